Source: an optimization exercise on an open RTL-to-GDS flow (aim: small area and a short achievable clock period). Production flows keep margins and buffers that such runs may drop.
RTL that was checked went through simulation tests only; none was proved equivalent to the original.
The runs stand in the order in which they began. Some may have run side by side, so a run need not build on the results above it, and the first need not be the original design.
Not every run is shown, and edits may drop behaviour that the tests do not exercise.
The RTL of runs 10, 17, 21, 23, 24, 26, 30, 33 and 34 was laid out without a check of its function.
No activity file was given, so power comes from the tool's default toggle rates.

<file path="design/flow/run.sh">
#!/bin/bash
# synth_recipe.tcl (not shown) runs the flow's synth.tcl, then flattens the netlist and writes it again
# the make line also repeats each setting of config.mk as NAME=value (left out here)
make -C /OpenROAD-flow-scripts/flow DESIGN_CONFIG=/design/flow/config.mk WORK_HOME=/design/flow/orfs CLKGATE_MAP_FILE= SYNTH_SCRIPT=/design/flow/synth_recipe.tcl finish
</file>
<file path="design/flow/config.mk">
export PLATFORM = sky130hd
export DESIGN_NAME = DALU
export DESIGN_NICKNAME = DALU
export VERILOG_FILES = /design/flow/design.v
export SDC_FILE = /design/flow/constraint.sdc
export NUM_CORES = 4
export LEC_CHECK = 0
export CAP_MARGIN = 20
export CORE_MARGIN = 2
export CORE_UTILIZATION = 40
export SLEW_MARGIN = 20
</file>
<file path="design/flow/constraint.sdc">
create_clock -name core_clock -period 9.0 [get_ports {clk}]
set_input_delay 1.8000 -clock core_clock [delete_from_list [all_inputs] [get_ports {clk}]]
set_output_delay 1.8000 -clock core_clock [all_outputs]
set_load 0.01 [all_outputs]
</file>
<file path="design/flow/design.v">
`timescale 1ns / 1ps
module DALU(
	clk,
	rst,
	in_valid,
	instruction,
  out_valid,
  out
    );
input signed [18:0] instruction;
input clk,rst,in_valid;
output reg signed [15:0] out;
output reg out_valid;
reg signed [2:0] op;
reg signed [5:0] s,t;
reg signed [3:0] fun;
reg signed [9:0] i;
reg count;
always@(posedge clk) begin
	if(rst==1) out<=0;
	else if(count==1) begin
		if(op==3'b000) begin
			case(fun)
				4'b0000:out<=s&t;
				4'b0001:out<=s|t;
				4'b0010:out<=s^t;
				4'b0011:out<=s+t;
				4'b0100:out<=s-t;
				default:out<=0;
			endcase
		end
		else if(op==3'b001) out<=s*t*fun;
		else if(op==3'b010) out<=(s+t+fun)*(s+t+fun);
		else if(op==3'b011) out<=s+i;
		else if(op==3'b100) out<=s-i;
		else out<=0;
	end
	else out<=0;
end
always@(posedge clk) begin
	if(rst==1) out_valid<=0;
	else if(count==1) out_valid<=1;
	else out_valid<=0;
end
always@(posedge clk) begin
	if(rst==1) count<=0;
	else if(in_valid==1) count<=1;
	else count<=0;
end
always@(posedge clk) begin
	if(rst==1) op<=0;
	else if(in_valid==1) op<=instruction[18:16];
	else op<=op;
end
always@(posedge clk) begin
	if(rst==1) s<=0;
	else if(in_valid==1) s<=instruction[15:10];
	else s<=s;
end
always@(posedge clk) begin
	if(rst==1) t<=0;
	else if(in_valid==1&&instruction[18:16]==3'b000||instruction[18:16]==3'b001||instruction[18:16]==3'b010) t<=instruction[9:4];
	else t<=t;
end
always@(posedge clk) begin
	if(rst==1) i<=0;
	else if(in_valid==1&&instruction[18:16]==3'b011||instruction[18:16]==3'b100) i<=instruction[9:0];
	else i<=i;
end
always@(posedge clk) begin
	if(rst==1) fun<=0;
	else if(in_valid==1&&instruction[18:16]==3'b000||instruction[18:16]==3'b001||instruction[18:16]==3'b010) fun<=instruction[3:0];
	else fun<=fun;
end
endmodule
</file>
==> summary.txt, run 1 <==
DRC 0; Worst-Margin Slew about 1.1 ns; cts hold-fix bufs 0; htree depth 2; largest net degree at the start of global routing 33; critical path class register to register; hold path start i[2]; number of enable flip-flop cells after synthesis 0; asr flop ratio synth 0; slew margin rel. 0.294; Initial Utilization 0.405; cell family with the largest share of critical-path delay adder cells; IO buf count 38; vias in the first global route 7243; synthesized net count ~1.3k; placed cells around 1.4k; Hold Fails Final Rpt 0; Routed Antenna Nets 0; Max Slew Vio Count 0; Synth Cell Area 8810 um^2; DRT iter0 DRCs 436; die height around 150 um; area delta synth->final 9.92%; initial antenna violation count 0; gr ovfl total 0; Finished Cell Area 9690 um^2; final core utilization 0.445; ANT cells 0; syn avg cell area around 8.1 um^2; post-synthesis register bit count 47; CTS buffer count 5; Fmax between 100 and 150 MHz; # nets final roughly 1.4k; Setup violations, final 0; WHS between 0.5 and 0.6 ns; Worst Hold Path Cells 2; Cell Rows 54; FF-to-FF setup slack ~1.6 ns; RR Startpoint t[0]; Crit path top cell by count fa_1; # IOs 39; main flop type after synthesis dfxtp_1; worst min-delay path category register to register; Die ar. between 20000 and 25000 um^2; unrepaired setup endpoints after global routing false; status no timing/DRC/antenna violations; post-cts resize count 0; main area contributors after synthesis fa_1, ha_1, dfxtp_1; CTS root buffer clkbuf_16; WP data required between 9 and 10 ns; endpoint arrival time on the critical path around 7.6 ns; Core ar. 21800 um^2; post-synth top area share 0.213; total track usage 0.190; slowest stage cell, crit path fa_1; register area share after synthesis 0.107; Mapped Cells about 1.1k; vias per cell roughly 5.2; Min-Delay Endpoint i[2]; Worst Setup End Kind register; slowest stage delay, CP 0.56 ns; drt total wl between 20000 and 25000 um; shortest period the worst path allows 7.39 ns; Synth warnings 1; area post-placement about 9500 um^2; clk_skew around 0.011 ns; leakage about 4.7 nW; maximum vdd ir drop between 0.15 and 0.2 mV; post-synth top area cell fa_1; Fillers 2215; crit share post-route 0.821; die width roughly 150 um; placed wire-length estimate roughly 18000 um; Post-synth top cells inv_1, ha_1, nor2_1; Layout Cells excl Fill between 1k and 1.5k; share of cells above drive strength 1 0.0386; Worst setup SP type register; max_cap viols 0; maximum fanout along the worst path 5; clk sinks 47; WP buf/inv 3; gpl congestion 0.881; Bufs on Longest Clock Path 2; CTS tree built; first-pass GRT wire length 36400 um; Setup TNS 0 ns; Reg clk slew, reported paths about 0.07 ns; DR WL/cell between 15 and 20 um; synth unique cells 60; drt pass-1 iters 5; most common cell in the netlist inv_1; PwrDens 183 nW/um^2; r2r worst-path depth 25; # Post-CTS Setup Buffers 0; via count 7270; Clk Latency, worst-skew pair between 0.3 and 0.4 ns; RR Endpoint out[15]
cells by family (layout without fill, tap and decap cells):
logic type      Yosys count  after routing  share of synthesized area
simple gates            299            299                      0.153
fa+ha+maj               226            226                      0.401
buf+inv                 221            248                     0.0954
compound gates          191            191                      0.138
xor+xnor                 69             69                     0.0686
flops                    47             47                      0.107
mux                      33             33                     0.0376
power by group:
group	internal, mW	switching [mW]	total (mW)
clock	0.106	0.0955	0.202
sequential	0.220	0.0159	0.235
combinational	0.578	0.762	1.34
flip-flops by register name, summed over array words and instances (netlist names):
name and cells:
count 1, fun 4, i 10, op 3, out 16, out_valid 1, s 6, t 6
worst reg2reg max path, stage by stage, from the launching register on:
cell and delay (ns):
dfxtp_1 0.43, inv_1 0.14, nor2_1 0.34, fa_1 0.49
inv_1 0.09, fa_1 0.38, inv_1 0.08, fa_1 0.42
fa_1 0.48, fa_1 0.42, a21o_1 0.18, a21oi_1 0.22
o21bai_1 0.09, a21oi_1 0.17, xnor2_1 0.13, and2_1 0.20
fa_1 0.56, fa_1 0.42, ha_1 0.30, ha_1 0.35
a2111oi_0 0.54, nand2b_1 0.14, a311oi_1 0.32, xnor2_1 0.17
xnor2_1 0.14, o21ai_1 0.08
how the worst max path moves through the flow:
| stage | start | end | cells after the start |
|---|---|---|---|
| 2_1_floorplan | s[5] | out[15] | 25 |
| 3_3_place_gp | t[1] | out[15] | 25 |
| 3_5_place_dp | s[3] | out[15] | 25 |
| 4_1_cts | s[3] | out[15] | 25 |
| 5_1_grt | t[0] | out[15] | 25 |
| 6_report | t[0] | out[15] | 25 |
metrics by stage:
| step | total power, mW | worst slack (ns) |
|---|---|---|
| 2_1_floorplan | 1.27 | 1.76 |
| 3_3_place_gp | 1.56 | 1.68 |
| 3_5_place_dp | 1.57 | 1.58 |
| 4_1_cts | 1.79 | 1.55 |
| 5_1_grt | 2.02 | 1.01 |
| 6_report | 1.78 | 1.61 |
cells in the final DEF (no fill, tap or decap), types with 6 or more instances in the layout:
master           Yosys  routed
inv_1              182     182
ha_1               132     132
nor2_1             123     123
fa_1                94      94
nand2_1             77      77
a21oi_1             62      62
xnor2_1             50      50
dfxtp_1             47      47
clkdlybuf4s50_1      0      38
mux2i_1             32      32
o21ai_0             31      31
and2_1              20      20
xor2_1              19      19
nand3_1             17      17
buf_4                0      16
nor3_1              14      14
nand2b_1            14      14
nor2b_1             11      11
a21o_1              10      10
a31oi_1             10      10
o21bai_1            10      10
o21ai_1              8       8
o21a_1               6       6
o211ai_1             6       6
or2_2                6       6
per-layer routing:
metal,track usage,vias up,part of all wire
met3,0.0245,32,0.045
met5,0,-,0
li1,-,3577,-
met4,0.0485,0,0.020
met1,0.266,3449,0.47
met2,0.312,212,0.47
area by class of cell:
| type | instances | area (um^2) | area share |
|---|---|---|---|
| Tap cell | 280 | 350 | 0.0362 |
| Clock buffer | 5 | 125 | 0.0129 |
| Sequential cell | 47 | 941 | 0.0971 |
| Multi-Input combinational cell | 818 | 7050 | 0.727 |
| Clock inverter | 3 | 27.5 | 0.00284 |
| Timing Repair Buffer | 54 | 500 | 0.0517 |
| Inverter | 186 | 698 | 0.0721 |
==> inputs of run 2 (changes only) <==
==> design/flow/design.v (replaced) <==
module DALU(clk, rst, in_valid, instruction, out_valid, out);
input clk, rst, in_valid;
input [18:0] instruction;
output [15:0] out;
output reg out_valid;
wire [18:0] ins = instruction;
wire [2:0] op = ins[18:16];
wire [5:0] s = ins[15:10];
wire [3:0] f = ins[3:0];
wire op0 = op == 3'd0, mo1 = op == 3'd1, mo2 = op == 3'd2, mo3 = op == 3'd3, mo4 = op == 3'd4;
wire mlog = op0 & (f == 4'd0 | f == 4'd1 | f == 4'd2);
wire madd = op0 & (f == 4'd3);
wire msub = op0 & (f == 4'd4);
wire selAs = madd | msub | mo2 | mo3 | mo4;
wire selBt = madd | mo2;
wire selBnt = msub;
wire [5:0] tt = ins[9:4];
wire [5:0] lg = f[1] ? (s ^ tt) : f[0] ? (s | tt) : (s & tt);
wire pass = (op0 & (f <= 4'd4)) | mo3 | mo4;
wire [10:0] sum;
wire a0 = ins[0] ^ 1'b0;
wire a1 = (ins[1] & ~ins[0] & ~1'b0) | (~ins[1] & ins[0] & 1'b0);
wire a2 = ((a0 & ins[4]) | (a1 & 1'b0)) ^ ins[1];
wire a3 = ((a0 & ins[5]) | (a1 & ins[4])) ^ ins[1];
wire a4 = ((a0 & ins[6]) | (a1 & ins[5])) ^ ins[1];
wire a5 = ((a0 & ins[7]) | (a1 & ins[6])) ^ ins[1];
wire a6 = ((a0 & ins[8]) | (a1 & ins[7])) ^ ins[1];
wire a7 = ((a0 & ins[9]) | (a1 & ins[8])) ^ ins[1];
wire a8 = ((a0 & ins[9]) | (a1 & ins[9])) ^ ins[1];
wire a9 = ins[2] ^ ins[1];
wire a10 = (ins[3] & ~ins[2] & ~ins[1]) | (~ins[3] & ins[2] & ins[1]);
wire a11 = ((a9 & ins[4]) | (a10 & 1'b0)) ^ ins[3];
wire a12 = ((a9 & ins[5]) | (a10 & ins[4])) ^ ins[3];
wire a13 = ((a9 & ins[6]) | (a10 & ins[5])) ^ ins[3];
wire a14 = ((a9 & ins[7]) | (a10 & ins[6])) ^ ins[3];
wire a15 = ((a9 & ins[8]) | (a10 & ins[7])) ^ ins[3];
wire a16 = ((a9 & ins[9]) | (a10 & ins[8])) ^ ins[3];
wire a17 = ((a9 & ins[9]) | (a10 & ins[9])) ^ ins[3];
wire a18 = (selAs & s[0]) | (mo1 & a2) | (mlog & lg[0]);
wire a19 = (selBt & ins[4]) | (selBnt & ~ins[4]) | (mo3 & ins[0]) | (mo4 & ~ins[0]);
wire a20 = (mo2 & ins[0]);
wire a21 = (selAs & s[1]) | (mo1 & a3) | (mlog & lg[1]);
wire a22 = (selBt & ins[5]) | (selBnt & ~ins[5]) | (mo3 & ins[1]) | (mo4 & ~ins[1]);
wire a23 = (mo2 & ins[1]);
wire a24 = (selAs & s[2]) | (mo1 & a4) | (mlog & lg[2]);
wire a25 = (selBt & ins[6]) | (selBnt & ~ins[6]) | (mo3 & ins[2]) | (mo4 & ~ins[2]) | (mo1 & a11);
wire a26 = (mo2 & ins[2]) | (mo1 & ins[3]);
wire a27 = (selAs & s[3]) | (mo1 & a5) | (mlog & lg[3]);
wire a28 = (selBt & ins[7]) | (selBnt & ~ins[7]) | (mo3 & ins[3]) | (mo4 & ~ins[3]) | (mo1 & a12);
wire a29 = (mo2 & ins[3]);
wire a30 = (selAs & s[4]) | (mo1 & a6) | (mlog & lg[4]);
wire a31 = (selBt & ins[8]) | (selBnt & ~ins[8]) | (mo3 & ins[4]) | (mo4 & ~ins[4]) | (mo1 & a13);
wire a32 = (mo2 & ins[3]);
wire a33 = (selAs & s[5]) | (mo1 & a7) | (mlog & lg[5]);
wire a34 = (selBt & ins[9]) | (selBnt & ~ins[9]) | (mo3 & ins[5]) | (mo4 & ~ins[5]) | (mo1 & a14);
wire a35 = (mo2 & ins[3]);
wire a36 = (selAs & s[5]) | (mo1 & a8) | (mlog & lg[5]);
wire a37 = (selBt & ins[9]) | (selBnt & ~ins[9]) | (mo3 & ins[6]) | (mo4 & ~ins[6]) | (mo1 & a15);
wire a38 = (mo2 & ins[3]);
wire a39 = (selAs & s[5]) | (mo1 & a8) | (mlog & lg[5]);
wire a40 = (selBt & ins[9]) | (selBnt & ~ins[9]) | (mo3 & ins[7]) | (mo4 & ~ins[7]) | (mo1 & a16);
wire a41 = (mo2 & ins[3]);
wire a42 = (selAs & s[5]) | (mo1 & a8) | (mlog & lg[5]);
wire a43 = (selBt & ins[9]) | (selBnt & ~ins[9]) | (mo3 & ins[8]) | (mo4 & ~ins[8]) | (mo1 & a17);
wire a44 = (mo2 & ins[3]);
wire a45 = (selAs & s[5]) | (mo1 & a8) | (mlog & lg[5]);
wire a46 = (selBt & ins[9]) | (selBnt & ~ins[9]) | (mo3 & ins[9]) | (mo4 & ~ins[9]) | (mo1 & a17);
wire a47 = (mo2 & ins[3]);
wire a48 = (selAs & s[5]) | (mo1 & a8) | (mlog & lg[5]);
wire a49 = (selBt & ins[9]) | (selBnt & ~ins[9]) | (mo3 & ins[9]) | (mo4 & ~ins[9]) | (mo1 & a17);
wire a50 = (mo2 & ins[3]);
wire a51 = selBnt | mo4 | (mo1 & ins[1]);
wire a52 = a20 ^ a51 ^ a18;
wire a53 = (a20 & a51) | (a20 & a18) | (a51 & a18);
wire a54 = a23 ^ a21 ^ a22;
wire a55 = (a23 & a21) | (a23 & a22) | (a21 & a22);
wire a56 = a26 ^ a24 ^ a25;
wire a57 = (a26 & a24) | (a26 & a25) | (a24 & a25);
wire a58 = a29 ^ a27 ^ a28;
wire a59 = (a29 & a27) | (a29 & a28) | (a27 & a28);
wire a60 = a32 ^ a30 ^ a31;
wire a61 = (a32 & a30) | (a32 & a31) | (a30 & a31);
wire a62 = a35 ^ a33 ^ a34;
wire a63 = (a35 & a33) | (a35 & a34) | (a33 & a34);
wire a64 = a38 ^ a36 ^ a37;
wire a65 = (a38 & a36) | (a38 & a37) | (a36 & a37);
wire a66 = a41 ^ a39 ^ a40;
wire a67 = (a41 & a39) | (a41 & a40) | (a39 & a40);
wire a68 = a44 ^ a42 ^ a43;
wire a69 = (a44 & a42) | (a44 & a43) | (a42 & a43);
wire a70 = a47 ^ a45 ^ a46;
wire a71 = (a47 & a45) | (a47 & a46) | (a45 & a46);
wire a72 = a50 ^ a48 ^ a49;
wire a73 = (a50 & a48) | (a50 & a49) | (a48 & a49);
assign sum = {a71, a69, a67, a65, a63, a61, a59, a57, a55, a53, a19} + {a72, a70, a68, a66, a64, a62, a60, a58, a56, a54, a52};
wire [5:0] ua = sum[7:2];
wire [5:0] ar = ua + {5'd0, sum[1]};
wire [5:0] xn = mo1 ? s : mo2 ? ar : {5'd0, pass};
wire [10:0] yn = mo2 ? {sum[7], ua, sum[0], 3'b000} : sum;
wire [1:0] en = {mo2 & sum[1] & ~sum[0], mo2 & sum[0]};
reg v1;
reg [5:0] x;
reg [10:0] y;
reg [1:0] e;
reg [13:0] r;
wire [13:0] p;
always @(posedge clk) begin
  v1 <= in_valid & ~rst;
  out_valid <= v1 & ~rst;
  x <= xn;
  y <= yn;
  e <= en;
  r <= p;
end
wire m0 = x[0] & y[0];
wire m1 = x[0] & y[1];
wire m2 = x[0] & y[2];
wire m3 = x[0] & y[3];
wire m4 = x[0] & y[4];
wire m5 = x[0] & y[5];
wire m6 = x[0] & y[6];
wire m7 = x[0] & y[7];
wire m8 = x[0] & y[8];
wire m9 = x[0] & y[9];
wire m10 = ~(x[0] & y[10]);
wire m11 = x[1] & y[0];
wire m12 = x[1] & y[1];
wire m13 = x[1] & y[2];
wire m14 = x[1] & y[3];
wire m15 = x[1] & y[4];
wire m16 = x[1] & y[5];
wire m17 = x[1] & y[6];
wire m18 = x[1] & y[7];
wire m19 = x[1] & y[8];
wire m20 = x[1] & y[9];
wire m21 = ~(x[1] & y[10]);
wire m22 = x[2] & y[0];
wire m23 = x[2] & y[1];
wire m24 = x[2] & y[2];
wire m25 = x[2] & y[3];
wire m26 = x[2] & y[4];
wire m27 = x[2] & y[5];
wire m28 = x[2] & y[6];
wire m29 = x[2] & y[7];
wire m30 = x[2] & y[8];
wire m31 = x[2] & y[9];
wire m32 = ~(x[2] & y[10]);
wire m33 = x[3] & y[0];
wire m34 = x[3] & y[1];
wire m35 = x[3] & y[2];
wire m36 = x[3] & y[3];
wire m37 = x[3] & y[4];
wire m38 = x[3] & y[5];
wire m39 = x[3] & y[6];
wire m40 = x[3] & y[7];
wire m41 = x[3] & y[8];
wire m42 = x[3] & y[9];
wire m43 = ~(x[3] & y[10]);
wire m44 = x[4] & y[0];
wire m45 = x[4] & y[1];
wire m46 = x[4] & y[2];
wire m47 = x[4] & y[3];
wire m48 = x[4] & y[4];
wire m49 = x[4] & y[5];
wire m50 = x[4] & y[6];
wire m51 = x[4] & y[7];
wire m52 = x[4] & y[8];
wire m53 = x[4] & y[9];
wire m54 = ~(x[5] & y[0]);
wire m55 = ~(x[5] & y[1]);
wire m56 = ~(x[5] & y[2]);
wire m57 = ~(x[5] & y[3]);
wire m58 = ~(x[5] & y[4]);
wire m59 = ~(x[5] & y[5]);
wire m60 = ~(x[5] & y[6]);
wire m61 = ~(x[5] & y[7]);
wire m62 = ~(x[5] & y[8]);
wire m63 = e[1] ^ m2 ^ m12;
wire m64 = (e[1] & m2) | (e[1] & m12) | (m2 & m12);
wire m65 = m3 ^ m13 ^ m23;
wire m66 = (m3 & m13) | (m3 & m23) | (m13 & m23);
wire m67 = m33 ^ m64;
wire m68 = m33 & m64;
wire m69 = m4 ^ m14 ^ m24;
wire m70 = (m4 & m14) | (m4 & m24) | (m14 & m24);
wire m71 = m34 ^ m44 ^ m66;
wire m72 = (m34 & m44) | (m34 & m66) | (m44 & m66);
wire m73 = m69 ^ m68;
wire m74 = m69 & m68;
wire m75 = 1'b1 ^ m5 ^ m15;
wire m76 = (1'b1 & m5) | (1'b1 & m15) | (m5 & m15);
wire m77 = m25 ^ m35 ^ m45;
wire m78 = (m25 & m35) | (m25 & m45) | (m35 & m45);
wire m79 = m54 ^ m70 ^ m75;
wire m80 = (m54 & m70) | (m54 & m75) | (m70 & m75);
wire m81 = m77 ^ m72 ^ m74;
wire m82 = (m77 & m72) | (m77 & m74) | (m72 & m74);
wire m83 = m6 ^ m16 ^ m26;
wire m84 = (m6 & m16) | (m6 & m26) | (m16 & m26);
wire m85 = m36 ^ m46 ^ m55;
wire m86 = (m36 & m46) | (m36 & m55) | (m46 & m55);
wire m87 = m76 ^ m78 ^ m83;
wire m88 = (m76 & m78) | (m76 & m83) | (m78 & m83);
wire m89 = m85 ^ m80 ^ m87;
wire m90 = (m85 & m80) | (m85 & m87) | (m80 & m87);
wire m91 = m7 ^ m17 ^ m27;
wire m92 = (m7 & m17) | (m7 & m27) | (m17 & m27);
wire m93 = m37 ^ m47 ^ m56;
wire m94 = (m37 & m47) | (m37 & m56) | (m47 & m56);
wire m95 = m84 ^ m86 ^ m91;
wire m96 = (m84 & m86) | (m84 & m91) | (m86 & m91);
wire m97 = m93 ^ m88 ^ m95;
wire m98 = (m93 & m88) | (m93 & m95) | (m88 & m95);
wire m99 = m8 ^ m18 ^ m28;
wire m100 = (m8 & m18) | (m8 & m28) | (m18 & m28);
wire m101 = m38 ^ m48 ^ m57;
wire m102 = (m38 & m48) | (m38 & m57) | (m48 & m57);
wire m103 = m92 ^ m94 ^ m99;
wire m104 = (m92 & m94) | (m92 & m99) | (m94 & m99);
wire m105 = m101 ^ m96 ^ m103;
wire m106 = (m101 & m96) | (m101 & m103) | (m96 & m103);
wire m107 = m9 ^ m19 ^ m29;
wire m108 = (m9 & m19) | (m9 & m29) | (m19 & m29);
wire m109 = m39 ^ m49 ^ m58;
wire m110 = (m39 & m49) | (m39 & m58) | (m49 & m58);
wire m111 = m100 ^ m102 ^ m107;
wire m112 = (m100 & m102) | (m100 & m107) | (m102 & m107);
wire m113 = m109 ^ m104 ^ m111;
wire m114 = (m109 & m104) | (m109 & m111) | (m104 & m111);
wire m115 = 1'b1 ^ m10 ^ m20;
wire m116 = (1'b1 & m10) | (1'b1 & m20) | (m10 & m20);
wire m117 = m30 ^ m40 ^ m50;
wire m118 = (m30 & m40) | (m30 & m50) | (m40 & m50);
wire m119 = m59 ^ m108 ^ m110;
wire m120 = (m59 & m108) | (m59 & m110) | (m108 & m110);
wire m121 = m115 ^ m117 ^ m112;
wire m122 = (m115 & m117) | (m115 & m112) | (m117 & m112);
wire m123 = m119 ^ m114;
wire m124 = m119 & m114;
wire m125 = m21 ^ m31 ^ m41;
wire m126 = (m21 & m31) | (m21 & m41) | (m31 & m41);
wire m127 = m51 ^ m60 ^ m116;
wire m128 = (m51 & m60) | (m51 & m116) | (m60 & m116);
wire m129 = m118 ^ m125 ^ m120;
wire m130 = (m118 & m125) | (m118 & m120) | (m125 & m120);
wire m131 = m127 ^ m122 ^ m129;
wire m132 = (m127 & m122) | (m127 & m129) | (m122 & m129);
wire m133 = m32 ^ m42 ^ m52;
wire m134 = (m32 & m42) | (m32 & m52) | (m42 & m52);
wire m135 = m61 ^ m126 ^ m133;
wire m136 = (m61 & m126) | (m61 & m133) | (m126 & m133);
wire m137 = m128 ^ m135 ^ m130;
wire m138 = (m128 & m135) | (m128 & m130) | (m135 & m130);
wire m139 = m43 ^ m53 ^ m62;
wire m140 = (m43 & m53) | (m43 & m62) | (m53 & m62);
wire m141 = m134 ^ m139 ^ m136;
wire m142 = (m134 & m139) | (m134 & m136) | (m139 & m136);
wire m143 = e[0] & m0;
wire m144 = m1 & m11;
wire m145 = m22 & m63;
wire m146 = m65 & m67;
wire m147 = m71 & m73;
wire m148 = m79 & m81;
wire m149 = m82 & m89;
wire m150 = m90 & m97;
wire m151 = m98 & m105;
wire m152 = m106 & m113;
wire m153 = m121 & m123;
wire m154 = m124 & m131;
wire m155 = m132 & m137;
wire m156 = m138 & m141;
wire m157 = e[0] ^ m0;
wire m158 = m1 ^ m11;
wire m159 = m22 ^ m63;
wire m160 = m65 ^ m67;
wire m161 = m71 ^ m73;
wire m162 = m79 ^ m81;
wire m163 = m82 ^ m89;
wire m164 = m90 ^ m97;
wire m165 = m98 ^ m105;
wire m166 = m106 ^ m113;
wire m167 = m121 ^ m123;
wire m168 = m124 ^ m131;
wire m169 = m132 ^ m137;
wire m170 = m138 ^ m141;
wire m171 = m144 | (m158 & m143);
wire m172 = m158 & m157;
wire m173 = m146 | (m160 & m145);
wire m174 = m160 & m159;
wire m175 = m148 | (m162 & m147);
wire m176 = m162 & m161;
wire m177 = m150 | (m164 & m149);
wire m178 = m164 & m163;
wire m179 = m152 | (m166 & m151);
wire m180 = m166 & m165;
wire m181 = m154 | (m168 & m153);
wire m182 = m168 & m167;
wire m183 = m156 | (m170 & m155);
wire m184 = m170 & m169;
wire m185 = m145 | (m159 & m171);
wire m186 = m159 & m172;
wire m187 = m173 | (m174 & m171);
wire m188 = m174 & m172;
wire m189 = m149 | (m163 & m175);
wire m190 = m163 & m176;
wire m191 = m177 | (m178 & m175);
wire m192 = m178 & m176;
wire m193 = m153 | (m167 & m179);
wire m194 = m167 & m180;
wire m195 = m181 | (m182 & m179);
wire m196 = m182 & m180;
wire m197 = m147 | (m161 & m187);
wire m198 = m161 & m188;
wire m199 = m175 | (m176 & m187);
wire m200 = m176 & m188;
wire m201 = m189 | (m190 & m187);
wire m202 = m190 & m188;
wire m203 = m191 | (m192 & m187);
wire m204 = m192 & m188;
wire m205 = m155 | (m169 & m195);
wire m206 = m169 & m196;
wire m207 = m183 | (m184 & m195);
wire m208 = m184 & m196;
wire m209 = m151 | (m165 & m203);
wire m210 = m165 & m204;
wire m211 = m179 | (m180 & m203);
wire m212 = m180 & m204;
wire m213 = m193 | (m194 & m203);
wire m214 = m194 & m204;
wire m215 = m195 | (m196 & m203);
wire m216 = m196 & m204;
wire m217 = m205 | (m206 & m203);
wire m218 = m206 & m204;
wire m219 = m207 | (m208 & m203);
wire m220 = m208 & m204;
assign p[0] = m157;
assign p[1] = m158 ^ m143;
assign p[2] = m159 ^ m171;
assign p[3] = m160 ^ m185;
assign p[4] = m161 ^ m187;
assign p[5] = m162 ^ m197;
assign p[6] = m163 ^ m199;
assign p[7] = m164 ^ m201;
assign p[8] = m165 ^ m203;
assign p[9] = m166 ^ m209;
assign p[10] = m167 ^ m211;
assign p[11] = m168 ^ m213;
assign p[12] = m169 ^ m215;
assign p[13] = m170 ^ m217;
assign out = {{2{r[13]}}, r};
endmodule
==> summary.txt, run 2 <==
status no timing/DRC/antenna violations; area of the multi-input gates ~3500 um^2; DR WL/cell roughly 14 um; # Post-CTS Setup Buffers 0; Crit. Startpoint instruction[1]; Hold Fails Final Rpt 0; placed wire-length estimate roughly 8400 um; die height around 110 um; most common cell in the netlist inv_1; Worst-Margin Slew slightly above 0.7 ns; Clk Latency, worst-skew pair between 0.2 and 0.3 ns; Biggest register r; maximum vdd ir drop approximately 0.24 mV; Mapped Cells 566; post-cts resize count 0; Bufs on Longest Clock Path 2; IO buf count 38; gpl congestion 0.887; worst min-delay path category register to register; post-synthesis register bit count 35; die width around 110 um; max reg flops 14; DRC 0; GR Util met1 0.233; worst path cell trace clkdlybuf4s50_1, buf_4, nand2b_1, nor2_1, a21oi_1, o221ai_1, a222oi_1, inv_1, fa_1, ha_1, inv_1, fa_1, nor2b_1, o31a_1, nor4b_2, a211oi_1, nor3_1, a221o_1; max_cap viols 0; CTS tree built; shortest period the worst path allows ~6.7 ns; Synth Cell Area between 4000 and 5000 um^2; share of cells above drive strength 1 0.0325; RR Startpoint x[0]; initial antenna violation count 0; vias in the first global route 3816; Setup TNS 0 ns; Setup violations, final 0; gr ovfl total 0; number of enable flip-flop cells after synthesis 0; Die ar. between 10000 and 15000 um^2; most frequent cells in the layout inv_1, nand2_1, fa_1, o21ai_0, ha_1; total track usage 0.175; cts hold-fix bufs 0; unrepaired setup endpoints after global routing false; placed cells between 700 and 800; Power, Total 1.10 mW; Core ar. approximately 11000 um^2; most common cell after layout, fill and taps aside inv_1; htree depth 2; hold path start v1; Worst setup SP type input port; main flop type after synthesis dfxtp_1; via count around 3.9k; # IOs 39; slowest stage cell, crit path clkdlybuf4s50_1; critical path class input port to register; # nets final just under 700; Top Registers r (14), y (11), x (6); clk_skew around 0.0065 ns; ANT cells 0; register area share after synthesis 0.152; leakage between 2 and 2.5 nW; WP buf/inv 4; Fmax roughly 150 MHz; clk sinks 35; Fillers roughly 1.1k; cell family with the largest share of critical-path delay compound AO/OA/AOI/OAI gates; WP data required roughly 9.2 ns; crit share post-route 0.743; global routing's busiest layer met2; post-synth top area share 0.208; asr flop ratio synth 0; first-pass GRT wire length ~18000 um; DRT iter0 DRCs between 200 and 300; Max Slew Vio Count 0; Synth warnings 1; Post-synth top cells inv_1, nand2_1, fa_1; Cell Rows 39; post-synth top area cell fa_1; area delta synth->final 12.8%; synth unique cells a little under 60; CTS buffer count 5; vias per cell about 5.3; Routed Antenna Nets 0; slew margin rel. 0.503; Storage cell area about 700 um^2; Worst Setup End Kind register; met2 usage 0.304; Initial Utilization 0.407; slowest stage delay, CP 0.78 ns; drt total wl between 10000 and 15000 um; maximum fanout along the worst path 22; Layout Cells excl Fill about 730; main area contributors after synthesis fa_1, dfxtp_1, ha_1; synthesized net count ~680; drt pass-1 iters 5; Reg clk slew, reported paths 0.05 ns; syn avg cell area about 8.2 um^2; endpoint arrival time on the critical path between 6 and 7 ns; largest net degree at the start of global routing 27; PwrDens 210 nW/um^2; CTS root buffer clkbuf_16; M3 GR Usage 0.0169
run 2: metal layers:
layer  up-vias  wire length [um]
met2       112              5120
met5         -                 0
met3        12               411
met4         0               151
met1      1837              4770
li1       1915                 -
run 2: area by class of cell:
| class | instances | area share |
|---|---|---|
| flip-flops and latches | 35 | 0.134 |
| repair buffers | 41 | 0.0773 |
| well taps | 143 | 0.0343 |
| clock buffers | 6 | 0.0266 |
| multi-input cells | 420 | 0.667 |
| clock inverters | 1 | 0.000960 |
| inverters | 82 | 0.0590 |
run 2: logic make-up (layout without fill, tap and decap cells):
kind of cell,count (synthesis),after routing,synth area share
buffers and inverters,111,130,0.0958
adder cells (fa/ha/maj),89,89,0.319
flip-flops,35,35,0.152
multiplexers,9,9,0.0198
AO/OA/AOI/OAI,129,129,0.187
XOR/XNOR,23,23,0.0436
AND/OR/NAND/NOR,170,170,0.184
run 2: power by group:
part	internal [mW]	total, mW	switching (mW)
clock network	0.108	0.171	0.0627
logic	0.323	0.671	0.348
registers	0.215	0.255	0.0400
run 2: worst paths after layout:
kind / endpoint / slack [ns] / depth (start not counted)
hold / removal: out_valid / 0.44 / 1
setup reg to reg: r[9] / 4.98 / 12
setup / recovery: x[5] / 2.31 / 18
hold reg to reg: out_valid / 0.44 / 1
run 2: stage by stage:
step	hold slack [ns]	worst slack [ns]	area (um^2)	util
after global placement	0.426	2.27	5070	0.446
after CTS	0.446	2.37	5220	0.459
after floorplan	0.414	3.31	4620	-
after detailed placement	0.440	2.06	5070	0.446
final	0.440	2.31	5220	0.459
after global routing	0.481	2.00	5220	0.459
==> inputs of run 3 (changes only) <==
==> design/flow/design.v (replaced) <==
module DALU(clk, rst, in_valid, instruction, out_valid, out);
input clk, rst, in_valid;
input [18:0] instruction;
output [15:0] out;
output reg out_valid;
wire [18:0] ins = instruction;
wire [2:0] op = ins[18:16];
wire [5:0] s = ins[15:10];
wire [3:0] f = ins[3:0];
wire op0 = op == 3'd0, mo1 = op == 3'd1, mo2 = op == 3'd2, mo3 = op == 3'd3, mo4 = op == 3'd4;
wire mlog = op0 & (f == 4'd0 | f == 4'd1 | f == 4'd2);
wire madd = op0 & (f == 4'd3);
wire msub = op0 & (f == 4'd4);
wire selAs = madd | msub | mo3 | mo4;
wire [5:0] tt = ins[9:4];
wire [5:0] lg = f[1] ? (s ^ tt) : f[0] ? (s | tt) : (s & tt);
wire pass = (op0 & (f <= 4'd4)) | mo3 | mo4;
wire [10:0] sum;
wire a0 = ins[0] ^ 1'b0;
wire a1 = (ins[1] & ~ins[0] & ~1'b0) | (~ins[1] & ins[0] & 1'b0);
wire a2 = ((a0 & ins[4]) | (a1 & 1'b0)) ^ ins[1];
wire a3 = ((a0 & ins[5]) | (a1 & ins[4])) ^ ins[1];
wire a4 = ((a0 & ins[6]) | (a1 & ins[5])) ^ ins[1];
wire a5 = ((a0 & ins[7]) | (a1 & ins[6])) ^ ins[1];
wire a6 = ((a0 & ins[8]) | (a1 & ins[7])) ^ ins[1];
wire a7 = ((a0 & ins[9]) | (a1 & ins[8])) ^ ins[1];
wire a8 = ((a0 & ins[9]) | (a1 & ins[9])) ^ ins[1];
wire a9 = ins[2] ^ ins[1];
wire a10 = (ins[3] & ~ins[2] & ~ins[1]) | (~ins[3] & ins[2] & ins[1]);
wire a11 = ((a9 & ins[4]) | (a10 & 1'b0)) ^ ins[3];
wire a12 = ((a9 & ins[5]) | (a10 & ins[4])) ^ ins[3];
wire a13 = ((a9 & ins[6]) | (a10 & ins[5])) ^ ins[3];
wire a14 = ((a9 & ins[7]) | (a10 & ins[6])) ^ ins[3];
wire a15 = ((a9 & ins[8]) | (a10 & ins[7])) ^ ins[3];
wire a16 = ((a9 & ins[9]) | (a10 & ins[8])) ^ ins[3];
wire a17 = ((a9 & ins[9]) | (a10 & ins[9])) ^ ins[3];
wire a18 = (selAs & s[0]) | (mo1 & a2) | (mlog & lg[0]);
wire a19 = (madd & ins[4]) | (msub & ~ins[4]) | (mo3 & ins[0]) | (mo4 & ~ins[0]);
wire a20 = (selAs & s[1]) | (mo1 & a3) | (mlog & lg[1]);
wire a21 = (madd & ins[5]) | (msub & ~ins[5]) | (mo3 & ins[1]) | (mo4 & ~ins[1]);
wire a22 = (selAs & s[2]) | (mo1 & a4) | (mlog & lg[2]) | (mo2 & s[0]);
wire a23 = (madd & ins[6]) | (msub & ~ins[6]) | (mo3 & ins[2]) | (mo4 & ~ins[2]) | (mo1 & a11) | (mo2 & ins[4]);
wire a24 = (mo2 & ins[0]) | (mo1 & ins[3]);
wire a25 = (selAs & s[3]) | (mo1 & a5) | (mlog & lg[3]) | (mo2 & s[1]);
wire a26 = (madd & ins[7]) | (msub & ~ins[7]) | (mo3 & ins[3]) | (mo4 & ~ins[3]) | (mo1 & a12) | (mo2 & ins[5]);
wire a27 = (mo2 & ins[1]);
wire a28 = (selAs & s[4]) | (mo1 & a6) | (mlog & lg[4]) | (mo2 & s[2]);
wire a29 = (madd & ins[8]) | (msub & ~ins[8]) | (mo3 & ins[4]) | (mo4 & ~ins[4]) | (mo1 & a13) | (mo2 & ins[6]);
wire a30 = (mo2 & ins[2]);
wire a31 = (selAs & s[5]) | (mo1 & a7) | (mlog & lg[5]) | (mo2 & s[3]);
wire a32 = (madd & ins[9]) | (msub & ~ins[9]) | (mo3 & ins[5]) | (mo4 & ~ins[5]) | (mo1 & a14) | (mo2 & ins[7]);
wire a33 = (mo2 & ins[3]);
wire a34 = (selAs & s[5]) | (mo1 & a8) | (mlog & lg[5]) | (mo2 & s[4]);
wire a35 = (madd & ins[9]) | (msub & ~ins[9]) | (mo3 & ins[6]) | (mo4 & ~ins[6]) | (mo1 & a15) | (mo2 & ins[8]);
wire a36 = (mo2 & ins[3]);
wire a37 = (selAs & s[5]) | (mo1 & a8) | (mlog & lg[5]) | (mo2 & s[5]);
wire a38 = (madd & ins[9]) | (msub & ~ins[9]) | (mo3 & ins[7]) | (mo4 & ~ins[7]) | (mo1 & a16) | (mo2 & ins[9]);
wire a39 = (mo2 & ins[3]);
wire a40 = (selAs & s[5]) | (mo1 & a8) | (mlog & lg[5]) | (mo2 & s[5]);
wire a41 = (madd & ins[9]) | (msub & ~ins[9]) | (mo3 & ins[8]) | (mo4 & ~ins[8]) | (mo1 & a17) | (mo2 & ins[9]);
wire a42 = (mo2 & ins[3]);
wire a43 = (selAs & s[5]) | (mo1 & a8) | (mlog & lg[5]) | (mo2 & s[5]);
wire a44 = (madd & ins[9]) | (msub & ~ins[9]) | (mo3 & ins[9]) | (mo4 & ~ins[9]) | (mo1 & a17) | (mo2 & ins[9]);
wire a45 = (mo2 & ins[3]);
wire a46 = (selAs & s[5]) | (mo1 & a8) | (mlog & lg[5]) | (mo2 & s[5]);
wire a47 = (madd & ins[9]) | (msub & ~ins[9]) | (mo3 & ins[9]) | (mo4 & ~ins[9]) | (mo1 & a17) | (mo2 & ins[9]);
wire a48 = (mo2 & ins[3]);
wire a49 = msub | mo4 | (mo1 & ins[1]);
wire a50, a51;
DALU_fa u_a50 (.a(a49), .b(a18), .c(a19), .s(a50), .co(a51));
wire a52, a53;
DALU_fa u_a52 (.a(a20), .b(a21), .c(a51), .s(a52), .co(a53));
wire a54, a55;
DALU_fa u_a54 (.a(a24), .b(a22), .c(a23), .s(a54), .co(a55));
wire a56, a57;
DALU_fa u_a56 (.a(a27), .b(a25), .c(a26), .s(a56), .co(a57));
wire a58, a59;
DALU_fa u_a58 (.a(a30), .b(a28), .c(a29), .s(a58), .co(a59));
wire a60, a61;
DALU_fa u_a60 (.a(a33), .b(a31), .c(a32), .s(a60), .co(a61));
wire a62, a63;
DALU_fa u_a62 (.a(a36), .b(a34), .c(a35), .s(a62), .co(a63));
wire a64, a65;
DALU_fa u_a64 (.a(a39), .b(a37), .c(a38), .s(a64), .co(a65));
wire a66, a67;
DALU_fa u_a66 (.a(a42), .b(a40), .c(a41), .s(a66), .co(a67));
wire a68, a69;
DALU_fa u_a68 (.a(a45), .b(a43), .c(a44), .s(a68), .co(a69));
wire a70, a71;
DALU_fa u_a70 (.a(a48), .b(a46), .c(a47), .s(a70), .co(a71));
wire a72, a73;
DALU_ha u_a72 (.a(a54), .b(a53), .s(a72), .co(a73));
wire a74, a75;
DALU_ha u_a74 (.a(a55), .b(a56), .s(a74), .co(a75));
wire a76, a77;
DALU_ha u_a76 (.a(a57), .b(a58), .s(a76), .co(a77));
wire a78, a79;
DALU_ha u_a78 (.a(a59), .b(a60), .s(a78), .co(a79));
wire a80, a81;
DALU_ha u_a80 (.a(a61), .b(a62), .s(a80), .co(a81));
wire a82, a83;
DALU_ha u_a82 (.a(a63), .b(a64), .s(a82), .co(a83));
wire a84, a85;
DALU_ha u_a84 (.a(a65), .b(a66), .s(a84), .co(a85));
wire a86, a87;
DALU_ha u_a86 (.a(a67), .b(a68), .s(a86), .co(a87));
wire a88, a89;
DALU_ha u_a88 (.a(a69), .b(a70), .s(a88), .co(a89));
wire a90 = a52 & a50;
wire a91 = a75 | (a74 & a73);
wire a92 = a74 & a72;
wire a93 = a79 | (a78 & a77);
wire a94 = a78 & a76;
wire a95 = a83 | (a82 & a81);
wire a96 = a82 & a80;
wire a97 = a87 | (a86 & a85);
wire a98 = a86 & a84;
wire a99 = a72 & a90;
wire a100 = a92 & a90;
wire a101 = a81 | (a80 & a93);
wire a102 = a80 & a94;
wire a103 = a95 | (a96 & a93);
wire a104 = a96 & a94;
wire a105 = a89 | (a88 & a97);
wire a106 = a88 & a98;
wire a107 = a77 | (a76 & a91);
wire a108 = a76 & a100;
wire a109 = a93 | (a94 & a91);
wire a110 = a94 & a100;
wire a111 = a101 | (a102 & a91);
wire a112 = a102 & a100;
wire a113 = a103 | (a104 & a91);
wire a114 = a104 & a100;
wire a115 = a85 | (a84 & a113);
wire a116 = a84 & a114;
wire a117 = a97 | (a98 & a113);
wire a118 = a98 & a114;
wire a119 = a105 | (a106 & a113);
wire a120 = a106 & a114;
wire a121 = a74 ^ a73;
wire a122 = a76 ^ a91;
wire a123 = a78 ^ a107;
wire a124 = a80 ^ a109;
wire a125 = a82 ^ a111;
wire a126 = a84 ^ a113;
wire a127 = a86 ^ a115;
wire a128 = a88 ^ a117;
assign sum[0] = a50;
assign sum[1] = a52;
assign sum[2] = a72;
assign sum[3] = a121;
assign sum[4] = a122;
assign sum[5] = a123;
assign sum[6] = a124;
assign sum[7] = a125;
assign sum[8] = a126;
assign sum[9] = a127;
assign sum[10] = a128;
wire [5:0] xn = mo1 ? s : mo2 ? sum[9:4] : {5'd0, pass};
wire [10:0] yn = {sum[10:4], mo2 ? sum[2] : sum[3], ~mo2 & sum[2], sum[1:0]};
reg v1;
reg [5:0] x;
reg [10:0] y;
reg g, e0;
reg [13:0] r;
wire [13:0] p;
always @(posedge clk) begin
  v1 <= in_valid & ~rst;
  out_valid <= v1 & ~rst;
  x <= xn;
  y <= yn;
  g <= mo2 & sum[3];
  e0 <= mo2 & sum[2];
  r <= p;
end
wire m0 = x[0] & y[0];
wire m1 = x[0] & y[1];
wire m2 = x[0] & y[2];
wire m3 = x[0] & y[3];
wire m4 = x[0] & y[4];
wire m5 = x[0] & y[5];
wire m6 = x[0] & y[6];
wire m7 = x[0] & y[7];
wire m8 = x[0] & y[8];
wire m9 = x[0] & y[9];
wire m10 = ~(x[0] & y[10]);
wire m11 = x[1] & y[0];
wire m12 = x[1] & y[1];
wire m13 = x[1] & y[2];
wire m14 = x[1] & y[3];
wire m15 = x[1] & y[4];
wire m16 = x[1] & y[5];
wire m17 = x[1] & y[6];
wire m18 = x[1] & y[7];
wire m19 = x[1] & y[8];
wire m20 = x[1] & y[9];
wire m21 = ~(x[1] & y[10]);
wire m22 = x[2] & y[0];
wire m23 = x[2] & y[1];
wire m24 = x[2] & y[2];
wire m25 = x[2] & y[3];
wire m26 = x[2] & y[4];
wire m27 = x[2] & y[5];
wire m28 = x[2] & y[6];
wire m29 = x[2] & y[7];
wire m30 = x[2] & y[8];
wire m31 = x[2] & y[9];
wire m32 = ~(x[2] & y[10]);
wire m33 = x[3] & y[0];
wire m34 = x[3] & y[1];
wire m35 = x[3] & y[2];
wire m36 = x[3] & y[3];
wire m37 = x[3] & y[4];
wire m38 = x[3] & y[5];
wire m39 = x[3] & y[6];
wire m40 = x[3] & y[7];
wire m41 = x[3] & y[8];
wire m42 = x[3] & y[9];
wire m43 = ~(x[3] & y[10]);
wire m44 = x[4] & y[0];
wire m45 = x[4] & y[1];
wire m46 = x[4] & y[2];
wire m47 = x[4] & y[3];
wire m48 = x[4] & y[4];
wire m49 = x[4] & y[5];
wire m50 = x[4] & y[6];
wire m51 = x[4] & y[7];
wire m52 = x[4] & y[8];
wire m53 = x[4] & y[9];
wire m54 = ~(x[5] & y[0]);
wire m55 = ~(x[5] & y[1]);
wire m56 = ~(x[5] & y[2]);
wire m57 = ~(x[5] & y[3]);
wire m58 = ~(x[5] & y[4]);
wire m59 = ~(x[5] & y[5]);
wire m60 = ~(x[5] & y[6]);
wire m61 = ~(x[5] & y[7]);
wire m62 = ~(x[5] & y[8]);
wire m63 = g & x[0];
wire m64 = g & x[1];
wire m65 = g & x[2];
wire m66 = g & x[3];
wire m67 = g & x[4];
wire m68 = ~(g & x[5]);
wire m69 = g & ~e0;
wire m70 = g & e0;
wire m71, m72;
DALU_fa u_m71 (.a(m69), .b(m2), .c(m12), .s(m71), .co(m72));
wire m73, m74;
DALU_fa u_m73 (.a(m70), .b(m3), .c(m13), .s(m73), .co(m74));
wire m75, m76;
DALU_fa u_m75 (.a(m23), .b(m33), .c(m72), .s(m75), .co(m76));
wire m77, m78;
DALU_fa u_m77 (.a(m4), .b(m14), .c(m24), .s(m77), .co(m78));
wire m79, m80;
DALU_fa u_m79 (.a(m34), .b(m44), .c(m63), .s(m79), .co(m80));
wire m81, m82;
DALU_fa u_m81 (.a(m74), .b(m77), .c(m79), .s(m81), .co(m82));
wire m83 = ~(m5 ^ m15);
wire m84 = m5 | m15;
wire m85, m86;
DALU_fa u_m85 (.a(m25), .b(m35), .c(m45), .s(m85), .co(m86));
wire m87, m88;
DALU_fa u_m87 (.a(m54), .b(m64), .c(m78), .s(m87), .co(m88));
wire m89, m90;
DALU_fa u_m89 (.a(m80), .b(m83), .c(m85), .s(m89), .co(m90));
wire m91, m92;
DALU_fa u_m91 (.a(m82), .b(m87), .c(m89), .s(m91), .co(m92));
wire m93, m94;
DALU_fa u_m93 (.a(m6), .b(m16), .c(m26), .s(m93), .co(m94));
wire m95, m96;
DALU_fa u_m95 (.a(m36), .b(m46), .c(m55), .s(m95), .co(m96));
wire m97, m98;
DALU_fa u_m97 (.a(m65), .b(m84), .c(m86), .s(m97), .co(m98));
wire m99, m100;
DALU_fa u_m99 (.a(m93), .b(m95), .c(m88), .s(m99), .co(m100));
wire m101, m102;
DALU_fa u_m101 (.a(m90), .b(m97), .c(m99), .s(m101), .co(m102));
wire m103, m104;
DALU_fa u_m103 (.a(m7), .b(m17), .c(m27), .s(m103), .co(m104));
wire m105, m106;
DALU_fa u_m105 (.a(m37), .b(m47), .c(m56), .s(m105), .co(m106));
wire m107, m108;
DALU_fa u_m107 (.a(m66), .b(m94), .c(m96), .s(m107), .co(m108));
wire m109, m110;
DALU_fa u_m109 (.a(m103), .b(m105), .c(m98), .s(m109), .co(m110));
wire m111, m112;
DALU_fa u_m111 (.a(m107), .b(m100), .c(m109), .s(m111), .co(m112));
wire m113, m114;
DALU_fa u_m113 (.a(m8), .b(m18), .c(m28), .s(m113), .co(m114));
wire m115, m116;
DALU_fa u_m115 (.a(m38), .b(m48), .c(m57), .s(m115), .co(m116));
wire m117, m118;
DALU_fa u_m117 (.a(m67), .b(m104), .c(m106), .s(m117), .co(m118));
wire m119, m120;
DALU_fa u_m119 (.a(m113), .b(m115), .c(m108), .s(m119), .co(m120));
wire m121, m122;
DALU_fa u_m121 (.a(m117), .b(m110), .c(m119), .s(m121), .co(m122));
wire m123 = ~(m9 ^ m19);
wire m124 = m9 | m19;
wire m125, m126;
DALU_fa u_m125 (.a(m29), .b(m39), .c(m49), .s(m125), .co(m126));
wire m127, m128;
DALU_fa u_m127 (.a(m58), .b(m68), .c(m114), .s(m127), .co(m128));
wire m129, m130;
DALU_fa u_m129 (.a(m116), .b(m123), .c(m125), .s(m129), .co(m130));
wire m131, m132;
DALU_fa u_m131 (.a(m118), .b(m127), .c(m129), .s(m131), .co(m132));
wire m133, m134;
DALU_fa u_m133 (.a(m120), .b(m131), .c(m122), .s(m133), .co(m134));
wire m135, m136;
DALU_fa u_m135 (.a(m10), .b(m20), .c(m30), .s(m135), .co(m136));
wire m137, m138;
DALU_fa u_m137 (.a(m40), .b(m50), .c(m59), .s(m137), .co(m138));
wire m139, m140;
DALU_fa u_m139 (.a(m124), .b(m126), .c(m135), .s(m139), .co(m140));
wire m141, m142;
DALU_fa u_m141 (.a(m137), .b(m128), .c(m130), .s(m141), .co(m142));
wire m143, m144;
DALU_fa u_m143 (.a(m139), .b(m132), .c(m141), .s(m143), .co(m144));
wire m145, m146;
DALU_fa u_m145 (.a(m21), .b(m31), .c(m41), .s(m145), .co(m146));
wire m147, m148;
DALU_fa u_m147 (.a(m51), .b(m60), .c(m136), .s(m147), .co(m148));
wire m149, m150;
DALU_fa u_m149 (.a(m138), .b(m145), .c(m140), .s(m149), .co(m150));
wire m151, m152;
DALU_fa u_m151 (.a(m147), .b(m142), .c(m149), .s(m151), .co(m152));
wire m153, m154;
DALU_fa u_m153 (.a(m32), .b(m42), .c(m52), .s(m153), .co(m154));
wire m155, m156;
DALU_fa u_m155 (.a(m61), .b(m146), .c(m153), .s(m155), .co(m156));
wire m157, m158;
DALU_fa u_m157 (.a(m148), .b(m155), .c(m150), .s(m157), .co(m158));
wire m159, m160;
DALU_fa u_m159 (.a(m43), .b(m53), .c(m62), .s(m159), .co(m160));
wire m161, m162;
DALU_fa u_m161 (.a(m154), .b(m159), .c(m156), .s(m161), .co(m162));
wire m163, m164;
DALU_ha u_m163 (.a(e0), .b(m0), .s(m163), .co(m164));
wire m165, m166;
DALU_ha u_m165 (.a(m1), .b(m11), .s(m165), .co(m166));
wire m167, m168;
DALU_ha u_m167 (.a(m22), .b(m71), .s(m167), .co(m168));
wire m169, m170;
DALU_ha u_m169 (.a(m73), .b(m75), .s(m169), .co(m170));
wire m171, m172;
DALU_ha u_m171 (.a(m76), .b(m81), .s(m171), .co(m172));
wire m173, m174;
DALU_ha u_m173 (.a(m92), .b(m101), .s(m173), .co(m174));
wire m175, m176;
DALU_ha u_m175 (.a(m102), .b(m111), .s(m175), .co(m176));
wire m177, m178;
DALU_ha u_m177 (.a(m112), .b(m121), .s(m177), .co(m178));
wire m179, m180;
DALU_ha u_m179 (.a(m143), .b(m134), .s(m179), .co(m180));
wire m181, m182;
DALU_ha u_m181 (.a(m144), .b(m151), .s(m181), .co(m182));
wire m183, m184;
DALU_ha u_m183 (.a(m152), .b(m157), .s(m183), .co(m184));
wire m185, m186;
DALU_ha u_m185 (.a(m161), .b(m158), .s(m185), .co(m186));
wire m187 = m166 | (m165 & m164);
wire m188 = m165 & m163;
wire m189 = m170 | (m169 & m168);
wire m190 = m169 & m167;
wire m191 = m91 & m172;
wire m192 = m91 & m171;
wire m193 = m176 | (m175 & m174);
wire m194 = m175 & m173;
wire m195 = m133 & m178;
wire m196 = m133 & m177;
wire m197 = m182 | (m181 & m180);
wire m198 = m181 & m179;
wire m199 = m186 | (m185 & m184);
wire m200 = m185 & m183;
wire m201 = m168 | (m167 & m187);
wire m202 = m167 & m188;
wire m203 = m189 | (m190 & m187);
wire m204 = m190 & m188;
wire m205 = m174 | (m173 & m191);
wire m206 = m173 & m192;
wire m207 = m193 | (m194 & m191);
wire m208 = m194 & m192;
wire m209 = m180 | (m179 & m195);
wire m210 = m179 & m196;
wire m211 = m197 | (m198 & m195);
wire m212 = m198 & m196;
wire m213 = m172 | (m171 & m203);
wire m214 = m171 & m204;
wire m215 = m191 | (m192 & m203);
wire m216 = m192 & m204;
wire m217 = m205 | (m206 & m203);
wire m218 = m206 & m204;
wire m219 = m207 | (m208 & m203);
wire m220 = m208 & m204;
wire m221 = m184 | (m183 & m211);
wire m222 = m183 & m212;
wire m223 = m199 | (m200 & m211);
wire m224 = m200 & m212;
wire m225 = m178 | (m177 & m219);
wire m226 = m177 & m220;
wire m227 = m195 | (m196 & m219);
wire m228 = m196 & m220;
wire m229 = m209 | (m210 & m219);
wire m230 = m210 & m220;
wire m231 = m211 | (m212 & m219);
wire m232 = m212 & m220;
wire m233 = m221 | (m222 & m219);
wire m234 = m222 & m220;
wire m235 = m223 | (m224 & m219);
wire m236 = m224 & m220;
wire m237 = m165 ^ m164;
wire m238 = m167 ^ m187;
wire m239 = m169 ^ m201;
wire m240 = m171 ^ m203;
wire m241 = m91 ^ m213;
wire m242 = m173 ^ m215;
wire m243 = m175 ^ m217;
wire m244 = m177 ^ m219;
wire m245 = m133 ^ m225;
wire m246 = m179 ^ m227;
wire m247 = m181 ^ m229;
wire m248 = m183 ^ m231;
wire m249 = m185 ^ m233;
assign p[0] = m163;
assign p[1] = m237;
assign p[2] = m238;
assign p[3] = m239;
assign p[4] = m240;
assign p[5] = m241;
assign p[6] = m242;
assign p[7] = m243;
assign p[8] = m244;
assign p[9] = m245;
assign p[10] = m246;
assign p[11] = m247;
assign p[12] = m248;
assign p[13] = m249;
assign out = {{2{r[13]}}, r};
endmodule
module DALU_fa(input a, input b, input c, output s, output co);
assign s = a ^ b ^ c;
assign co = (a & b) | (a & c) | (b & c);
endmodule
module DALU_ha(input a, input b, output s, output co);
assign s = a ^ b;
assign co = a & b;
endmodule
--- a/design/flow/config.mk
+++ b/design/flow/config.mk
@@ -10,2 +10,4 @@
 export CORE_UTILIZATION = 40
 export SLEW_MARGIN = 20
+export SYNTH_HIERARCHICAL = 1
+export SYNTH_MINIMUM_KEEP_SIZE = 0
==> summary.txt, run 3 <==
most common cell after layout, fill and taps aside and2_1; first-pass GRT wire length 17300 um; ANT cells 0; gpl congestion ~0.87; Min-Delay Endpoint out_valid; Power, Total between 1 and 1.5 mW; Initial Utilization 0.413; most frequent cells in the layout and2_1, fa_1, nand2_1, ha_1, clkdlybuf4s50_1; sequential power share 0.252; hold path start v1; switching share of power 0.416; Top Registers r (14), y (11), x (6); Hold Fails Final Rpt 0; cts hold-fix bufs 0; largest net degree at the start of global routing 26; DRC 0; critical path class input port to register; Cell Rows 38; drt total wl about 10000 um; slew margin rel. 0.277; die height 110 um; unrepaired setup endpoints after global routing false; placed cells about 650; slowest stage delay, CP roughly 1.0 ns; endpoint arrival time on the critical path around 6.7 ns; Met1 Routed Length ~4600 um; Layout Cells excl Fill approximately 660; leakage around 2.2 nW; via count ~3.6k; clk sinks 35; PwrDens between 200 and 250 nW/um^2; Max Slew Vio Count 0; htree depth 2; DRT iter0 DRCs 357; Worst setup SP type input port; Synth Cell Area 4500 um^2; CTS tree built; total track usage 0.182; CTS buffer count 5; clk_skew 0.0111 ns; post-synth top area cell fa_1; internal power around 0.59 mW; final core utilization 0.458; IO buf count 38; number of enable flip-flop cells after synthesis 0; slowest stage cell, crit path clkdlybuf4s50_1; Setup violations, final 0; WP data required between 9 and 10 ns; drt pass-1 iters 5; Bufs on Longest Clock Path 2; Die ar. about 12000 um^2; post-cts resize count 0; Setup TNS 0 ns; Mapped Cells approximately 500; DR top layer met4; worst path cell trace clkdlybuf4s50_1, inv_1, nand2b_1, nand3_1, a222oi_1, inv_1, fa_1, fa_1, ha_1, ha_1, o21a_1, o21ai_1, nand2b_1, a31o_2, ha_1, nor2_1, xnor2_1, nand2_1, o21ai_0; register area share after synthesis 0.156; die width around 110 um; synthesized net count 621; maximum vdd ir drop between 0.1 and 0.15 mV; Setup WS post-layout between 2 and 2.5 ns; Reg clk slew, reported paths about 0.080 ns; crit share post-route 0.724; WP buf/inv 3; Biggest register r; Clk Latency, worst-skew pair 0.30 ns; DR WL met2 4830 um; shortest period the worst path allows between 6 and 7 ns; CTS root buffer clkbuf_8; syn avg cell area 8.96 um^2; vias in the first global route 3582; max reg flops 14; Net Sw Power 0.418 mW; pre-CTS WS between 2 and 2.5 ns; clock network power share 0.124; synth unique cells 52; Core ar. between 10000 and 15000 um^2; Worst Setup End Kind register; FF-to-FF setup slack 4.99 ns; share of cells above drive strength 1 0.0466; DR WL/cell between 15 and 20 um; area delta synth->final 10.8%; Post-synth top cells and2_1, fa_1, nand2_1; # nets final between 600 and 700; RR Startpoint x[0]; post-synth top area share 0.245; max_cap viols 0; initial antenna violation count 0; Worst-Margin Slew 1.08 ns; RR Endpoint r[13]; r2r worst-path depth 12; cell family with the largest share of critical-path delay adder cells; # IOs 39; routed length on met3 between 400 and 500 um; Fmax 153 MHz; main flop type after synthesis dfxtp_1; Crit path top cell by count ha_1; post-synthesis register bit count 35; most common cell in the netlist and2_1; gr ovfl total 0; main area contributors after synthesis fa_1, dfxtp_1, ha_1; vias per cell approximately 5.5; Gate power share 0.624; status no timing/DRC/antenna violations; placed wire-length estimate a little under 8000 um; maximum fanout along the worst path 21; worst min-delay path category register to register; Worst Hold Path Cells 1; # Post-CTS Setup Buffers 0; Synth warnings 7; WP depth 19; Routed Antenna Nets 0; asr flop ratio synth 0
## run 3: final cells by class
type | count | area (um^2)
fillers | 1056 | 5910
multi-input cells | 410 | 3540
flip-flops and latches | 35 | 701
repair buffers | 40 | 395
well taps | 140 | 175
inverters | 22 | 82.6
clock buffers | 5 | 68.8
clock inverters | 3 | 23.8
## run 3: through the flow
stage	instance area (um^2)	hold WS (ns)
2_1_floorplan	4500	0.414
3_3_place_gp	4890	0.434
3_5_place_dp	4890	0.436
4_1_cts	4980	0.458
5_1_grt	4980	0.475
6_report	4980	0.451
## run 3: routing by layer
metal	vias up	GRT usage
met1	1752	0.245
met4	0	0.0470
met3	13	0.0241
met2	102	0.308
met5	-	0
li1	1748	-
## run 3: power groups by stage
stage          logic [mW]  registers [mW]  clock network (mW)
2_1_floorplan       0.465           0.256                   0
3_3_place_gp        0.623           0.257                   0
3_5_place_dp        0.638           0.258                   0
4_1_cts             0.642           0.255               0.128
5_1_grt             0.728           0.262               0.134
6_report            0.628           0.254               0.125
## run 3: Yosys stat by module, one instance, submodules excluded
module   copies in the design  area [um^2]
DALU                        1         3130
DALU_fa                    55         20.0
DALU_ha                    21         12.5
## run 3: worst max-delay path by stage
stage / slack (ns) / from / to
2_1_floorplan: 3.68 / instruction[4] / x[5]
4_1_cts: 2.50 / instruction[16] / x[5]
6_report: 2.48 / instruction[16] / x[5]
3_3_place_gp: 2.39 / instruction[16] / x[5]
3_5_place_dp: 2.21 / instruction[16] / x[5]
5_1_grt: 2.10 / instruction[16] / x[5]
## run 3: logic make-up (layout without fill, tap and decap cells)
group,after synthesis,count (layout),share of synthesized area
AND/OR/NAND/NOR,162,162,0.191
AO/OA/AOI/OAI,119,119,0.168
adder cells (fa/ha/maj),98,98,0.364
buffers and inverters,57,70,0.0579
flip-flops,35,35,0.156
XOR/XNOR,19,19,0.0370
multiplexers,12,12,0.0270
==> inputs of run 4 (changes only) <==
--- a/design/flow/config.mk
+++ b/design/flow/config.mk
@@ -9,4 +9,5 @@
 export CORE_MARGIN = 2
 export CORE_UTILIZATION = 40
+export SETUP_SLACK_MARGIN = 5
 export SLEW_MARGIN = 20
 export SYNTH_HIERARCHICAL = 1
==> summary.txt, run 4 <==
Top Registers r (14), y (11), x (6); Fmax 206 MHz; RR Startpoint x[5]; crit share post-route 0.539; cts hold-fix bufs 0; gpl congestion about 0.87; CTS root buffer clkbuf_8; Core ar. roughly 11000 um^2; RR Endpoint r[13]; die width between 100 and 150 um; first-pass GRT wire length ~19000 um; Setup TNS 0 ns; Worst setup SP type input port; total track usage 0.198; Max Slew Vio Count 0; Setup violations, final 0; most common cell in the netlist and2_1; WP buf/inv 2; Worst Hold Path Cells 1; Worst-Margin Slew roughly 0.60 ns; slowest stage cell, crit path fa_1; # IOs 39; DR WL/cell around 16 um; unrepaired setup endpoints after global routing true; WHS between 0.4 and 0.5 ns; Post-synth top cells and2_1, fa_1, nand2_1; maximum vdd ir drop approximately 0.14 mV; status no timing/DRC/antenna violations; DRT iter0 DRCs 224; leakage 2.44 nW; slowest stage delay, CP approximately 0.57 ns; worst path cell trace clkdlybuf4s50_1, inv_1, ha_1, mux2i_1, o22ai_1, a22oi_2, nand2_2, fa_1, ha_4, a21o_1, a31o_4, ha_4, nor2_4, xnor2_2, nand2_1, o21ai_1; synth unique cells 52; Synth Cell Area 4500 um^2; Initial Utilization 0.413; via count 3816; endpoint arrival time on the critical path approximately 5.1 ns; shortest period the worst path allows roughly 4.9 ns; Mapped Cells approximately 500; largest net degree at the start of global routing 26; clk_skew 0.00977 ns; vias in the first global route between 3k and 4k; Synth warnings 7; htree depth 2; initial antenna violation count 0; drt pass-1 iters 5; main flop type after synthesis dfxtp_1; main area contributors after synthesis fa_1, dfxtp_1, ha_1; Finished Cell Area between 5000 and 6000 um^2; die height ~110 um; Biggest register r; clk sinks 35; WP data required between 9 and 10 ns; syn avg cell area around 9 um^2; vias per cell about 5.6; Cell Rows 38; drt total wl between 10000 and 15000 um; final core utilization 0.514; area delta synth->final 24.4%; hold path start v1; Layout Cells excl Fill between 600 and 700; Die ar. ~12000 um^2; Clk Latency, worst-skew pair slightly below 0.3 ns; post-synthesis register bit count 35; Worst Setup End Kind register; CTS tree built; ANT cells 0; most common cell after layout, fill and taps aside and2_1; r2r worst-path depth 12; post-synth top area share 0.245; share of cells above drive strength 1 0.208; Crit path top cell by count ha_4; asr flop ratio synth 0; PwrDens about 200 nW/um^2; maximum fanout along the worst path 4; cell family with the largest share of critical-path delay adder cells; DRC 0; Min-Delay Endpoint out_valid; post-synth top area cell fa_1; FF-to-FF setup slack between 5 and 6 ns; critical path class input port to register; max_cap viols 0; Hold Fails Final Rpt 0; CTS buffer count 5; slew margin rel. 0.595; synthesized net count slightly above 600; gr ovfl total 0; # nets final 660; placed cells between 600 and 700; IO buf count 38; placed wire-length estimate around 8100 um; number of enable flip-flop cells after synthesis 0; Reg clk slew, reported paths 0.08 ns; max reg flops 14; worst min-delay path category register to register; most frequent cells in the layout and2_1, fa_1, nand2_1, ha_1, dfxtp_1; area post-placement about 5000 um^2; Bufs on Longest Clock Path 2; register area share after synthesis 0.156; Routed Antenna Nets 0
==> run 4: changes by cell type in the layout (fill, tap and decap cells not counted), sizes merged <==
cell and delta:
bufinv +2, buf +41, clkinvlp -1, dlygate4sd2 +1, bufbuf +1, clkdlybuf4s50 -18, clkdlybuf4s15 +1, inv -2
clkbuf +2
==> run 4: repair_timing <==
item / 4_1_cts / 5_1_grt
setup buffers: 24 / 3
gates cloned: 1 / 0
pin swaps: 20 / 9
gates resized for setup: 144 / 19
setup endpoints to repair: 21 / 18
==> run 4: cell type report <==
class	instances	area, um^2
fillers	1024	5300
inverters	22	101
repair buffers	67	683
flip-flops and latches	35	707
clock buffers	6	72.6
multi-input cells	410	3790
well taps	140	175
clock inverters	2	60.1
==> run 4: logic make-up (layout without fill, tap and decap cells) <==
logic type | after synthesis | after routing | synth area share
DFF | 35 | 35 | 0.156
adders and majority gates | 98 | 98 | 0.364
AOI/OAI and AO/OA | 119 | 119 | 0.168
muxes | 12 | 12 | 0.0270
buffers and inverters | 57 | 97 | 0.0579
xor gates and xnor gates | 19 | 19 | 0.0370
and+or+nand+nor | 162 | 162 | 0.191
==> run 4: worst max path at each step <==
stage / start / endpoint / slack [ns] / depth (start not counted)
after floorplan: instruction[4] / x[5] / 4.04 / 20
after global placement: instruction[16] / x[5] / 2.63 / 19
after detailed placement: instruction[16] / x[5] / 2.56 / 19
after CTS: instruction[10] / x[5] / 4.14 / 20
after global routing: instruction[10] / x[5] / 3.99 / 20
final: instruction[15] / x[5] / 4.14 / 16
==> run 4: where the power goes <==
part / total [mW] / internal, mW / switching (mW) / leakage [nW]
Sequential: 0.255 / 0.215 / 0.0396 / 0.294
Clock: 0.172 / 0.111 / 0.0607 / 0.0654
Combinational: 0.713 / 0.373 / 0.340 / 2.08
==> run 4: metrics by stage <==
stage               power [mW]  setup slack (ns)
finish                    1.14              4.14
CTS                       1.14              4.14
global route              1.26              3.99
detailed placement       0.912              2.56
global placement         0.893              2.63
floorplan                0.734              4.04
==> run 4: modules after synthesis, one instance, submodules excluded <==
module / cell area, um^2 / copies in the design / cells
DALU: 3130 / 1 / 426
DALU_ha: 12.5 / 21 / 1
DALU_fa: 20.0 / 55 / 1
==> run 4: layer usage <==
| layer | share of wire | track usage | vias to the layer above |
|---|---|---|---|
| met5 | 0 | 0 | - |
| met2 | 0.49 | 0.331 | 123 |
| met3 | 0.047 | 0.0300 | 14 |
| met1 | 0.45 | 0.265 | 1876 |
| met4 | 0.018 | 0.0606 | 0 |
| li1 | - | - | 1803 |
==> run 4: worst register-to-register path: cells and delay by family (launching register included) <==
kind / cells / cell delay [ns]
and+or+nand+nor: 2 / 0.24
buffers and inverters: 1 / 0.15
xor gates and xnor gates: 1 / 0.14
DFF: 1 / 0.59
AOI/OAI and AO/OA: 2 / 0.30
adders and majority gates: 6 / 2.33
==> inputs of run 5 (changes only) <==
==> design/flow/flow/run.sh (new file) <==
#!/bin/bash
# The standard layout, with the port buffers made of buf_2 cells instead of
# the resizer's default choice (a slow delay cell).
set -euo pipefail
echo 'export BUFFER_PORTS_ARGS = -buffer_cell sky130_fd_sc_hd__buf_2' >> config.mk
bash standard.sh finish > flow.log 2>&1
==> design/flow/standard.sh (new file) <==
#!/bin/bash
# synth_recipe.tcl (not shown) runs the flow's synth.tcl, then flattens the netlist and writes it again
# the make line also repeats each setting of config.mk as NAME=value (left out here)
make -C /OpenROAD-flow-scripts/flow DESIGN_CONFIG=/design/flow/config.mk WORK_HOME=/design/flow/orfs CLKGATE_MAP_FILE= SYNTH_SCRIPT=/design/flow/synth_recipe.tcl "${@:-finish}"
--- a/design/flow/config.mk
+++ b/design/flow/config.mk
@@ -13,2 +13,3 @@
 export SYNTH_HIERARCHICAL = 1
 export SYNTH_MINIMUM_KEEP_SIZE = 0
+export BUFFER_PORTS_ARGS = -buffer_cell sky130_fd_sc_hd__buf_2
removed: design/flow/run.sh
==> summary.txt, run 5 <==
slew margin rel. 0.677; leakage between 2 and 2.5 nW; main flop type after synthesis dfxtp_1; Synth Cell Area between 4000 and 5000 um^2; worst min-delay path category register to register; vias per cell 5.54; main area contributors after synthesis fa_1, dfxtp_1, ha_1; hold path start v1; # nets final about 660; post-synthesis register bit count 35; post-synth top area cell fa_1; first-pass GRT wire length 18500 um; gpl congestion 0.925; CTS tree built; Core ar. between 10000 and 15000 um^2; largest net degree at the start of global routing 26; critical path class input port to register; Max Slew Vio Count 0; gr ovfl total 0; Clk Latency, worst-skew pair 0.28 ns; final core utilization 0.507; slowest stage delay, CP around 0.5 ns; unrepaired setup endpoints after global routing true; slowest stage cell, crit path or4_1; IO buf count 38; synth unique cells 52; Synth warnings 7; area post-placement ~4800 um^2; post-synth top area share 0.245; shortest period the worst path allows around 4.9 ns; WP data required ~9.2 ns; Initial Utilization 0.413; drt total wl 11100 um; die height 110 um; Finished Cell Area approximately 5500 um^2; Post-synth top cells and2_1, fa_1, nand2_1; htree depth 2; vias in the first global route approximately 3.8k; WHS 0.451 ns; max_cap viols 0; Top Registers r (14), y (11), x (6); endpoint arrival time on the critical path 5.09 ns; worst path cell trace buf_16, clkinvlp_4, and2_4, buf_4, a222oi_1, inv_1, fa_2, fa_2, ha_4, ha_4, o21a_1, o21ai_1, nand2b_1, a31o_4, or4_1, nand4_1; Worst Hold Path Cells 1; pre-CTS WS between 3 and 4 ns; CTS root buffer clkbuf_8; FF-to-FF setup slack slightly above 5 ns; Biggest register r; Worst setup SP type input port; ANT cells 0; clk sinks 35; Min-Delay Endpoint out_valid; Bufs on Longest Clock Path 2; drt pass-1 iters 5; # IOs 39; area delta synth->final 22.7%; Power, Total around 1.1 mW; Worst-Margin Slew just under 0.5 ns; via count around 3.8k; most frequent cells in the layout and2_1, fa_1, nand2_1, ha_1, dfxtp_1; Reg clk slew, reported paths 0.08 ns; status no timing/DRC/antenna violations; Routed Antenna Nets 0; PwrDens roughly 190 nW/um^2; Hold Fails Final Rpt 0; Mapped Cells between 500 and 600; DRT iter0 DRCs around 280; Die ar. 12100 um^2; crit share post-route 0.541; Fillers ~1k; DR WL/cell between 15 and 20 um; Cell Rows 38; asr flop ratio synth 0; Setup WS post-layout 4.14 ns; number of enable flip-flop cells after synthesis 0; RR Endpoint r[13]; cts hold-fix bufs 0; total track usage 0.194; RR Startpoint x[5]; die width ~110 um; placed cells 645; maximum vdd ir drop roughly 0.13 mV; clk_skew around 0.0042 ns; Setup TNS 0 ns; Worst Setup End Kind register; synthesized net count between 600 and 700; Fmax slightly above 200 MHz; Setup violations, final 0; placed wire-length estimate about 8200 um; Layout Cells excl Fill roughly 690; DRC 0; CTS buffer count 5; syn avg cell area about 9.0 um^2; register area share after synthesis 0.156; maximum fanout along the worst path 22; most common cell in the netlist and2_1; initial antenna violation count 0; max reg flops 14; r2r worst-path depth 12; most common cell after layout, fill and taps aside and2_1; share of cells above drive strength 1 0.244
-- run 5: cell type report --
cell class                      count  area (um^2)  share of cell area
Sequential cell                    35          707               0.128
Inverter                           22          103              0.0186
Tap cell                          140          175              0.0317
Clock buffer                        6         82.6              0.0150
Clock inverter                      2         16.3             0.00295
Multi-Input combinational cell    410         3770               0.683
Timing Repair Buffer               70          663               0.120
-- run 5: logic make-up (layout without fill, tap and decap cells) --
family / after synthesis / after routing / synth area share
AND/OR/NAND/NOR: 162 / 162 / 0.191
AO/OA/AOI/OAI: 119 / 119 / 0.168
XOR/XNOR: 19 / 19 / 0.0370
adder cells (fa/ha/maj): 98 / 98 / 0.364
multiplexers: 12 / 12 / 0.0270
flip-flops: 35 / 35 / 0.156
buffers and inverters: 57 / 100 / 0.0579
-- run 5: critical path, delay by kind of cell --
| kind | cells | cell delay, ns |
|---|---|---|
| AND/OR/NAND/NOR | 4 | 0.88 |
| adder cells (fa/ha/maj) | 4 | 1.04 |
| buffers and inverters | 4 | 0.52 |
| AO/OA/AOI/OAI | 4 | 0.87 |
-- run 5: how the worst max path moves through the flow --
stage / slack (ns) / start / end / cells after the start
2_1_floorplan: 4.04 / instruction[4] / x[5] / 20
3_3_place_gp: 3.28 / instruction[1] / x[5] / 20
3_5_place_dp: 3.20 / instruction[1] / x[5] / 20
4_1_cts: 4.18 / instruction[10] / x[5] / 20
5_1_grt: 3.97 / instruction[9] / x[5] / 16
6_report: 4.14 / instruction[2] / y[10] / 16
-- run 5: report_power, final --
group	leakage, nW	switching, mW	internal (mW)
Combinational	2.11	0.344	0.347
Sequential	0.294	0.0375	0.215
Clock	0.0474	0.0612	0.0625
Total	2.46	0.442	0.624
-- run 5: modules after synthesis (local to each module, per instance) --
module / times used / area [um^2] / cells inside / flops+latches
DALU: 1 / 3130 / 426 / 35
DALU_fa: 55 / 20.0 / 1 / 0
DALU_ha: 21 / 12.5 / 1 / 0
-- run 5: repair_timing --
action                     in CTS  in global routing
gates resized for setup        71                 23
cloned                          1                  1
pin swaps                      26                 12
hold endpoints to repair        0                  0
setup endpoints to repair      20                 17
buffers inserted               23                  7
-- run 5: per-layer routing --
metal,vias to the layer above,share of wire,track usage
met5,-,0,0
met4,0,0.011,0.0479
met3,11,0.055,0.0176
met2,114,0.48,0.326
met1,1875,0.45,0.268
li1,1798,-,-
==> inputs of run 6 (changes only) <==
==> design/flow/design.v (replaced) <==
module DALU(clk, rst, in_valid, instruction, out_valid, out);
input clk, rst, in_valid;
input [18:0] instruction;
output [15:0] out;
output reg out_valid;
wire [18:0] ins = instruction;
wire [2:0] op = ins[18:16];
wire [5:0] s = ins[15:10];
wire [5:0] tt = ins[9:4];
wire [3:0] f = ins[3:0];
wire op0 = op == 3'd0, mo1 = op == 3'd1, mo2 = op == 3'd2, mo3 = op == 3'd3, mo4 = op == 3'd4;
wire mlog = op0 & (f == 4'd0 | f == 4'd1 | f == 4'd2);
wire madd = op0 & (f == 4'd3);
wire msub = op0 & (f == 4'd4);
wire selAs = madd | msub | mo3 | mo4;
wire pass = (op0 & (f <= 4'd4)) | mo3 | mo4;
wire [5:0] lg = f[1] ? (s ^ tt) : f[0] ? (s | tt) : (s & tt);
wire [6:0] nt = 7'd0 - {tt[5], tt};
reg [7:0] r0, r1;
always @* begin
  case (f[1:0])
    2'b01: r0 = {{2{tt[5]}}, tt};
    2'b10: r0 = {nt, 1'b0};
    2'b11: r0 = {nt[6], nt};
    default: r0 = 8'd0;
  endcase
  case (f[3:1])
    3'b001, 3'b010: r1 = {{2{tt[5]}}, tt};
    3'b011: r1 = {tt[5], tt, 1'b0};
    3'b100: r1 = {nt, 1'b0};
    3'b101, 3'b110: r1 = {nt[6], nt};
    default: r1 = 8'd0;
  endcase
end
wire [7:0] u;
wire a0, a1;
DALU_fa u_a0 (.a(s[0]), .b(tt[0]), .c(f[0]), .s(a0), .co(a1));
wire a2, a3;
DALU_fa u_a2 (.a(s[1]), .b(tt[1]), .c(f[1]), .s(a2), .co(a3));
wire a4, a5;
DALU_fa u_a4 (.a(s[2]), .b(tt[2]), .c(f[2]), .s(a4), .co(a5));
wire a6, a7;
DALU_fa u_a6 (.a(s[3]), .b(tt[3]), .c(f[3]), .s(a6), .co(a7));
wire a8, a9;
DALU_fa u_a8 (.a(s[4]), .b(tt[4]), .c(f[3]), .s(a8), .co(a9));
wire a10, a11;
DALU_fa u_a10 (.a(s[5]), .b(tt[5]), .c(f[3]), .s(a10), .co(a11));
wire a12, a13;
DALU_fa u_a12 (.a(s[5]), .b(tt[5]), .c(f[3]), .s(a12), .co(a13));
wire a14, a15;
DALU_fa u_a14 (.a(s[5]), .b(tt[5]), .c(f[3]), .s(a14), .co(a15));
wire a16, a17;
DALU_ha u_a16 (.a(a1), .b(a2), .s(a16), .co(a17));
wire a18, a19;
DALU_ha u_a18 (.a(a3), .b(a4), .s(a18), .co(a19));
wire a20, a21;
DALU_ha u_a20 (.a(a5), .b(a6), .s(a20), .co(a21));
wire a22, a23;
DALU_ha u_a22 (.a(a7), .b(a8), .s(a22), .co(a23));
wire a24, a25;
DALU_ha u_a24 (.a(a9), .b(a10), .s(a24), .co(a25));
wire a26, a27;
DALU_ha u_a26 (.a(a11), .b(a12), .s(a26), .co(a27));
wire a28, a29;
DALU_ha u_a28 (.a(a13), .b(a14), .s(a28), .co(a29));
wire a30 = a16 & a0;
wire a31 = a21 | (a20 & a19);
wire a32 = a20 & a18;
wire a33 = a25 | (a24 & a23);
wire a34 = a24 & a22;
wire a35 = a29 | (a28 & a27);
wire a36 = a28 & a26;
wire a37 = a19 | (a18 & a17);
wire a38 = a18 & a30;
wire a39 = a31 | (a32 & a17);
wire a40 = a32 & a30;
wire a41 = a27 | (a26 & a33);
wire a42 = a26 & a34;
wire a43 = a35 | (a36 & a33);
wire a44 = a36 & a34;
wire a45 = a23 | (a22 & a39);
wire a46 = a22 & a40;
wire a47 = a33 | (a34 & a39);
wire a48 = a34 & a40;
wire a49 = a41 | (a42 & a39);
wire a50 = a42 & a40;
wire a51 = a43 | (a44 & a39);
wire a52 = a44 & a40;
wire a53 = a18 ^ a17;
wire a54 = a20 ^ a37;
wire a55 = a22 ^ a39;
wire a56 = a24 ^ a45;
wire a57 = a26 ^ a47;
wire a58 = a28 ^ a49;
assign u[0] = a0;
assign u[1] = a16;
assign u[2] = a53;
assign u[3] = a54;
assign u[4] = a55;
assign u[5] = a56;
assign u[6] = a57;
assign u[7] = a58;
reg v1;
reg ya0;
reg ya1;
reg ya2;
reg ya3;
reg ya4;
reg ya5;
reg ya6;
reg ya7;
reg ya8;
reg ya9;
reg yb0;
reg yb1;
reg yb2;
reg yb3;
reg yb4;
reg yb5;
reg yb6;
reg yb7;
reg yb8;
reg yb9;
reg yc0;
reg x0;
reg x1;
reg x2;
reg x3;
reg x4;
reg x5;
reg g0;
reg e0;
reg plo0;
reg plo1;
reg plo2;
reg plo3;
reg plo4;
reg plo5;
reg pc0;
reg pa0;
reg pa1;
reg pa2;
reg pa3;
reg pa4;
reg pa5;
reg pa6;
reg pa7;
reg pb0;
reg pb1;
reg pb2;
reg pb4;
reg pb5;
reg pb6;
reg pb7;
always @(posedge clk) begin
  v1 <= in_valid & ~rst;
  out_valid <= v1 & ~rst;
  ya0 <= (selAs & s[0]) | (mo1 & r0[0]) | (mlog & lg[0]) | (mo2 & 1'b0);
  ya1 <= (selAs & s[1]) | (mo1 & r0[1]) | (mlog & lg[1]) | (mo2 & 1'b0);
  ya2 <= (selAs & s[2]) | (mo1 & r0[2]) | (mlog & lg[2]) | (mo2 & 1'b0);
  ya3 <= (selAs & s[3]) | (mo1 & r0[3]) | (mlog & lg[3]) | (mo2 & u[0]);
  ya4 <= (selAs & s[4]) | (mo1 & r0[4]) | (mlog & lg[4]) | (mo2 & u[2]);
  ya5 <= (selAs & s[5]) | (mo1 & r0[5]) | (mlog & lg[5]) | (mo2 & u[3]);
  ya6 <= (selAs & s[5]) | (mo1 & r0[6]) | (mlog & lg[5]) | (mo2 & u[4]);
  ya7 <= (selAs & s[5]) | (mo1 & r0[7]) | (mlog & lg[5]) | (mo2 & u[5]);
  ya8 <= (selAs & s[5]) | (mo1 & r0[7]) | (mlog & lg[5]) | (mo2 & u[6]);
  ya9 <= (selAs & s[5]) | (mo1 & r0[7]) | (mlog & lg[5]) | (mo2 & u[7]);
  yb0 <= (madd & tt[0]) | (msub & nt[0]) | (mo3 & ins[0]) | (mo4 & ~ins[0]) | (mo1 & 1'b0);
  yb1 <= (madd & tt[1]) | (msub & nt[1]) | (mo3 & ins[1]) | (mo4 & ~ins[1]) | (mo1 & 1'b0);
  yb2 <= (madd & tt[2]) | (msub & nt[2]) | (mo3 & ins[2]) | (mo4 & ~ins[2]) | (mo1 & r1[0]);
  yb3 <= (madd & tt[3]) | (msub & nt[3]) | (mo3 & ins[3]) | (mo4 & ~ins[3]) | (mo1 & r1[1]);
  yb4 <= (madd & tt[4]) | (msub & nt[4]) | (mo3 & ins[4]) | (mo4 & ~ins[4]) | (mo1 & r1[2]);
  yb5 <= (madd & tt[5]) | (msub & nt[5]) | (mo3 & ins[5]) | (mo4 & ~ins[5]) | (mo1 & r1[3]);
  yb6 <= (madd & tt[5]) | (msub & nt[6]) | (mo3 & ins[6]) | (mo4 & ~ins[6]) | (mo1 & r1[4]);
  yb7 <= (madd & tt[5]) | (msub & nt[6]) | (mo3 & ins[7]) | (mo4 & ~ins[7]) | (mo1 & r1[5]);
  yb8 <= (madd & tt[5]) | (msub & nt[6]) | (mo3 & ins[8]) | (mo4 & ~ins[8]) | (mo1 & r1[6]);
  yb9 <= (madd & tt[5]) | (msub & nt[6]) | (mo3 & ins[9]) | (mo4 & ~ins[9]) | (mo1 & r1[7]);
  yc0 <= mo4;
  x0 <= mo1 ? s[0] : mo2 ? u[2] : pass;
  x1 <= mo1 ? s[1] : mo2 ? u[3] : 1'b0;
  x2 <= mo1 ? s[2] : mo2 ? u[4] : 1'b0;
  x3 <= mo1 ? s[3] : mo2 ? u[5] : 1'b0;
  x4 <= mo1 ? s[4] : mo2 ? u[6] : 1'b0;
  x5 <= mo1 ? s[5] : mo2 ? u[7] : 1'b0;
  g0 <= mo2 & u[1];
  e0 <= mo2 & u[0];
  plo0 <= m241;
  plo1 <= m243;
  plo2 <= m245;
  plo3 <= m247;
  plo4 <= m249;
  plo5 <= m251;
  pc0 <= m252;
  pa0 <= m170;
  pa1 <= m180;
  pa2 <= m190;
  pa3 <= m211;
  pa4 <= m212;
  pa5 <= m222;
  pa6 <= m230;
  pa7 <= m239;
  pb0 <= m179;
  pb1 <= m189;
  pb2 <= m199;
  pb4 <= m221;
  pb5 <= m229;
  pb6 <= m235;
  pb7 <= m236;
end
wire [10:0] y;
wire m0, m1;
DALU_ha u_m0 (.a(ya0), .b(yb0), .s(m0), .co(m1));
wire m2, m3;
DALU_ha u_m2 (.a(ya1), .b(yb1), .s(m2), .co(m3));
wire m4, m5;
DALU_ha u_m4 (.a(ya2), .b(yb2), .s(m4), .co(m5));
wire m6, m7;
DALU_ha u_m6 (.a(ya3), .b(yb3), .s(m6), .co(m7));
wire m8, m9;
DALU_ha u_m8 (.a(ya4), .b(yb4), .s(m8), .co(m9));
wire m10, m11;
DALU_ha u_m10 (.a(ya5), .b(yb5), .s(m10), .co(m11));
wire m12, m13;
DALU_ha u_m12 (.a(ya6), .b(yb6), .s(m12), .co(m13));
wire m14, m15;
DALU_ha u_m14 (.a(ya7), .b(yb7), .s(m14), .co(m15));
wire m16, m17;
DALU_ha u_m16 (.a(ya8), .b(yb8), .s(m16), .co(m17));
wire m18, m19;
DALU_ha u_m18 (.a(ya9), .b(yb9), .s(m18), .co(m19));
wire m20, m21;
DALU_ha u_m20 (.a(ya9), .b(yb9), .s(m20), .co(m21));
wire m22 = m3 | (m2 & m1);
wire m23 = m2 & m0;
wire m24 = m7 | (m6 & m5);
wire m25 = m6 & m4;
wire m26 = m11 | (m10 & m9);
wire m27 = m10 & m8;
wire m28 = m15 | (m14 & m13);
wire m29 = m14 & m12;
wire m30 = m19 | (m18 & m17);
wire m31 = m18 & m16;
wire m32 = m5 | (m4 & m22);
wire m33 = m4 & m23;
wire m34 = m24 | (m25 & m22);
wire m35 = m25 & m23;
wire m36 = m13 | (m12 & m26);
wire m37 = m12 & m27;
wire m38 = m28 | (m29 & m26);
wire m39 = m29 & m27;
wire m40 = m21 | (m20 & m30);
wire m41 = m20 & m31;
wire m42 = m9 | (m8 & m34);
wire m43 = m8 & m35;
wire m44 = m26 | (m27 & m34);
wire m45 = m27 & m35;
wire m46 = m36 | (m37 & m34);
wire m47 = m37 & m35;
wire m48 = m38 | (m39 & m34);
wire m49 = m39 & m35;
wire m50 = m17 | (m16 & m48);
wire m51 = m16 & m49;
wire m52 = m30 | (m31 & m48);
wire m53 = m31 & m49;
wire m54 = m40 | (m41 & m48);
wire m55 = m41 & m49;
wire m56 = m1 | (m0 & yc0);
wire m57 = m22 | (m23 & yc0);
wire m58 = m32 | (m33 & yc0);
wire m59 = m34 | (m35 & yc0);
wire m60 = m42 | (m43 & yc0);
wire m61 = m44 | (m45 & yc0);
wire m62 = m46 | (m47 & yc0);
wire m63 = m48 | (m49 & yc0);
wire m64 = m50 | (m51 & yc0);
wire m65 = m52 | (m53 & yc0);
wire m66 = m54 | (m55 & yc0);
wire m67 = m0 ^ yc0;
wire m68 = m2 ^ m56;
wire m69 = m4 ^ m57;
wire m70 = m6 ^ m58;
wire m71 = m8 ^ m59;
wire m72 = m10 ^ m60;
wire m73 = m12 ^ m61;
wire m74 = m14 ^ m62;
wire m75 = m16 ^ m63;
wire m76 = m18 ^ m64;
wire m77 = m20 ^ m65;
assign y[0] = m67;
assign y[1] = m68;
assign y[2] = m69;
assign y[3] = m70;
assign y[4] = m71;
assign y[5] = m72;
assign y[6] = m73;
assign y[7] = m74;
assign y[8] = m75;
assign y[9] = m76;
assign y[10] = m77;
wire m78 = x0 & y[0];
wire m79 = x0 & y[1];
wire m80 = x0 & y[2];
wire m81 = x0 & y[3];
wire m82 = x0 & y[4];
wire m83 = x0 & y[5];
wire m84 = x0 & y[6];
wire m85 = x0 & y[7];
wire m86 = x0 & y[8];
wire m87 = x0 & y[9];
wire m88 = ~(x0 & y[10]);
wire m89 = x1 & y[0];
wire m90 = x1 & y[1];
wire m91 = x1 & y[2];
wire m92 = x1 & y[3];
wire m93 = x1 & y[4];
wire m94 = x1 & y[5];
wire m95 = x1 & y[6];
wire m96 = x1 & y[7];
wire m97 = x1 & y[8];
wire m98 = x1 & y[9];
wire m99 = ~(x1 & y[10]);
wire m100 = x2 & y[0];
wire m101 = x2 & y[1];
wire m102 = x2 & y[2];
wire m103 = x2 & y[3];
wire m104 = x2 & y[4];
wire m105 = x2 & y[5];
wire m106 = x2 & y[6];
wire m107 = x2 & y[7];
wire m108 = x2 & y[8];
wire m109 = x2 & y[9];
wire m110 = ~(x2 & y[10]);
wire m111 = x3 & y[0];
wire m112 = x3 & y[1];
wire m113 = x3 & y[2];
wire m114 = x3 & y[3];
wire m115 = x3 & y[4];
wire m116 = x3 & y[5];
wire m117 = x3 & y[6];
wire m118 = x3 & y[7];
wire m119 = x3 & y[8];
wire m120 = x3 & y[9];
wire m121 = ~(x3 & y[10]);
wire m122 = x4 & y[0];
wire m123 = x4 & y[1];
wire m124 = x4 & y[2];
wire m125 = x4 & y[3];
wire m126 = x4 & y[4];
wire m127 = x4 & y[5];
wire m128 = x4 & y[6];
wire m129 = x4 & y[7];
wire m130 = x4 & y[8];
wire m131 = x4 & y[9];
wire m132 = ~(x5 & y[0]);
wire m133 = ~(x5 & y[1]);
wire m134 = ~(x5 & y[2]);
wire m135 = ~(x5 & y[3]);
wire m136 = ~(x5 & y[4]);
wire m137 = ~(x5 & y[5]);
wire m138 = ~(x5 & y[6]);
wire m139 = ~(x5 & y[7]);
wire m140 = ~(x5 & y[8]);
wire m141 = g0 & x0;
wire m142 = g0 & x1;
wire m143 = g0 & x2;
wire m144 = g0 & x3;
wire m145 = g0 & x4;
wire m146 = ~(g0 & x5);
wire m147 = g0 & ~e0;
wire m148 = g0 & e0;
wire m149, m150;
DALU_fa u_m149 (.a(m147), .b(m100), .c(m90), .s(m149), .co(m150));
wire m151, m152;
DALU_fa u_m151 (.a(m148), .b(m111), .c(m101), .s(m151), .co(m152));
wire m153, m154;
DALU_fa u_m153 (.a(m91), .b(m81), .c(m150), .s(m153), .co(m154));
wire m155, m156;
DALU_fa u_m155 (.a(m141), .b(m122), .c(m112), .s(m155), .co(m156));
wire m157, m158;
DALU_fa u_m157 (.a(m102), .b(m92), .c(m82), .s(m157), .co(m158));
wire m159, m160;
DALU_fa u_m159 (.a(m152), .b(m155), .c(m154), .s(m159), .co(m160));
wire m161 = ~(m142 ^ m132);
wire m162 = m142 | m132;
wire m163, m164;
DALU_fa u_m163 (.a(m123), .b(m113), .c(m103), .s(m163), .co(m164));
wire m165, m166;
DALU_fa u_m165 (.a(m161), .b(m93), .c(m156), .s(m165), .co(m166));
wire m167, m168;
DALU_fa u_m167 (.a(m83), .b(m163), .c(m158), .s(m167), .co(m168));
wire m169, m170;
DALU_fa u_m169 (.a(m165), .b(m160), .c(m167), .s(m169), .co(m170));
wire m171, m172;
DALU_fa u_m171 (.a(m143), .b(m133), .c(m124), .s(m171), .co(m172));
wire m173, m174;
DALU_fa u_m173 (.a(m114), .b(m162), .c(m104), .s(m173), .co(m174));
wire m175, m176;
DALU_fa u_m175 (.a(m94), .b(m171), .c(m84), .s(m175), .co(m176));
wire m177, m178;
DALU_fa u_m177 (.a(m164), .b(m166), .c(m173), .s(m177), .co(m178));
wire m179, m180;
DALU_fa u_m179 (.a(m175), .b(m168), .c(m177), .s(m179), .co(m180));
wire m181, m182;
DALU_fa u_m181 (.a(m144), .b(m134), .c(m125), .s(m181), .co(m182));
wire m183, m184;
DALU_fa u_m183 (.a(m115), .b(m105), .c(m172), .s(m183), .co(m184));
wire m185, m186;
DALU_fa u_m185 (.a(m95), .b(m181), .c(m85), .s(m185), .co(m186));
wire m187, m188;
DALU_fa u_m187 (.a(m174), .b(m183), .c(m176), .s(m187), .co(m188));
wire m189, m190;
DALU_fa u_m189 (.a(m185), .b(m178), .c(m187), .s(m189), .co(m190));
wire m191, m192;
DALU_fa u_m191 (.a(m145), .b(m135), .c(m126), .s(m191), .co(m192));
wire m193, m194;
DALU_fa u_m193 (.a(m116), .b(m106), .c(m182), .s(m193), .co(m194));
wire m195, m196;
DALU_fa u_m195 (.a(m96), .b(m191), .c(m86), .s(m195), .co(m196));
wire m197, m198;
DALU_fa u_m197 (.a(m184), .b(m193), .c(m186), .s(m197), .co(m198));
wire m199, m200;
DALU_fa u_m199 (.a(m195), .b(m188), .c(m197), .s(m199), .co(m200));
wire m201 = ~(m146 ^ m136);
wire m202 = m146 | m136;
wire m203, m204;
DALU_fa u_m203 (.a(m127), .b(m117), .c(m107), .s(m203), .co(m204));
wire m205, m206;
DALU_fa u_m205 (.a(m192), .b(m201), .c(m87), .s(m205), .co(m206));
wire m207, m208;
DALU_fa u_m207 (.a(m97), .b(m194), .c(m203), .s(m207), .co(m208));
wire m209, m210;
DALU_fa u_m209 (.a(m196), .b(m205), .c(m198), .s(m209), .co(m210));
wire m211, m212;
DALU_fa u_m211 (.a(m207), .b(m200), .c(m209), .s(m211), .co(m212));
wire m213, m214;
DALU_fa u_m213 (.a(m137), .b(m128), .c(m118), .s(m213), .co(m214));
wire m215, m216;
DALU_fa u_m215 (.a(m202), .b(m88), .c(m98), .s(m215), .co(m216));
wire m217, m218;
DALU_fa u_m217 (.a(m108), .b(m204), .c(m213), .s(m217), .co(m218));
wire m219, m220;
DALU_fa u_m219 (.a(m206), .b(m215), .c(m208), .s(m219), .co(m220));
wire m221, m222;
DALU_fa u_m221 (.a(m217), .b(m210), .c(m219), .s(m221), .co(m222));
wire m223, m224;
DALU_fa u_m223 (.a(m138), .b(m129), .c(m99), .s(m223), .co(m224));
wire m225, m226;
DALU_fa u_m225 (.a(m109), .b(m119), .c(m214), .s(m225), .co(m226));
wire m227, m228;
DALU_fa u_m227 (.a(m216), .b(m223), .c(m218), .s(m227), .co(m228));
wire m229, m230;
DALU_fa u_m229 (.a(m225), .b(m220), .c(m227), .s(m229), .co(m230));
wire m231, m232;
DALU_fa u_m231 (.a(m139), .b(m110), .c(m120), .s(m231), .co(m232));
wire m233, m234;
DALU_fa u_m233 (.a(m130), .b(m224), .c(m231), .s(m233), .co(m234));
wire m235, m236;
DALU_fa u_m235 (.a(m226), .b(m233), .c(m228), .s(m235), .co(m236));
wire m237, m238;
DALU_fa u_m237 (.a(m121), .b(m131), .c(m140), .s(m237), .co(m238));
wire m239, m240;
DALU_fa u_m239 (.a(m232), .b(m237), .c(m234), .s(m239), .co(m240));
wire m241, m242;
DALU_ha u_m241 (.a(e0), .b(m78), .s(m241), .co(m242));
wire m243, m244;
DALU_fa u_m243 (.a(m89), .b(m79), .c(m242), .s(m243), .co(m244));
wire m245, m246;
DALU_fa u_m245 (.a(m80), .b(m149), .c(m244), .s(m245), .co(m246));
wire m247, m248;
DALU_fa u_m247 (.a(m151), .b(m153), .c(m246), .s(m247), .co(m248));
wire m249, m250;
DALU_fa u_m249 (.a(m157), .b(m159), .c(m248), .s(m249), .co(m250));
wire m251, m252;
DALU_ha u_m251 (.a(m169), .b(m250), .s(m251), .co(m252));
wire [7:0] phi;
wire o0, o1;
DALU_ha u_o0 (.a(pa0), .b(pb0), .s(o0), .co(o1));
wire o2, o3;
DALU_ha u_o2 (.a(pa1), .b(pb1), .s(o2), .co(o3));
wire o4, o5;
DALU_ha u_o4 (.a(pa2), .b(pb2), .s(o4), .co(o5));
wire o6, o7;
DALU_ha u_o6 (.a(pa4), .b(pb4), .s(o6), .co(o7));
wire o8, o9;
DALU_ha u_o8 (.a(pa5), .b(pb5), .s(o8), .co(o9));
wire o10, o11;
DALU_ha u_o10 (.a(pa6), .b(pb6), .s(o10), .co(o11));
wire o12, o13;
DALU_ha u_o12 (.a(pa7), .b(pb7), .s(o12), .co(o13));
wire o14 = o3 | (o2 & o1);
wire o15 = o2 & o0;
wire o16 = pa3 & o5;
wire o17 = pa3 & o4;
wire o18 = o9 | (o8 & o7);
wire o19 = o8 & o6;
wire o20 = o13 | (o12 & o11);
wire o21 = o12 & o10;
wire o22 = o5 | (o4 & o14);
wire o23 = o4 & o15;
wire o24 = o16 | (o17 & o14);
wire o25 = o17 & o15;
wire o26 = o11 | (o10 & o18);
wire o27 = o10 & o19;
wire o28 = o20 | (o21 & o18);
wire o29 = o21 & o19;
wire o30 = o7 | (o6 & o24);
wire o31 = o6 & o25;
wire o32 = o18 | (o19 & o24);
wire o33 = o19 & o25;
wire o34 = o26 | (o27 & o24);
wire o35 = o27 & o25;
wire o36 = o28 | (o29 & o24);
wire o37 = o29 & o25;
wire o38 = o1 | (o0 & pc0);
wire o39 = o14 | (o15 & pc0);
wire o40 = o22 | (o23 & pc0);
wire o41 = o24 | (o25 & pc0);
wire o42 = o30 | (o31 & pc0);
wire o43 = o32 | (o33 & pc0);
wire o44 = o34 | (o35 & pc0);
wire o45 = o36 | (o37 & pc0);
wire o46 = o0 ^ pc0;
wire o47 = o2 ^ o38;
wire o48 = o4 ^ o39;
wire o49 = pa3 ^ o40;
wire o50 = o6 ^ o41;
wire o51 = o8 ^ o42;
wire o52 = o10 ^ o43;
wire o53 = o12 ^ o44;
assign phi[0] = o46;
assign phi[1] = o47;
assign phi[2] = o48;
assign phi[3] = o49;
assign phi[4] = o50;
assign phi[5] = o51;
assign phi[6] = o52;
assign phi[7] = o53;
wire [13:0] p = {phi, plo5, plo4, plo3, plo2, plo1, plo0};
assign out = {{2{p[13]}}, p};
endmodule
module DALU_fa(input a, input b, input c, output s, output co);
assign s = a ^ b ^ c;
assign co = (a & b) | (a & c) | (b & c);
endmodule
module DALU_ha(input a, input b, output s, output co);
assign s = a ^ b;
assign co = a & b;
endmodule
==> design/flow/run.sh (new file) <==
#!/bin/bash
# synth_recipe.tcl (not shown) runs the flow's synth.tcl, then flattens the netlist and writes it again
# the make line also repeats each setting of config.mk as NAME=value (left out here)
make -C /OpenROAD-flow-scripts/flow DESIGN_CONFIG=/design/flow/config.mk WORK_HOME=/design/flow/orfs CLKGATE_MAP_FILE= SYNTH_SCRIPT=/design/flow/synth_recipe.tcl finish
--- a/design/flow/config.mk
+++ b/design/flow/config.mk
@@ -13,3 +13,2 @@
 export SYNTH_HIERARCHICAL = 1
 export SYNTH_MINIMUM_KEEP_SIZE = 0
-export BUFFER_PORTS_ARGS = -buffer_cell sky130_fd_sc_hd__buf_2
removed: design/flow/flow/run.sh
removed: design/flow/standard.sh
==> summary.txt, run 6 <==
status no timing/DRC/antenna violations; main area contributors after synthesis fa_1, dfxtp_1, ha_1; largest net degree at the start of global routing 30; Worst-Margin Slew approximately 0.87 ns; Bufs on Longest Clock Path 2; area delta synth->final 14.8%; Storage cell area between 1000 and 1500 um^2; DR WL/cell ~17 um; GR Util met1 0.257; drt pass-1 iters 5; slew margin rel. 0.415; gpl congestion roughly 0.94; Cell Rows just over 40; CTS buffer count 5; register area share after synthesis 0.202; share of cells above drive strength 1 0.108; Fmax ~260 MHz; ANT cells 0; FF-to-FF setup slack a little over 5 ns; area post-placement 5650 um^2; Reg clk slew, reported paths roughly 0.07 ns; worst min-delay path category register to register; clk_skew slightly below 0.008 ns; clk sinks 53; global routing's busiest layer met2; number of enable flip-flop cells after synthesis 0; maximum vdd ir drop 0.0785 mV; main flop type after synthesis dfxtp_1; synth unique cells 68; Initial Utilization 0.412; most common cell after layout, fill and taps aside fa_1; area of the multi-input gates between 3000 and 4000 um^2; asr flop ratio synth 0; post-synthesis register bit count 53; Worst setup SP type register; gr ovfl total 0; RR Endpoint pb4; Die ar. between 10000 and 15000 um^2; IO buf count 38; Hold Fails Final Rpt 0; shortest period the worst path allows 3.89 ns; post-synth top area cell fa_1; vias in the first global route approximately 4.2k; post-synth top area share 0.214; # IOs 39; r2r worst-path depth 10; DRC 0; Setup violations, final 0; most frequent cells in the layout fa_1, dfxtp_1, nand2_1, ha_1, nor2_1; drt total wl ~13000 um; total track usage 0.186; critical path class register to output pin; CTS root buffer clkbuf_16; Synth warnings 7; syn avg cell area 9.33 um^2; first-pass GRT wire length 21200 um; DRT iter0 DRCs ~240; Finished Cell Area roughly 6000 um^2; initial antenna violation count 0; endpoint arrival time on the critical path between 2 and 2.5 ns; Core ar. around 13000 um^2; Setup TNS 0 ns; Synth Cell Area 5240 um^2; hold path start v1; max_cap viols 0; PwrDens approximately 190 nW/um^2; Clk Latency, worst-skew pair ~0.3 ns; unrepaired setup endpoints after global routing false; Min-Delay Endpoint out_valid; htree depth 2; Max Slew Vio Count 0; placed wire-length estimate 9740 um; die height 118 um; Routed Antenna Nets 0; Fillers 1241; M3 GR Usage 0.0246; RR Startpoint ya2; via count 4190; Worst Setup End Kind output pin; Worst Hold Path Cells 1; Mapped Cells ~560; leakage around 2.7 nW; met2 usage 0.310; synthesized net count 686; Post-synth top cells fa_1, dfxtp_1, nand2_1; # nets final 707; maximum fanout along the worst path 3; cts hold-fix bufs 0; most common cell in the netlist fa_1; CTS tree built; WP data required between 7 and 8 ns; crit share post-route 0.432; die width 118 um; vias per cell approximately 5.5
## run 6: logic make-up (layout without fill, tap and decap cells)
kind of cell | Yosys count | after routing | synth area share
simple gates | 193 | 193 | 0.191
compound gates | 119 | 119 | 0.162
fa+ha+maj | 102 | 102 | 0.324
buf+inv | 64 | 86 | 0.0616
flops | 53 | 53 | 0.202
xor+xnor | 18 | 18 | 0.0315
mux | 13 | 13 | 0.0284
## run 6: metal layers
layer	routed length [um]	share of wire	up-vias
met5	0	0	-
met4	143	0.011	0
met3	804	0.063	12
met2	6120	0.48	162
met1	5710	0.45	2034
li1	-	-	1982
## run 6: what timing repair did
| item | CTS | global route |
|---|---|---|
| gates cloned | 1 | 2 |
| gates resized for setup | 30 | 39 |
| pin swaps | 5 | 9 |
| setup endpoints to repair | 24 | 18 |
| setup buffers | 1 | 3 |
## run 6: worst max-delay path, cell delays in order (launching register included)
cell and delay, ns:
dfxtp_2 0.34, ha_4 0.23, a21o_1 0.15, a21o_1 0.18, a21oi_2 0.20, o211ai_1 0.18
a21oi_2 0.22, xnor2_2 0.14, clkbuf_2 0.16
## run 6: cell type report
type / instances / share of cell area
Inverter: 30 / 0.0187
Timing Repair Buffer: 48 / 0.0875
Sequential cell: 53 / 0.177
Clock inverter: 3 / 0.00416
Multi-Input combinational cell: 445 / 0.657
Tap cell: 172 / 0.0357
Clock buffer: 5 / 0.0208
## run 6: worst max path at each step
| stage | from | end | slack, ns | cells after the start |
|---|---|---|---|---|
| floorplan | ya0 | pa3 | 5.35 | 12 |
| global placement | instruction[2] | x5 | 4.30 | 9 |
| detailed placement | instruction[2] | x5 | 4.25 | 9 |
| CTS | pb0 | out[15] | 4.88 | 8 |
| global route | ya2 | pb4 | 4.99 | 10 |
| finish | pa0 | out[15] | 5.11 | 8 |
## run 6: where the power goes
part / switching (mW) / internal (mW)
logic: 0.315 / 0.299
registers: 0.0254 / 0.290
clock network: 0.0911 / 0.105
## run 6: modules after synthesis, one instance, submodules excluded
module / area (um^2) / cells
DALU: 3780 / 479
DALU_fa: 20.0 / 1
DALU_ha: 12.5 / 1
## run 6: metrics by stage
stage               hold slack, ns  setup WS, ns  cells  power [mW]   util
floorplan                    0.414          5.35    562       0.791      -
CTS                          0.442          4.88    751        1.11  0.459
global route                 0.456          4.99    756        1.22  0.473
global placement             0.420          4.30    741       0.922  0.444
finish                       0.438          5.11    756        1.12  0.473
detailed placement           0.423          4.25    741       0.938  0.444
==> inputs of run 7 (changes only) <==
==> design/flow/flow/run.sh (new file) <==
#!/bin/bash
# The standard layout, with the port buffers made of buf_2 cells instead of
# the resizer's default choice (a slow delay cell).
set -euo pipefail
echo 'export BUFFER_PORTS_ARGS = -buffer_cell sky130_fd_sc_hd__buf_2' >> config.mk
bash standard.sh finish > flow.log 2>&1
==> design/flow/standard.sh (new file) <==
#!/bin/bash
# synth_recipe.tcl (not shown) runs the flow's synth.tcl, then flattens the netlist and writes it again
# the make line also repeats each setting of config.mk as NAME=value (left out here)
make -C /OpenROAD-flow-scripts/flow DESIGN_CONFIG=/design/flow/config.mk WORK_HOME=/design/flow/orfs CLKGATE_MAP_FILE= SYNTH_SCRIPT=/design/flow/synth_recipe.tcl "${@:-finish}"
--- a/design/flow/config.mk
+++ b/design/flow/config.mk
@@ -13,2 +13,3 @@
 export SYNTH_HIERARCHICAL = 1
 export SYNTH_MINIMUM_KEEP_SIZE = 0
+export BUFFER_PORTS_ARGS = -buffer_cell sky130_fd_sc_hd__buf_2
removed: design/flow/run.sh
==> summary.txt, run 7 <==
status no timing/DRC/antenna violations; post-synthesis register bit count between 50 and 60; drt pass-1 iters 4; FF-to-FF setup slack roughly 5.2 ns; gpl congestion 0.988; Fillers between 1k and 1.5k; Worst Setup End Kind output pin; initial antenna violation count 0; share of cells above drive strength 1 0.141; CTS root buffer clkbuf_16; die width roughly 120 um; area post-placement ~5400 um^2; CTS buffer count 5; endpoint arrival time on the critical path about 2.1 ns; placed wire-length estimate roughly 9600 um; synthesized net count 686; Synth Cell Area about 5200 um^2; Worst setup SP type register; Fmax ~250 MHz; Setup TNS 0 ns; WHS 0.445 ns; CTS tree built; crit share post-route 0.438; global routing's busiest layer met2; leakage ~2.6 nW; die height 118 um; area delta synth->final 8.61%; vias in the first global route 4236; RR Endpoint pa3; DR WL/cell 16.0 um; Die ar. ~14000 um^2; maximum vdd ir drop between 0.07 and 0.08 mV; final core utilization 0.448; synth unique cells around 70; # nets final between 600 and 700; Power, Total 1.09 mW; slowest stage delay, CP between 0.3 and 0.4 ns; main flop type after synthesis dfxtp_1; most common cell after layout, fill and taps aside fa_1; RR Startpoint ya0; Reg clk slew, reported paths 0.07 ns; Max Slew Vio Count 0; gr ovfl total 0; Worst-Margin Slew around 0.8 ns; via count around 4k; critical path class register to output pin; WP data required ~7 ns; post-synth top area share 0.214; DRC 0; hold path start v1; Min-Delay Endpoint out_valid; worst path cell trace ha_4, a21o_1, a21o_1, a21oi_2, o211ai_1, a21oi_2, xnor2_2, buf_2; slew margin rel. 0.464; Cell Rows just over 40; largest net degree at the start of global routing 43; most frequent cells in the layout fa_1, dfxtp_1, nand2_1, ha_1, nor2_1; r2r worst-path depth 12; slowest stage cell, crit path dfxtp_2; Setup WS post-layout 5.06 ns; Synth warnings 7; Post-synth top cells fa_1, dfxtp_1, nand2_1; Finished Cell Area 5700 um^2; PwrDens around 190 nW/um^2; Setup violations, final 0; Hold Fails Final Rpt 0; Mapped Cells approximately 560; maximum fanout along the worst path 3; unrepaired setup endpoints after global routing true; Worst Hold Path Cells 1; main area contributors after synthesis fa_1, dfxtp_1, ha_1; post-synth top area cell fa_1; GR Util met1 0.251; htree depth 2; total track usage 0.184; max_cap viols 0; register area share after synthesis 0.202; Initial Utilization 0.412; Routed Antenna Nets 0; drt total wl roughly 12000 um; shortest period the worst path allows between 3 and 4 ns; clk_skew 0.00390 ns; number of enable flip-flop cells after synthesis 0; most common cell in the netlist fa_1; DRT iter0 DRCs 257; Clk Latency, worst-skew pair approximately 0.30 ns; asr flop ratio synth 0; worst min-delay path category register to register; syn avg cell area between 9 and 10 um^2; vias per cell 5.46; met2 usage 0.305; placed cells 738; ANT cells 0; Bufs on Longest Clock Path 2; # IOs 39; pre-CTS WS roughly 4.6 ns; Layout Cells excl Fill 747; first-pass GRT wire length ~21000 um; clk sinks between 50 and 60; M3 GR Usage 0.0227; IO buf count 38; Core ar. roughly 13000 um^2
## run 7: worst max path at each step
stage	start	end	slack [ns]
global placement	instruction[1]	x5	4.70
floorplan	ya0	pa3	5.35
detailed placement	instruction[1]	x5	4.61
CTS	pa0	out[13]	5.01
finish	pb0	out[13]	5.06
global route	pb0	out[13]	4.97
## run 7: logic make-up after synthesis
kind of cell	after synthesis	synth area share
AND/OR/NAND/NOR	193	0.191
multiplexers	13	0.0284
XOR/XNOR	18	0.0315
adder cells (fa/ha/maj)	102	0.324
buffers and inverters	64	0.0616
flip-flops	53	0.202
AO/OA/AOI/OAI	119	0.162
## run 7: cell type report
| type | count | area [um^2] | area share |
|---|---|---|---|
| clock buffer | 6 | 139 | 0.0244 |
| clock inverter | 2 | 37.5 | 0.00659 |
| inverter | 30 | 113 | 0.0198 |
| multi-input combinational | 445 | 3920 | 0.689 |
| sequential | 53 | 1060 | 0.187 |
| tap | 172 | 215 | 0.0378 |
| timing repair buffer | 39 | 204 | 0.0358 |
## run 7: where the power goes
group	switching (mW)	internal, mW
registers	0.0243	0.290
clock network	0.0852	0.139
logic	0.305	0.250
## run 7: worst max-delay path, delay by kind of cell (launching register included)
| kind | cells | cell delay (ns) |
|---|---|---|
| adder cells (fa/ha/maj) | 1 | 0.24 |
| AO/OA/AOI/OAI | 5 | 0.97 |
| XOR/XNOR | 1 | 0.14 |
| flip-flops | 1 | 0.33 |
| buffers and inverters | 1 | 0.16 |
## run 7: routing by layer
metal  vias to the layer above  wire length, um
li1                       1962                -
met1                      1994             5510
met2                       111             5740
met3                        11              577
met4                         0              166
met5                         -                0
## run 7: timing repair
action	CTS	global route
hold buffers	0	0
resized for setup	2	15
setup buffers	1	0
pin swaps	3	7
setup endpoints to repair	5	12
## run 7: Yosys stat by module (local to each module, per instance)
module | copies in the design | flops+latches
DALU_fa | 56 | 0
DALU_ha | 27 | 0
DALU | 1 | 53
==> inputs of run 8 (changes only) <==
==> design/flow/flow/run.sh (replaced) <==
#!/bin/bash
# The standard layout, with the port buffers made of buf_2 cells instead of
# the resizer's default choice (a slow delay cell), and timing repair aiming
# at 5.5 ns of setup slack.
set -euo pipefail
echo 'export BUFFER_PORTS_ARGS = -buffer_cell sky130_fd_sc_hd__buf_2' >> config.mk
echo 'export SETUP_SLACK_MARGIN = 5.5' >> config.mk
bash standard.sh finish > flow.log 2>&1
--- a/design/flow/config.mk
+++ b/design/flow/config.mk
@@ -9,7 +9,7 @@
 export CORE_MARGIN = 2
 export CORE_UTILIZATION = 40
-export SETUP_SLACK_MARGIN = 5
 export SLEW_MARGIN = 20
 export SYNTH_HIERARCHICAL = 1
 export SYNTH_MINIMUM_KEEP_SIZE = 0
 export BUFFER_PORTS_ARGS = -buffer_cell sky130_fd_sc_hd__buf_2
+export SETUP_SLACK_MARGIN = 5.5
==> summary.txt, run 8 <==
htree depth 2; initial antenna violation count 0; number of enable flip-flop cells after synthesis 0; total track usage 0.194; cts hold-fix bufs 0; largest net degree at the start of global routing 43; Initial Utilization 0.412; slowest stage cell, crit path dfxtp_2; max_cap viols 0; hold path start v1; Clk Latency, worst-skew pair roughly 0.3 ns; # IOs 39; slowest stage delay, CP 0.33 ns; worst min-delay path category register to register; main area contributors after synthesis fa_1, dfxtp_1, ha_1; first-pass GRT wire length 21800 um; vias in the first global route around 4.4k; maximum vdd ir drop ~0.074 mV; Worst setup SP type register; placed wire-length estimate 9630 um; Reg clk slew, reported paths ~0.07 ns; unrepaired setup endpoints after global routing true; RR Endpoint pb5; Post-synth top cells fa_1, dfxtp_1, nand2_1; slew margin rel. 0.401; Crit path top cell by count a21o_1; WP buf/inv 1; status no timing/DRC/antenna violations; die height 118 um; # nets final 723; endpoint arrival time on the critical path approximately 2 ns; most common cell in the netlist fa_1; DR WL/cell between 15 and 20 um; DRC 0; cell family with the largest share of critical-path delay compound AO/OA/AOI/OAI gates; Layout Cells excl Fill 772; IO buf count 38; synth unique cells 68; register area share after synthesis 0.202; post-synth top area share 0.214; FF-to-FF setup slack roughly 5.3 ns; post-synth top area cell fa_1; clk_skew 0.00772 ns; Mapped Cells 562; Setup violations, final 0; Bufs on Longest Clock Path 2; Hold Fails Final Rpt 0; vias per cell about 5.6; RR Startpoint yb0; area post-placement between 5000 and 6000 um^2; CTS buffer count 5; WP data required between 7 and 8 ns; leakage between 2 and 3 nW; Cell Rows 41; gpl congestion between 0.9 and 1; clk sinks 53; Worst Hold Path Cells 1; Power, Total around 1.2 mW; maximum fanout along the worst path 3; Finished Cell Area around 6300 um^2; Max Slew Vio Count 0; critical path class register to output pin; share of cells above drive strength 1 0.275; shortest period the worst path allows 3.78 ns; DRT iter0 DRCs about 210; area delta synth->final 20.8%; drt pass-1 iters 5; post-synthesis register bit count 53; die width 118 um; syn avg cell area ~9.3 um^2; placed cells between 700 and 800; Fillers roughly 1.2k; gr ovfl total 0; Die ar. roughly 14000 um^2; Setup TNS 0 ns; Min-Delay Endpoint out_valid; PwrDens 192 nW/um^2; Core ar. about 13000 um^2; ANT cells 0; Routed Antenna Nets 0; CTS tree built; r2r worst-path depth 13; CTS root buffer clkbuf_16; main flop type after synthesis dfxtp_1; Fmax roughly 260 MHz; worst path cell trace ha_4, a21o_1, a21o_1, a21oi_4, o211ai_1, a21oi_2, xnor2_2, buf_2; Synth Cell Area 5240 um^2; Worst-Margin Slew 0.892 ns; crit share post-route 0.420; Synth warnings 7; Worst Setup End Kind output pin; most frequent cells in the layout nand2_1, dfxtp_1, fa_1, nor2_1, ha_1; drt total wl approximately 13000 um; synthesized net count 686; asr flop ratio synth 0; via count approximately 4.3k
==> run 8: cell counts after synthesis <==
Identical to the previous run, type by type.
==> run 8: worst max path at each step <==
stage / start / endpoint / slack, ns / cells past startpoint
floorplan: ya0 / pa3 / 5.42 / 12
global placement: instruction[1] / x5 / 4.78 / 9
detailed placement: instruction[1] / x5 / 4.70 / 9
CTS: pb0 / out[14] / 5.07 / 8
global route: pb0 / out[14] / 5.11 / 8
finish: pb0 / out[14] / 5.22 / 8
==> run 8: cell families after synthesis <==
logic type / after synthesis / synth area share
buf+inv: 64 / 0.0616
mux: 13 / 0.0284
compound gates: 119 / 0.162
fa+ha+maj: 102 / 0.324
simple gates: 193 / 0.191
flops: 53 / 0.202
xor+xnor: 18 / 0.0315
==> run 8: routing by layer <==
layer	up-vias	wire, um	track usage
met5	-	0	0
met4	0	329	0.0707
met3	27	807	0.0333
met2	171	6380	0.318
met1	2096	5720	0.256
li1	2005	-	-
==> run 8: final cells by class <==
class / count / area (um^2) / share of cell area
flip-flops and latches: 53 / 1070 / 0.168
multi-input cells: 445 / 4250 / 0.672
clock buffers: 5 / 125 / 0.0198
inverters: 30 / 113 / 0.0178
well taps: 172 / 215 / 0.0340
clock inverters: 3 / 65.1 / 0.0103
repair buffers: 64 / 495 / 0.0782
==> run 8: worst register-to-register path, stage by stage (launching register included) <==
cell      delay, ns
dfxtp_2        0.33
ha_4           0.25
a21oi_4        0.15
nand4b_1       0.25
buf_4          0.17
a21boi_2       0.05
o21a_4         0.21
nor3_4         0.23
buf_6          0.15
nor3_4         0.03
fa_1           0.52
fa_2           0.35
fa_1           0.50
fa_2           0.43
==> run 8: report_power, final <==
part           switching, mW  total, mW  internal [mW]
Sequential            0.0273      0.317          0.290
Combinational          0.342      0.655          0.313
Clock                 0.0871      0.246          0.159
==> run 8: metrics by stage <==
step	hold slack (ns)	setup WS, ns	util
after CTS	0.450	5.07	0.475
after detailed placement	0.434	4.70	0.430
final	0.440	5.22	0.498
after global placement	0.444	4.78	0.430
after floorplan	0.414	5.42	-
after global routing	0.464	5.11	0.498
==> run 8: repair_timing <==
item | 4_1_cts | 5_1_grt
gates cloned | 0 | 1
gates resized for setup | 63 | 47
endpoints found under the setup margin | 33 | 31
setup buffers | 18 | 7
pin swaps | 24 | 38
==> run 8: modules after synthesis, one instance, submodules excluded <==
module | flip-flops and latches | area, um^2
DALU | 53 | 3780
DALU_fa | 0 | 20.0
DALU_ha | 0 | 12.5
==> inputs of run 9 (changes only) <==
==> design/flow/flow/run.sh (replaced) <==
#!/bin/bash
# The standard layout, with the port buffers made of buf_2 cells instead of
# the resizer's default choice (a slow delay cell).
set -euo pipefail
echo 'export BUFFER_PORTS_ARGS = -buffer_cell sky130_fd_sc_hd__buf_2' >> config.mk
bash standard.sh finish > flow.log 2>&1
--- a/design/flow/config.mk
+++ b/design/flow/config.mk
@@ -6,10 +6,12 @@
 export NUM_CORES = 4
 export LEC_CHECK = 0
+export ABC_AREA = 1
 export CAP_MARGIN = 20
 export CORE_MARGIN = 2
 export CORE_UTILIZATION = 40
+export CTS_BUF_LIST = sky130_fd_sc_hd__clkbuf_8
+export SETUP_SLACK_MARGIN = 5
 export SLEW_MARGIN = 20
 export SYNTH_HIERARCHICAL = 1
 export SYNTH_MINIMUM_KEEP_SIZE = 0
 export BUFFER_PORTS_ARGS = -buffer_cell sky130_fd_sc_hd__buf_2
-export SETUP_SLACK_MARGIN = 5.5
==> summary.txt, run 9 <==
drt pass-1 iters 4; most common cell in the netlist nand2_1; Setup TNS 0 ns; DRC 0; vias in the first global route about 4.4k; drt total wl 12700 um; Fillers 1240; Clk Latency, worst-skew pair around 0.30 ns; # nets final between 700 and 800; Mapped Cells around 640; max_cap viols 0; Synth warnings 7; Crit path top cell by count fa_1; Worst setup SP type register; PwrDens roughly 170 nW/um^2; Fmax between 200 and 300 MHz; main flop type after synthesis dfxtp_1; Worst Setup End Kind register; maximum fanout along the worst path 6; maximum vdd ir drop between 0.06 and 0.07 mV; status no timing/DRC/antenna violations; placed wire-length estimate 10500 um; DRT iter0 DRCs between 200 and 300; vias per cell between 5 and 6; worst path cell trace ha_1, nand2_1, nand3_1, a21oi_1, xor2_2, nor2_1, fa_1, fa_1, fa_1, fa_1, fa_1; synth unique cells 37; largest net degree at the start of global routing 18; ANT cells 0; register area share after synthesis 0.211; # IOs 39; Setup WS post-layout around 5.2 ns; pre-CTS WS 5.07 ns; number of enable flip-flop cells after synthesis 0; initial antenna violation count 0; htree depth 2; most common cell after layout, fill and taps aside nand2_1; via count 4290; post-synth top area share 0.223; Max Slew Vio Count 0; most frequent cells in the layout nand2_1, nor2_1, inv_1, fa_1, dfxtp_1; Core ar. around 12000 um^2; post-synth top area cell fa_1; asr flop ratio synth 0; leakage 2.78 nW; WHS roughly 0.41 ns; Bufs on Longest Clock Path 2; Initial Utilization 0.415; slowest stage cell, crit path fa_1; Synth Cell Area between 5000 and 6000 um^2; Layout Cells excl Fill 834; clk sinks 53; Routed Antenna Nets 0; CTS tree built; shortest period the worst path allows roughly 3.8 ns; gr ovfl total 0; CTS root buffer clkbuf_8; total track usage 0.205; slew margin rel. 0.649; unrepaired setup endpoints after global routing true; IO buf count 38; worst min-delay path category register to register; Worst-Margin Slew 0.522 ns; syn avg cell area just under 8 um^2; DR WL/cell roughly 15 um; post-synthesis register bit count 53; critical path class register to register; main area contributors after synthesis fa_1, dfxtp_1, ha_1; slowest stage delay, CP 0.51 ns; area delta synth->final 7.38%; WP data required 9.19 ns; cts hold-fix bufs 0; Post-synth top cells nand2_1, nor2_1, inv_1; synthesized net count roughly 760; share of cells above drive strength 1 0.114; Setup violations, final 0; Hold Fails Final Rpt 0; die width between 100 and 150 um; final core utilization 0.445; Die ar. between 10000 and 15000 um^2; post-cts resize count 0; first-pass GRT wire length around 21000 um; # Post-CTS Setup Buffers 0; die height approximately 120 um; placed cells 826; Cell Rows 40; CTS buffer count 5; gpl congestion 0.926; crit share post-route 0.425; Reg clk slew, reported paths ~0.10 ns; clk_skew between 0.005 and 0.006 ns; endpoint arrival time on the critical path 4.02 ns
-- run 9: kinds of logic (layout without fill, tap and decap cells) --
family                   Yosys count  count (layout)  share of synthesized area
buffers and inverters            108             135                     0.0942
AND/OR/NAND/NOR                  293             293                      0.255
XOR/XNOR                           9               9                     0.0157
adder cells (fa/ha/maj)          102             102                      0.338
AO/OA/AOI/OAI                     74              74                     0.0857
flip-flops                        53              53                      0.211
-- run 9: worst paths after layout --
kind	to	slack, ns	depth (start not counted)	from
worst max-delay path	pa3	5.17	11	ya1
worst min-delay path	out_valid	0.41	2	v1
worst max register to register	pa3	5.17	11	ya1
worst min register to register	out_valid	0.41	2	v1
-- run 9: report_power, final --
part	leakage [nW]	internal (mW)	switching, mW	total (mW)
Clock	0.0364	0.0547	0.0809	0.136
Combinational	2.31	0.198	0.304	0.503
Sequential	0.439	0.285	0.0198	0.305
-- run 9: through the flow --
stage / cell area [um^2] / total power [mW]
6_report: 5390 / 0.943
5_1_grt: 5390 / 1.04
2_1_floorplan: 5020 / 0.744
4_1_cts: 5380 / 0.952
3_3_place_gp: 5290 / 0.798
3_5_place_dp: 5290 / 0.814
-- run 9: final cells by class --
type                    count  area [um^2]  share of cell area
multi-input cells         478         3500               0.649
inverters                  88          333              0.0617
clock inverters             3         22.5             0.00418
flip-flops and latches     53         1060               0.197
repair buffers             39          198              0.0367
well taps                 168          210              0.0390
clock buffers               5         68.8              0.0128
-- run 9: metal layers --
layer  share of wire  up-vias  track usage
met1            0.44     2057        0.265
met3           0.055       22       0.0251
met5               0        -            0
met2            0.48      126        0.355
li1                -     2085            -
met4           0.024        0       0.0722
-- run 9: worst max-delay path: cells and delay by family, from the launching register on --
kind                       cells  cell delay, ns
adders and majority gates      6            2.53
and+or+nand+nor                3            0.33
xor gates and xnor gates       1            0.32
DFF                            1            0.31
AOI/OAI and AO/OA              1            0.23
-- run 9: per-module statistics from Yosys, one instance, submodules excluded --
module / cells / area [um^2] / copies in the design / flip-flops and latches
DALU_fa: 1 / 20.0 / 56 / 0
DALU_ha: 1 / 12.5 / 27 / 0
DALU: 556 / 3560 / 1 / 53
==> inputs of run 10 (changes only) <==
==> design/flow/design.v (replaced) <==
module DALU(clk, rst, in_valid, instruction, out_valid, out);
input clk, rst, in_valid;
input [18:0] instruction;
output [15:0] out;
output reg out_valid;
wire [18:0] ins = instruction;
wire [2:0] op = ins[18:16];
wire [5:0] s = ins[15:10];
wire [5:0] tt = ins[9:4];
wire [3:0] f = ins[3:0];
wire op0 = op == 3'd0, mo1 = op == 3'd1, mo2 = op == 3'd2, mo3 = op == 3'd3, mo4 = op == 3'd4;
wire mlog = op0 & (f == 4'd0 | f == 4'd1 | f == 4'd2);
wire madd = op0 & (f == 4'd3);
wire msub = op0 & (f == 4'd4);
wire selAs = madd | msub | mo3 | mo4;
wire selT = madd | msub, selI = mo3 | mo4, inv = msub | mo4;
wire pass = (op0 & (f <= 4'd4)) | mo3 | mo4;
wire [5:0] lg = f[1] ? (s ^ tt) : f[0] ? (s | tt) : (s & tt);
wire [6:0] nt = 7'd0 - {tt[5], tt};
reg [7:0] r0, r1;
always @* begin
  case (f[1:0])
    2'b01: r0 = {{2{tt[5]}}, tt};
    2'b10: r0 = {nt, 1'b0};
    2'b11: r0 = {nt[6], nt};
    default: r0 = 8'd0;
  endcase
  case (f[3:1])
    3'b001, 3'b010: r1 = {{2{tt[5]}}, tt};
    3'b011: r1 = {tt[5], tt, 1'b0};
    3'b100: r1 = {nt, 1'b0};
    3'b101, 3'b110: r1 = {nt[6], nt};
    default: r1 = 8'd0;
  endcase
end
wire [7:0] w;
wire a0 = ~s[1];
wire a1, a2;
DALU_ha u_a1 (.a(s[2]), .b(tt[2]), .s(a1), .co(a2));
wire a3, a4;
DALU_ha u_a3 (.a(s[3]), .b(tt[3]), .s(a3), .co(a4));
wire a5, a6;
DALU_ha u_a5 (.a(s[4]), .b(tt[4]), .s(a5), .co(a6));
wire a7, a8;
DALU_ha u_a7 (.a(s[5]), .b(tt[5]), .s(a7), .co(a8));
wire a9, a10;
DALU_ha u_a9 (.a(s[5]), .b(tt[5]), .s(a9), .co(a10));
wire a11, a12;
DALU_ha u_a11 (.a(s[5]), .b(tt[5]), .s(a11), .co(a12));
wire a13, a14;
DALU_ha u_a13 (.a(s[0]), .b(tt[0]), .s(a13), .co(a14));
wire a15, a16;
DALU_fa u_a15 (.a(tt[1]), .b(f[1]), .c(a0), .s(a15), .co(a16));
wire a17, a18;
DALU_fa u_a17 (.a(f[2]), .b(s[1]), .c(a1), .s(a17), .co(a18));
wire a19, a20;
DALU_fa u_a19 (.a(f[3]), .b(a2), .c(a3), .s(a19), .co(a20));
wire a21, a22;
DALU_fa u_a21 (.a(f[3]), .b(a4), .c(a5), .s(a21), .co(a22));
wire a23, a24;
DALU_fa u_a23 (.a(f[3]), .b(a6), .c(a7), .s(a23), .co(a24));
wire a25, a26;
DALU_fa u_a25 (.a(f[3]), .b(a8), .c(a9), .s(a25), .co(a26));
wire a27, a28;
DALU_fa u_a27 (.a(f[3]), .b(a10), .c(a11), .s(a27), .co(a28));
wire a29, a30;
DALU_ha u_a29 (.a(f[0]), .b(a13), .s(a29), .co(a30));
wire a31, a32;
DALU_ha u_a31 (.a(a14), .b(a15), .s(a31), .co(a32));
wire a33, a34;
DALU_ha u_a33 (.a(a16), .b(a17), .s(a33), .co(a34));
wire a35, a36;
DALU_ha u_a35 (.a(a18), .b(a19), .s(a35), .co(a36));
wire a37, a38;
DALU_ha u_a37 (.a(a20), .b(a21), .s(a37), .co(a38));
wire a39, a40;
DALU_ha u_a39 (.a(a22), .b(a23), .s(a39), .co(a40));
wire a41, a42;
DALU_ha u_a41 (.a(a24), .b(a25), .s(a41), .co(a42));
wire a43, a44;
DALU_ha u_a43 (.a(a26), .b(a27), .s(a43), .co(a44));
wire a45 = a32 | (a31 & a30);
wire a46 = a31 & a29;
wire a47 = a36 | (a35 & a34);
wire a48 = a35 & a33;
wire a49 = a40 | (a39 & a38);
wire a50 = a39 & a37;
wire a51 = a44 | (a43 & a42);
wire a52 = a43 & a41;
wire a53 = a34 | (a33 & a45);
wire a54 = a33 & a46;
wire a55 = a47 | (a48 & a45);
wire a56 = a48 & a46;
wire a57 = a42 | (a41 & a49);
wire a58 = a41 & a50;
wire a59 = a51 | (a52 & a49);
wire a60 = a52 & a50;
wire a61 = a38 | (a37 & a55);
wire a62 = a37 & a56;
wire a63 = a49 | (a50 & a55);
wire a64 = a50 & a56;
wire a65 = a57 | (a58 & a55);
wire a66 = a58 & a56;
wire a67 = a59 | (a60 & a55);
wire a68 = a60 & a56;
wire a69 = a31 ^ a30;
wire a70 = a33 ^ a45;
wire a71 = a35 ^ a53;
wire a72 = a37 ^ a55;
wire a73 = a39 ^ a61;
wire a74 = a41 ^ a63;
wire a75 = a43 ^ a65;
assign w[0] = a29;
assign w[1] = a69;
assign w[2] = a70;
assign w[3] = a71;
assign w[4] = a72;
assign w[5] = a73;
assign w[6] = a74;
assign w[7] = a75;
reg v1;
reg ya0;
reg ya1;
reg ya2;
reg ya3;
reg ya4;
reg ya5;
reg ya6;
reg ya7;
reg yb0;
reg yb1;
reg yb2;
reg yb3;
reg yb4;
reg yb5;
reg yb6;
reg yb7;
reg yb8;
reg yb9;
reg yc0;
reg x0;
reg x1;
reg x2;
reg x3;
reg x4;
reg x5;
reg e0;
reg f0;
reg plo0;
reg plo1;
reg plo2;
reg plo3;
reg plo4;
reg plo5;
reg pc0;
reg pa0;
reg pa1;
reg pa2;
reg pa3;
reg pa4;
reg pa5;
reg pa6;
reg pa7;
reg pb0;
reg pb1;
reg pb2;
reg pb3;
reg pb5;
reg pb6;
reg pb7;
always @(posedge clk) begin
  v1 <= in_valid & ~rst;
  out_valid <= v1 & ~rst;
  ya0 <= (selAs & s[0]) | (mo1 & r0[0]) | (mlog & lg[0]);
  ya1 <= (selAs & s[1]) | (mo1 & r0[1]) | (mlog & lg[1]);
  ya2 <= (selAs & s[2]) | (mo1 & r0[2]) | (mlog & lg[2]);
  ya3 <= (selAs & s[3]) | (mo1 & r0[3]) | (mlog & lg[3]);
  ya4 <= (selAs & s[4]) | (mo1 & r0[4]) | (mlog & lg[4]) | (mo2 & ~w[1]);
  ya5 <= (selAs & s[5]) | (mo1 & r0[5]) | (mlog & lg[5]) | (mo2 & ~w[1]);
  ya6 <= (selAs & s[5]) | (mo1 & r0[6]) | (mlog & lg[5]) | (mo2 & ~w[1]);
  ya7 <= (selAs & s[5]) | (mo1 & r0[7]) | (mlog & lg[5]) | (mo2 & ~w[1]);
  yb0 <= (madd & tt[0]) | (msub & nt[0]) | (mo3 & ins[0]) | (mo4 & ~ins[0]) | (mo1 & 1'b0) | (mo2 & 1'b0);
  yb1 <= (madd & tt[1]) | (msub & nt[1]) | (mo3 & ins[1]) | (mo4 & ~ins[1]) | (mo1 & 1'b0) | (mo2 & 1'b0);
  yb2 <= (madd & tt[2]) | (msub & nt[2]) | (mo3 & ins[2]) | (mo4 & ~ins[2]) | (mo1 & r1[0]) | (mo2 & 1'b0);
  yb3 <= (madd & tt[3]) | (msub & nt[3]) | (mo3 & ins[3]) | (mo4 & ~ins[3]) | (mo1 & r1[1]) | (mo2 & w[0]);
  yb4 <= (madd & tt[4]) | (msub & nt[4]) | (mo3 & ins[4]) | (mo4 & ~ins[4]) | (mo1 & r1[2]) | (mo2 & w[2]);
  yb5 <= (madd & tt[5]) | (msub & nt[5]) | (mo3 & ins[5]) | (mo4 & ~ins[5]) | (mo1 & r1[3]) | (mo2 & w[3]);
  yb6 <= (madd & tt[5]) | (msub & nt[6]) | (mo3 & ins[6]) | (mo4 & ~ins[6]) | (mo1 & r1[4]) | (mo2 & w[4]);
  yb7 <= (madd & tt[5]) | (msub & nt[6]) | (mo3 & ins[7]) | (mo4 & ~ins[7]) | (mo1 & r1[5]) | (mo2 & w[5]);
  yb8 <= (madd & tt[5]) | (msub & nt[6]) | (mo3 & ins[8]) | (mo4 & ~ins[8]) | (mo1 & r1[6]) | (mo2 & w[6]);
  yb9 <= (madd & tt[5]) | (msub & nt[6]) | (mo3 & ins[9]) | (mo4 & ~ins[9]) | (mo1 & r1[7]) | (mo2 & w[7]);
  yc0 <= mo4;
  x0 <= mo1 ? s[0] : mo2 ? w[2] : pass;
  x1 <= mo1 ? s[1] : mo2 ? w[3] : 1'b0;
  x2 <= mo1 ? s[2] : mo2 ? w[4] : 1'b0;
  x3 <= mo1 ? s[3] : mo2 ? w[5] : 1'b0;
  x4 <= mo1 ? s[4] : mo2 ? w[6] : 1'b0;
  x5 <= mo1 ? s[5] : mo2 ? w[7] : 1'b0;
  e0 <= mo2 & w[0];
  f0 <= mo2 & ~w[1] & ~w[0];
  plo0 <= m221;
  plo1 <= m223;
  plo2 <= m225;
  plo3 <= m227;
  plo4 <= m229;
  plo5 <= m231;
  pc0 <= m232;
  pa0 <= m160;
  pa1 <= m168;
  pa2 <= m176;
  pa3 <= m184;
  pa4 <= m201;
  pa5 <= m209;
  pa6 <= m210;
  pa7 <= m219;
  pb0 <= m167;
  pb1 <= m175;
  pb2 <= m183;
  pb3 <= m191;
  pb5 <= m202;
  pb6 <= m215;
  pb7 <= m216;
end
wire [10:0] y;
wire m0, m1;
DALU_ha u_m0 (.a(ya0), .b(yb0), .s(m0), .co(m1));
wire m2, m3;
DALU_ha u_m2 (.a(ya1), .b(yb1), .s(m2), .co(m3));
wire m4, m5;
DALU_ha u_m4 (.a(ya2), .b(yb2), .s(m4), .co(m5));
wire m6, m7;
DALU_ha u_m6 (.a(ya3), .b(yb3), .s(m6), .co(m7));
wire m8, m9;
DALU_ha u_m8 (.a(ya4), .b(yb4), .s(m8), .co(m9));
wire m10, m11;
DALU_ha u_m10 (.a(ya5), .b(yb5), .s(m10), .co(m11));
wire m12, m13;
DALU_ha u_m12 (.a(ya6), .b(yb6), .s(m12), .co(m13));
wire m14, m15;
DALU_ha u_m14 (.a(ya7), .b(yb7), .s(m14), .co(m15));
wire m16, m17;
DALU_ha u_m16 (.a(ya7), .b(yb8), .s(m16), .co(m17));
wire m18, m19;
DALU_ha u_m18 (.a(ya7), .b(yb9), .s(m18), .co(m19));
wire m20, m21;
DALU_ha u_m20 (.a(ya7), .b(yb9), .s(m20), .co(m21));
wire m22 = m3 | (m2 & m1);
wire m23 = m2 & m0;
wire m24 = m7 | (m6 & m5);
wire m25 = m6 & m4;
wire m26 = m11 | (m10 & m9);
wire m27 = m10 & m8;
wire m28 = m15 | (m14 & m13);
wire m29 = m14 & m12;
wire m30 = m19 | (m18 & m17);
wire m31 = m18 & m16;
wire m32 = m5 | (m4 & m22);
wire m33 = m4 & m23;
wire m34 = m24 | (m25 & m22);
wire m35 = m25 & m23;
wire m36 = m13 | (m12 & m26);
wire m37 = m12 & m27;
wire m38 = m28 | (m29 & m26);
wire m39 = m29 & m27;
wire m40 = m21 | (m20 & m30);
wire m41 = m20 & m31;
wire m42 = m9 | (m8 & m34);
wire m43 = m8 & m35;
wire m44 = m26 | (m27 & m34);
wire m45 = m27 & m35;
wire m46 = m36 | (m37 & m34);
wire m47 = m37 & m35;
wire m48 = m38 | (m39 & m34);
wire m49 = m39 & m35;
wire m50 = m17 | (m16 & m48);
wire m51 = m16 & m49;
wire m52 = m30 | (m31 & m48);
wire m53 = m31 & m49;
wire m54 = m40 | (m41 & m48);
wire m55 = m41 & m49;
wire m56 = m1 | (m0 & yc0);
wire m57 = m22 | (m23 & yc0);
wire m58 = m32 | (m33 & yc0);
wire m59 = m34 | (m35 & yc0);
wire m60 = m42 | (m43 & yc0);
wire m61 = m44 | (m45 & yc0);
wire m62 = m46 | (m47 & yc0);
wire m63 = m48 | (m49 & yc0);
wire m64 = m50 | (m51 & yc0);
wire m65 = m52 | (m53 & yc0);
wire m66 = m54 | (m55 & yc0);
wire m67 = m0 ^ yc0;
wire m68 = m2 ^ m56;
wire m69 = m4 ^ m57;
wire m70 = m6 ^ m58;
wire m71 = m8 ^ m59;
wire m72 = m10 ^ m60;
wire m73 = m12 ^ m61;
wire m74 = m14 ^ m62;
wire m75 = m16 ^ m63;
wire m76 = m18 ^ m64;
wire m77 = m20 ^ m65;
assign y[0] = m67;
assign y[1] = m68;
assign y[2] = m69;
assign y[3] = m70;
assign y[4] = m71;
assign y[5] = m72;
assign y[6] = m73;
assign y[7] = m74;
assign y[8] = m75;
assign y[9] = m76;
assign y[10] = m77;
wire m78 = x0 & y[0];
wire m79 = x0 & y[1];
wire m80 = x0 & y[2];
wire m81 = x0 & y[3];
wire m82 = x0 & y[4];
wire m83 = x0 & y[5];
wire m84 = x0 & y[6];
wire m85 = x0 & y[7];
wire m86 = x0 & y[8];
wire m87 = x0 & y[9];
wire m88 = ~(x0 & y[10]);
wire m89 = x1 & y[0];
wire m90 = x1 & y[1];
wire m91 = x1 & y[2];
wire m92 = x1 & y[3];
wire m93 = x1 & y[4];
wire m94 = x1 & y[5];
wire m95 = x1 & y[6];
wire m96 = x1 & y[7];
wire m97 = x1 & y[8];
wire m98 = x1 & y[9];
wire m99 = ~(x1 & y[10]);
wire m100 = x2 & y[0];
wire m101 = x2 & y[1];
wire m102 = x2 & y[2];
wire m103 = x2 & y[3];
wire m104 = x2 & y[4];
wire m105 = x2 & y[5];
wire m106 = x2 & y[6];
wire m107 = x2 & y[7];
wire m108 = x2 & y[8];
wire m109 = x2 & y[9];
wire m110 = ~(x2 & y[10]);
wire m111 = x3 & y[0];
wire m112 = x3 & y[1];
wire m113 = x3 & y[2];
wire m114 = x3 & y[3];
wire m115 = x3 & y[4];
wire m116 = x3 & y[5];
wire m117 = x3 & y[6];
wire m118 = x3 & y[7];
wire m119 = x3 & y[8];
wire m120 = x3 & y[9];
wire m121 = ~(x3 & y[10]);
wire m122 = x4 & y[0];
wire m123 = x4 & y[1];
wire m124 = x4 & y[2];
wire m125 = x4 & y[3];
wire m126 = x4 & y[4];
wire m127 = x4 & y[5];
wire m128 = x4 & y[6];
wire m129 = x4 & y[7];
wire m130 = x4 & y[8];
wire m131 = x4 & y[9];
wire m132 = ~(x5 & y[0]);
wire m133 = ~(x5 & y[1]);
wire m134 = ~(x5 & y[2]);
wire m135 = ~(x5 & y[3]);
wire m136 = ~(x5 & y[4]);
wire m137 = ~(x5 & y[5]);
wire m138 = ~(x5 & y[6]);
wire m139 = ~(x5 & y[7]);
wire m140 = ~(x5 & y[8]);
wire m141, m142;
DALU_fa u_m141 (.a(f0), .b(m100), .c(m90), .s(m141), .co(m142));
wire m143, m144;
DALU_fa u_m143 (.a(m111), .b(m101), .c(m91), .s(m143), .co(m144));
wire m145, m146;
DALU_fa u_m145 (.a(m81), .b(m142), .c(m143), .s(m145), .co(m146));
wire m147, m148;
DALU_fa u_m147 (.a(m122), .b(m112), .c(m102), .s(m147), .co(m148));
wire m149, m150;
DALU_fa u_m149 (.a(m92), .b(m82), .c(m144), .s(m149), .co(m150));
wire m151, m152;
DALU_fa u_m151 (.a(m147), .b(m146), .c(m149), .s(m151), .co(m152));
wire m153 = ~(m132 ^ m123);
wire m154 = m132 | m123;
wire m155, m156;
DALU_fa u_m155 (.a(m113), .b(m103), .c(m93), .s(m155), .co(m156));
wire m157, m158;
DALU_fa u_m157 (.a(m153), .b(m83), .c(m148), .s(m157), .co(m158));
wire m159, m160;
DALU_fa u_m159 (.a(m155), .b(m150), .c(m157), .s(m159), .co(m160));
wire m161, m162;
DALU_fa u_m161 (.a(m133), .b(m124), .c(m114), .s(m161), .co(m162));
wire m163, m164;
DALU_fa u_m163 (.a(m104), .b(m154), .c(m94), .s(m163), .co(m164));
wire m165, m166;
DALU_fa u_m165 (.a(m84), .b(m161), .c(m156), .s(m165), .co(m166));
wire m167, m168;
DALU_fa u_m167 (.a(m158), .b(m163), .c(m165), .s(m167), .co(m168));
wire m169, m170;
DALU_fa u_m169 (.a(m134), .b(m125), .c(m115), .s(m169), .co(m170));
wire m171, m172;
DALU_fa u_m171 (.a(m105), .b(m95), .c(m162), .s(m171), .co(m172));
wire m173, m174;
DALU_fa u_m173 (.a(m85), .b(m169), .c(m164), .s(m173), .co(m174));
wire m175, m176;
DALU_fa u_m175 (.a(m171), .b(m166), .c(m173), .s(m175), .co(m176));
wire m177, m178;
DALU_fa u_m177 (.a(m135), .b(m126), .c(m116), .s(m177), .co(m178));
wire m179, m180;
DALU_fa u_m179 (.a(m106), .b(m96), .c(m170), .s(m179), .co(m180));
wire m181, m182;
DALU_fa u_m181 (.a(m86), .b(m177), .c(m172), .s(m181), .co(m182));
wire m183, m184;
DALU_fa u_m183 (.a(m179), .b(m174), .c(m181), .s(m183), .co(m184));
wire m185, m186;
DALU_fa u_m185 (.a(m136), .b(m127), .c(m117), .s(m185), .co(m186));
wire m187, m188;
DALU_fa u_m187 (.a(m107), .b(m87), .c(m97), .s(m187), .co(m188));
wire m189, m190;
DALU_fa u_m189 (.a(m178), .b(m185), .c(m180), .s(m189), .co(m190));
wire m191, m192;
DALU_fa u_m191 (.a(m187), .b(m182), .c(m189), .s(m191), .co(m192));
wire m193 = ~(m137 ^ m128);
wire m194 = m137 | m128;
wire m195, m196;
DALU_fa u_m195 (.a(m118), .b(m88), .c(m98), .s(m195), .co(m196));
wire m197, m198;
DALU_fa u_m197 (.a(m108), .b(m186), .c(m193), .s(m197), .co(m198));
wire m199, m200;
DALU_fa u_m199 (.a(m188), .b(m195), .c(m197), .s(m199), .co(m200));
wire m201, m202;
DALU_fa u_m201 (.a(m190), .b(m199), .c(m192), .s(m201), .co(m202));
wire m203, m204;
DALU_fa u_m203 (.a(m138), .b(m129), .c(m99), .s(m203), .co(m204));
wire m205, m206;
DALU_fa u_m205 (.a(m109), .b(m119), .c(m194), .s(m205), .co(m206));
wire m207, m208;
DALU_fa u_m207 (.a(m196), .b(m203), .c(m198), .s(m207), .co(m208));
wire m209, m210;
DALU_fa u_m209 (.a(m205), .b(m200), .c(m207), .s(m209), .co(m210));
wire m211, m212;
DALU_fa u_m211 (.a(m139), .b(m110), .c(m120), .s(m211), .co(m212));
wire m213, m214;
DALU_fa u_m213 (.a(m130), .b(m204), .c(m211), .s(m213), .co(m214));
wire m215, m216;
DALU_fa u_m215 (.a(m206), .b(m213), .c(m208), .s(m215), .co(m216));
wire m217, m218;
DALU_fa u_m217 (.a(m121), .b(m131), .c(m140), .s(m217), .co(m218));
wire m219, m220;
DALU_fa u_m219 (.a(m212), .b(m217), .c(m214), .s(m219), .co(m220));
wire m221, m222;
DALU_ha u_m221 (.a(e0), .b(m78), .s(m221), .co(m222));
wire m223, m224;
DALU_fa u_m223 (.a(m89), .b(m79), .c(m222), .s(m223), .co(m224));
wire m225, m226;
DALU_fa u_m225 (.a(m80), .b(m141), .c(m224), .s(m225), .co(m226));
wire m227, m228;
DALU_ha u_m227 (.a(m145), .b(m226), .s(m227), .co(m228));
wire m229, m230;
DALU_ha u_m229 (.a(m151), .b(m228), .s(m229), .co(m230));
wire m231, m232;
DALU_fa u_m231 (.a(m152), .b(m159), .c(m230), .s(m231), .co(m232));
wire [7:0] phi;
wire o0, o1;
DALU_ha u_o0 (.a(pa0), .b(pb0), .s(o0), .co(o1));
wire o2, o3;
DALU_ha u_o2 (.a(pa1), .b(pb1), .s(o2), .co(o3));
wire o4, o5;
DALU_ha u_o4 (.a(pa2), .b(pb2), .s(o4), .co(o5));
wire o6, o7;
DALU_ha u_o6 (.a(pa3), .b(pb3), .s(o6), .co(o7));
wire o8, o9;
DALU_ha u_o8 (.a(pa5), .b(pb5), .s(o8), .co(o9));
wire o10, o11;
DALU_ha u_o10 (.a(pa6), .b(pb6), .s(o10), .co(o11));
wire o12, o13;
DALU_ha u_o12 (.a(pa7), .b(pb7), .s(o12), .co(o13));
wire o14 = o3 | (o2 & o1);
wire o15 = o2 & o0;
wire o16 = o7 | (o6 & o5);
wire o17 = o6 & o4;
wire o18 = o8 & pa4;
wire o19 = o13 | (o12 & o11);
wire o20 = o12 & o10;
wire o21 = o5 | (o4 & o14);
wire o22 = o4 & o15;
wire o23 = o16 | (o17 & o14);
wire o24 = o17 & o15;
wire o25 = o11 | (o10 & o9);
wire o26 = o10 & o18;
wire o27 = o19 | (o20 & o9);
wire o28 = o20 & o18;
wire o29 = pa4 & o23;
wire o30 = pa4 & o24;
wire o31 = o9 | (o18 & o23);
wire o32 = o18 & o24;
wire o33 = o25 | (o26 & o23);
wire o34 = o26 & o24;
wire o35 = o27 | (o28 & o23);
wire o36 = o28 & o24;
wire o37 = o1 | (o0 & pc0);
wire o38 = o14 | (o15 & pc0);
wire o39 = o21 | (o22 & pc0);
wire o40 = o23 | (o24 & pc0);
wire o41 = o29 | (o30 & pc0);
wire o42 = o31 | (o32 & pc0);
wire o43 = o33 | (o34 & pc0);
wire o44 = o35 | (o36 & pc0);
wire o45 = o0 ^ pc0;
wire o46 = o2 ^ o37;
wire o47 = o4 ^ o38;
wire o48 = o6 ^ o39;
wire o49 = pa4 ^ o40;
wire o50 = o8 ^ o41;
wire o51 = o10 ^ o42;
wire o52 = o12 ^ o43;
assign phi[0] = o45;
assign phi[1] = o46;
assign phi[2] = o47;
assign phi[3] = o48;
assign phi[4] = o49;
assign phi[5] = o50;
assign phi[6] = o51;
assign phi[7] = o52;
wire [13:0] p = {phi, plo5, plo4, plo3, plo2, plo1, plo0};
assign out = {{2{p[13]}}, p};
endmodule
module DALU_fa(input a, input b, input c, output s, output co);
assign s = a ^ b ^ c;
assign co = (a & b) | (a & c) | (b & c);
endmodule
module DALU_ha(input a, input b, output s, output co);
assign s = a ^ b;
assign co = a & b;
endmodule
==> summary.txt, run 10 <==
largest net degree at the start of global routing 18; post-synth top area cell dfxtp_1; area of the multi-input gates approximately 3400 um^2; DR WL/cell 15.7 um; PwrDens 185 nW/um^2; Worst Setup End Kind register; initial antenna violation count 0; vias per cell around 5.3; most frequent cells in the layout nand2_1, nor2_1, inv_1, ha_1, dfxtp_1; clk_skew 0.00432 ns; area delta synth->final 6.94%; area post-placement ~5100 um^2; worst min-delay path category register to register; post-synthesis register bit count around 50; Core ar. roughly 12000 um^2; Die ar. 13200 um^2; Finished Cell Area around 5200 um^2; Synth warnings 7; Synth Area in Adders 0.339; Worst setup SP type input port; Setup violations, final 0; maximum vdd ir drop 0.0791 mV; Initial Utilization 0.408; slowest stage cell, crit path fa_1; Synth Area in XOR/XNOR 0.0179; placed wire-length estimate approximately 10000 um; first-pass GRT wire length about 21000 um; die height 115 um; worst path cell trace buf_2, ha_1, fa_1, ha_1, a21oi_1, nand2_1, ha_1, nor2_1, a21oi_1, nor3_1, nand2_1; drt total wl ~12000 um; DRT iter0 DRCs 357; Worst-Margin Slew approximately 0.59 ns; endpoint arrival time on the critical path 4.02 ns; gr ovfl total 0; synth unique cells 42; portion of netlist area occupied by mux cells 0; unrepaired setup endpoints after global routing false; Storage cell area between 1000 and 1500 um^2; share of cells above drive strength 1 0.112; RR Startpoint ya2; CP endpoint yb7; CTS buffer count 5; # Post-CTS Setup Buffers 0; main area contributors after synthesis dfxtp_1, fa_1, ha_1; WHS 0.411 ns; syn avg cell area between 7 and 8 um^2; Clk Latency, worst-skew pair roughly 0.3 ns; Crit path top cell by count ha_1; DRC 0; shortest period the worst path allows approximately 3.8 ns; complex-gate fraction of the synthesized area 0.0961; Fmax between 200 and 300 MHz; most common cell in the netlist nand2_1; drt pass-1 iters 5; leakage approximately 2.7 nW; Synth Cell Area a little under 5000 um^2; Fillers between 1k and 1.5k; critical path class input port to register; Crit. Startpoint instruction[7]; status no timing/DRC/antenna violations; Reg clk slew, reported paths about 0.09 ns; Bufs on Longest Clock Path 2; register area share after synthesis 0.208; Post-synth top cells nand2_1, nor2_1, inv_1; synthesized net count 741; ANT cells 0; via count approximately 4.2k; RR Endpoint pa4; Hold Fails Final Rpt 0; main flop type after synthesis dfxtp_1; r2r worst-path depth 13; # nets final ~770; clk sinks 51; CTS root buffer clkbuf_8; asr flop ratio synth 0; CTS tree built; Max Slew Vio Count 0; IO buf count 38; maximum fanout along the worst path 9; crit share post-route 0.425; post-synth top area share 0.208; largest family of logic cells by synthesized area adder cells; most common cell after layout, fill and taps aside nand2_1; slew margin rel. 0.604; htree depth 2; Setup TNS 0 ns; number of enable flip-flop cells after synthesis 0; die width approximately 110 um; max_cap viols 0; vias in the first global route around 4.3k; WP data required between 9 and 10 ns; slowest stage delay, CP 0.44 ns; # IOs 39; Routed Antenna Nets 0; cts hold-fix bufs 0; post-cts resize count 0; gpl congestion about 0.95; FF-to-FF setup slack around 5.2 ns; Mapped Cells 615; simple logic cell fraction of the synthesized area 0.250; Cell Rows 40; total track usage 0.205
run 10: logic make-up after synthesis:
group           after synthesis
compound gates               79
xor+xnor                     10
simple gates                273
flops                        51
buf+inv                      98
fa+ha+maj                   104
run 10: area by class of cell:
cell class,count,share of cell area
Clock buffer,7,0.0184
Clock inverter,1,0.000715
Inverter,79,0.0575
Multi-Input combinational cell,466,0.658
Sequential cell,51,0.195
Tap cell,147,0.0351
Timing Repair Buffer,38,0.0363
run 10: critical path, delay by kind of cell:
family / cells / cell delay [ns]
AO/OA/AOI/OAI: 2 / 0.25
adder cells (fa/ha/maj): 4 / 1.27
buffers and inverters: 1 / 0.15
AND/OR/NAND/NOR: 4 / 0.52
run 10: worst min-delay path by stage:
stage | from | end | slack, ns | depth (start not counted)
after CTS | v1 | out_valid | 0.42 | 2
after floorplan | v1 | out_valid | 0.39 | 2
after global routing | v1 | out_valid | 0.44 | 2
final | v1 | out_valid | 0.41 | 2
after detailed placement | v1 | out_valid | 0.40 | 2
after global placement | v1 | out_valid | 0.39 | 2
run 10: per-module statistics from Yosys, one instance, submodules excluded:
| module | cells inside | flip-flops and latches | copies in the design |
|---|---|---|---|
| DALU | 531 | 51 | 1 |
| DALU_fa | 1 | 0 | 48 |
| DALU_ha | 1 | 0 | 36 |
run 10: metrics by stage:
stage / util / setup WS, ns / power [mW] / cells
6_report: 0.437 / 5.18 / 0.971 / 789
5_1_grt: 0.437 / 5.02 / 1.08 / 789
4_1_cts: 0.437 / 5.17 / 0.989 / 789
3_5_place_dp: 0.428 / 4.84 / 0.841 / 781
3_3_place_gp: 0.428 / 4.88 / 0.829 / 781
2_1_floorplan: - / 5.21 / 0.768 / 615
run 10: where the power goes:
part / internal [mW] / leakage (nW) / switching [mW]
registers: 0.278 / 0.423 / 0.0210
clock network: 0.0692 / 0.0557 / 0.0741
logic: 0.212 / 2.21 / 0.317
total: 0.560 / 2.69 / 0.412
run 10: layer usage:
layer / vias to the layer above / track usage / routed length [um]
met2: 129 / 0.383 / 6350
met3: 24 / 0.0227 / 540
met1: 1992 / 0.243 / 5210
met4: 0 / 0.0691 / 280
met5: - / 0 / 0
li1: 2035 / - / -
==> inputs of run 11 (changes only) <==
--- a/design/flow/design.v
+++ b/design/flow/design.v
@@ -14,5 +14,4 @@
 wire msub = op0 & (f == 4'd4);
 wire selAs = madd | msub | mo3 | mo4;
-wire selT = madd | msub, selI = mo3 | mo4, inv = msub | mo4;
 wire pass = (op0 & (f <= 4'd4)) | mo3 | mo4;
 wire [5:0] lg = f[1] ? (s ^ tt) : f[0] ? (s | tt) : (s & tt);
@@ -128,4 +127,6 @@
 reg ya6;
 reg ya7;
+reg ya8;
+reg ya9;
 reg yb0;
 reg yb1;
@@ -172,22 +173,24 @@
   v1 <= in_valid & ~rst;
   out_valid <= v1 & ~rst;
-  ya0 <= (selAs & s[0]) | (mo1 & r0[0]) | (mlog & lg[0]);
-  ya1 <= (selAs & s[1]) | (mo1 & r0[1]) | (mlog & lg[1]);
-  ya2 <= (selAs & s[2]) | (mo1 & r0[2]) | (mlog & lg[2]);
-  ya3 <= (selAs & s[3]) | (mo1 & r0[3]) | (mlog & lg[3]);
-  ya4 <= (selAs & s[4]) | (mo1 & r0[4]) | (mlog & lg[4]) | (mo2 & ~w[1]);
-  ya5 <= (selAs & s[5]) | (mo1 & r0[5]) | (mlog & lg[5]) | (mo2 & ~w[1]);
-  ya6 <= (selAs & s[5]) | (mo1 & r0[6]) | (mlog & lg[5]) | (mo2 & ~w[1]);
-  ya7 <= (selAs & s[5]) | (mo1 & r0[7]) | (mlog & lg[5]) | (mo2 & ~w[1]);
-  yb0 <= (madd & tt[0]) | (msub & nt[0]) | (mo3 & ins[0]) | (mo4 & ~ins[0]) | (mo1 & 1'b0) | (mo2 & 1'b0);
-  yb1 <= (madd & tt[1]) | (msub & nt[1]) | (mo3 & ins[1]) | (mo4 & ~ins[1]) | (mo1 & 1'b0) | (mo2 & 1'b0);
-  yb2 <= (madd & tt[2]) | (msub & nt[2]) | (mo3 & ins[2]) | (mo4 & ~ins[2]) | (mo1 & r1[0]) | (mo2 & 1'b0);
-  yb3 <= (madd & tt[3]) | (msub & nt[3]) | (mo3 & ins[3]) | (mo4 & ~ins[3]) | (mo1 & r1[1]) | (mo2 & w[0]);
-  yb4 <= (madd & tt[4]) | (msub & nt[4]) | (mo3 & ins[4]) | (mo4 & ~ins[4]) | (mo1 & r1[2]) | (mo2 & w[2]);
-  yb5 <= (madd & tt[5]) | (msub & nt[5]) | (mo3 & ins[5]) | (mo4 & ~ins[5]) | (mo1 & r1[3]) | (mo2 & w[3]);
-  yb6 <= (madd & tt[5]) | (msub & nt[6]) | (mo3 & ins[6]) | (mo4 & ~ins[6]) | (mo1 & r1[4]) | (mo2 & w[4]);
-  yb7 <= (madd & tt[5]) | (msub & nt[6]) | (mo3 & ins[7]) | (mo4 & ~ins[7]) | (mo1 & r1[5]) | (mo2 & w[5]);
-  yb8 <= (madd & tt[5]) | (msub & nt[6]) | (mo3 & ins[8]) | (mo4 & ~ins[8]) | (mo1 & r1[6]) | (mo2 & w[6]);
-  yb9 <= (madd & tt[5]) | (msub & nt[6]) | (mo3 & ins[9]) | (mo4 & ~ins[9]) | (mo1 & r1[7]) | (mo2 & w[7]);
+  ya0 <= (selAs & s[0]) | (mo1 & r0[0]) | (mlog & lg[0]) | (mo2 & 1'b0);
+  ya1 <= (selAs & s[1]) | (mo1 & r0[1]) | (mlog & lg[1]) | (mo2 & 1'b0);
+  ya2 <= (selAs & s[2]) | (mo1 & r0[2]) | (mlog & lg[2]) | (mo2 & 1'b0);
+  ya3 <= (selAs & s[3]) | (mo1 & r0[3]) | (mlog & lg[3]) | (mo2 & w[0]);
+  ya4 <= (selAs & s[4]) | (mo1 & r0[4]) | (mlog & lg[4]) | (mo2 & w[2]);
+  ya5 <= (selAs & s[5]) | (mo1 & r0[5]) | (mlog & lg[5]) | (mo2 & w[3]);
+  ya6 <= (selAs & s[5]) | (mo1 & r0[6]) | (mlog & lg[5]) | (mo2 & w[4]);
+  ya7 <= (selAs & s[5]) | (mo1 & r0[7]) | (mlog & lg[5]) | (mo2 & w[5]);
+  ya8 <= (selAs & s[5]) | (mo1 & r0[7]) | (mlog & lg[5]) | (mo2 & w[6]);
+  ya9 <= (selAs & s[5]) | (mo1 & r0[7]) | (mlog & lg[5]) | (mo2 & w[7]);
+  yb0 <= (madd & tt[0]) | (msub & nt[0]) | (mo3 & ins[0]) | (mo4 & ~ins[0]) | (mo1 & 1'b0);
+  yb1 <= (madd & tt[1]) | (msub & nt[1]) | (mo3 & ins[1]) | (mo4 & ~ins[1]) | (mo1 & 1'b0);
+  yb2 <= (madd & tt[2]) | (msub & nt[2]) | (mo3 & ins[2]) | (mo4 & ~ins[2]) | (mo1 & r1[0]);
+  yb3 <= (madd & tt[3]) | (msub & nt[3]) | (mo3 & ins[3]) | (mo4 & ~ins[3]) | (mo1 & r1[1]);
+  yb4 <= (madd & tt[4]) | (msub & nt[4]) | (mo3 & ins[4]) | (mo4 & ~ins[4]) | (mo1 & r1[2]) | (mo2 & ~w[1]);
+  yb5 <= (madd & tt[5]) | (msub & nt[5]) | (mo3 & ins[5]) | (mo4 & ~ins[5]) | (mo1 & r1[3]) | (mo2 & ~w[1]);
+  yb6 <= (madd & tt[5]) | (msub & nt[6]) | (mo3 & ins[6]) | (mo4 & ~ins[6]) | (mo1 & r1[4]) | (mo2 & ~w[1]);
+  yb7 <= (madd & tt[5]) | (msub & nt[6]) | (mo3 & ins[7]) | (mo4 & ~ins[7]) | (mo1 & r1[5]) | (mo2 & ~w[1]);
+  yb8 <= (madd & tt[5]) | (msub & nt[6]) | (mo3 & ins[8]) | (mo4 & ~ins[8]) | (mo1 & r1[6]) | (mo2 & ~w[1]);
+  yb9 <= (madd & tt[5]) | (msub & nt[6]) | (mo3 & ins[9]) | (mo4 & ~ins[9]) | (mo1 & r1[7]) | (mo2 & ~w[1]);
   yc0 <= mo4;
   x0 <= mo1 ? s[0] : mo2 ? w[2] : pass;
@@ -240,9 +243,9 @@
 DALU_ha u_m14 (.a(ya7), .b(yb7), .s(m14), .co(m15));
 wire m16, m17;
-DALU_ha u_m16 (.a(ya7), .b(yb8), .s(m16), .co(m17));
+DALU_ha u_m16 (.a(ya8), .b(yb8), .s(m16), .co(m17));
 wire m18, m19;
-DALU_ha u_m18 (.a(ya7), .b(yb9), .s(m18), .co(m19));
+DALU_ha u_m18 (.a(ya9), .b(yb9), .s(m18), .co(m19));
 wire m20, m21;
-DALU_ha u_m20 (.a(ya7), .b(yb9), .s(m20), .co(m21));
+DALU_ha u_m20 (.a(ya9), .b(yb9), .s(m20), .co(m21));
 wire m22 = m3 | (m2 & m1);
 wire m23 = m2 & m0;
==> summary.txt, run 11 <==
syn avg cell area between 7 and 8 um^2; Met1 Routed Length approximately 5200 um; initial antenna violation count 0; Initial Utilization 0.410; DRT iter0 DRCs about 200; CTS tree built; routed length on met3 ~560 um; placed wire-length estimate 10200 um; Max Slew Vio Count 0; worst min-delay path category register to register; Worst Setup End Kind output pin; post-synthesis register bit count 53; WHS between 0.4 and 0.5 ns; post-synth top area share 0.217; htree depth 2; number of enable flip-flop cells after synthesis 0; share of cells above drive strength 1 0.108; Hold Fails Final Rpt 0; DR WL/cell approximately 15 um; leakage 2.72 nW; largest net degree at the start of global routing 20; Bufs on Longest Clock Path 2; synthesized net count around 740; unrepaired setup endpoints after global routing false; IO buf count 38; Clk Latency, worst-skew pair 0.32 ns; CTS buffer count 5; gr ovfl total 0; # Post-CTS Setup Buffers 0; synth unique cells 36; gpl congestion 0.949; main flop type after synthesis dfxtp_1; Fillers ~1.2k; Worst-Margin Slew roughly 0.57 ns; die width around 110 um; critical path class register to output pin; # IOs 39; Core ar. 12000 um^2; DR top layer met4; die height between 100 and 150 um; CTS root buffer clkbuf_8; ANT cells 0; area delta synth->final 7.00%; Routed Antenna Nets 0; register area share after synthesis 0.217; total track usage 0.195; Reg clk slew, reported paths roughly 0.10 ns; Mapped Cells just over 600; maximum vdd ir drop ~0.055 mV; Gate power share 0.537; WP data required between 7 and 8 ns; most common cell after layout, fill and taps aside nand2_1; first-pass GRT wire length 20000 um; DRC 0; Worst setup SP type register; # nets final between 700 and 800; clock network power share 0.146; slew margin rel. 0.622; endpoint arrival time on the critical path about 2 ns; vias per cell about 5.2; Setup TNS 0 ns; status no timing/DRC/antenna violations; vias in the first global route slightly above 4k; switching share of power 0.426; clk sinks 53; post-synth top area cell dfxtp_1; shortest period the worst path allows about 3.8 ns; Synth Cell Area ~4900 um^2; Synth warnings 7; area post-placement 5140 um^2; Net Sw Power ~0.41 mW; via count about 4k; main area contributors after synthesis dfxtp_1, fa_1, ha_1; asr flop ratio synth 0; maximum fanout along the worst path 4; crit share post-route 0.422; most common cell in the netlist nand2_1; most frequent cells in the layout nand2_1, nor2_1, inv_1, ha_1, dfxtp_1; PwrDens 185 nW/um^2; internal power about 0.56 mW; DR WL met2 just over 6000 um; clk_skew around 0.0085 ns; Post-synth top cells nand2_1, nor2_1, inv_1; Setup violations, final 0; Fmax 263 MHz; drt total wl ~12000 um; Finished Cell Area about 5200 um^2; Die ar. between 10000 and 15000 um^2; max_cap viols 0; final core utilization 0.438; drt pass-1 iters 5; Cell Rows 40; sequential power share 0.317
-- run 11: cell count changes after synthesis, moves of 3 or more --
cell      before  now
inv_1         69   66
nand2_2        5    2
nand2_4        0    3
nand3_1       43   46
nand4_1        7   11
nor2_1        72   79
o211ai_1      10    4
o21ai_0       21   25
o221ai_1       3    0
-- run 11: Yosys stat by module, one instance, submodules excluded --
| module | flops+latches | cells | times used |
|---|---|---|---|
| DALU | 53 | 534 | 1 |
| DALU_fa | 0 | 1 | 48 |
| DALU_ha | 0 | 1 | 36 |
-- run 11: repair_timing --
| item | in CTS | in global routing |
|---|---|---|
| endpoints found under the setup margin | 0 | 1 |
| resized for setup | 0 | 1 |
| hold buffers | 0 | 0 |
-- run 11: logic make-up (layout without fill, tap and decap cells) --
group	Yosys count	count (layout)	share of synthesized area
xor gates and xnor gates	10	10	0.0179
AOI/OAI and AO/OA	73	73	0.0861
adders and majority gates	104	104	0.339
DFF	53	53	0.217
and+or+nand+nor	285	285	0.256
buffers and inverters	93	121	0.0838
-- run 11: final timing paths --
kind         slack [ns]        end  from  depth (start not counted)
max                5.20    out[14]   pb1                          7
max reg2reg        5.21        pa4   ya1                         13
min                0.41  out_valid    v1                          2
min reg2reg        0.41  out_valid    v1                          2
-- run 11: area by class of cell --
class	instances	area [um^2]	share of cell area
sequential	53	1060	0.202
tap	147	184	0.0351
clock inverter	3	26.3	0.00501
multi-input combinational	472	3430	0.654
inverter	75	282	0.0537
timing repair buffer	38	190	0.0363
clock buffer	5	68.8	0.0131
-- run 11: metrics by stage --
stage / setup WS (ns) / std cells / total power [mW]
3_5_place_dp: 4.98 / 785 / 0.838
3_3_place_gp: 5.00 / 785 / 0.826
6_report: 5.20 / 793 / 0.970
4_1_cts: 5.13 / 793 / 0.983
5_1_grt: 5.00 / 793 / 1.07
2_1_floorplan: 5.29 / 618 / 0.773
-- run 11: critical path, cell delays in order, from the launching register on --
cell	delay, ns
dfxtp_1	0.32
ha_1	0.34
a21oi_1	0.10
o21ai_0	0.34
nand3_1	0.12
nand3_1	0.11
xor2_1	0.20
buf_2	0.16
-- run 11: power by group through the flow --
stage	sequential [mW]	clock, mW	combinational, mW
CTS	0.309	0.148	0.526
floorplan	0.306	0	0.467
global placement	0.313	0	0.513
global route	0.313	0.157	0.600
finish	0.308	0.141	0.521
detailed placement	0.314	0	0.524
-- run 11: metal layers --
metal	global-route usage	vias to the layer above
met5	0	-
met4	0.0650	0
met3	0.0254	20
met2	0.365	122
met1	0.229	1930
li1	-	2050
==> inputs of run 12 (changes only) <==
--- a/design/flow/config.mk
+++ b/design/flow/config.mk
@@ -9,5 +9,5 @@
 export CAP_MARGIN = 20
 export CORE_MARGIN = 2
-export CORE_UTILIZATION = 40
+export CORE_UTILIZATION = 60
 export CTS_BUF_LIST = sky130_fd_sc_hd__clkbuf_8
 export SETUP_SLACK_MARGIN = 5
==> summary.txt, run 12 <==
drt pass-1 iters 5; maximum vdd ir drop 0.0844 mV; Clk Latency, worst-skew pair between 0.3 and 0.4 ns; syn avg cell area approximately 7.9 um^2; unrepaired setup endpoints after global routing false; Bufs on Longest Clock Path 2; Post-synth top cells nand2_1, nor2_1, inv_1; WHS 0.412 ns; register area share after synthesis 0.217; Routed Antenna Nets 0; IO buf count 38; crit share post-route 0.426; Synth Area in Adders 0.339; area post-placement approximately 5100 um^2; maximum fanout along the worst path 5; ANT cells 0; most common cell after layout, fill and taps aside nand2_1; Die ar. ~9000 um^2; Core ar. ~8000 um^2; drt total wl 12100 um; Worst Setup End Kind register; worst min-delay path category register to register; shortest period the worst path allows ~3.8 ns; Setup TNS 0 ns; status no timing/DRC/antenna violations; Worst setup SP type register; post-synth top area cell dfxtp_1; post-synth top area share 0.217; die height 94.4 um; critical path class register to register; Worst-Margin Slew roughly 0.57 ns; die width approximately 94 um; # nets final a little under 800; Mapped Cells about 600; slew margin rel. 0.617; main flop type after synthesis dfxtp_1; # Post-CTS Setup Buffers 0; placed wire-length estimate 10100 um; clk_skew roughly 0.011 ns; gpl congestion 1.00; most frequent cells in the layout nand2_1, nor2_1, inv_1, ha_1, dfxtp_1; DRC 0; first-pass GRT wire length between 20000 and 25000 um; gr ovfl total 0; post-synthesis register bit count 53; WP data required roughly 9 ns; complex-gate fraction of the synthesized area 0.0861; PwrDens ~190 nW/um^2; Setup violations, final 0; synth unique cells 36; largest family of logic cells by synthesized area adder cells; # IOs 39; share of cells above drive strength 1 0.107; max_cap viols 0; simple logic cell fraction of the synthesized area 0.256; DRT iter0 DRCs roughly 200; number of enable flip-flop cells after synthesis 0; synthesized net count between 700 and 800; CTS buffer count 5; htree depth 2; Initial Utilization 0.627; area delta synth->final 6.18%; largest net degree at the start of global routing 17; initial antenna violation count 0; leakage between 2 and 3 nW; CTS tree built; Cell Rows 32; asr flop ratio synth 0; DR WL/cell approximately 16 um; cts hold-fix bufs 0; Synth warnings 7; most common cell in the netlist nand2_1; portion of netlist area occupied by mux cells 0; clk sinks between 50 and 60; Synth Cell Area between 4000 and 5000 um^2; Hold Fails Final Rpt 0; endpoint arrival time on the critical path 4.03 ns; total track usage 0.296; Fmax 261 MHz; Finished Cell Area between 5000 and 6000 um^2; vias per cell ~5.7; Power, Total between 0.9 and 1 mW; vias in the first global route 4393; main area contributors after synthesis dfxtp_1, fa_1, ha_1; CTS root buffer clkbuf_8; Max Slew Vio Count 0; Reg clk slew, reported paths approximately 0.090 ns; via count approximately 4.3k; Synth Area in XOR/XNOR 0.0179
## run 12: cell count changes in the layout (fill, tap and decap cells not counted)
cell / before / now
bufinv_16: 0 / 1
clkinv_4: 0 / 1
inv_1: 66 / 67
inv_6: 3 / 0
o21ai_0: 25 / 24
o21ai_1: 2 / 3
## run 12: what timing repair did
action	4_1_cts	5_1_grt
gates resized for setup	0	2
endpoints found under the setup margin	0	5
endpoints found under the hold margin	0	0
## run 12: logic make-up after synthesis
family / Yosys count
buf+inv: 93
compound gates: 73
xor+xnor: 10
flops: 53
fa+ha+maj: 104
simple gates: 285
## run 12: critical path: stages (launching register included)
cell,delay [ns]
dfxtp_1,0.33
ha_1,0.34
nand2_1,0.12
nand2_1,0.09
nand2_1,0.07
nand2_1,0.11
or3_1,0.36
nand2_2,0.14
nor2_1,0.07
fa_1,0.40
fa_1,0.42
fa_1,0.47
fa_1,0.40
fa_1,0.43
## run 12: per-module statistics from Yosys, one instance, submodules excluded
module	copies in the design	cells
DALU	1	534
DALU_fa	48	1
DALU_ha	36	1
## run 12: final cells by class
class	instances	area [um^2]
tap	102	128
clock inverter	3	42.5
timing repair buffer	38	190
multi-input combinational	472	3430
sequential	53	1060
fill	709	2610
inverter	75	282
clock buffer	5	68.8
## run 12: final timing paths
| check | depth (start not counted) | start | end | slack (ns) |
|---|---|---|---|---|
| max | 13 | ya1 | pa4 | 5.16 |
| min | 2 | v1 | out_valid | 0.41 |
| max reg2reg | 13 | ya1 | pa4 | 5.16 |
| min reg2reg | 2 | v1 | out_valid | 0.41 |
## run 12: layer usage
metal / GRT usage / up-vias / part of all wire
met4: 0.144 / 0 / 0.046
met5: 0 / - / 0
li1: - / 2046 / -
met3: 0.0335 / 45 / 0.049
met2: 0.563 / 168 / 0.52
met1: 0.324 / 1996 / 0.39
## run 12: power breakdown
part	leakage (nW)	switching [mW]	internal, mW	total (mW)
clock network	0.0595	0.0782	0.0825	0.161
logic	2.23	0.315	0.212	0.527
registers	0.439	0.0213	0.287	0.309
total	2.73	0.415	0.582	0.997
## run 12: metrics by stage
step / std cells / utilization / setup slack [ns]
2_1_floorplan: 618 / - / 5.29
3_3_place_gp: 740 / 0.652 / 5.02
3_5_place_dp: 740 / 0.652 / 4.98
4_1_cts: 748 / 0.666 / 5.13
5_1_grt: 748 / 0.666 / 5.01
6_report: 748 / 0.666 / 5.16
==> inputs of run 13 (changes only) <==
==> design/flow/flow/run.sh (replaced) <==
#!/bin/bash
# The standard layout, with the port buffers made of buf_2 cells instead of
# the resizer's default choice (a slow delay cell), and timing repair aiming
# at 4.7 ns of setup slack.
set -euo pipefail
echo 'export BUFFER_PORTS_ARGS = -buffer_cell sky130_fd_sc_hd__buf_2' >> config.mk
echo 'export SETUP_SLACK_MARGIN = 4.7' >> config.mk
bash standard.sh finish > flow.log 2>&1
--- a/design/flow/config.mk
+++ b/design/flow/config.mk
@@ -9,9 +9,9 @@
 export CAP_MARGIN = 20
 export CORE_MARGIN = 2
-export CORE_UTILIZATION = 60
+export CORE_UTILIZATION = 40
 export CTS_BUF_LIST = sky130_fd_sc_hd__clkbuf_8
-export SETUP_SLACK_MARGIN = 5
 export SLEW_MARGIN = 20
 export SYNTH_HIERARCHICAL = 1
 export SYNTH_MINIMUM_KEEP_SIZE = 0
 export BUFFER_PORTS_ARGS = -buffer_cell sky130_fd_sc_hd__buf_2
+export SETUP_SLACK_MARGIN = 4.7
==> summary.txt, run 13 <==
PwrDens about 190 nW/um^2; # nets final roughly 770; CTS root buffer clkbuf_8; share of cells above drive strength 1 0.107; Max Slew Vio Count 0; Bufs on Longest Clock Path 2; Worst setup SP type register; # IOs 39; Cell Rows 40; Setup WS post-layout just over 5 ns; status no timing/DRC/antenna violations; hold path start v1; Reg clk slew, reported paths about 0.10 ns; worst min-delay path category register to register; synthesized net count about 740; Worst Hold Path Cells 2; DRT iter0 DRCs 208; most common cell in the netlist nand2_1; asr flop ratio synth 0; worst path cell trace ha_1, nand2_1, nand2_1, nand2_1, nand2_1, or3_1, nand2_1, nor2_1, fa_1, fa_1, fa_1, fa_1, fa_1; RR Endpoint pa4; CTS buffer count 5; gr ovfl total 0; WP data required between 9 and 10 ns; unrepaired setup endpoints after global routing false; syn avg cell area ~7.9 um^2; Post-synth top cells nand2_1, nor2_1, inv_1; clk sinks 53; max_cap viols 0; Synth Cell Area 4900 um^2; WP buf/inv 0; placed cells 785; vias per cell ~5.2; simple logic cell fraction of the synthesized area 0.256; Routed Antenna Nets 0; pre-CTS WS 4.98 ns; Layout Cells excl Fill 793; endpoint arrival time on the critical path ~4.0 ns; DRC 0; via count 4129; Worst-Margin Slew approximately 0.56 ns; area delta synth->final 6.95%; Synth Area in XOR/XNOR 0.0179; Setup TNS 0 ns; Mapped Cells roughly 620; most common cell after layout, fill and taps aside nand2_1; WHS 0.408 ns; most frequent cells in the layout nand2_1, nor2_1, inv_1, ha_1, dfxtp_1; slew margin rel. 0.627; main area contributors after synthesis dfxtp_1, fa_1, ha_1; clk_skew around 0.0085 ns; slowest stage cell, crit path fa_1; initial antenna violation count 0; Synth warnings 7; complex-gate fraction of the synthesized area 0.0861; Clk Latency, worst-skew pair roughly 0.32 ns; largest net degree at the start of global routing 20; post-synth top area share 0.217; RR Startpoint ya1; largest family of logic cells by synthesized area adder cells; gpl congestion approximately 0.95; Initial Utilization 0.410; Fmax around 260 MHz; drt total wl approximately 12000 um; total track usage 0.195; Synth Area in Adders 0.339; main flop type after synthesis dfxtp_1; FF-to-FF setup slack roughly 5.2 ns; Worst Setup End Kind register; maximum fanout along the worst path 5; maximum vdd ir drop approximately 0.055 mV; post-synthesis register bit count 53; placed wire-length estimate about 10000 um; post-cts resize count 0; Min-Delay Endpoint out_valid; r2r worst-path depth 13; htree depth 2; leakage 2.72 nW; DR WL/cell ~15 um; Die ar. ~13000 um^2; register area share after synthesis 0.217; first-pass GRT wire length about 20000 um; Setup violations, final 0; cts hold-fix bufs 0; shortest period the worst path allows 3.84 ns; portion of netlist area occupied by mux cells 0; die width between 100 and 150 um; # Post-CTS Setup Buffers 0; Hold Fails Final Rpt 0; IO buf count 38; post-synth top area cell dfxtp_1; Fillers between 1k and 1.5k; CTS tree built; Core ar. roughly 12000 um^2; crit share post-route 0.427; critical path class register to register; ANT cells 0; number of enable flip-flop cells after synthesis 0; drt pass-1 iters 5; die height approximately 110 um; synth unique cells 36; slowest stage delay, CP between 0.4 and 0.5 ns; cell family with the largest share of critical-path delay adder cells; vias in the first global route 4110
-- run 13: stage by stage --
step,area [um^2],utilization,power [mW]
5_1_grt,5240,0.438,1.07
6_report,5240,0.438,0.970
3_5_place_dp,5140,0.430,0.838
2_1_floorplan,4900,-,0.773
3_3_place_gp,5140,0.430,0.826
4_1_cts,5240,0.438,0.983
-- run 13: final cells by class --
cell class / instances / area, um^2 / area share
multi-input combinational: 472 / 3430 / 0.654
timing repair buffer: 38 / 190 / 0.0363
tap: 147 / 184 / 0.0351
inverter: 75 / 282 / 0.0537
clock buffer: 5 / 68.8 / 0.0131
sequential: 53 / 1060 / 0.203
clock inverter: 3 / 26.3 / 0.00502
-- run 13: worst max path at each step --
| stage | to | slack (ns) | depth (start not counted) | start |
|---|---|---|---|---|
| after floorplan | x3 | 5.29 | 10 | instruction[13] |
| after global placement | x3 | 5.00 | 11 | instruction[7] |
| after detailed placement | x3 | 4.98 | 11 | instruction[7] |
| after CTS | out[14] | 5.13 | 7 | pb1 |
| after global routing | pa4 | 4.99 | 13 | ya1 |
| final | pa4 | 5.16 | 13 | ya1 |
-- run 13: cell families (layout without fill, tap and decap cells) --
kind of cell             count (synthesis)  in the layout
AND/OR/NAND/NOR                        285            285
adder cells (fa/ha/maj)                104            104
buffers and inverters                   93            121
AO/OA/AOI/OAI                           73             73
flip-flops                              53             53
XOR/XNOR                                10             10
-- run 13: Yosys stat by module (local to each module, per instance) --
module   copies in the design  area, um^2  flops+latches
DALU                        1        3490             53
DALU_fa                    48        20.0              0
DALU_ha                    36        12.5              0
-- run 13: power breakdown --
group / switching (mW) / internal, mW / total [mW]
Sequential: 0.0204 / 0.287 / 0.308
Combinational: 0.309 / 0.211 / 0.521
Clock: 0.0836 / 0.0578 / 0.141
-- run 13: metal layers --
layer	wire, um	track usage
met5	0	0
met4	311	0.0650
met3	479	0.0254
met2	6210	0.365
met1	5240	0.229
-- run 13: tightest hold or removal path, stage by stage, from the launching register on --
cell and delay, ns:
dfxtp_1 0.31, inv_1 0.04, nor2_1 0.03
==> inputs of run 14 (changes only) <==
==> design/flow/flow/run.sh (replaced) <==
#!/bin/bash
# The standard layout, with the port buffers made of buf_2 cells instead of
# the resizer's default choice (a slow delay cell), and timing repair aiming
# at 5.5 ns of setup slack.
set -euo pipefail
echo 'export BUFFER_PORTS_ARGS = -buffer_cell sky130_fd_sc_hd__buf_2' >> config.mk
echo 'export SETUP_SLACK_MARGIN = 5.5' >> config.mk
bash standard.sh finish > flow.log 2>&1
--- a/design/flow/config.mk
+++ b/design/flow/config.mk
@@ -15,3 +15,3 @@
 export SYNTH_MINIMUM_KEEP_SIZE = 0
 export BUFFER_PORTS_ARGS = -buffer_cell sky130_fd_sc_hd__buf_2
-export SETUP_SLACK_MARGIN = 4.7
+export SETUP_SLACK_MARGIN = 5.5
==> summary.txt, run 14 <==
share of cells above drive strength 1 0.247; clk sinks 53; area delta synth->final 18.1%; Cell Rows 40; max_cap viols 0; main flop type after synthesis dfxtp_1; critical path class input port to register; most frequent cells in the layout nand2_1, nor2_1, inv_1, ha_1, fa_1; Synth Area in Adders 0.339; largest family of logic cells by synthesized area adder cells; complex-gate fraction of the synthesized area 0.0861; via count 4288; slew margin rel. 0.621; ANT cells 0; Worst-Margin Slew 0.566 ns; cts hold-fix bufs 0; DR WL/cell about 16 um; Clk Latency, worst-skew pair around 0.32 ns; Hold Fails Final Rpt 0; Fillers 1146; Core ar. 12000 um^2; unrepaired setup endpoints after global routing true; die width approximately 110 um; Routed Antenna Nets 0; simple logic cell fraction of the synthesized area 0.256; gpl congestion 0.919; DRC 0; total track usage 0.211; Fmax ~280 MHz; Worst Setup End Kind register; DRT iter0 DRCs roughly 220; hold path start v1; htree depth 2; Reg clk slew, reported paths 0.11 ns; Min-Delay Endpoint out_valid; shortest period the worst path allows 3.52 ns; Setup TNS 0 ns; endpoint arrival time on the critical path around 3.7 ns; most common cell after layout, fill and taps aside nand2_1; crit share post-route 0.391; CTS root buffer clkbuf_8; IO buf count 38; area of the multi-input gates about 3800 um^2; portion of netlist area occupied by mux cells 0; # IOs 39; FF-to-FF setup slack between 5 and 6 ns; Layout Cells excl Fill ~810; Synth Cell Area just under 5000 um^2; die height around 110 um; maximum vdd ir drop between 0.08 and 0.09 mV; synth unique cells 36; first-pass GRT wire length around 22000 um; drt pass-1 iters 5; PwrDens roughly 190 nW/um^2; maximum fanout along the worst path 5; placed cells approximately 800; number of enable flip-flop cells after synthesis 0; initial antenna violation count 0; RR Endpoint pa4; # nets final ~800; RR Startpoint ya1; Worst setup SP type input port; largest net degree at the start of global routing 18; leakage approximately 2.8 nW; Die ar. ~13000 um^2; CTS buffer count 5; Bufs on Longest Clock Path 2; worst min-delay path category register to register; WP data required approximately 9.2 ns; Max Slew Vio Count 0; drt total wl roughly 13000 um; vias in the first global route roughly 4.4k; post-synthesis register bit count 53; status no timing/DRC/antenna violations; vias per cell approximately 5.3; Worst Hold Path Cells 2; Mapped Cells 618; clk_skew 0.0156 ns; register area share after synthesis 0.217; Initial Utilization 0.410; Synth warnings 7; post-synth top area cell dfxtp_1; placed wire-length estimate around 11000 um; r2r worst-path depth 13; gr ovfl total 0; main area contributors after synthesis dfxtp_1, fa_1, ha_1; Synth Area in XOR/XNOR 0.0179; Post-synth top cells nand2_1, nor2_1, inv_1; post-synth top area share 0.217; Setup violations, final 0; CTS tree built; most common cell in the netlist nand2_1; asr flop ratio synth 0; Storage cell area 1080 um^2; synthesized net count roughly 740; syn avg cell area about 8 um^2
==> run 14: cell counts after synthesis <==
Identical to the previous run, type by type.
==> run 14: per-module statistics from Yosys (local to each module, per instance) <==
module   times used  area, um^2  flip-flops and latches  cells inside
DALU_ha          36        12.5                       0             1
DALU              1        3490                      53           534
DALU_fa          48        20.0                       0             1
==> run 14: where the power goes <==
| part | internal [mW] | switching (mW) | total [mW] |
|---|---|---|---|
| clock | 0.0548 | 0.0866 | 0.141 |
| sequential | 0.291 | 0.0295 | 0.320 |
| combinational | 0.292 | 0.367 | 0.660 |
==> run 14: cell families after synthesis <==
kind of cell	after synthesis
and+or+nand+nor	285
adders and majority gates	104
buffers and inverters	93
AOI/OAI and AO/OA	73
DFF	53
xor gates and xnor gates	10
==> run 14: critical path, cell delays in order <==
cell     delay [ns]
buf_12         0.11
ha_4           0.24
fa_1           0.58
ha_4           0.23
a21oi_2        0.14
nand2_2        0.09
ha_4           0.17
nor2_4         0.11
a21oi_2        0.06
o21ai_1        0.11
o21ai_1        0.09
==> run 14: cell type report <==
class | count | share of cell area
well taps | 147 | 0.0318
clock inverters | 3 | 0.00389
inverters | 75 | 0.0497
flip-flops and latches | 53 | 0.186
clock buffers | 5 | 0.0119
repair buffers | 51 | 0.0562
multi-input cells | 472 | 0.660
==> run 14: how the worst max path moves through the flow <==
stage / slack, ns / startpoint / endpoint
2_1_floorplan: 5.39 / instruction[13] / x3
3_3_place_gp: 5.11 / instruction[7] / x3
3_5_place_dp: 5.06 / instruction[7] / x3
4_1_cts: 5.41 / pa1 / out[13]
5_1_grt: 5.38 / pa2 / out[11]
6_report: 5.48 / instruction[7] / x3
==> run 14: stage by stage <==
stage / hold WS (ns) / instance area, um^2 / total power [mW] / util / setup WS [ns]
2_1_floorplan: 0.388 / 4930 / 0.778 / - / 5.39
3_3_place_gp: 0.392 / 5180 / 0.834 / 0.433 / 5.11
3_5_place_dp: 0.398 / 5180 / 0.851 / 0.433 / 5.06
4_1_cts: 0.415 / 5540 / 1.08 / 0.463 / 5.41
5_1_grt: 0.452 / 5790 / 1.22 / 0.484 / 5.38
6_report: 0.411 / 5790 / 1.12 / 0.484 / 5.48
==> run 14: repair_timing <==
item                                    CTS  global route
pin swaps                                14            26
endpoints found under the hold margin     0             0
buffers inserted                          7             6
endpoints found under the setup margin   17            23
resized for setup                        47            55
==> run 14: layer usage <==
metal / wire length, um / GRT usage / part of all wire / vias to the layer above
met5: 0 / 0 / 0 / -
met4: 410 / 0.0902 / 0.031 / 0
met3: 501 / 0.0244 / 0.038 / 26
met2: 6830 / 0.388 / 0.52 / 130
met1: 5510 / 0.245 / 0.42 / 2059
li1: - / - / - / 2073
==> inputs of run 15 (changes only) <==
==> design/flow/flow/run.sh (replaced) <==
#!/bin/bash
# The standard layout, with the port buffers made of buf_2 cells instead of
# the resizer's default choice (a slow delay cell), and timing repair aiming
# at 5.8 ns of setup slack.
set -euo pipefail
echo 'export BUFFER_PORTS_ARGS = -buffer_cell sky130_fd_sc_hd__buf_2' >> config.mk
echo 'export SETUP_SLACK_MARGIN = 5.8' >> config.mk
bash standard.sh finish > flow.log 2>&1
--- a/design/flow/config.mk
+++ b/design/flow/config.mk
@@ -15,3 +15,3 @@
 export SYNTH_MINIMUM_KEEP_SIZE = 0
 export BUFFER_PORTS_ARGS = -buffer_cell sky130_fd_sc_hd__buf_2
-export SETUP_SLACK_MARGIN = 5.5
+export SETUP_SLACK_MARGIN = 5.8
==> summary.txt, run 15 <==
Cell Rows 40; Fillers 1111; area post-placement 5330 um^2; RR Endpoint pa4; Die ar. between 10000 and 15000 um^2; vias per cell about 5.3; Min-Delay Endpoint out_valid; most frequent cells in the layout nand2_1, inv_1, nor2_1, dfxtp_1, ha_1; leakage approximately 3.0 nW; Worst-Margin Slew between 0.5 and 0.6 ns; main flop type after synthesis dfxtp_1; placed wire-length estimate between 9000 and 10000 um; slew margin rel. 0.610; total track usage 0.200; critical path class register to output pin; maximum vdd ir drop between 0.07 and 0.08 mV; switching share of power 0.424; htree depth 2; endpoint arrival time on the critical path ~1.7 ns; FF-to-FF setup slack 5.54 ns; vias in the first global route between 4k and 5k; final core utilization 0.531; DRC 0; synthesized net count approximately 740; synth unique cells 36; DRT iter0 DRCs 441; die width about 110 um; register area share after synthesis 0.217; PwrDens approximately 190 nW/um^2; Mapped Cells just over 600; CTS tree built; Initial Utilization 0.410; Worst setup SP type register; Layout Cells excl Fill 820; syn avg cell area slightly below 8 um^2; Gate power share 0.628; DR WL/cell about 16 um; WP data required between 7 and 8 ns; drt pass-1 iters 6; via count between 4k and 5k; Fmax 284 MHz; ANT cells 0; post-synth top area share 0.217; drt total wl between 10000 and 15000 um; area delta synth->final 29.7%; RR Startpoint yb1; Routed Antenna Nets 0; post-synthesis register bit count between 50 and 60; Bufs on Longest Clock Path 2; # nets final about 800; Hold Fails Final Rpt 0; main area contributors after synthesis dfxtp_1, fa_1, ha_1; gpl congestion 0.928; number of enable flip-flop cells after synthesis 0; most common cell after layout, fill and taps aside nand2_1; crit share post-route 0.392; post-synth top area cell dfxtp_1; max_cap viols 0; placed cells 785; r2r worst-path depth 13; Max Slew Vio Count 0; Core ar. between 10000 and 15000 um^2; share of cells above drive strength 1 0.342; hold path start v1; Setup violations, final 0; asr flop ratio synth 0; WHS around 0.42 ns; Worst Setup End Kind output pin; unrepaired setup endpoints after global routing true; clk_skew 0.00970 ns; clock network power share 0.104; CTS root buffer clkbuf_8; initial antenna violation count 0; CTS buffer count 5; maximum fanout along the worst path 3; Net Sw Power approximately 0.5 mW; largest net degree at the start of global routing 17; Setup TNS 0 ns; sequential power share 0.268; Reg clk slew, reported paths roughly 0.09 ns; worst min-delay path category register to register; Finished Cell Area between 6000 and 7000 um^2; most common cell in the netlist nand2_1; die height around 110 um; internal power slightly below 0.7 mW; Synth Cell Area 4900 um^2; IO buf count 38; Worst Hold Path Cells 2; Post-synth top cells nand2_1, nor2_1, inv_1; Clk Latency, worst-skew pair approximately 0.30 ns; Synth warnings 7; shortest period the worst path allows 3.53 ns; first-pass GRT wire length 20900 um; gr ovfl total 0; cts hold-fix bufs 0; clk sinks 53; status no timing/DRC/antenna violations; # IOs 39
## run 15: cell counts after synthesis
No cell type changed its count.
## run 15: routing by layer
layer / share of wire / global-route usage / vias to the layer above
met3: 0.044 / 0.0222 / 26
li1: - / - / 2101
met2: 0.52 / 0.372 / 147
met1: 0.42 / 0.238 / 2069
met5: 0 / 0 / -
met4: 0.024 / 0.0675 / 0
## run 15: timing repair
action / CTS / global route
buffers inserted: 18 / 9
resized for setup: 98 / 74
endpoints found under the setup margin: 39 / 40
pin swaps: 45 / 54
## run 15: worst max path at each step
stage,start,end,slack (ns),cells after the start
finish,pa1,out[14],5.47,7
global route,pa1,out[14],5.39,7
CTS,pa3,out[14],5.48,7
global placement,instruction[7],x3,5.12,11
detailed placement,instruction[7],x3,5.06,11
floorplan,instruction[13],x3,5.39,10
## run 15: modules after synthesis, one instance, submodules excluded
module | cells inside | flip-flops and latches | area [um^2] | copies in the design
DALU | 534 | 53 | 3490 | 1
DALU_ha | 1 | 0 | 12.5 | 36
DALU_fa | 1 | 0 | 20.0 | 48
## run 15: critical path, stage by stage, from the launching register on
cell and delay [ns]:
dfxtp_2 0.34, ha_4 0.29, a21oi_4 0.07, o21ai_4 0.19, nand3_2 0.09, nand3_2 0.11
xor2_2 0.17, buf_2 0.16
## run 15: cell families after synthesis
logic type / after synthesis / synth area share
adder cells (fa/ha/maj): 104 / 0.339
buffers and inverters: 93 / 0.0838
XOR/XNOR: 10 / 0.0179
flip-flops: 53 / 0.217
AND/OR/NAND/NOR: 285 / 0.256
AO/OA/AOI/OAI: 73 / 0.0861
## run 15: final cells by class
class	instances	area, um^2	share of cell area
tap	147	184	0.0289
multi-input combinational	472	4220	0.664
sequential	53	1080	0.169
clock inverter	3	11.3	0.00177
inverter	75	293	0.0461
timing repair buffer	65	499	0.0786
clock buffer	5	68.8	0.0108
## run 15: metrics by stage
step	power, mW	worst slack [ns]
floorplan	0.797	5.39
finish	1.20	5.47
detailed placement	0.869	5.06
global placement	0.854	5.12
CTS	1.15	5.48
global route	1.31	5.39
## run 15: power groups by stage
stage	combinational [mW]	clock, mW	sequential, mW
2_1_floorplan	0.490	0	0.307
3_5_place_dp	0.555	0	0.315
5_1_grt	0.842	0.138	0.325
3_3_place_gp	0.540	0	0.314
6_report	0.752	0.125	0.321
4_1_cts	0.698	0.132	0.318
==> inputs of run 16 (changes only) <==
==> design/flow/flow/run.sh (replaced) <==
#!/bin/bash
# The standard layout, with the port buffers made of buf_2 cells instead of
# the resizer's default choice (a slow delay cell), and timing repair aiming
# at 5.3 ns of setup slack.
set -euo pipefail
echo 'export BUFFER_PORTS_ARGS = -buffer_cell sky130_fd_sc_hd__buf_2' >> config.mk
echo 'export SETUP_SLACK_MARGIN = 5.3' >> config.mk
bash standard.sh finish > flow.log 2>&1
--- a/design/flow/config.mk
+++ b/design/flow/config.mk
@@ -15,3 +15,3 @@
 export SYNTH_MINIMUM_KEEP_SIZE = 0
 export BUFFER_PORTS_ARGS = -buffer_cell sky130_fd_sc_hd__buf_2
-export SETUP_SLACK_MARGIN = 5.8
+export SETUP_SLACK_MARGIN = 5.3
==> summary.txt, run 16 <==
register area share after synthesis 0.217; placed cells just under 800; WP buf/inv 0; vias in the first global route 4334; initial antenna violation count 0; Layout Cells excl Fill about 800; Synth Cell Area between 4000 and 5000 um^2; status no timing/DRC/antenna violations; Net Sw Power ~0.44 mW; syn avg cell area slightly below 8 um^2; most frequent cells in the layout nand2_1, nor2_1, inv_1, dfxtp_1, ha_1; via count ~4.2k; synth unique cells 36; clock network power share 0.135; Hold Fails Final Rpt 0; most common cell after layout, fill and taps aside nand2_1; Routed Antenna Nets 0; worst path cell trace ha_1, nand3_1, nand3_2, xnor2_2, or2_2, fa_2, fa_1, fa_1, fa_1, fa_1; CTS tree built; Setup violations, final 0; Reg clk slew, reported paths 0.10 ns; Die ar. approximately 13000 um^2; # nets final a little under 800; WP data required just over 9 ns; largest net degree at the start of global routing 19; Clk Latency, worst-skew pair 0.32 ns; main flop type after synthesis dfxtp_1; # IOs 39; Fillers roughly 1.2k; clk sinks 53; CTS buffer count 5; post-synthesis register bit count 53; drt total wl 12400 um; Post-synth top cells nand2_1, nor2_1, inv_1; Worst setup SP type register; leakage around 2.7 nW; IO buf count 38; vias per cell about 5.3; cts hold-fix bufs 0; slew margin rel. 0.613; Setup TNS 0 ns; Gate power share 0.561; internal power 0.595 mW; post-synth top area share 0.217; switching share of power 0.425; Mapped Cells a little over 600; htree depth 2; RR Startpoint ya0; Core ar. between 10000 and 15000 um^2; maximum vdd ir drop around 0.066 mV; max_cap viols 0; Bufs on Longest Clock Path 2; crit share post-route 0.401; asr flop ratio synth 0; unrepaired setup endpoints after global routing true; ANT cells 0; Synth warnings 7; DR WL/cell about 16 um; main area contributors after synthesis dfxtp_1, fa_1, ha_1; Fmax 277 MHz; CTS root buffer clkbuf_8; gr ovfl total 0; slowest stage delay, CP between 0.4 and 0.5 ns; drt pass-1 iters 5; slowest stage cell, crit path fa_1; placed wire-length estimate 10300 um; Cell Rows 40; Initial Utilization 0.410; synthesized net count between 700 and 800; critical path class register to register; die width roughly 110 um; first-pass GRT wire length 20400 um; Power, Total 1.03 mW; Crit path top cell by count fa_1; Max Slew Vio Count 0; maximum fanout along the worst path 6; total track usage 0.200; share of cells above drive strength 1 0.157; area delta synth->final 11.0%; endpoint arrival time on the critical path approximately 3.8 ns; gpl congestion approximately 0.94; Worst-Margin Slew between 0.5 and 0.6 ns; most common cell in the netlist nand2_1; DRC 0; shortest period the worst path allows roughly 3.6 ns; cell family with the largest share of critical-path delay adder cells; PwrDens ~190 nW/um^2; DRT iter0 DRCs 210; worst min-delay path category register to register; number of enable flip-flop cells after synthesis 0; Crit. Startpoint ya0; Worst Setup End Kind register; clk_skew approximately 0.007 ns; post-synth top area cell dfxtp_1; sequential power share 0.305; die height ~110 um; hold path start v1
==> run 16: Yosys stat by module (local to each module, per instance) <==
module | times used | cells | flip-flops and latches
DALU_fa | 48 | 1 | 0
DALU | 1 | 534 | 53
DALU_ha | 36 | 1 | 0
==> run 16: power by group through the flow <==
stage | clock network, mW | registers (mW) | logic (mW)
after floorplan | 0 | 0.306 | 0.469
after global placement | 0 | 0.312 | 0.516
after detailed placement | 0 | 0.313 | 0.529
after CTS | 0.146 | 0.308 | 0.537
after global routing | 0.155 | 0.320 | 0.664
final | 0.139 | 0.315 | 0.580
==> run 16: path summary, 6_finish.rpt <==
kind	cells after the start	slack [ns]	to
setup reg to reg	10	5.39	pa4
setup / recovery	10	5.39	pa4
hold reg to reg	2	0.41	out_valid
hold / removal	2	0.41	out_valid
==> run 16: what timing repair did <==
item | in CTS | in global routing
setup buffers | 0 | 4
endpoints found under the setup margin | 8 | 13
pin swaps | 0 | 5
gates resized for setup | 8 | 25
==> run 16: final cells by class <==
| type | count | area (um^2) | share of cell area |
|---|---|---|---|
| Clock buffer | 5 | 68.8 | 0.0127 |
| Clock inverter | 3 | 25.0 | 0.00460 |
| Inverter | 75 | 282 | 0.0518 |
| Multi-Input combinational cell | 472 | 3590 | 0.661 |
| Sequential cell | 53 | 1060 | 0.195 |
| Tap cell | 147 | 184 | 0.0338 |
| Timing Repair Buffer | 42 | 223 | 0.0410 |
==> run 16: cell families (layout without fill, tap and decap cells) <==
family          count (synthesis)  in the layout  share of synthesized area
buf+inv                        93            125                     0.0838
flops                          53             53                      0.217
fa+ha+maj                     104            104                      0.339
compound gates                 73             73                     0.0861
simple gates                  285            285                      0.256
xor+xnor                       10             10                     0.0179
==> run 16: per-stage QoR <==
step	hold slack, ns	worst slack [ns]	utilization	area (um^2)
6_report	0.409	5.39	0.454	5440
5_1_grt	0.420	5.25	0.454	5440
4_1_cts	0.413	5.30	0.442	5280
3_5_place_dp	0.396	5.01	0.431	5160
3_3_place_gp	0.393	5.05	0.431	5160
2_1_floorplan	0.388	5.32	-	4910
==> run 16: worst reg2reg max path, stage by stage, from the launching register on <==
cell     delay, ns
dfxtp_1       0.31
ha_1          0.33
nand3_1       0.14
nand3_2       0.11
xnor2_2       0.20
or2_2         0.32
fa_2          0.41
fa_1          0.39
fa_1          0.46
fa_1          0.39
fa_1          0.42
==> run 16: routing by layer <==
| metal | vias up | GRT usage | part of all wire |
|---|---|---|---|
| li1 | 2059 | - | - |
| met1 | 2015 | 0.215 | 0.40 |
| met2 | 125 | 0.381 | 0.52 |
| met3 | 29 | 0.0318 | 0.050 |
| met4 | 0 | 0.0878 | 0.033 |
| met5 | - | 0 | 0 |
==> inputs of run 17 (changes only) <==
--- a/design/flow/design.v
+++ b/design/flow/design.v
@@ -14,108 +14,91 @@
 wire msub = op0 & (f == 4'd4);
 wire selAs = madd | msub | mo3 | mo4;
+wire aT = mo1 & ~f[1] & f[0], aN = mo1 & f[1] & f[0], aN2 = mo1 & f[1] & ~f[0];
+wire bT = mo1 & ~f[3] & (f[2] ^ f[1]), bT2 = mo1 & ~f[3] & f[2] & f[1];
+wire bN = mo1 & f[3] & (f[2] ^ f[1]), bN2 = mo1 & f[3] & ~f[2] & ~f[1];
 wire pass = (op0 & (f <= 4'd4)) | mo3 | mo4;
 wire [5:0] lg = f[1] ? (s ^ tt) : f[0] ? (s | tt) : (s & tt);
-wire [6:0] nt = 7'd0 - {tt[5], tt};
-reg [7:0] r0, r1;
-always @* begin
-  case (f[1:0])
-    2'b01: r0 = {{2{tt[5]}}, tt};
-    2'b10: r0 = {nt, 1'b0};
-    2'b11: r0 = {nt[6], nt};
-    default: r0 = 8'd0;
-  endcase
-  case (f[3:1])
-    3'b001, 3'b010: r1 = {{2{tt[5]}}, tt};
-    3'b011: r1 = {tt[5], tt, 1'b0};
-    3'b100: r1 = {nt, 1'b0};
-    3'b101, 3'b110: r1 = {nt[6], nt};
-    default: r1 = 8'd0;
-  endcase
-end
+wire [6:0] nt;
+assign nt[0] = tt[0];
+assign nt[1] = tt[1] ^ tt[0];
+assign nt[2] = tt[2] ^ (tt[1] | tt[0]);
+assign nt[3] = tt[3] ^ (tt[2] | tt[1] | tt[0]);
+assign nt[4] = tt[4] ^ (tt[3] | tt[2] | tt[1] | tt[0]);
+assign nt[5] = tt[5] ^ (tt[4] | tt[3] | tt[2] | tt[1] | tt[0]);
+assign nt[6] = ~tt[5] & (tt[5] | tt[4] | tt[3] | tt[2] | tt[1] | tt[0]);
 wire [7:0] w;
-wire a0 = ~s[1];
+wire a0 = ~(s[1]);
 wire a1, a2;
 DALU_ha u_a1 (.a(s[2]), .b(tt[2]), .s(a1), .co(a2));
-wire a3, a4;
-DALU_ha u_a3 (.a(s[3]), .b(tt[3]), .s(a3), .co(a4));
-wire a5, a6;
-DALU_ha u_a5 (.a(s[4]), .b(tt[4]), .s(a5), .co(a6));
+wire a3 = ~(s[3] ^ tt[3]);
+wire a4 = s[3] | tt[3];
+wire a5 = ~(s[4]);
+wire a6 = ~(~s[5]);
 wire a7, a8;
-DALU_ha u_a7 (.a(s[5]), .b(tt[5]), .s(a7), .co(a8));
+DALU_ha u_a7 (.a(s[0]), .b(tt[0]), .s(a7), .co(a8));
 wire a9, a10;
-DALU_ha u_a9 (.a(s[5]), .b(tt[5]), .s(a9), .co(a10));
+DALU_fa u_a9 (.a(tt[1]), .b(f[1]), .c(a0), .s(a9), .co(a10));
 wire a11, a12;
-DALU_ha u_a11 (.a(s[5]), .b(tt[5]), .s(a11), .co(a12));
+DALU_fa u_a11 (.a(f[2]), .b(s[1]), .c(a1), .s(a11), .co(a12));
 wire a13, a14;
-DALU_ha u_a13 (.a(s[0]), .b(tt[0]), .s(a13), .co(a14));
+DALU_fa u_a13 (.a(~f[3]), .b(a2), .c(a3), .s(a13), .co(a14));
 wire a15, a16;
-DALU_fa u_a15 (.a(tt[1]), .b(f[1]), .c(a0), .s(a15), .co(a16));
+DALU_fa u_a15 (.a(tt[4]), .b(a5), .c(a4), .s(a15), .co(a16));
 wire a17, a18;
-DALU_fa u_a17 (.a(f[2]), .b(s[1]), .c(a1), .s(a17), .co(a18));
+DALU_fa u_a17 (.a(~tt[5]), .b(s[4]), .c(a6), .s(a17), .co(a18));
 wire a19, a20;
-DALU_fa u_a19 (.a(f[3]), .b(a2), .c(a3), .s(a19), .co(a20));
+DALU_ha u_a19 (.a(f[0]), .b(a7), .s(a19), .co(a20));
 wire a21, a22;
-DALU_fa u_a21 (.a(f[3]), .b(a4), .c(a5), .s(a21), .co(a22));
+DALU_ha u_a21 (.a(a8), .b(a9), .s(a21), .co(a22));
 wire a23, a24;
-DALU_fa u_a23 (.a(f[3]), .b(a6), .c(a7), .s(a23), .co(a24));
+DALU_ha u_a23 (.a(a10), .b(a11), .s(a23), .co(a24));
 wire a25, a26;
-DALU_fa u_a25 (.a(f[3]), .b(a8), .c(a9), .s(a25), .co(a26));
+DALU_ha u_a25 (.a(a12), .b(a13), .s(a25), .co(a26));
 wire a27, a28;
-DALU_fa u_a27 (.a(f[3]), .b(a10), .c(a11), .s(a27), .co(a28));
+DALU_ha u_a27 (.a(a14), .b(a15), .s(a27), .co(a28));
 wire a29, a30;
-DALU_ha u_a29 (.a(f[0]), .b(a13), .s(a29), .co(a30));
+DALU_ha u_a29 (.a(a17), .b(a16), .s(a29), .co(a30));
 wire a31, a32;
-DALU_ha u_a31 (.a(a14), .b(a15), .s(a31), .co(a32));
-wire a33, a34;
-DALU_ha u_a33 (.a(a16), .b(a17), .s(a33), .co(a34));
-wire a35, a36;
-DALU_ha u_a35 (.a(a18), .b(a19), .s(a35), .co(a36));
-wire a37, a38;
-DALU_ha u_a37 (.a(a20), .b(a21), .s(a37), .co(a38));
-wire a39, a40;
-DALU_ha u_a39 (.a(a22), .b(a23), .s(a39), .co(a40));
-wire a41, a42;
-DALU_ha u_a41 (.a(a24), .b(a25), .s(a41), .co(a42));
-wire a43, a44;
-DALU_ha u_a43 (.a(a26), .b(a27), .s(a43), .co(a44));
-wire a45 = a32 | (a31 & a30);
-wire a46 = a31 & a29;
-wire a47 = a36 | (a35 & a34);
-wire a48 = a35 & a33;
-wire a49 = a40 | (a39 & a38);
-wire a50 = a39 & a37;
-wire a51 = a44 | (a43 & a42);
-wire a52 = a43 & a41;
-wire a53 = a34 | (a33 & a45);
-wire a54 = a33 & a46;
-wire a55 = a47 | (a48 & a45);
-wire a56 = a48 & a46;
-wire a57 = a42 | (a41 & a49);
-wire a58 = a41 & a50;
-wire a59 = a51 | (a52 & a49);
-wire a60 = a52 & a50;
-wire a61 = a38 | (a37 & a55);
-wire a62 = a37 & a56;
-wire a63 = a49 | (a50 & a55);
-wire a64 = a50 & a56;
-wire a65 = a57 | (a58 & a55);
-wire a66 = a58 & a56;
-wire a67 = a59 | (a60 & a55);
-wire a68 = a60 & a56;
-wire a69 = a31 ^ a30;
-wire a70 = a33 ^ a45;
-wire a71 = a35 ^ a53;
-wire a72 = a37 ^ a55;
-wire a73 = a39 ^ a61;
-wire a74 = a41 ^ a63;
-wire a75 = a43 ^ a65;
-assign w[0] = a29;
-assign w[1] = a69;
-assign w[2] = a70;
-assign w[3] = a71;
-assign w[4] = a72;
-assign w[5] = a73;
-assign w[6] = a74;
-assign w[7] = a75;
+DALU_ha u_a31 (.a(~s[5]), .b(a18), .s(a31), .co(a32));
+wire a33 = a22 | (a21 & a20);
+wire a34 = a21 & a19;
+wire a35 = a26 | (a25 & a24);
+wire a36 = a25 & a23;
+wire a37 = a30 | (a29 & a28);
+wire a38 = a29 & a27;
+wire a39 = 1'b1 & a32;
+wire a40 = 1'b1 & a31;
+wire a41 = a24 | (a23 & a33);
+wire a42 = a23 & a34;
+wire a43 = a35 | (a36 & a33);
+wire a44 = a36 & a34;
+wire a45 = a32 | (a31 & a37);
+wire a46 = a31 & a38;
+wire a47 = a39 | (a40 & a37);
+wire a48 = a40 & a38;
+wire a49 = a28 | (a27 & a43);
+wire a50 = a27 & a44;
+wire a51 = a37 | (a38 & a43);
+wire a52 = a38 & a44;
+wire a53 = a45 | (a46 & a43);
+wire a54 = a46 & a44;
+wire a55 = a47 | (a48 & a43);
+wire a56 = a48 & a44;
+wire a57 = a21 ^ a20;
+wire a58 = a23 ^ a33;
+wire a59 = a25 ^ a41;
+wire a60 = a27 ^ a43;
+wire a61 = a29 ^ a49;
+wire a62 = a31 ^ a51;
+wire a63 = 1'b1 ^ a53;
+assign w[0] = a19;
+assign w[1] = a57;
+assign w[2] = a58;
+assign w[3] = a59;
+assign w[4] = a60;
+assign w[5] = a61;
+assign w[6] = a62;
+assign w[7] = a63;
+wire aM = mo2 & ~w[1];
 reg v1;
 reg ya0;
@@ -127,6 +110,4 @@
 reg ya6;
 reg ya7;
-reg ya8;
-reg ya9;
 reg yb0;
 reg yb1;
@@ -173,24 +154,22 @@
   v1 <= in_valid & ~rst;
   out_valid <= v1 & ~rst;
-  ya0 <= (selAs & s[0]) | (mo1 & r0[0]) | (mlog & lg[0]) | (mo2 & 1'b0);
-  ya1 <= (selAs & s[1]) | (mo1 & r0[1]) | (mlog & lg[1]) | (mo2 & 1'b0);
-  ya2 <= (selAs & s[2]) | (mo1 & r0[2]) | (mlog & lg[2]) | (mo2 & 1'b0);
-  ya3 <= (selAs & s[3]) | (mo1 & r0[3]) | (mlog & lg[3]) | (mo2 & w[0]);
-  ya4 <= (selAs & s[4]) | (mo1 & r0[4]) | (mlog & lg[4]) | (mo2 & w[2]);
-  ya5 <= (selAs & s[5]) | (mo1 & r0[5]) | (mlog & lg[5]) | (mo2 & w[3]);
-  ya6 <= (selAs & s[5]) | (mo1 & r0[6]) | (mlog & lg[5]) | (mo2 & w[4]);
-  ya7 <= (selAs & s[5]) | (mo1 & r0[7]) | (mlog & lg[5]) | (mo2 & w[5]);
-  ya8 <= (selAs & s[5]) | (mo1 & r0[7]) | (mlog & lg[5]) | (mo2 & w[6]);
-  ya9 <= (selAs & s[5]) | (mo1 & r0[7]) | (mlog & lg[5]) | (mo2 & w[7]);
-  yb0 <= (madd & tt[0]) | (msub & nt[0]) | (mo3 & ins[0]) | (mo4 & ~ins[0]) | (mo1 & 1'b0);
-  yb1 <= (madd & tt[1]) | (msub & nt[1]) | (mo3 & ins[1]) | (mo4 & ~ins[1]) | (mo1 & 1'b0);
-  yb2 <= (madd & tt[2]) | (msub & nt[2]) | (mo3 & ins[2]) | (mo4 & ~ins[2]) | (mo1 & r1[0]);
-  yb3 <= (madd & tt[3]) | (msub & nt[3]) | (mo3 & ins[3]) | (mo4 & ~ins[3]) | (mo1 & r1[1]);
-  yb4 <= (madd & tt[4]) | (msub & nt[4]) | (mo3 & ins[4]) | (mo4 & ~ins[4]) | (mo1 & r1[2]) | (mo2 & ~w[1]);
-  yb5 <= (madd & tt[5]) | (msub & nt[5]) | (mo3 & ins[5]) | (mo4 & ~ins[5]) | (mo1 & r1[3]) | (mo2 & ~w[1]);
-  yb6 <= (madd & tt[5]) | (msub & nt[6]) | (mo3 & ins[6]) | (mo4 & ~ins[6]) | (mo1 & r1[4]) | (mo2 & ~w[1]);
-  yb7 <= (madd & tt[5]) | (msub & nt[6]) | (mo3 & ins[7]) | (mo4 & ~ins[7]) | (mo1 & r1[5]) | (mo2 & ~w[1]);
-  yb8 <= (madd & tt[5]) | (msub & nt[6]) | (mo3 & ins[8]) | (mo4 & ~ins[8]) | (mo1 & r1[6]) | (mo2 & ~w[1]);
-  yb9 <= (madd & tt[5]) | (msub & nt[6]) | (mo3 & ins[9]) | (mo4 & ~ins[9]) | (mo1 & r1[7]) | (mo2 & ~w[1]);
+  ya0 <= (selAs & s[0]) | (mlog & lg[0]) | (aT & tt[0]) | (aN & nt[0]);
+  ya1 <= (selAs & s[1]) | (mlog & lg[1]) | (aT & tt[1]) | (aN & nt[1]) | (aN2 & nt[0]);
+  ya2 <= (selAs & s[2]) | (mlog & lg[2]) | (aT & tt[2]) | (aN & nt[2]) | (aN2 & nt[1]);
+  ya3 <= (selAs & s[3]) | (mlog & lg[3]) | (aT & tt[3]) | (aN & nt[3]) | (aN2 & nt[2]);
+  ya4 <= (selAs & s[4]) | (mlog & lg[4]) | (aT & tt[4]) | (aN & nt[4]) | (aN2 & nt[3]) | aM;
+  ya5 <= (selAs & s[5]) | (mlog & lg[5]) | (aT & tt[5]) | (aN & nt[5]) | (aN2 & nt[4]) | aM;
+  ya6 <= (selAs & s[5]) | (mlog & lg[5]) | (aT & tt[5]) | (aN & nt[6]) | (aN2 & nt[5]) | aM;
+  ya7 <= (selAs & s[5]) | (mlog & lg[5]) | (aT & tt[5]) | (aN & nt[6]) | (aN2 & nt[6]) | aM;
+  yb0 <= (madd & tt[0]) | (msub & nt[0]) | (mo3 & ins[0]) | (mo4 & ~ins[0]);
+  yb1 <= (madd & tt[1]) | (msub & nt[1]) | (mo3 & ins[1]) | (mo4 & ~ins[1]);
+  yb2 <= (madd & tt[2]) | (msub & nt[2]) | (mo3 & ins[2]) | (mo4 & ~ins[2]) | (bT & tt[0]) | (bN & nt[0]);
+  yb3 <= (madd & tt[3]) | (msub & nt[3]) | (mo3 & ins[3]) | (mo4 & ~ins[3]) | (bT & tt[1]) | (bT2 & tt[0]) | (bN & nt[1]) | (bN2 & nt[0]) | (mo2 & w[0]);
+  yb4 <= (madd & tt[4]) | (msub & nt[4]) | (mo3 & ins[4]) | (mo4 & ~ins[4]) | (bT & tt[2]) | (bT2 & tt[1]) | (bN & nt[2]) | (bN2 & nt[1]) | (mo2 & w[2]);
+  yb5 <= (madd & tt[5]) | (msub & nt[5]) | (mo3 & ins[5]) | (mo4 & ~ins[5]) | (bT & tt[3]) | (bT2 & tt[2]) | (bN & nt[3]) | (bN2 & nt[2]) | (mo2 & w[3]);
+  yb6 <= (madd & tt[5]) | (msub & nt[6]) | (mo3 & ins[6]) | (mo4 & ~ins[6]) | (bT & tt[4]) | (bT2 & tt[3]) | (bN & nt[4]) | (bN2 & nt[3]) | (mo2 & w[4]);
+  yb7 <= (madd & tt[5]) | (msub & nt[6]) | (mo3 & ins[7]) | (mo4 & ~ins[7]) | (bT & tt[5]) | (bT2 & tt[4]) | (bN & nt[5]) | (bN2 & nt[4]) | (mo2 & w[5]);
+  yb8 <= (madd & tt[5]) | (msub & nt[6]) | (mo3 & ins[8]) | (mo4 & ~ins[8]) | (bT & tt[5]) | (bT2 & tt[5]) | (bN & nt[6]) | (bN2 & nt[5]) | (mo2 & w[6]);
+  yb9 <= (madd & tt[5]) | (msub & nt[6]) | (mo3 & ins[9]) | (mo4 & ~ins[9]) | (bT & tt[5]) | (bT2 & tt[5]) | (bN & nt[6]) | (bN2 & nt[6]) | (mo2 & w[7]);
   yc0 <= mo4;
   x0 <= mo1 ? s[0] : mo2 ? w[2] : pass;
@@ -243,9 +222,9 @@
 DALU_ha u_m14 (.a(ya7), .b(yb7), .s(m14), .co(m15));
 wire m16, m17;
-DALU_ha u_m16 (.a(ya8), .b(yb8), .s(m16), .co(m17));
+DALU_ha u_m16 (.a(ya7), .b(yb8), .s(m16), .co(m17));
 wire m18, m19;
-DALU_ha u_m18 (.a(ya9), .b(yb9), .s(m18), .co(m19));
+DALU_ha u_m18 (.a(ya7), .b(yb9), .s(m18), .co(m19));
 wire m20, m21;
-DALU_ha u_m20 (.a(ya9), .b(yb9), .s(m20), .co(m21));
+DALU_ha u_m20 (.a(ya7), .b(yb9), .s(m20), .co(m21));
 wire m22 = m3 | (m2 & m1);
 wire m23 = m2 & m0;
==> summary.txt, run 17 <==
status no timing/DRC/antenna violations; Synth Cell Area ~4700 um^2; r2r worst-path depth 13; # nets final between 700 and 800; maximum vdd ir drop slightly below 0.2 mV; htree depth 2; post-synth top area share 0.215; Setup TNS 0 ns; Routed Antenna Nets 0; CTS buffer count 5; largest net degree at the start of global routing 15; most frequent cells in the layout nand2_1, nor2_1, inv_1, dfxtp_1, fa_1; first-pass GRT wire length slightly above 20000 um; synthesized net count between 700 and 800; post-synthesis register bit count 51; slowest stage delay, CP between 0.5 and 0.6 ns; maximum fanout along the worst path 6; cell family with the largest share of critical-path delay adder cells; Core ar. 11500 um^2; placed wire-length estimate approximately 10000 um; share of cells above drive strength 1 0.213; DRT iter0 DRCs 280; # IOs 39; initial antenna violation count 0; drt total wl ~12000 um; PwrDens around 190 nW/um^2; vias in the first global route ~4.2k; clk sinks between 50 and 60; crit share post-route 0.415; WP buf/inv 5; slew margin rel. 0.422; slowest stage cell, crit path fa_1; FF-to-FF setup slack about 5.4 ns; die width 113 um; Clk Latency, worst-skew pair around 0.30 ns; Initial Utilization 0.413; Die ar. 12700 um^2; syn avg cell area slightly above 8 um^2; main flop type after synthesis dfxtp_1; IO buf count 38; max_cap viols 0; post-synth top area cell dfxtp_1; Reg clk slew, reported paths ~0.09 ns; CTS root buffer clkbuf_8; Hold Fails Final Rpt 0; clk_skew between 0.008 and 0.009 ns; most common cell in the netlist nand2_1; DR WL/cell around 16 um; Post-synth top cells nand2_1, nor2_1, inv_1; CP endpoint x4; number of enable flip-flop cells after synthesis 0; Cell Rows 39; Max Slew Vio Count 0; area delta synth->final 14.3%; via count between 4k and 5k; worst path cell trace buf_12, inv_12, ha_4, inv_2, fa_1, ha_4, a21oi_2, nand2_2, buf_4, buf_4, nand3_1, nand2_1, nand2_1, nand3_1, o21ai_2; most common cell after layout, fill and taps aside nand2_1; critical path class input port to register; register area share after synthesis 0.215; Setup violations, final 0; Mapped Cells about 600; endpoint arrival time on the critical path between 3 and 4 ns; Bufs on Longest Clock Path 2; total track usage 0.201; unrepaired setup endpoints after global routing true; WP data required a little over 9 ns; drt pass-1 iters 5; Worst Setup End Kind register; gr ovfl total 0; cts hold-fix bufs 0; DRC 0; asr flop ratio synth 0; synth unique cells 38; Worst-Margin Slew around 0.86 ns; Crit. Startpoint instruction[7]; CTS tree built; worst min-delay path category register to register; area post-placement 5030 um^2; WP depth 15; shortest period the worst path allows 3.73 ns; die height 113 um; Finished Cell Area 5420 um^2; gpl congestion a little over 0.9; main area contributors after synthesis dfxtp_1, fa_1, ha_1; leakage about 2.6 nW; Synth warnings 7; RR Startpoint ya1; RR Endpoint pa4; Fmax between 200 and 300 MHz; vias per cell ~5.3; ANT cells 0; Worst setup SP type input port
-- run 17: worst min path at each step --
stage | start | to | slack, ns | cells after the start
after floorplan | v1 | out_valid | 0.39 | 2
after global placement | v1 | out_valid | 0.39 | 2
after detailed placement | v1 | out_valid | 0.40 | 2
after CTS | v1 | out_valid | 0.41 | 2
after global routing | v1 | out_valid | 0.43 | 2
final | v1 | out_valid | 0.41 | 2
-- run 17: routing by layer --
metal | wire (um) | track usage | up-vias
li1 | - | - | 1959
met4 | 277 | 0.0537 | 0
met5 | 0 | 0 | -
met3 | 518 | 0.0214 | 21
met1 | 5300 | 0.258 | 1964
met2 | 6080 | 0.358 | 115
-- run 17: through the flow --
stage                      util  setup WS, ns  hold WS, ns  total power, mW  std cells
after global routing      0.472          5.20        0.427             1.12        764
final                     0.472          5.27        0.408             1.02        764
after floorplan               -          5.20        0.388            0.761        585
after CTS                 0.456          5.30        0.411            0.992        760
after detailed placement  0.438          4.82        0.396            0.830        748
after global placement    0.438          4.83        0.394            0.814        748
-- run 17: per-module statistics from Yosys (local to each module, per instance) --
module / flip-flops and latches / copies in the design
DALU: 51 / 1
DALU_fa: 0 / 46
DALU_ha: 0 / 30
-- run 17: logic make-up after synthesis --
group	count (synthesis)	synth area share
flip-flops	51	0.215
AND/OR/NAND/NOR	258	0.258
AO/OA/AOI/OAI	74	0.0908
adder cells (fa/ha/maj)	96	0.326
XOR/XNOR	11	0.0203
buffers and inverters	95	0.0895
-- run 17: worst register-to-register path: stages, from the launching register on --
cell and delay, ns:
dfxtp_2 0.34, ha_4 0.25, nand2_1 0.11, nand2_1 0.06, nand2_1 0.09, o211ai_1 0.14, or2_4 0.27, nand2_4 0.09
nor2_1 0.06, fa_1 0.40, fa_2 0.36, fa_1 0.46, fa_1 0.39, fa_1 0.44
-- run 17: area by class of cell --
class	instances	area, um^2
clock buffer	7	96.3
clock inverter	1	3.75
fill	1104	6050
inverter	77	307
multi-input combinational	439	3530
sequential	51	1030
tap	143	179
timing repair buffer	46	277
-- run 17: where the power goes --
| part | internal, mW | switching, mW | leakage, nW |
|---|---|---|---|
| Combinational | 0.246 | 0.334 | 2.16 |
| Clock | 0.0692 | 0.0730 | 0.0557 |
| Sequential | 0.279 | 0.0230 | 0.425 |
| Total | 0.594 | 0.430 | 2.64 |
-- run 17: what timing repair did --
| item | in CTS | in global routing |
|---|---|---|
| buffers inserted | 4 | 4 |
| gates resized for setup | 14 | 38 |
| hold endpoints to repair | 0 | 0 |
| endpoints found under the setup margin | 10 | 20 |
| pin swaps | 5 | 13 |
==> inputs of run 18 (changes only) <==
==> design/flow/design.v: back to that of run 11 <==
==> design/flow/flow/run.sh (replaced) <==
#!/bin/bash
# The standard layout, with the port buffers made of buf_2 cells instead of
# the resizer's default choice (a slow delay cell), and timing repair aiming
# at 5.2 ns of setup slack.
set -euo pipefail
echo 'export BUFFER_PORTS_ARGS = -buffer_cell sky130_fd_sc_hd__buf_2' >> config.mk
echo 'export SETUP_SLACK_MARGIN = 5.2' >> config.mk
bash standard.sh finish > flow.log 2>&1
--- a/design/flow/config.mk
+++ b/design/flow/config.mk
@@ -15,3 +15,3 @@
 export SYNTH_MINIMUM_KEEP_SIZE = 0
 export BUFFER_PORTS_ARGS = -buffer_cell sky130_fd_sc_hd__buf_2
-export SETUP_SLACK_MARGIN = 5.3
+export SETUP_SLACK_MARGIN = 5.2
==> summary.txt, run 18 <==
crit share post-route 0.410; RR Startpoint ya3; first-pass GRT wire length approximately 20000 um; CTS tree built; Power, Total 0.987 mW; Setup WS post-layout between 5 and 6 ns; Worst-Margin Slew 0.566 ns; placed wire-length estimate just over 10000 um; Synth warnings 7; worst min-delay path category register to register; pre-CTS WS 4.98 ns; # IOs 39; area delta synth->final 8.89%; endpoint arrival time on the critical path ~3.9 ns; Cell Rows 40; drt total wl about 12000 um; via count about 4.1k; syn avg cell area ~7.9 um^2; Reg clk slew, reported paths approximately 0.10 ns; Mapped Cells 618; hold path start v1; vias in the first global route between 4k and 5k; unrepaired setup endpoints after global routing true; max_cap viols 0; main area contributors after synthesis dfxtp_1, fa_1, ha_1; status no timing/DRC/antenna violations; WP data required just over 9 ns; PwrDens around 190 nW/um^2; cts hold-fix bufs 0; RR Endpoint pa4; slew margin rel. 0.622; htree depth 2; Worst setup SP type register; area of the multi-input gates about 3500 um^2; Storage cell area roughly 1100 um^2; register area share after synthesis 0.217; shortest period the worst path allows 3.69 ns; leakage around 2.7 nW; Post-synth top cells nand2_1, nor2_1, inv_1; die width 115 um; Worst Hold Path Cells 2; maximum fanout along the worst path 5; total track usage 0.195; vias per cell 5.21; DR WL/cell about 15 um; clk_skew around 0.0081 ns; drt pass-1 iters 4; Fillers 1220; IO buf count 38; r2r worst-path depth 13; maximum vdd ir drop around 0.055 mV; post-synthesis register bit count between 50 and 60; DRT iter0 DRCs 206; critical path class register to register; Bufs on Longest Clock Path 2; Min-Delay Endpoint out_valid; number of enable flip-flop cells after synthesis 0; share of cells above drive strength 1 0.130; Routed Antenna Nets 0; FF-to-FF setup slack 5.31 ns; Setup violations, final 0; ANT cells 0; Max Slew Vio Count 0; initial antenna violation count 0; final core utilization 0.446; main flop type after synthesis dfxtp_1; most frequent cells in the layout nand2_1, nor2_1, inv_1, ha_1, dfxtp_1; post-synth top area cell dfxtp_1; Hold Fails Final Rpt 0; Clk Latency, worst-skew pair about 0.32 ns; Worst Setup End Kind register; Synth Cell Area about 4900 um^2; clk sinks 53; # nets final 772; WHS just over 0.4 ns; CTS buffer count 5; DRC 0; most common cell in the netlist nand2_1; post-synth top area share 0.217; CTS root buffer clkbuf_8; most common cell after layout, fill and taps aside nand2_1; largest net degree at the start of global routing 20; die height roughly 110 um; synth unique cells 36; synthesized net count 744; gr ovfl total 0; Core ar. roughly 12000 um^2; Initial Utilization 0.410; gpl congestion around 0.95; Die ar. ~13000 um^2; asr flop ratio synth 0; Fmax ~270 MHz; Setup TNS 0 ns
## run 18: cell types whose count changed after synthesis, sizes merged, moves of 3 or more
| cell | previous run | this run |
|---|---|---|
| a21o | 0 | 3 |
| o2111ai | 1 | 4 |
| o22ai | 9 | 6 |
| nand2 | 100 | 126 |
| ha | 50 | 56 |
| a21oi | 31 | 25 |
| o21ai | 18 | 27 |
## run 18: how the worst max path moves through the flow
stage,start,endpoint
floorplan,instruction[13],x3
global placement,instruction[7],x3
detailed placement,instruction[7],x3
CTS,ya3,pa4
global route,ya3,pa4
finish,ya3,pa4
## run 18: cell families (layout without fill, tap and decap cells)
logic type | after synthesis | count (layout) | synth area share
flip-flops | 53 | 53 | 0.217
XOR/XNOR | 10 | 10 | 0.0179
AND/OR/NAND/NOR | 285 | 285 | 0.256
adder cells (fa/ha/maj) | 104 | 104 | 0.339
buffers and inverters | 93 | 122 | 0.0838
AO/OA/AOI/OAI | 73 | 73 | 0.0861
## run 18: layout make-up
class                           instances  area share
Clock buffer                            5      0.0129
Clock inverter                          3     0.00493
Tap cell                              147      0.0345
Multi-Input combinational cell        472       0.659
Timing Repair Buffer                   39      0.0371
Sequential cell                        53       0.199
Inverter                               75      0.0528
## run 18: timing repair
action | in CTS | in global routing
pin swaps | 0 | 1
endpoints found under the hold margin | 0 | 0
gates resized for setup | 2 | 17
buffers inserted | 0 | 1
setup endpoints to repair | 4 | 8
## run 18: per-module statistics from Yosys, one instance, submodules excluded
module / copies in the design / cells / area, um^2
DALU: 1 / 534 / 3490
DALU_fa: 48 / 1 / 20.0
DALU_ha: 36 / 1 / 12.5
## run 18: through the flow
stage          cell area, um^2  std cells
2_1_floorplan             4900        618
3_3_place_gp              5140        785
3_5_place_dp              5140        785
4_1_cts                   5240        793
5_1_grt                   5330        794
6_report                  5330        794
## run 18: routing by layer
metal | share of wire | up-vias | global-route usage
met5 | 0 | - | 0
met4 | 0.029 | 0 | 0.0650
met3 | 0.038 | 23 | 0.0254
met2 | 0.51 | 106 | 0.365
met1 | 0.42 | 1951 | 0.228
li1 | - | 2054 | -
## run 18: critical path: stages (launching register included)
cell and delay [ns]:
dfxtp_1 0.33, ha_1 0.33, nand2_1 0.12, inv_1 0.05, nand2_1 0.07, nand2_2 0.09
or3_4 0.35, nand2_2 0.09, nor2_1 0.05, fa_1 0.41, fa_1 0.40, fa_1 0.47
fa_1 0.39, fa_1 0.43
## run 18: where the power goes
| group | switching, mW | leakage [nW] | internal (mW) |
|---|---|---|---|
| Sequential | 0.0212 | 0.439 | 0.288 |
| Combinational | 0.316 | 2.25 | 0.221 |
| Clock | 0.0833 | 0.0495 | 0.0578 |
==> inputs of run 19 (changes only) <==
==> design/flow/flow/run.sh (replaced) <==
#!/bin/bash
# The standard layout, with the port buffers made of buf_2 cells instead of
# the resizer's default choice (a slow delay cell), and timing repair aiming
# at 5.4 ns of setup slack.
set -euo pipefail
echo 'export BUFFER_PORTS_ARGS = -buffer_cell sky130_fd_sc_hd__buf_2' >> config.mk
echo 'export SETUP_SLACK_MARGIN = 5.4' >> config.mk
bash standard.sh finish > flow.log 2>&1
--- a/design/flow/config.mk
+++ b/design/flow/config.mk
@@ -15,3 +15,3 @@
 export SYNTH_MINIMUM_KEEP_SIZE = 0
 export BUFFER_PORTS_ARGS = -buffer_cell sky130_fd_sc_hd__buf_2
-export SETUP_SLACK_MARGIN = 5.2
+export SETUP_SLACK_MARGIN = 5.4
==> summary.txt, run 19 <==
endpoint arrival time on the critical path approximately 3.8 ns; post-synthesis register bit count 53; CTS root buffer clkbuf_8; Die ar. 13100 um^2; synth unique cells 36; syn avg cell area 7.93 um^2; drt pass-1 iters 5; die height 115 um; register area share after synthesis 0.217; slew margin rel. 0.604; crit share post-route 0.398; synthesized net count about 740; first-pass GRT wire length between 20000 and 25000 um; via count 4295; placed wire-length estimate between 10000 and 15000 um; Post-synth top cells nand2_1, nor2_1, inv_1; shortest period the worst path allows ~3.6 ns; Reg clk slew, reported paths around 0.1 ns; GR Util met1 0.241; r2r worst-path depth 13; IO buf count 38; sequential power share 0.295; RR Startpoint ya1; CTS buffer count 5; Crit path top cell by count nand3_1; Hold Fails Final Rpt 0; initial antenna violation count 0; post-synth top area share 0.217; most common cell in the netlist nand2_1; clk_skew 0.0109 ns; Fillers 1193; leakage around 2.8 nW; WP buf/inv 1; slowest stage cell, crit path fa_1; WP data required 9.18 ns; Synth Cell Area around 4900 um^2; main flop type after synthesis dfxtp_1; post-synth top area cell dfxtp_1; unrepaired setup endpoints after global routing true; total track usage 0.207; main area contributors after synthesis dfxtp_1, fa_1, ha_1; most common cell after layout, fill and taps aside nand2_1; most frequent cells in the layout nand2_1, nor2_1, inv_1, dfxtp_1, ha_1; die width roughly 110 um; gr ovfl total 0; WHS around 0.4 ns; worst min-delay path category register to register; number of enable flip-flop cells after synthesis 0; Fmax between 200 and 300 MHz; drt total wl about 13000 um; htree depth 2; cell family with the largest share of critical-path delay adder cells; global routing's busiest layer met2; vias in the first global route about 4.4k; met2 usage 0.376; Worst Setup End Kind register; critical path class input port to register; M3 GR Usage 0.0222; share of cells above drive strength 1 0.191; CTS tree built; Mapped Cells 618; area delta synth->final 13.5%; vias per cell roughly 5.4; Initial Utilization 0.410; Setup violations, final 0; Max Slew Vio Count 0; Synth warnings 7; DRC 0; switching share of power 0.427; RR Endpoint pa4; Routed Antenna Nets 0; ANT cells 0; clk sinks 53; status no timing/DRC/antenna violations; Setup TNS 0 ns; PwrDens about 190 nW/um^2; # IOs 39; slowest stage delay, CP ~0.48 ns; DR WL/cell around 16 um; gpl congestion roughly 0.92; maximum fanout along the worst path 7; Worst setup SP type input port; WP depth 11; largest net degree at the start of global routing 18; # nets final between 700 and 800; max_cap viols 0; worst path cell trace buf_2, ha_2, fa_1, ha_4, nand3_1, nand2_2, nand3_1, nand2_1, nand2_1, nand3_1, o21ai_0; Cell Rows 40; DRT iter0 DRCs ~210; Crit. Startpoint instruction[6]; maximum vdd ir drop 0.0631 mV; Net Sw Power 0.460 mW; FF-to-FF setup slack about 5.5 ns; Clk Latency, worst-skew pair a little over 0.3 ns; CP endpoint x4; clock network power share 0.129; Bufs on Longest Clock Path 2; Core ar. between 10000 and 15000 um^2; asr flop ratio synth 0; Worst-Margin Slew 0.593 ns; Gate power share 0.577; internal power slightly above 0.6 mW
run 19: worst min-delay path by stage:
stage	slack (ns)	to	cells after the start	start
detailed placement	0.40	out_valid	2	v1
CTS	0.42	out_valid	2	v1
finish	0.41	out_valid	2	v1
floorplan	0.39	out_valid	2	v1
global route	0.44	out_valid	2	v1
global placement	0.39	out_valid	2	v1
run 19: what timing repair did:
action	4_1_cts	5_1_grt
setup endpoints to repair	9	16
pin swaps	3	13
hold buffers	0	0
gates resized for setup	20	33
buffers inserted	3	4
run 19: modules after synthesis (local to each module, per instance):
module	flip-flops and latches	copies in the design	cells	area [um^2]
DALU	53	1	534	3490
DALU_fa	0	48	1	20.0
DALU_ha	0	36	1	12.5
run 19: power by group through the flow:
stage / clock network [mW] / registers, mW / logic (mW)
final: 0.138 / 0.317 / 0.620
after global routing: 0.153 / 0.322 / 0.705
after CTS: 0.146 / 0.315 / 0.579
after detailed placement: 0 / 0.315 / 0.539
after global placement: 0 / 0.314 / 0.520
after floorplan: 0 / 0.306 / 0.472
run 19: worst reg2reg max path, stage by stage (launching register included):
cell and delay, ns:
dfxtp_2 0.34, ha_4 0.26, nand2_1 0.10, nand2_1 0.06
nand2_1 0.10, nand2_4 0.09, or3_4 0.34, nand2_2 0.07
nor2_1 0.05, fa_2 0.35, fa_2 0.35, fa_1 0.46
fa_2 0.35, fa_1 0.42
run 19: kinds of logic after synthesis:
group           share of synthesized area
simple gates                        0.256
buf+inv                            0.0838
fa+ha+maj                           0.339
xor+xnor                           0.0179
compound gates                     0.0861
flops                               0.217
run 19: per-layer routing:
| layer | up-vias | part of all wire |
|---|---|---|
| met5 | - | 0 |
| met4 | 0 | 0.041 |
| met3 | 39 | 0.042 |
| met2 | 135 | 0.51 |
| met1 | 2057 | 0.40 |
| li1 | 2064 | - |
run 19: metrics by stage:
stage          std cells  instance area, um^2  setup slack (ns)  utilization  power (mW)
2_1_floorplan        618                 4930              5.39            -       0.778
3_3_place_gp         785                 5180              5.09        0.433       0.834
3_5_place_dp         785                 5180              5.06        0.433       0.854
4_1_cts              796                 5410              5.40        0.452        1.04
5_1_grt              800                 5560              5.34        0.465        1.18
6_report             800                 5560              5.42        0.465        1.08
run 19: cell type report:
class / count / area, um^2 / share of cell area
Timing Repair Buffer: 45 / 248 / 0.0445
Inverter: 75 / 282 / 0.0506
Clock buffer: 5 / 68.8 / 0.0124
Clock inverter: 3 / 22.5 / 0.00405
Tap cell: 147 / 184 / 0.0331
Sequential cell: 53 / 1070 / 0.192
Multi-Input combinational cell: 472 / 3690 / 0.664
==> inputs of run 20 (changes only) <==
==> design/flow/flow/run.sh (replaced) <==
#!/bin/bash
# The standard layout, with the port buffers made of buf_2 cells instead of
# the resizer's default choice (a slow delay cell), and timing repair aiming
# at 5.3 ns of setup slack.
set -euo pipefail
echo 'export BUFFER_PORTS_ARGS = -buffer_cell sky130_fd_sc_hd__buf_2' >> config.mk
echo 'export SETUP_SLACK_MARGIN = 5.3' >> config.mk
bash standard.sh finish > flow.log 2>&1
--- a/design/flow/config.mk
+++ b/design/flow/config.mk
@@ -11,7 +11,8 @@
 export CORE_UTILIZATION = 40
 export CTS_BUF_LIST = sky130_fd_sc_hd__clkbuf_8
+export PLACE_DENSITY = 0.8
 export SLEW_MARGIN = 20
 export SYNTH_HIERARCHICAL = 1
 export SYNTH_MINIMUM_KEEP_SIZE = 0
 export BUFFER_PORTS_ARGS = -buffer_cell sky130_fd_sc_hd__buf_2
-export SETUP_SLACK_MARGIN = 5.4
+export SETUP_SLACK_MARGIN = 5.3
==> summary.txt, run 20 <==
status no timing/DRC/antenna violations; sequential power share 0.307; DRT iter0 DRCs about 250; Worst setup SP type input port; maximum vdd ir drop between 0.07 and 0.08 mV; maximum fanout along the worst path 7; final core utilization 0.452; Fmax 277 MHz; vias in the first global route approximately 4.1k; die height about 110 um; number of enable flip-flop cells after synthesis 0; Post-synth top cells nand2_1, nor2_1, inv_1; area delta synth->final 10.3%; Clk Latency, worst-skew pair between 0.3 and 0.4 ns; # nets final approximately 770; DRC 0; first-pass GRT wire length between 15000 and 20000 um; Core ar. 12000 um^2; WP data required between 9 and 10 ns; crit share post-route 0.401; RR Startpoint ya0; worst min-delay path category register to register; PwrDens about 190 nW/um^2; Bufs on Longest Clock Path 2; routed length on met3 between 700 and 800 um; register area share after synthesis 0.217; Die ar. 13100 um^2; Synth warnings 7; Worst Hold Path Cells 2; # IOs 39; via count ~4.2k; most common cell after layout, fill and taps aside nand2_1; critical path class input port to register; WHS approximately 0.41 ns; vias per cell between 5 and 6; Finished Cell Area roughly 5400 um^2; RR Endpoint pa4; synthesized net count around 740; placed wire-length estimate roughly 9600 um; ANT cells 0; clk sinks 53; CTS root buffer clkbuf_8; Initial Utilization 0.410; Setup violations, final 0; Routed Antenna Nets 0; Max Slew Vio Count 0; Gate power share 0.551; syn avg cell area 7.93 um^2; Cell Rows 40; main flop type after synthesis dfxtp_1; post-synthesis register bit count 53; Setup TNS 0 ns; Net Sw Power 0.435 mW; switching share of power 0.427; synth unique cells 36; gpl congestion ~0.94; clk_skew between 0.01 and 0.015 ns; CP endpoint x3; asr flop ratio synth 0; initial antenna violation count 0; die width 115 um; unrepaired setup endpoints after global routing false; DR WL/cell around 15 um; endpoint arrival time on the critical path ~3.8 ns; internal power between 0.5 and 0.6 mW; Worst Setup End Kind register; leakage roughly 2.7 nW; CTS buffer count 5; Reg clk slew, reported paths 0.11 ns; post-synth top area cell dfxtp_1; largest net degree at the start of global routing 20; Crit. Startpoint instruction[6]; CTS tree built; FF-to-FF setup slack 5.46 ns; clock network power share 0.142; DR top layer met4; post-synth top area share 0.217; Met1 Routed Length around 5000 um; total track usage 0.185; most frequent cells in the layout nand2_1, nor2_1, inv_1, dfxtp_1, ha_1; Synth Cell Area 4900 um^2; IO buf count 38; share of cells above drive strength 1 0.153; area post-placement between 5000 and 6000 um^2; slew margin rel. 0.643; Mapped Cells between 600 and 700; r2r worst-path depth 10; gr ovfl total 0; htree depth 2; most common cell in the netlist nand2_1; drt total wl approximately 12000 um; main area contributors after synthesis dfxtp_1, fa_1, ha_1; cts hold-fix bufs 0; DR WL met2 around 5900 um; Worst-Margin Slew about 0.53 ns; max_cap viols 0; shortest period the worst path allows between 3 and 4 ns; Power, Total ~1.0 mW; drt pass-1 iters 5; Hold Fails Final Rpt 0
==> run 20: cell count changes in the layout (fill, tap and decap cells not counted), sizes merged <==
cell | before | now
buf | 43 | 40
clkinv | 4 | 5
inv | 71 | 73
clkbuf | 7 | 5
clkinvlp | 3 | 0
==> run 20: timing repair <==
item,in CTS,in global routing
resized for setup,5,26
cloned,0,0
setup endpoints to repair,6,11
setup buffers,1,1
pin swaps,0,2
==> run 20: cells by family after synthesis <==
kind of cell / after synthesis / share of synthesized area
fa+ha+maj: 104 / 0.339
xor+xnor: 10 / 0.0179
simple gates: 285 / 0.256
compound gates: 73 / 0.0861
flops: 53 / 0.217
buf+inv: 93 / 0.0838
==> run 20: cell type report <==
| type | count | area (um^2) |
|---|---|---|
| Inverter | 75 | 282 |
| Fill cell | 1161 | 6560 |
| Multi-Input combinational cell | 472 | 3570 |
| Clock buffer | 5 | 68.8 |
| Clock inverter | 3 | 28.8 |
| Timing Repair Buffer | 40 | 205 |
| Tap cell | 147 | 184 |
| Sequential cell | 53 | 1060 |
==> run 20: through the flow <==
step / worst slack, ns / cells
after floorplan: 5.32 / 618
after global placement: 5.06 / 785
after detailed placement: 5.04 / 785
after CTS: 5.30 / 794
after global routing: 5.29 / 795
final: 5.39 / 795
==> run 20: power by group through the flow <==
stage / combinational [mW] / sequential, mW / clock [mW]
after floorplan: 0.469 / 0.306 / 0
after global placement: 0.508 / 0.312 / 0
after detailed placement: 0.528 / 0.313 / 0
after CTS: 0.540 / 0.308 / 0.149
after global routing: 0.640 / 0.317 / 0.156
final: 0.561 / 0.313 / 0.145
==> run 20: Yosys stat by module (local to each module, per instance) <==
module   flip-flops and latches  cell area [um^2]
DALU                         53              3490
DALU_fa                       0              20.0
DALU_ha                       0              12.5
==> run 20: critical path, stage by stage <==
cell,delay (ns)
buf_2,0.16
ha_1,0.31
fa_1,0.44
ha_4,0.28
a21oi_1,0.17
nand2_2,0.10
ha_1,0.18
nor2_1,0.13
a21oi_1,0.08
o21ai_1,0.10
o21ai_1,0.08
==> run 20: routing by layer <==
layer	vias to the layer above	track usage
met3	14	0.0254
met5	-	0
met4	0	0.0610
met2	155	0.335
met1	1991	0.224
li1	2051	-
==> run 20: worst min-delay path by stage <==
stage | end | slack, ns | start
final | out_valid | 0.41 | v1
after global routing | out_valid | 0.44 | v1
after CTS | out_valid | 0.41 | v1
after detailed placement | out_valid | 0.40 | v1
after global placement | out_valid | 0.39 | v1
after floorplan | out_valid | 0.39 | v1
==> inputs of run 21 (changes only) <==
--- a/design/flow/design.v
+++ b/design/flow/design.v
@@ -34,5 +34,5 @@
 end
 wire [7:0] w;
-wire a0 = ~s[1];
+wire a0 = ~(s[1]);
 wire a1, a2;
 DALU_ha u_a1 (.a(s[2]), .b(tt[2]), .s(a1), .co(a2));
@@ -167,4 +167,5 @@
 reg pb2;
 reg pb3;
+reg pb4;
 reg pb5;
 reg pb6;
@@ -202,26 +203,27 @@
   e0 <= mo2 & w[0];
   f0 <= mo2 & ~w[1] & ~w[0];
-  plo0 <= m221;
-  plo1 <= m223;
-  plo2 <= m225;
-  plo3 <= m227;
-  plo4 <= m229;
-  plo5 <= m231;
-  pc0 <= m232;
-  pa0 <= m160;
-  pa1 <= m168;
-  pa2 <= m176;
-  pa3 <= m184;
-  pa4 <= m201;
-  pa5 <= m209;
-  pa6 <= m210;
-  pa7 <= m219;
-  pb0 <= m167;
-  pb1 <= m175;
-  pb2 <= m183;
-  pb3 <= m191;
+  plo0 <= m210;
+  plo1 <= m212;
+  plo2 <= m214;
+  plo3 <= m216;
+  plo4 <= m218;
+  plo5 <= m220;
+  pc0 <= m221;
+  pa0 <= m157;
+  pa1 <= m165;
+  pa2 <= m173;
+  pa3 <= m181;
+  pa4 <= m189;
+  pa5 <= m197;
+  pa6 <= m203;
+  pa7 <= m208;
+  pb0 <= m164;
+  pb1 <= m172;
+  pb2 <= m180;
+  pb3 <= m188;
+  pb4 <= m196;
   pb5 <= m202;
-  pb6 <= m215;
-  pb7 <= m216;
+  pb6 <= m206;
+  pb7 <= m207;
 end
 wire [10:0] y;
@@ -335,139 +337,128 @@
 wire m96 = x1 & y[7];
 wire m97 = x1 & y[8];
-wire m98 = x1 & y[9];
-wire m99 = ~(x1 & y[10]);
-wire m100 = x2 & y[0];
-wire m101 = x2 & y[1];
-wire m102 = x2 & y[2];
-wire m103 = x2 & y[3];
-wire m104 = x2 & y[4];
-wire m105 = x2 & y[5];
-wire m106 = x2 & y[6];
-wire m107 = x2 & y[7];
-wire m108 = x2 & y[8];
-wire m109 = x2 & y[9];
-wire m110 = ~(x2 & y[10]);
-wire m111 = x3 & y[0];
-wire m112 = x3 & y[1];
-wire m113 = x3 & y[2];
-wire m114 = x3 & y[3];
-wire m115 = x3 & y[4];
-wire m116 = x3 & y[5];
-wire m117 = x3 & y[6];
-wire m118 = x3 & y[7];
-wire m119 = x3 & y[8];
-wire m120 = x3 & y[9];
-wire m121 = ~(x3 & y[10]);
-wire m122 = x4 & y[0];
-wire m123 = x4 & y[1];
-wire m124 = x4 & y[2];
-wire m125 = x4 & y[3];
-wire m126 = x4 & y[4];
-wire m127 = x4 & y[5];
-wire m128 = x4 & y[6];
-wire m129 = x4 & y[7];
-wire m130 = x4 & y[8];
-wire m131 = x4 & y[9];
-wire m132 = ~(x5 & y[0]);
-wire m133 = ~(x5 & y[1]);
-wire m134 = ~(x5 & y[2]);
-wire m135 = ~(x5 & y[3]);
-wire m136 = ~(x5 & y[4]);
-wire m137 = ~(x5 & y[5]);
-wire m138 = ~(x5 & y[6]);
-wire m139 = ~(x5 & y[7]);
-wire m140 = ~(x5 & y[8]);
-wire m141, m142;
-DALU_fa u_m141 (.a(f0), .b(m100), .c(m90), .s(m141), .co(m142));
-wire m143, m144;
-DALU_fa u_m143 (.a(m111), .b(m101), .c(m91), .s(m143), .co(m144));
-wire m145, m146;
-DALU_fa u_m145 (.a(m81), .b(m142), .c(m143), .s(m145), .co(m146));
-wire m147, m148;
-DALU_fa u_m147 (.a(m122), .b(m112), .c(m102), .s(m147), .co(m148));
-wire m149, m150;
-DALU_fa u_m149 (.a(m92), .b(m82), .c(m144), .s(m149), .co(m150));
-wire m151, m152;
-DALU_fa u_m151 (.a(m147), .b(m146), .c(m149), .s(m151), .co(m152));
-wire m153 = ~(m132 ^ m123);
-wire m154 = m132 | m123;
-wire m155, m156;
-DALU_fa u_m155 (.a(m113), .b(m103), .c(m93), .s(m155), .co(m156));
-wire m157, m158;
-DALU_fa u_m157 (.a(m153), .b(m83), .c(m148), .s(m157), .co(m158));
-wire m159, m160;
-DALU_fa u_m159 (.a(m155), .b(m150), .c(m157), .s(m159), .co(m160));
-wire m161, m162;
-DALU_fa u_m161 (.a(m133), .b(m124), .c(m114), .s(m161), .co(m162));
-wire m163, m164;
-DALU_fa u_m163 (.a(m104), .b(m154), .c(m94), .s(m163), .co(m164));
-wire m165, m166;
-DALU_fa u_m165 (.a(m84), .b(m161), .c(m156), .s(m165), .co(m166));
-wire m167, m168;
-DALU_fa u_m167 (.a(m158), .b(m163), .c(m165), .s(m167), .co(m168));
-wire m169, m170;
-DALU_fa u_m169 (.a(m134), .b(m125), .c(m115), .s(m169), .co(m170));
-wire m171, m172;
-DALU_fa u_m171 (.a(m105), .b(m95), .c(m162), .s(m171), .co(m172));
-wire m173, m174;
-DALU_fa u_m173 (.a(m85), .b(m169), .c(m164), .s(m173), .co(m174));
-wire m175, m176;
-DALU_fa u_m175 (.a(m171), .b(m166), .c(m173), .s(m175), .co(m176));
-wire m177, m178;
-DALU_fa u_m177 (.a(m135), .b(m126), .c(m116), .s(m177), .co(m178));
-wire m179, m180;
-DALU_fa u_m179 (.a(m106), .b(m96), .c(m170), .s(m179), .co(m180));
-wire m181, m182;
-DALU_fa u_m181 (.a(m86), .b(m177), .c(m172), .s(m181), .co(m182));
-wire m183, m184;
-DALU_fa u_m183 (.a(m179), .b(m174), .c(m181), .s(m183), .co(m184));
-wire m185, m186;
-DALU_fa u_m185 (.a(m136), .b(m127), .c(m117), .s(m185), .co(m186));
-wire m187, m188;
-DALU_fa u_m187 (.a(m107), .b(m87), .c(m97), .s(m187), .co(m188));
-wire m189, m190;
-DALU_fa u_m189 (.a(m178), .b(m185), .c(m180), .s(m189), .co(m190));
-wire m191, m192;
-DALU_fa u_m191 (.a(m187), .b(m182), .c(m189), .s(m191), .co(m192));
-wire m193 = ~(m137 ^ m128);
-wire m194 = m137 | m128;
-wire m195, m196;
-DALU_fa u_m195 (.a(m118), .b(m88), .c(m98), .s(m195), .co(m196));
-wire m197, m198;
-DALU_fa u_m197 (.a(m108), .b(m186), .c(m193), .s(m197), .co(m198));
-wire m199, m200;
-DALU_fa u_m199 (.a(m188), .b(m195), .c(m197), .s(m199), .co(m200));
-wire m201, m202;
-DALU_fa u_m201 (.a(m190), .b(m199), .c(m192), .s(m201), .co(m202));
-wire m203, m204;
-DALU_fa u_m203 (.a(m138), .b(m129), .c(m99), .s(m203), .co(m204));
-wire m205, m206;
-DALU_fa u_m205 (.a(m109), .b(m119), .c(m194), .s(m205), .co(m206));
-wire m207, m208;
-DALU_fa u_m207 (.a(m196), .b(m203), .c(m198), .s(m207), .co(m208));
-wire m209, m210;
-DALU_fa u_m209 (.a(m205), .b(m200), .c(m207), .s(m209), .co(m210));
-wire m211, m212;
-DALU_fa u_m211 (.a(m139), .b(m110), .c(m120), .s(m211), .co(m212));
-wire m213, m214;
-DALU_fa u_m213 (.a(m130), .b(m204), .c(m211), .s(m213), .co(m214));
-wire m215, m216;
-DALU_fa u_m215 (.a(m206), .b(m213), .c(m208), .s(m215), .co(m216));
-wire m217, m218;
-DALU_fa u_m217 (.a(m121), .b(m131), .c(m140), .s(m217), .co(m218));
-wire m219, m220;
-DALU_fa u_m219 (.a(m212), .b(m217), .c(m214), .s(m219), .co(m220));
-wire m221, m222;
-DALU_ha u_m221 (.a(e0), .b(m78), .s(m221), .co(m222));
-wire m223, m224;
-DALU_fa u_m223 (.a(m89), .b(m79), .c(m222), .s(m223), .co(m224));
-wire m225, m226;
-DALU_fa u_m225 (.a(m80), .b(m141), .c(m224), .s(m225), .co(m226));
-wire m227, m228;
-DALU_ha u_m227 (.a(m145), .b(m226), .s(m227), .co(m228));
-wire m229, m230;
-DALU_ha u_m229 (.a(m151), .b(m228), .s(m229), .co(m230));
-wire m231, m232;
-DALU_fa u_m231 (.a(m152), .b(m159), .c(m230), .s(m231), .co(m232));
+wire m98 = ~(x1 & y[9]);
+wire m99 = x2 & y[0];
+wire m100 = x2 & y[1];
+wire m101 = x2 & y[2];
+wire m102 = x2 & y[3];
+wire m103 = x2 & y[4];
+wire m104 = x2 & y[5];
+wire m105 = x2 & y[6];
+wire m106 = x2 & y[7];
+wire m107 = x2 & y[8];
+wire m108 = ~(x2 & y[9]);
+wire m109 = x3 & y[0];
+wire m110 = x3 & y[1];
+wire m111 = x3 & y[2];
+wire m112 = x3 & y[3];
+wire m113 = x3 & y[4];
+wire m114 = x3 & y[5];
+wire m115 = x3 & y[6];
+wire m116 = x3 & y[7];
+wire m117 = x3 & y[8];
+wire m118 = ~(x3 & y[9]);
+wire m119 = x4 & y[0];
+wire m120 = x4 & y[1];
+wire m121 = x4 & y[2];
+wire m122 = x4 & y[3];
+wire m123 = x4 & y[4];
+wire m124 = x4 & y[5];
+wire m125 = x4 & y[6];
+wire m126 = x4 & y[7];
+wire m127 = x4 & y[8];
+wire m128 = ~(x4 & y[9]);
+wire m129 = ~(x5 & y[0]);
+wire m130 = ~(x5 & y[1]);
+wire m131 = ~(x5 & y[2]);
+wire m132 = ~(x5 & y[3]);
+wire m133 = ~(x5 & y[4]);
+wire m134 = ~(x5 & y[5]);
+wire m135 = ~(x5 & y[6]);
+wire m136 = ~(x5 & y[7]);
+wire m137 = ~(x5 & y[8]);
+wire m138, m139;
+DALU_fa u_m138 (.a(f0), .b(m99), .c(m90), .s(m138), .co(m139));
+wire m140, m141;
+DALU_fa u_m140 (.a(m109), .b(m100), .c(m91), .s(m140), .co(m141));
+wire m142, m143;
+DALU_fa u_m142 (.a(m81), .b(m139), .c(m140), .s(m142), .co(m143));
+wire m144, m145;
+DALU_fa u_m144 (.a(m119), .b(m110), .c(m101), .s(m144), .co(m145));
+wire m146, m147;
+DALU_fa u_m146 (.a(m92), .b(m82), .c(m141), .s(m146), .co(m147));
+wire m148, m149;
+DALU_fa u_m148 (.a(m144), .b(m143), .c(m146), .s(m148), .co(m149));
+wire m150 = ~(m129 ^ m120);
+wire m151 = m129 | m120;
+wire m152, m153;
+DALU_fa u_m152 (.a(m111), .b(m102), .c(m93), .s(m152), .co(m153));
+wire m154, m155;
+DALU_fa u_m154 (.a(m150), .b(m83), .c(m145), .s(m154), .co(m155));
+wire m156, m157;
+DALU_fa u_m156 (.a(m152), .b(m147), .c(m154), .s(m156), .co(m157));
+wire m158, m159;
+DALU_fa u_m158 (.a(m130), .b(m121), .c(m112), .s(m158), .co(m159));
+wire m160, m161;
+DALU_fa u_m160 (.a(m103), .b(m151), .c(m94), .s(m160), .co(m161));
+wire m162, m163;
+DALU_fa u_m162 (.a(m84), .b(m158), .c(m153), .s(m162), .co(m163));
+wire m164, m165;
+DALU_fa u_m164 (.a(m155), .b(m160), .c(m162), .s(m164), .co(m165));
+wire m166, m167;
+DALU_fa u_m166 (.a(m131), .b(m122), .c(m113), .s(m166), .co(m167));
+wire m168, m169;
+DALU_fa u_m168 (.a(m104), .b(m95), .c(m159), .s(m168), .co(m169));
+wire m170, m171;
+DALU_fa u_m170 (.a(m85), .b(m166), .c(m161), .s(m170), .co(m171));
+wire m172, m173;
+DALU_fa u_m172 (.a(m168), .b(m163), .c(m170), .s(m172), .co(m173));
+wire m174, m175;
+DALU_fa u_m174 (.a(m132), .b(m123), .c(m114), .s(m174), .co(m175));
+wire m176, m177;
+DALU_fa u_m176 (.a(m105), .b(m96), .c(m167), .s(m176), .co(m177));
+wire m178, m179;
+DALU_fa u_m178 (.a(m86), .b(m174), .c(m169), .s(m178), .co(m179));
+wire m180, m181;
+DALU_fa u_m180 (.a(m176), .b(m171), .c(m178), .s(m180), .co(m181));
+wire m182, m183;
+DALU_fa u_m182 (.a(m133), .b(m124), .c(m115), .s(m182), .co(m183));
+wire m184, m185;
+DALU_fa u_m184 (.a(m106), .b(m87), .c(m97), .s(m184), .co(m185));
+wire m186, m187;
+DALU_fa u_m186 (.a(m175), .b(m182), .c(m177), .s(m186), .co(m187));
+wire m188, m189;
+DALU_fa u_m188 (.a(m184), .b(m179), .c(m186), .s(m188), .co(m189));
+wire m190, m191;
+DALU_fa u_m190 (.a(m134), .b(m125), .c(m116), .s(m190), .co(m191));
+wire m192, m193;
+DALU_fa u_m192 (.a(m88), .b(m98), .c(m107), .s(m192), .co(m193));
+wire m194, m195;
+DALU_fa u_m194 (.a(m183), .b(m190), .c(m185), .s(m194), .co(m195));
+wire m196, m197;
+DALU_fa u_m196 (.a(m192), .b(m187), .c(m194), .s(m196), .co(m197));
+wire m198, m199;
+DALU_fa u_m198 (.a(m135), .b(m126), .c(m108), .s(m198), .co(m199));
+wire m200, m201;
+DALU_fa u_m200 (.a(m117), .b(m191), .c(m193), .s(m200), .co(m201));
+wire m202, m203;
+DALU_fa u_m202 (.a(m198), .b(m195), .c(m200), .s(m202), .co(m203));
+wire m204, m205;
+DALU_fa u_m204 (.a(m136), .b(m118), .c(m127), .s(m204), .co(m205));
+wire m206, m207;
+DALU_fa u_m206 (.a(m199), .b(m204), .c(m201), .s(m206), .co(m207));
+wire m208, m209;
+DALU_fa u_m208 (.a(m128), .b(m137), .c(m205), .s(m208), .co(m209));
+wire m210, m211;
+DALU_ha u_m210 (.a(e0), .b(m78), .s(m210), .co(m211));
+wire m212, m213;
+DALU_fa u_m212 (.a(m89), .b(m79), .c(m211), .s(m212), .co(m213));
+wire m214, m215;
+DALU_fa u_m214 (.a(m80), .b(m138), .c(m213), .s(m214), .co(m215));
+wire m216, m217;
+DALU_ha u_m216 (.a(m142), .b(m215), .s(m216), .co(m217));
+wire m218, m219;
+DALU_ha u_m218 (.a(m148), .b(m217), .s(m218), .co(m219));
+wire m220, m221;
+DALU_fa u_m220 (.a(m149), .b(m156), .c(m219), .s(m220), .co(m221));
 wire [7:0] phi;
 wire o0, o1;
@@ -480,56 +471,59 @@
 DALU_ha u_o6 (.a(pa3), .b(pb3), .s(o6), .co(o7));
 wire o8, o9;
-DALU_ha u_o8 (.a(pa5), .b(pb5), .s(o8), .co(o9));
+DALU_ha u_o8 (.a(pa4), .b(pb4), .s(o8), .co(o9));
 wire o10, o11;
-DALU_ha u_o10 (.a(pa6), .b(pb6), .s(o10), .co(o11));
+DALU_ha u_o10 (.a(pa5), .b(pb5), .s(o10), .co(o11));
 wire o12, o13;
-DALU_ha u_o12 (.a(pa7), .b(pb7), .s(o12), .co(o13));
-wire o14 = o3 | (o2 & o1);
-wire o15 = o2 & o0;
-wire o16 = o7 | (o6 & o5);
-wire o17 = o6 & o4;
-wire o18 = o8 & pa4;
-wire o19 = o13 | (o12 & o11);
-wire o20 = o12 & o10;
-wire o21 = o5 | (o4 & o14);
-wire o22 = o4 & o15;
-wire o23 = o16 | (o17 & o14);
-wire o24 = o17 & o15;
-wire o25 = o11 | (o10 & o9);
-wire o26 = o10 & o18;
-wire o27 = o19 | (o20 & o9);
-wire o28 = o20 & o18;
-wire o29 = pa4 & o23;
-wire o30 = pa4 & o24;
-wire o31 = o9 | (o18 & o23);
-wire o32 = o18 & o24;
-wire o33 = o25 | (o26 & o23);
-wire o34 = o26 & o24;
-wire o35 = o27 | (o28 & o23);
-wire o36 = o28 & o24;
-wire o37 = o1 | (o0 & pc0);
-wire o38 = o14 | (o15 & pc0);
-wire o39 = o21 | (o22 & pc0);
-wire o40 = o23 | (o24 & pc0);
-wire o41 = o29 | (o30 & pc0);
-wire o42 = o31 | (o32 & pc0);
-wire o43 = o33 | (o34 & pc0);
-wire o44 = o35 | (o36 & pc0);
-wire o45 = o0 ^ pc0;
-wire o46 = o2 ^ o37;
-wire o47 = o4 ^ o38;
-wire o48 = o6 ^ o39;
-wire o49 = pa4 ^ o40;
-wire o50 = o8 ^ o41;
-wire o51 = o10 ^ o42;
-wire o52 = o12 ^ o43;
-assign phi[0] = o45;
-assign phi[1] = o46;
-assign phi[2] = o47;
-assign phi[3] = o48;
-assign phi[4] = o49;
-assign phi[5] = o50;
-assign phi[6] = o51;
-assign phi[7] = o52;
+DALU_ha u_o12 (.a(pa6), .b(pb6), .s(o12), .co(o13));
+wire o14, o15;
+DALU_ha u_o14 (.a(pa7), .b(pb7), .s(o14), .co(o15));
+wire o16 = o3 | (o2 & o1);
+wire o17 = o2 & o0;
+wire o18 = o7 | (o6 & o5);
+wire o19 = o6 & o4;
+wire o20 = o11 | (o10 & o9);
+wire o21 = o10 & o8;
+wire o22 = o15 | (o14 & o13);
+wire o23 = o14 & o12;
+wire o24 = o5 | (o4 & o16);
+wire o25 = o4 & o17;
+wire o26 = o18 | (o19 & o16);
+wire o27 = o19 & o17;
+wire o28 = o13 | (o12 & o20);
+wire o29 = o12 & o21;
+wire o30 = o22 | (o23 & o20);
+wire o31 = o23 & o21;
+wire o32 = o9 | (o8 & o26);
+wire o33 = o8 & o27;
+wire o34 = o20 | (o21 & o26);
+wire o35 = o21 & o27;
+wire o36 = o28 | (o29 & o26);
+wire o37 = o29 & o27;
+wire o38 = o30 | (o31 & o26);
+wire o39 = o31 & o27;
+wire o40 = o1 | (o0 & pc0);
+wire o41 = o16 | (o17 & pc0);
+wire o42 = o24 | (o25 & pc0);
+wire o43 = o26 | (o27 & pc0);
+wire o44 = o32 | (o33 & pc0);
+wire o45 = o34 | (o35 & pc0);
+wire o46 = o36 | (o37 & pc0);
+wire o47 = o38 | (o39 & pc0);
+wire o48 = o0 ^ pc0;
+wire o49 = o2 ^ o40;
+wire o50 = o4 ^ o41;
+wire o51 = o6 ^ o42;
+wire o52 = o8 ^ o43;
+wire o53 = o10 ^ o44;
+wire o54 = o12 ^ o45;
+wire o55 = o14 ^ o46;
+assign phi[0] = o48;
+assign phi[1] = o49;
+assign phi[2] = o50;
+assign phi[3] = o51;
+assign phi[4] = o52;
+assign phi[5] = o53;
+assign phi[6] = o54;
+assign phi[7] = o55;
 wire [13:0] p = {phi, plo5, plo4, plo3, plo2, plo1, plo0};
 assign out = {{2{p[13]}}, p};
--- a/design/flow/config.mk
+++ b/design/flow/config.mk
@@ -11,5 +11,4 @@
 export CORE_UTILIZATION = 40
 export CTS_BUF_LIST = sky130_fd_sc_hd__clkbuf_8
-export PLACE_DENSITY = 0.8
 export SLEW_MARGIN = 20
 export SYNTH_HIERARCHICAL = 1
==> summary.txt, run 21 <==
most common cell in the netlist nand2_1; Routed Antenna Nets 0; worst path cell trace ha_1, a21oi_2, inv_1, a21oi_1, nand3_2, xor2_2, buf_2; unrepaired setup endpoints after global routing true; Worst-Margin Slew about 0.59 ns; Synth Cell Area between 4000 and 5000 um^2; synthesized net count around 750; slowest stage cell, crit path ha_1; via count 4151; DRT iter0 DRCs 206; Cell Rows 40; post-synth top area share 0.217; DRC 0; Bufs on Longest Clock Path 2; Initial Utilization 0.412; gpl congestion around 0.91; Fmax ~280 MHz; slowest stage delay, CP approximately 0.34 ns; maximum fanout along the worst path 3; Finished Cell Area 5450 um^2; main flop type after synthesis dfxtp_1; # IOs 39; placed cells 816; # nets final approximately 780; most common cell after layout, fill and taps aside nand2_1; worst min-delay path category register to register; Reg clk slew, reported paths ~0.09 ns; syn avg cell area roughly 7.9 um^2; cts hold-fix bufs 0; shortest period the worst path allows ~3.6 ns; ANT cells 0; vias in the first global route about 4.2k; Core ar. between 10000 and 15000 um^2; largest net degree at the start of global routing 17; simple logic cell fraction of the synthesized area 0.262; Synth warnings 7; Mapped Cells 631; gr ovfl total 0; Max Slew Vio Count 0; status no timing/DRC/antenna violations; complex-gate fraction of the synthesized area 0.0833; share of cells above drive strength 1 0.152; Worst Setup End Kind output pin; placed wire-length estimate approximately 11000 um; die width 116 um; first-pass GRT wire length about 21000 um; Layout Cells excl Fill slightly above 800; die height approximately 120 um; total track usage 0.200; post-synth top area cell dfxtp_1; drt pass-1 iters 5; area post-placement around 5200 um^2; cell family with the largest share of critical-path delay adder cells; Setup TNS 0 ns; Gate power share 0.563; Clk Latency, worst-skew pair 0.32 ns; crit share post-route 0.399; CTS buffer count 5; area of the multi-input gates approximately 3500 um^2; CTS root buffer clkbuf_8; PwrDens approximately 200 nW/um^2; clk sinks 54; synth unique cells 38; most frequent cells in the layout nand2_1, inv_1, nor2_1, dfxtp_1, ha_1; Synth Area in Adders 0.321; leakage ~2.8 nW; area delta synth->final 9.36%; asr flop ratio synth 0; critical path class register to output pin; max_cap viols 0; number of enable flip-flop cells after synthesis 0; slew margin rel. 0.604; maximum vdd ir drop roughly 0.09 mV; post-synthesis register bit count 54; register area share after synthesis 0.217; endpoint arrival time on the critical path 1.79 ns; Synth Area in XOR/XNOR 0.0226; Storage cell area about 1100 um^2; clock network power share 0.149; WP data required approximately 7.2 ns; main area contributors after synthesis dfxtp_1, fa_1, ha_1; WHS just over 0.4 ns; WP buf/inv 2; vias per cell 5.04; sequential power share 0.288; largest family of logic cells by synthesized area adder cells; internal power between 0.6 and 0.7 mW; switching share of power 0.420; Post-synth top cells nand2_1, inv_1, nor2_1; Fillers 1234; Setup violations, final 0; clk_skew approximately 0.011 ns; DR WL/cell approximately 15 um; drt total wl approximately 12000 um; IO buf count 38; Hold Fails Final Rpt 0; portion of netlist area occupied by mux cells 0; htree depth 2; Worst setup SP type register; initial antenna violation count 0; CTS tree built; Net Sw Power about 0.46 mW; Die ar. between 10000 and 15000 um^2
[run 21: changes by cell type in the layout (fill, tap and decap cells not counted), sizes merged, moves of 2 or more]
cell and delta:
clkbuf +3, nand2 +11, clkinv -4, nand3 +5, fa -3, nand4 -4
nand3b +2, buf -3, o211ai +4, or2 -3, o2111ai -2, inv +8
nor2 -5
[run 21: final cells by class]
| type | instances | area share |
|---|---|---|
| clock buffers | 6 | 0.0151 |
| clock inverters | 1 | 0.00551 |
| inverters | 82 | 0.0569 |
| multi-input cells | 474 | 0.648 |
| flip-flops and latches | 54 | 0.198 |
| well taps | 168 | 0.0385 |
| repair buffers | 39 | 0.0372 |
[run 21: worst paths after layout]
kind / startpoint / end / slack (ns) / cells past startpoint
worst max register to register: ya0 / plo5 / 5.49 / 11
worst min-delay path: v1 / out_valid / 0.41 / 2
worst max-delay path: pa5 / out[14] / 5.41 / 7
worst min register to register: v1 / out_valid / 0.41 / 2
[run 21: worst register-to-register path: cells and delay by family, from the launching register on]
kind | cells | cell delay [ns]
adder cells (fa/ha/maj) | 7 | 2.49
flip-flops | 1 | 0.32
AND/OR/NAND/NOR | 2 | 0.25
XOR/XNOR | 1 | 0.23
buffers and inverters | 1 | 0.11
[run 21: cells by family after synthesis]
logic type | count (synthesis)
xor gates and xnor gates | 12
buffers and inverters | 103
AOI/OAI and AO/OA | 72
DFF | 54
and+or+nand+nor | 289
adders and majority gates | 101
[run 21: per-module statistics from Yosys (local to each module, per instance)]
module	area (um^2)	cells	times used
DALU_fa	20.0	1	45
DALU_ha	12.5	1	37
DALU	3620	549	1
[run 21: per-stage QoR]
step                utilization  power, mW  setup slack (ns)
floorplan                     -      0.835              5.32
global placement          0.433      0.890              5.04
detailed placement        0.433      0.903              5.02
CTS                       0.444       1.09              5.34
global route              0.450       1.21              5.28
finish                    0.450       1.11              5.41
[run 21: power groups by stage]
stage               combinational [mW]  sequential, mW  clock (mW)
detailed placement               0.580           0.323           0
CTS                              0.597           0.320       0.170
global placement                 0.568           0.322           0
global route                     0.708           0.324       0.178
finish                           0.623           0.318       0.164
floorplan                        0.520           0.314           0
[run 21: timing repair]
item / in CTS / in global routing
endpoints found under the setup margin: 5 / 7
resized for setup: 5 / 17
pin swaps: 0 / 4
cloned: 0 / 0
setup buffers: 0 / 1
[run 21: routing by layer]
layer / part of all wire / vias to the layer above / routed length, um / GRT usage
met5: 0 / - / 0 / 0
met4: 0.036 / 0 / 441 / 0.0921
met3: 0.036 / 31 / 445 / 0.0251
met2: 0.50 / 108 / 6220 / 0.359
met1: 0.43 / 1947 / 5310 / 0.238
li1: - / 2065 / - / -
==> inputs of run 22 (changes only) <==
--- a/design/flow/design.v
+++ b/design/flow/design.v
@@ -15,5 +15,6 @@
 wire selAs = madd | msub | mo3 | mo4;
 wire pass = (op0 & (f <= 4'd4)) | mo3 | mo4;
-wire [5:0] lg = f[1] ? (s ^ tt) : f[0] ? (s | tt) : (s & tt);
+wire [5:0] sx = s ^ tt, sa = s & tt;
+wire lx = op0 & (f == 4'd1 | f == 4'd2), la = op0 & (f == 4'd0 | f == 4'd1);
 wire [6:0] nt = 7'd0 - {tt[5], tt};
 reg [7:0] r0, r1;
@@ -174,24 +175,24 @@
   v1 <= in_valid & ~rst;
   out_valid <= v1 & ~rst;
-  ya0 <= (selAs & s[0]) | (mo1 & r0[0]) | (mlog & lg[0]) | (mo2 & 1'b0);
-  ya1 <= (selAs & s[1]) | (mo1 & r0[1]) | (mlog & lg[1]) | (mo2 & 1'b0);
-  ya2 <= (selAs & s[2]) | (mo1 & r0[2]) | (mlog & lg[2]) | (mo2 & 1'b0);
-  ya3 <= (selAs & s[3]) | (mo1 & r0[3]) | (mlog & lg[3]) | (mo2 & w[0]);
-  ya4 <= (selAs & s[4]) | (mo1 & r0[4]) | (mlog & lg[4]) | (mo2 & w[2]);
-  ya5 <= (selAs & s[5]) | (mo1 & r0[5]) | (mlog & lg[5]) | (mo2 & w[3]);
-  ya6 <= (selAs & s[5]) | (mo1 & r0[6]) | (mlog & lg[5]) | (mo2 & w[4]);
-  ya7 <= (selAs & s[5]) | (mo1 & r0[7]) | (mlog & lg[5]) | (mo2 & w[5]);
-  ya8 <= (selAs & s[5]) | (mo1 & r0[7]) | (mlog & lg[5]) | (mo2 & w[6]);
-  ya9 <= (selAs & s[5]) | (mo1 & r0[7]) | (mlog & lg[5]) | (mo2 & w[7]);
-  yb0 <= (madd & tt[0]) | (msub & nt[0]) | (mo3 & ins[0]) | (mo4 & ~ins[0]) | (mo1 & 1'b0);
-  yb1 <= (madd & tt[1]) | (msub & nt[1]) | (mo3 & ins[1]) | (mo4 & ~ins[1]) | (mo1 & 1'b0);
-  yb2 <= (madd & tt[2]) | (msub & nt[2]) | (mo3 & ins[2]) | (mo4 & ~ins[2]) | (mo1 & r1[0]);
-  yb3 <= (madd & tt[3]) | (msub & nt[3]) | (mo3 & ins[3]) | (mo4 & ~ins[3]) | (mo1 & r1[1]);
-  yb4 <= (madd & tt[4]) | (msub & nt[4]) | (mo3 & ins[4]) | (mo4 & ~ins[4]) | (mo1 & r1[2]) | (mo2 & ~w[1]);
-  yb5 <= (madd & tt[5]) | (msub & nt[5]) | (mo3 & ins[5]) | (mo4 & ~ins[5]) | (mo1 & r1[3]) | (mo2 & ~w[1]);
-  yb6 <= (madd & tt[5]) | (msub & nt[6]) | (mo3 & ins[6]) | (mo4 & ~ins[6]) | (mo1 & r1[4]) | (mo2 & ~w[1]);
-  yb7 <= (madd & tt[5]) | (msub & nt[6]) | (mo3 & ins[7]) | (mo4 & ~ins[7]) | (mo1 & r1[5]) | (mo2 & ~w[1]);
-  yb8 <= (madd & tt[5]) | (msub & nt[6]) | (mo3 & ins[8]) | (mo4 & ~ins[8]) | (mo1 & r1[6]) | (mo2 & ~w[1]);
-  yb9 <= (madd & tt[5]) | (msub & nt[6]) | (mo3 & ins[9]) | (mo4 & ~ins[9]) | (mo1 & r1[7]) | (mo2 & ~w[1]);
+  ya0 <= (selAs & s[0]) | (mo1 & r0[0]) | (lx & sx[0]) | (mo2 & 1'b0);
+  ya1 <= (selAs & s[1]) | (mo1 & r0[1]) | (lx & sx[1]) | (mo2 & 1'b0);
+  ya2 <= (selAs & s[2]) | (mo1 & r0[2]) | (lx & sx[2]) | (mo2 & 1'b0);
+  ya3 <= (selAs & s[3]) | (mo1 & r0[3]) | (lx & sx[3]) | (mo2 & w[0]);
+  ya4 <= (selAs & s[4]) | (mo1 & r0[4]) | (lx & sx[4]) | (mo2 & w[2]);
+  ya5 <= (selAs & s[5]) | (mo1 & r0[5]) | (lx & sx[5]) | (mo2 & w[3]);
+  ya6 <= (selAs & s[5]) | (mo1 & r0[6]) | (lx & sx[5]) | (mo2 & w[4]);
+  ya7 <= (selAs & s[5]) | (mo1 & r0[7]) | (lx & sx[5]) | (mo2 & w[5]);
+  ya8 <= (selAs & s[5]) | (mo1 & r0[7]) | (lx & sx[5]) | (mo2 & w[6]);
+  ya9 <= (selAs & s[5]) | (mo1 & r0[7]) | (lx & sx[5]) | (mo2 & w[7]);
+  yb0 <= (la & sa[0]) | (madd & tt[0]) | (msub & nt[0]) | (mo3 & ins[0]) | (mo4 & ~ins[0]) | (mo1 & 1'b0);
+  yb1 <= (la & sa[1]) | (madd & tt[1]) | (msub & nt[1]) | (mo3 & ins[1]) | (mo4 & ~ins[1]) | (mo1 & 1'b0);
+  yb2 <= (la & sa[2]) | (madd & tt[2]) | (msub & nt[2]) | (mo3 & ins[2]) | (mo4 & ~ins[2]) | (mo1 & r1[0]);
+  yb3 <= (la & sa[3]) | (madd & tt[3]) | (msub & nt[3]) | (mo3 & ins[3]) | (mo4 & ~ins[3]) | (mo1 & r1[1]);
+  yb4 <= (la & sa[4]) | (madd & tt[4]) | (msub & nt[4]) | (mo3 & ins[4]) | (mo4 & ~ins[4]) | (mo1 & r1[2]) | (mo2 & ~w[1]);
+  yb5 <= (la & sa[5]) | (madd & tt[5]) | (msub & nt[5]) | (mo3 & ins[5]) | (mo4 & ~ins[5]) | (mo1 & r1[3]) | (mo2 & ~w[1]);
+  yb6 <= (la & sa[5]) | (madd & tt[5]) | (msub & nt[6]) | (mo3 & ins[6]) | (mo4 & ~ins[6]) | (mo1 & r1[4]) | (mo2 & ~w[1]);
+  yb7 <= (la & sa[5]) | (madd & tt[5]) | (msub & nt[6]) | (mo3 & ins[7]) | (mo4 & ~ins[7]) | (mo1 & r1[5]) | (mo2 & ~w[1]);
+  yb8 <= (la & sa[5]) | (madd & tt[5]) | (msub & nt[6]) | (mo3 & ins[8]) | (mo4 & ~ins[8]) | (mo1 & r1[6]) | (mo2 & ~w[1]);
+  yb9 <= (la & sa[5]) | (madd & tt[5]) | (msub & nt[6]) | (mo3 & ins[9]) | (mo4 & ~ins[9]) | (mo1 & r1[7]) | (mo2 & ~w[1]);
   yc0 <= mo4;
   x0 <= mo1 ? s[0] : mo2 ? w[2] : pass;
--- a/design/flow/config.mk
+++ b/design/flow/config.mk
@@ -11,4 +11,5 @@
 export CORE_UTILIZATION = 40
 export CTS_BUF_LIST = sky130_fd_sc_hd__clkbuf_8
+export PLACE_DENSITY = 0.8
 export SLEW_MARGIN = 20
 export SYNTH_HIERARCHICAL = 1
==> summary.txt, run 22 <==
status no timing/DRC/antenna violations; WP buf/inv 2; Finished Cell Area between 5000 and 6000 um^2; WHS between 0.4 and 0.5 ns; Routed Antenna Nets 0; synthesized net count between 700 and 800; critical path class register to output pin; total track usage 0.176; slowest stage cell, crit path ha_1; Core ar. ~12000 um^2; Worst Setup End Kind output pin; slowest stage delay, CP 0.34 ns; placed wire-length estimate between 9000 and 10000 um; r2r worst-path depth 11; IO buf count 38; endpoint arrival time on the critical path approximately 1.8 ns; Synth Cell Area around 4800 um^2; share of cells above drive strength 1 0.154; PwrDens roughly 210 nW/um^2; Mapped Cells about 600; worst path cell trace ha_1, nand2_2, o21ai_4, buf_4, a21oi_2, nand2_1, xor2_1, buf_2; Worst setup SP type register; Hold Fails Final Rpt 0; Worst Hold Path Cells 2; gr ovfl total 0; # IOs 39; initial antenna violation count 0; CTS buffer count 5; first-pass GRT wire length between 15000 and 20000 um; main area contributors after synthesis dfxtp_1, fa_1, ha_1; register area share after synthesis 0.223; Max Slew Vio Count 0; DRT iter0 DRCs between 150 and 200; Min-Delay Endpoint out_valid; Reg clk slew, reported paths approximately 0.10 ns; syn avg cell area 7.86 um^2; slew margin rel. 0.684; WP data required between 7 and 8 ns; number of enable flip-flop cells after synthesis 0; leakage roughly 2.7 nW; RR Startpoint ya0; max_cap viols 0; cell family with the largest share of critical-path delay adder cells; die width ~110 um; hold path start v1; DR WL/cell between 10 and 15 um; final core utilization 0.445; Initial Utilization 0.406; Setup WS post-layout between 5 and 6 ns; gpl congestion 0.910; vias per cell roughly 5.1; area post-placement between 5000 and 6000 um^2; most frequent cells in the layout nand2_1, nor2_1, inv_1, dfxtp_1, nand3_1; ANT cells 0; Clk Latency, worst-skew pair 0.32 ns; Cell Rows 40; die height between 100 and 150 um; area delta synth->final 9.43%; CTS root buffer clkbuf_8; main flop type after synthesis dfxtp_1; # nets final approximately 760; Worst-Margin Slew roughly 0.47 ns; Post-synth top cells nand2_1, nor2_1, inv_1; maximum vdd ir drop between 0.07 and 0.08 mV; asr flop ratio synth 0; Fmax approximately 280 MHz; drt total wl between 10000 and 15000 um; cts hold-fix bufs 0; Bufs on Longest Clock Path 2; placed cells 780; crit share post-route 0.401; Die ar. 13000 um^2; Fillers between 1k and 1.5k; vias in the first global route 3864; via count around 4k; htree depth 2; Setup TNS 0 ns; Synth warnings 7; post-synthesis register bit count 54; CTS tree built; Layout Cells excl Fill 789; clk_skew 0.0114 ns; shortest period the worst path allows 3.61 ns; unrepaired setup endpoints after global routing true; FF-to-FF setup slack around 5.5 ns; most common cell in the netlist nand2_1; clk sinks 54; Power, Total roughly 1.1 mW; largest net degree at the start of global routing 20; synth unique cells 40; drt pass-1 iters 4; RR Endpoint plo5; post-synth top area cell dfxtp_1; pre-CTS WS between 5 and 6 ns; post-synth top area share 0.223; most common cell after layout, fill and taps aside nand2_1; maximum fanout along the worst path 4; DRC 0; worst min-delay path category register to register; Setup violations, final 0
[run 22: layout make-up]
class	instances	area (um^2)	share of cell area
clock buffer	5	68.8	0.0130
clock inverter	3	26.3	0.00496
inverter	73	274	0.0517
multi-input combinational	467	3460	0.653
sequential	54	1080	0.204
tap	147	184	0.0347
timing repair buffer	40	205	0.0387
[run 22: worst max path at each step]
stage                         end             from  cells after the start
final                     out[11]              pa2                      8
after global placement        ya7   instruction[7]                     11
after CTS                 out[15]              pa1                      7
after floorplan               ya7  instruction[13]                     10
after global routing      out[13]              pb4                      7
after detailed placement       x3   instruction[7]                     11
[run 22: where the power goes]
| part | total [mW] | internal, mW | switching (mW) |
|---|---|---|---|
| sequential | 0.323 | 0.294 | 0.0281 |
| combinational | 0.631 | 0.270 | 0.361 |
| clock | 0.141 | 0.0573 | 0.0832 |
[run 22: layer usage]
metal / share of wire / global-route usage / vias to the layer above
met5: 0 / 0 / -
met4: 0.021 / 0.0537 / 0
met3: 0.052 / 0.0207 / 18
met2: 0.49 / 0.310 / 106
met1: 0.43 / 0.226 / 1853
li1: - / - / 2013
[run 22: per-module statistics from Yosys (local to each module, per instance)]
module	copies in the design	cell area, um^2	cells	flip-flops and latches
DALU_ha	37	12.5	1	0
DALU_fa	45	20.0	1	0
DALU	1	3480	534	54
[run 22: cells by family (layout without fill, tap and decap cells)]
group                    Yosys count  after routing  synth area share
AO/OA/AOI/OAI                     58             58            0.0706
XOR/XNOR                          13             13            0.0266
adder cells (fa/ha/maj)           95             95             0.315
buffers and inverters             95            121            0.0889
flip-flops                        54             54             0.223
AND/OR/NAND/NOR                  301            301             0.275
[run 22: worst register-to-register path: stages (launching register included)]
cell,delay (ns)
dfxtp_1,0.32
ha_1,0.32
ha_1,0.19
nor2_1,0.12
xnor2_1,0.18
inv_1,0.14
nor2_1,0.15
fa_1,0.45
fa_1,0.41
fa_1,0.47
ha_1,0.22
fa_1,0.42
[run 22: timing repair]
action | in CTS | in global routing
endpoints found under the setup margin | 5 | 6
resized for setup | 5 | 16
pin swaps | 0 | 5
buffers inserted | 0 | 1
==> inputs of run 23 (changes only) <==
--- a/design/flow/design.v
+++ b/design/flow/design.v
@@ -155,4 +155,5 @@
 reg plo4;
 reg plo5;
+reg plo6;
 reg pc0;
 reg pa0;
@@ -163,5 +164,4 @@
 reg pa5;
 reg pa6;
-reg pa7;
 reg pb0;
 reg pb1;
@@ -171,5 +171,4 @@
 reg pb5;
 reg pb6;
-reg pb7;
 always @(posedge clk) begin
   v1 <= in_valid & ~rst;
@@ -210,21 +209,20 @@
   plo4 <= m218;
   plo5 <= m220;
-  pc0 <= m221;
-  pa0 <= m157;
-  pa1 <= m165;
-  pa2 <= m173;
-  pa3 <= m181;
-  pa4 <= m189;
-  pa5 <= m197;
-  pa6 <= m203;
-  pa7 <= m208;
-  pb0 <= m164;
-  pb1 <= m172;
-  pb2 <= m180;
-  pb3 <= m188;
-  pb4 <= m196;
-  pb5 <= m202;
-  pb6 <= m206;
-  pb7 <= m207;
+  plo6 <= m222;
+  pc0 <= m223;
+  pa0 <= m165;
+  pa1 <= m173;
+  pa2 <= m181;
+  pa3 <= m189;
+  pa4 <= m197;
+  pa5 <= m203;
+  pa6 <= m208;
+  pb0 <= m172;
+  pb1 <= m180;
+  pb2 <= m188;
+  pb3 <= m196;
+  pb4 <= m202;
+  pb5 <= m206;
+  pb6 <= m207;
 end
 wire [10:0] y;
@@ -462,5 +460,7 @@
 wire m220, m221;
 DALU_fa u_m220 (.a(m149), .b(m156), .c(m219), .s(m220), .co(m221));
-wire [7:0] phi;
+wire m222, m223;
+DALU_fa u_m222 (.a(m157), .b(m164), .c(m221), .s(m222), .co(m223));
+wire [6:0] phi;
 wire o0, o1;
 DALU_ha u_o0 (.a(pa0), .b(pb0), .s(o0), .co(o1));
@@ -477,55 +477,44 @@
 wire o12, o13;
 DALU_ha u_o12 (.a(pa6), .b(pb6), .s(o12), .co(o13));
-wire o14, o15;
-DALU_ha u_o14 (.a(pa7), .b(pb7), .s(o14), .co(o15));
-wire o16 = o3 | (o2 & o1);
-wire o17 = o2 & o0;
-wire o18 = o7 | (o6 & o5);
-wire o19 = o6 & o4;
-wire o20 = o11 | (o10 & o9);
-wire o21 = o10 & o8;
-wire o22 = o15 | (o14 & o13);
-wire o23 = o14 & o12;
-wire o24 = o5 | (o4 & o16);
-wire o25 = o4 & o17;
-wire o26 = o18 | (o19 & o16);
-wire o27 = o19 & o17;
-wire o28 = o13 | (o12 & o20);
-wire o29 = o12 & o21;
-wire o30 = o22 | (o23 & o20);
-wire o31 = o23 & o21;
-wire o32 = o9 | (o8 & o26);
-wire o33 = o8 & o27;
-wire o34 = o20 | (o21 & o26);
-wire o35 = o21 & o27;
-wire o36 = o28 | (o29 & o26);
-wire o37 = o29 & o27;
-wire o38 = o30 | (o31 & o26);
-wire o39 = o31 & o27;
-wire o40 = o1 | (o0 & pc0);
-wire o41 = o16 | (o17 & pc0);
-wire o42 = o24 | (o25 & pc0);
-wire o43 = o26 | (o27 & pc0);
-wire o44 = o32 | (o33 & pc0);
-wire o45 = o34 | (o35 & pc0);
-wire o46 = o36 | (o37 & pc0);
-wire o47 = o38 | (o39 & pc0);
-wire o48 = o0 ^ pc0;
-wire o49 = o2 ^ o40;
-wire o50 = o4 ^ o41;
-wire o51 = o6 ^ o42;
-wire o52 = o8 ^ o43;
-wire o53 = o10 ^ o44;
-wire o54 = o12 ^ o45;
-wire o55 = o14 ^ o46;
-assign phi[0] = o48;
-assign phi[1] = o49;
-assign phi[2] = o50;
-assign phi[3] = o51;
-assign phi[4] = o52;
-assign phi[5] = o53;
-assign phi[6] = o54;
-assign phi[7] = o55;
-wire [13:0] p = {phi, plo5, plo4, plo3, plo2, plo1, plo0};
+wire o14 = o3 | (o2 & o1);
+wire o15 = o2 & o0;
+wire o16 = o7 | (o6 & o5);
+wire o17 = o6 & o4;
+wire o18 = o11 | (o10 & o9);
+wire o19 = o10 & o8;
+wire o20 = o5 | (o4 & o14);
+wire o21 = o4 & o15;
+wire o22 = o16 | (o17 & o14);
+wire o23 = o17 & o15;
+wire o24 = o13 | (o12 & o18);
+wire o25 = o12 & o19;
+wire o26 = o9 | (o8 & o22);
+wire o27 = o8 & o23;
+wire o28 = o18 | (o19 & o22);
+wire o29 = o19 & o23;
+wire o30 = o24 | (o25 & o22);
+wire o31 = o25 & o23;
+wire o32 = o1 | (o0 & pc0);
+wire o33 = o14 | (o15 & pc0);
+wire o34 = o20 | (o21 & pc0);
+wire o35 = o22 | (o23 & pc0);
+wire o36 = o26 | (o27 & pc0);
+wire o37 = o28 | (o29 & pc0);
+wire o38 = o30 | (o31 & pc0);
+wire o39 = o0 ^ pc0;
+wire o40 = o2 ^ o32;
+wire o41 = o4 ^ o33;
+wire o42 = o6 ^ o34;
+wire o43 = o8 ^ o35;
+wire o44 = o10 ^ o36;
+wire o45 = o12 ^ o37;
+assign phi[0] = o39;
+assign phi[1] = o40;
+assign phi[2] = o41;
+assign phi[3] = o42;
+assign phi[4] = o43;
+assign phi[5] = o44;
+assign phi[6] = o45;
+wire [13:0] p = {phi, plo6, plo5, plo4, plo3, plo2, plo1, plo0};
 assign out = {{2{p[13]}}, p};
 endmodule
==> summary.txt, run 23 <==
CTS buffer count 5; Synth Cell Area 4760 um^2; CTS tree built; RR Startpoint yb0; internal power ~0.6 mW; # nets final about 750; maximum vdd ir drop 0.0784 mV; Min-Delay Endpoint out_valid; Die ar. 12800 um^2; main flop type after synthesis dfxtp_1; post-synthesis register bit count between 50 and 60; htree depth 2; Worst Setup End Kind register; Hold Fails Final Rpt 0; cts hold-fix bufs 0; initial antenna violation count 0; RR Endpoint plo6; gpl congestion 0.971; post-synth top area share 0.223; r2r worst-path depth 14; area delta synth->final 12.8%; gr ovfl total 0; CTS root buffer clkbuf_8; Reg clk slew, reported paths 0.10 ns; Worst-Margin Slew 0.809 ns; Clk Latency, worst-skew pair between 0.3 and 0.4 ns; ANT cells 0; crit share post-route 0.398; drt total wl around 11000 um; main area contributors after synthesis dfxtp_1, fa_1, ha_1; switching share of power 0.421; via count just over 4k; Worst setup SP type register; hold path start v1; vias in the first global route between 4k and 5k; Core ar. between 10000 and 15000 um^2; vias per cell 5.19; clock network power share 0.136; unrepaired setup endpoints after global routing false; placed wire-length estimate 8930 um; die height around 110 um; total track usage 0.179; clk sinks 53; Net Sw Power approximately 0.43 mW; Max Slew Vio Count 0; synth unique cells 37; max_cap viols 0; slew margin rel. 0.459; sequential power share 0.302; asr flop ratio synth 0; syn avg cell area 7.92 um^2; post-synth top area cell dfxtp_1; most common cell in the netlist nand2_1; critical path class register to register; Gate power share 0.563; share of cells above drive strength 1 0.188; drt pass-1 iters 23; Initial Utilization 0.413; status no timing/DRC/antenna violations; most frequent cells in the layout nand2_1, inv_1, nor2_1, dfxtp_1; die width around 110 um; register area share after synthesis 0.223; WP data required 9.21 ns; Mapped Cells 601; shortest period the worst path allows 3.58 ns; leakage about 2.7 nW; synthesized net count 718; maximum fanout along the worst path 3; IO buf count 38; Setup TNS 0 ns; Post-synth top cells nand2_1, inv_1, nor2_1; Power, Total 1.03 mW; clk_skew 0.00897 ns; Fillers roughly 1.1k; DR WL/cell 14.2 um; Fmax roughly 280 MHz; DRC 0; Cell Rows 39; worst min-delay path category register to register; DRT iter0 DRCs 244; PwrDens between 150 and 200 nW/um^2; endpoint arrival time on the critical path between 3 and 4 ns; number of enable flip-flop cells after synthesis 0; Routed Antenna Nets 0; largest net degree at the start of global routing 20; first-pass GRT wire length 18700 um; Worst Hold Path Cells 2; FF-to-FF setup slack between 5 and 6 ns; Bufs on Longest Clock Path 2; Setup violations, final 0; most common cell after layout, fill and taps aside nand2_1; Synth warnings 7; # IOs 39
==> run 23: changes by cell type after synthesis, moves of 3 or more <==
cell / previous run / this run
nor2_1: 66 / 61
a21oi_1: 22 / 26
nand2_2: 3 / 6
o21ai_0: 18 / 24
nand3_1: 51 / 41
inv_1: 64 / 67
nand2_1: 151 / 139
nor3_1: 1 / 5
inv_2: 8 / 5
==> run 23: power groups by stage <==
stage | clock, mW | sequential (mW) | combinational [mW]
2_1_floorplan | 0 | 0.308 | 0.490
3_3_place_gp | 0 | 0.314 | 0.523
3_5_place_dp | 0 | 0.316 | 0.535
4_1_cts | 0.145 | 0.310 | 0.548
5_1_grt | 0.154 | 0.318 | 0.658
6_report | 0.140 | 0.312 | 0.582
==> run 23: stage by stage <==
stage / worst slack [ns] / util / hold WS (ns) / instance area (um^2) / cells
detailed placement: 5.01 / 0.433 / 0.399 / 4990 / 762
global route: 5.30 / 0.466 / 0.462 / 5370 / 780
global placement: 5.07 / 0.433 / 0.391 / 4990 / 762
floorplan: 5.32 / - / 0.388 / 4760 / 601
finish: 5.42 / 0.466 / 0.412 / 5370 / 780
CTS: 5.28 / 0.448 / 0.414 / 5160 / 776
==> run 23: logic make-up after synthesis <==
logic type / synth area share
compound gates: 0.0805
xor+xnor: 0.0252
fa+ha+maj: 0.322
buf+inv: 0.0873
flops: 0.223
simple gates: 0.262
==> run 23: per-layer routing <==
layer | share of wire | GRT usage | up-vias
li1 | - | - | 1990
met1 | 0.43 | 0.226 | 1885
met2 | 0.49 | 0.310 | 148
met3 | 0.058 | 0.0252 | 23
met4 | 0.026 | 0.0683 | 0
met5 | 0 | 0 | -
==> run 23: cell type report <==
type / instances / area (um^2) / share of cell area
repair buffers: 48 / 273 / 0.0508
well taps: 143 / 179 / 0.0333
multi-input cells: 455 / 3480 / 0.648
clock buffers: 5 / 68.8 / 0.0128
inverters: 73 / 274 / 0.0510
clock inverters: 3 / 28.8 / 0.00536
flip-flops and latches: 53 / 1060 / 0.198
==> run 23: per-module statistics from Yosys, one instance, submodules excluded <==
| module | flops+latches | cell area (um^2) | cells |
|---|---|---|---|
| DALU | 53 | 3390 | 519 |
| DALU_fa | 0 | 20.0 | 1 |
| DALU_ha | 0 | 12.5 | 1 |
==> run 23: repair_timing <==
action / 4_1_cts / 5_1_grt
buffers inserted: 6 / 4
pin swaps: 7 / 19
endpoints found under the setup margin: 5 / 9
gates resized for setup: 8 / 40
==> run 23: worst max-delay path by stage <==
stage	cells past startpoint	endpoint	startpoint	slack, ns
2_1_floorplan	12	plo6	ya0	5.32
3_3_place_gp	11	x3	instruction[7]	5.07
3_5_place_dp	11	x3	instruction[7]	5.01
4_1_cts	12	plo6	yb0	5.28
5_1_grt	14	x3	instruction[11]	5.30
6_report	14	plo6	yb0	5.42
==> run 23: worst max-delay path: stages (launching register included) <==
cell	delay (ns)
dfxtp_2	0.34
ha_4	0.26
ha_4	0.16
nor2_4	0.12
xnor2_2	0.14
buf_4	0.14
buf_4	0.09
buf_4	0.09
nand2_1	0.05
ha_1	0.31
inv_2	0.07
fa_1	0.43
fa_1	0.49
fa_2	0.35
fa_1	0.42
==> inputs of run 24 (changes only) <==
--- a/design/flow/design.v
+++ b/design/flow/design.v
@@ -128,6 +128,4 @@
 reg ya6;
 reg ya7;
-reg ya8;
-reg ya9;
 reg yb0;
 reg yb1;
@@ -155,5 +153,4 @@
 reg plo4;
 reg plo5;
-reg plo6;
 reg pc0;
 reg pa0;
@@ -164,4 +161,5 @@
 reg pa5;
 reg pa6;
+reg pa7;
 reg pb0;
 reg pb1;
@@ -171,27 +169,26 @@
 reg pb5;
 reg pb6;
+reg pb7;
 always @(posedge clk) begin
   v1 <= in_valid & ~rst;
   out_valid <= v1 & ~rst;
-  ya0 <= (selAs & s[0]) | (mo1 & r0[0]) | (lx & sx[0]) | (mo2 & 1'b0);
-  ya1 <= (selAs & s[1]) | (mo1 & r0[1]) | (lx & sx[1]) | (mo2 & 1'b0);
-  ya2 <= (selAs & s[2]) | (mo1 & r0[2]) | (lx & sx[2]) | (mo2 & 1'b0);
-  ya3 <= (selAs & s[3]) | (mo1 & r0[3]) | (lx & sx[3]) | (mo2 & w[0]);
-  ya4 <= (selAs & s[4]) | (mo1 & r0[4]) | (lx & sx[4]) | (mo2 & w[2]);
-  ya5 <= (selAs & s[5]) | (mo1 & r0[5]) | (lx & sx[5]) | (mo2 & w[3]);
-  ya6 <= (selAs & s[5]) | (mo1 & r0[6]) | (lx & sx[5]) | (mo2 & w[4]);
-  ya7 <= (selAs & s[5]) | (mo1 & r0[7]) | (lx & sx[5]) | (mo2 & w[5]);
-  ya8 <= (selAs & s[5]) | (mo1 & r0[7]) | (lx & sx[5]) | (mo2 & w[6]);
-  ya9 <= (selAs & s[5]) | (mo1 & r0[7]) | (lx & sx[5]) | (mo2 & w[7]);
-  yb0 <= (la & sa[0]) | (madd & tt[0]) | (msub & nt[0]) | (mo3 & ins[0]) | (mo4 & ~ins[0]) | (mo1 & 1'b0);
-  yb1 <= (la & sa[1]) | (madd & tt[1]) | (msub & nt[1]) | (mo3 & ins[1]) | (mo4 & ~ins[1]) | (mo1 & 1'b0);
-  yb2 <= (la & sa[2]) | (madd & tt[2]) | (msub & nt[2]) | (mo3 & ins[2]) | (mo4 & ~ins[2]) | (mo1 & r1[0]);
-  yb3 <= (la & sa[3]) | (madd & tt[3]) | (msub & nt[3]) | (mo3 & ins[3]) | (mo4 & ~ins[3]) | (mo1 & r1[1]);
-  yb4 <= (la & sa[4]) | (madd & tt[4]) | (msub & nt[4]) | (mo3 & ins[4]) | (mo4 & ~ins[4]) | (mo1 & r1[2]) | (mo2 & ~w[1]);
-  yb5 <= (la & sa[5]) | (madd & tt[5]) | (msub & nt[5]) | (mo3 & ins[5]) | (mo4 & ~ins[5]) | (mo1 & r1[3]) | (mo2 & ~w[1]);
-  yb6 <= (la & sa[5]) | (madd & tt[5]) | (msub & nt[6]) | (mo3 & ins[6]) | (mo4 & ~ins[6]) | (mo1 & r1[4]) | (mo2 & ~w[1]);
-  yb7 <= (la & sa[5]) | (madd & tt[5]) | (msub & nt[6]) | (mo3 & ins[7]) | (mo4 & ~ins[7]) | (mo1 & r1[5]) | (mo2 & ~w[1]);
-  yb8 <= (la & sa[5]) | (madd & tt[5]) | (msub & nt[6]) | (mo3 & ins[8]) | (mo4 & ~ins[8]) | (mo1 & r1[6]) | (mo2 & ~w[1]);
-  yb9 <= (la & sa[5]) | (madd & tt[5]) | (msub & nt[6]) | (mo3 & ins[9]) | (mo4 & ~ins[9]) | (mo1 & r1[7]) | (mo2 & ~w[1]);
+  ya0 <= (selAs & s[0]) | (mo1 & r0[0]) | (lx & sx[0]);
+  ya1 <= (selAs & s[1]) | (mo1 & r0[1]) | (lx & sx[1]);
+  ya2 <= (selAs & s[2]) | (mo1 & r0[2]) | (lx & sx[2]);
+  ya3 <= (selAs & s[3]) | (mo1 & r0[3]) | (lx & sx[3]);
+  ya4 <= (selAs & s[4]) | (mo1 & r0[4]) | (lx & sx[4]) | (mo2 & ~w[1]);
+  ya5 <= (selAs & s[5]) | (mo1 & r0[5]) | (lx & sx[5]) | (mo2 & ~w[1]);
+  ya6 <= (selAs & s[5]) | (mo1 & r0[6]) | (lx & sx[5]) | (mo2 & ~w[1]);
+  ya7 <= (selAs & s[5]) | (mo1 & r0[7]) | (lx & sx[5]) | (mo2 & ~w[1]);
+  yb0 <= (la & sa[0]) | (madd & tt[0]) | (msub & nt[0]) | (mo3 & ins[0]) | (mo4 & ~ins[0]) | (mo1 & 1'b0) | (mo2 & 1'b0);
+  yb1 <= (la & sa[1]) | (madd & tt[1]) | (msub & nt[1]) | (mo3 & ins[1]) | (mo4 & ~ins[1]) | (mo1 & 1'b0) | (mo2 & 1'b0);
+  yb2 <= (la & sa[2]) | (madd & tt[2]) | (msub & nt[2]) | (mo3 & ins[2]) | (mo4 & ~ins[2]) | (mo1 & r1[0]) | (mo2 & 1'b0);
+  yb3 <= (la & sa[3]) | (madd & tt[3]) | (msub & nt[3]) | (mo3 & ins[3]) | (mo4 & ~ins[3]) | (mo1 & r1[1]) | (mo2 & w[0]);
+  yb4 <= (la & sa[4]) | (madd & tt[4]) | (msub & nt[4]) | (mo3 & ins[4]) | (mo4 & ~ins[4]) | (mo1 & r1[2]) | (mo2 & w[2]);
+  yb5 <= (la & sa[5]) | (madd & tt[5]) | (msub & nt[5]) | (mo3 & ins[5]) | (mo4 & ~ins[5]) | (mo1 & r1[3]) | (mo2 & w[3]);
+  yb6 <= (la & sa[5]) | (madd & tt[5]) | (msub & nt[6]) | (mo3 & ins[6]) | (mo4 & ~ins[6]) | (mo1 & r1[4]) | (mo2 & w[4]);
+  yb7 <= (la & sa[5]) | (madd & tt[5]) | (msub & nt[6]) | (mo3 & ins[7]) | (mo4 & ~ins[7]) | (mo1 & r1[5]) | (mo2 & w[5]);
+  yb8 <= (la & sa[5]) | (madd & tt[5]) | (msub & nt[6]) | (mo3 & ins[8]) | (mo4 & ~ins[8]) | (mo1 & r1[6]) | (mo2 & w[6]);
+  yb9 <= (la & sa[5]) | (madd & tt[5]) | (msub & nt[6]) | (mo3 & ins[9]) | (mo4 & ~ins[9]) | (mo1 & r1[7]) | (mo2 & w[7]);
   yc0 <= mo4;
   x0 <= mo1 ? s[0] : mo2 ? w[2] : pass;
@@ -209,20 +206,21 @@
   plo4 <= m218;
   plo5 <= m220;
-  plo6 <= m222;
-  pc0 <= m223;
-  pa0 <= m165;
-  pa1 <= m173;
-  pa2 <= m181;
-  pa3 <= m189;
-  pa4 <= m197;
-  pa5 <= m203;
-  pa6 <= m208;
-  pb0 <= m172;
-  pb1 <= m180;
-  pb2 <= m188;
-  pb3 <= m196;
-  pb4 <= m202;
-  pb5 <= m206;
-  pb6 <= m207;
+  pc0 <= m221;
+  pa0 <= m157;
+  pa1 <= m165;
+  pa2 <= m173;
+  pa3 <= m181;
+  pa4 <= m189;
+  pa5 <= m197;
+  pa6 <= m203;
+  pa7 <= m208;
+  pb0 <= m164;
+  pb1 <= m172;
+  pb2 <= m180;
+  pb3 <= m188;
+  pb4 <= m196;
+  pb5 <= m202;
+  pb6 <= m206;
+  pb7 <= m207;
 end
 wire [10:0] y;
@@ -244,9 +242,9 @@
 DALU_ha u_m14 (.a(ya7), .b(yb7), .s(m14), .co(m15));
 wire m16, m17;
-DALU_ha u_m16 (.a(ya8), .b(yb8), .s(m16), .co(m17));
+DALU_ha u_m16 (.a(ya7), .b(yb8), .s(m16), .co(m17));
 wire m18, m19;
-DALU_ha u_m18 (.a(ya9), .b(yb9), .s(m18), .co(m19));
+DALU_ha u_m18 (.a(ya7), .b(yb9), .s(m18), .co(m19));
 wire m20, m21;
-DALU_ha u_m20 (.a(ya9), .b(yb9), .s(m20), .co(m21));
+DALU_ha u_m20 (.a(ya7), .b(yb9), .s(m20), .co(m21));
 wire m22 = m3 | (m2 & m1);
 wire m23 = m2 & m0;
@@ -460,7 +458,5 @@
 wire m220, m221;
 DALU_fa u_m220 (.a(m149), .b(m156), .c(m219), .s(m220), .co(m221));
-wire m222, m223;
-DALU_fa u_m222 (.a(m157), .b(m164), .c(m221), .s(m222), .co(m223));
-wire [6:0] phi;
+wire [7:0] phi;
 wire o0, o1;
 DALU_ha u_o0 (.a(pa0), .b(pb0), .s(o0), .co(o1));
@@ -477,44 +473,55 @@
 wire o12, o13;
 DALU_ha u_o12 (.a(pa6), .b(pb6), .s(o12), .co(o13));
-wire o14 = o3 | (o2 & o1);
-wire o15 = o2 & o0;
-wire o16 = o7 | (o6 & o5);
-wire o17 = o6 & o4;
-wire o18 = o11 | (o10 & o9);
-wire o19 = o10 & o8;
-wire o20 = o5 | (o4 & o14);
-wire o21 = o4 & o15;
-wire o22 = o16 | (o17 & o14);
-wire o23 = o17 & o15;
-wire o24 = o13 | (o12 & o18);
-wire o25 = o12 & o19;
-wire o26 = o9 | (o8 & o22);
-wire o27 = o8 & o23;
-wire o28 = o18 | (o19 & o22);
-wire o29 = o19 & o23;
-wire o30 = o24 | (o25 & o22);
-wire o31 = o25 & o23;
-wire o32 = o1 | (o0 & pc0);
-wire o33 = o14 | (o15 & pc0);
-wire o34 = o20 | (o21 & pc0);
-wire o35 = o22 | (o23 & pc0);
-wire o36 = o26 | (o27 & pc0);
-wire o37 = o28 | (o29 & pc0);
-wire o38 = o30 | (o31 & pc0);
-wire o39 = o0 ^ pc0;
-wire o40 = o2 ^ o32;
-wire o41 = o4 ^ o33;
-wire o42 = o6 ^ o34;
-wire o43 = o8 ^ o35;
-wire o44 = o10 ^ o36;
-wire o45 = o12 ^ o37;
-assign phi[0] = o39;
-assign phi[1] = o40;
-assign phi[2] = o41;
-assign phi[3] = o42;
-assign phi[4] = o43;
-assign phi[5] = o44;
-assign phi[6] = o45;
-wire [13:0] p = {phi, plo6, plo5, plo4, plo3, plo2, plo1, plo0};
+wire o14, o15;
+DALU_ha u_o14 (.a(pa7), .b(pb7), .s(o14), .co(o15));
+wire o16 = o3 | (o2 & o1);
+wire o17 = o2 & o0;
+wire o18 = o7 | (o6 & o5);
+wire o19 = o6 & o4;
+wire o20 = o11 | (o10 & o9);
+wire o21 = o10 & o8;
+wire o22 = o15 | (o14 & o13);
+wire o23 = o14 & o12;
+wire o24 = o5 | (o4 & o16);
+wire o25 = o4 & o17;
+wire o26 = o18 | (o19 & o16);
+wire o27 = o19 & o17;
+wire o28 = o13 | (o12 & o20);
+wire o29 = o12 & o21;
+wire o30 = o22 | (o23 & o20);
+wire o31 = o23 & o21;
+wire o32 = o9 | (o8 & o26);
+wire o33 = o8 & o27;
+wire o34 = o20 | (o21 & o26);
+wire o35 = o21 & o27;
+wire o36 = o28 | (o29 & o26);
+wire o37 = o29 & o27;
+wire o38 = o30 | (o31 & o26);
+wire o39 = o31 & o27;
+wire o40 = o1 | (o0 & pc0);
+wire o41 = o16 | (o17 & pc0);
+wire o42 = o24 | (o25 & pc0);
+wire o43 = o26 | (o27 & pc0);
+wire o44 = o32 | (o33 & pc0);
+wire o45 = o34 | (o35 & pc0);
+wire o46 = o36 | (o37 & pc0);
+wire o47 = o38 | (o39 & pc0);
+wire o48 = o0 ^ pc0;
+wire o49 = o2 ^ o40;
+wire o50 = o4 ^ o41;
+wire o51 = o6 ^ o42;
+wire o52 = o8 ^ o43;
+wire o53 = o10 ^ o44;
+wire o54 = o12 ^ o45;
+wire o55 = o14 ^ o46;
+assign phi[0] = o48;
+assign phi[1] = o49;
+assign phi[2] = o50;
+assign phi[3] = o51;
+assign phi[4] = o52;
+assign phi[5] = o53;
+assign phi[6] = o54;
+assign phi[7] = o55;
+wire [13:0] p = {phi, plo5, plo4, plo3, plo2, plo1, plo0};
 assign out = {{2{p[13]}}, p};
 endmodule
==> summary.txt, run 24 <==
maximum vdd ir drop 0.0796 mV; slowest stage cell, crit path fa_1; DRC 0; Synth Cell Area between 4000 and 5000 um^2; maximum fanout along the worst path 9; Fillers 1114; post-synth top area cell dfxtp_1; status no timing/DRC/antenna violations; WP buf/inv 1; Fmax about 280 MHz; post-synth top area share 0.219; Hold Fails Final Rpt 0; Setup TNS 0 ns; vias per cell about 5.3; CTS tree built; main area contributors after synthesis dfxtp_1, fa_1, ha_1; die width about 110 um; largest net degree at the start of global routing 22; total track usage 0.186; ANT cells 0; placed wire-length estimate approximately 9500 um; most common cell after layout, fill and taps aside nand2_1; slowest stage delay, CP approximately 0.45 ns; Worst setup SP type input port; RR Endpoint plo5; number of enable flip-flop cells after synthesis 0; Mapped Cells a little over 600; DR WL/cell around 15 um; Routed Antenna Nets 0; via count roughly 4.1k; Synth warnings 7; IO buf count 38; slew margin rel. 0.647; shortest period the worst path allows approximately 3.6 ns; CTS root buffer clkbuf_8; gpl congestion just under 1; Bufs on Longest Clock Path 2; # IOs 39; Setup violations, final 0; clk_skew 0.0146 ns; Initial Utilization 0.412; vias in the first global route 4048; DRT iter0 DRCs ~180; Worst Setup End Kind register; first-pass GRT wire length 19100 um; endpoint arrival time on the critical path approximately 3.8 ns; Die ar. roughly 13000 um^2; main flop type after synthesis dfxtp_1; unrepaired setup endpoints after global routing true; synth unique cells 38; leakage 2.66 nW; PwrDens about 210 nW/um^2; # nets final roughly 750; area of the multi-input gates between 3000 and 4000 um^2; most frequent cells in the layout nand2_1, nor2_1, inv_1, dfxtp_1, fa_1; cell family with the largest share of critical-path delay adder cells; Storage cell area about 1000 um^2; share of cells above drive strength 1 0.147; WP data required a little over 9 ns; synthesized net count 727; Reg clk slew, reported paths approximately 0.10 ns; r2r worst-path depth 10; die height 113 um; Clk Latency, worst-skew pair 0.31 ns; max_cap viols 0; crit share post-route 0.404; asr flop ratio synth 0; Post-synth top cells nand2_1, nor2_1, inv_1; Cell Rows 39; area delta synth->final 10.4%; most common cell in the netlist nand2_1; CTS buffer count 5; worst path cell trace clkbuf_4, ha_4, fa_1, ha_4, nand3_1, nand2_2, ha_2, nand2_1, o21ai_1, nor3_1, nand2_1; drt total wl between 10000 and 15000 um; Min-Delay Endpoint out_valid; syn avg cell area around 7.8 um^2; register area share after synthesis 0.219; worst min-delay path category register to register; critical path class input port to register; initial antenna violation count 0; hold path start v1; final core utilization 0.455; clk sinks 52; Worst-Margin Slew 0.526 ns; Max Slew Vio Count 0; RR Startpoint ya1; Worst Hold Path Cells 2; drt pass-1 iters 16; htree depth 2; Core ar. roughly 12000 um^2; gr ovfl total 0; post-synthesis register bit count 52; FF-to-FF setup slack 5.46 ns
## run 24: cell count changes after synthesis, moves of 2 or more
cell,delta
inv_1,-2
o21ai_0,-2
a21oi_1,-8
nand2_2,-3
nand3_1,+3
nand2_1,+9
nand3b_1,-2
nor2_1,+11
## run 24: worst max path at each step
stage / from / endpoint / slack (ns) / cells past startpoint
finish: instruction[6] / yb6 / 5.36 / 11
global route: instruction[5] / yb6 / 5.27 / 13
CTS: pa1 / out[14] / 5.32 / 7
detailed placement: instruction[1] / yb6 / 5.01 / 13
global placement: instruction[13] / yb7 / 5.04 / 14
floorplan: instruction[13] / yb6 / 5.31 / 10
## run 24: final cells by class
class | count | area share
flip-flops and latches | 52 | 0.199
repair buffers | 41 | 0.0420
clock inverters | 2 | 0.00740
inverters | 70 | 0.0501
clock buffers | 6 | 0.0158
multi-input cells | 467 | 0.652
well taps | 143 | 0.0341
## run 24: layer usage
metal	routed length [um]	vias to the layer above	track usage
li1	-	1999	-
met1	4790	1934	0.225
met2	5620	165	0.334
met3	734	25	0.0321
met4	348	0	0.0667
met5	0	-	0
## run 24: Yosys stat by module, one instance, submodules excluded
module | times used | cells inside | cell area [um^2] | flip-flops and latches
DALU | 1 | 528 | 3380 | 52
DALU_ha | 37 | 1 | 12.5 | 0
DALU_fa | 45 | 1 | 20.0 | 0
## run 24: metrics by stage
step | power (mW) | hold slack [ns] | std cells | setup slack (ns) | area (um^2)
6_report | 1.09 | 0.412 | 781 | 5.36 | 5240
5_1_grt | 1.19 | 0.445 | 781 | 5.27 | 5240
4_1_cts | 1.05 | 0.413 | 779 | 5.32 | 5130
3_5_place_dp | 0.875 | 0.399 | 771 | 5.01 | 5000
3_3_place_gp | 0.856 | 0.390 | 771 | 5.04 | 5000
2_1_floorplan | 0.813 | 0.388 | 610 | 5.31 | 4770
## run 24: logic make-up after synthesis
family / after synthesis / share of synthesized area
xor gates and xnor gates: 13 / 0.0271
DFF: 52 / 0.219
and+or+nand+nor: 299 / 0.272
buffers and inverters: 91 / 0.0862
AOI/OAI and AO/OA: 60 / 0.0735
adders and majority gates: 95 / 0.321
## run 24: worst reg2reg max path, cell delays in order, from the launching register on
cell and delay, ns:
dfxtp_1 0.32, ha_1 0.35, nand2_1 0.12, nand3_2 0.10, xor2_1 0.43, nor2_1 0.11
fa_1 0.42, fa_1 0.51, fa_1 0.42, ha_1 0.22, fa_1 0.43
## run 24: repair_timing
| item | CTS | global route |
|---|---|---|
| endpoints found under the setup margin | 5 | 10 |
| resized for setup | 2 | 20 |
| setup buffers | 0 | 2 |
| pin swaps | 0 | 8 |
| hold buffers | 0 | 0 |
## run 24: where the power goes
part	total [mW]	internal, mW	switching [mW]
registers	0.307	0.285	0.0221
clock network	0.166	0.0909	0.0753
logic	0.612	0.257	0.354
total	1.09	0.633	0.452
==> inputs of run 25 (changes only) <==
==> design/flow/design.v: back to that of run 22 <==
==> design/flow/flow/run.sh (replaced) <==
#!/bin/bash
# The standard layout with three changes: buf_2 port buffers instead of the
# resizer's default choice (a slow delay cell); an area-oriented restructure of
# the combinational logic after the floorplan; timing repair aiming at 5.3 ns
# of setup slack.
set -euo pipefail
here=$(pwd)
echo 'export BUFFER_PORTS_ARGS = -buffer_cell sky130_fd_sc_hd__buf_2' >> config.mk
echo 'export SETUP_SLACK_MARGIN = 5.3' >> config.mk
bash standard.sh floorplan > flow_floorplan.log 2>&1
res=$here/orfs/results/$FLOW_PLATFORM/DALU/base
lib=$FLOW_HOME/platforms/$FLOW_PLATFORM/lib/sky130_fd_sc_hd__tt_025C_1v80.lib
python3 flow/filtlib.py $lib rmp_cells.lib lpflow probe > filtlib.log 2>&1
RESULTS=$res WORK=$here LIB=$lib \
  openroad -no_init -exit flow/restructure.tcl > restructure.log 2>&1
bash standard.sh finish > flow_finish.log 2>&1
==> design/flow/flow/filtlib.py (new file) <==
# Copy a liberty file without the cells matching the given name fragments.
import sys, re
src, dst = sys.argv[1], sys.argv[2]
drop = sys.argv[3:]
out = []
skip = 0
depth = 0
with open(src) as f:
    for line in f:
        if skip == 0:
            m = re.match(r'\s*cell\s*\(\s*"?([\w]+)"?\s*\)', line)
            if m and any(d in m.group(1) for d in drop):
                skip = 1
                depth = line.count('{') - line.count('}')
                if depth <= 0 and '{' in line:
                    skip = 0
                continue
            out.append(line)
        else:
            depth += line.count('{') - line.count('}')
            if depth <= 0:
                skip = 0
with open(dst, 'w') as f:
    f.writelines(out)
==> design/flow/flow/restructure.tcl (new file) <==
# Area-oriented re-mapping of the combinational logic of the floorplanned
# netlist (registers untouched), before placement.
set res $::env(RESULTS)
read_db $res/2_floorplan.odb
read_liberty $::env(LIB)
read_sdc $res/2_floorplan.sdc
proc core_area {} {
  set a 0
  foreach i [[ord::get_db_block] getInsts] {
    set m [$i getMaster]
    if {[$m getType] eq "CORE"} { set a [expr {$a + [$m getWidth] * [$m getHeight]}] }
  }
  return [expr {$a / 1e6}]
}
puts "restructure: cell area before [core_area]"
file mkdir $::env(WORK)/rmp
restructure -target area -liberty_file $::env(WORK)/rmp_cells.lib \
  -tielo_port sky130_fd_sc_hd__conb_1/LO -tiehi_port sky130_fd_sc_hd__conb_1/HI \
  -work_dir $::env(WORK)/rmp -abc_logfile $::env(WORK)/restructure_abc.log
puts "restructure: cell area after [core_area]"
write_db $res/2_floorplan.odb
==> summary.txt, run 25 <==
die height 114 um; IO buf count 38; CTS tree built; asr flop ratio synth 0; # IOs 39; CTS root buffer clkbuf_8; PwrDens ~180 nW/um^2; Worst-Margin Slew approximately 0.97 ns; Mapped Cells 616; area of the multi-input gates 3380 um^2; DR WL/cell approximately 14 um; number of enable flip-flop cells after synthesis 0; Fillers 1135; critical path class register to output pin; Worst Hold Path Cells 1; DRT iter0 DRCs approximately 250; slowest stage delay, CP ~0.37 ns; Storage cell area ~1100 um^2; htree depth 2; CTS buffer count 5; Min-Delay Endpoint out_valid; Max Slew Vio Count 0; shortest period the worst path allows ~4.2 ns; vias per cell ~5.6; most common cell in the netlist nand2_1; clk_skew between 0.006 and 0.007 ns; r2r worst-path depth 23; Reg clk slew, reported paths 0.10 ns; placed cells around 850; gpl congestion 0.958; post-synth top area share 0.223; leakage approximately 2.0 nW; worst min-delay path category register to register; RR Startpoint ya0; post-synth top area cell dfxtp_1; first-pass GRT wire length 18800 um; maximum fanout along the worst path 3; synth unique cells 40; Synth warnings 7; synthesized net count 733; Setup violations, final 0; placed wire-length estimate 8520 um; slew margin rel. 0.351; main flop type after synthesis dfxtp_1; Clk Latency, worst-skew pair about 0.30 ns; Hold Fails Final Rpt 0; unrepaired setup endpoints after global routing true; slowest stage cell, crit path dfxtp_4; total track usage 0.171; ANT cells 0; clk sinks 54; most common cell after layout, fill and taps aside nor2_1; endpoint arrival time on the critical path 2.37 ns; share of cells above drive strength 1 0.232; area delta synth->final 15.5%; drt pass-1 iters 6; Worst Setup End Kind output pin; die width 114 um; RR Endpoint pb4; syn avg cell area 7.86 um^2; Power, Total just over 1 mW; WP data required between 7 and 8 ns; Post-synth top cells nand2_1, nor2_1, inv_1; main area contributors after synthesis dfxtp_1, fa_1, ha_1; Core ar. 11900 um^2; Routed Antenna Nets 0; most frequent cells in the layout nor2_1, clkinv_1, o21ai_0, dfxtp_1, nand2_1; drt total wl around 12000 um; initial antenna violation count 0; # nets final ~760; maximum vdd ir drop 0.0554 mV; Synth Cell Area about 4800 um^2; Initial Utilization 0.406; DRC 0; hold path start v1; worst path cell trace buf_6, o22ai_4, o22ai_2, a22oi_2, o22ai_2, a22oi_2, o22ai_2, a22oi_2, o22a_1, a2bb2oi_2, buf_2; pre-CTS WS ~4.3 ns; vias in the first global route 4249; post-synthesis register bit count 54; Setup TNS 0 ns; crit share post-route 0.463; Layout Cells excl Fill ~900; Setup WS post-layout slightly below 5 ns; Worst setup SP type register; max_cap viols 0; status no timing/DRC/antenna violations; Die ar. 13000 um^2; FF-to-FF setup slack around 5.4 ns; via count 4949; gr ovfl total 0; Bufs on Longest Clock Path 2; Cell Rows 40; WHS around 0.45 ns; largest net degree at the start of global routing 19; register area share after synthesis 0.223; Fmax roughly 240 MHz
[run 25: cell count changes in the layout (fill, tap and decap cells not counted), moves of 16 or more]
cell,change
nor3_1,+16
buf_4,+23
o21bai_1,+18
inv_1,-64
clkinv_1,+69
ha_1,-44
or2_0,+17
fa_1,-45
nand3_1,-39
a21oi_1,+21
nor2_1,+34
o22ai_1,+26
nand2_1,-108
o21ai_0,+35
[run 25: final cells by class]
class | count | share of cell area
multi-input combinational | 520 | 0.604
sequential | 54 | 0.196
timing repair buffer | 70 | 0.0839
inverter | 88 | 0.0673
tap | 147 | 0.0329
clock buffer | 5 | 0.0123
clock inverter | 3 | 0.00403
[run 25: worst max path at each step]
| stage | end | depth (start not counted) | slack, ns | start |
|---|---|---|---|---|
| detailed placement | ya8 | 16 | 4.30 | instruction[6] |
| finish | out[14] | 11 | 4.83 | pa0 |
| global placement | ya8 | 16 | 4.37 | instruction[6] |
| CTS | out[14] | 11 | 4.82 | pb0 |
| floorplan | ya7 | 10 | 5.33 | instruction[13] |
| global route | out[15] | 11 | 4.68 | pa0 |
[run 25: timing repair]
item,CTS,global route
hold buffers,0,0
gates resized for setup,45,103
setup buffers,15,16
pin swaps,13,37
endpoints found under the setup margin,26,36
[run 25: report_power, final]
part           internal (mW)  switching, mW
clock network         0.0565         0.0812
registers              0.284         0.0280
logic                  0.268          0.303
total                  0.608          0.412
[run 25: critical path, delay by kind of cell (launching register included)]
| family | cells | cell delay, ns |
|---|---|---|
| buffers and inverters | 2 | 0.27 |
| DFF | 1 | 0.37 |
| AOI/OAI and AO/OA | 9 | 1.43 |
[run 25: per-module statistics from Yosys (local to each module, per instance)]
module   area, um^2  cells inside  flops+latches  copies in the design
DALU_fa        20.0             1              0                    45
DALU           3480           534             54                     1
DALU_ha        12.5             1              0                    37
[run 25: layer usage]
| layer | up-vias | GRT usage | routed length [um] |
|---|---|---|---|
| met5 | - | 0 | 0 |
| met4 | 0 | 0.0634 | 393 |
| met3 | 34 | 0.0159 | 635 |
| met2 | 174 | 0.297 | 5820 |
| met1 | 2200 | 0.221 | 5290 |
| li1 | 2541 | - | - |
[run 25: logic make-up (layout without fill, tap and decap cells)]
family,Yosys count,after routing,share of synthesized area
simple gates,301,237,0.275
compound gates,58,260,0.0706
buf+inv,95,166,0.0889
flops,54,54,0.223
xor+xnor,13,22,0.0266
other cells,0,1,0
fa+ha+maj,95,0,0.315
[run 25: through the flow]
step,util,instance area [um^2]
floorplan,-,4840
global placement,0.397,4720
detailed placement,0.397,4720
CTS,0.428,5100
global route,0.470,5590
finish,0.470,5590
==> inputs of run 26 (changes only) <==
--- a/design/flow/design.v
+++ b/design/flow/design.v
@@ -154,5 +154,4 @@
 reg plo3;
 reg plo4;
-reg plo5;
 reg pc0;
 reg pa0;
@@ -164,4 +163,5 @@
 reg pa6;
 reg pa7;
+reg pa8;
 reg pb0;
 reg pb1;
@@ -172,4 +172,5 @@
 reg pb6;
 reg pb7;
+reg pb8;
 always @(posedge clk) begin
   v1 <= in_valid & ~rst;
@@ -209,22 +210,23 @@
   plo3 <= m216;
   plo4 <= m218;
-  plo5 <= m220;
-  pc0 <= m221;
-  pa0 <= m157;
-  pa1 <= m165;
-  pa2 <= m173;
-  pa3 <= m181;
-  pa4 <= m189;
-  pa5 <= m197;
-  pa6 <= m203;
-  pa7 <= m208;
-  pb0 <= m164;
-  pb1 <= m172;
-  pb2 <= m180;
-  pb3 <= m188;
-  pb4 <= m196;
-  pb5 <= m202;
-  pb6 <= m206;
-  pb7 <= m207;
+  pc0 <= m219;
+  pa0 <= m149;
+  pa1 <= m157;
+  pa2 <= m165;
+  pa3 <= m173;
+  pa4 <= m181;
+  pa5 <= m189;
+  pa6 <= m197;
+  pa7 <= m203;
+  pa8 <= m208;
+  pb0 <= m156;
+  pb1 <= m164;
+  pb2 <= m172;
+  pb3 <= m180;
+  pb4 <= m188;
+  pb5 <= m196;
+  pb6 <= m202;
+  pb7 <= m206;
+  pb8 <= m207;
 end
 wire [10:0] y;
@@ -460,7 +462,5 @@
 wire m218, m219;
 DALU_ha u_m218 (.a(m148), .b(m217), .s(m218), .co(m219));
-wire m220, m221;
-DALU_fa u_m220 (.a(m149), .b(m156), .c(m219), .s(m220), .co(m221));
-wire [7:0] phi;
+wire [8:0] phi;
 wire o0, o1;
 DALU_ha u_o0 (.a(pa0), .b(pb0), .s(o0), .co(o1));
@@ -479,53 +479,60 @@
 wire o14, o15;
 DALU_ha u_o14 (.a(pa7), .b(pb7), .s(o14), .co(o15));
-wire o16 = o3 | (o2 & o1);
-wire o17 = o2 & o0;
-wire o18 = o7 | (o6 & o5);
-wire o19 = o6 & o4;
-wire o20 = o11 | (o10 & o9);
-wire o21 = o10 & o8;
-wire o22 = o15 | (o14 & o13);
-wire o23 = o14 & o12;
-wire o24 = o5 | (o4 & o16);
-wire o25 = o4 & o17;
-wire o26 = o18 | (o19 & o16);
-wire o27 = o19 & o17;
-wire o28 = o13 | (o12 & o20);
-wire o29 = o12 & o21;
-wire o30 = o22 | (o23 & o20);
-wire o31 = o23 & o21;
-wire o32 = o9 | (o8 & o26);
-wire o33 = o8 & o27;
-wire o34 = o20 | (o21 & o26);
-wire o35 = o21 & o27;
-wire o36 = o28 | (o29 & o26);
-wire o37 = o29 & o27;
-wire o38 = o30 | (o31 & o26);
-wire o39 = o31 & o27;
-wire o40 = o1 | (o0 & pc0);
-wire o41 = o16 | (o17 & pc0);
-wire o42 = o24 | (o25 & pc0);
-wire o43 = o26 | (o27 & pc0);
-wire o44 = o32 | (o33 & pc0);
-wire o45 = o34 | (o35 & pc0);
-wire o46 = o36 | (o37 & pc0);
-wire o47 = o38 | (o39 & pc0);
-wire o48 = o0 ^ pc0;
-wire o49 = o2 ^ o40;
-wire o50 = o4 ^ o41;
-wire o51 = o6 ^ o42;
-wire o52 = o8 ^ o43;
-wire o53 = o10 ^ o44;
-wire o54 = o12 ^ o45;
-wire o55 = o14 ^ o46;
-assign phi[0] = o48;
-assign phi[1] = o49;
-assign phi[2] = o50;
-assign phi[3] = o51;
-assign phi[4] = o52;
-assign phi[5] = o53;
-assign phi[6] = o54;
-assign phi[7] = o55;
-wire [13:0] p = {phi, plo5, plo4, plo3, plo2, plo1, plo0};
+wire o16, o17;
+DALU_ha u_o16 (.a(pa8), .b(pb8), .s(o16), .co(o17));
+wire o18 = o3 | (o2 & o1);
+wire o19 = o2 & o0;
+wire o20 = o7 | (o6 & o5);
+wire o21 = o6 & o4;
+wire o22 = o11 | (o10 & o9);
+wire o23 = o10 & o8;
+wire o24 = o15 | (o14 & o13);
+wire o25 = o14 & o12;
+wire o26 = o5 | (o4 & o18);
+wire o27 = o4 & o19;
+wire o28 = o20 | (o21 & o18);
+wire o29 = o21 & o19;
+wire o30 = o13 | (o12 & o22);
+wire o31 = o12 & o23;
+wire o32 = o24 | (o25 & o22);
+wire o33 = o25 & o23;
+wire o34 = o9 | (o8 & o28);
+wire o35 = o8 & o29;
+wire o36 = o22 | (o23 & o28);
+wire o37 = o23 & o29;
+wire o38 = o30 | (o31 & o28);
+wire o39 = o31 & o29;
+wire o40 = o32 | (o33 & o28);
+wire o41 = o33 & o29;
+wire o42 = o17 | (o16 & o40);
+wire o43 = o16 & o41;
+wire o44 = o1 | (o0 & pc0);
+wire o45 = o18 | (o19 & pc0);
+wire o46 = o26 | (o27 & pc0);
+wire o47 = o28 | (o29 & pc0);
+wire o48 = o34 | (o35 & pc0);
+wire o49 = o36 | (o37 & pc0);
+wire o50 = o38 | (o39 & pc0);
+wire o51 = o40 | (o41 & pc0);
+wire o52 = o42 | (o43 & pc0);
+wire o53 = o0 ^ pc0;
+wire o54 = o2 ^ o44;
+wire o55 = o4 ^ o45;
+wire o56 = o6 ^ o46;
+wire o57 = o8 ^ o47;
+wire o58 = o10 ^ o48;
+wire o59 = o12 ^ o49;
+wire o60 = o14 ^ o50;
+wire o61 = o16 ^ o51;
+assign phi[0] = o53;
+assign phi[1] = o54;
+assign phi[2] = o55;
+assign phi[3] = o56;
+assign phi[4] = o57;
+assign phi[5] = o58;
+assign phi[6] = o59;
+assign phi[7] = o60;
+assign phi[8] = o61;
+wire [13:0] p = {phi, plo4, plo3, plo2, plo1, plo0};
 assign out = {{2{p[13]}}, p};
 endmodule
==> design/flow/flow/run.sh (replaced) <==
#!/bin/bash
# The standard layout, with the port buffers made of buf_2 cells instead of
# the resizer's default choice (a slow delay cell), and timing repair aiming
# at 5.3 ns of setup slack.
set -euo pipefail
echo 'export BUFFER_PORTS_ARGS = -buffer_cell sky130_fd_sc_hd__buf_2' >> config.mk
echo 'export SETUP_SLACK_MARGIN = 5.3' >> config.mk
bash standard.sh finish > flow.log 2>&1
removed: design/flow/flow/filtlib.py
removed: design/flow/flow/restructure.tcl
==> summary.txt, run 26 <==
largest net degree at the start of global routing 21; main area contributors after synthesis dfxtp_1, fa_1, ha_1; Bufs on Longest Clock Path 2; PwrDens just over 200 nW/um^2; die width 114 um; internal power roughly 0.63 mW; max_cap viols 0; Worst-Margin Slew slightly above 0.7 ns; DRT iter0 DRCs ~230; CTS buffer count 5; htree depth 2; Initial Utilization 0.408; DR WL/cell between 10 and 15 um; Setup violations, final 0; Setup TNS 0 ns; maximum fanout along the worst path 4; area delta synth->final 9.56%; main flop type after synthesis dfxtp_1; Worst setup SP type register; DR top layer met4; most common cell in the netlist nand2_1; leakage 2.74 nW; vias per cell around 5.2; placed wire-length estimate 9010 um; worst path cell trace ha_4, a21oi_2, o21ai_4, buf_4, a21oi_1, nand2_1, xor2_1, buf_2; switching share of power 0.428; Post-synth top cells nand2_1, inv_1, nor2_1; share of cells above drive strength 1 0.140; IO buf count 38; asr flop ratio synth 0; total track usage 0.176; routed length on met3 roughly 650 um; clk sinks 55; first-pass GRT wire length approximately 19000 um; synthesized net count between 700 and 800; # nets final between 700 and 800; most common cell after layout, fill and taps aside nand2_1; initial antenna violation count 0; DR WL met2 about 5300 um; crit share post-route 0.402; sequential power share 0.298; Die ar. around 13000 um^2; area of the multi-input gates about 3500 um^2; drt pass-1 iters 5; endpoint arrival time on the critical path 1.82 ns; via count 4123; register area share after synthesis 0.226; Worst Setup End Kind output pin; Reg clk slew, reported paths 0.11 ns; unrepaired setup endpoints after global routing false; WHS a little over 0.4 ns; Routed Antenna Nets 0; Storage cell area roughly 1100 um^2; Synth Cell Area between 4000 and 5000 um^2; Cell Rows 40; vias in the first global route 4022; post-synth top area cell dfxtp_1; post-synth top area share 0.226; die height about 110 um; Core ar. around 12000 um^2; maximum vdd ir drop roughly 0.080 mV; synth unique cells 39; Gate power share 0.568; Mapped Cells approximately 620; most frequent cells in the layout nand2_1, inv_1, nor2_1, dfxtp_1, nand3_1; Net Sw Power 0.468 mW; clk_skew 0.0109 ns; Met1 Routed Length a little under 5000 um; WP data required between 7 and 8 ns; slowest stage delay, CP 0.37 ns; DRC 0; ANT cells 0; number of enable flip-flop cells after synthesis 0; slowest stage cell, crit path dfxtp_1; # IOs 39; worst min-delay path category register to register; Fmax 276 MHz; drt total wl around 11000 um; CTS tree built; CTS root buffer clkbuf_8; syn avg cell area 7.84 um^2; clock network power share 0.134; Synth warnings 7; Clk Latency, worst-skew pair slightly above 0.3 ns; Fillers between 1k and 1.5k; critical path class register to output pin; Power, Total 1.10 mW; gr ovfl total 0; shortest period the worst path allows about 3.6 ns; Hold Fails Final Rpt 0; status no timing/DRC/antenna violations; Max Slew Vio Count 0; post-synthesis register bit count between 50 and 60; gpl congestion 0.975; slew margin rel. 0.515
## run 26: worst paths after layout
kind / start / depth (start not counted) / to / slack (ns)
worst min-delay path: v1 / 2 / out_valid / 0.41
worst max register to register: ya1 / 12 / pb4 / 5.58
worst max-delay path: pa3 / 8 / out[10] / 5.38
worst min register to register: v1 / 2 / out_valid / 0.41
## run 26: per-layer routing
metal,vias to the layer above,global-route usage
met5,-,0
met4,0,0.0504
met3,17,0.0217
met2,161,0.312
met1,1898,0.226
li1,2047,-
## run 26: power by group through the flow
stage	Combinational, mW	Sequential [mW]	Clock [mW]
final	0.622	0.326	0.147
after global routing	0.705	0.331	0.164
after CTS	0.574	0.320	0.152
after detailed placement	0.564	0.326	0
after global placement	0.553	0.324	0
after floorplan	0.514	0.318	0
## run 26: layout make-up
cell class | count | area share
timing repair buffer | 39 | 0.0374
multi-input combinational | 472 | 0.650
clock inverter | 3 | 0.00585
sequential | 55 | 0.206
tap | 147 | 0.0344
clock buffer | 5 | 0.0129
inverter | 77 | 0.0540
## run 26: repair_timing
| item | CTS | global route |
|---|---|---|
| buffers inserted | 0 | 1 |
| endpoints found under the setup margin | 7 | 9 |
| gates resized for setup | 5 | 16 |
| pin swaps | 1 | 6 |
| hold buffers | 0 | 0 |
## run 26: modules after synthesis (local to each module, per instance)
module   flip-flops and latches  copies in the design  cell area (um^2)  cells inside
DALU_fa                       0                    44              20.0             1
DALU                         55                     1              3530           541
DALU_ha                       0                    38              12.5             1
## run 26: cell families (layout without fill, tap and decap cells)
family,count (synthesis),after routing,share of synthesized area
xor gates and xnor gates,14,14,0.0282
AOI/OAI and AO/OA,73,73,0.0833
DFF,55,55,0.226
adders and majority gates,95,95,0.311
and+or+nand+nor,290,290,0.264
buffers and inverters,96,124,0.0879
## run 26: worst max-delay path: cells and delay by family, from the launching register on
family / cells / cell delay, ns
flip-flops: 1 / 0.37
adder cells (fa/ha/maj): 1 / 0.23
buffers and inverters: 2 / 0.28
AND/OR/NAND/NOR: 1 / 0.08
XOR/XNOR: 1 / 0.13
AO/OA/AOI/OAI: 3 / 0.42
## run 26: metrics by stage
step	util	instances	area, um^2	setup WS, ns
2_1_floorplan	-	623	4880	5.33
6_report	0.447	798	5350	5.38
5_1_grt	0.447	798	5350	5.29
3_5_place_dp	0.428	789	5120	5.01
3_3_place_gp	0.428	789	5120	5.06
4_1_cts	0.437	797	5230	5.31
==> inputs of run 27 (changes only) <==
==> design/flow/design.v: back to that of run 22 <==
--- a/design/flow/config.mk
+++ b/design/flow/config.mk
@@ -11,5 +11,5 @@
 export CORE_UTILIZATION = 40
 export CTS_BUF_LIST = sky130_fd_sc_hd__clkbuf_8
-export PLACE_DENSITY = 0.8
+export PLACE_DENSITY = 0.9
 export SLEW_MARGIN = 20
 export SYNTH_HIERARCHICAL = 1
==> summary.txt, run 27 <==
syn avg cell area around 8 um^2; die height ~110 um; largest net degree at the start of global routing 20; shortest period the worst path allows ~3.6 ns; CTS tree built; Worst Setup End Kind register; number of enable flip-flop cells after synthesis 0; max_cap viols 0; final core utilization 0.445; Setup TNS 0 ns; maximum vdd ir drop around 0.08 mV; htree depth 2; area delta synth->final 9.61%; sequential power share 0.292; initial antenna violation count 1; most frequent cells in the layout nand2_1, inv_1, nor2_1, dfxtp_1, nand3_1; clk_skew about 0.012 ns; largest family of logic cells by synthesized area adder cells; gr ovfl total 0; portion of netlist area occupied by mux cells 0; most common cell in the netlist nand2_1; drt total wl about 11000 um; Gate power share 0.575; Die ar. between 10000 and 15000 um^2; critical path class input port to register; vias in the first global route slightly above 4k; PwrDens about 210 nW/um^2; leakage around 2.7 nW; Worst-Margin Slew slightly below 0.5 ns; Synth Cell Area 4840 um^2; complex-gate fraction of the synthesized area 0.0706; main flop type after synthesis dfxtp_1; share of cells above drive strength 1 0.156; Bufs on Longest Clock Path 2; WHS 0.410 ns; maximum fanout along the worst path 4; drt pass-1 iters 4; slowest stage cell, crit path fa_1; cell family with the largest share of critical-path delay adder cells; area of the multi-input gates ~3400 um^2; # nets final between 700 and 800; clock network power share 0.132; first-pass GRT wire length between 15000 and 20000 um; Setup violations, final 0; internal power just over 0.6 mW; ANT cells 0; slowest stage delay, CP around 0.43 ns; # IOs 39; Post-synth top cells nand2_1, nor2_1, inv_1; Synth Area in Adders 0.315; DR WL/cell roughly 14 um; Cell Rows 40; worst min-delay path category register to register; synthesized net count approximately 730; DRC 0; WP buf/inv 3; Power, Total 1.09 mW; cts hold-fix bufs 0; asr flop ratio synth 0; Storage cell area about 1100 um^2; Fmax ~280 MHz; Synth warnings 7; DRT iter0 DRCs around 190; Mapped Cells between 600 and 700; post-synth top area share 0.223; most common cell after layout, fill and taps aside nand2_1; IO buf count 38; Routed Antenna Nets 0; Finished Cell Area between 5000 and 6000 um^2; area post-placement 5070 um^2; post-synthesis register bit count 54; post-synth top area cell dfxtp_1; crit share post-route 0.402; die width 114 um; Crit path top cell by count ha_1; Initial Utilization 0.406; Max Slew Vio Count 0; endpoint arrival time on the critical path 3.83 ns; WP data required 9.22 ns; CTS buffer count 5; Hold Fails Final Rpt 0; status no timing/DRC/antenna violations; register area share after synthesis 0.223; Synth Area in XOR/XNOR 0.0266; total track usage 0.175; Worst setup SP type input port; simple logic cell fraction of the synthesized area 0.275; clk sinks 54; Core ar. roughly 12000 um^2; vias per cell about 5.2; Clk Latency, worst-skew pair between 0.3 and 0.4 ns; CTS root buffer clkbuf_8; unrepaired setup endpoints after global routing false; via count 4083; main area contributors after synthesis dfxtp_1, fa_1, ha_1; placed wire-length estimate about 8900 um; worst path cell trace buf_2, inv_1, fa_1, ha_1, ha_1, inv_1, nand2_1, nand3_1, nand2_2, ha_1, nor2_2, a21oi_1, o21ai_1, nand2_1; slew margin rel. 0.676; Reg clk slew, reported paths 0.11 ns; Fillers roughly 1.2k; gpl congestion 0.929; synth unique cells 40; Net Sw Power between 0.4 and 0.5 mW; switching share of power 0.432
-- run 27: kinds of logic (layout without fill, tap and decap cells) --
kind of cell	Yosys count	in the layout
compound gates	58	58
xor+xnor	13	13
fa+ha+maj	95	95
buf+inv	95	122
flops	54	54
simple gates	301	301
-- run 27: worst reg2reg max path, delay by kind of cell (launching register included) --
family,cells,cell delay (ns)
adders and majority gates,7,2.50
DFF,1,0.32
and+or+nand+nor,2,0.27
xor gates and xnor gates,1,0.17
buffers and inverters,1,0.13
-- run 27: timing repair --
action / 4_1_cts / 5_1_grt
setup buffers: 0 / 2
endpoints found under the hold margin: 0 / 0
gates resized for setup: 2 / 22
setup endpoints to repair: 5 / 6
pin swaps: 0 / 5
-- run 27: final cells by class --
class,count,share of cell area
Clock buffer,5,0.0130
Clock inverter,3,0.00542
Inverter,73,0.0516
Multi-Input combinational cell,467,0.650
Sequential cell,54,0.204
Tap cell,147,0.0347
Timing Repair Buffer,41,0.0415
-- run 27: metrics by stage --
step                setup slack, ns  cells
floorplan                      5.33    616
global placement               5.08    780
detailed placement             4.98    780
CTS                            5.31    788
global route                   5.26    790
finish                         5.39    790
-- run 27: per-layer routing --
layer / part of all wire / routed length (um) / GRT usage
met3: 0.066 / 725 / 0.0324
met4: 0.011 / 117 / 0.0390
met2: 0.50 / 5480 / 0.313
met5: 0.0012 / 13 / 0
met1: 0.43 / 4700 / 0.220
-- run 27: per-module statistics from Yosys, one instance, submodules excluded --
module	cell area, um^2	copies in the design
DALU_ha	12.5	37
DALU	3480	1
DALU_fa	20.0	45
-- run 27: power groups by stage --
stage          logic (mW)  clock network [mW]  registers (mW)
3_5_place_dp        0.555                   0           0.321
3_3_place_gp        0.534                   0           0.319
4_1_cts             0.562               0.146           0.315
2_1_floorplan       0.501                   0           0.312
6_report            0.627               0.144           0.319
5_1_grt             0.716               0.156           0.323
-- run 27: final timing paths --
path	endpoint	start	cells after the start	slack [ns]
worst max-delay path	x3	instruction[11]	14	5.39
worst min-delay path	out_valid	v1	2	0.41
worst max register to register	plo5	ya0	11	5.52
worst min register to register	out_valid	v1	2	0.41
==> inputs of run 28 (changes only) <==
==> design/flow/flow/run.sh (replaced) <==
#!/bin/bash
# The standard layout, with the port buffers made of buf_2 cells instead of
# the resizer's default choice (a slow delay cell), and timing repair aiming
# at 5.25 ns of setup slack.
set -euo pipefail
echo 'export BUFFER_PORTS_ARGS = -buffer_cell sky130_fd_sc_hd__buf_2' >> config.mk
echo 'export SETUP_SLACK_MARGIN = 5.25' >> config.mk
bash standard.sh finish > flow.log 2>&1
--- a/design/flow/config.mk
+++ b/design/flow/config.mk
@@ -11,8 +11,8 @@
 export CORE_UTILIZATION = 40
 export CTS_BUF_LIST = sky130_fd_sc_hd__clkbuf_8
-export PLACE_DENSITY = 0.9
+export PLACE_DENSITY = 0.8
 export SLEW_MARGIN = 20
 export SYNTH_HIERARCHICAL = 1
 export SYNTH_MINIMUM_KEEP_SIZE = 0
 export BUFFER_PORTS_ARGS = -buffer_cell sky130_fd_sc_hd__buf_2
-export SETUP_SLACK_MARGIN = 5.3
+export SETUP_SLACK_MARGIN = 5.25
==> summary.txt, run 28 <==
status no timing/DRC/antenna violations; clk sinks 54; Reg clk slew, reported paths around 0.10 ns; Crit. Startpoint pa1; Fillers about 1.2k; Core ar. between 10000 and 15000 um^2; post-synth top area cell dfxtp_1; RR Endpoint plo5; M3 GR Usage 0.0207; Fmax between 200 and 300 MHz; Synth warnings 7; total track usage 0.176; Worst Setup End Kind output pin; via count ~4k; Bufs on Longest Clock Path 2; htree depth 2; endpoint arrival time on the critical path between 1.5 and 2 ns; # IOs 39; DRT iter0 DRCs between 150 and 200; max_cap viols 0; asr flop ratio synth 0; Cell Rows 40; Worst setup SP type register; r2r worst-path depth 11; pre-CTS WS roughly 5.0 ns; IO buf count 38; Setup TNS 0 ns; placed wire-length estimate around 9000 um; Die ar. ~13000 um^2; initial antenna violation count 0; gr ovfl total 0; area delta synth->final 8.63%; vias per cell between 5 and 6; drt pass-1 iters 4; vias in the first global route between 3k and 4k; DR WL/cell roughly 14 um; largest net degree at the start of global routing 20; worst min-delay path category register to register; placed cells 780; slowest stage delay, CP around 0.34 ns; die height between 100 and 150 um; drt total wl about 11000 um; Routed Antenna Nets 0; CTS tree built; Max Slew Vio Count 0; cts hold-fix bufs 0; # nets final 758; shortest period the worst path allows ~3.6 ns; WP data required 7.20 ns; synthesized net count 733; DRC 0; post-synth top area share 0.223; most common cell in the netlist nand2_1; number of enable flip-flop cells after synthesis 0; Min-Delay Endpoint out_valid; critical path class register to output pin; share of cells above drive strength 1 0.145; PwrDens 204 nW/um^2; main flop type after synthesis dfxtp_1; WHS about 0.41 ns; gpl congestion 0.910; first-pass GRT wire length ~18000 um; WP buf/inv 2; crit share post-route 0.401; Post-synth top cells nand2_1, nor2_1, inv_1; Setup violations, final 0; leakage approximately 2.7 nW; main area contributors after synthesis dfxtp_1, fa_1, ha_1; final core utilization 0.441; worst path cell trace ha_4, a21oi_2, o21ai_4, buf_4, a21oi_1, nand2_1, xor2_1, buf_2; CTS root buffer clkbuf_8; register area share after synthesis 0.223; Worst-Margin Slew between 0.4 and 0.5 ns; clk_skew between 0.01 and 0.015 ns; post-synthesis register bit count 54; Mapped Cells between 600 and 700; most common cell after layout, fill and taps aside nand2_1; most frequent cells in the layout nand2_1, nor2_1, inv_1, dfxtp_1, nand3_1; Initial Utilization 0.406; Worst Hold Path Cells 2; slew margin rel. 0.686; Hold Fails Final Rpt 0; slowest stage cell, crit path dfxtp_1; unrepaired setup endpoints after global routing false; ANT cells 0; synth unique cells 40; Synth Cell Area ~4800 um^2; met2 usage 0.309; CTS buffer count 5; FF-to-FF setup slack between 5 and 6 ns; syn avg cell area between 7 and 8 um^2; die width about 110 um; Setup WS post-layout about 5.4 ns; global routing's busiest layer met2; maximum fanout along the worst path 4; maximum vdd ir drop 0.0712 mV; RR Startpoint ya0; cell family with the largest share of critical-path delay compound AO/OA/AOI/OAI gates; Clk Latency, worst-skew pair 0.32 ns; Layout Cells excl Fill roughly 790; hold path start v1; GR Util met1 0.226
run 28: cell types whose count changed in the layout (fill, tap and decap cells not counted), moves of 2 or more:
| cell | previous run | this run |
|---|---|---|
| buf_2 | 35 | 38 |
| nand3_1 | 49 | 51 |
| clkbuf_4 | 3 | 0 |
| nand3_2 | 6 | 4 |
run 28: timing repair:
item,in CTS,in global routing
setup buffers,0,1
pin swaps,0,3
resized for setup,3,11
setup endpoints to repair,3,6
run 28: worst max path at each step:
stage	slack (ns)	end	cells past startpoint
2_1_floorplan	5.33	ya7	10
3_3_place_gp	5.08	ya7	11
3_5_place_dp	5.01	x3	11
4_1_cts	5.26	out[15]	7
5_1_grt	5.25	out[11]	8
6_report	5.39	out[11]	8
run 28: modules after synthesis, one instance, submodules excluded:
module,flip-flops and latches,times used,area [um^2]
DALU_fa,0,45,20.0
DALU_ha,0,37,12.5
DALU,54,1,3480
run 28: final cells by class:
cell class	instances	area, um^2	share of cell area
Multi-Input combinational cell	467	3420	0.650
Clock inverter	3	26.3	0.00500
Timing Repair Buffer	40	205	0.0390
Tap cell	147	184	0.0350
Inverter	73	274	0.0521
Sequential cell	54	1080	0.206
Clock buffer	5	68.8	0.0131
run 28: cells by family after synthesis:
logic type / synth area share
xor gates and xnor gates: 0.0266
adders and majority gates: 0.315
DFF: 0.223
and+or+nand+nor: 0.275
AOI/OAI and AO/OA: 0.0706
buffers and inverters: 0.0889
run 28: power breakdown:
group          total [mW]  switching (mW)  leakage, nW  internal, mW
Sequential          0.323          0.0287        0.448         0.294
Combinational       0.609           0.347         2.18         0.262
Clock               0.140          0.0832       0.0491        0.0573
run 28: per-layer routing:
metal,wire [um],share of wire
met4,251,0.023
met2,5370,0.49
met1,4630,0.42
met3,655,0.060
met5,0,0
run 28: through the flow:
step	power, mW	area (um^2)
2_1_floorplan	0.814	4840
3_3_place_gp	0.858	5070
3_5_place_dp	0.871	5070
4_1_cts	1.02	5170
5_1_grt	1.18	5260
6_report	1.07	5260
run 28: tightest hold or removal path: stages, from the launching register on:
cell and delay (ns):
dfxtp_1 0.31, inv_1 0.04, nor2_1 0.03
==> inputs of run 29 (changes only) <==
==> design/flow/flow/run.sh (replaced) <==
#!/bin/bash
# The standard layout, with the port buffers made of buf_2 cells instead of
# the resizer's default choice (a slow delay cell), and timing repair aiming
# at 5.35 ns of setup slack.
set -euo pipefail
echo 'export BUFFER_PORTS_ARGS = -buffer_cell sky130_fd_sc_hd__buf_2' >> config.mk
echo 'export SETUP_SLACK_MARGIN = 5.35' >> config.mk
bash standard.sh finish > flow.log 2>&1
--- a/design/flow/config.mk
+++ b/design/flow/config.mk
@@ -16,3 +16,3 @@
 export SYNTH_MINIMUM_KEEP_SIZE = 0
 export BUFFER_PORTS_ARGS = -buffer_cell sky130_fd_sc_hd__buf_2
-export SETUP_SLACK_MARGIN = 5.25
+export SETUP_SLACK_MARGIN = 5.35
==> summary.txt, run 29 <==
most common cell in the netlist nand2_1; status no timing/DRC/antenna violations; Synth Cell Area a little under 5000 um^2; DR WL/cell between 10 and 15 um; # nets final between 700 and 800; clk_skew ~0.012 ns; first-pass GRT wire length about 18000 um; Routed Antenna Nets 0; Worst-Margin Slew about 0.48 ns; DRT iter0 DRCs between 200 and 250; Setup TNS 0 ns; RR Endpoint plo5; Gate power share 0.586; maximum fanout along the worst path 4; critical path class register to output pin; CTS tree built; main area contributors after synthesis dfxtp_1, fa_1, ha_1; htree depth 2; Setup violations, final 0; die height around 110 um; post-synth top area cell dfxtp_1; WP data required a little over 7 ns; initial antenna violation count 0; clk sinks 54; shortest period the worst path allows approximately 3.6 ns; Max Slew Vio Count 0; Bufs on Longest Clock Path 2; Initial Utilization 0.406; syn avg cell area a little under 8 um^2; Clk Latency, worst-skew pair 0.32 ns; most common cell after layout, fill and taps aside nand2_1; Layout Cells excl Fill ~790; IO buf count 38; Worst setup SP type register; synthesized net count around 730; Fmax between 200 and 300 MHz; Worst Setup End Kind output pin; max_cap viols 0; RR Startpoint ya1; placed cells 780; vias in the first global route 3898; ANT cells 0; placed wire-length estimate roughly 8700 um; hold path start v1; sequential power share 0.288; most frequent cells in the layout nand2_1, inv_1, nor2_1, dfxtp_1, nand3_1; register area share after synthesis 0.223; CTS buffer count 5; internal power between 0.6 and 0.7 mW; drt total wl approximately 11000 um; die width about 110 um; leakage around 2.7 nW; slew margin rel. 0.679; area post-placement ~5100 um^2; Net Sw Power 0.486 mW; post-synth top area share 0.223; share of cells above drive strength 1 0.170; post-synthesis register bit count 54; drt pass-1 iters 6; synth unique cells 40; Synth warnings 7; switching share of power 0.429; Post-synth top cells nand2_1, nor2_1, inv_1; cts hold-fix bufs 0; number of enable flip-flop cells after synthesis 0; worst path cell trace ha_4, a21oi_4, o21ai_4, buf_4, a21oi_1, xnor2_1, buf_2; Hold Fails Final Rpt 0; routed length on met3 685 um; worst min-delay path category register to register; Core ar. approximately 12000 um^2; clock network power share 0.126; DRC 0; Cell Rows 40; r2r worst-path depth 10; # IOs 39; endpoint arrival time on the critical path approximately 1.8 ns; DR WL met2 roughly 5300 um; PwrDens approximately 210 nW/um^2; Min-Delay Endpoint out_valid; slowest stage cell, crit path dfxtp_1; crit share post-route 0.398; gr ovfl total 0; main flop type after synthesis dfxtp_1; asr flop ratio synth 0; FF-to-FF setup slack 5.53 ns; gpl congestion approximately 0.95; total track usage 0.170; Mapped Cells 616; maximum vdd ir drop between 0.07 and 0.08 mV; Worst Hold Path Cells 2; DR top layer met4; area delta synth->final 11.1%; unrepaired setup endpoints after global routing false; slowest stage delay, CP approximately 0.34 ns; CTS root buffer clkbuf_8; Die ar. ~13000 um^2; Reg clk slew, reported paths between 0.1 and 0.15 ns; Finished Cell Area ~5400 um^2; via count about 4k; Met1 Routed Length between 4000 and 5000 um; vias per cell between 5 and 6; largest net degree at the start of global routing 20; WHS around 0.42 ns
==> run 29: how the worst max path moves through the flow <==
stage / start / to / depth (start not counted)
detailed placement: instruction[7] / x3 / 11
global placement: instruction[7] / ya7 / 11
CTS: pa5 / out[15] / 7
floorplan: instruction[13] / ya7 / 10
global route: pb0 / out[14] / 7
finish: pa1 / out[10] / 7
==> run 29: final cells by class <==
class	count	area (um^2)
multi-input combinational	467	3490
tap	147	184
clock buffer	5	68.8
clock inverter	3	28.8
sequential	54	1080
inverter	73	274
fill	1164	6530
timing repair buffer	45	248
==> run 29: modules after synthesis (local to each module, per instance) <==
module / area, um^2 / copies in the design / flip-flops and latches / cells
DALU_ha: 12.5 / 37 / 0 / 1
DALU_fa: 20.0 / 45 / 0 / 1
DALU: 3480 / 1 / 54 / 534
==> run 29: worst max-delay path, delay by kind of cell, from the launching register on <==
family,cells,cell delay [ns]
AO/OA/AOI/OAI,3,0.41
flip-flops,1,0.34
adder cells (fa/ha/maj),1,0.27
XOR/XNOR,1,0.14
buffers and inverters,2,0.29
==> run 29: logic make-up (layout without fill, tap and decap cells) <==
logic type      Yosys count  in the layout  share of synthesized area
buf+inv                  95            126                     0.0889
flops                    54             54                      0.223
fa+ha+maj                95             95                      0.315
compound gates           58             58                     0.0706
xor+xnor                 13             13                     0.0266
simple gates            301            301                      0.275
==> run 29: power by group through the flow <==
stage	registers, mW	logic, mW	clock network, mW
2_1_floorplan	0.312	0.502	0
3_3_place_gp	0.319	0.538	0
3_5_place_dp	0.321	0.550	0
4_1_cts	0.318	0.590	0.148
5_1_grt	0.331	0.750	0.158
6_report	0.326	0.663	0.143
==> run 29: what timing repair did <==
action                                  CTS  global route
pin swaps                                 2             9
endpoints found under the setup margin    6             8
buffers inserted                          1             5
resized for setup                        10            19
==> run 29: metal layers <==
layer	vias to the layer above	GRT usage
li1	2018	-
met1	1894	0.223
met2	170	0.306
met3	16	0.0191
met4	0	0.0325
met5	-	0
==> run 29: stage by stage <==
step | setup slack (ns) | util | power, mW
floorplan | 5.35 | - | 0.814
global placement | 5.10 | 0.426 | 0.857
detailed placement | 5.05 | 0.426 | 0.871
CTS | 5.36 | 0.438 | 1.06
global route | 5.31 | 0.452 | 1.24
finish | 5.42 | 0.452 | 1.13
==> inputs of run 30 (changes only) <==
--- a/design/flow/design.v
+++ b/design/flow/design.v
@@ -38,85 +38,73 @@
 wire a1, a2;
 DALU_ha u_a1 (.a(s[2]), .b(tt[2]), .s(a1), .co(a2));
-wire a3, a4;
-DALU_ha u_a3 (.a(s[3]), .b(tt[3]), .s(a3), .co(a4));
-wire a5, a6;
-DALU_ha u_a5 (.a(s[4]), .b(tt[4]), .s(a5), .co(a6));
+wire a3 = ~(s[3] ^ tt[3]);
+wire a4 = s[3] | tt[3];
+wire a5 = ~(s[4]);
+wire a6 = ~(~s[5]);
 wire a7, a8;
-DALU_ha u_a7 (.a(s[5]), .b(tt[5]), .s(a7), .co(a8));
+DALU_ha u_a7 (.a(s[0]), .b(tt[0]), .s(a7), .co(a8));
 wire a9, a10;
-DALU_ha u_a9 (.a(s[5]), .b(tt[5]), .s(a9), .co(a10));
+DALU_fa u_a9 (.a(tt[1]), .b(f[1]), .c(a0), .s(a9), .co(a10));
 wire a11, a12;
-DALU_ha u_a11 (.a(s[5]), .b(tt[5]), .s(a11), .co(a12));
+DALU_fa u_a11 (.a(f[2]), .b(s[1]), .c(a1), .s(a11), .co(a12));
 wire a13, a14;
-DALU_ha u_a13 (.a(s[0]), .b(tt[0]), .s(a13), .co(a14));
+DALU_fa u_a13 (.a(~f[3]), .b(a2), .c(a3), .s(a13), .co(a14));
 wire a15, a16;
-DALU_fa u_a15 (.a(tt[1]), .b(f[1]), .c(a0), .s(a15), .co(a16));
+DALU_fa u_a15 (.a(tt[4]), .b(a5), .c(a4), .s(a15), .co(a16));
 wire a17, a18;
-DALU_fa u_a17 (.a(f[2]), .b(s[1]), .c(a1), .s(a17), .co(a18));
+DALU_fa u_a17 (.a(~tt[5]), .b(s[4]), .c(a6), .s(a17), .co(a18));
 wire a19, a20;
-DALU_fa u_a19 (.a(f[3]), .b(a2), .c(a3), .s(a19), .co(a20));
+DALU_ha u_a19 (.a(f[0]), .b(a7), .s(a19), .co(a20));
 wire a21, a22;
-DALU_fa u_a21 (.a(f[3]), .b(a4), .c(a5), .s(a21), .co(a22));
+DALU_ha u_a21 (.a(a8), .b(a9), .s(a21), .co(a22));
 wire a23, a24;
-DALU_fa u_a23 (.a(f[3]), .b(a6), .c(a7), .s(a23), .co(a24));
+DALU_ha u_a23 (.a(a10), .b(a11), .s(a23), .co(a24));
 wire a25, a26;
-DALU_fa u_a25 (.a(f[3]), .b(a8), .c(a9), .s(a25), .co(a26));
+DALU_ha u_a25 (.a(a12), .b(a13), .s(a25), .co(a26));
 wire a27, a28;
-DALU_fa u_a27 (.a(f[3]), .b(a10), .c(a11), .s(a27), .co(a28));
+DALU_ha u_a27 (.a(a14), .b(a15), .s(a27), .co(a28));
 wire a29, a30;
-DALU_ha u_a29 (.a(f[0]), .b(a13), .s(a29), .co(a30));
+DALU_ha u_a29 (.a(a17), .b(a16), .s(a29), .co(a30));
 wire a31, a32;
-DALU_ha u_a31 (.a(a14), .b(a15), .s(a31), .co(a32));
-wire a33, a34;
-DALU_ha u_a33 (.a(a16), .b(a17), .s(a33), .co(a34));
-wire a35, a36;
-DALU_ha u_a35 (.a(a18), .b(a19), .s(a35), .co(a36));
-wire a37, a38;
-DALU_ha u_a37 (.a(a20), .b(a21), .s(a37), .co(a38));
-wire a39, a40;
-DALU_ha u_a39 (.a(a22), .b(a23), .s(a39), .co(a40));
-wire a41, a42;
-DALU_ha u_a41 (.a(a24), .b(a25), .s(a41), .co(a42));
-wire a43, a44;
-DALU_ha u_a43 (.a(a26), .b(a27), .s(a43), .co(a44));
-wire a45 = a32 | (a31 & a30);
-wire a46 = a31 & a29;
-wire a47 = a36 | (a35 & a34);
-wire a48 = a35 & a33;
-wire a49 = a40 | (a39 & a38);
-wire a50 = a39 & a37;
-wire a51 = a44 | (a43 & a42);
-wire a52 = a43 & a41;
-wire a53 = a34 | (a33 & a45);
-wire a54 = a33 & a46;
-wire a55 = a47 | (a48 & a45);
-wire a56 = a48 & a46;
-wire a57 = a42 | (a41 & a49);
-wire a58 = a41 & a50;
-wire a59 = a51 | (a52 & a49);
-wire a60 = a52 & a50;
-wire a61 = a38 | (a37 & a55);
-wire a62 = a37 & a56;
-wire a63 = a49 | (a50 & a55);
-wire a64 = a50 & a56;
-wire a65 = a57 | (a58 & a55);
-wire a66 = a58 & a56;
-wire a67 = a59 | (a60 & a55);
-wire a68 = a60 & a56;
-wire a69 = a31 ^ a30;
-wire a70 = a33 ^ a45;
-wire a71 = a35 ^ a53;
-wire a72 = a37 ^ a55;
-wire a73 = a39 ^ a61;
-wire a74 = a41 ^ a63;
-wire a75 = a43 ^ a65;
-assign w[0] = a29;
-assign w[1] = a69;
-assign w[2] = a70;
-assign w[3] = a71;
-assign w[4] = a72;
-assign w[5] = a73;
-assign w[6] = a74;
-assign w[7] = a75;
+DALU_ha u_a31 (.a(~s[5]), .b(a18), .s(a31), .co(a32));
+wire a33 = a22 | (a21 & a20);
+wire a34 = a21 & a19;
+wire a35 = a26 | (a25 & a24);
+wire a36 = a25 & a23;
+wire a37 = a30 | (a29 & a28);
+wire a38 = a29 & a27;
+wire a39 = 1'b1 & a32;
+wire a40 = 1'b1 & a31;
+wire a41 = a24 | (a23 & a33);
+wire a42 = a23 & a34;
+wire a43 = a35 | (a36 & a33);
+wire a44 = a36 & a34;
+wire a45 = a32 | (a31 & a37);
+wire a46 = a31 & a38;
+wire a47 = a39 | (a40 & a37);
+wire a48 = a40 & a38;
+wire a49 = a28 | (a27 & a43);
+wire a50 = a27 & a44;
+wire a51 = a37 | (a38 & a43);
+wire a52 = a38 & a44;
+wire a53 = a45 | (a46 & a43);
+wire a54 = a46 & a44;
+wire a55 = a47 | (a48 & a43);
+wire a56 = a48 & a44;
+wire a57 = a21 ^ a20;
+wire a58 = a23 ^ a33;
+wire a59 = a25 ^ a41;
+wire a60 = a27 ^ a43;
+wire a61 = a29 ^ a49;
+wire a62 = a31 ^ a51;
+wire a63 = 1'b1 ^ a53;
+assign w[0] = a19;
+assign w[1] = a57;
+assign w[2] = a58;
+assign w[3] = a59;
+assign w[4] = a60;
+assign w[5] = a61;
+assign w[6] = a62;
+assign w[7] = a63;
 reg v1;
 reg ya0;
@@ -128,6 +116,4 @@
 reg ya6;
 reg ya7;
-reg ya8;
-reg ya9;
 reg yb0;
 reg yb1;
@@ -175,24 +161,22 @@
   v1 <= in_valid & ~rst;
   out_valid <= v1 & ~rst;
-  ya0 <= (selAs & s[0]) | (mo1 & r0[0]) | (lx & sx[0]) | (mo2 & 1'b0);
-  ya1 <= (selAs & s[1]) | (mo1 & r0[1]) | (lx & sx[1]) | (mo2 & 1'b0);
-  ya2 <= (selAs & s[2]) | (mo1 & r0[2]) | (lx & sx[2]) | (mo2 & 1'b0);
-  ya3 <= (selAs & s[3]) | (mo1 & r0[3]) | (lx & sx[3]) | (mo2 & w[0]);
-  ya4 <= (selAs & s[4]) | (mo1 & r0[4]) | (lx & sx[4]) | (mo2 & w[2]);
-  ya5 <= (selAs & s[5]) | (mo1 & r0[5]) | (lx & sx[5]) | (mo2 & w[3]);
-  ya6 <= (selAs & s[5]) | (mo1 & r0[6]) | (lx & sx[5]) | (mo2 & w[4]);
-  ya7 <= (selAs & s[5]) | (mo1 & r0[7]) | (lx & sx[5]) | (mo2 & w[5]);
-  ya8 <= (selAs & s[5]) | (mo1 & r0[7]) | (lx & sx[5]) | (mo2 & w[6]);
-  ya9 <= (selAs & s[5]) | (mo1 & r0[7]) | (lx & sx[5]) | (mo2 & w[7]);
-  yb0 <= (la & sa[0]) | (madd & tt[0]) | (msub & nt[0]) | (mo3 & ins[0]) | (mo4 & ~ins[0]) | (mo1 & 1'b0);
-  yb1 <= (la & sa[1]) | (madd & tt[1]) | (msub & nt[1]) | (mo3 & ins[1]) | (mo4 & ~ins[1]) | (mo1 & 1'b0);
-  yb2 <= (la & sa[2]) | (madd & tt[2]) | (msub & nt[2]) | (mo3 & ins[2]) | (mo4 & ~ins[2]) | (mo1 & r1[0]);
-  yb3 <= (la & sa[3]) | (madd & tt[3]) | (msub & nt[3]) | (mo3 & ins[3]) | (mo4 & ~ins[3]) | (mo1 & r1[1]);
-  yb4 <= (la & sa[4]) | (madd & tt[4]) | (msub & nt[4]) | (mo3 & ins[4]) | (mo4 & ~ins[4]) | (mo1 & r1[2]) | (mo2 & ~w[1]);
-  yb5 <= (la & sa[5]) | (madd & tt[5]) | (msub & nt[5]) | (mo3 & ins[5]) | (mo4 & ~ins[5]) | (mo1 & r1[3]) | (mo2 & ~w[1]);
-  yb6 <= (la & sa[5]) | (madd & tt[5]) | (msub & nt[6]) | (mo3 & ins[6]) | (mo4 & ~ins[6]) | (mo1 & r1[4]) | (mo2 & ~w[1]);
-  yb7 <= (la & sa[5]) | (madd & tt[5]) | (msub & nt[6]) | (mo3 & ins[7]) | (mo4 & ~ins[7]) | (mo1 & r1[5]) | (mo2 & ~w[1]);
-  yb8 <= (la & sa[5]) | (madd & tt[5]) | (msub & nt[6]) | (mo3 & ins[8]) | (mo4 & ~ins[8]) | (mo1 & r1[6]) | (mo2 & ~w[1]);
-  yb9 <= (la & sa[5]) | (madd & tt[5]) | (msub & nt[6]) | (mo3 & ins[9]) | (mo4 & ~ins[9]) | (mo1 & r1[7]) | (mo2 & ~w[1]);
+  ya0 <= (selAs & s[0]) | (mo1 & r0[0]) | (lx & sx[0]);
+  ya1 <= (selAs & s[1]) | (mo1 & r0[1]) | (lx & sx[1]);
+  ya2 <= (selAs & s[2]) | (mo1 & r0[2]) | (lx & sx[2]);
+  ya3 <= (selAs & s[3]) | (mo1 & r0[3]) | (lx & sx[3]);
+  ya4 <= (selAs & s[4]) | (mo1 & r0[4]) | (lx & sx[4]) | (mo2 & ~w[1]);
+  ya5 <= (selAs & s[5]) | (mo1 & r0[5]) | (lx & sx[5]) | (mo2 & ~w[1]);
+  ya6 <= (selAs & s[5]) | (mo1 & r0[6]) | (lx & sx[5]) | (mo2 & ~w[1]);
+  ya7 <= (selAs & s[5]) | (mo1 & r0[7]) | (lx & sx[5]) | (mo2 & ~w[1]);
+  yb0 <= (la & sa[0]) | (madd & tt[0]) | (msub & nt[0]) | (mo3 & ins[0]) | (mo4 & ~ins[0]) | (mo1 & 1'b0) | (mo2 & 1'b0);
+  yb1 <= (la & sa[1]) | (madd & tt[1]) | (msub & nt[1]) | (mo3 & ins[1]) | (mo4 & ~ins[1]) | (mo1 & 1'b0) | (mo2 & 1'b0);
+  yb2 <= (la & sa[2]) | (madd & tt[2]) | (msub & nt[2]) | (mo3 & ins[2]) | (mo4 & ~ins[2]) | (mo1 & r1[0]) | (mo2 & 1'b0);
+  yb3 <= (la & sa[3]) | (madd & tt[3]) | (msub & nt[3]) | (mo3 & ins[3]) | (mo4 & ~ins[3]) | (mo1 & r1[1]) | (mo2 & w[0]);
+  yb4 <= (la & sa[4]) | (madd & tt[4]) | (msub & nt[4]) | (mo3 & ins[4]) | (mo4 & ~ins[4]) | (mo1 & r1[2]) | (mo2 & w[2]);
+  yb5 <= (la & sa[5]) | (madd & tt[5]) | (msub & nt[5]) | (mo3 & ins[5]) | (mo4 & ~ins[5]) | (mo1 & r1[3]) | (mo2 & w[3]);
+  yb6 <= (la & sa[5]) | (madd & tt[5]) | (msub & nt[6]) | (mo3 & ins[6]) | (mo4 & ~ins[6]) | (mo1 & r1[4]) | (mo2 & w[4]);
+  yb7 <= (la & sa[5]) | (madd & tt[5]) | (msub & nt[6]) | (mo3 & ins[7]) | (mo4 & ~ins[7]) | (mo1 & r1[5]) | (mo2 & w[5]);
+  yb8 <= (la & sa[5]) | (madd & tt[5]) | (msub & nt[6]) | (mo3 & ins[8]) | (mo4 & ~ins[8]) | (mo1 & r1[6]) | (mo2 & w[6]);
+  yb9 <= (la & sa[5]) | (madd & tt[5]) | (msub & nt[6]) | (mo3 & ins[9]) | (mo4 & ~ins[9]) | (mo1 & r1[7]) | (mo2 & w[7]);
   yc0 <= mo4;
   x0 <= mo1 ? s[0] : mo2 ? w[2] : pass;
@@ -246,9 +230,9 @@
 DALU_ha u_m14 (.a(ya7), .b(yb7), .s(m14), .co(m15));
 wire m16, m17;
-DALU_ha u_m16 (.a(ya8), .b(yb8), .s(m16), .co(m17));
+DALU_ha u_m16 (.a(ya7), .b(yb8), .s(m16), .co(m17));
 wire m18, m19;
-DALU_ha u_m18 (.a(ya9), .b(yb9), .s(m18), .co(m19));
+DALU_ha u_m18 (.a(ya7), .b(yb9), .s(m18), .co(m19));
 wire m20, m21;
-DALU_ha u_m20 (.a(ya9), .b(yb9), .s(m20), .co(m21));
+DALU_ha u_m20 (.a(ya7), .b(yb9), .s(m20), .co(m21));
 wire m22 = m3 | (m2 & m1);
 wire m23 = m2 & m0;
==> design/flow/flow/run.sh (replaced) <==
#!/bin/bash
# The standard layout, with the port buffers made of buf_2 cells instead of
# the resizer's default choice (a slow delay cell), and timing repair aiming
# at 5.3 ns of setup slack.
set -euo pipefail
echo 'export BUFFER_PORTS_ARGS = -buffer_cell sky130_fd_sc_hd__buf_2' >> config.mk
echo 'export SETUP_SLACK_MARGIN = 5.3' >> config.mk
bash standard.sh finish > flow.log 2>&1
--- a/design/flow/config.mk
+++ b/design/flow/config.mk
@@ -16,3 +16,3 @@
 export SYNTH_MINIMUM_KEEP_SIZE = 0
 export BUFFER_PORTS_ARGS = -buffer_cell sky130_fd_sc_hd__buf_2
-export SETUP_SLACK_MARGIN = 5.35
+export SETUP_SLACK_MARGIN = 5.3
==> summary.txt, run 30 <==
number of enable flip-flop cells after synthesis 0; synthesized net count 712; most common cell after layout, fill and taps aside nand2_1; via count 3959; status no timing/DRC/antenna violations; Fmax roughly 270 MHz; shortest period the worst path allows about 3.7 ns; endpoint arrival time on the critical path about 4 ns; Fillers around 1.1k; DRC 0; GR Util met1 0.219; Setup violations, final 0; CTS root buffer clkbuf_8; Worst-Margin Slew between 0.5 and 0.6 ns; clk_skew between 0.015 and 0.02 ns; PwrDens around 200 nW/um^2; met2 usage 0.306; DRT iter0 DRCs 145; RR Startpoint ya1; vias in the first global route slightly below 4k; worst min-delay path category register to register; # IOs 39; main area contributors after synthesis dfxtp_1, fa_1, ha_1; unrepaired setup endpoints after global routing true; slew margin rel. 0.648; slowest stage cell, crit path fa_1; # nets final approximately 740; placed wire-length estimate just under 9000 um; Cell Rows 39; most frequent cells in the layout nand2_1, inv_1, nor2_1, dfxtp_1, nand3_1; most common cell in the netlist nand2_1; Max Slew Vio Count 0; max_cap viols 0; Mapped Cells between 600 and 700; Crit path top cell by count ha_4; Crit. Startpoint instruction[7]; drt pass-1 iters 6; Synth warnings 7; die width 112 um; Hold Fails Final Rpt 0; slowest stage delay, CP 0.55 ns; Setup TNS 0 ns; crit share post-route 0.411; hold path start v1; maximum vdd ir drop ~0.26 mV; CTS buffer count 5; final core utilization 0.461; Initial Utilization 0.409; Core ar. between 10000 and 15000 um^2; M3 GR Usage 0.0327; total track usage 0.177; WP data required about 9.2 ns; main flop type after synthesis dfxtp_1; CTS tree built; post-synth top area share 0.224; Setup WS post-layout 5.30 ns; critical path class input port to register; gpl congestion 0.960; post-synth top area cell dfxtp_1; clk sinks 52; Worst Setup End Kind register; syn avg cell area ~7.7 um^2; Clk Latency, worst-skew pair 0.32 ns; post-synthesis register bit count 52; htree depth 2; synth unique cells 37; WP buf/inv 3; worst path cell trace buf_12, inv_12, ha_4, inv_2, fa_1, ha_4, a21oi_2, nand2_2, ha_4, nor2_4, a21oi_2, o21ai_2, o211ai_1, nor2_1, nand2_1; register area share after synthesis 0.224; Routed Antenna Nets 0; asr flop ratio synth 0; Worst setup SP type input port; cell family with the largest share of critical-path delay adder cells; maximum fanout along the worst path 6; drt total wl ~11000 um; largest net degree at the start of global routing 20; vias per cell slightly above 5; area delta synth->final 12.7%; gr ovfl total 0; Synth Cell Area 4650 um^2; Bufs on Longest Clock Path 2; die height about 110 um; ANT cells 0; global routing's busiest layer met2; Die ar. between 10000 and 15000 um^2; Reg clk slew, reported paths around 0.10 ns; pre-CTS WS 4.72 ns; initial antenna violation count 0; share of cells above drive strength 1 0.167; DR WL/cell roughly 14 um; IO buf count 38; first-pass GRT wire length around 18000 um; Post-synth top cells nand2_1, inv_1, nor2_1; leakage 2.63 nW
run 30: layout make-up:
cell class                 count  area [um^2]  share of cell area
clock inverter                 3         28.8             0.00550
inverter                      81          319              0.0609
sequential                    52         1040               0.199
clock buffer                   5         68.8              0.0131
multi-input combinational    449         3320               0.635
tap                          143          179              0.0342
timing repair buffer          45          275              0.0526
run 30: path summary, 6_finish.rpt:
path / cells after the start / to / slack, ns
worst max-delay path: 15 / yb7 / 5.30
worst min-delay path: 2 / out_valid / 0.42
worst max register to register: 10 / plo5 / 5.50
worst min register to register: 2 / out_valid / 0.42
run 30: kinds of logic after synthesis:
group	share of synthesized area
and+or+nand+nor	0.268
buffers and inverters	0.0950
adders and majority gates	0.306
AOI/OAI and AO/OA	0.0765
DFF	0.224
xor gates and xnor gates	0.0299
run 30: power breakdown:
| part | switching (mW) | total [mW] | leakage (nW) | internal [mW] |
|---|---|---|---|---|
| clock network | 0.0840 | 0.143 | 0.0511 | 0.0588 |
| logic | 0.338 | 0.595 | 2.14 | 0.257 |
| registers | 0.0244 | 0.308 | 0.431 | 0.284 |
| total | 0.447 | 1.05 | 2.63 | 0.599 |
run 30: Yosys stat by module (local to each module, per instance):
module	cells inside	flops+latches	copies in the design	cell area, um^2
DALU_fa	1	0	43	20.0
DALU	528	52	1	3400
DALU_ha	1	0	31	12.5
run 30: metal layers:
metal  vias up  routed length, um  part of all wire
li1       1975                  -                 -
met3        28                742             0.069
met4         0                377             0.035
met2       152               5140              0.48
met1      1804               4470              0.42
met5         -                  0                 0
run 30: timing repair:
action | CTS | global route
hold buffers | 0 | 0
gates cloned | 0 | 0
gates resized for setup | 7 | 30
setup endpoints to repair | 9 | 10
buffers inserted | 0 | 6
hold endpoints to repair | 0 | 0
pin swaps | 2 | 17
run 30: metrics by stage:
stage               power [mW]  hold WS (ns)  instances  area [um^2]
detailed placement       0.840         0.400        764         4930
finish                    1.05         0.417        778         5240
global route              1.14         0.449        778         5240
floorplan                0.787         0.388        602         4700
global placement         0.822         0.390        764         4930
CTS                      0.990         0.417        772         5050
run 30: worst min-delay path, delay by kind of cell, from the launching register on:
family                 cells  cell delay [ns]
flip-flops                 1             0.31
buffers and inverters      1             0.05
AND/OR/NAND/NOR            1             0.03
==> inputs of run 31 (changes only) <==
==> design/flow/design.v: back to that of run 22 <==
--- a/design/flow/config.mk
+++ b/design/flow/config.mk
@@ -9,5 +9,5 @@
 export CAP_MARGIN = 20
 export CORE_MARGIN = 2
-export CORE_UTILIZATION = 40
+export CORE_UTILIZATION = 70
 export CTS_BUF_LIST = sky130_fd_sc_hd__clkbuf_8
 export PLACE_DENSITY = 0.8
==> summary.txt, run 31 <==
status no timing/DRC/antenna violations; final core utilization 0.779; # nets final between 700 and 800; Cell Rows 30; Worst setup SP type register; most frequent cells in the layout nand2_1, inv_1, nor2_1, dfxtp_1, nand3_1; placed cells roughly 710; Fmax 263 MHz; Worst Setup End Kind output pin; die height between 80 and 90 um; Synth warnings 7; placed wire-length estimate 10400 um; post-synthesis register bit count 54; Worst-Margin Slew roughly 0.52 ns; Hold Fails Final Rpt 0; register area share after synthesis 0.223; CTS buffer count 5; syn avg cell area 7.86 um^2; # IOs 39; most common cell after layout, fill and taps aside nand2_1; Core ar. approximately 6800 um^2; Initial Utilization 0.716; WHS between 0.4 and 0.5 ns; endpoint arrival time on the critical path roughly 2.0 ns; maximum vdd ir drop between 0.1 and 0.15 mV; number of enable flip-flop cells after synthesis 0; vias in the first global route between 4k and 5k; crit share post-route 0.422; most common cell in the netlist nand2_1; post-synth top area cell dfxtp_1; ANT cells 0; die width 87.2 um; Clk Latency, worst-skew pair approximately 0.32 ns; clk sinks 54; unrepaired setup endpoints after global routing false; Setup WS post-layout approximately 5.2 ns; worst min-delay path category register to register; Synth Cell Area about 4800 um^2; post-synth top area share 0.223; CTS tree built; Max Slew Vio Count 0; asr flop ratio synth 0; share of cells above drive strength 1 0.165; drt pass-1 iters 7; leakage roughly 2.7 nW; synth unique cells 40; DR WL/cell 22.6 um; critical path class register to output pin; area delta synth->final 8.71%; Setup violations, final 0; via count 4727; first-pass GRT wire length roughly 23000 um; Die ar. 7600 um^2; gpl congestion 0.945; initial antenna violation count 0; drt total wl 16300 um; synthesized net count approximately 730; total track usage 0.404; pre-CTS WS 5.01 ns; largest net degree at the start of global routing 20; CTS root buffer clkbuf_8; Routed Antenna Nets 0; DRC 0; main flop type after synthesis dfxtp_1; Post-synth top cells nand2_1, nor2_1, inv_1; WP data required a little over 7 ns; shortest period the worst path allows between 3 and 4 ns; vias per cell approximately 6.6; max_cap viols 0; Mapped Cells a little over 600; DRT iter0 DRCs between 400 and 500; htree depth 2; main area contributors after synthesis dfxtp_1, fa_1, ha_1; Reg clk slew, reported paths around 0.10 ns; maximum fanout along the worst path 4; clk_skew just under 0.006 ns; gr ovfl total 0; slew margin rel. 0.651; Setup TNS 0 ns; cts hold-fix bufs 0; PwrDens between 200 and 250 nW/um^2; Layout Cells excl Fill around 720; Bufs on Longest Clock Path 2; IO buf count 38
-- run 31: area by class of cell --
class | instances | area [um^2]
fillers | 420 | 1490
clock inverters | 3 | 28.8
repair buffers | 39 | 200
multi-input cells | 467 | 3510
inverters | 73 | 274
clock buffers | 5 | 68.8
well taps | 80 | 100
flip-flops and latches | 54 | 1080
-- run 31: final timing paths --
check	startpoint	to	slack, ns	cells after the start
min reg2reg	v1	out_valid	0.41	2
max reg2reg	ya0	plo5	5.28	11
min	v1	out_valid	0.41	2
max	pb0	out[13]	5.20	7
-- run 31: cell families (layout without fill, tap and decap cells) --
group	Yosys count	in the layout	synth area share
AOI/OAI and AO/OA	58	58	0.0706
DFF	54	54	0.223
buffers and inverters	95	120	0.0889
xor gates and xnor gates	13	13	0.0266
and+or+nand+nor	301	301	0.275
adders and majority gates	95	95	0.315
-- run 31: repair_timing --
item	CTS	global route
resized for setup	7	26
buffers inserted	0	0
endpoints found under the setup margin	6	10
pin swaps	2	4
-- run 31: modules after synthesis, one instance, submodules excluded --
module   cell area [um^2]  flops+latches
DALU                 3480             54
DALU_ha              12.5              0
DALU_fa              20.0              0
-- run 31: metal layers --
layer	wire, um	GRT usage	up-vias
met5	0	0.0210	-
met3	1970	0.101	150
met1	5360	0.429	2144
met4	1540	0.273	0
li1	-	-	2017
met2	7410	0.700	416
-- run 31: worst max-delay path: stages (launching register included) --
cell	delay [ns]
dfxtp_1	0.33
ha_1	0.34
nand2_1	0.21
nor2_4	0.19
nand4_1	0.14
nand3_2	0.13
xor2_2	0.17
buf_2	0.16
-- run 31: through the flow --
step | power, mW | area [um^2]
floorplan | 0.814 | 4840
global placement | 0.851 | 4980
detailed placement | 0.898 | 4980
CTS | 1.07 | 5110
global route | 1.26 | 5260
finish | 1.19 | 5260
-- run 31: power by group --
group	switching, mW	total (mW)	leakage, nW	internal, mW
sequential	0.0362	0.330	0.448	0.294
combinational	0.433	0.715	2.19	0.282
clock	0.0884	0.147	0.0506	0.0583
total	0.558	1.19	2.69	0.634
==> inputs of run 32 (changes only) <==
--- a/design/flow/config.mk
+++ b/design/flow/config.mk
@@ -9,5 +9,5 @@
 export CAP_MARGIN = 20
 export CORE_MARGIN = 2
-export CORE_UTILIZATION = 70
+export CORE_UTILIZATION = 60
 export CTS_BUF_LIST = sky130_fd_sc_hd__clkbuf_8
 export PLACE_DENSITY = 0.8
==> summary.txt, run 32 <==
sequential power share 0.295; asr flop ratio synth 0; Worst setup SP type register; first-pass GRT wire length about 19000 um; complex-gate fraction of the synthesized area 0.0706; most frequent cells in the layout nand2_1, inv_1, nor2_1, dfxtp_1, nand3_1; placed wire-length estimate approximately 10000 um; Bufs on Longest Clock Path 2; portion of netlist area occupied by mux cells 0; Die ar. 8800 um^2; worst path cell trace ha_1, nand2_1, nor2_4, nand4_1, nand3_2, xor2_2, buf_2; leakage 2.69 nW; placed cells roughly 740; DRT iter0 DRCs roughly 180; register area share after synthesis 0.223; crit share post-route 0.402; CTS root buffer clkbuf_8; largest net degree at the start of global routing 18; WP data required between 7 and 8 ns; CTS buffer count 5; WP buf/inv 1; CTS tree built; shortest period the worst path allows around 3.6 ns; unrepaired setup endpoints after global routing false; ANT cells 0; initial antenna violation count 0; worst min-delay path category register to register; clock network power share 0.128; maximum vdd ir drop 0.0894 mV; simple logic cell fraction of the synthesized area 0.275; synth unique cells 40; number of enable flip-flop cells after synthesis 0; IO buf count 38; DR WL/cell 16.5 um; Worst-Margin Slew 0.536 ns; # IOs 39; Finished Cell Area between 5000 and 6000 um^2; Setup TNS 0 ns; Reg clk slew, reported paths 0.09 ns; Routed Antenna Nets 0; Mapped Cells 616; drt pass-1 iters 5; cell family with the largest share of critical-path delay simple AND/OR/NAND/NOR gates; Clk Latency, worst-skew pair a little over 0.3 ns; largest family of logic cells by synthesized area adder cells; clk_skew roughly 0.007 ns; gr ovfl total 0; Cell Rows 32; area of the multi-input gates ~3400 um^2; clk sinks 54; die height ~94 um; Core ar. just under 8000 um^2; critical path class register to output pin; Synth Area in Adders 0.315; max_cap viols 0; Initial Utilization 0.623; via count about 4.2k; most common cell after layout, fill and taps aside nand2_1; Post-synth top cells nand2_1, nor2_1, inv_1; share of cells above drive strength 1 0.151; area delta synth->final 8.12%; Fillers 661; Worst Setup End Kind output pin; Hold Fails Final Rpt 0; Fmax approximately 280 MHz; Net Sw Power ~0.48 mW; slowest stage cell, crit path ha_1; Max Slew Vio Count 0; most common cell in the netlist nand2_1; synthesized net count between 700 and 800; Setup violations, final 0; internal power around 0.63 mW; post-synthesis register bit count between 50 and 60; syn avg cell area roughly 7.9 um^2; Layout Cells excl Fill around 750; Gate power share 0.577; # nets final 759; DRC 0; Storage cell area 1080 um^2; total track usage 0.287; Synth warnings 7; slowest stage delay, CP approximately 0.33 ns; main area contributors after synthesis dfxtp_1, fa_1, ha_1; slew margin rel. 0.641; status no timing/DRC/antenna violations; vias per cell around 5.6; vias in the first global route ~4.2k; endpoint arrival time on the critical path ~1.8 ns; post-synth top area share 0.223; Synth Cell Area roughly 4800 um^2; htree depth 2; Synth Area in XOR/XNOR 0.0266; die width between 90 and 100 um; cts hold-fix bufs 0; gpl congestion 0.963; post-synth top area cell dfxtp_1; PwrDens between 200 and 250 nW/um^2; maximum fanout along the worst path 4; main flop type after synthesis dfxtp_1; area post-placement between 5000 and 6000 um^2; drt total wl 12300 um; switching share of power 0.432
run 32: cell counts after synthesis:
Identical to the previous run, type by type.
run 32: power by group through the flow:
stage	Sequential, mW	Clock (mW)	Combinational (mW)
after global routing	0.329	0.153	0.710
after detailed placement	0.322	0	0.562
final	0.326	0.141	0.636
after floorplan	0.312	0	0.501
after CTS	0.317	0.143	0.583
after global placement	0.319	0	0.535
run 32: Yosys stat by module (local to each module, per instance):
| module | area, um^2 | flip-flops and latches | times used |
|---|---|---|---|
| DALU | 3480 | 54 | 1 |
| DALU_fa | 20.0 | 0 | 45 |
| DALU_ha | 12.5 | 0 | 37 |
run 32: what timing repair did:
item                       in CTS  in global routing
pin swaps                       1                  5
resized for setup               6                 15
setup endpoints to repair       6                  6
setup buffers                   0                  2
cloned                          0                  0
run 32: final cells by class:
type	instances	area share
clock inverter	2	0.00311
clock buffer	6	0.0158
inverter	73	0.0524
sequential	54	0.207
timing repair buffer	41	0.0416
tap	102	0.0244
multi-input combinational	467	0.656
run 32: worst register-to-register path, delay by kind of cell (launching register included):
family	cells	cell delay, ns
and+or+nand+nor	3	0.35
xor gates and xnor gates	1	0.40
adders and majority gates	6	2.34
DFF	1	0.32
run 32: logic make-up after synthesis:
group                      Yosys count
and+or+nand+nor                    301
buffers and inverters               95
adders and majority gates           95
AOI/OAI and AO/OA                   58
DFF                                 54
xor gates and xnor gates            13
run 32: layer usage:
layer | vias to the layer above | wire (um) | global-route usage | share of wire
li1 | 2015 | - | - | -
met1 | 1995 | 4680 | 0.311 | 0.38
met2 | 134 | 6740 | 0.564 | 0.55
met3 | 32 | 497 | 0.0353 | 0.041
met4 | 0 | 342 | 0.104 | 0.028
met5 | - | 0 | 0 | 0
run 32: final timing paths:
| check | depth (start not counted) | slack [ns] | to | startpoint |
|---|---|---|---|---|
| max | 7 | 5.38 | out[13] | pa0 |
| min | 2 | 0.43 | out_valid | v1 |
| max reg2reg | 10 | 5.47 | plo5 | ya1 |
| min reg2reg | 2 | 0.43 | out_valid | v1 |
run 32: per-stage QoR:
| step | hold slack, ns | setup slack (ns) | util | power, mW |
|---|---|---|---|---|
| floorplan | 0.388 | 5.33 | - | 0.814 |
| global placement | 0.395 | 5.09 | 0.645 | 0.854 |
| detailed placement | 0.407 | 5.03 | 0.645 | 0.884 |
| CTS | 0.423 | 5.30 | 0.661 | 1.04 |
| global route | 0.467 | 5.29 | 0.674 | 1.19 |
| finish | 0.425 | 5.38 | 0.674 | 1.10 |
==> inputs of run 33 (changes only) <==
--- a/design/flow/design.v
+++ b/design/flow/design.v
@@ -204,27 +204,27 @@
   e0 <= mo2 & w[0];
   f0 <= mo2 & ~w[1] & ~w[0];
-  plo0 <= m210;
-  plo1 <= m212;
-  plo2 <= m214;
-  plo3 <= m216;
-  plo4 <= m218;
-  plo5 <= m220;
-  pc0 <= m221;
-  pa0 <= m157;
-  pa1 <= m165;
-  pa2 <= m173;
-  pa3 <= m181;
-  pa4 <= m189;
-  pa5 <= m197;
-  pa6 <= m203;
-  pa7 <= m208;
-  pb0 <= m164;
-  pb1 <= m172;
-  pb2 <= m180;
-  pb3 <= m188;
-  pb4 <= m196;
-  pb5 <= m202;
-  pb6 <= m206;
-  pb7 <= m207;
+  plo0 <= m229;
+  plo1 <= m231;
+  plo2 <= m233;
+  plo3 <= m235;
+  plo4 <= m237;
+  plo5 <= m239;
+  pc0 <= m240;
+  pa0 <= m212;
+  pa1 <= m214;
+  pa2 <= m216;
+  pa3 <= m218;
+  pa4 <= m220;
+  pa5 <= m222;
+  pa6 <= m224;
+  pa7 <= m227;
+  pb0 <= m213;
+  pb1 <= m215;
+  pb2 <= m217;
+  pb3 <= m219;
+  pb4 <= m221;
+  pb5 <= m223;
+  pb6 <= m225;
+  pb7 <= m226;
 end
 wire [10:0] y;
@@ -378,88 +378,107 @@
 wire m136 = ~(x5 & y[7]);
 wire m137 = ~(x5 & y[8]);
-wire m138, m139;
-DALU_fa u_m138 (.a(f0), .b(m99), .c(m90), .s(m138), .co(m139));
-wire m140, m141;
-DALU_fa u_m140 (.a(m109), .b(m100), .c(m91), .s(m140), .co(m141));
-wire m142, m143;
-DALU_fa u_m142 (.a(m81), .b(m139), .c(m140), .s(m142), .co(m143));
-wire m144, m145;
-DALU_fa u_m144 (.a(m119), .b(m110), .c(m101), .s(m144), .co(m145));
-wire m146, m147;
-DALU_fa u_m146 (.a(m92), .b(m82), .c(m141), .s(m146), .co(m147));
-wire m148, m149;
-DALU_fa u_m148 (.a(m144), .b(m143), .c(m146), .s(m148), .co(m149));
-wire m150 = ~(m129 ^ m120);
-wire m151 = m129 | m120;
-wire m152, m153;
-DALU_fa u_m152 (.a(m111), .b(m102), .c(m93), .s(m152), .co(m153));
-wire m154, m155;
-DALU_fa u_m154 (.a(m150), .b(m83), .c(m145), .s(m154), .co(m155));
-wire m156, m157;
-DALU_fa u_m156 (.a(m152), .b(m147), .c(m154), .s(m156), .co(m157));
-wire m158, m159;
-DALU_fa u_m158 (.a(m130), .b(m121), .c(m112), .s(m158), .co(m159));
-wire m160, m161;
-DALU_fa u_m160 (.a(m103), .b(m151), .c(m94), .s(m160), .co(m161));
-wire m162, m163;
-DALU_fa u_m162 (.a(m84), .b(m158), .c(m153), .s(m162), .co(m163));
-wire m164, m165;
-DALU_fa u_m164 (.a(m155), .b(m160), .c(m162), .s(m164), .co(m165));
-wire m166, m167;
-DALU_fa u_m166 (.a(m131), .b(m122), .c(m113), .s(m166), .co(m167));
-wire m168, m169;
-DALU_fa u_m168 (.a(m104), .b(m95), .c(m159), .s(m168), .co(m169));
-wire m170, m171;
-DALU_fa u_m170 (.a(m85), .b(m166), .c(m161), .s(m170), .co(m171));
-wire m172, m173;
-DALU_fa u_m172 (.a(m168), .b(m163), .c(m170), .s(m172), .co(m173));
-wire m174, m175;
-DALU_fa u_m174 (.a(m132), .b(m123), .c(m114), .s(m174), .co(m175));
-wire m176, m177;
-DALU_fa u_m176 (.a(m105), .b(m96), .c(m167), .s(m176), .co(m177));
-wire m178, m179;
-DALU_fa u_m178 (.a(m86), .b(m174), .c(m169), .s(m178), .co(m179));
-wire m180, m181;
-DALU_fa u_m180 (.a(m176), .b(m171), .c(m178), .s(m180), .co(m181));
-wire m182, m183;
-DALU_fa u_m182 (.a(m133), .b(m124), .c(m115), .s(m182), .co(m183));
-wire m184, m185;
-DALU_fa u_m184 (.a(m106), .b(m87), .c(m97), .s(m184), .co(m185));
-wire m186, m187;
-DALU_fa u_m186 (.a(m175), .b(m182), .c(m177), .s(m186), .co(m187));
-wire m188, m189;
-DALU_fa u_m188 (.a(m184), .b(m179), .c(m186), .s(m188), .co(m189));
-wire m190, m191;
-DALU_fa u_m190 (.a(m134), .b(m125), .c(m116), .s(m190), .co(m191));
-wire m192, m193;
-DALU_fa u_m192 (.a(m88), .b(m98), .c(m107), .s(m192), .co(m193));
-wire m194, m195;
-DALU_fa u_m194 (.a(m183), .b(m190), .c(m185), .s(m194), .co(m195));
-wire m196, m197;
-DALU_fa u_m196 (.a(m192), .b(m187), .c(m194), .s(m196), .co(m197));
-wire m198, m199;
-DALU_fa u_m198 (.a(m135), .b(m126), .c(m108), .s(m198), .co(m199));
-wire m200, m201;
-DALU_fa u_m200 (.a(m117), .b(m191), .c(m193), .s(m200), .co(m201));
-wire m202, m203;
-DALU_fa u_m202 (.a(m198), .b(m195), .c(m200), .s(m202), .co(m203));
-wire m204, m205;
-DALU_fa u_m204 (.a(m136), .b(m118), .c(m127), .s(m204), .co(m205));
-wire m206, m207;
-DALU_fa u_m206 (.a(m199), .b(m204), .c(m201), .s(m206), .co(m207));
-wire m208, m209;
-DALU_fa u_m208 (.a(m128), .b(m137), .c(m205), .s(m208), .co(m209));
-wire m210, m211;
-DALU_ha u_m210 (.a(e0), .b(m78), .s(m210), .co(m211));
-wire m212, m213;
-DALU_fa u_m212 (.a(m89), .b(m79), .c(m211), .s(m212), .co(m213));
-wire m214, m215;
-DALU_fa u_m214 (.a(m80), .b(m138), .c(m213), .s(m214), .co(m215));
-wire m216, m217;
-DALU_ha u_m216 (.a(m142), .b(m215), .s(m216), .co(m217));
-wire m218, m219;
-DALU_ha u_m218 (.a(m148), .b(m217), .s(m218), .co(m219));
-wire m220, m221;
-DALU_fa u_m220 (.a(m149), .b(m156), .c(m219), .s(m220), .co(m221));
+wire m138 = ~(m129);
+wire m139, m140;
+DALU_ha u_m139 (.a(m130), .b(m121), .s(m139), .co(m140));
+wire m141, m142;
+DALU_ha u_m141 (.a(m131), .b(m122), .s(m141), .co(m142));
+wire m143, m144;
+DALU_ha u_m143 (.a(m132), .b(m123), .s(m143), .co(m144));
+wire m145, m146;
+DALU_ha u_m145 (.a(m133), .b(m124), .s(m145), .co(m146));
+wire m147, m148;
+DALU_ha u_m147 (.a(m134), .b(m125), .s(m147), .co(m148));
+wire m149, m150;
+DALU_ha u_m149 (.a(m119), .b(m110), .s(m149), .co(m150));
+wire m151, m152;
+DALU_fa u_m151 (.a(m120), .b(m111), .c(m138), .s(m151), .co(m152));
+wire m153, m154;
+DALU_ha u_m153 (.a(m102), .b(m93), .s(m153), .co(m154));
+wire m155, m156;
+DALU_fa u_m155 (.a(m129), .b(m112), .c(m103), .s(m155), .co(m156));
+wire m157, m158;
+DALU_fa u_m157 (.a(m139), .b(m94), .c(m84), .s(m157), .co(m158));
+wire m159, m160;
+DALU_fa u_m159 (.a(m140), .b(m113), .c(m104), .s(m159), .co(m160));
+wire m161, m162;
+DALU_fa u_m161 (.a(m141), .b(m95), .c(m85), .s(m161), .co(m162));
+wire m163, m164;
+DALU_fa u_m163 (.a(m142), .b(m114), .c(m105), .s(m163), .co(m164));
+wire m165, m166;
+DALU_fa u_m165 (.a(m143), .b(m96), .c(m86), .s(m165), .co(m166));
+wire m167, m168;
+DALU_fa u_m167 (.a(m144), .b(m115), .c(m106), .s(m167), .co(m168));
+wire m169, m170;
+DALU_fa u_m169 (.a(m145), .b(m87), .c(m97), .s(m169), .co(m170));
+wire m171, m172;
+DALU_fa u_m171 (.a(m146), .b(m116), .c(m88), .s(m171), .co(m172));
+wire m173, m174;
+DALU_fa u_m173 (.a(m98), .b(m107), .c(m147), .s(m173), .co(m174));
+wire m175, m176;
+DALU_fa u_m175 (.a(m135), .b(m126), .c(m148), .s(m175), .co(m176));
+wire m177, m178;
+DALU_ha u_m177 (.a(m108), .b(m117), .s(m177), .co(m178));
+wire m179, m180;
+DALU_ha u_m179 (.a(m136), .b(m118), .s(m179), .co(m180));
+wire m181, m182;
+DALU_ha u_m181 (.a(f0), .b(m99), .s(m181), .co(m182));
+wire m183, m184;
+DALU_fa u_m183 (.a(m109), .b(m100), .c(m91), .s(m183), .co(m184));
+wire m185, m186;
+DALU_fa u_m185 (.a(m101), .b(m92), .c(m149), .s(m185), .co(m186));
+wire m187, m188;
+DALU_fa u_m187 (.a(m150), .b(m83), .c(m151), .s(m187), .co(m188));
+wire m189, m190;
+DALU_fa u_m189 (.a(m154), .b(m152), .c(m155), .s(m189), .co(m190));
+wire m191, m192;
+DALU_fa u_m191 (.a(m156), .b(m159), .c(m158), .s(m191), .co(m192));
+wire m193, m194;
+DALU_fa u_m193 (.a(m160), .b(m163), .c(m162), .s(m193), .co(m194));
+wire m195, m196;
+DALU_fa u_m195 (.a(m164), .b(m167), .c(m166), .s(m195), .co(m196));
+wire m197, m198;
+DALU_fa u_m197 (.a(m168), .b(m170), .c(m171), .s(m197), .co(m198));
+wire m199, m200;
+DALU_fa u_m199 (.a(m177), .b(m172), .c(m175), .s(m199), .co(m200));
+wire m201, m202;
+DALU_fa u_m201 (.a(m127), .b(m178), .c(m179), .s(m201), .co(m202));
+wire m203, m204;
+DALU_ha u_m203 (.a(m128), .b(m137), .s(m203), .co(m204));
+wire m205, m206;
+DALU_ha u_m205 (.a(m90), .b(m80), .s(m205), .co(m206));
+wire m207, m208;
+DALU_fa u_m207 (.a(m182), .b(m81), .c(m183), .s(m207), .co(m208));
+wire m209, m210;
+DALU_fa u_m209 (.a(m82), .b(m184), .c(m185), .s(m209), .co(m210));
+wire m211, m212;
+DALU_fa u_m211 (.a(m153), .b(m186), .c(m187), .s(m211), .co(m212));
+wire m213, m214;
+DALU_fa u_m213 (.a(m188), .b(m157), .c(m189), .s(m213), .co(m214));
+wire m215, m216;
+DALU_fa u_m215 (.a(m161), .b(m190), .c(m191), .s(m215), .co(m216));
+wire m217, m218;
+DALU_fa u_m217 (.a(m165), .b(m192), .c(m193), .s(m217), .co(m218));
+wire m219, m220;
+DALU_fa u_m219 (.a(m169), .b(m194), .c(m195), .s(m219), .co(m220));
+wire m221, m222;
+DALU_fa u_m221 (.a(m173), .b(m196), .c(m197), .s(m221), .co(m222));
+wire m223, m224;
+DALU_fa u_m223 (.a(m174), .b(m198), .c(m199), .s(m223), .co(m224));
+wire m225, m226;
+DALU_fa u_m225 (.a(m176), .b(m201), .c(m200), .s(m225), .co(m226));
+wire m227, m228;
+DALU_fa u_m227 (.a(m180), .b(m203), .c(m202), .s(m227), .co(m228));
+wire m229, m230;
+DALU_ha u_m229 (.a(e0), .b(m78), .s(m229), .co(m230));
+wire m231, m232;
+DALU_fa u_m231 (.a(m89), .b(m79), .c(m230), .s(m231), .co(m232));
+wire m233, m234;
+DALU_fa u_m233 (.a(m181), .b(m205), .c(m232), .s(m233), .co(m234));
+wire m235, m236;
+DALU_fa u_m235 (.a(m206), .b(m207), .c(m234), .s(m235), .co(m236));
+wire m237, m238;
+DALU_fa u_m237 (.a(m208), .b(m209), .c(m236), .s(m237), .co(m238));
+wire m239, m240;
+DALU_fa u_m239 (.a(m210), .b(m211), .c(m238), .s(m239), .co(m240));
 wire [7:0] phi;
 wire o0, o1;
--- a/design/flow/config.mk
+++ b/design/flow/config.mk
@@ -9,5 +9,5 @@
 export CAP_MARGIN = 20
 export CORE_MARGIN = 2
-export CORE_UTILIZATION = 60
+export CORE_UTILIZATION = 40
 export CTS_BUF_LIST = sky130_fd_sc_hd__clkbuf_8
 export PLACE_DENSITY = 0.8
==> summary.txt, run 33 <==
post-synth top area cell dfxtp_1; unrepaired setup endpoints after global routing true; syn avg cell area 7.93 um^2; Synth Cell Area approximately 4900 um^2; area delta synth->final 8.92%; Power, Total roughly 1.0 mW; hold path start v1; Reg clk slew, reported paths approximately 0.11 ns; cts hold-fix bufs 0; slew margin rel. 0.479; pre-CTS WS 4.98 ns; status no timing/DRC/antenna violations; Max Slew Vio Count 0; crit share post-route 0.401; maximum fanout along the worst path 5; DR WL/cell 14.0 um; area of the multi-input gates 3530 um^2; Worst Setup End Kind register; r2r worst-path depth 10; first-pass GRT wire length between 15000 and 20000 um; Initial Utilization 0.410; Fmax approximately 280 MHz; number of enable flip-flop cells after synthesis 0; placed wire-length estimate around 9100 um; post-synthesis register bit count between 50 and 60; WP data required between 9 and 10 ns; drt total wl 11100 um; main area contributors after synthesis dfxtp_1, fa_1, ha_1; asr flop ratio synth 0; DR top layer met4; Worst Hold Path Cells 2; synthesized net count about 750; maximum vdd ir drop approximately 0.066 mV; Post-synth top cells nand2_1, nor2_1, ha_1; Crit. Startpoint ya1; worst min-delay path category register to register; slowest stage cell, crit path fa_1; Hold Fails Final Rpt 0; routed length on met3 approximately 750 um; gpl congestion around 0.94; DRC 0; critical path class register to register; most common cell after layout, fill and taps aside nand2_1; leakage ~2.8 nW; Core ar. 12000 um^2; Fillers ~1.2k; ANT cells 0; total track usage 0.179; Mapped Cells around 620; die width 115 um; max_cap viols 0; gr ovfl total 0; Cell Rows 40; Min-Delay Endpoint out_valid; WP buf/inv 0; Die ar. ~13000 um^2; DRT iter0 DRCs about 220; FF-to-FF setup slack approximately 5.4 ns; CTS root buffer clkbuf_8; Storage cell area between 1000 and 1500 um^2; Crit path top cell by count fa_1; Setup WS post-layout 5.39 ns; vias per cell between 5 and 6; clk sinks 54; Layout Cells excl Fill a little under 800; worst path cell trace ha_1, nand2_1, nand3_2, xor2_2, nor2_1, fa_1, fa_1, fa_2, fa_1, fa_1; Worst-Margin Slew approximately 0.78 ns; Setup violations, final 0; clk_skew roughly 0.014 ns; Setup TNS 0 ns; RR Startpoint ya1; Clk Latency, worst-skew pair 0.32 ns; synth unique cells 39; htree depth 2; CTS tree built; largest net degree at the start of global routing 20; share of cells above drive strength 1 0.156; via count approximately 4.2k; placed cells 784; # nets final between 700 and 800; CTS buffer count 5; shortest period the worst path allows ~3.6 ns; IO buf count 38; endpoint arrival time on the critical path between 3 and 4 ns; slowest stage delay, CP between 0.5 and 0.6 ns; main flop type after synthesis dfxtp_1; initial antenna violation count 0; # IOs 39; drt pass-1 iters 6; Worst setup SP type register; Bufs on Longest Clock Path 2; post-synth top area share 0.219; most frequent cells in the layout nand2_1, nor2_1, inv_1, ha_1, dfxtp_1; RR Endpoint plo5; register area share after synthesis 0.219; Routed Antenna Nets 0; PwrDens about 190 nW/um^2; cell family with the largest share of critical-path delay adder cells; DR WL met2 roughly 5300 um; Met1 Routed Length between 4000 and 5000 um; vias in the first global route around 4.1k; Synth warnings 7; die height about 110 um; most common cell in the netlist nand2_1; final core utilization 0.447
[run 33: report_power, final]
part	switching [mW]	total, mW	internal (mW)	leakage, nW
sequential	0.0220	0.316	0.294	0.448
combinational	0.336	0.584	0.248	2.28
clock	0.0867	0.145	0.0583	0.0506
total	0.445	1.04	0.600	2.78
[run 33: area by class of cell]
| class | instances | area share |
|---|---|---|
| Timing Repair Buffer | 41 | 0.0406 |
| Multi-Input combinational cell | 476 | 0.657 |
| Inverter | 69 | 0.0483 |
| Tap cell | 147 | 0.0343 |
| Clock inverter | 3 | 0.00536 |
| Clock buffer | 5 | 0.0128 |
| Sequential cell | 54 | 0.201 |
[run 33: cells by family (layout without fill, tap and decap cells)]
logic type	Yosys count	in the layout	synth area share
AO/OA/AOI/OAI	66	66	0.0749
AND/OR/NAND/NOR	294	294	0.266
buffers and inverters	91	118	0.0838
adder cells (fa/ha/maj)	104	104	0.333
flip-flops	54	54	0.219
XOR/XNOR	12	12	0.0229
[run 33: metrics by stage]
step / hold slack, ns / cell area (um^2)
floorplan: 0.388 / 4930
global placement: 0.390 / 5150
detailed placement: 0.400 / 5150
CTS: 0.414 / 5270
global route: 0.424 / 5370
finish: 0.411 / 5370
[run 33: worst max-delay path by stage]
stage,cells after the start,endpoint,slack (ns)
after floorplan,11,ya7,5.32
after global placement,12,ya7,5.02
after detailed placement,12,ya7,4.98
after CTS,11,plo5,5.32
after global routing,10,plo5,5.28
final,10,plo5,5.39
[run 33: worst register-to-register path, delay by kind of cell (launching register included)]
| kind | cells | cell delay, ns |
|---|---|---|
| flip-flops | 1 | 0.32 |
| AND/OR/NAND/NOR | 3 | 0.35 |
| XOR/XNOR | 1 | 0.29 |
| adder cells (fa/ha/maj) | 6 | 2.54 |
[run 33: repair_timing]
action	CTS	global route
setup endpoints to repair	6	11
resized for setup	5	17
setup buffers	0	3
pin swaps	0	4
[run 33: per-module statistics from Yosys (local to each module, per instance)]
module   flip-flops and latches  times used  area [um^2]
DALU_fa                       0          45         20.0
DALU_ha                       0          47         12.5
DALU                         54           1         3440
[run 33: layer usage]
| metal | vias up | GRT usage |
|---|---|---|
| met1 | 1908 | 0.216 |
| li1 | 2049 | - |
| met3 | 31 | 0.0290 |
| met5 | - | 0 |
| met2 | 185 | 0.318 |
| met4 | 0 | 0.0723 |
==> inputs of run 34 (changes only) <==
--- a/design/flow/design.v
+++ b/design/flow/design.v
@@ -204,27 +204,27 @@
   e0 <= mo2 & w[0];
   f0 <= mo2 & ~w[1] & ~w[0];
-  plo0 <= m229;
-  plo1 <= m231;
-  plo2 <= m233;
-  plo3 <= m235;
-  plo4 <= m237;
-  plo5 <= m239;
-  pc0 <= m240;
-  pa0 <= m212;
-  pa1 <= m214;
-  pa2 <= m216;
-  pa3 <= m218;
-  pa4 <= m220;
-  pa5 <= m222;
-  pa6 <= m224;
-  pa7 <= m227;
-  pb0 <= m213;
-  pb1 <= m215;
-  pb2 <= m217;
-  pb3 <= m219;
-  pb4 <= m221;
-  pb5 <= m223;
-  pb6 <= m225;
-  pb7 <= m226;
+  plo0 <= m210;
+  plo1 <= m212;
+  plo2 <= m214;
+  plo3 <= m216;
+  plo4 <= m218;
+  plo5 <= m220;
+  pc0 <= m221;
+  pa0 <= m157;
+  pa1 <= m165;
+  pa2 <= m173;
+  pa3 <= m181;
+  pa4 <= m189;
+  pa5 <= m197;
+  pa6 <= m203;
+  pa7 <= m208;
+  pb0 <= m164;
+  pb1 <= m172;
+  pb2 <= m180;
+  pb3 <= m188;
+  pb4 <= m196;
+  pb5 <= m202;
+  pb6 <= m206;
+  pb7 <= m207;
 end
 wire [10:0] y;
@@ -378,107 +378,88 @@
 wire m136 = ~(x5 & y[7]);
 wire m137 = ~(x5 & y[8]);
-wire m138 = ~(m129);
-wire m139, m140;
-DALU_ha u_m139 (.a(m130), .b(m121), .s(m139), .co(m140));
-wire m141, m142;
-DALU_ha u_m141 (.a(m131), .b(m122), .s(m141), .co(m142));
-wire m143, m144;
-DALU_ha u_m143 (.a(m132), .b(m123), .s(m143), .co(m144));
-wire m145, m146;
-DALU_ha u_m145 (.a(m133), .b(m124), .s(m145), .co(m146));
-wire m147, m148;
-DALU_ha u_m147 (.a(m134), .b(m125), .s(m147), .co(m148));
-wire m149, m150;
-DALU_ha u_m149 (.a(m119), .b(m110), .s(m149), .co(m150));
-wire m151, m152;
-DALU_fa u_m151 (.a(m120), .b(m111), .c(m138), .s(m151), .co(m152));
-wire m153, m154;
-DALU_ha u_m153 (.a(m102), .b(m93), .s(m153), .co(m154));
-wire m155, m156;
-DALU_fa u_m155 (.a(m129), .b(m112), .c(m103), .s(m155), .co(m156));
-wire m157, m158;
-DALU_fa u_m157 (.a(m139), .b(m94), .c(m84), .s(m157), .co(m158));
-wire m159, m160;
-DALU_fa u_m159 (.a(m140), .b(m113), .c(m104), .s(m159), .co(m160));
-wire m161, m162;
-DALU_fa u_m161 (.a(m141), .b(m95), .c(m85), .s(m161), .co(m162));
-wire m163, m164;
-DALU_fa u_m163 (.a(m142), .b(m114), .c(m105), .s(m163), .co(m164));
-wire m165, m166;
-DALU_fa u_m165 (.a(m143), .b(m96), .c(m86), .s(m165), .co(m166));
-wire m167, m168;
-DALU_fa u_m167 (.a(m144), .b(m115), .c(m106), .s(m167), .co(m168));
-wire m169, m170;
-DALU_fa u_m169 (.a(m145), .b(m87), .c(m97), .s(m169), .co(m170));
-wire m171, m172;
-DALU_fa u_m171 (.a(m146), .b(m116), .c(m88), .s(m171), .co(m172));
-wire m173, m174;
-DALU_fa u_m173 (.a(m98), .b(m107), .c(m147), .s(m173), .co(m174));
-wire m175, m176;
-DALU_fa u_m175 (.a(m135), .b(m126), .c(m148), .s(m175), .co(m176));
-wire m177, m178;
-DALU_ha u_m177 (.a(m108), .b(m117), .s(m177), .co(m178));
-wire m179, m180;
-DALU_ha u_m179 (.a(m136), .b(m118), .s(m179), .co(m180));
-wire m181, m182;
-DALU_ha u_m181 (.a(f0), .b(m99), .s(m181), .co(m182));
-wire m183, m184;
-DALU_fa u_m183 (.a(m109), .b(m100), .c(m91), .s(m183), .co(m184));
-wire m185, m186;
-DALU_fa u_m185 (.a(m101), .b(m92), .c(m149), .s(m185), .co(m186));
-wire m187, m188;
-DALU_fa u_m187 (.a(m150), .b(m83), .c(m151), .s(m187), .co(m188));
-wire m189, m190;
-DALU_fa u_m189 (.a(m154), .b(m152), .c(m155), .s(m189), .co(m190));
-wire m191, m192;
-DALU_fa u_m191 (.a(m156), .b(m159), .c(m158), .s(m191), .co(m192));
-wire m193, m194;
-DALU_fa u_m193 (.a(m160), .b(m163), .c(m162), .s(m193), .co(m194));
-wire m195, m196;
-DALU_fa u_m195 (.a(m164), .b(m167), .c(m166), .s(m195), .co(m196));
-wire m197, m198;
-DALU_fa u_m197 (.a(m168), .b(m170), .c(m171), .s(m197), .co(m198));
-wire m199, m200;
-DALU_fa u_m199 (.a(m177), .b(m172), .c(m175), .s(m199), .co(m200));
-wire m201, m202;
-DALU_fa u_m201 (.a(m127), .b(m178), .c(m179), .s(m201), .co(m202));
-wire m203, m204;
-DALU_ha u_m203 (.a(m128), .b(m137), .s(m203), .co(m204));
-wire m205, m206;
-DALU_ha u_m205 (.a(m90), .b(m80), .s(m205), .co(m206));
-wire m207, m208;
-DALU_fa u_m207 (.a(m182), .b(m81), .c(m183), .s(m207), .co(m208));
-wire m209, m210;
-DALU_fa u_m209 (.a(m82), .b(m184), .c(m185), .s(m209), .co(m210));
-wire m211, m212;
-DALU_fa u_m211 (.a(m153), .b(m186), .c(m187), .s(m211), .co(m212));
-wire m213, m214;
-DALU_fa u_m213 (.a(m188), .b(m157), .c(m189), .s(m213), .co(m214));
-wire m215, m216;
-DALU_fa u_m215 (.a(m161), .b(m190), .c(m191), .s(m215), .co(m216));
-wire m217, m218;
-DALU_fa u_m217 (.a(m165), .b(m192), .c(m193), .s(m217), .co(m218));
-wire m219, m220;
-DALU_fa u_m219 (.a(m169), .b(m194), .c(m195), .s(m219), .co(m220));
-wire m221, m222;
-DALU_fa u_m221 (.a(m173), .b(m196), .c(m197), .s(m221), .co(m222));
-wire m223, m224;
-DALU_fa u_m223 (.a(m174), .b(m198), .c(m199), .s(m223), .co(m224));
-wire m225, m226;
-DALU_fa u_m225 (.a(m176), .b(m201), .c(m200), .s(m225), .co(m226));
-wire m227, m228;
-DALU_fa u_m227 (.a(m180), .b(m203), .c(m202), .s(m227), .co(m228));
-wire m229, m230;
-DALU_ha u_m229 (.a(e0), .b(m78), .s(m229), .co(m230));
-wire m231, m232;
-DALU_fa u_m231 (.a(m89), .b(m79), .c(m230), .s(m231), .co(m232));
-wire m233, m234;
-DALU_fa u_m233 (.a(m181), .b(m205), .c(m232), .s(m233), .co(m234));
-wire m235, m236;
-DALU_fa u_m235 (.a(m206), .b(m207), .c(m234), .s(m235), .co(m236));
-wire m237, m238;
-DALU_fa u_m237 (.a(m208), .b(m209), .c(m236), .s(m237), .co(m238));
-wire m239, m240;
-DALU_fa u_m239 (.a(m210), .b(m211), .c(m238), .s(m239), .co(m240));
+wire m138, m139;
+DALU_fa u_m138 (.a(f0), .b(m99), .c(m90), .s(m138), .co(m139));
+wire m140, m141;
+DALU_fa u_m140 (.a(m109), .b(m100), .c(m91), .s(m140), .co(m141));
+wire m142, m143;
+DALU_ha u_m142 (.a(m81), .b(m139), .s(m142), .co(m143));
+wire m144, m145;
+DALU_fa u_m144 (.a(m119), .b(m110), .c(m101), .s(m144), .co(m145));
+wire m146, m147;
+DALU_fa u_m146 (.a(m92), .b(m82), .c(m141), .s(m146), .co(m147));
+wire m148, m149;
+DALU_ha u_m148 (.a(m144), .b(m143), .s(m148), .co(m149));
+wire m150 = ~(m129 ^ m120);
+wire m151 = m129 | m120;
+wire m152, m153;
+DALU_fa u_m152 (.a(m111), .b(m102), .c(m93), .s(m152), .co(m153));
+wire m154, m155;
+DALU_fa u_m154 (.a(m150), .b(m83), .c(m145), .s(m154), .co(m155));
+wire m156, m157;
+DALU_fa u_m156 (.a(m149), .b(m152), .c(m147), .s(m156), .co(m157));
+wire m158, m159;
+DALU_fa u_m158 (.a(m130), .b(m121), .c(m112), .s(m158), .co(m159));
+wire m160, m161;
+DALU_fa u_m160 (.a(m103), .b(m151), .c(m94), .s(m160), .co(m161));
+wire m162, m163;
+DALU_fa u_m162 (.a(m84), .b(m158), .c(m153), .s(m162), .co(m163));
+wire m164, m165;
+DALU_fa u_m164 (.a(m155), .b(m160), .c(m162), .s(m164), .co(m165));
+wire m166, m167;
+DALU_fa u_m166 (.a(m131), .b(m122), .c(m113), .s(m166), .co(m167));
+wire m168, m169;
+DALU_fa u_m168 (.a(m104), .b(m95), .c(m159), .s(m168), .co(m169));
+wire m170, m171;
+DALU_fa u_m170 (.a(m85), .b(m166), .c(m161), .s(m170), .co(m171));
+wire m172, m173;
+DALU_fa u_m172 (.a(m168), .b(m163), .c(m170), .s(m172), .co(m173));
+wire m174, m175;
+DALU_fa u_m174 (.a(m132), .b(m123), .c(m114), .s(m174), .co(m175));
+wire m176, m177;
+DALU_fa u_m176 (.a(m105), .b(m96), .c(m167), .s(m176), .co(m177));
+wire m178, m179;
+DALU_fa u_m178 (.a(m86), .b(m174), .c(m169), .s(m178), .co(m179));
+wire m180, m181;
+DALU_fa u_m180 (.a(m176), .b(m171), .c(m178), .s(m180), .co(m181));
+wire m182, m183;
+DALU_fa u_m182 (.a(m133), .b(m124), .c(m115), .s(m182), .co(m183));
+wire m184, m185;
+DALU_fa u_m184 (.a(m106), .b(m87), .c(m97), .s(m184), .co(m185));
+wire m186, m187;
+DALU_fa u_m186 (.a(m175), .b(m182), .c(m177), .s(m186), .co(m187));
+wire m188, m189;
+DALU_fa u_m188 (.a(m184), .b(m179), .c(m186), .s(m188), .co(m189));
+wire m190, m191;
+DALU_fa u_m190 (.a(m134), .b(m125), .c(m116), .s(m190), .co(m191));
+wire m192, m193;
+DALU_fa u_m192 (.a(m88), .b(m98), .c(m107), .s(m192), .co(m193));
+wire m194, m195;
+DALU_fa u_m194 (.a(m183), .b(m190), .c(m185), .s(m194), .co(m195));
+wire m196, m197;
+DALU_fa u_m196 (.a(m192), .b(m187), .c(m194), .s(m196), .co(m197));
+wire m198, m199;
+DALU_fa u_m198 (.a(m135), .b(m126), .c(m108), .s(m198), .co(m199));
+wire m200, m201;
+DALU_fa u_m200 (.a(m117), .b(m191), .c(m193), .s(m200), .co(m201));
+wire m202, m203;
+DALU_fa u_m202 (.a(m198), .b(m195), .c(m200), .s(m202), .co(m203));
+wire m204, m205;
+DALU_fa u_m204 (.a(m136), .b(m118), .c(m127), .s(m204), .co(m205));
+wire m206, m207;
+DALU_fa u_m206 (.a(m199), .b(m204), .c(m201), .s(m206), .co(m207));
+wire m208, m209;
+DALU_fa u_m208 (.a(m128), .b(m137), .c(m205), .s(m208), .co(m209));
+wire m210, m211;
+DALU_ha u_m210 (.a(e0), .b(m78), .s(m210), .co(m211));
+wire m212, m213;
+DALU_fa u_m212 (.a(m89), .b(m79), .c(m211), .s(m212), .co(m213));
+wire m214, m215;
+DALU_fa u_m214 (.a(m80), .b(m138), .c(m213), .s(m214), .co(m215));
+wire m216, m217;
+DALU_fa u_m216 (.a(m140), .b(m142), .c(m215), .s(m216), .co(m217));
+wire m218, m219;
+DALU_fa u_m218 (.a(m148), .b(m146), .c(m217), .s(m218), .co(m219));
+wire m220, m221;
+DALU_fa u_m220 (.a(m154), .b(m156), .c(m219), .s(m220), .co(m221));
 wire [7:0] phi;
 wire o0, o1;
==> summary.txt, run 34 <==
post-synth top area cell dfxtp_1; # nets final between 700 and 800; max_cap viols 0; CTS root buffer clkbuf_8; most frequent cells in the layout nand2_1, inv_1, nor2_1, dfxtp_1, nand3_1; die width 114 um; clk sinks 54; status no timing/DRC/antenna violations; total track usage 0.184; WHS 0.410 ns; vias in the first global route between 4k and 5k; share of cells above drive strength 1 0.159; WP depth 11; PwrDens between 200 and 250 nW/um^2; shortest period the worst path allows 3.60 ns; Core ar. approximately 12000 um^2; Routed Antenna Nets 0; CTS tree built; Worst-Margin Slew about 0.47 ns; most common cell after layout, fill and taps aside nand2_1; WP data required between 9 and 10 ns; Post-synth top cells nand2_1, nor2_1, inv_1; vias per cell 5.10; maximum fanout along the worst path 10; CTS buffer count 5; Synth warnings 7; DR WL/cell roughly 14 um; Cell Rows 40; post-synthesis register bit count 54; CP endpoint x3; slowest stage delay, CP around 0.46 ns; Synth Cell Area slightly below 5000 um^2; FF-to-FF setup slack around 5.5 ns; Mapped Cells just over 600; cts hold-fix bufs 0; RR Endpoint plo5; asr flop ratio synth 0; gpl congestion approximately 0.93; Reg clk slew, reported paths 0.11 ns; clk_skew between 0.015 and 0.02 ns; Fmax between 200 and 300 MHz; first-pass GRT wire length 19100 um; Setup violations, final 0; RR Startpoint ya0; DRC 0; unrepaired setup endpoints after global routing false; register area share after synthesis 0.223; endpoint arrival time on the critical path around 3.8 ns; gr ovfl total 0; area post-placement roughly 5100 um^2; synthesized net count 733; ANT cells 0; slew margin rel. 0.683; crit share post-route 0.400; WP buf/inv 1; cell family with the largest share of critical-path delay adder cells; placed wire-length estimate about 9100 um; DRT iter0 DRCs around 170; critical path class input port to register; die height around 110 um; Worst setup SP type input port; syn avg cell area between 7 and 8 um^2; number of enable flip-flop cells after synthesis 0; r2r worst-path depth 11; slowest stage cell, crit path fa_1; Initial Utilization 0.406; main area contributors after synthesis dfxtp_1, fa_1, ha_1; Max Slew Vio Count 0; via count between 4k and 5k; main flop type after synthesis dfxtp_1; Clk Latency, worst-skew pair about 0.32 ns; synth unique cells 40; Worst Setup End Kind register; area delta synth->final 10.0%; post-synth top area share 0.223; Setup TNS 0 ns; leakage between 2 and 3 nW; Die ar. around 13000 um^2; Crit. Startpoint instruction[6]; maximum vdd ir drop about 0.074 mV; drt pass-1 iters 4; initial antenna violation count 0; htree depth 2; Bufs on Longest Clock Path 2; IO buf count 38; most common cell in the netlist nand2_1; drt total wl around 11000 um; worst path cell trace buf_2, ha_1, fa_1, ha_1, nand3_1, nand2_1, ha_1, nor2_2, a21oi_1, o21ai_1, nand2_1; largest net degree at the start of global routing 20; Power, Total ~1.1 mW; Crit path top cell by count ha_1; Finished Cell Area around 5300 um^2; final core utilization 0.447; worst min-delay path category register to register; # IOs 39; Hold Fails Final Rpt 0
## run 34: cell count changes after synthesis, moves of 4 or more
cell     delta
ha_1        -9
inv_1       +7
nand2_1     +7
o21ai_0     -6
nor3_1      -4
## run 34: layer usage
metal / GRT usage / part of all wire / routed length (um)
met3: 0.0244 / 0.049 / 540
met1: 0.235 / 0.44 / 4880
met4: 0.0585 / 0.020 / 227
met2: 0.321 / 0.49 / 5450
met5: 0 / 0 / 0
## run 34: layout make-up
| class | instances | area [um^2] |
|---|---|---|
| Clock buffer | 5 | 68.8 |
| Clock inverter | 3 | 26.3 |
| Fill cell | 1205 | 6590 |
| Inverter | 73 | 274 |
| Multi-Input combinational cell | 467 | 3480 |
| Sequential cell | 54 | 1080 |
| Tap cell | 147 | 184 |
| Timing Repair Buffer | 41 | 215 |
## run 34: repair_timing
| action | in CTS | in global routing |
|---|---|---|
| buffers inserted | 0 | 2 |
| setup endpoints to repair | 6 | 7 |
| resized for setup | 6 | 19 |
| pin swaps | 0 | 8 |
| gates cloned | 0 | 0 |
## run 34: worst min-delay path, delay by kind of cell (launching register included)
kind                   cells  cell delay [ns]
flip-flops                 1             0.31
buffers and inverters      1             0.04
AND/OR/NAND/NOR            1             0.03
## run 34: cell families after synthesis
| group | after synthesis | share of synthesized area |
|---|---|---|
| flip-flops | 54 | 0.223 |
| AO/OA/AOI/OAI | 58 | 0.0706 |
| XOR/XNOR | 13 | 0.0266 |
| AND/OR/NAND/NOR | 301 | 0.275 |
| buffers and inverters | 95 | 0.0889 |
| adder cells (fa/ha/maj) | 95 | 0.315 |
## run 34: power breakdown
part	switching [mW]	internal, mW
Clock	0.0859	0.0574
Combinational	0.356	0.270
Sequential	0.0295	0.294
## run 34: stage by stage
stage / instances / worst slack, ns
3_3_place_gp: 780 / 5.09
2_1_floorplan: 616 / 5.33
5_1_grt: 790 / 5.28
6_report: 790 / 5.40
3_5_place_dp: 780 / 4.97
4_1_cts: 788 / 5.32
## run 34: how the worst min path moves through the flow
stage | from | end | slack [ns] | cells past startpoint
finish | v1 | out_valid | 0.41 | 2
global route | v1 | out_valid | 0.44 | 2
CTS | v1 | out_valid | 0.41 | 2
detailed placement | v1 | out_valid | 0.40 | 2
global placement | v1 | out_valid | 0.39 | 2
floorplan | v1 | out_valid | 0.39 | 2
## run 34: modules after synthesis (local to each module, per instance)
module	flops+latches	cells inside	times used
DALU_fa	0	1	45
DALU_ha	0	1	37
DALU	54	534	1

==> static timing again, ports no longer ideal <==
How much do the figures lean on ideal ports? The routed layouts below were timed once more, with nothing changed but the port constraints. Step 1 assumes that a clkbuf_16 drives the clock port and a buf_2 every other input. Step 2 adds t to the input delays and takes it off the output delays; t is the mean of the earliest and latest rising clock arrival at the registers after step 1. Input paths then give back, and output paths get back, about the clock's delay inside the block. Slacks: ideal ports / drivers / drivers and shift; pairs: ideal ports / drivers.
| run | t, ns | setup WS [ns] | hold WS [ns] | worst setup path after step 2 | slew at the worst register clock pin (ns) |
|---|---|---|---|---|---|
| run 1 | 0.348 | 1.607 / 1.607 / 1.607 | 0.541 / 0.541 / 0.541 | register to register | 0.08 / 0.08 |
| run 2 | 0.307 | 2.310 / 2.323 / 2.015 | 0.440 / 0.440 / 0.440 | input to register | 0.06 / 0.06 |
| run 3 | 0.325 | 2.483 / 2.490 / 2.166 | 0.451 / 0.451 / 0.451 | input to register | 0.09 / 0.09 |
| run 4 | 0.316 | 4.145 / 4.139 / 3.823 | 0.448 / 0.448 / 0.448 | input to register | 0.08 / 0.08 |
| run 5 | 0.312 | 4.135 / 4.072 / 3.760 | 0.451 / 0.451 / 0.451 | input to register | 0.08 / 0.08 |
| run 6 | 0.329 | 5.114 / 5.079 / 4.799 | 0.438 / 0.438 / 0.438 | input to register | 0.07 / 0.07 |
| run 7 | 0.332 | 5.059 / 5.020 / 4.830 | 0.445 / 0.445 / 0.445 | input to register | 0.07 / 0.07 |
| run 8 | 0.336 | 5.216 / 5.176 / 5.036 | 0.440 / 0.440 / 0.440 | input to register | 0.07 / 0.07 |
| run 9 | 0.336 | 5.171 / 5.170 / 5.163 | 0.414 / 0.414 / 0.414 | input to register | 0.10 / 0.10 |
| run 10 | 0.336 | 5.178 / 5.145 / 4.858 | 0.411 / 0.411 / 0.411 | input to register | 0.09 / 0.09 |
| run 11 | 0.346 | 5.200 / 5.169 / 4.966 | 0.408 / 0.408 / 0.408 | input to register | 0.10 / 0.10 |
| run 12 | 0.337 | 5.164 / 5.164 / 4.940 | 0.412 / 0.412 / 0.412 | input to register | 0.10 / 0.10 |
| run 13 | 0.346 | 5.160 / 5.160 / 4.970 | 0.408 / 0.408 / 0.408 | input to register | 0.10 / 0.10 |
| run 14 | 0.349 | 5.479 / 5.460 / 5.112 | 0.411 / 0.411 / 0.411 | input to register | 0.11 / 0.11 |
| run 15 | 0.329 | 5.474 / 5.442 / 5.156 | 0.420 / 0.420 / 0.420 | input to register | 0.09 / 0.09 |
| run 16 | 0.347 | 5.394 / 5.375 / 5.072 | 0.409 / 0.409 / 0.409 | input to register | 0.10 / 0.10 |
| run 17 | 0.332 | 5.267 / 5.232 / 4.901 | 0.408 / 0.408 / 0.408 | input to register | 0.09 / 0.09 |
| run 18 | 0.346 | 5.308 / 5.308 / 4.987 | 0.408 / 0.408 / 0.408 | input to register | 0.10 / 0.10 |
| run 19 | 0.343 | 5.418 / 5.425 / 5.084 | 0.411 / 0.411 / 0.411 | input to register | 0.10 / 0.10 |
| run 20 | 0.343 | 5.388 / 5.371 / 5.056 | 0.411 / 0.411 / 0.411 | input to register | 0.11 / 0.11 |
| run 21 | 0.344 | 5.410 / 5.378 / 5.092 | 0.407 / 0.407 / 0.407 | input to register | 0.09 / 0.09 |
| run 22 | 0.346 | 5.395 / 5.364 / 5.082 | 0.415 / 0.415 / 0.415 | input to register | 0.10 / 0.10 |
| run 23 | 0.342 | 5.417 / 5.417 / 5.100 | 0.412 / 0.412 / 0.412 | input to register | 0.10 / 0.10 |
| run 24 | 0.332 | 5.364 / 5.373 / 5.042 | 0.412 / 0.412 / 0.412 | input to register | 0.10 / 0.10 |
| run 25 | 0.329 | 4.832 / 4.802 / 5.023 | 0.450 / 0.450 / 0.450 | input to register | 0.10 / 0.10 |
| run 26 | 0.342 | 5.379 / 5.347 / 5.072 | 0.410 / 0.410 / 0.410 | input to register | 0.11 / 0.11 |
| run 27 | 0.341 | 5.386 / 5.358 / 5.054 | 0.410 / 0.410 / 0.410 | input to register | 0.11 / 0.11 |
| run 28 | 0.346 | 5.389 / 5.359 / 5.064 | 0.415 / 0.415 / 0.415 | input to register | 0.10 / 0.10 |
| run 29 | 0.340 | 5.421 / 5.390 / 5.142 | 0.417 / 0.417 / 0.417 | input to register | 0.11 / 0.11 |
| run 30 | 0.345 | 5.304 / 5.274 / 4.929 | 0.417 / 0.417 / 0.417 | input to register | 0.11 / 0.11 |
| run 31 | 0.357 | 5.203 / 5.167 / 5.000 | 0.410 / 0.410 / 0.410 | input to register | 0.10 / 0.10 |
| run 32 | 0.335 | 5.382 / 5.354 / 5.081 | 0.425 / 0.425 / 0.425 | input to register | 0.09 / 0.09 |
| run 33 | 0.345 | 5.390 / 5.386 / 5.061 | 0.411 / 0.411 / 0.411 | input to register | 0.11 / 0.11 |
| run 34 | 0.344 | 5.399 / 5.389 / 5.067 | 0.410 / 0.410 / 0.410 | input to register | 0.11 / 0.11 |
After both steps setup and hold are still met in every run listed.
